This design comes from an exercise in tuning for small area, a short achievable clock period and few clock cycles on the open sky130 flow, not from production work.
At most, simulation tests tie the RTL to the original design; equivalence was not proved.
The runs stand in the order in which they began. Some may have run side by side, so a run need not build on the results above it, and the first need not be the original design.
Some runs may be left out. An edit can pass the tests and still lose a function that they never use.
The RTL of runs 2 to 4, 11 to 17 and 23 was laid out without a check of its function.
Power figures rest on the tool's default switching activity, not on a simulated workload.

==> design/flow/design.v <==
module ALU(
	input [32 -1:0] in1      , 
	input [32 -1:0] in2      ,
	input [5 -1:0] ALUCtl    ,
	input Sign               ,
	output reg [32 -1:0] out ,
	output zero
);
	assign zero = (out==32'b0)?1:0;
	wire ss;
	assign ss = {in1[31], in2[31]};
	wire lt_31;
	assign lt_31 = (in1[30:0] < in2[30:0]);
	wire lt_signed;
	assign lt_signed = (in1[31] ^ in2[31])? 
		((ss == 2'b01)? 0: 1): lt_31;
	always @(*)
		case (ALUCtl)
			5'b00000: out <= in1 & in2;
			5'b00001: out <= in1 | in2;
			5'b00010: out <= in1 + in2;
			5'b00110: out <= in1 - in2;
			5'b00111: out <= {31'h00000000, Sign? lt_signed: (in1 < in2)};
			5'b01100: out <= ~(in1 | in2);
			5'b01101: out <= in1 ^ in2;
			5'b10000: out <= (in2 << in1[4:0]);
			5'b11000: out <= (in2 >> in1[4:0]);
			5'b11001: out <= ({{32{in2[31]}}, in2} >> in1[4:0]);
			5'b11010: out <= in1 * in2;
			default: out <= 32'h00000000;
		endcase
endmodule
module ALUControl(
	input  [4 -1:0] ALUOp      , 
	input  [6 -1:0] Funct      , 
	output reg [5 -1:0] ALUCtl , 
	output  Sign
);
	parameter aluAND = 5'b00000;
	parameter aluOR  = 5'b00001;
	parameter aluADD = 5'b00010;
	parameter aluSUB = 5'b00110;
	parameter aluSLT = 5'b00111;
	parameter aluNOR = 5'b01100;
	parameter aluXOR = 5'b01101;
	parameter aluSLL = 5'b10000;
	parameter aluSRL = 5'b11000;
	parameter aluSRA = 5'b11001;
	parameter aluMUL = 5'b11010;
	assign Sign = (ALUOp[2:0] == 3'b010)? ~Funct[0]: ~ALUOp[3];
	reg [4:0] aluFunct;
	always @(*)
		case (Funct)
			6'b00_0000: aluFunct <= aluSLL;
			6'b00_0010: aluFunct <= aluSRL;
			6'b00_0011: aluFunct <= aluSRA;
			6'b10_0000: aluFunct <= aluADD;
			6'b10_0001: aluFunct <= aluADD;
			6'b10_0010: aluFunct <= aluSUB;
			6'b10_0011: aluFunct <= aluSUB;
			6'b10_0100: aluFunct <= aluAND;
			6'b10_0101: aluFunct <= aluOR;
			6'b10_0110: aluFunct <= aluXOR;
			6'b10_0111: aluFunct <= aluNOR;
			6'b10_1010: aluFunct <= aluSLT;
			6'b10_1011: aluFunct <= aluSLT;
			default: aluFunct <= aluADD;
		endcase
	always @(*)
		case (ALUOp[2:0])
			3'b000: ALUCtl <= aluADD;
			3'b001: ALUCtl <= aluSUB;
			3'b100: ALUCtl <= aluAND;
			3'b101: ALUCtl <= aluSLT;
			3'b010: ALUCtl <= aluFunct;
			3'b110: ALUCtl <= aluMUL;
			default: ALUCtl <= aluADD;
		endcase
endmodule
module Control(
	input  [6 -1:0] OpCode   ,
	input  [6 -1:0] Funct    ,
	output [2 -1:0] PCSrc    ,
	output Branch            ,
	output RegWrite          ,
	output [2 -1:0] RegDst   ,
	output MemRead           ,
	output MemWrite          ,
	output [2 -1:0] MemtoReg ,
	output ALUSrc1           ,
	output ALUSrc2           ,
	output ExtOp             ,
	output LuOp              ,
	output [4 -1:0] ALUOp	 ,
	output [2 : 0] BranchType	
);
	assign PCSrc = (OpCode==6'h04||OpCode==6'h05||OpCode==6'h06||OpCode==6'h07)? 2'b01: (OpCode==6'h02||OpCode==6'h03)? 2'b10:(OpCode==6'h00&&(Funct==6'h08||Funct==6'h09))? 2'b11:2'b00;
	assign Branch = (OpCode == 6'h04||OpCode==6'h05||OpCode==6'h06||OpCode==6'h07)? 1'b1: 1'b0;
	assign RegWrite = ((OpCode == 6'h00 && Funct != 6'h08) || OpCode == 6'h23 || OpCode == 6'h0f || OpCode == 6'h08 || OpCode == 6'h09 || OpCode == 6'h0a || OpCode == 6'h0b || OpCode == 6'h0c || OpCode == 6'h03 || OpCode == 6'h1c)? 1'b1: 1'b0;
	assign RegDst = (OpCode == 6'h23 || OpCode == 6'h0f || OpCode == 6'h08 || OpCode == 6'h09 || OpCode == 6'h0a || OpCode == 6'h0b || OpCode == 6'h0c)? 2'b01: (OpCode == 6'h00 || OpCode == 6'h1c)? 2'b00: 2'b10;
	assign MemRead = (OpCode == 6'h23)? 1'b1: 1'b0;
	assign MemWrite = (OpCode == 6'h2b)? 1'b1: 1'b0;
	assign MemtoReg = (OpCode == 6'h03 || (OpCode == 6'h00 && Funct == 6'h09))? 2'b10: (OpCode == 6'h23)? 2'b01: 2'b00;
	assign ALUSrc1 = ((OpCode==6'h00&&Funct==6'h00)||(OpCode==6'h00&&Funct==6'h02)||(OpCode==6'h00&&Funct==6'h03))? 1'b1: 1'b0;
	assign ALUSrc2 = (OpCode == 6'h00 || OpCode == 6'h04 || OpCode == 6'h05 || OpCode == 6'h06 || OpCode == 6'h07 || OpCode == 6'h1c)? 1'b0: 1'b1;
	assign ExtOp = (OpCode == 6'h0c)? 1'b0: 1'b1;
	assign LuOp = (OpCode == 6'h0f)? 1'b1: 1'b0;
	assign ALUOp[2:0] = 
		(OpCode == 6'h00)? 3'b010: 
		(OpCode == 6'h04 || OpCode == 6'h05 || OpCode == 6'h06 || OpCode == 6'h07)? 3'b001: 
		(OpCode == 6'h0c)? 3'b100: 
		(OpCode == 6'h0a || OpCode == 6'h0b)? 3'b101:
		(OpCode == 6'h1c)? 3'b110:
		3'b000;
	assign ALUOp[3] = OpCode[0];
	assign BranchType=(OpCode==6'h04)? 3'b000:(OpCode==6'h05)? 3'b001:(OpCode==6'h06)? 3'b010:(OpCode==6'h07)? 3'b011:3'b100;
endmodule
module ImmProcess(ExtOp, LuiOp, Immediate, ImmExtOut); 
    input ExtOp;  
    input LuiOp;  
    input [15:0] Immediate;
    output [31:0] ImmExtOut;
    wire [31:0] ImmExt;
    assign ImmExt = {ExtOp? {16{Immediate[15]}}: 16'h0000, Immediate};
    assign ImmExtOut = LuiOp? {Immediate, 16'h0000}: ImmExt;
endmodule
module Forwarding(
    input EX_MEM_RegWrite,
    input MEM_WB_RegWrite,
    input [4:0] EX_MEM_Write_Address,
    input [4:0] MEM_WB_Write_Address,
    input [4:0] ID_EX_Rs,
    input [4:0] ID_EX_Rt,
    input [4:0] IF_ID_Rs,
    output [1:0] Forward_EXMEM_EX,
    output [1:0] Forward_MEMWB_EX,
    output  Forward_EXMEM_ID
);
    assign Forward_EXMEM_EX = (EX_MEM_RegWrite && (EX_MEM_Write_Address != 0) && (EX_MEM_Write_Address == ID_EX_Rs))?2'b10:
                               (MEM_WB_RegWrite && (MEM_WB_Write_Address != 0) && (MEM_WB_Write_Address == ID_EX_Rs))?2'b01:
                               2'b00;
    assign Forward_MEMWB_EX = (EX_MEM_RegWrite && (EX_MEM_Write_Address != 0) && (EX_MEM_Write_Address == ID_EX_Rt))?2'b10:
                                 (MEM_WB_RegWrite && (MEM_WB_Write_Address != 0) && (MEM_WB_Write_Address == ID_EX_Rt))?2'b01:
                                 2'b00;
    assign Forward_EXMEM_ID = (EX_MEM_RegWrite && (EX_MEM_Write_Address != 0) && (EX_MEM_Write_Address == IF_ID_Rs))?1'b1:1'b0;
endmodule
module Hazard_Detect(
    input ID_EX_MemRead,
    input [4:0] IF_ID_Rs,
    input [4:0] IF_ID_Rt,
    input [4:0] ID_EX_Rt,
    input ID_Jump_Reg,
    input ID_EX_RegWrite,
    input [4:0] ID_EX_Write_Address,
    input EX_MEM_MemRead,
    input [4:0] EX_MEM_Write_Address,
    input EX_zero,
    input EX_sign,
    input EX_Branch,
    input [2:0] EX_Branch_Type,
    input [1:0] ID_PCSrc,
    output load_use_hazard_stall,
    output branch_hazard_flush,
    output jump_flush
);
    wire load_use = (ID_EX_MemRead && ((IF_ID_Rs == ID_EX_Rt) || (IF_ID_Rt == ID_EX_Rt)))?1'b1:1'b0;
    wire jump_reg_use = ID_Jump_Reg && (IF_ID_Rs != 0) &&
                        ((ID_EX_RegWrite && ID_EX_Write_Address == IF_ID_Rs) ||
                         (EX_MEM_MemRead && EX_MEM_Write_Address == IF_ID_Rs));
    assign load_use_hazard_stall = load_use || jump_reg_use;
    wire taken = (EX_Branch_Type == 3'b000)? EX_zero:
                 (EX_Branch_Type == 3'b001)? ~EX_zero:
                 (EX_Branch_Type == 3'b010)? (EX_zero | EX_sign):
                 (EX_Branch_Type == 3'b011)? ~(EX_zero | EX_sign): 1'b0;
    assign branch_hazard_flush = (taken && EX_Branch==1)?1'b1:1'b0;
    assign jump_flush = (ID_PCSrc[1] && !load_use_hazard_stall)? 1'b1:1'b0;
endmodule
module PC(
    clk,reset,PC_i,PC_o
);
    input clk,reset;
    input [31:0] PC_i;
    output reg [31:0] PC_o;
    always @(posedge clk or posedge reset) begin
        if(reset) PC_o<=32'b0;
        else PC_o<=PC_i;
    end
endmodule
module RegisterFile(
	input  reset                    , 
	input  clk                      ,
	input  RegWrite                 ,
	input  [5 -1:0]  Read_register1 , 
	input  [5 -1:0]  Read_register2 , 
	input  [5 -1:0]  Write_register ,
	input  [32 -1:0] Write_data     ,
	output [32 -1:0] Read_data1     , 
	output [32 -1:0] Read_data2
);
	reg [31:0] RF_data[31:1];
	assign Read_data1 = (Read_register1 == 5'b00000)? 32'h00000000: RF_data[Read_register1];
	assign Read_data2 = (Read_register2 == 5'b00000)? 32'h00000000: RF_data[Read_register2];
	integer i;
	always @(posedge reset or posedge clk)
		if (reset)
			for (i = 1; i < 32; i = i + 1) begin
				if(i==29) RF_data[i]<=32'd256;
				else RF_data[i] <= 32'h00000000;
			end
		else if (RegWrite && (Write_register != 5'b00000))
			RF_data[Write_register] <= Write_data;
endmodule
module IF_ID(
    input clk,
    input rst,
    input Stall,
    input IF_Flush,
    input [31:0] IF_PC,
    input [31:0] IF_Instruction,
    output reg [31:0] ID_Instruction,
    output reg [31:0] ID_PC
);
    always@(posedge clk or posedge rst)
        if(rst)
        begin
            ID_Instruction <= 32'h00000000;
            ID_PC <= 32'h00000000;
        end
        else if(IF_Flush)
        begin
            ID_Instruction <= 32'h00000000;
            ID_PC <= 32'h00000000;
        end
        else if(Stall)
        begin
            ID_Instruction <= ID_Instruction;
            ID_PC <= ID_PC;
        end
        else 
        begin
            ID_Instruction <= IF_Instruction;
            ID_PC <= IF_PC;
        end
endmodule
module ID_EX(
    input clk,
    input rst,
    input ID_Flush,
    input [4:0] ID_Rs,
    input [4:0] ID_Rt,
    input [4:0] ID_Rd,
    input [4:0] ID_Shamt,
    input [31:0] ID_Imm,
    input [31:0] ID_ReadData_1,
    input [31:0] ID_ReadData_2,
    input [31:0] ID_PC,
    input [31:0] ID_PC_address,
    input [1:0] ID_PCSrc,
    input [5:0] ID_OPCode,
    input ID_ALUSrc_1,
    input ID_ALUSrc_2,
    input ID_MemWrite,
    input ID_MemRead,
    input ID_RegWrite,
    input ID_Branch,
    input ID_Sign,
    input ID_LuOp,
    input [1:0] ID_RegDst,
    input [1:0] ID_MemtoReg,
    input [4:0] ID_ALUCtl,
    input [2:0] ID_BranchType,
    output reg [31:0] EX_PC,
    output reg [31:0] EX_PC_address, 
    output reg [31:0] EX_Imm,
    output reg [31:0] EX_ReadData_1,
    output reg [31:0] EX_ReadData_2,
    output reg [1:0] EX_PCSrc,
    output reg [5:0] EX_OPCode,
    output reg [4:0] EX_Rs,
    output reg [4:0] EX_Rt,
    output reg [4:0] EX_Rd,
    output reg [4:0] EX_Shamt,
    output reg EX_ALUSrc_1,
    output reg EX_ALUSrc_2,
    output reg EX_MemWrite,
    output reg EX_MemRead,
    output reg EX_Branch,
    output reg EX_Sign,
    output reg EX_RegWrite,
    output reg EX_LuOp,
    output reg [1:0] EX_RegDst,
    output reg [1:0] EX_MemtoReg,
    output reg [4:0] EX_ALUCtl,
    output reg [2:0] EX_BranchType
);
always @ (posedge clk or posedge rst) begin
    if (rst) begin
        EX_PC <= 0;
        EX_PC_address <= 0;
        EX_Imm <= 0;
        EX_ReadData_1 <= 0;
        EX_ReadData_2 <= 0;
        EX_PCSrc <= 0;
        EX_OPCode <= 0;
        EX_Rs <= 0;
        EX_Rt <= 0;
        EX_Rd <= 0;
        EX_Shamt <= 0;
        EX_ALUSrc_1 <= 0;
        EX_ALUSrc_2 <= 0;
        EX_MemWrite <= 0;
        EX_MemRead <= 0;
        EX_Branch <= 0;
        EX_Sign <= 0;
        EX_RegWrite <= 0;
        EX_LuOp <= 0;
        EX_RegDst <= 0;
        EX_MemtoReg <= 0;
        EX_ALUCtl <= 0;
        EX_BranchType <= 0;
    end
    else if (ID_Flush) begin
        EX_PC <= 0;
        EX_PC_address <= 0;
        EX_Imm <= 0;
        EX_ReadData_1 <= 0;
        EX_ReadData_2 <= 0;
        EX_PCSrc <= 0;
        EX_OPCode <= 0;
        EX_Rs <= 0;
        EX_Rt <= 0;
        EX_Rd <= 0;
        EX_Shamt <= 0;
        EX_ALUSrc_1 <= 0;
        EX_ALUSrc_2 <= 0;
        EX_MemWrite <= 0;
        EX_MemRead <= 0;
        EX_Branch <= 0;
        EX_Sign <= 0;
        EX_RegWrite <= 0;
        EX_LuOp <= 0;
        EX_RegDst <= 0;
        EX_MemtoReg <= 0;
        EX_ALUCtl <= 0;
        EX_BranchType <= 0;
    end
    else begin
        EX_PC <= ID_PC;
        EX_PC_address <= ID_PC_address;
        EX_Imm <= ID_Imm;
        EX_ReadData_1 <= ID_ReadData_1;
        EX_ReadData_2 <= ID_ReadData_2;
        EX_PCSrc <= ID_PCSrc;
        EX_OPCode <= ID_OPCode;
        EX_Rs <= ID_Rs;
        EX_Rt <= ID_Rt;
        EX_Rd <= ID_Rd;
        EX_Shamt <= ID_Shamt;
        EX_ALUSrc_1 <= ID_ALUSrc_1;
        EX_ALUSrc_2 <= ID_ALUSrc_2;
        EX_MemWrite <= ID_MemWrite;
        EX_MemRead <= ID_MemRead;
        EX_Branch <= ID_Branch;
        EX_Sign <= ID_Sign;
        EX_RegWrite <= ID_RegWrite;
        EX_LuOp <= ID_LuOp;
        EX_RegDst <= ID_RegDst;
        EX_MemtoReg <= ID_MemtoReg;
        EX_ALUCtl <= ID_ALUCtl;
        EX_BranchType <= ID_BranchType;
        end
end
endmodule
module EX_MEM(
    input clk,
    input rst,
    input [31:0] EX_PC,
    input [31:0] EX_ALUOut,
    input [31:0] EX_ReadData_2,
    input [4:0] EX_Rs,
    input [4:0] EX_Rt,
    input [4:0] EX_Write_Address,
    input [1:0] EX_MemtoReg,
    input EX_MemWrite,
    input EX_RegWrite,
    input EX_MemRead,
    output reg [31:0] MEM_PC,
    output reg [31:0] MEM_ALUOut,
    output reg [31:0] MEM_ReadData_2,
    output reg [4:0] MEM_Rs,
    output reg [4:0] MEM_Rt,
    output reg [4:0] MEM_Write_Address,
    output reg [1:0] MEM_MemtoReg,
    output reg MEM_MemWrite,
    output reg MEM_RegWrite,
    output reg MEM_MemRead
);
always @(posedge clk or posedge rst) begin
    if (rst) begin
        MEM_PC <= 0;
        MEM_ALUOut <= 0;
        MEM_ReadData_2 <= 0;
        MEM_Rs <= 0;
        MEM_Rt <= 0;
        MEM_Write_Address <= 0;
        MEM_MemtoReg <= 0;
        MEM_MemWrite <= 0;
        MEM_RegWrite <= 0;
        MEM_MemRead <= 0;
    end
    else begin
        MEM_PC <= EX_PC;
        MEM_ALUOut <= EX_ALUOut;
        MEM_ReadData_2 <= EX_ReadData_2;
        MEM_Rs <= EX_Rs;
        MEM_Rt <= EX_Rt;
        MEM_Write_Address <= EX_Write_Address;
        MEM_MemtoReg <= EX_MemtoReg;
        MEM_MemWrite <= EX_MemWrite;
        MEM_RegWrite <= EX_RegWrite;
        MEM_MemRead <= EX_MemRead;
    end
end
endmodule
module MEM_WB(
    input clk,
    input rst,
    input [31:0] MEM_ALU_Out,
    input [1:0] MEM_MemtoReg,
    input [4:0] MEM_Write_Address,
    input MEM_RegWrite,
    output reg [31:0] WB_ALU_Out,
    output reg [1:0] WB_MemtoReg,
    output reg [4:0] WB_Write_Address,
    output reg WB_RegWrite
);
always @(posedge clk or posedge rst) begin
    if (rst) begin
        WB_ALU_Out <= 0;
        WB_MemtoReg <= 0;
        WB_Write_Address <= 0;
        WB_RegWrite <= 0;
    end
    else begin
        WB_ALU_Out <= MEM_ALU_Out;
        WB_MemtoReg <= MEM_MemtoReg;
        WB_Write_Address <= MEM_Write_Address;
        WB_RegWrite <= MEM_RegWrite;
    end
end
endmodule
module CPU(clk,reset,imem_addr,imem_rdata,dmem_addr,dmem_we,dmem_wdata,dmem_rdata);
	input clk,reset;
	output [31:0] imem_addr;
	input  [31:0] imem_rdata;
	output [31:0] dmem_addr;
	output dmem_we;
	output [31:0] dmem_wdata;
	input  [31:0] dmem_rdata;
	wire [31:0] IF_instruction;
	wire [31:0] ID_instruction;
	wire [31:0] PC_i;
	wire [31:0] PC_o;
	wire [31:0] IF_PC;
	wire [31:0] ID_PC;
	wire [1:0] ID_PC_Src;
	wire ID_Branch;
	wire ID_Reg_Write;
	wire [1:0] ID_Reg_Dst;
	wire ID_Mem_Read;
	wire ID_Mem_Write;
	wire [1:0] ID_Mem_To_Reg;
	wire ID_ALU_Src1;
	wire ID_ALU_Src2;
	wire ID_Ext_Op;
	wire ID_Lu_Op;
	wire [31:0] PCjump;
	wire [31:0] EX_PC;
	wire [31:0] ID_PC_Address;
	wire [31:0] EX_PC_Address;
	wire [1:0] EX_PC_Src;
	wire [31:0] ID_Imm;
	wire [31:0] ID_Read_Data1;
	wire [31:0] ID_Read_Data2;
	wire [4:0] ID_ALU_Ctl;
	wire [3:0] ID_ALU_Op;
	wire [2:0] ID_Branch_Type;
	wire ID_Sign;
	wire [4:0] EX_Rs;
	wire [4:0] EX_Rt;
	wire [4:0] EX_Rd;
	wire [4:0] EX_Shamt;
	wire [31:0] EX_Imm;
	wire [31:0] EX_Read_Data1;
	wire [31:0] EX_Read_Data2;
	wire [5:0] EX_OP_Code;
	wire EX_ALU_Src1;
	wire EX_ALU_Src2;
	wire [1:0] EX_Reg_Dst;
	wire EX_Mem_Write;
	wire EX_Branch;
	wire EX_Mem_Read;
	wire [1:0] EX_Mem_To_Reg;
	wire EX_Reg_Write;
	wire EX_Sign;
	wire [4:0] EX_ALU_Op; 
	wire EX_Lu_Op;
	wire [2:0] EX_Branch_Type;
	wire [31:0] MEM_PC;
	wire [4:0] EX_Write_Address;
	wire [31:0] ALU_Out;
	wire [31:0] EX_ALU_Out;
	wire EX_zero;
	wire [4:0] MEM_Rs;
	wire [4:0] MEM_Rt;
	wire MEM_Mem_Write;
	wire [1:0] MEM_Mem_To_Reg;
	wire MEM_Reg_Write;
	wire [4:0] MEM_Write_Address;
	wire MEM_Mem_Read;
	wire [31:0] MEM_ALU_Out;
	wire [31:0] MEM_Read_Data_2;
	wire [1:0]WB_Mem_To_Reg;
	wire WB_Reg_Write;
	wire [4:0] WB_Write_Address;
	wire [31:0] WB_ALU_Out;
	wire [31:0] Reg_Write_Data;
	wire [1:0] Forwarding1;
	wire [1:0] Forwarding2;
	wire Forwarding3;
	wire [31:0] PC_Reg;
	wire [31:0] EX_in1;
	wire [31:0] EX_in2;
	wire [31:0] EX_fwd1;
	wire [31:0] EX_fwd2;
	wire Load_Use_Hazard_Stall;
	wire Branch_Hazard_Flush;
	wire Jump_Flush;
	wire [31:0] Refresh_ID_Read_Data1;
	wire [31:0] Refresh_ID_Read_Data2;
	wire [31:0] Refresh_EX_Read_Data;
	assign IF_PC=PC_o+32'h4;
	assign PC_i=(Branch_Hazard_Flush==1'b1)?EX_PC_Address:
	(Load_Use_Hazard_Stall==1'b1)?PC_o:
	(ID_PC_Src==2'b10)?PCjump:
	(ID_PC_Src==2'b11)?PC_Reg:
	IF_PC;
	PC PC_Counter(
		.clk(clk),
		.reset(reset),
		.PC_i(PC_i),
		.PC_o(PC_o)
	);
	assign imem_addr=PC_i;
	assign IF_instruction=imem_rdata;
	IF_ID IF_ID_test(
		.clk(clk),
		.rst(reset),
		.Stall(Load_Use_Hazard_Stall),
		.IF_Flush(Jump_Flush||Branch_Hazard_Flush),
		.IF_PC(IF_PC),
		.IF_Instruction(IF_instruction),
		.ID_PC(ID_PC),
		.ID_Instruction(ID_instruction)
	);
	Control Control_test(
		.OpCode(ID_instruction[31:26]),
		.Funct(ID_instruction[5:0]),
		.PCSrc(ID_PC_Src),
		.Branch(ID_Branch),
		.RegWrite(ID_Reg_Write),
		.RegDst(ID_Reg_Dst),
		.MemRead(ID_Mem_Read),
		.MemWrite(ID_Mem_Write),
		.MemtoReg(ID_Mem_To_Reg),
		.ALUSrc1(ID_ALU_Src1),
		.ALUSrc2(ID_ALU_Src2),
		.ExtOp(ID_Ext_Op),
		.LuOp(ID_Lu_Op),
		.ALUOp(ID_ALU_Op),
		.BranchType(ID_Branch_Type)
	);
	ID_EX ID_EX_test(
		.clk(clk),
		.rst(reset),
		.ID_Flush(Load_Use_Hazard_Stall||Branch_Hazard_Flush),
		.ID_ReadData_1(Refresh_ID_Read_Data1),
		.ID_ReadData_2(Refresh_ID_Read_Data2),
		.ID_Sign(ID_Sign),
		.ID_PC(ID_PC),
		.ID_PC_address(ID_PC_Address),
		.ID_PCSrc(ID_PC_Src),
		.ID_Rs(ID_instruction[25:21]),
		.ID_Rt(ID_instruction[20:16]),
		.ID_Rd(ID_instruction[15:11]),
		.ID_Shamt(ID_instruction[10:6]),
		.ID_Imm(ID_Imm),
		.ID_OPCode(ID_instruction[31:26]),
		.ID_ALUSrc_1(ID_ALU_Src1),
		.ID_ALUSrc_2(ID_ALU_Src2),
		.ID_RegDst(ID_Reg_Dst),
		.ID_MemWrite(ID_Mem_Write),
		.ID_Branch(ID_Branch),
		.ID_MemRead(ID_Mem_Read),
		.ID_MemtoReg(ID_Mem_To_Reg),
		.ID_RegWrite(ID_Reg_Write),
		.ID_ALUCtl(ID_ALU_Ctl),
		.ID_LuOp(ID_Lu_Op),
		.ID_BranchType(ID_Branch_Type),
		.EX_PC(EX_PC),
		.EX_PC_address(EX_PC_Address),
		.EX_Imm(EX_Imm),
		.EX_ReadData_1(EX_Read_Data1),
		.EX_ReadData_2(EX_Read_Data2),
		.EX_PCSrc(EX_PC_Src),
		.EX_OPCode(EX_OP_Code),
		.EX_Rs(EX_Rs),
		.EX_Rt(EX_Rt),
		.EX_Rd(EX_Rd),
		.EX_Shamt(EX_Shamt),
		.EX_ALUSrc_1(EX_ALU_Src1),
		.EX_ALUSrc_2(EX_ALU_Src2),
		.EX_MemWrite(EX_Mem_Write),
		.EX_MemRead(EX_Mem_Read),
		.EX_Branch(EX_Branch),
		.EX_Sign(EX_Sign),
		.EX_RegWrite(EX_Reg_Write),
		.EX_LuOp(EX_Lu_Op),
		.EX_RegDst(EX_Reg_Dst),
		.EX_MemtoReg(EX_Mem_To_Reg),
		.EX_ALUCtl(EX_ALU_Op),
		.EX_BranchType(EX_Branch_Type)
	);
	ImmProcess ImmProcess_test(
		.ExtOp(ID_Ext_Op),
		.LuiOp(ID_Lu_Op),
		.Immediate(ID_instruction[15:0]),
		.ImmExtOut(ID_Imm)
	);
	RegisterFile RegisterFile_test(
		.clk(clk),
		.reset(reset),
		.RegWrite(WB_Reg_Write),
		.Read_register1(ID_instruction[25:21]),
		.Read_register2(ID_instruction[20:16]),
		.Write_register(WB_Write_Address),
		.Write_data(Reg_Write_Data),
		.Read_data1(ID_Read_Data1),
		.Read_data2(ID_Read_Data2)
	);
	ALUControl ALUControl_test(
		.ALUOp(ID_ALU_Op),
		.Funct(ID_instruction[5:0]),
		.ALUCtl(ID_ALU_Ctl),
		.Sign(ID_Sign)
	);
	assign PCjump={ID_PC[31:28],ID_instruction[25:0],2'b00};
	assign ID_PC_Address=ID_PC+{{14{ID_instruction[15]}},ID_instruction[15:0],2'b00};
	assign PC_Reg=(Forwarding3==1'b1)?MEM_ALU_Out:Refresh_ID_Read_Data1;
	assign Refresh_ID_Read_Data1=(WB_Reg_Write&&WB_Write_Address!=0&&WB_Write_Address==ID_instruction[25:21])?Reg_Write_Data:ID_Read_Data1;
	assign Refresh_ID_Read_Data2=(WB_Reg_Write&&WB_Write_Address!=0&&WB_Write_Address==ID_instruction[20:16])?Reg_Write_Data:ID_Read_Data2;
	ALU ALU_test(
		.in1(EX_in1),
		.in2(EX_in2),
		.ALUCtl(EX_ALU_Op),
		.Sign(EX_Sign),
		.out(ALU_Out),
		.zero(EX_zero)
	);
	EX_MEM EX_MEM_test(
		.clk(clk),
		.rst(reset),
		.EX_PC(EX_PC),
		.EX_ALUOut(EX_ALU_Out),
		.EX_ReadData_2(Refresh_EX_Read_Data),
		.EX_Rs(EX_Rs),
		.EX_Rt(EX_Rt),
		.EX_Write_Address(EX_Write_Address),
		.EX_MemtoReg(EX_Mem_To_Reg),
		.EX_MemWrite(EX_Mem_Write),
		.EX_MemRead(EX_Mem_Read),
		.EX_RegWrite(EX_Reg_Write),
		.MEM_PC(MEM_PC),
		.MEM_ALUOut(MEM_ALU_Out),
		.MEM_ReadData_2(MEM_Read_Data_2),
		.MEM_Rs(MEM_Rs),
		.MEM_Rt(MEM_Rt),
		.MEM_Write_Address(MEM_Write_Address),
		.MEM_MemtoReg(MEM_Mem_To_Reg),
		.MEM_MemWrite(MEM_Mem_Write),
		.MEM_MemRead(MEM_Mem_Read),
		.MEM_RegWrite(MEM_Reg_Write)
	);
	assign EX_Write_Address=(EX_Reg_Dst==2'b00)?EX_Rd:(EX_Reg_Dst==2'b01)?EX_Rt:5'b11111;
	assign EX_fwd1=(Forwarding1==2'b10)?MEM_ALU_Out:(Forwarding1==2'b01)?Reg_Write_Data:EX_Read_Data1;
	assign EX_fwd2=(Forwarding2==2'b10)?MEM_ALU_Out:(Forwarding2==2'b01)?Reg_Write_Data:EX_Read_Data2;
	assign EX_in1=(EX_ALU_Src1==1'b0)?EX_fwd1:{27'b0,EX_Shamt};
	assign EX_in2=(EX_ALU_Src2==1'b0)?EX_fwd2:EX_Imm;
	assign EX_ALU_Out=(EX_Mem_To_Reg==2'b10)?EX_PC:(EX_Lu_Op==1'b0)?ALU_Out:EX_Imm;
	assign Refresh_EX_Read_Data=EX_fwd2;
	assign dmem_addr=MEM_ALU_Out;
	assign dmem_we=MEM_Mem_Write;
	assign dmem_wdata=MEM_Read_Data_2;
	MEM_WB MEM_WB_test(
		.clk(clk),
		.rst(reset),
		.MEM_ALU_Out(MEM_ALU_Out),
		.MEM_MemtoReg(MEM_Mem_To_Reg),
		.MEM_Write_Address(MEM_Write_Address),
		.MEM_RegWrite(MEM_Reg_Write),
		.WB_ALU_Out(WB_ALU_Out),
		.WB_MemtoReg(WB_Mem_To_Reg),
		.WB_Write_Address(WB_Write_Address),
		.WB_RegWrite(WB_Reg_Write)
	);
	assign Reg_Write_Data=(WB_Mem_To_Reg==2'b01)?dmem_rdata:WB_ALU_Out;
	Forwarding Forwarding_test(
		.EX_MEM_RegWrite(MEM_Reg_Write),
		.MEM_WB_RegWrite(WB_Reg_Write),
		.EX_MEM_Write_Address(MEM_Write_Address),
		.MEM_WB_Write_Address(WB_Write_Address),
		.ID_EX_Rs(EX_Rs),
		.ID_EX_Rt(EX_Rt),
		.IF_ID_Rs(ID_instruction[25:21]),
		.Forward_EXMEM_EX(Forwarding1),
		.Forward_MEMWB_EX(Forwarding2),
		.Forward_EXMEM_ID(Forwarding3)
	);
	Hazard_Detect Hazard_Detect_test(
		.ID_EX_MemRead(EX_Mem_Read),
		.IF_ID_Rs(ID_instruction[25:21]),
		.IF_ID_Rt(ID_instruction[20:16]),
		.ID_EX_Rt(EX_Rt),
		.ID_Jump_Reg(ID_PC_Src==2'b11),
		.ID_EX_RegWrite(EX_Reg_Write),
		.ID_EX_Write_Address(EX_Write_Address),
		.EX_MEM_MemRead(MEM_Mem_Read),
		.EX_MEM_Write_Address(MEM_Write_Address),
		.EX_zero(EX_zero),
		.EX_sign(ALU_Out[31]),
		.EX_Branch(EX_Branch),
		.EX_Branch_Type(EX_Branch_Type),
		.ID_PCSrc(ID_PC_Src),
		.load_use_hazard_stall(Load_Use_Hazard_Stall),
		.branch_hazard_flush(Branch_Hazard_Flush),
		.jump_flush(Jump_Flush)
	);
endmodule
==> design/flow/run.sh <==
#!/bin/bash
# synth_recipe.tcl (not shown) runs the flow's synth.tcl, then flattens the netlist and writes it again
# the make line also repeats each setting of config.mk as NAME=value (left out here)
make -C /OpenROAD-flow-scripts/flow DESIGN_CONFIG=/design/flow/config.mk WORK_HOME=/design/flow/orfs CLKGATE_MAP_FILE= SYNTH_SCRIPT=/design/flow/synth_recipe.tcl finish
==> design/flow/config.mk <==
export PLATFORM = sky130hd
export DESIGN_NAME = CPU
export DESIGN_NICKNAME = CPU
export VERILOG_FILES = /design/flow/design.v
export SDC_FILE = /design/flow/constraint.sdc
export NUM_CORES = 8
export LEC_CHECK = 0
export CAP_MARGIN = 30
export CORE_MARGIN = 2
export CORE_UTILIZATION = 40
export SETUP_SLACK_MARGIN = 0.4
export SLEW_MARGIN = 30
==> design/flow/constraint.sdc <==
create_clock -name core_clock -period 20.0 [get_ports {clk}]
set_input_delay 4.0000 -clock core_clock [delete_from_list [all_inputs] [get_ports {clk}]]
set_output_delay 4.0000 -clock core_clock [all_outputs]
set_load 0.01 [all_outputs]
==> key figures, run 1 <==
Worst setup path
  – Critical path capture point type: primary output
  – Crit path launch type: input pin
  – Top cell by count, worst path: fa_1
  – Class of the most critical setup path: in -> out
  – Worst Reg-to-Reg Cells: 39
  – Crit path DAT: 15530 ps
  – Critical-path top delay cell: clkdlybuf4s50_1
  – CP peak stage delay: 930 ps
  – Worst EP required: 16000 ps
  – Crit Path Max Fanout: 21

Timing
  – Setup WS post-layout: 467 ps
  – Final Max Slew Viols: 0
  – Max-slew headroom: 11.8%
  – Final hold vios: 0
  – RSZ-0062 raised after global routing: false
  – Final clock skew: 44.9 ps
  – Worst Max-Slew Pin Slew: 1320 ps
  – Min Tclk post-route: 19530 ps
  – Period Utilization, post-route: 97.7%
  – FMAX: 51.2 MHz
  – Setup-failing EPs final: 0

Logic synthesis
  – Syn Inst Count: 10400
  – Avg Cell Area, Syn: 8.86 µm²
  – Synthesized area: 0.0919 mm²
  – Asr flop ratio synth: 100%
  – Number of flops mapped to enable cells by yosys: 0
  – Post-Synth Adder-Cell Area: 12.4%
  – Yosys reg bits: 1400
  – Post-synthesis compound-gate area fraction: 23.4%
  – Simple-gate share of the synthesized area: 15.7%
  – Synth unique cells: 99
  – Seq/Total Area, Yosys: 38.1%
  – Largest family of logic cells by synthesized area: compound AO/OA/AOI/OAI gates
  – Synth Flop Type: dfrtp_1
  – Synth warn: 9
  – Multiplexer area fraction after synthesis: 2.59%
  – Xor/xnor cell area share of the yosys netlist: 1.98%

Routing
  – Drt via density: 6.96
  – Routed Antenna Nets: 0
  – First-pass iteration count of the detailed router: 15
  – DR WL/cell: 36.9 µm
  – DRT Wirelength: 493000 µm
  – DRC: 0
  – Vias: 93100
  – 1st-iter DRT viols: 16100

Global routing
  – Initial antenna violation count: 42
  – Total gr overflow: 0
  – Number of global-route vias before repair: 89000
  – First-pass GRT wire length: 687000 µm
  – Total track usage: 40.9%
  – Largest net degree at the start of global routing: 179

Layout
  – # nets final: 10900
  – Fillers: 21900
  – P&R area growth vs syn: 12.8%
  – Share of cells above drive strength 1: 9.89%

Place
  – Final GP Congestion: 1.07
  – Dpl hpwl: 329000 µm
  – Place WS: 187 ps
  – Port Buf Inserts: 162

Min path
  – Worst hold path class: reg -> reg
  – Hold Path Depth: 0

Clocking
  – CTS tree: done
  – TritonCTS buffer count: 146
  – Root Driver: clkbuf_16
  – Maximum clock path buffer count: 3
  – Clock Latency Late Sink: 860 ps
  – Num Clock Sinks: 1400
  – H-tree lvl count: 4
  – Clock slew at the register clock pins of the worst setup and hold paths: 60 ps

Run status
  – Outcome: timing/DRC/antenna clean

Floorplanning
  – Die width: 483 µm
  – Die height: 483 µm
  – Core Rows: 175
  – I/O Pins: 163
  – Core area: 0.228 mm²
  – Starting Density: 40.3%
  – DIE AREA: 0.234 mm²

Flow run
  – # Max-Cap Violations: 0
## flip-flops by register name, summed over array words and instances (netlist names), 3 cells and up
name                           count
ID_EX_test.EX_Rs                   5
ID_EX_test.EX_ReadData_2          32
ID_EX_test.EX_Imm                 32
ID_EX_test.EX_Rt                   5
ID_EX_test.EX_ALUCtl               5
ID_EX_test.EX_PC_address          30
IF_ID_test.ID_PC                  32
PC_Counter.PC_o                   32
ID_EX_test.EX_ReadData_1          32
MEM_WB_test.WB_Write_Address       5
ID_EX_test.EX_Rd                   5
ID_EX_test.EX_Shamt                5
EX_MEM_test.MEM_Write_Address      5
EX_MEM_test.MEM_ALUOut            32
IF_ID_test.ID_Instruction         32
EX_MEM_test.MEM_ReadData_2        32
ID_EX_test.EX_BranchType           3
MEM_WB_test.WB_ALU_Out            32
ID_EX_test.EX_PC                  32
RegisterFile_test.RF_data        992
## per-stage QoR
stage               hold slack [ps]  area [µm²]  utilization, %  setup TNS, ps  instances
CTS                             349      103000            45.2              0      13300
finish                          350      104000            45.5              0      13400
global placement                334       97800            42.9          -2000      13000
detailed placement              336       98200            43.1              0      13000
global route                    362      104000            45.4              0      13300
floorplan                       331       91900               -       -4718030      10400
## layout make-up
type | instances | area [µm²] | share of cell area, %
well taps | 3009 | 3760 | 3.63
multi-input cells | 7605 | 52800 | 50.9
inverters | 457 | 1740 | 1.68
diodes | 42 | 105 | 0.101
clock buffers | 207 | 4220 | 4.07
flip-flops and latches | 1400 | 35000 | 33.8
clock inverters | 53 | 697 | 0.672
repair buffers | 590 | 5340 | 5.15
## logic make-up after synthesis
logic type      Yosys count
flops                  1400
fa+ha+maj               665
xor+xnor                197
buf+inv                1364
simple gates           3271
mux                     222
compound gates         3249
## worst max-delay path: cells and delay by family
family                   cells  cell delay, ps
AO/OA/AOI/OAI                5            1770
XOR/XNOR                     9            2160
adder cells (fa/ha/maj)      9            4260
buffers and inverters        6            2330
multiplexers                 2             690
AND/OR/NAND/NOR              2             290
## synthesized netlist by cell type, drive strengths merged, types with 17 or more instances
library cell | number | area share [%]
dfrtp | 1399 | 38
nand2 | 1131 | 4.6
nor2 | 1055 | 4.3
a21oi | 956 | 5.2
clkbuf | 721 | 2.9
o21ai | 718 | 3.9
inv | 439 | 1.8
a22oi | 437 | 3.6
fa | 411 | 9.0
nor3 | 374 | 2.1
ha | 254 | 3.5
a221oi | 240 | 2.3
a22o | 213 | 2.0
nand3 | 205 | 1.1
buf | 186 | 1.0
nand4 | 181 | 1.2
mux2i | 140 | 1.5
xnor2 | 133 | 1.3
o211ai | 92 | 0.77
mux2 | 77 | 0.94
o31ai | 72 | 0.70
nor4 | 71 | 0.48
a222oi | 65 | 0.71
a211oi | 62 | 0.51
xor2 | 57 | 0.54
a21o | 56 | 0.46
nor2b | 53 | 0.36
nand2b | 42 | 0.29
a32oi | 38 | 0.36
o221ai | 36 | 0.34
and3 | 33 | 0.22
nor3b | 29 | 0.24
a2111oi | 27 | 0.29
a31oi | 25 | 0.17
or3 | 25 | 0.17
and2 | 23 | 0.16
o21a | 23 | 0.19
o22ai | 23 | 0.16
a221o | 19 | 0.21
clkinv | 18 | 0.075
o311ai | 17 | 0.18
or2 | 17 | 0.12
## repair_timing
item | CTS | global route
pin swaps | 1 | 2
buffers inserted | 1 | 10
hold buffers | 0 | 0
gates resized for setup | 1 | 18
cloned | 0 | 1
setup endpoints to repair | 32 | 32
## metal layers
metal	up-vias	share of wire, %	track usage, %	wire [µm]
met5	-	0.094	0.469	462
met4	40	9.4	30.4	46600
li1	36800	-	-	-
met2	8367	39	55.8	194000
met1	45300	36	51.2	177000
met3	2539	15	17.3	75100
## placed cells by master (no fill, tap or decap), types with 70 or more instances in the layout
master,instances
dfrtp_1,1395
nand2_1,1120
nor2_1,974
a21oi_1,935
o21ai_0,710
a22oi_1,437
inv_1,424
fa_1,411
buf_4,381
nor3_1,348
ha_1,254
a221oi_1,238
a22o_1,212
nand3_1,204
nand4_1,181
clkdlybuf4s50_1,158
clkbuf_16,148
xnor2_1,133
mux2i_1,107
o211ai_1,89
nor2_4,73
mux2_2,70
## path summary, 6_finish.rpt
path / from / to / slack (ps)
hold reg to reg: EX_MEM_test.MEM_MemtoReg[1]$_DFF_PP0_ / MEM_WB_test.WB_MemtoReg[1]$_DFF_PP0_ / 350
setup reg to reg: EX_MEM_test.MEM_Write_Address[3]$_DFF_PP0_ / ID_EX_test.EX_ALUCtl[3]$_DFF_PP0_ / 5920
max in group asynchronous: reset / ID_EX_test.EX_ALUCtl[0]$_DFF_PP0_ / 12810
hold / removal: EX_MEM_test.MEM_MemtoReg[1]$_DFF_PP0_ / MEM_WB_test.WB_MemtoReg[1]$_DFF_PP0_ / 350
setup / recovery: dmem_rdata[15] / imem_addr[3] / 470
min in group asynchronous: reset / RegisterFile_test.RF_data[15][8]$_DFFE_PP0P_ / 3640
Testbench counts, summed over its fixed seeds: cycles 105,245.
Power of run 1 is left out: the tool's default activity adds up to more than one toggle a clock period on the data nets, which glitch-free logic cannot reach.
==> run 2: too many edits to list; what changed since run 1 <==
design/flow/design.v: 748 -> 1847 lines; modules unchanged: 0
  MulTree: new, 1616 lines, shown in part
  CPU: edited, 297 -> 231 lines
  removed: ALU, ALUControl, Control, ImmProcess, Forwarding, Hazard_Detect, PC, RegisterFile, IF_ID, ID_EX, EX_MEM, MEM_WB
==> module MulTree as of run 2, first 14 of 1616 lines <==
module MulTree(input [31:0] a, input [31:0] b, output [31:0] s, output [31:0] c);
  wire pp0_0, pp0_1, pp0_2, pp0_3, pp0_4, pp0_5, pp0_6, pp0_7, pp0_8, pp0_9, pp0_10, pp0_11, pp0_12, pp0_13, pp0_14, pp0_15;
  wire pp0_16, pp0_17, pp0_18, pp0_19, pp0_20, pp0_21, pp0_22, pp0_23, pp0_24, pp0_25, pp0_26, pp0_27, pp0_28, pp0_29, pp0_30, pp0_31;
  wire pp1_0, pp1_1, pp1_2, pp1_3, pp1_4, pp1_5, pp1_6, pp1_7, pp1_8, pp1_9, pp1_10, pp1_11, pp1_12, pp1_13, pp1_14, pp1_15;
  wire pp1_16, pp1_17, pp1_18, pp1_19, pp1_20, pp1_21, pp1_22, pp1_23, pp1_24, pp1_25, pp1_26, pp1_27, pp1_28, pp1_29, pp1_30, pp2_0;
  wire pp2_1, pp2_2, pp2_3, pp2_4, pp2_5, pp2_6, pp2_7, pp2_8, pp2_9, pp2_10, pp2_11, pp2_12, pp2_13, pp2_14, pp2_15, pp2_16;
  wire pp2_17, pp2_18, pp2_19, pp2_20, pp2_21, pp2_22, pp2_23, pp2_24, pp2_25, pp2_26, pp2_27, pp2_28, pp2_29, pp3_0, pp3_1, pp3_2;
  wire pp3_3, pp3_4, pp3_5, pp3_6, pp3_7, pp3_8, pp3_9, pp3_10, pp3_11, pp3_12, pp3_13, pp3_14, pp3_15, pp3_16, pp3_17, pp3_18;
  wire pp3_19, pp3_20, pp3_21, pp3_22, pp3_23, pp3_24, pp3_25, pp3_26, pp3_27, pp3_28, pp4_0, pp4_1, pp4_2, pp4_3, pp4_4, pp4_5;
  wire pp4_6, pp4_7, pp4_8, pp4_9, pp4_10, pp4_11, pp4_12, pp4_13, pp4_14, pp4_15, pp4_16, pp4_17, pp4_18, pp4_19, pp4_20, pp4_21;
  wire pp4_22, pp4_23, pp4_24, pp4_25, pp4_26, pp4_27, pp5_0, pp5_1, pp5_2, pp5_3, pp5_4, pp5_5, pp5_6, pp5_7, pp5_8, pp5_9;
  wire pp5_10, pp5_11, pp5_12, pp5_13, pp5_14, pp5_15, pp5_16, pp5_17, pp5_18, pp5_19, pp5_20, pp5_21, pp5_22, pp5_23, pp5_24, pp5_25;
  wire pp5_26, pp6_0, pp6_1, pp6_2, pp6_3, pp6_4, pp6_5, pp6_6, pp6_7, pp6_8, pp6_9, pp6_10, pp6_11, pp6_12, pp6_13, pp6_14;
  wire pp6_15, pp6_16, pp6_17, pp6_18, pp6_19, pp6_20, pp6_21, pp6_22, pp6_23, pp6_24, pp6_25, pp7_0, pp7_1, pp7_2, pp7_3, pp7_4;
==> module CPU as of run 2 <==
module CPU(clk,reset,imem_addr,imem_rdata,dmem_addr,dmem_we,dmem_wdata,dmem_rdata);
	input clk,reset;
	output [31:0] imem_addr;
	input  [31:0] imem_rdata;
	output [31:0] dmem_addr;
	output dmem_we;
	output [31:0] dmem_wdata;
	input  [31:0] dmem_rdata;
	reg [31:2] fpc;         
	reg        f2v;         
	reg [31:0] sk;          
	reg        skv;
	reg [31:0] ir;          
	reg        irv;
	reg [31:2] ipc4;        
	reg        jdone;       
	reg [31:0] opa, opb;    
	reg [4:0]  e_dst;       
	reg        e_ld, e_mul;
	reg [3:0]  e_fn;        
	reg        e_br;        
	reg [1:0]  e_bt;        
	reg [31:2] e_tgt;       
	reg [31:0] m_res;       
	reg [31:0] m_s, m_c;    
	reg [4:0]  m_dst;
	reg        m_ld, m_mul;
	reg [31:0] daddr, dwdata;
	reg        dwe;
	reg [31:0] rf [1:31];
	reg [31:1] rfv;         
	assign imem_addr  = {fpc, 2'b00};
	assign dmem_addr  = daddr;
	assign dmem_we    = dwe;
	assign dmem_wdata = dwdata;
	wire [5:0] op = ir[31:26];
	wire [4:0] rs = ir[25:21];
	wire [4:0] rt = ir[20:16];
	wire [4:0] rd = ir[15:11];
	wire [5:0] fn = ir[5:0];
	wire [15:0] imm = ir[15:0];
	wire c_mem   = op[5];                                   
	wire c_sw    = op[5] & op[3];
	wire c_lw    = op[5] & ~op[3];
	wire c_mul   = ~op[5] & op[4];                           
	wire c_imm   = ~op[5] & ~op[4] & op[3];                  
	wire c_br    = ~op[5] & ~op[4] & ~op[3] & op[2];         
	wire c_j     = ~op[5] & ~op[4] & ~op[3] & ~op[2] & op[1];  
	wire c_r     = op == 6'd0;
	wire c_jr    = c_r & ~fn[5] & fn[3];                     
	wire c_shift = c_r & ~fn[5] & ~fn[3];
	wire c_lui   = c_imm & op[2] & op[1];                    
	wire c_link  = (c_j & op[0]) | (c_jr & fn[0]);            
	wire [4:0] dst = (c_r | c_mul) ? ((c_jr & ~fn[0]) ? 5'd0 : rd) :
	                 (c_imm | c_lw) ? rt :
	                 (c_j & op[0]) ? 5'd31 : 5'd0;
	wire use_rs  = ~c_j & ~c_lui;
	wire use_rt  = c_r | c_mul | c_br | c_sw;
	wire rs_dneed = c_mem | c_jr;    
	localparam F_ADD = 4'd0, F_SUB = 4'd1, F_SLT = 4'd2, F_SLTU = 4'd3,
	           F_AND = 4'd4, F_OR = 4'd5, F_XOR = 4'd6, F_NOR = 4'd7,
	           F_SLL = 4'd8, F_SRL = 4'd9, F_SRA = 4'd10;
	reg [3:0] d_fn;
	always @(*) begin
		d_fn = F_ADD;
		if (c_r & ~c_jr) begin
			if (c_shift) d_fn = (fn[1:0] == 2'b00) ? F_SLL : fn[0] ? F_SRA : F_SRL;
			else case (fn[3:0])
				4'h2, 4'h3: d_fn = F_SUB;
				4'h4: d_fn = F_AND;
				4'h5: d_fn = F_OR;
				4'h6: d_fn = F_XOR;
				4'h7: d_fn = F_NOR;
				4'ha: d_fn = F_SLT;
				4'hb: d_fn = F_SLTU;
				default: d_fn = F_ADD;
			endcase
		end else if (c_imm) begin
			case (op[2:0])
				3'h2: d_fn = F_SLT;
				3'h3: d_fn = F_SLTU;
				3'h4: d_fn = F_AND;
				default: d_fn = F_ADD;
			endcase
		end else if (c_br) d_fn = F_SUB;
	end
	wire [31:0] rf_a = rf[rs];
	wire [31:0] rf_b = rf[rt];
	wire va = (rs != 5'd0) & rfv[rs];
	wire vb = (rt != 5'd0) & rfv[rt];
	wire [31:0] rs_rf = va ? rf_a : {23'd0, rs == 5'd29, 8'd0};
	wire [31:0] rt_rf = vb ? rf_b : {23'd0, rt == 5'd29, 8'd0};
	wire [31:0] m_prod = m_s + m_c;
	wire [31:0] m_out = m_ld ? dmem_rdata : m_mul ? m_prod : m_res;
	wire [31:0] e_out;
	wire rs_e = (rs != 5'd0) & (rs == e_dst);
	wire rt_e = (rt != 5'd0) & (rt == e_dst);
	wire rs_m = (rs != 5'd0) & (rs == m_dst);
	wire rt_m = (rt != 5'd0) & (rt == m_dst);
	wire e_late = e_ld | e_mul;
	wire m_late = m_ld | m_mul;
	wire [31:0] rs_val = rs_e ? e_out : rs_m ? m_out : rs_rf;    
	wire [31:0] rt_val = rt_e ? e_out : rt_m ? m_out : rt_rf;
	wire [31:0] rs_early = rs_m ? m_res : rs_rf;                 
	wire stall = irv & ((use_rs & rs_e & (e_late | rs_dneed)) |
	                    (use_rt & rt_e & e_late) |
	                    (rs_dneed & rs_m & m_late));
	wire e_sub = (e_fn == F_SUB) | (e_fn == F_SLT) | (e_fn == F_SLTU);
	wire [32:0] e_sum = {1'b0, opa} + {1'b0, opb ^ {32{e_sub}}} + {32'd0, e_sub};
	wire e_zero = e_sum[31:0] == 32'd0;
	wire e_lt  = (opa[31] ^ opb[31]) ? opa[31] : e_sum[31];
	wire e_ltu = ~e_sum[32];
	wire e_left = e_fn == F_SLL;
	wire [31:0] sh_in;
	wire [31:0] sh_r;
	wire [31:0] sh_out;
	genvar g;
	generate for (g = 0; g < 32; g = g + 1) begin : rev
		assign sh_in[g]  = e_left ? opb[31-g] : opb[g];
		assign sh_out[g] = e_left ? sh_r[31-g] : sh_r[g];
	end endgenerate
	wire sh_fill = (e_fn == F_SRA) & opb[31];
	assign sh_r = $signed({sh_fill, sh_in}) >>> opa[4:0];
	reg [31:0] e_alu;
	always @(*) begin
		case (e_fn)
			F_ADD, F_SUB: e_alu = e_sum[31:0];
			F_SLT:  e_alu = {31'd0, e_lt};
			F_SLTU: e_alu = {31'd0, e_ltu};
			F_AND:  e_alu = opa & opb;
			F_OR:   e_alu = opa | opb;
			F_XOR:  e_alu = opa ^ opb;
			F_NOR:  e_alu = ~(opa | opb);
			default: e_alu = sh_out;
		endcase
	end
	assign e_out = e_alu;
	wire [31:0] mt_s, mt_c;
	MulTree mul_tree(.a(opa), .b(opb), .s(mt_s), .c(mt_c));
	wire e_taken = e_br & (e_bt == 2'd0 ?  e_zero :
	                       e_bt == 2'd1 ? ~e_zero :
	                       e_bt == 2'd2 ?  (e_zero | opa[31]) :
	                                      ~(e_zero | opa[31]));
	wire d_free  = ~irv | ~stall;                  
	wire d_go    = irv & ~stall & ~e_taken;         
	wire d_redir = d_go & (c_jr | (c_j & ~jdone));
	wire [31:2] d_tgt = c_jr ? rs_early[31:2] : {ipc4[31:28], ir[25:0]};
	wire aw_j    = imem_rdata[31:27] == 5'b00001;
	wire f2j     = f2v & aw_j & d_free & ~skv & ~e_taken & ~d_redir;
	wire hold    = ~d_free & (skv | f2v);
	always @(posedge clk or posedge reset) begin
		if (reset) begin
			fpc <= 30'd1;
			f2v <= 1'b1;
			skv <= 1'b0;
			irv <= 1'b0;
		end else begin
			if (e_taken)      fpc <= e_tgt;
			else if (d_redir) fpc <= d_tgt;
			else if (f2j)     fpc <= {fpc[31:28], imem_rdata[25:0]};
			else if (!hold)   fpc <= fpc + 30'd1;
			f2v <= ~(e_taken | d_redir | f2j | hold);
			if (e_taken | d_redir) begin
				irv <= 1'b0;
				skv <= 1'b0;
			end else if (d_free) begin
				irv <= skv | f2v;
				skv <= 1'b0;
			end else if (f2v & ~skv) begin
				skv <= 1'b1;
			end
		end
	end
	always @(posedge clk) begin
		if (d_free) begin
			ir    <= skv ? sk : imem_rdata;
			ipc4  <= fpc;
			jdone <= ~skv & f2j;
		end
		if (~d_free & ~skv) sk <= imem_rdata;
	end
	always @(posedge clk or posedge reset) begin
		if (reset) begin
			e_dst <= 5'd0;
			e_ld  <= 1'b0;
			e_mul <= 1'b0;
			e_br  <= 1'b0;
			dwe   <= 1'b0;
		end else begin
			e_dst <= d_go ? dst : 5'd0;
			e_ld  <= d_go & c_lw;
			e_mul <= d_go & c_mul;
			e_br  <= d_go & c_br;
			dwe   <= d_go & c_sw;
		end
	end
	always @(posedge clk) begin
		e_fn   <= d_fn;
		e_bt   <= op[1:0];
		e_tgt  <= ipc4 + {{14{imm[15]}}, imm};
		opa    <= c_link ? {ipc4, 2'b00} : c_shift ? {27'd0, ir[10:6]} : c_lui ? 32'd0 : rs_val;
		opb    <= c_link ? 32'd0 :
		          c_imm ? (c_lui ? {imm, 16'd0} : (op[2:0] == 3'h4) ? {16'd0, imm} : {{16{imm[15]}}, imm}) :
		          rt_val;
		daddr  <= rs_early + {{16{imm[15]}}, imm};
		dwdata <= rt_val;
	end
	always @(posedge clk or posedge reset) begin
		if (reset) begin
			m_dst <= 5'd0;
			m_ld  <= 1'b0;
			m_mul <= 1'b0;
		end else begin
			m_dst <= e_dst;
			m_ld  <= e_ld;
			m_mul <= e_mul;
		end
	end
	always @(posedge clk) begin
		m_res <= e_out;
		m_s   <= mt_s;
		m_c   <= mt_c;
	end
	always @(posedge clk or posedge reset) begin
		if (reset) rfv <= 31'd0;
		else if (m_dst != 5'd0) rfv[m_dst] <= 1'b1;
	end
	always @(posedge clk) begin
		if (m_dst != 5'd0) rf[m_dst] <= m_out;
	end
endmodule
==> key figures, run 2 <==
Floorplanning
  – Core Rows: 171 (was 175)
  – Starting Density: 40.3% (about the same)
  – I/O Pins: 163 (unchanged)
  – Core area: 0.218 mm² (was 0.228 mm²)
  – DIE AREA: 0.223 mm² (was 0.234 mm²)
  – Die width: 472 µm (was 483 µm)
  – Die height: 472 µm (was 483 µm)

Worst setup path
  – Top cell by count, worst path: a21oi_1 (was fa_1)
  – Worst EP required: 20770 ps (was 16000 ps)
  – Class of the most critical setup path: reg -> reg (was in -> out)
  – Critical-path top delay cell: dfxtp_4 (was clkdlybuf4s50_1)
  – CP peak stage delay: 850 ps (was 930 ps)
  – Reg-to-reg setup timing slack: 12380 ps (was 5920 ps)
  – Worst path buffer plus inverter count: 2 (was 6)
  – Crit path DAT: 8380 ps (was 15530 ps)
  – Worst reg2reg path endpoint: daddr[30]$_DFF_P_ (was ID_EX_test.EX_ALUCtl[3]$_DFF_PP0_)
  – Worst-path cell chain: buf_4 > buf_12 > mux4_2 > mux4_2 > mux2i_1 > nor2_1 > a21o_1 > ha_1 > fa_1 > a21oi_1 > o21ai_0 > a21oi_1 > o22ai_1 > a31oi_1 > o21ai_0 > o31a_1 > a211oi_1 > nor3_1 > a21o_1 > a21oi_1 > xnor2_1
  – Worst path depth: 21 (was 33)
  – Crit path launch type: register (was input pin)
  – Worst Reg-to-Reg Cells: 21 (was 39)
  – Crit path max-delay family: compound AO/OA/AOI/OAI gates (was adder cells)
  – Crit Path Max Fanout: 94 (was 21)
  – Critical path capture point type: register (was primary output)

Logic synthesis
  – Asr flop ratio synth: 5.56% (was 100%)
  – Synthesized area: 0.0877 mm² (was 0.0919 mm²)
  – Seq/Total Area, Yosys: 45.7% (was 38.1%)
  – Synth Flop Type: edfxtp_1 (was dfrtp_1)
  – Count leader, synth: edfxtp_1 (was dfrtp_1)
  – Top cells by count, synth: edfxtp_1 (1087), nor2_1 (811), mux4_2 (616) (was dfrtp_1 (1399), nand2_1 (1131), nor2_1 (1054))
  – Cell taking the most area after synthesis: edfxtp_1 (was dfrtp_1)
  – Syn Inst Count: 6803 (was 10400)
  – Top post-synthesis cells by area: edfxtp_1 (37%), mux4_2 (16%), fa_1 (9.4%), dfxtp_1 (6.2%), nor2_1 (3.5%) (was dfrtp_1 (38%), fa_1 (9.0%), a21oi_1 (5.2%), nand2_1 (4.6%), nor2_1 (4.3%))
  – Number of flops mapped to enable cells by yosys: 1087 (was 0)
  – Share of the synthesized area in the top cell type: 37.2% (was 38.1%)
  – Synth warn: 1 (was 9)
  – Avg Cell Area, Syn: 12.9 µm² (was 8.86 µm²)
  – Yosys reg bits: 1439 (was 1400)
  – Synth unique cells: 98 (was 99)

Clocking
  – CTS tree: done (unchanged)
  – # Post-CTS Setup Buffers: 0 (was 1)
  – Num Clock Sinks: 1439 (was 1400)
  – Post-cts gate resize count: 0 (was 1)
  – Clock slew at the register clock pins of the worst setup and hold paths: 60 ps (about the same)
  – TritonCTS buffer count: 157 (was 146)
  – CTS Hold Bufs: 0 (unchanged)
  – Maximum clock path buffer count: 3 (unchanged)
  – Clock Latency Late Sink: 840 ps (was 860 ps)
  – Root Driver: clkbuf_16 (unchanged)
  – H-tree lvl count: 4 (unchanged)

Layout
  – Final Non-Filler Cells: 9862 (was 13400)
  – Share of cells above drive strength 1: 18.1% (was 9.89%)
  – Largest register FFs: 992 (unchanged)
  – # nets final: 7577 (was 10900)
  – Most common cell after layout, fill and taps aside: edfxtp_1 (was dfrtp_1)
  – Most frequent cells in the layout: edfxtp_1 (1087), nor2_1 (779), mux4_2 (616) (was dfrtp_1 (1395), nand2_1 (1120), nor2_1 (974))
  – Fillers: 19200 (was 21900)
  – Register bank with the most flops: rf (was RegisterFile_test.RF_data)
  – P&R area growth vs syn: 12.4% (was 12.8%)

Timing
  – Setup-failing EPs final: 0 (unchanged)
  – Worst Max-Slew Pin Slew: 1120 ps (was 1320 ps)
  – Period Utilization, post-route: 38.1% (was 97.7%)
  – Final Max Slew Viols: 0 (unchanged)
  – FMAX: 131 MHz (was 51.2 MHz)
  – Min Tclk post-route: 7620 ps (was 19530 ps)
  – Setup TNS: 0 ps (unchanged)
  – Final clock skew: 63.1 ps (was 44.9 ps)
  – Final hold vios: 0 (unchanged)
  – RSZ-0062 raised after global routing: false (unchanged)
  – Max-slew headroom: 23.2% (was 11.8%)

Routing
  – DRT Wirelength: 318000 µm (was 493000 µm)
  – 1st-iter DRT viols: 8065 (was 16100)
  – Routed Antenna Nets: 0 (unchanged)
  – DR WL/cell: 32.2 µm (was 36.9 µm)
  – First-pass iteration count of the detailed router: 6 (was 15)
  – Drt via density: 6.26 (was 6.96)
  – DRC: 0 (unchanged)
  – Vias: 61800 (was 93100)

Place
  – Dpl hpwl: 215000 µm (was 329000 µm)
  – Port Buf Inserts: 160 (was 162)
  – Final GP Congestion: 1.02 (was 1.07)
  – Dpl cells: 9559 (was 13000)

Global routing
  – Total track usage: 28.2% (was 40.9%)
  – First-pass GRT wire length: 451000 µm (was 687000 µm)
  – Busiest grt layer: met2 (unchanged)
  – Number of global-route vias before repair: 61400 (was 89000)
  – Met1 global-route usage: 36.7% (was 51.2%)
  – Met3 GRT Util: 6.43% (was 17.3%)
  – Largest net degree at the start of global routing: 115 (was 179)
  – Total gr overflow: 0 (unchanged)
  – Initial antenna violation count: 18 (was 42)
  – Met2 Resource Use GR: 44.3% (was 55.8%)

Min path
  – Hold Path Depth: 0 (unchanged)
  – Worst hold path class: reg -> reg (unchanged)
  – HP Start: e_mul$_DFF_PP0_ (was EX_MEM_test.MEM_MemtoReg[1]$_DFF_PP0_)
  – Hold path endpoint: m_mul$_DFF_PP0_ (was MEM_WB_test.WB_MemtoReg[1]$_DFF_PP0_)

Flow run
  – # Max-Cap Violations: 0 (unchanged)

Run status
  – Outcome: timing/DRC/antenna clean (unchanged)

Power and ir drop
  – Pwr Density: 168 mW/mm²
  – Worst VDD drop: 0.0000911 V
  – Pleak: 35.8 nW
==> run 2: cell count changes in the layout (fill, tap and decap cells not counted), sizes merged, moves of 432 or more <==
cell    before   now
mux4         5   616
a21oi      956   326
nand2     1131   319
a22oi      437     5
dfrtp     1399    78
o21ai      718   219
edfxtp       0  1087
==> run 2: logic make-up (layout without fill, tap and decap cells) <==
group	Yosys count	in the layout	synth area share (%)
fa+ha+maj	641	641	12.6
compound gates	1045	1045	7.73
other cells	1	12	0.00427
flops	1439	1439	45.7
mux	937	937	19.7
xor+xnor	248	248	2.48
simple gates	1492	1492	7.35
buf+inv	1000	1194	4.40
==> run 2: metal layers <==
layer,vias to the layer above,part of all wire (%)
met5,-,0.030
met4,12,5.9
met3,792,10
met2,3686,46
met1,32100,38
li1,25200,-
==> run 2: worst max path at each step <==
stage                   startpoint                   to  slack [ps]
global placement    imem_rdata[30]  fpc[17]$_DFFE_PP0P_       12460
detailed placement        register    daddr[30]$_DFF_P_       12380
CTS                       register    daddr[30]$_DFF_P_       12340
finish                    register    daddr[30]$_DFF_P_       12380
global route              register    daddr[30]$_DFF_P_       11920
floorplan           imem_rdata[30]  fpc[21]$_DFFE_PP0P_       13770
==> run 2: where the power goes <==
| group | switching (mW) | internal, mW | leakage (nW) | total, mW |
|---|---|---|---|---|
| registers | 0.648 | 4.36 | 13.3 | 5.01 |
| logic | 5.49 | 3.17 | 20.0 | 8.66 |
| clock network | 1.28 | 1.66 | 2.51 | 2.95 |
| total | 7.42 | 9.19 | 35.8 | 16.6 |
==> run 2: layout make-up <==
cell class,count,area (µm²),share of cell area (%)
multi-input combinational,4365,44400,45.0
sequential,1439,40100,40.7
clock buffer,188,4100,4.15
tap,2854,3570,3.62
timing repair buffer,350,3260,3.30
inverter,557,2090,2.12
clock inverter,99,1110,1.12
antenna,10,25.0,0.0254
==> run 2: worst register-to-register path: cells and delay by family, from the launching register on <==
family	cells	cell delay [ps]
compound gates	11	2370
flops	1	850
buf+inv	2	1540
fa+ha+maj	2	740
xor+xnor	1	130
simple gates	2	250
mux	3	1680
==> run 2: through the flow <==
step	utilization (%)	hold WS, ps	power [mW]	area [µm²]	setup slack, ps
after floorplan	-	346	10.0	87700	13770
after global placement	42.8	358	13.4	93100	12460
after detailed placement	42.9	360	13.5	93200	12380
after CTS	45.2	374	16.5	98500	12340
after global routing	45.3	378	17.4	98600	11920
final	45.3	373	16.6	98600	12380
==> run 3: changes to the inputs <==
--- a/design/flow/design.v
+++ b/design/flow/design.v
@@ -1635,7 +1635,4 @@
 	reg        e_ld, e_mul;
 	reg [3:0]  e_fn;        
-	reg        e_br;        
-	reg [1:0]  e_bt;        
-	reg [31:2] e_tgt;       
 	reg [31:0] m_res;       
 	reg [31:0] m_s, m_c;    
@@ -1673,5 +1670,5 @@
 	wire use_rs  = ~c_j & ~c_lui;
 	wire use_rt  = c_r | c_mul | c_br | c_sw;
-	wire rs_dneed = c_mem | c_jr;    
+	wire c_bj     = c_br | c_jr;     
 	localparam F_ADD = 4'd0, F_SUB = 4'd1, F_SLT = 4'd2, F_SLTU = 4'd3,
 	           F_AND = 4'd4, F_OR = 4'd5, F_XOR = 4'd6, F_NOR = 4'd7,
@@ -1699,12 +1696,16 @@
 				default: d_fn = F_ADD;
 			endcase
-		end else if (c_br) d_fn = F_SUB;
+		end
+	end
+	reg [31:0] rs_rf, rt_rf;
+	integer i;
+	always @(*) begin
+		rs_rf = {23'd0, (rs == 5'd29) & ~rfv[29], 8'd0};
+		rt_rf = {23'd0, (rt == 5'd29) & ~rfv[29], 8'd0};
+		for (i = 1; i < 32; i = i + 1) begin
+			rs_rf = rs_rf | ({32{(rs == i) & rfv[i]}} & rf[i]);
+			rt_rf = rt_rf | ({32{(rt == i) & rfv[i]}} & rf[i]);
+		end
 	end
-	wire [31:0] rf_a = rf[rs];
-	wire [31:0] rf_b = rf[rt];
-	wire va = (rs != 5'd0) & rfv[rs];
-	wire vb = (rt != 5'd0) & rfv[rt];
-	wire [31:0] rs_rf = va ? rf_a : {23'd0, rs == 5'd29, 8'd0};
-	wire [31:0] rt_rf = vb ? rf_b : {23'd0, rt == 5'd29, 8'd0};
 	wire [31:0] m_prod = m_s + m_c;
 	wire [31:0] m_out = m_ld ? dmem_rdata : m_mul ? m_prod : m_res;
@@ -1719,10 +1720,17 @@
 	wire [31:0] rt_val = rt_e ? e_out : rt_m ? m_out : rt_rf;
 	wire [31:0] rs_early = rs_m ? m_res : rs_rf;                 
-	wire stall = irv & ((use_rs & rs_e & (e_late | rs_dneed)) |
+	wire [31:0] rt_early = rt_m ? m_res : rt_rf;
+	wire [31:0] rs_mid = rs_e ? e_out : rs_early;                
+	wire [31:0] rt_mid = rt_e ? e_out : rt_early;
+	wire stall = irv & ((use_rs & rs_e & (e_late | c_mem)) |
 	                    (use_rt & rt_e & e_late) |
-	                    (rs_dneed & rs_m & m_late));
+	                    ((c_mem | c_bj) & rs_m & m_late) |
+	                    (c_br & rt_m & m_late));
+	wire br_eq = rs_mid == rt_mid;
+	wire br_le = rs_mid[31] | (rs_mid == 32'd0);
+	wire br_taken = op[1] ? (op[0] ^ br_le) : (op[0] ^ br_eq);
+	wire [31:2] br_tgt = ipc4 + {{14{imm[15]}}, imm};
 	wire e_sub = (e_fn == F_SUB) | (e_fn == F_SLT) | (e_fn == F_SLTU);
 	wire [32:0] e_sum = {1'b0, opa} + {1'b0, opb ^ {32{e_sub}}} + {32'd0, e_sub};
-	wire e_zero = e_sum[31:0] == 32'd0;
 	wire e_lt  = (opa[31] ^ opb[31]) ? opa[31] : e_sum[31];
 	wire e_ltu = ~e_sum[32];
@@ -1754,14 +1762,10 @@
 	wire [31:0] mt_s, mt_c;
 	MulTree mul_tree(.a(opa), .b(opb), .s(mt_s), .c(mt_c));
-	wire e_taken = e_br & (e_bt == 2'd0 ?  e_zero :
-	                       e_bt == 2'd1 ? ~e_zero :
-	                       e_bt == 2'd2 ?  (e_zero | opa[31]) :
-	                                      ~(e_zero | opa[31]));
 	wire d_free  = ~irv | ~stall;                  
-	wire d_go    = irv & ~stall & ~e_taken;         
-	wire d_redir = d_go & (c_jr | (c_j & ~jdone));
-	wire [31:2] d_tgt = c_jr ? rs_early[31:2] : {ipc4[31:28], ir[25:0]};
+	wire d_go    = irv & ~stall;                    
+	wire d_redir = d_go & (c_jr | (c_j & ~jdone) | (c_br & br_taken));
+	wire [31:2] d_tgt = c_br ? br_tgt : c_jr ? rs_mid[31:2] : {ipc4[31:28], ir[25:0]};
 	wire aw_j    = imem_rdata[31:27] == 5'b00001;
-	wire f2j     = f2v & aw_j & d_free & ~skv & ~e_taken & ~d_redir;
+	wire f2j     = f2v & aw_j & d_free & ~skv;       
 	wire hold    = ~d_free & (skv | f2v);
 	always @(posedge clk or posedge reset) begin
@@ -1772,10 +1776,9 @@
 			irv <= 1'b0;
 		end else begin
-			if (e_taken)      fpc <= e_tgt;
-			else if (d_redir) fpc <= d_tgt;
+			if (d_redir)      fpc <= d_tgt;
 			else if (f2j)     fpc <= {fpc[31:28], imem_rdata[25:0]};
 			else if (!hold)   fpc <= fpc + 30'd1;
-			f2v <= ~(e_taken | d_redir | f2j | hold);
-			if (e_taken | d_redir) begin
+			f2v <= ~(d_redir | f2j | hold);
+			if (d_redir) begin
 				irv <= 1'b0;
 				skv <= 1'b0;
@@ -1792,5 +1795,5 @@
 			ir    <= skv ? sk : imem_rdata;
 			ipc4  <= fpc;
-			jdone <= ~skv & f2j;
+			jdone <= f2j;
 		end
 		if (~d_free & ~skv) sk <= imem_rdata;
@@ -1801,5 +1804,4 @@
 			e_ld  <= 1'b0;
 			e_mul <= 1'b0;
-			e_br  <= 1'b0;
 			dwe   <= 1'b0;
 		end else begin
@@ -1807,5 +1809,4 @@
 			e_ld  <= d_go & c_lw;
 			e_mul <= d_go & c_mul;
-			e_br  <= d_go & c_br;
 			dwe   <= d_go & c_sw;
 		end
@@ -1813,6 +1814,4 @@
 	always @(posedge clk) begin
 		e_fn   <= d_fn;
-		e_bt   <= op[1:0];
-		e_tgt  <= ipc4 + {{14{imm[15]}}, imm};
 		opa    <= c_link ? {ipc4, 2'b00} : c_shift ? {27'd0, ir[10:6]} : c_lui ? 32'd0 : rs_val;
 		opb    <= c_link ? 32'd0 :
==> design/flow/flow/run.sh (new file) <==
#!/bin/bash
# Standard synthesis and layout, with repair_timing aimed at a short clock period: the
# setup margin asks every path for this much slack at the design's period, so the
# resizer works on the paths that set the period the layout achieves.
set -euo pipefail
bash standard.sh SETUP_SLACK_MARGIN=14.6 finish > make_finish.log 2>&1
==> design/flow/standard.sh (new file) <==
#!/bin/bash
# synth_recipe.tcl (not shown) runs the flow's synth.tcl, then flattens the netlist and writes it again
# the make line also repeats each setting of config.mk as NAME=value (left out here)
make -C /OpenROAD-flow-scripts/flow DESIGN_CONFIG=/design/flow/config.mk WORK_HOME=/design/flow/orfs CLKGATE_MAP_FILE= SYNTH_SCRIPT=/design/flow/synth_recipe.tcl "${@:-finish}"
--- a/design/flow/config.mk
+++ b/design/flow/config.mk
@@ -6,4 +6,5 @@
 export NUM_CORES = 8
 export LEC_CHECK = 0
+export ABC_CLOCK_PERIOD_IN_PS = 4500
 export CAP_MARGIN = 30
 export CORE_MARGIN = 2
removed: design/flow/run.sh
==> key figures, run 3 <==
Timing
  – WHS: 408 ps (was 373 ps)
  – Setup TNS: 0 ps (unchanged)
  – Setup WS post-layout: 13260 ps (was 12380 ps)
  – Min Tclk post-route: 6740 ps (was 7620 ps)
  – Final clock skew: 78.3 ps (was 63.1 ps)
  – Final Max Slew Viols: 0 (unchanged)
  – Max-slew headroom: 11.5% (was 23.2%)
  – Worst Max-Slew Pin Slew: 1310 ps (was 1120 ps)
  – Setup-failing EPs final: 0 (unchanged)
  – FMAX: 148 MHz (was 131 MHz)
  – Final hold vios: 0 (unchanged)
  – RSZ-0062 raised after global routing: true (was false)
  – Period Utilization, post-route: 33.7% (was 38.1%)

Layout
  – Register area: 0.0394 mm² (was 0.0401 mm²)
  – Final Instance Area: 0.109 mm² (was 0.0986 mm²)
  – Final core occ: 49.7% (was 45.3%)
  – Fillers: 19900 (was 19200)
  – Most common cell after layout, fill and taps aside: edfxtp_1 (unchanged)
  – Multi-input gate area: 0.0476 mm² (was 0.0444 mm²)
  – # nets final: 9813 (was 7577)
  – P&R area growth vs syn: 23.2% (was 12.4%)
  – Share of cells above drive strength 1: 20.4% (was 18.1%)
  – Register bank with the most flops: rf (unchanged)
  – Largest register FFs: 992 (unchanged)
  – Most frequent cells in the layout: edfxtp_1 (1087), nor2_1 (805), nand2_1 (618) (was edfxtp_1 (1087), nor2_1 (779), mux4_2 (616))

Clocking
  – Num Clock Sinks: 1396 (was 1439)
  – Root Driver: clkbuf_16 (unchanged)
  – H-tree lvl count: 4 (unchanged)
  – Clock Latency Late Sink: 920 ps (was 840 ps)
  – Clock slew at the register clock pins of the worst setup and hold paths: 60 ps (about the same)
  – Maximum clock path buffer count: 3 (unchanged)
  – TritonCTS buffer count: 158 (was 157)
  – CTS tree: done (unchanged)

Floorplanning
  – Starting Density: 40.3% (about the same)
  – Core area: 0.220 mm² (was 0.218 mm²)
  – Die width: 475 µm (was 472 µm)
  – DIE AREA: 0.225 mm² (was 0.223 mm²)
  – Core Rows: 172 (was 171)
  – Die height: 475 µm (was 472 µm)
  – I/O Pins: 163 (unchanged)

Worst setup path
  – CP peak stage delay: 610 ps (was 850 ps)
  – Crit path max-delay family: compound AO/OA/AOI/OAI gates (unchanged)
  – Worst path buffer plus inverter count: 4 (was 2)
  – Crit Path Max Fanout: 12 (was 94)
  – Critical-path top delay cell: nor3_1 (was dfxtp_4)
  – Crit path launch type: register (unchanged)
  – Worst-path cell chain: buf_12 > buf_16 > and4bb_4 > buf_4 > nand3_1 > o2111ai_1 > nor3_1 > nand4_1 > o21ai_2 > inv_1 > ha_1 > nand3_1 > nand2_1 > a41o_1 > o41a_1 > a41o_1 > o41ai_4 > o21ai_2 > o41ai_4 > nor2_2 > a2111oi_4 > a21oi_2 > xnor2_1 (was buf_4 > buf_12 > mux4_2 > mux4_2 > mux2i_1 > nor2_1 > a21o_1 > ha_1 > fa_1 > a21oi_1 > o21ai_0 > a21oi_1 > o22ai_1 > a31oi_1 > o21ai_0 > o31a_1 > a211oi_1 > nor3_1 > a21o_1 > a21oi_1 > xnor2_1)
  – Class of the most critical setup path: reg -> reg (unchanged)
  – Crit path DAT: 7470 ps (was 8380 ps)
  – Worst EP required: 20730 ps (was 20770 ps)
  – Critical path capture point type: register (unchanged)

Routing
  – First-pass iteration count of the detailed router: 8 (was 6)
  – Routed Antenna Nets: 0 (unchanged)
  – DR WL/cell: 50.5 µm (was 32.2 µm)
  – WL met1: 203000 µm (was 120000 µm)
  – Metal2 WL: 255000 µm (was 146000 µm)
  – 1st-iter DRT viols: 18300 (was 8065)
  – DRC: 0 (unchanged)
  – Drt via density: 7.43 (was 6.26)
  – Vias: 91300 (was 61800)
  – DRT Wirelength: 621000 µm (was 318000 µm)
  – Top Metal Used: met5 (unchanged)
  – Met3 wire len: 85700 µm (was 32800 µm)

Min path
  – Worst hold path class: reg -> reg (unchanged)

Power and ir drop
  – Flop pwr share: 29.6% (was 30.1%)
  – Psw: 7.48 mW (was 7.42 mW)
  – Worst VDD drop: 0.000132 V (was 0.0000911 V)
  – Clk pwr share: 20.6% (was 17.7%)
  – Pleak: 40.4 nW (was 35.8 nW)
  – Pwr Density: 143 mW/mm² (was 168 mW/mm²)
  – P_int: 8.12 mW (was 9.19 mW)
  – Switching share of power: 47.9% (was 44.6%)
  – Combinational power share: 49.8% (was 52.1%)

Place
  – Port Buf Inserts: 160 (unchanged)
  – Place WS: 11730 ps (was 12380 ps)
  – DP Area: 0.0955 mm² (was 0.0932 mm²)
  – Dpl hpwl: 406000 µm (was 215000 µm)
  – Final GP Congestion: 1.10 (was 1.02)

Logic synthesis
  – Asr flop ratio synth: 5.66% (was 5.56%)
  – Seq/Total Area, Yosys: 44.2% (was 45.7%)
  – Share of the synthesized area in the top cell type: 36.8% (was 37.2%)
  – Number of flops mapped to enable cells by yosys: 1087 (unchanged)
  – Yosys reg bits: 1396 (was 1439)
  – Top post-synthesis cells by area: edfxtp_1 (37%), fa_1 (9.3%), dfxtp_1 (5.2%), nor2_1 (3.6%), a22oi_1 (3.3%) (was edfxtp_1 (37%), mux4_2 (16%), fa_1 (9.4%), dfxtp_1 (6.2%), nor2_1 (3.5%))
  – Synth Flop Type: edfxtp_1 (unchanged)
  – Synthesized area: 0.0887 mm² (was 0.0877 mm²)
  – Avg Cell Area, Syn: 10.3 µm² (was 12.9 µm²)
  – Synth warn: 1 (unchanged)
  – Cell taking the most area after synthesis: edfxtp_1 (unchanged)
  – Count leader, synth: edfxtp_1 (unchanged)
  – Syn Inst Count: 8611 (was 6803)
  – Top cells by count, synth: edfxtp_1 (1087), nor2_1 (861), nand2_1 (631) (was edfxtp_1 (1087), nor2_1 (811), mux4_2 (616))
  – Synth unique cells: 111 (was 98)

Global routing
  – Total track usage: 54.0% (was 28.2%)
  – First-pass GRT wire length: 806000 µm (was 451000 µm)
  – Total gr overflow: 0 (unchanged)
  – Largest net degree at the start of global routing: 56 (was 115)
  – Number of global-route vias before repair: 84700 (was 61400)
  – Initial antenna violation count: 80 (was 18)

Flow run
  – # Max-Cap Violations: 0 (unchanged)

Run status
  – Outcome: timing/DRC/antenna clean (unchanged)
[run 3: layer usage]
layer	track usage, %	up-vias
met5	0.562	-
met4	52.6	40
met3	21.9	3270
met2	76.3	9652
met1	60.9	45200
li1	-	33200
[run 3: logic make-up after synthesis]
logic type	count (synthesis)	synth area share (%)
XOR/XNOR	245	2.42
adder cells (fa/ha/maj)	637	12.5
AND/OR/NAND/NOR	2907	16.3
AO/OA/AOI/OAI	2018	16.6
flip-flops	1396	44.2
buffers and inverters	1222	5.38
multiplexers	185	2.67
other	1	0.00423
[run 3: per-stage QoR]
stage	total power [mW]	instances
6_report	15.6	12300
5_1_grt	15.7	12200
4_1_cts	14.9	12200
3_5_place_dp	11.0	11500
3_3_place_gp	11.0	11500
2_1_floorplan	7.47	8612
[run 3: repair_timing]
action,CTS,global route
setup endpoints to repair,309,160
cloned,46,1
pin swaps,141,41
hold buffers,0,0
resized for setup,1254,122
setup buffers,330,33
[run 3: area by class of cell]
class | instances | share of cell area (%)
diodes | 88 | 0.202
clock buffers | 191 | 3.86
clock inverters | 102 | 1.29
inverters | 580 | 2.07
multi-input cells | 5996 | 43.5
flip-flops and latches | 1396 | 36.0
well taps | 2958 | 3.39
repair buffers | 978 | 9.60
[run 3: power groups by stage]
stage	sequential, mW	combinational [mW]	clock (mW)
finish	4.62	7.77	3.21
global placement	4.62	6.37	0
detailed placement	4.61	6.39	0
CTS	4.55	7.19	3.19
floorplan	4.31	3.16	0
global route	4.59	7.76	3.30
[run 3: worst register-to-register path: stages (launching register included)]
cell and delay (ps):
edfxtp_1 390, buf_12 180, buf_16 230, and4bb_4 330, buf_4 230, nand3_1 490
o2111ai_1 420, nor3_1 620, nand4_1 450, o21ai_2 330, inv_1 140, ha_1 380
nand3_1 100, nand2_1 50, a41o_1 240, o41a_1 420, a41o_1 240, o41ai_4 330
o21ai_2 140, o41ai_4 260, nor2_2 90, a2111oi_4 270, a21oi_2 120, xnor2_1 150
[run 3: worst paths after layout]
path                                       start                   to  slack (ps)  cells past startpoint
worst max-delay path            ir[25]$_DFFE_PN_    daddr[31]$_DFF_P_       13260                     23
worst min-delay path              e_ld$_DFF_PP0_       m_ld$_DFF_PP0_         410                      0
worst max register to register  ir[25]$_DFFE_PN_    daddr[31]$_DFF_P_       13260                     23
worst min register to register    e_ld$_DFF_PP0_       m_ld$_DFF_PP0_         410                      0
max in group asynchronous                  reset  fpc[21]$_DFFE_PP0P_       14720                      4
min in group asynchronous                  reset  rfv[12]$_DFFE_PP0P_        3710                      3
==> run 4: changes to the inputs <==
--- a/design/flow/design.v
+++ b/design/flow/design.v
@@ -1615,4 +1615,74 @@
   assign c[31] = s464;
 endmodule
+module ALU(
+	input  [31:0] opa,
+	input  [31:0] opb,
+	input         sub,
+	input  [7:0]  sel,
+	input         left,
+	input         sra,
+	output [31:0] out
+);
+	wire [32:0] sum = {1'b0, opa} + {1'b0, opb ^ {32{sub}}} + {32'd0, sub};
+	wire lt  = (opa[31] ^ opb[31]) ? opa[31] : sum[31];
+	wire ltu = ~sum[32];
+	wire [31:0] sh_in, sh_r, sh_out;
+	genvar g;
+	generate for (g = 0; g < 32; g = g + 1) begin : rev
+		assign sh_in[g]  = left ? opb[31-g] : opb[g];
+		assign sh_out[g] = left ? sh_r[31-g] : sh_r[g];
+	end endgenerate
+	assign sh_r = $signed({sra & opb[31], sh_in}) >>> opa[4:0];
+	assign out = ({32{sel[0]}} & sum[31:0]) |
+	             {31'd0, sel[1] & lt} |
+	             {31'd0, sel[2] & ltu} |
+	             ({32{sel[3]}} & (opa & opb)) |
+	             ({32{sel[4]}} & (opa | opb)) |
+	             ({32{sel[5]}} & (opa ^ opb)) |
+	             ({32{sel[6]}} & ~(opa | opb)) |
+	             ({32{sel[7]}} & sh_out);
+endmodule
+module Add32(
+	input  [31:0] a,
+	input  [31:0] b,
+	output [31:0] s
+);
+	assign s = a + b;
+endmodule
+module AddImm #(parameter W = 32) (
+	input  [W-1:0]  a,
+	input  [15:0]   imm,
+	output [W-1:0]  s
+);
+	assign s = a + {{(W-16){imm[15]}}, imm};
+endmodule
+module BrCmp(
+	input  [31:0] e_out,
+	input  [31:0] rs_early,
+	input  [31:0] rt_early,
+	input         rs_e,
+	input         rt_e,
+	input  [1:0]  bt,
+	output        taken
+);
+	wire [31:0] a = rs_e ? e_out : rs_early;
+	wire [31:0] b = rt_e ? e_out : rt_early;
+	wire eq = a == b;
+	wire le = a[31] | (a == 32'd0);
+	assign taken = bt[1] ? (bt[0] ^ le) : (bt[0] ^ eq);
+endmodule
+module RegRead(
+	input  [4:0]        sel,
+	input  [32*31-1:0]  rf,      
+	input  [31:1]       rfv,
+	output reg [31:0]   q
+);
+	integer i;
+	always @(*) begin
+		q = {23'd0, (sel == 5'd29) & ~rfv[29], 8'd0};
+		for (i = 1; i < 32; i = i + 1)
+			q = q | ({32{(sel == i) & rfv[i]}} & rf[32*i-1 -: 32]);
+	end
+endmodule
 module CPU(clk,reset,imem_addr,imem_rdata,dmem_addr,dmem_we,dmem_wdata,dmem_rdata);
 	input clk,reset;
@@ -1634,5 +1704,7 @@
 	reg [4:0]  e_dst;       
 	reg        e_ld, e_mul;
-	reg [3:0]  e_fn;        
+	reg        e_sub;       
+	reg [7:0]  e_sel;
+	reg        e_left, e_sra;
 	reg [31:0] m_res;       
 	reg [31:0] m_s, m_c;    
@@ -1663,4 +1735,5 @@
 	wire c_jr    = c_r & ~fn[5] & fn[3];                     
 	wire c_shift = c_r & ~fn[5] & ~fn[3];
+	wire c_alur  = c_r & fn[5];                              
 	wire c_lui   = c_imm & op[2] & op[1];                    
 	wire c_link  = (c_j & op[0]) | (c_jr & fn[0]);            
@@ -1670,43 +1743,27 @@
 	wire use_rs  = ~c_j & ~c_lui;
 	wire use_rt  = c_r | c_mul | c_br | c_sw;
-	wire c_bj     = c_br | c_jr;     
-	localparam F_ADD = 4'd0, F_SUB = 4'd1, F_SLT = 4'd2, F_SLTU = 4'd3,
-	           F_AND = 4'd4, F_OR = 4'd5, F_XOR = 4'd6, F_NOR = 4'd7,
-	           F_SLL = 4'd8, F_SRL = 4'd9, F_SRA = 4'd10;
-	reg [3:0] d_fn;
-	always @(*) begin
-		d_fn = F_ADD;
-		if (c_r & ~c_jr) begin
-			if (c_shift) d_fn = (fn[1:0] == 2'b00) ? F_SLL : fn[0] ? F_SRA : F_SRL;
-			else case (fn[3:0])
-				4'h2, 4'h3: d_fn = F_SUB;
-				4'h4: d_fn = F_AND;
-				4'h5: d_fn = F_OR;
-				4'h6: d_fn = F_XOR;
-				4'h7: d_fn = F_NOR;
-				4'ha: d_fn = F_SLT;
-				4'hb: d_fn = F_SLTU;
-				default: d_fn = F_ADD;
-			endcase
-		end else if (c_imm) begin
-			case (op[2:0])
-				3'h2: d_fn = F_SLT;
-				3'h3: d_fn = F_SLTU;
-				3'h4: d_fn = F_AND;
-				default: d_fn = F_ADD;
-			endcase
-		end
-	end
-	reg [31:0] rs_rf, rt_rf;
-	integer i;
-	always @(*) begin
-		rs_rf = {23'd0, (rs == 5'd29) & ~rfv[29], 8'd0};
-		rt_rf = {23'd0, (rt == 5'd29) & ~rfv[29], 8'd0};
-		for (i = 1; i < 32; i = i + 1) begin
-			rs_rf = rs_rf | ({32{(rs == i) & rfv[i]}} & rf[i]);
-			rt_rf = rt_rf | ({32{(rt == i) & rfv[i]}} & rf[i]);
-		end
-	end
-	wire [31:0] m_prod = m_s + m_c;
+	wire c_bj    = c_br | c_jr;      
+	wire [3:0] afn = c_alur ? fn[3:0] : {1'b0, op[2:0]};
+	wire a_arith = c_alur | c_imm;                   
+	wire d_sub  = c_alur & (fn[3:1] == 3'b001 | fn[3:1] == 3'b101) |
+	              c_imm & (op[2:1] == 2'b01);         
+	wire d_slt  = a_arith & (c_alur ? fn[3:0] == 4'ha : op[2:0] == 3'h2);
+	wire d_sltu = a_arith & (c_alur ? fn[3:0] == 4'hb : op[2:0] == 3'h3);
+	wire d_and  = a_arith & (c_alur ? fn[3:0] == 4'h4 : op[2:0] == 3'h4);
+	wire d_or   = c_alur & (fn[3:0] == 4'h5);
+	wire d_xor  = c_alur & (fn[3:0] == 4'h6);
+	wire d_nor  = c_alur & (fn[3:0] == 4'h7);
+	wire d_shl  = c_shift;
+	wire d_sum  = ~(d_slt | d_sltu | d_and | d_or | d_xor | d_nor | d_shl);
+	wire [32*31-1:0] rf_flat;
+	genvar q;
+	generate for (q = 1; q < 32; q = q + 1) begin : rff
+		assign rf_flat[32*q-1 -: 32] = rf[q];
+	end endgenerate
+	wire [31:0] rs_rf, rt_rf;
+	RegRead read_rs(.sel(rs), .rf(rf_flat), .rfv(rfv), .q(rs_rf));
+	RegRead read_rt(.sel(rt), .rf(rf_flat), .rfv(rfv), .q(rt_rf));
+	wire [31:0] m_prod;
+	Add32 cpa(.a(m_s), .b(m_c), .s(m_prod));
 	wire [31:0] m_out = m_ld ? dmem_rdata : m_mul ? m_prod : m_res;
 	wire [31:0] e_out;
@@ -1722,63 +1779,41 @@
 	wire [31:0] rt_early = rt_m ? m_res : rt_rf;
 	wire [31:0] rs_mid = rs_e ? e_out : rs_early;                
-	wire [31:0] rt_mid = rt_e ? e_out : rt_early;
 	wire stall = irv & ((use_rs & rs_e & (e_late | c_mem)) |
 	                    (use_rt & rt_e & e_late) |
 	                    ((c_mem | c_bj) & rs_m & m_late) |
 	                    (c_br & rt_m & m_late));
-	wire br_eq = rs_mid == rt_mid;
-	wire br_le = rs_mid[31] | (rs_mid == 32'd0);
-	wire br_taken = op[1] ? (op[0] ^ br_le) : (op[0] ^ br_eq);
-	wire [31:2] br_tgt = ipc4 + {{14{imm[15]}}, imm};
-	wire e_sub = (e_fn == F_SUB) | (e_fn == F_SLT) | (e_fn == F_SLTU);
-	wire [32:0] e_sum = {1'b0, opa} + {1'b0, opb ^ {32{e_sub}}} + {32'd0, e_sub};
-	wire e_lt  = (opa[31] ^ opb[31]) ? opa[31] : e_sum[31];
-	wire e_ltu = ~e_sum[32];
-	wire e_left = e_fn == F_SLL;
-	wire [31:0] sh_in;
-	wire [31:0] sh_r;
-	wire [31:0] sh_out;
-	genvar g;
-	generate for (g = 0; g < 32; g = g + 1) begin : rev
-		assign sh_in[g]  = e_left ? opb[31-g] : opb[g];
-		assign sh_out[g] = e_left ? sh_r[31-g] : sh_r[g];
-	end endgenerate
-	wire sh_fill = (e_fn == F_SRA) & opb[31];
-	assign sh_r = $signed({sh_fill, sh_in}) >>> opa[4:0];
-	reg [31:0] e_alu;
-	always @(*) begin
-		case (e_fn)
-			F_ADD, F_SUB: e_alu = e_sum[31:0];
-			F_SLT:  e_alu = {31'd0, e_lt};
-			F_SLTU: e_alu = {31'd0, e_ltu};
-			F_AND:  e_alu = opa & opb;
-			F_OR:   e_alu = opa | opb;
-			F_XOR:  e_alu = opa ^ opb;
-			F_NOR:  e_alu = ~(opa | opb);
-			default: e_alu = sh_out;
-		endcase
-	end
-	assign e_out = e_alu;
+	wire br_taken;
+	BrCmp brcmp(.e_out(e_out), .rs_early(rs_early), .rt_early(rt_early), .rs_e(rs_e), .rt_e(rt_e),
+	            .bt(op[1:0]), .taken(br_taken));
+	wire [31:2] br_tgt;
+	AddImm #(30) btgt(.a(ipc4), .imm(imm), .s(br_tgt));
+	wire [31:0] agu_sum;
+	AddImm #(32) agu(.a(rs_early), .imm(imm), .s(agu_sum));
+	ALU alu(.opa(opa), .opb(opb), .sub(e_sub), .sel(e_sel), .left(e_left), .sra(e_sra), .out(e_out));
 	wire [31:0] mt_s, mt_c;
 	MulTree mul_tree(.a(opa), .b(opb), .s(mt_s), .c(mt_c));
 	wire d_free  = ~irv | ~stall;                  
 	wire d_go    = irv & ~stall;                    
-	wire d_redir = d_go & (c_jr | (c_j & ~jdone) | (c_br & br_taken));
-	wire [31:2] d_tgt = c_br ? br_tgt : c_jr ? rs_mid[31:2] : {ipc4[31:28], ir[25:0]};
+	wire d_gobr  = d_go & c_br;
+	wire d_jump  = d_go & (c_jr | (c_j & ~jdone));  
+	wire [31:2] d_jtgt = c_jr ? rs_mid[31:2] : {ipc4[31:28], ir[25:0]};
 	wire aw_j    = imem_rdata[31:27] == 5'b00001;
-	wire f2j     = f2v & aw_j & d_free & ~skv;       
+	wire f2j     = f2v & aw_j & d_free & ~skv;
 	wire hold    = ~d_free & (skv | f2v);
+	wire [31:2] fpc_nb = d_jump ? d_jtgt :
+	                     f2j    ? {fpc[31:28], imem_rdata[25:0]} :
+	                     hold   ? fpc : fpc + 30'd1;
+	wire nb_redir = d_jump | f2j | hold;            
+	wire br_redir = d_gobr & br_taken;
 	always @(posedge clk or posedge reset) begin
 		if (reset) begin
-			fpc <= 30'd1;
-			f2v <= 1'b1;
+			fpc <= 30'd0;         
+			f2v <= 1'b0;          
 			skv <= 1'b0;
 			irv <= 1'b0;
 		end else begin
-			if (d_redir)      fpc <= d_tgt;
-			else if (f2j)     fpc <= {fpc[31:28], imem_rdata[25:0]};
-			else if (!hold)   fpc <= fpc + 30'd1;
-			f2v <= ~(d_redir | f2j | hold);
-			if (d_redir) begin
+			fpc <= br_redir ? br_tgt : fpc_nb;
+			f2v <= ~(br_redir | nb_redir);
+			if (br_redir | d_jump) begin
 				irv <= 1'b0;
 				skv <= 1'b0;
@@ -1813,10 +1848,13 @@
 	end
 	always @(posedge clk) begin
-		e_fn   <= d_fn;
+		e_sub  <= d_sub;
+		e_sel  <= {d_shl, d_nor, d_xor, d_or, d_and, d_sltu, d_slt, d_sum};
+		e_left <= ~fn[1];
+		e_sra  <= fn[0];
 		opa    <= c_link ? {ipc4, 2'b00} : c_shift ? {27'd0, ir[10:6]} : c_lui ? 32'd0 : rs_val;
 		opb    <= c_link ? 32'd0 :
 		          c_imm ? (c_lui ? {imm, 16'd0} : (op[2:0] == 3'h4) ? {16'd0, imm} : {{16{imm[15]}}, imm}) :
 		          rt_val;
-		daddr  <= rs_early + {{16{imm[15]}}, imm};
+		daddr  <= agu_sum;
 		dwdata <= rt_val;
 	end
==> design/flow/flow/run.sh (replaced) <==
#!/bin/bash
# Standard synthesis and layout (standard.sh), with:
#  - repair_timing aimed at a short clock period: the setup margin asks every path for this
#    much slack at the design's period, so the resizer works on the paths that set the
#    period the layout achieves;
#  - sizing free to change a cell's footprint;
#  - clock tree synthesis without dummy loads.
# make's full output goes to make_finish.log here; each step's log is under orfs/logs/.
set -euo pipefail
bash standard.sh \
  SETUP_SLACK_MARGIN=14.5 \
  MATCH_CELL_FOOTPRINT=0 \
  CTS_ARGS="-sink_clustering_enable -repair_clock_nets -dont_use_dummy_load" \
  finish > make_finish.log 2>&1
--- a/design/flow/config.mk
+++ b/design/flow/config.mk
@@ -6,5 +6,4 @@
 export NUM_CORES = 8
 export LEC_CHECK = 0
-export ABC_CLOCK_PERIOD_IN_PS = 4500
 export CAP_MARGIN = 30
 export CORE_MARGIN = 2
@@ -12,2 +11,3 @@
 export SETUP_SLACK_MARGIN = 0.4
 export SLEW_MARGIN = 30
+export SYNTH_HIERARCHICAL = 1
==> key figures, run 4 <==
Run status
  – Outcome: timing/DRC/antenna clean (unchanged)

Layout
  – # nets final: 8804 (was 9813)
  – Largest register FFs: 992 (unchanged)
  – Register bank with the most flops: rf (unchanged)
  – P&R area growth vs syn: 16.5% (was 23.2%)
  – Most common cell after layout, fill and taps aside: edfxtp_1 (unchanged)
  – Fillers: 19800 (was 19900)
  – Final Instance Area: 0.102 mm² (was 0.109 mm²)
  – Most frequent cells in the layout: edfxtp_1 (1087), a22oi_1 (701), nand2_1 (600) (was edfxtp_1 (1087), nor2_1 (805), nand2_1 (618))
  – Share of cells above drive strength 1: 17.7% (was 20.4%)

Routing
  – 1st-iter DRT viols: 15700 (was 18300)
  – WL met1: 161000 µm (was 203000 µm)
  – Met3 wire len: 72100 µm (was 85700 µm)
  – Drt via density: 7.19 (was 7.43)
  – DR WL/cell: 41.5 µm (was 50.5 µm)
  – Metal2 WL: 181000 µm (was 255000 µm)
  – DRT Wirelength: 456000 µm (was 621000 µm)
  – Top Metal Used: met5 (unchanged)
  – DRC: 0 (unchanged)
  – Routed Antenna Nets: 0 (unchanged)
  – First-pass iteration count of the detailed router: 10 (was 8)
  – Vias: 79100 (was 91300)

Timing
  – Setup TNS: 0 ps (unchanged)
  – Min Tclk post-route: 6220 ps (was 6740 ps)
  – Setup WS post-layout: 13780 ps (was 13260 ps)
  – Final hold vios: 0 (unchanged)
  – Worst Max-Slew Pin Slew: 1110 ps (was 1310 ps)
  – Final clock skew: 117 ps (was 78.3 ps)
  – Setup-failing EPs final: 0 (unchanged)
  – Period Utilization, post-route: 31.1% (was 33.7%)
  – RSZ-0062 raised after global routing: true (unchanged)
  – FMAX: 161 MHz (was 148 MHz)
  – Final Max Slew Viols: 0 (unchanged)
  – Max-slew headroom: 26.0% (was 11.5%)

Worst setup path
  – Crit path launch type: register (unchanged)
  – Crit path DAT: 6930 ps (was 7470 ps)
  – Class of the most critical setup path: reg -> reg (unchanged)
  – Critical path capture point type: register (unchanged)
  – Crit Path Max Fanout: 32 (was 12)
  – Worst Reg-to-Reg Cells: 21 (was 23)
  – Worst EP required: 20710 ps (was 20730 ps)

Logic synthesis
  – Top post-synthesis cells by area: edfxtp_1 (37%), fa_1 (9.3%), a22oi_1 (6.1%), dfxtp_1 (5.3%), ha_1 (3.2%) (was edfxtp_1 (37%), fa_1 (9.3%), dfxtp_1 (5.2%), nor2_1 (3.6%), a22oi_1 (3.3%))
  – Avg Cell Area, Syn: 11.1 µm² (was 10.3 µm²)
  – Yosys reg bits: 1401 (was 1396)
  – Cell taking the most area after synthesis: edfxtp_1 (unchanged)
  – Syn Inst Count: 7910 (was 8611)
  – Asr flop ratio synth: 5.64% (was 5.66%)
  – Top cells by count, synth: edfxtp_1 (1087), a22oi_1 (711), nand2_1 (647) (was edfxtp_1 (1087), nor2_1 (861), nand2_1 (631))
  – Synth Flop Type: edfxtp_1 (unchanged)
  – Count leader, synth: edfxtp_1 (unchanged)
  – Synth warn: 8 (was 1)
  – Synthesized area: 0.0880 mm² (was 0.0887 mm²)
  – Synth unique cells: 134 (was 111)
  – Number of flops mapped to enable cells by yosys: 1087 (unchanged)
  – Share of the synthesized area in the top cell type: 37.1% (was 36.8%)
  – Seq/Total Area, Yosys: 44.7% (was 44.2%)

Clocking
  – Maximum clock path buffer count: 3 (unchanged)
  – CTS tree: done (unchanged)
  – H-tree lvl count: 4 (unchanged)
  – Root Driver: clkbuf_16 (unchanged)
  – CTS Hold Bufs: 0 (unchanged)
  – Clock slew at the register clock pins of the worst setup and hold paths: 60 ps (about the same)
  – TritonCTS buffer count: 152 (was 158)
  – Clock Latency Late Sink: 910 ps (was 920 ps)
  – Num Clock Sinks: 1401 (was 1396)

Min path
  – Worst hold path class: reg -> reg (unchanged)
  – Hold Path Depth: 0 (unchanged)

Floorplanning
  – Die width: 473 µm (was 475 µm)
  – Core area: 0.219 mm² (was 0.220 mm²)
  – DIE AREA: 0.224 mm² (was 0.225 mm²)
  – Core Rows: 172 (unchanged)
  – Die height: 473 µm (was 475 µm)
  – Starting Density: 40.2% (was 40.3%)
  – I/O Pins: 163 (unchanged)

Power and ir drop
  – Pwr Density: 135 mW/mm² (was 143 mW/mm²)
  – Pleak: 39.6 nW (was 40.4 nW)
  – Worst VDD drop: 0.0000875 V (was 0.000132 V)

Global routing
  – Initial antenna violation count: 46 (was 80)
  – Total gr overflow: 0 (unchanged)
  – Largest net degree at the start of global routing: 65 (was 56)
  – Total track usage: 39.5% (was 54.0%)
  – First-pass GRT wire length: 613000 µm (was 806000 µm)
  – Number of global-route vias before repair: 75200 (was 84700)

Place
  – DP Area: 0.0930 mm² (was 0.0955 mm²)
  – Final GP Congestion: 1.00 (was 1.10)
  – Place WS: 12200 ps (was 11730 ps)
  – Port Buf Inserts: 160 (unchanged)
  – Dpl hpwl: 283000 µm (was 406000 µm)

Flow run
  – # Max-Cap Violations: 0 (unchanged)
run 4: cell types whose count changed in the layout (fill, tap and decap cells not counted), sizes merged, moves of 127 or more:
cell	before	now
nor3	172	45
a22oi	388	712
nor2	861	244
and3	193	358
and2	92	317
buf	877	449
run 4: final cells by class:
cell class | instances | area, µm² | share of cell area, %
Timing Repair Buffer | 634 | 6810 | 6.65
Clock buffer | 152 | 3800 | 3.71
Multi-Input combinational cell | 5449 | 47000 | 45.9
Tap cell | 2871 | 3590 | 3.51
Inverter | 461 | 1750 | 1.71
Timing Repair inverter | 1 | 5.00 | 0.00488
Sequential cell | 1401 | 39400 | 38.5
Antenna cell | 28 | 70.1 | 0.0684
run 4: metrics by stage:
stage	util (%)	hold slack, ps	std cells	power (mW)
floorplan	-	376	7911	7.64
detailed placement	42.4	388	10600	10.4
finish	46.8	401	11000	13.8
global route	46.8	411	11000	14.1
global placement	42.4	385	10600	10.4
CTS	46.1	399	10900	13.3
run 4: power breakdown:
part / switching [mW] / total, mW / internal [mW]
registers: 0.568 / 4.52 / 3.96
clock network: 1.14 / 2.47 / 1.33
logic: 4.64 / 6.85 / 2.21
total: 6.35 / 13.8 / 7.49
run 4: cell families after synthesis:
family | share of synthesized area [%]
AOI/OAI and AO/OA | 16.4
buffers and inverters | 5.43
other | 0.00854
DFF | 44.7
muxes | 4.17
and+or+nand+nor | 13.8
xor gates and xnor gates | 2.90
adders and majority gates | 12.6
run 4: timing repair:
item / CTS / global route
resized for setup: 777 / 201
pin swaps: 58 / 74
buffers inserted: 121 / 34
cloned: 26 / 9
setup endpoints to repair: 197 / 78
run 4: modules after synthesis, one instance, submodules excluded, a selection:
| module | cells | flip-flops and latches | times used |
|---|---|---|---|
| ALU | 896 | 0 | 1 |
| Add32 | 275 | 0 | 1 |
| BrCmp | 207 | 0 | 1 |
| CPU | 2676 | 1401 | 1 |
| MulTree | 1469 | 0 | 1 |
| RegRead | 944 | 0 | 2 |
run 4: path summary, 6_finish.rpt:
check                                           end             start  slack (ps)
worst max register to register  fpc[30]$_DFFE_PP0P_  ir[20]$_DFFE_PP_       13780
max in group asynchronous       fpc[10]$_DFFE_PP0P_             reset       15600
min in group asynchronous        m_dst[0]$_DFF_PP0_             reset        3450
worst max-delay path            fpc[30]$_DFFE_PP0P_  ir[20]$_DFFE_PP_       13780
worst min register to register      m_mul$_DFF_PP0_   e_mul$_DFF_PP0_         400
worst min-delay path                m_mul$_DFF_PP0_   e_mul$_DFF_PP0_         400
run 4: worst max-delay path, stage by stage, from the launching register on:
cell       delay (ps)
edfxtp_1          410
buf_8             200
nor3b_1           180
buf_4             200
and4b_2           280
buf_12            230
a2111oi_0         720
nand3_1           180
or4_1             710
mux2_2            410
xor2_1            180
o31ai_4           410
nand4_1           230
a31oi_2           240
o2111ai_2         160
and3_4            240
buf_4             140
nor2_4            190
nand2_1           110
o221a_4           300
o21a_1            110
a22o_1            190
run 4: metal layers:
metal / vias to the layer above / GRT usage [%]
li1: 30000 / -
met1: 39200 / 49.9
met2: 7805 / 54.2
met3: 2030 / 16.1
met4: 28 / 28.1
met5: - / 0.151
==> run 5: changes to the inputs <==
--- a/design/flow/design.v
+++ b/design/flow/design.v
@@ -1633,5 +1633,10 @@
 		assign sh_out[g] = left ? sh_r[31-g] : sh_r[g];
 	end endgenerate
-	assign sh_r = $signed({sra & opb[31], sh_in}) >>> opa[4:0];
+	wire fill = sra & opb[31];
+	wire [31:0] s1 = opa[0] ? {fill, sh_in[31:1]} : sh_in;
+	wire [31:0] s2 = opa[1] ? {{2{fill}}, s1[31:2]} : s1;
+	wire [31:0] s3 = opa[2] ? {{4{fill}}, s2[31:4]} : s2;
+	wire [31:0] s4 = opa[3] ? {{8{fill}}, s3[31:8]} : s3;
+	assign sh_r = opa[4] ? {{16{fill}}, s4[31:16]} : s4;
 	assign out = ({32{sel[0]}} & sum[31:0]) |
 	             {31'd0, sel[1] & lt} |
@@ -1666,22 +1671,43 @@
 	output        taken
 );
-	wire [31:0] a = rs_e ? e_out : rs_early;
-	wire [31:0] b = rt_e ? e_out : rt_early;
-	wire eq = a == b;
-	wire le = a[31] | (a == 32'd0);
+	wire eq_rr = rs_early == rt_early;
+	wire eq_er = e_out == rt_early;
+	wire eq_re = rs_early == e_out;
+	wire le_r = rs_early[31] | (rs_early == 32'd0);
+	wire le_e = e_out[31] | (e_out == 32'd0);
+	wire eq = rs_e ? (rt_e | eq_er) : (rt_e ? eq_re : eq_rr);
+	wire le = rs_e ? le_e : le_r;
 	assign taken = bt[1] ? (bt[0] ^ le) : (bt[0] ^ eq);
 endmodule
 module RegRead(
-	input  [4:0]        sel,
+	input  [7:0]        lo,
+	input  [3:0]        hi,
 	input  [32*31-1:0]  rf,      
 	input  [31:1]       rfv,
-	output reg [31:0]   q
+	output [31:0]       q
 );
-	integer i;
+	wire [32*32-1:0] r = {rf, 32'd0};
+	wire [31:0] v = {rfv, 1'b0};
+	reg [31:0] grp;
+	reg [31:0] acc;
+	integer a, b;
 	always @(*) begin
-		q = {23'd0, (sel == 5'd29) & ~rfv[29], 8'd0};
-		for (i = 1; i < 32; i = i + 1)
-			q = q | ({32{(sel == i) & rfv[i]}} & rf[32*i-1 -: 32]);
+		acc = {23'd0, hi[3] & lo[5] & ~rfv[29], 8'd0};
+		for (a = 0; a < 4; a = a + 1) begin
+			grp = 32'd0;
+			for (b = 0; b < 8; b = b + 1)
+				grp = grp | ({32{lo[b] & v[8*a+b]}} & r[32*(8*a+b) +: 32]);
+			acc = acc | ({32{hi[a]}} & grp);
+		end
 	end
+	assign q = acc;
+endmodule
+module LMux #(parameter W = 32) (
+	input          s,
+	input  [W-1:0] a,
+	input  [W-1:0] b,
+	output [W-1:0] y
+);
+	assign y = s ? a : b;
 endmodule
 module CPU(clk,reset,imem_addr,imem_rdata,dmem_addr,dmem_we,dmem_wdata,dmem_rdata);
@@ -1701,4 +1727,6 @@
 	reg [31:2] ipc4;        
 	reg        jdone;       
+	reg [7:0]  rs_lo, rt_lo;  
+	reg [3:0]  rs_hi, rt_hi;  
 	reg [31:0] opa, opb;    
 	reg [4:0]  e_dst;       
@@ -1762,9 +1790,11 @@
 	end endgenerate
 	wire [31:0] rs_rf, rt_rf;
-	RegRead read_rs(.sel(rs), .rf(rf_flat), .rfv(rfv), .q(rs_rf));
-	RegRead read_rt(.sel(rt), .rf(rf_flat), .rfv(rfv), .q(rt_rf));
+	RegRead read_rs(.lo(rs_lo), .hi(rs_hi), .rf(rf_flat), .rfv(rfv), .q(rs_rf));
+	RegRead read_rt(.lo(rt_lo), .hi(rt_hi), .rf(rf_flat), .rfv(rfv), .q(rt_rf));
 	wire [31:0] m_prod;
 	Add32 cpa(.a(m_s), .b(m_c), .s(m_prod));
-	wire [31:0] m_out = m_ld ? dmem_rdata : m_mul ? m_prod : m_res;
+	wire [31:0] m_alu = m_mul ? m_prod : m_res;
+	wire [31:0] m_out;
+	LMux #(32) m_out_mux(.s(m_ld), .a(dmem_rdata), .b(m_alu), .y(m_out));
 	wire [31:0] e_out;
 	wire rs_e = (rs != 5'd0) & (rs == e_dst);
@@ -1774,9 +1804,11 @@
 	wire e_late = e_ld | e_mul;
 	wire m_late = m_ld | m_mul;
-	wire [31:0] rs_val = rs_e ? e_out : rs_m ? m_out : rs_rf;    
-	wire [31:0] rt_val = rt_e ? e_out : rt_m ? m_out : rt_rf;
 	wire [31:0] rs_early = rs_m ? m_res : rs_rf;                 
 	wire [31:0] rt_early = rt_m ? m_res : rt_rf;
 	wire [31:0] rs_mid = rs_e ? e_out : rs_early;                
+	wire rs_ld = ~rs_e & rs_m & m_ld;
+	wire rt_ld = ~rt_e & rt_m & m_ld;
+	wire [31:0] rs_nold = rs_m ? m_alu : rs_rf;
+	wire [31:0] rt_nold = rt_m ? m_alu : rt_rf;
 	wire stall = irv & ((use_rs & rs_e & (e_late | c_mem)) |
 	                    (use_rt & rt_e & e_late) |
@@ -1801,9 +1833,10 @@
 	wire f2j     = f2v & aw_j & d_free & ~skv;
 	wire hold    = ~d_free & (skv | f2v);
-	wire [31:2] fpc_nb = d_jump ? d_jtgt :
-	                     f2j    ? {fpc[31:28], imem_rdata[25:0]} :
-	                     hold   ? fpc : fpc + 30'd1;
+	wire [31:2] fpc_rest = d_jump ? d_jtgt : hold ? fpc : fpc + 30'd1;
+	wire [31:2] fpc_nb, fpc_next;
+	LMux #(30) fpc_j_mux(.s(f2j & ~d_jump), .a({fpc[31:28], imem_rdata[25:0]}), .b(fpc_rest), .y(fpc_nb));
 	wire nb_redir = d_jump | f2j | hold;            
 	wire br_redir = d_gobr & br_taken;
+	LMux #(30) fpc_br_mux(.s(br_redir), .a(br_tgt), .b(fpc_nb), .y(fpc_next));
 	always @(posedge clk or posedge reset) begin
 		if (reset) begin
@@ -1813,5 +1846,5 @@
 			irv <= 1'b0;
 		end else begin
-			fpc <= br_redir ? br_tgt : fpc_nb;
+			fpc <= fpc_next;
 			f2v <= ~(br_redir | nb_redir);
 			if (br_redir | d_jump) begin
@@ -1826,12 +1859,29 @@
 		end
 	end
+	wire [31:0] ir_next = skv ? sk : imem_rdata;
 	always @(posedge clk) begin
 		if (d_free) begin
-			ir    <= skv ? sk : imem_rdata;
+			ir    <= ir_next;
 			ipc4  <= fpc;
 			jdone <= f2j;
+			rs_lo <= 8'd1 << ir_next[23:21];
+			rs_hi <= 4'd1 << ir_next[25:24];
+			rt_lo <= 8'd1 << ir_next[18:16];
+			rt_hi <= 4'd1 << ir_next[20:19];
 		end
 		if (~d_free & ~skv) sk <= imem_rdata;
 	end
+	wire a_const = c_link | c_shift | c_lui;
+	wire b_const = c_link | c_imm;
+	wire [31:0] a_fix = c_link ? {ipc4, 2'b00} : c_shift ? {27'd0, ir[10:6]} : 32'd0;
+	wire [31:0] b_fix = c_link ? 32'd0 : c_lui ? {imm, 16'd0} :
+	                    (op[2:0] == 3'h4) ? {16'd0, imm} : {{16{imm[15]}}, imm};
+	wire [31:0] opa_e, opa_next, opb_e, opb_next, dwdata_e, dwdata_next;
+	LMux #(32) opa_e_mux(.s(~a_const & rs_e), .a(e_out), .b(a_const ? a_fix : rs_nold), .y(opa_e));
+	LMux #(32) opa_l_mux(.s(~a_const & rs_ld), .a(dmem_rdata), .b(opa_e), .y(opa_next));
+	LMux #(32) opb_e_mux(.s(~b_const & rt_e), .a(e_out), .b(b_const ? b_fix : rt_nold), .y(opb_e));
+	LMux #(32) opb_l_mux(.s(~b_const & rt_ld), .a(dmem_rdata), .b(opb_e), .y(opb_next));
+	LMux #(32) dwd_e_mux(.s(rt_e), .a(e_out), .b(rt_nold), .y(dwdata_e));
+	LMux #(32) dwd_l_mux(.s(rt_ld), .a(dmem_rdata), .b(dwdata_e), .y(dwdata_next));
 	always @(posedge clk or posedge reset) begin
 		if (reset) begin
@@ -1852,10 +1902,8 @@
 		e_left <= ~fn[1];
 		e_sra  <= fn[0];
-		opa    <= c_link ? {ipc4, 2'b00} : c_shift ? {27'd0, ir[10:6]} : c_lui ? 32'd0 : rs_val;
-		opb    <= c_link ? 32'd0 :
-		          c_imm ? (c_lui ? {imm, 16'd0} : (op[2:0] == 3'h4) ? {16'd0, imm} : {{16{imm[15]}}, imm}) :
-		          rt_val;
+		opa    <= opa_next;
+		opb    <= opb_next;
 		daddr  <= agu_sum;
-		dwdata <= rt_val;
+		dwdata <= dwdata_next;
 	end
 	always @(posedge clk or posedge reset) begin
==> design/flow/flow/run.sh (replaced) <==
#!/bin/bash
# Standard synthesis and layout (standard.sh), with:
#  - repair_timing aimed at a short clock period: the setup margin asks every path for this
#    much slack at the design's period, so the resizer works on the paths that set the
#    period the layout achieves;
#  - sizing free to change a cell's footprint;
#  - clock tree synthesis without dummy loads, with larger sink clusters.
# make's full output goes to make_finish.log here; each step's log is under orfs/logs/.
set -euo pipefail
bash standard.sh \
  SETUP_SLACK_MARGIN=14.8 \
  MATCH_CELL_FOOTPRINT=0 \
  CTS_ARGS="-sink_clustering_enable -repair_clock_nets -dont_use_dummy_load -sink_clustering_size 25 -sink_clustering_max_diameter 70" \
  finish > make_finish.log 2>&1
--- a/design/flow/config.mk
+++ b/design/flow/config.mk
@@ -8,5 +8,6 @@
 export CAP_MARGIN = 30
 export CORE_MARGIN = 2
-export CORE_UTILIZATION = 40
+export CORE_UTILIZATION = 55
+export PLACE_DENSITY = 0.7
 export SETUP_SLACK_MARGIN = 0.4
 export SLEW_MARGIN = 30
==> key figures, run 5 <==
Routing
  – Vias: 75100 (was 79100)
  – DRC: 0 (unchanged)
  – DR WL/cell: 39.8 µm (was 41.5 µm)
  – Routed Antenna Nets: 0 (unchanged)
  – 1st-iter DRT viols: 14100 (was 15700)
  – Drt via density: 7.51 (was 7.19)
  – DRT Wirelength: 398000 µm (was 456000 µm)
  – First-pass iteration count of the detailed router: 13 (was 10)

Power and ir drop
  – Power, Total: 12.6 mW (was 13.8 mW)
  – Pwr Density: 127 mW/mm² (was 135 mW/mm²)
  – Psw: 5.62 mW (was 6.35 mW)
  – P_int: 6.94 mW (was 7.49 mW)
  – Clk pwr share: 14.5% (was 17.8%)
  – Switching share of power: 44.7% (was 45.9%)
  – Worst VDD drop: 0.000118 V (was 0.0000875 V)
  – Pleak: 34.3 nW (was 39.6 nW)
  – Combinational power share: 49.9% (was 49.5%)
  – Flop pwr share: 35.6% (was 32.7%)

Floorplanning
  – Core Rows: 148 (was 172)
  – DIE AREA: 0.168 mm² (was 0.224 mm²)
  – Starting Density: 55.4% (was 40.2%)
  – Die height: 409 µm (was 473 µm)
  – Core area: 0.163 mm² (was 0.219 mm²)
  – Die width: 409 µm (was 473 µm)
  – I/O Pins: 163 (unchanged)

Clocking
  – Root Driver: clkbuf_16 (unchanged)
  – TritonCTS buffer count: 95 (was 152)
  – Clock slew at the register clock pins of the worst setup and hold paths: 80 ps (was 60 ps)
  – Clock Latency Late Sink: 780 ps (was 910 ps)
  – CTS Hold Bufs: 0 (unchanged)
  – H-tree lvl count: 3 (was 4)
  – Maximum clock path buffer count: 3 (unchanged)
  – CTS tree: done (unchanged)
  – Num Clock Sinks: 1425 (was 1401)

Logic synthesis
  – Share of the synthesized area in the top cell type: 36.9% (was 37.1%)
  – Number of flops mapped to enable cells by yosys: 1111 (was 1087)
  – Synthesized area: 0.0903 mm² (was 0.0880 mm²)
  – Avg Cell Area, Syn: 11.6 µm² (was 11.1 µm²)
  – Top post-synthesis cells by area: edfxtp_1 (37%), fa_1 (9.1%), a22oi_1 (7.6%), dfxtp_1 (5.2%), mux2_4 (4.5%) (was edfxtp_1 (37%), fa_1 (9.3%), a22oi_1 (6.1%), dfxtp_1 (5.3%), ha_1 (3.2%))
  – Top cells by count, synth: edfxtp_1 (1111), a22oi_1 (909), nand2_1 (691) (was edfxtp_1 (1087), a22oi_1 (711), nand2_1 (647))
  – Synth warn: 8 (unchanged)
  – Synth unique cells: 124 (was 134)
  – Cell taking the most area after synthesis: edfxtp_1 (unchanged)
  – Syn Inst Count: 7774 (was 7910)
  – Count leader, synth: edfxtp_1 (unchanged)
  – Seq/Total Area, Yosys: 44.3% (was 44.7%)
  – Synth Flop Type: edfxtp_1 (unchanged)
  – Yosys reg bits: 1425 (was 1401)
  – Asr flop ratio synth: 5.54% (was 5.64%)

Layout
  – # nets final: 8499 (was 8804)
  – Share of cells above drive strength 1: 17.0% (was 17.7%)
  – Largest register FFs: 992 (unchanged)
  – Register bank with the most flops: rf (unchanged)
  – Most frequent cells in the layout: edfxtp_1 (1111), a22oi_1 (903), nand2_1 (686) (was edfxtp_1 (1087), a22oi_1 (701), nand2_1 (600))
  – P&R area growth vs syn: 9.59% (was 16.5%)
  – Most common cell after layout, fill and taps aside: edfxtp_1 (unchanged)

Global routing
  – Number of global-route vias before repair: 70400 (was 75200)
  – Met1 global-route usage: 57.5% (was 49.9%)
  – Largest net degree at the start of global routing: 64 (was 65)
  – Met3 GRT Util: 17.2% (was 16.1%)
  – First-pass GRT wire length: 547000 µm (was 613000 µm)
  – Met2 Resource Use GR: 66.7% (was 54.2%)
  – Total track usage: 46.2% (was 39.5%)
  – Busiest grt layer: met2 (unchanged)
  – Total gr overflow: 0 (unchanged)
  – Initial antenna violation count: 71 (was 46)

Worst setup path
  – Critical path capture point type: register (unchanged)
  – Worst EP required: 20600 ps (was 20710 ps)
  – RR Startpoint: rt_lo[5]$_SDFFCE_PN0N_ (was ir[20]$_DFFE_PP_)
  – Crit path launch type: register (unchanged)
  – Class of the most critical setup path: reg -> reg (unchanged)
  – Worst Reg-to-Reg Cells: 18 (was 21)
  – Crit path DAT: 6330 ps (was 6930 ps)
  – Reg-to-reg setup timing slack: 14260 ps (was 13780 ps)
  – Worst reg2reg path endpoint: fpc[2]$_DFF_PP0_ (was fpc[30]$_DFFE_PP0P_)
  – Crit Path Max Fanout: 32 (unchanged)

Timing
  – Setup TNS: 0 ps (unchanged)
  – Max-slew headroom: 14.1% (was 26.0%)
  – Setup WS post-layout: 14260 ps (was 13780 ps)
  – Min Tclk post-route: 5740 ps (was 6220 ps)
  – Final Max Slew Viols: 0 (unchanged)
  – Final hold vios: 0 (unchanged)
  – RSZ-0062 raised after global routing: true (unchanged)
  – Setup-failing EPs final: 0 (unchanged)
  – Worst Max-Slew Pin Slew: 1280 ps (was 1110 ps)
  – FMAX: 174 MHz (was 161 MHz)
  – Period Utilization, post-route: 28.7% (was 31.1%)
  – Final clock skew: 133 ps (was 117 ps)

Flow run
  – # Max-Cap Violations: 0 (unchanged)

Min path
  – Hold path endpoint: m_mul$_DFF_PP0_ (unchanged)
  – Hold Path Depth: 0 (unchanged)
  – Worst hold path class: reg -> reg (unchanged)
  – HP Start: e_mul$_DFF_PP0_ (unchanged)

Place
  – Final GP Congestion: 1.04 (was 1.00)
  – Place WS: 12780 ps (was 12200 ps)
  – Dpl hpwl: 257000 µm (was 283000 µm)
  – Port Buf Inserts: 160 (unchanged)

Run status
  – Outcome: timing/DRC/antenna clean (unchanged)
==> run 5: per-stage QoR <==
| step | instance area [µm²] | hold slack, ps | std cells | util, % |
|---|---|---|---|---|
| after floorplan | 90400 | 376 | 7775 | - |
| after global placement | 93200 | 379 | 9691 | 57.2 |
| after detailed placement | 93300 | 389 | 9692 | 57.3 |
| after CTS | 97700 | 405 | 9916 | 60.0 |
| after global routing | 98900 | 430 | 9974 | 60.7 |
| final | 99000 | 409 | 10000 | 60.8 |
==> run 5: worst max-delay path by stage <==
stage                         to  slack, ps                   start
3_5_place_dp   fpc[16]$_DFF_PP0_      12780          opa[0]$_DFF_P_
3_3_place_gp   fpc[31]$_DFF_PP0_      12880          opa[0]$_DFF_P_
2_1_floorplan  fpc[10]$_DFF_PP0_      14170          imem_rdata[28]
4_1_cts        fpc[18]$_DFF_PP0_      14600          imem_rdata[31]
5_1_grt         fpc[2]$_DFF_PP0_      14420           e_sub$_DFF_P_
6_report        fpc[2]$_DFF_PP0_      14260  rt_lo[5]$_SDFFCE_PN0N_
==> run 5: modules after synthesis (local to each module, per instance), excerpt <==
module	flops+latches	times used	cells
ALU	0	1	896
Add32	0	1	275
BrCmp	0	1	155
CPU	1425	1	2538
MulTree	0	1	1469
RegRead	0	2	812
==> run 5: critical path: stages, from the launching register on <==
cell and delay [ps]:
edfxtp_1 680, and2_1 210, buf_4 460, a22oi_1 160, a41oi_1 910, or4_1 390, nand2_1 140, nand2_1 150
mux2i_1 90, xnor2_1 170, nor4_2 450, nand4_1 280, nor4b_2 330, nand4bb_4 240, nand2_4 80, nor2_4 140
buf_12 160, clkbuf_16 190, mux2_4 300
==> run 5: what timing repair did <==
item,CTS,global route
setup buffers,110,44
pin swaps,47,38
endpoints found under the setup margin,147,133
resized for setup,475,123
cloned,19,4
==> run 5: metal layers <==
metal | wire length [µm] | part of all wire [%]
met1 | 135000 | 34
met5 | 735 | 0.18
met2 | 167000 | 42
met4 | 35200 | 8.8
met3 | 60500 | 15
==> run 5: kinds of logic (layout without fill, tap and decap cells) <==
family	Yosys count	in the layout	synth area share (%)
AOI/OAI and AO/OA	2126	2126	17.7
and+or+nand+nor	1680	1681	9.30
DFF	1425	1425	44.3
buffers and inverters	1114	1131	5.78
adders and majority gates	638	638	12.2
muxes	520	520	8.06
xor gates and xnor gates	269	269	2.62
other	2	37	0.00831
==> run 5: cell type report <==
cell class	instances	area [µm²]
Multi-Input combinational cell	5237	46500
Fill cell	13000	63900
Sequential cell	1425	40200
Tap cell	2175	2720
Inverter	479	1810
Antenna cell	34	85.1
Clock buffer	95	2380
Timing Repair Buffer	557	5350
==> run 5: power groups by stage <==
stage	clock network [mW]	registers [mW]	logic (mW)
finish	1.82	4.48	6.26
global route	1.90	4.47	6.38
detailed placement	0	4.51	5.35
floorplan	0	4.27	3.23
global placement	0	4.50	5.31
CTS	1.81	4.43	5.76
Testbench counts for the RTL of run 5, summed over its fixed seeds: cycles 109,020.
==> run 6: changes to the inputs <==
--- a/design/flow/design.v
+++ b/design/flow/design.v
@@ -1624,5 +1624,6 @@
 	output [31:0] out
 );
-	wire [32:0] sum = {1'b0, opa} + {1'b0, opb ^ {32{sub}}} + {32'd0, sub};
+	wire [33:0] sum_x = {1'b0, opa, 1'b1} + {1'b0, opb ^ {32{sub}}, sub};
+	wire [32:0] sum = sum_x[33:1];
 	wire lt  = (opa[31] ^ opb[31]) ? opa[31] : sum[31];
 	wire ltu = ~sum[32];
@@ -1830,8 +1831,9 @@
 	wire d_jump  = d_go & (c_jr | (c_j & ~jdone));  
 	wire [31:2] d_jtgt = c_jr ? rs_mid[31:2] : {ipc4[31:28], ir[25:0]};
-	wire aw_j    = imem_rdata[31:27] == 5'b00001;
-	wire f2j     = f2v & aw_j & d_free & ~skv;
+	wire aw_j    = ~(imem_rdata[31] | imem_rdata[30] | imem_rdata[29] | imem_rdata[28]) & imem_rdata[27];
+	wire f2ok    = f2v & d_free & ~skv;              
+	wire f2j     = f2ok & aw_j;
 	wire hold    = ~d_free & (skv | f2v);
-	wire [31:2] fpc_rest = d_jump ? d_jtgt : hold ? fpc : fpc + 30'd1;
+	wire [31:2] fpc_rest = reset ? 30'd0 : d_jump ? d_jtgt : hold ? fpc : fpc + 30'd1;
 	wire [31:2] fpc_nb, fpc_next;
 	LMux #(30) fpc_j_mux(.s(f2j & ~d_jump), .a({fpc[31:28], imem_rdata[25:0]}), .b(fpc_rest), .y(fpc_nb));
@@ -1839,12 +1841,11 @@
 	wire br_redir = d_gobr & br_taken;
 	LMux #(30) fpc_br_mux(.s(br_redir), .a(br_tgt), .b(fpc_nb), .y(fpc_next));
+	always @(posedge clk) fpc <= fpc_next;
 	always @(posedge clk or posedge reset) begin
 		if (reset) begin
-			fpc <= 30'd0;         
 			f2v <= 1'b0;          
-			skv <= 1'b0;
+			skv <= 1'b0;          
 			irv <= 1'b0;
 		end else begin
-			fpc <= fpc_next;
 			f2v <= ~(br_redir | nb_redir);
 			if (br_redir | d_jump) begin
@@ -1878,9 +1879,9 @@
 	                    (op[2:0] == 3'h4) ? {16'd0, imm} : {{16{imm[15]}}, imm};
 	wire [31:0] opa_e, opa_next, opb_e, opb_next, dwdata_e, dwdata_next;
-	LMux #(32) opa_e_mux(.s(~a_const & rs_e), .a(e_out), .b(a_const ? a_fix : rs_nold), .y(opa_e));
+	assign opa_e = (~a_const & rs_e) ? e_out : a_const ? a_fix : rs_nold;
 	LMux #(32) opa_l_mux(.s(~a_const & rs_ld), .a(dmem_rdata), .b(opa_e), .y(opa_next));
-	LMux #(32) opb_e_mux(.s(~b_const & rt_e), .a(e_out), .b(b_const ? b_fix : rt_nold), .y(opb_e));
+	assign opb_e = (~b_const & rt_e) ? e_out : b_const ? b_fix : rt_nold;
 	LMux #(32) opb_l_mux(.s(~b_const & rt_ld), .a(dmem_rdata), .b(opb_e), .y(opb_next));
-	LMux #(32) dwd_e_mux(.s(rt_e), .a(e_out), .b(rt_nold), .y(dwdata_e));
+	assign dwdata_e = rt_e ? e_out : rt_nold;
 	LMux #(32) dwd_l_mux(.s(rt_ld), .a(dmem_rdata), .b(dwdata_e), .y(dwdata_next));
 	always @(posedge clk or posedge reset) begin
@@ -1889,12 +1890,11 @@
 			e_ld  <= 1'b0;
 			e_mul <= 1'b0;
-			dwe   <= 1'b0;
 		end else begin
 			e_dst <= d_go ? dst : 5'd0;
 			e_ld  <= d_go & c_lw;
 			e_mul <= d_go & c_mul;
-			dwe   <= d_go & c_sw;
 		end
 	end
+	always @(posedge clk) dwe <= ~reset & d_go & c_sw;
 	always @(posedge clk) begin
 		e_sub  <= d_sub;
--- a/design/flow/flow/run.sh
+++ b/design/flow/flow/run.sh
@@ -4,5 +4,5 @@
 #    much slack at the design's period, so the resizer works on the paths that set the
 #    period the layout achieves;
-#  - sizing free to change a cell's footprint;
+#  - sizing free to change a cell's footprint; port buffers start as buf_4;
 #  - clock tree synthesis without dummy loads, with larger sink clusters.
 # make's full output goes to make_finish.log here; each step's log is under orfs/logs/.
@@ -11,4 +11,5 @@
   SETUP_SLACK_MARGIN=14.8 \
   MATCH_CELL_FOOTPRINT=0 \
+  BUFFER_PORTS_ARGS="-buffer_cell sky130_fd_sc_hd__buf_4" \
   CTS_ARGS="-sink_clustering_enable -repair_clock_nets -dont_use_dummy_load -sink_clustering_size 25 -sink_clustering_max_diameter 70" \
   finish > make_finish.log 2>&1
==> key figures, run 6 <==
Logic synthesis
  – Syn Inst Count: 7768 (was 7774)
  – Synthesized area: 0.0894 mm² (was 0.0903 mm²)
  – Synth warn: 8 (unchanged)
  – Post-synthesis compound-gate area fraction: 17.5% (was 17.7%)
  – Simple-gate share of the synthesized area: 9.53% (was 9.30%)
  – Count leader, synth: edfxtp_1 (unchanged)
  – Number of flops mapped to enable cells by yosys: 1111 (unchanged)
  – Asr flop ratio synth: 3.37% (was 5.54%)
  – Xor/xnor cell area share of the yosys netlist: 3.03% (was 2.62%)
  – Yosys reg bits: 1425 (unchanged)
  – Avg Cell Area, Syn: 11.5 µm² (was 11.6 µm²)
  – Top post-synthesis cells by area: edfxtp_1 (37%), fa_1 (9.2%), a22oi_1 (7.7%), dfxtp_1 (6.0%), ha_1 (3.2%) (was edfxtp_1 (37%), fa_1 (9.1%), a22oi_1 (7.6%), dfxtp_1 (5.2%), mux2_4 (4.5%))
  – Cell taking the most area after synthesis: edfxtp_1 (unchanged)
  – Share of the synthesized area in the top cell type: 37.3% (was 36.9%)
  – Seq/Total Area, Yosys: 44.6% (was 44.3%)
  – Synth Flop Type: edfxtp_1 (unchanged)
  – Largest family of logic cells by synthesized area: compound AO/OA/AOI/OAI gates (unchanged)
  – Post-Synth Adder-Cell Area: 12.4% (was 12.2%)
  – Top cells by count, synth: edfxtp_1 (1111), a22oi_1 (922), nand2_1 (674) (was edfxtp_1 (1111), a22oi_1 (909), nand2_1 (691))
  – Synth unique cells: 119 (was 124)
  – Multiplexer area fraction after synthesis: 7.33% (was 8.06%)

Timing
  – Period Utilization, post-route: 27.4% (was 28.7%)
  – Final hold vios: 0 (unchanged)
  – Final clock skew: 154 ps (was 133 ps)
  – RSZ-0062 raised after global routing: true (unchanged)
  – FMAX: 183 MHz (was 174 MHz)
  – Worst Max-Slew Pin Slew: 1250 ps (was 1280 ps)
  – Setup TNS: 0 ps (unchanged)
  – Setup-failing EPs final: 0 (unchanged)
  – Max-slew headroom: 15.9% (was 14.1%)
  – Min Tclk post-route: 5470 ps (was 5740 ps)
  – Final Max Slew Viols: 0 (unchanged)

Routing
  – Vias: 72900 (was 75100)
  – Drt via density: 7.37 (was 7.51)
  – First-pass iteration count of the detailed router: 10 (was 13)
  – 1st-iter DRT viols: 13200 (was 14100)
  – Routed Antenna Nets: 0 (unchanged)
  – DRT Wirelength: 385000 µm (was 398000 µm)
  – DRC: 0 (unchanged)
  – DR WL/cell: 38.9 µm (was 39.8 µm)

Worst setup path
  – CP peak stage delay: 850 ps (was 910 ps)
  – Crit path max-delay family: simple AND/OR/NAND/NOR gates (unchanged)
  – Critical-path top delay cell: or4_1 (was a41oi_1)
  – Worst-path cell chain: and2_1 > buf_4 > a22oi_1 > a41oi_1 > or4_1 > nand2_1 > nand2_2 > nor4_1 > nand4_1 > nor2_2 > o31ai_1 > mux2i_1 > nand4bb_4 > nand2_4 > nor2_4 > buf_12 > clkbuf_16 > mux2_4 (was and2_1 > buf_4 > a22oi_1 > a41oi_1 > or4_1 > nand2_1 > nand2_1 > mux2i_1 > xnor2_1 > nor4_2 > nand4_1 > nor4b_2 > nand4bb_4 > nand2_4 > nor2_4 > buf_12 > clkbuf_16 > mux2_4)
  – Crit Path Max Fanout: 32 (unchanged)
  – Worst EP required: 20630 ps (was 20600 ps)
  – Worst path buffer plus inverter count: 3 (unchanged)
  – Critical path capture point type: register (unchanged)
  – Class of the most critical setup path: reg -> reg (unchanged)
  – Crit path launch type: register (unchanged)
  – Crit path DAT: 6100 ps (was 6330 ps)

Layout
  – Register area: 0.0402 mm² (about the same)
  – P&R area growth vs syn: 9.20% (was 9.59%)
  – Final Non-Filler Cells: 9894 (was 10000)
  – Share of cells above drive strength 1: 17.3% (was 17.0%)
  – Largest register FFs: 992 (unchanged)
  – Fillers: 12700 (was 13000)
  – Most frequent cells in the layout: edfxtp_1 (1111), a22oi_1 (921), nand2_1 (656) (was edfxtp_1 (1111), a22oi_1 (903), nand2_1 (686))
  – Register bank with the most flops: rf (unchanged)
  – Multi-input gate area: 0.0459 mm² (was 0.0465 mm²)
  – # nets final: 8418 (was 8499)
  – Most common cell after layout, fill and taps aside: edfxtp_1 (unchanged)

Global routing
  – Total track usage: 45.3% (was 46.2%)
  – Met1 global-route usage: 57.0% (was 57.5%)
  – Largest net degree at the start of global routing: 63 (was 64)
  – Met2 Resource Use GR: 66.6% (was 66.7%)
  – Total gr overflow: 0 (unchanged)
  – First-pass GRT wire length: 533000 µm (was 547000 µm)
  – Met3 GRT Util: 15.5% (was 17.2%)
  – Number of global-route vias before repair: 68900 (was 70400)
  – Busiest grt layer: met2 (unchanged)
  – Initial antenna violation count: 58 (was 71)

Floorplanning
  – Die width: 407 µm (was 409 µm)
  – I/O Pins: 163 (unchanged)
  – Core area: 0.161 mm² (was 0.163 mm²)
  – Core Rows: 147 (was 148)
  – DIE AREA: 0.166 mm² (was 0.168 mm²)
  – Die height: 407 µm (was 409 µm)
  – Starting Density: 55.6% (was 55.4%)

Clocking
  – CTS Hold Bufs: 0 (unchanged)
  – Clock slew at the register clock pins of the worst setup and hold paths: 80 ps (about the same)
  – Maximum clock path buffer count: 3 (unchanged)
  – TritonCTS buffer count: 98 (was 95)
  – Clock Latency Late Sink: 840 ps (was 780 ps)
  – Num Clock Sinks: 1425 (unchanged)
  – Root Driver: clkbuf_16 (unchanged)
  – CTS tree: done (unchanged)
  – H-tree lvl count: 3 (unchanged)

Power and ir drop
  – Pleak: 33.2 nW (was 34.3 nW)
  – Worst VDD drop: 0.000100 V (was 0.000118 V)
  – P_int: 6.80 mW (was 6.94 mW)
  – Flop pwr share: 36.7% (was 35.6%)
  – Pwr Density: 124 mW/mm² (was 127 mW/mm²)
  – Switching share of power: 43.9% (was 44.7%)
  – Psw: 5.32 mW (was 5.62 mW)
  – Clk pwr share: 15.3% (was 14.5%)
  – Combinational power share: 47.9% (was 49.9%)

Run status
  – Outcome: timing/DRC/antenna clean (unchanged)

Place
  – Port Buf Inserts: 160 (unchanged)
  – Final GP Congestion: 1.04 (about the same)
  – Dpl cells: 9660 (was 9692)
  – Dpl hpwl: 256000 µm (was 257000 µm)

Flow run
  – # Max-Cap Violations: 0 (unchanged)

Min path
  – Worst hold path class: reg -> reg (unchanged)
-- run 6: Yosys stat by module, one instance, submodules excluded, excerpt --
module	cells	flip-flops and latches	copies in the design
CPU	2621	1425	1
MulTree	1469	0	1
Add32	275	0	1
ALU	915	0	1
RegRead	812	0	2
BrCmp	155	0	1
-- run 6: cell families (layout without fill, tap and decap cells) --
logic type,after synthesis,count (layout)
AOI/OAI and AO/OA,2118,2118
and+or+nand+nor,1698,1698
DFF,1425,1425
buffers and inverters,1081,1023
adders and majority gates,639,639
muxes,498,498
xor gates and xnor gates,307,307
other,2,26
-- run 6: what timing repair did --
action	4_1_cts	5_1_grt
gates resized for setup	425	127
gates cloned	19	4
buffers inserted	68	21
pin swaps	43	39
endpoints found under the setup margin	112	122
-- run 6: power by group through the flow --
stage / clock, mW / combinational (mW) / sequential [mW]
2_1_floorplan: 0 / 3.04 / 4.28
3_3_place_gp: 0 / 4.98 / 4.43
3_5_place_dp: 0 / 5.02 / 4.44
4_1_cts: 1.85 / 5.46 / 4.40
5_1_grt: 1.96 / 5.96 / 4.46
6_report: 1.86 / 5.81 / 4.45
-- run 6: final timing paths --
path	startpoint	end	slack, ps	cells past startpoint
hold / removal	e_mul$_DFF_PP0_	m_mul$_DFF_PP0_	420	0
min in group asynchronous	reset	f2v$_DFF_PP0_	3490	2
max in group asynchronous	reset	rfv[23]$_DFFE_PP0P_	15720	3
hold reg to reg	e_mul$_DFF_PP0_	m_mul$_DFF_PP0_	420	0
setup reg to reg	rs_lo[3]$_SDFFCE_PP0N_	fpc[9]$_DFF_P_	14530	18
setup / recovery	rs_lo[3]$_SDFFCE_PP0N_	fpc[9]$_DFF_P_	14530	18
-- run 6: metrics by stage --
stage	power (mW)	hold slack (ps)	setup WS, ps	util, %	cell area [µm²]
finish	12.1	417	14530	60.7	97600
global route	12.4	429	14570	60.6	97600
floorplan	7.32	376	14590	-	89500
CTS	11.7	414	14720	60.1	96700
global placement	9.41	387	13370	57.1	91900
detailed placement	9.46	397	13130	57.1	91900
-- run 6: area by class of cell --
class                   instances  area share [%]
flip-flops and latches       1425            41.1
inverters                     444            1.72
diodes                         23          0.0589
clock buffers                  98            2.51
repair buffers                480            4.82
multi-input cells            5263            47.0
repair inverters                1         0.00513
well taps                    2160            2.77
-- run 6: worst reg2reg max path: cells and delay by family, from the launching register on --
kind,cells,cell delay (ps)
compound gates,3,960
simple gates,10,2680
buf+inv,3,630
mux,2,510
flops,1,530
-- run 6: metal layers --
metal | vias to the layer above | share of wire [%]
met5 | - | 0.075
met4 | 44 | 8.7
met3 | 1495 | 15
met2 | 6464 | 42
met1 | 36000 | 34
li1 | 29000 | -
Testbench counts for the RTL of run 6, summed over its fixed seeds: cycles 109,020.
==> run 7: changes to the inputs <==
--- a/design/flow/design.v
+++ b/design/flow/design.v
@@ -1622,5 +1622,6 @@
 	input         left,
 	input         sra,
-	output [31:0] out
+	output [31:0] out,
+	output [31:0] sum_out       
 );
 	wire [33:0] sum_x = {1'b0, opa, 1'b1} + {1'b0, opb ^ {32{sub}}, sub};
@@ -1628,16 +1629,18 @@
 	wire lt  = (opa[31] ^ opb[31]) ? opa[31] : sum[31];
 	wire ltu = ~sum[32];
-	wire [31:0] sh_in, sh_r, sh_out;
+	wire [4:0] sa = opa[9:5];
+	wire [31:0] r1 = opa[0] ? {opb[0], opb[31:1]} : opb;
+	wire [31:0] r2 = opa[1] ? {r1[1:0], r1[31:2]} : r1;
+	wire [31:0] r3 = opa[2] ? {r2[3:0], r2[31:4]} : r2;
+	wire [31:0] r4 = opa[3] ? {r3[7:0], r3[31:8]} : r3;
+	wire [31:0] rot = opa[4] ? {r4[15:0], r4[31:16]} : r4;
+	wire fill = sra & opb[31];
+	wire [31:0] keep;
 	genvar g;
-	generate for (g = 0; g < 32; g = g + 1) begin : rev
-		assign sh_in[g]  = left ? opb[31-g] : opb[g];
-		assign sh_out[g] = left ? sh_r[31-g] : sh_r[g];
+	generate for (g = 0; g < 32; g = g + 1) begin : th
+		assign keep[g] = left ? (sa <= g) : (sa <= 31 - g);
 	end endgenerate
-	wire fill = sra & opb[31];
-	wire [31:0] s1 = opa[0] ? {fill, sh_in[31:1]} : sh_in;
-	wire [31:0] s2 = opa[1] ? {{2{fill}}, s1[31:2]} : s1;
-	wire [31:0] s3 = opa[2] ? {{4{fill}}, s2[31:4]} : s2;
-	wire [31:0] s4 = opa[3] ? {{8{fill}}, s3[31:8]} : s3;
-	assign sh_r = opa[4] ? {{16{fill}}, s4[31:16]} : s4;
+	wire [31:0] sh_out = (rot & keep) | ({32{fill}} & ~keep);
+	assign sum_out = sum[31:0];
 	assign out = ({32{sel[0]}} & sum[31:0]) |
 	             {31'd0, sel[1] & lt} |
@@ -1649,11 +1652,4 @@
 	             ({32{sel[7]}} & sh_out);
 endmodule
-module Add32(
-	input  [31:0] a,
-	input  [31:0] b,
-	output [31:0] s
-);
-	assign s = a + b;
-endmodule
 module AddImm #(parameter W = 32) (
 	input  [W-1:0]  a,
@@ -1664,5 +1660,5 @@
 endmodule
 module BrCmp(
-	input  [31:0] e_out,
+	input  [31:0] e_sum,
 	input  [31:0] rs_early,
 	input  [31:0] rt_early,
@@ -1672,10 +1668,10 @@
 	output        taken
 );
+	wire [31:0] k = rs_e ? rt_early : rs_early;      
 	wire eq_rr = rs_early == rt_early;
-	wire eq_er = e_out == rt_early;
-	wire eq_re = rs_early == e_out;
+	wire eq_e  = e_sum == k;
 	wire le_r = rs_early[31] | (rs_early == 32'd0);
-	wire le_e = e_out[31] | (e_out == 32'd0);
-	wire eq = rs_e ? (rt_e | eq_er) : (rt_e ? eq_re : eq_rr);
+	wire le_e = e_sum[31] | (e_sum == 32'd0);
+	wire eq = (rs_e | rt_e) ? ((rs_e & rt_e) | eq_e) : eq_rr;
 	wire le = rs_e ? le_e : le_r;
 	assign taken = bt[1] ? (bt[0] ^ le) : (bt[0] ^ eq);
@@ -1793,6 +1789,5 @@
 	RegRead read_rs(.lo(rs_lo), .hi(rs_hi), .rf(rf_flat), .rfv(rfv), .q(rs_rf));
 	RegRead read_rt(.lo(rt_lo), .hi(rt_hi), .rf(rf_flat), .rfv(rfv), .q(rt_rf));
-	wire [31:0] m_prod;
-	Add32 cpa(.a(m_s), .b(m_c), .s(m_prod));
+	wire [31:0] m_prod = m_s + m_c;
 	wire [31:0] m_alu = m_mul ? m_prod : m_res;
 	wire [31:0] m_out;
@@ -1813,15 +1808,17 @@
 	wire [31:0] rt_nold = rt_m ? m_alu : rt_rf;
 	wire stall = irv & ((use_rs & rs_e & (e_late | c_mem)) |
+	                    (c_br & (rs_e | rt_e) & ~e_sel[0]) |
 	                    (use_rt & rt_e & e_late) |
 	                    ((c_mem | c_bj) & rs_m & m_late) |
 	                    (c_br & rt_m & m_late));
 	wire br_taken;
-	BrCmp brcmp(.e_out(e_out), .rs_early(rs_early), .rt_early(rt_early), .rs_e(rs_e), .rt_e(rt_e),
+	BrCmp brcmp(.e_sum(e_sum), .rs_early(rs_early), .rt_early(rt_early), .rs_e(rs_e), .rt_e(rt_e),
 	            .bt(op[1:0]), .taken(br_taken));
-	wire [31:2] br_tgt;
-	AddImm #(30) btgt(.a(ipc4), .imm(imm), .s(br_tgt));
+	wire [31:2] br_tgt = ipc4 + {{14{imm[15]}}, imm};
 	wire [31:0] agu_sum;
 	AddImm #(32) agu(.a(rs_early), .imm(imm), .s(agu_sum));
-	ALU alu(.opa(opa), .opb(opb), .sub(e_sub), .sel(e_sel), .left(e_left), .sra(e_sra), .out(e_out));
+	wire [31:0] e_sum;
+	ALU alu(.opa(opa), .opb(opb), .sub(e_sub), .sel(e_sel), .left(e_left), .sra(e_sra), .out(e_out),
+	        .sum_out(e_sum));
 	wire [31:0] mt_s, mt_c;
 	MulTree mul_tree(.a(opa), .b(opb), .s(mt_s), .c(mt_c));
@@ -1875,5 +1872,6 @@
 	wire a_const = c_link | c_shift | c_lui;
 	wire b_const = c_link | c_imm;
-	wire [31:0] a_fix = c_link ? {ipc4, 2'b00} : c_shift ? {27'd0, ir[10:6]} : 32'd0;
+	wire [4:0] rot_amt = fn[1] ? ir[10:6] : 5'd0 - ir[10:6];
+	wire [31:0] a_fix = c_link ? {ipc4, 2'b00} : c_shift ? {22'd0, ir[10:6], rot_amt} : 32'd0;
 	wire [31:0] b_fix = c_link ? 32'd0 : c_lui ? {imm, 16'd0} :
 	                    (op[2:0] == 3'h4) ? {16'd0, imm} : {{16{imm[15]}}, imm};
==> key figures, run 7 <==
Power and ir drop
  – Combinational power share: 47.1% (was 47.9%)
  – Switching share of power: 44.1% (was 43.9%)
  – Worst VDD drop: 0.000108 V (was 0.000100 V)
  – Pleak: 33.0 nW (was 33.2 nW)
  – Power, Total: 11.7 mW (was 12.1 mW)
  – Flop pwr share: 37.1% (was 36.7%)
  – Pwr Density: 122 mW/mm² (was 124 mW/mm²)
  – P_int: 6.57 mW (was 6.80 mW)
  – Clk pwr share: 15.8% (was 15.3%)
  – Psw: 5.18 mW (was 5.32 mW)

Logic synthesis
  – Share of the synthesized area in the top cell type: 37.5% (was 37.3%)
  – Top cells by count, synth: edfxtp_1 (1111), a22oi_1 (948), nand2_1 (755) (was edfxtp_1 (1111), a22oi_1 (922), nand2_1 (674))
  – Top post-synthesis cells by area: edfxtp_1 (38%), fa_1 (9.2%), a22oi_1 (8.0%), dfxtp_1 (6.0%), ha_1 (3.2%) (was edfxtp_1 (37%), fa_1 (9.2%), a22oi_1 (7.7%), dfxtp_1 (6.0%), ha_1 (3.2%))
  – Yosys reg bits: 1425 (unchanged)
  – Synth Flop Type: edfxtp_1 (unchanged)
  – Seq/Total Area, Yosys: 44.9% (was 44.6%)
  – Synth warn: 8 (unchanged)
  – Avg Cell Area, Syn: 11.3 µm² (was 11.5 µm²)
  – Number of flops mapped to enable cells by yosys: 1111 (unchanged)
  – Count leader, synth: edfxtp_1 (unchanged)
  – Asr flop ratio synth: 3.37% (unchanged)
  – Synth unique cells: 116 (was 119)
  – Cell taking the most area after synthesis: edfxtp_1 (unchanged)
  – Syn Inst Count: 7851 (was 7768)
  – Synthesized area: 0.0889 mm² (was 0.0894 mm²)

Clocking
  – Maximum clock path buffer count: 3 (unchanged)
  – Clock slew at the register clock pins of the worst setup and hold paths: 70 ps (was 80 ps)
  – Clock Latency Late Sink: 840 ps (about the same)
  – CTS tree: done (unchanged)
  – TritonCTS buffer count: 98 (unchanged)
  – Num Clock Sinks: 1425 (unchanged)
  – Root Driver: clkbuf_16 (unchanged)
  – H-tree lvl count: 3 (unchanged)

Global routing
  – First-pass GRT wire length: 525000 µm (was 533000 µm)
  – Number of global-route vias before repair: 70000 (was 68900)
  – Initial antenna violation count: 26 (was 58)
  – Total track usage: 45.2% (was 45.3%)
  – Total gr overflow: 0 (unchanged)
  – Largest net degree at the start of global routing: 66 (was 63)

Routing
  – 1st-iter DRT viols: 12500 (was 13200)
  – DR WL/cell: 38.2 µm (was 38.9 µm)
  – Metal2 WL: 160000 µm (was 163000 µm)
  – Top Metal Used: met5 (unchanged)
  – Drt via density: 7.37 (about the same)
  – Vias: 73000 (was 72900)
  – Routed Antenna Nets: 0 (unchanged)
  – WL met1: 128000 µm (was 133000 µm)
  – DRT Wirelength: 379000 µm (was 385000 µm)
  – First-pass iteration count of the detailed router: 9 (was 10)
  – Met3 wire len: 55800 µm (was 56100 µm)
  – DRC: 0 (unchanged)

Timing
  – Worst Max-Slew Pin Slew: 1220 ps (was 1250 ps)
  – FMAX: 188 MHz (was 183 MHz)
  – Max-slew headroom: 18.8% (was 15.9%)
  – Final Max Slew Viols: 0 (unchanged)
  – Setup TNS: 0 ps (unchanged)
  – Period Utilization, post-route: 26.7% (was 27.4%)
  – Final clock skew: 141 ps (was 154 ps)
  – Min Tclk post-route: 5330 ps (was 5470 ps)
  – RSZ-0062 raised after global routing: true (unchanged)
  – Final hold vios: 0 (unchanged)
  – Setup-failing EPs final: 0 (unchanged)

Worst setup path
  – Critical path capture point type: register (unchanged)
  – CP peak stage delay: 850 ps (about the same)
  – Crit Path Max Fanout: 12 (was 32)
  – RR Startpoint: opa[23]$_DFF_P_ (was rs_lo[3]$_SDFFCE_PP0N_)
  – Class of the most critical setup path: reg -> reg (unchanged)
  – Reg-to-reg setup timing slack: 14670 ps (was 14530 ps)
  – Worst reg2reg path endpoint: m_c[31]$_DFF_P_ (was fpc[9]$_DFF_P_)
  – Crit path max-delay family: adder cells (was simple AND/OR/NAND/NOR gates)
  – Critical-path top delay cell: dfxtp_1 (was or4_1)
  – Top cell by count, worst path: fa_1
  – Crit path launch type: register (unchanged)
  – Worst-path cell chain: and2_1 > ha_1 > fa_1 > inv_1 > fa_1 > fa_2 > fa_1 > fa_1 > xnor2_2 > xnor2_1 > xnor2_1 > xnor2_1 > xnor2_2 > xnor3_1 (was and2_1 > buf_4 > a22oi_1 > a41oi_1 > or4_1 > nand2_1 > nand2_2 > nor4_1 > nand4_1 > nor2_2 > o31ai_1 > mux2i_1 > nand4bb_4 > nand2_4 > nor2_4 > buf_12 > clkbuf_16 > mux2_4)
  – Worst path buffer plus inverter count: 1 (was 3)
  – Crit path DAT: 5900 ps (was 6100 ps)
  – Worst Reg-to-Reg Cells: 14 (was 18)
  – Worst EP required: 20560 ps (was 20630 ps)

Layout
  – Most frequent cells in the layout: edfxtp_1 (1111), a22oi_1 (938), nand2_1 (738) (was edfxtp_1 (1111), a22oi_1 (921), nand2_1 (656))
  – Fillers: 12900 (was 12700)
  – Register area: 0.0401 mm² (was 0.0402 mm²)
  – # nets final: 8441 (was 8418)
  – P&R area growth vs syn: 7.88% (was 9.20%)
  – Final Instance Area: 0.0959 mm² (was 0.0976 mm²)
  – Multi-input gate area: 0.0452 mm² (was 0.0459 mm²)
  – Largest register FFs: 992 (unchanged)
  – Final Non-Filler Cells: 9913 (was 9894)
  – Final core occ: 59.7% (was 60.7%)
  – Share of cells above drive strength 1: 14.8% (was 17.3%)
  – Register bank with the most flops: rf (unchanged)
  – Most common cell after layout, fill and taps aside: edfxtp_1 (unchanged)

Min path
  – Hold path endpoint: m_mul$_DFF_PP0_ (unchanged)
  – Hold Path Depth: 0 (unchanged)
  – HP Start: e_mul$_DFF_PP0_ (unchanged)
  – Worst hold path class: reg -> reg (unchanged)

Flow run
  – # Max-Cap Violations: 0 (unchanged)

Place
  – Port Buf Inserts: 160 (unchanged)
  – Dpl cells: 9736 (was 9660)
  – Final GP Congestion: 1.07 (was 1.04)
  – DP Area: 0.0915 mm² (was 0.0919 mm²)
  – Dpl hpwl: 252000 µm (was 256000 µm)

Floorplanning
  – Die height: 406 µm (was 407 µm)
  – Die width: 406 µm (was 407 µm)
  – Core area: 0.161 mm² (about the same)
  – I/O Pins: 163 (unchanged)
  – DIE AREA: 0.165 mm² (was 0.166 mm²)
  – Core Rows: 147 (unchanged)
  – Starting Density: 55.4% (was 55.6%)

Run status
  – Outcome: timing/DRC/antenna clean (unchanged)
==> run 7: cell count changes in the layout (fill, tap and decap cells not counted), moves of 39 or more <==
cell / delta
o21ai_0: +44
mux2i_1: -39
mux2_2: -60
nand2_1: +82
a21oi_1: +46
a31oi_1: -43
==> run 7: modules after synthesis, one instance, submodules excluded, excerpt <==
module	cell area, µm²	copies in the design	cells
CPU	50300	1	3156
BrCmp	1230	1	150
RegRead	5780	2	812
ALU	7110	1	967
MulTree	13600	1	1469
==> run 7: stage by stage <==
| stage | hold WS, ps | setup slack [ps] |
|---|---|---|
| final | 409 | 14670 |
| after CTS | 406 | 14710 |
| after detailed placement | 396 | 14040 |
| after floorplan | 376 | 14600 |
| after global placement | 394 | 13890 |
| after global routing | 425 | 14600 |
==> run 7: kinds of logic (layout without fill, tap and decap cells) <==
family,Yosys count,in the layout,share of synthesized area (%)
simple gates,1789,1790,9.72
flops,1425,1425,44.9
other cells,2,22,0.00845
buf+inv,1097,978,5.59
xor+xnor,312,312,3.11
compound gates,2184,2184,18.0
mux,403,403,6.24
fa+ha+maj,639,639,12.4
==> run 7: cell type report <==
cell class,count,area share (%)
Antenna cell,19,0.0496
Clock buffer,98,2.56
Inverter,454,1.78
Multi-Input combinational cell,5331,47.1
Sequential cell,1425,41.8
Tap cell,2160,2.82
Timing Repair Buffer,426,3.91
==> run 7: repair_timing <==
item                       in CTS  in global routing
setup endpoints to repair      91                113
setup buffers                  36                 17
gates cloned                    5                  1
resized for setup             210                176
hold buffers                    0                  0
pin swaps                       8                 13
==> run 7: how the worst max path moves through the flow <==
stage                    startpoint              end  slack (ps)  cells past startpoint
finish              opa[23]$_DFF_P_  m_c[31]$_DFF_P_       14670                     14
global route         opb[3]$_DFF_P_  m_c[31]$_DFF_P_       14600                     17
CTS                  opb[2]$_DFF_P_  m_c[31]$_DFF_P_       14710                     15
detailed placement    e_sub$_DFF_P_  fpc[14]$_DFF_P_       14040                     21
global placement      e_sub$_DFF_P_  fpc[11]$_DFF_P_       13890                     21
floorplan            imem_rdata[30]  fpc[10]$_DFF_P_       14600                      6
==> run 7: worst reg2reg max path, cell delays in order, from the launching register on <==
cell and delay, ps:
dfxtp_1 850, and2_1 240, ha_1 240, fa_1 510
inv_1 50, fa_1 590, fa_2 500, fa_1 510
fa_1 480, xnor2_2 150, xnor2_1 130, xnor2_1 140
xnor2_1 260, xnor2_2 140, xnor3_1 270
==> run 7: power by group through the flow <==
stage | sequential [mW] | clock [mW] | combinational, mW
6_report | 4.36 | 1.86 | 5.53
3_5_place_dp | 4.39 | 0 | 5.02
5_1_grt | 4.37 | 1.95 | 5.68
4_1_cts | 4.33 | 1.85 | 5.21
2_1_floorplan | 4.27 | 0 | 3.01
3_3_place_gp | 4.38 | 0 | 4.99
==> run 7: per-layer routing <==
layer | global-route usage (%) | vias up
met1 | 55.0 | 35800
met4 | 31.9 | 40
met2 | 66.5 | 6574
met3 | 16.3 | 1676
met5 | 0.387 | -
li1 | - | 29000
Testbench counts for the RTL of run 7, summed over its fixed seeds: cycles 109,373.
==> run 8: changes to the inputs <==
--- a/design/flow/design.v
+++ b/design/flow/design.v
@@ -1661,18 +1661,26 @@
 module BrCmp(
 	input  [31:0] e_sum,
-	input  [31:0] rs_early,
-	input  [31:0] rt_early,
+	input  [31:0] m_res,
+	input  [31:0] rs_rf,
+	input  [31:0] rt_rf,
 	input         rs_e,
 	input         rt_e,
+	input         rs_m,
+	input         rt_m,
 	input  [1:0]  bt,
 	output        taken
 );
-	wire [31:0] k = rs_e ? rt_early : rs_early;      
-	wire eq_rr = rs_early == rt_early;
-	wire eq_e  = e_sum == k;
-	wire le_r = rs_early[31] | (rs_early == 32'd0);
-	wire le_e = e_sum[31] | (e_sum == 32'd0);
-	wire eq = (rs_e | rt_e) ? ((rs_e & rt_e) | eq_e) : eq_rr;
-	wire le = rs_e ? le_e : le_r;
+	wire rs_b = rs_e | rs_m;                         
+	wire rt_b = rt_e | rt_m;
+	wire [31:0] rs_x = rs_e ? e_sum : m_res;         
+	wire [31:0] rt_y = rt_e ? e_sum : m_res;
+	wire eq_ff = rs_rf == rt_rf;
+	wire eq_bf = rs_x == rt_rf;
+	wire eq_fb = rs_rf == rt_y;
+	wire eq_bb = (rs_e == rt_e) | (e_sum == m_res);  
+	wire eq = rs_b ? (rt_b ? eq_bb : eq_bf) : (rt_b ? eq_fb : eq_ff);
+	wire le_f = rs_rf[31] | (rs_rf == 32'd0);
+	wire le_b = rs_x[31] | (rs_x == 32'd0);
+	wire le = rs_b ? le_b : le_f;
 	assign taken = bt[1] ? (bt[0] ^ le) : (bt[0] ^ eq);
 endmodule
@@ -1813,6 +1821,6 @@
 	                    (c_br & rt_m & m_late));
 	wire br_taken;
-	BrCmp brcmp(.e_sum(e_sum), .rs_early(rs_early), .rt_early(rt_early), .rs_e(rs_e), .rt_e(rt_e),
-	            .bt(op[1:0]), .taken(br_taken));
+	BrCmp brcmp(.e_sum(e_sum), .m_res(m_res), .rs_rf(rs_rf), .rt_rf(rt_rf), .rs_e(rs_e), .rt_e(rt_e),
+	            .rs_m(rs_m), .rt_m(rt_m), .bt(op[1:0]), .taken(br_taken));
 	wire [31:2] br_tgt = ipc4 + {{14{imm[15]}}, imm};
 	wire [31:0] agu_sum;
@@ -1858,4 +1866,11 @@
 	end
 	wire [31:0] ir_next = skv ? sk : imem_rdata;
+	wire [9:0] sel_src = d_free ? {ir_next[25:21], ir_next[20:16]} : {ir[25:21], ir[20:16]};
+	always @(posedge clk) begin
+		rs_lo <= 8'd1 << sel_src[7:5];
+		rs_hi <= 4'd1 << sel_src[9:8];
+		rt_lo <= 8'd1 << sel_src[2:0];
+		rt_hi <= 4'd1 << sel_src[4:3];
+	end
 	always @(posedge clk) begin
 		if (d_free) begin
@@ -1863,8 +1878,4 @@
 			ipc4  <= fpc;
 			jdone <= f2j;
-			rs_lo <= 8'd1 << ir_next[23:21];
-			rs_hi <= 4'd1 << ir_next[25:24];
-			rt_lo <= 8'd1 << ir_next[18:16];
-			rt_hi <= 4'd1 << ir_next[20:19];
 		end
 		if (~d_free & ~skv) sk <= imem_rdata;
==> key figures, run 8 <==
Floorplanning
  – DIE AREA: 0.167 mm² (was 0.165 mm²)
  – Core area: 0.163 mm² (was 0.161 mm²)
  – Die width: 408 µm (was 406 µm)
  – Core Rows: 148 (was 147)
  – Die height: 408 µm (was 406 µm)
  – Starting Density: 55.3% (was 55.4%)
  – I/O Pins: 163 (unchanged)

Routing
  – DRC: 0 (unchanged)
  – Routed Antenna Nets: 0 (unchanged)
  – Vias: 74200 (was 73000)
  – First-pass iteration count of the detailed router: 13 (was 9)
  – 1st-iter DRT viols: 12700 (was 12500)
  – Drt via density: 7.34 (was 7.37)
  – DRT Wirelength: 392000 µm (was 379000 µm)
  – DR WL/cell: 38.8 µm (was 38.2 µm)

Layout
  – P&R area growth vs syn: 8.28% (was 7.88%)
  – Largest register FFs: 992 (unchanged)
  – Most frequent cells in the layout: edfxtp_1 (1087), a22oi_1 (946), nand2_1 (672) (was edfxtp_1 (1111), a22oi_1 (938), nand2_1 (738))
  – Most common cell after layout, fill and taps aside: edfxtp_1 (unchanged)
  – # nets final: 8609 (was 8441)
  – Share of cells above drive strength 1: 15.1% (was 14.8%)
  – Final core occ: 59.8% (was 59.7%)
  – Register bank with the most flops: rf (unchanged)

Power and ir drop
  – Pleak: 33.3 nW (was 33.0 nW)
  – Power, Total: 13.0 mW (was 11.7 mW)
  – Combinational power share: 50.1% (was 47.1%)
  – Flop pwr share: 35.6% (was 37.1%)
  – Worst VDD drop: 0.000104 V (was 0.000108 V)
  – Clk pwr share: 14.3% (was 15.8%)
  – P_int: 7.00 mW (was 6.57 mW)
  – Pwr Density: 133 mW/mm² (was 122 mW/mm²)
  – Psw: 5.95 mW (was 5.18 mW)
  – Switching share of power: 45.9% (was 44.1%)

Timing
  – Final hold vios: 0 (unchanged)
  – Setup TNS: 0 ps (unchanged)
  – Setup-failing EPs final: 0 (unchanged)
  – Period Utilization, post-route: 27.2% (was 26.7%)
  – Min Tclk post-route: 5450 ps (was 5330 ps)
  – Final clock skew: 106 ps (was 141 ps)
  – Final Max Slew Viols: 0 (unchanged)
  – FMAX: 184 MHz (was 188 MHz)
  – Max-slew headroom: 20.6% (was 18.8%)
  – Worst Max-Slew Pin Slew: 1170 ps (was 1220 ps)
  – RSZ-0062 raised after global routing: true (unchanged)
  – Setup WS post-layout: 14550 ps (was 14670 ps)
  – WHS: 408 ps (was 409 ps)

Logic synthesis
  – Synth unique cells: 121 (was 116)
  – Cell taking the most area after synthesis: edfxtp_1 (unchanged)
  – Top cells by count, synth: edfxtp_1 (1087), a22oi_1 (946), nand2_1 (678) (was edfxtp_1 (1111), a22oi_1 (948), nand2_1 (755))
  – Avg Cell Area, Syn: 11.3 µm² (about the same)
  – Share of the synthesized area in the top cell type: 36.3% (was 37.5%)
  – Synth Flop Type: edfxtp_1 (unchanged)
  – Top post-synthesis cells by area: edfxtp_1 (36%), fa_1 (9.1%), a22oi_1 (7.9%), dfxtp_1 (6.5%), ha_1 (3.2%) (was edfxtp_1 (38%), fa_1 (9.2%), a22oi_1 (8.0%), dfxtp_1 (6.0%), ha_1 (3.2%))
  – Count leader, synth: edfxtp_1 (unchanged)
  – Yosys reg bits: 1425 (unchanged)
  – Synth warn: 8 (unchanged)
  – Syn Inst Count: 7985 (was 7851)
  – Seq/Total Area, Yosys: 44.1% (was 44.9%)
  – Number of flops mapped to enable cells by yosys: 1087 (was 1111)
  – Synthesized area: 0.0898 mm² (was 0.0889 mm²)
  – Asr flop ratio synth: 3.37% (unchanged)

Worst setup path
  – Critical path capture point type: register (unchanged)
  – Reg-to-reg setup timing slack: 14550 ps (was 14670 ps)
  – Class of the most critical setup path: reg -> reg (unchanged)
  – Crit path DAT: 6070 ps (was 5900 ps)
  – Worst EP required: 20620 ps (was 20560 ps)
  – Crit Path Max Fanout: 32 (was 12)
  – Crit path launch type: register (unchanged)

Clocking
  – Clock Latency Late Sink: 820 ps (was 840 ps)
  – Root Driver: clkbuf_16 (unchanged)
  – Maximum clock path buffer count: 3 (unchanged)
  – Clock slew at the register clock pins of the worst setup and hold paths: 80 ps (was 70 ps)
  – CTS tree: done (unchanged)
  – H-tree lvl count: 3 (unchanged)
  – Num Clock Sinks: 1425 (unchanged)
  – TritonCTS buffer count: 97 (was 98)

Global routing
  – Initial antenna violation count: 46 (was 26)
  – Number of global-route vias before repair: 70100 (was 70000)
  – Total track usage: 45.8% (was 45.2%)
  – First-pass GRT wire length: 540000 µm (was 525000 µm)
  – Total gr overflow: 0 (unchanged)
  – Largest net degree at the start of global routing: 72 (was 66)

Place
  – Port Buf Inserts: 160 (unchanged)
  – Final GP Congestion: 1.11 (was 1.07)
  – Dpl hpwl: 267000 µm (was 252000 µm)
  – Place WS: 13450 ps (was 14040 ps)

Min path
  – Worst hold path class: reg -> reg (unchanged)

Flow run
  – # Max-Cap Violations: 0 (unchanged)

Run status
  – Outcome: timing/DRC/antenna clean (unchanged)
==> run 8: logic make-up (layout without fill, tap and decap cells) <==
| group | after synthesis | count (layout) | share of synthesized area (%) |
|---|---|---|---|
| compound gates | 2230 | 2230 | 18.1 |
| other cells | 2 | 29 | 0.00836 |
| mux | 451 | 451 | 6.72 |
| fa+ha+maj | 639 | 639 | 12.3 |
| flops | 1425 | 1425 | 44.1 |
| xor+xnor | 334 | 334 | 3.27 |
| buf+inv | 1110 | 1026 | 5.58 |
| simple gates | 1794 | 1794 | 9.84 |
==> run 8: what timing repair did <==
| item | CTS | global route |
|---|---|---|
| endpoints found under the setup margin | 113 | 138 |
| pin swaps | 22 | 32 |
| hold buffers | 0 | 0 |
| buffers inserted | 59 | 20 |
| resized for setup | 281 | 109 |
| cloned | 7 | 4 |
==> run 8: layer usage <==
metal | track usage (%) | share of wire, % | vias to the layer above
li1 | - | - | 29600
met1 | 57.6 | 34 | 36700
met2 | 66.8 | 43 | 6451
met3 | 13.6 | 14 | 1463
met4 | 34.0 | 9.2 | 34
met5 | 0.0287 | 0.056 | -
==> run 8: final timing paths <==
path                                          start                 end  cells past startpoint
worst min-delay path                 e_ld$_DFF_PP0_      m_ld$_DFF_PP0_                      0
worst max-delay path            rt_lo[5]$_SDFF_PN0_     fpc[12]$_DFF_P_                     17
worst max register to register  rt_lo[5]$_SDFF_PN0_     fpc[12]$_DFF_P_                     17
worst min register to register       e_ld$_DFF_PP0_      m_ld$_DFF_PP0_                      0
min in group asynchronous                     reset  e_dst[3]$_DFF_PP0_                      3
max in group asynchronous                     reset      m_ld$_DFF_PP0_                      3
==> run 8: modules after synthesis (local to each module, per instance), a selection <==
| module | copies in the design | flops+latches |
|---|---|---|
| CPU | 1 | 1425 |
| MulTree | 1 | 0 |
| ALU | 1 | 0 |
| RegRead | 2 | 0 |
| BrCmp | 1 | 0 |
==> run 8: layout make-up <==
class / instances / area, µm²
Fill cell: 13200 / 65300
Multi-Input combinational cell: 5451 / 46300
Sequential cell: 1425 / 39900
Timing Repair Buffer: 471 / 4220
Tap cell: 2175 / 2720
Clock buffer: 97 / 2430
Inverter: 458 / 1730
Antenna cell: 26 / 65.1
==> run 8: power groups by stage <==
stage | Sequential, mW | Clock [mW] | Combinational [mW]
5_1_grt | 4.62 | 1.94 | 6.63
6_report | 4.61 | 1.85 | 6.49
4_1_cts | 4.56 | 1.85 | 6.08
2_1_floorplan | 4.40 | 0 | 3.47
3_3_place_gp | 4.59 | 0 | 5.79
3_5_place_dp | 4.61 | 0 | 5.84
==> run 8: critical path, cell delays in order, from the launching register on <==
cell       delay, ps
dfxtp_1          500
and2_1           180
buf_4            490
a22oi_1          160
a41oi_1          990
or4_1            610
mux2i_1          140
o21ai_0          260
xnor2_1          150
nand4_1          130
nor4_2           400
a311oi_1         150
nand3_1          150
nand2_2          100
nor2_4           150
buf_12           150
clkbuf_16        180
mux2_4           300
==> run 8: metrics by stage <==
stage	area (µm²)	instances
floorplan	89900	7986
global placement	92400	9889
detailed placement	92500	9889
CTS	96400	10100
global route	97200	10100
finish	97300	10100
Testbench counts for the RTL of run 8, summed over its fixed seeds: cycles 109,373.
==> run 9: changes to the inputs <==
--- a/design/flow/flow/run.sh
+++ b/design/flow/flow/run.sh
@@ -5,8 +5,10 @@
 #    period the layout achieves;
 #  - sizing free to change a cell's footprint; port buffers start as buf_4;
-#  - clock tree synthesis without dummy loads, with larger sink clusters.
+#  - clock tree synthesis without dummy loads, with larger sink clusters;
+#  - the repair after global routing on pessimistic wire parasitics (flow/grt_rc.tcl).
 # make's full output goes to make_finish.log here; each step's log is under orfs/logs/.
 set -euo pipefail
 bash standard.sh \
+  PRE_GLOBAL_ROUTE_TCL="$PWD/flow/grt_rc.tcl" \
   SETUP_SLACK_MARGIN=14.8 \
   MATCH_CELL_FOOTPRINT=0 \
==> design/flow/flow/grt_rc.tcl (new file) <==
# Sourced before global routing (PRE_GLOBAL_ROUTE_TCL): the repair after global routing sees
# wires 25% more resistive and capacitive than the platform's estimate, since the routed and
# extracted wires come out slower than that estimate.
set s 1.25
foreach {layer c r} {
  li1  1.499e-04   7.176e-02
  met1 1.72375E-04 8.929e-04
  met2 1.36233E-04 8.929e-04
  met3 2.14962E-04 1.567e-04
  met4 1.48128E-04 1.567e-04
  met5 1.54087E-04 1.781e-05
} {
  set_layer_rc -layer $layer -capacitance [expr {$c * $s}] -resistance [expr {$r * $s}]
}
set_wire_rc -signal -layer met1
set_wire_rc -clock -layer met3
==> key figures, run 9 <==
Logic synthesis
  – Avg Cell Area, Syn: 11.3 µm² (unchanged)
  – Syn Inst Count: 7985 (unchanged)
  – Share of the synthesized area in the top cell type: 36.3% (unchanged)
  – Number of flops mapped to enable cells by yosys: 1087 (unchanged)
  – Synth unique cells: 121 (unchanged)
  – Top post-synthesis cells by area: edfxtp_1 (36%), fa_1 (9.1%), a22oi_1 (7.9%), dfxtp_1 (6.5%), ha_1 (3.2%) (unchanged)
  – Yosys reg bits: 1425 (unchanged)
  – Count leader, synth: edfxtp_1 (unchanged)
  – Synth warn: 8 (unchanged)
  – Top cells by count, synth: edfxtp_1 (1087), a22oi_1 (946), nand2_1 (678) (unchanged)
  – Asr flop ratio synth: 3.37% (unchanged)
  – Synth Flop Type: edfxtp_1 (unchanged)
  – Synthesized area: 0.0898 mm² (unchanged)
  – Cell taking the most area after synthesis: edfxtp_1 (unchanged)
  – Seq/Total Area, Yosys: 44.1% (unchanged)

Timing
  – Final hold vios: 0 (unchanged)
  – Setup-failing EPs final: 0 (unchanged)
  – Max-slew headroom: 31.4% (was 20.6%)
  – WHS: 411 ps (was 408 ps)
  – FMAX: 190 MHz (was 184 MHz)
  – RSZ-0062 raised after global routing: true (unchanged)
  – Final clock skew: 112 ps (was 106 ps)
  – Final Max Slew Viols: 0 (unchanged)
  – Setup TNS: 0 ps (unchanged)
  – Worst Max-Slew Pin Slew: 1020 ps (was 1170 ps)
  – Min Tclk post-route: 5260 ps (was 5450 ps)
  – Period Utilization, post-route: 26.3% (was 27.2%)

Worst setup path
  – Worst EP required: 16000 ps (was 20620 ps)
  – Critical-path top delay cell: dfxtp_4 (was a41oi_1)
  – Crit path launch type: register (unchanged)
  – Crit Path Max Fanout: 5 (was 32)
  – Class of the most critical setup path: reg -> out (was reg -> reg)
  – Critical path capture point type: primary output (was register)
  – Crit path max-delay family: flip-flops (was simple AND/OR/NAND/NOR gates)
  – CP peak stage delay: 410 ps (was 990 ps)
  – Crit path DAT: 1260 ps (was 6070 ps)
  – Worst path buffer plus inverter count: 1 (was 3)
  – Worst-path cell chain: buf_6 (was and2_1 > buf_4 > a22oi_1 > a41oi_1 > or4_1 > mux2i_1 > o21ai_0 > xnor2_1 > nand4_1 > nor4_2 > a311oi_1 > nand3_1 > nand2_2 > nor2_4 > buf_12 > clkbuf_16 > mux2_4)

Floorplanning
  – DIE AREA: 0.167 mm² (unchanged)
  – I/O Pins: 163 (unchanged)
  – Die width: 408 µm (unchanged)
  – Core Rows: 148 (unchanged)
  – Die height: 408 µm (unchanged)
  – Starting Density: 55.3% (unchanged)
  – Core area: 0.163 mm² (unchanged)

Routing
  – First-pass iteration count of the detailed router: 7 (was 13)
  – Drt via density: 7.33 (was 7.34)
  – Vias: 74100 (was 74200)
  – 1st-iter DRT viols: 13300 (was 12700)
  – Routed Antenna Nets: 0 (unchanged)
  – DR WL/cell: 38.9 µm (was 38.8 µm)
  – DRC: 0 (unchanged)
  – DRT Wirelength: 393000 µm (was 392000 µm)

Power and ir drop
  – Combinational power share: 50.5% (was 50.1%)
  – Clk pwr share: 14.2% (was 14.3%)
  – Flop pwr share: 35.3% (was 35.6%)
  – Psw: 6.01 mW (was 5.95 mW)
  – Worst VDD drop: 0.000106 V (was 0.000104 V)
  – Power, Total: 13.1 mW (was 13.0 mW)
  – Pleak: 33.4 nW (was 33.3 nW)
  – Switching share of power: 45.9% (about the same)
  – P_int: 7.08 mW (was 7.00 mW)
  – Pwr Density: 133 mW/mm² (about the same)

Global routing
  – Initial antenna violation count: 42 (was 46)
  – Largest net degree at the start of global routing: 72 (unchanged)
  – First-pass GRT wire length: 540000 µm (about the same)
  – Total track usage: 45.8% (about the same)
  – Total gr overflow: 0 (unchanged)
  – Number of global-route vias before repair: 70100 (about the same)

Clocking
  – Clock Latency Late Sink: 820 ps (about the same)
  – Clock slew at the register clock pins of the worst setup and hold paths: 70 ps (was 80 ps)
  – H-tree lvl count: 3 (unchanged)
  – CTS Hold Bufs: 0 (unchanged)
  – Maximum clock path buffer count: 3 (unchanged)
  – CTS tree: done (unchanged)
  – Num Clock Sinks: 1425 (unchanged)
  – TritonCTS buffer count: 97 (unchanged)
  – Root Driver: clkbuf_16 (unchanged)

Place
  – Dpl hpwl: 267000 µm (unchanged)
  – Final GP Congestion: 1.11 (unchanged)
  – Port Buf Inserts: 160 (unchanged)

Min path
  – Worst hold path class: reg -> reg (unchanged)

Layout
  – Most common cell after layout, fill and taps aside: edfxtp_1 (unchanged)
  – Share of cells above drive strength 1: 17.1% (was 15.1%)
  – Largest register FFs: 992 (unchanged)
  – Final core occ: 60.6% (was 59.8%)
  – Register bank with the most flops: rf (unchanged)
  – Fillers: 13100 (was 13200)
  – # nets final: 8612 (was 8609)
  – Most frequent cells in the layout: edfxtp_1 (1087), a22oi_1 (936), nand2_1 (669) (was edfxtp_1 (1087), a22oi_1 (946), nand2_1 (672))
  – P&R area growth vs syn: 9.68% (was 8.28%)

Run status
  – Outcome: timing/DRC/antenna clean (unchanged)

Flow run
  – # Max-Cap Violations: 0 (unchanged)
==> run 9: final cells by class <==
class	instances	area, µm²	share of cell area [%]
Multi-Input combinational cell	5451	47300	48.0
Sequential cell	1425	39900	40.5
Timing Repair Buffer	474	4420	4.49
Tap cell	2175	2720	2.76
Clock buffer	97	2430	2.46
Inverter	458	1730	1.75
Antenna cell	25	62.6	0.0635
==> run 9: power by group through the flow <==
| stage | Combinational (mW) | Sequential (mW) | Clock [mW] |
|---|---|---|---|
| finish | 6.61 | 4.62 | 1.85 |
| global route | 7.44 | 4.71 | 2.08 |
| CTS | 6.08 | 4.56 | 1.85 |
| detailed placement | 5.84 | 4.61 | 0 |
| global placement | 5.79 | 4.59 | 0 |
| floorplan | 3.47 | 4.40 | 0 |
==> run 9: kinds of logic after synthesis <==
group,after synthesis,synth area share (%)
muxes,451,6.72
AOI/OAI and AO/OA,2230,18.1
xor gates and xnor gates,334,3.27
other,2,0.00836
and+or+nand+nor,1794,9.84
DFF,1425,44.1
buffers and inverters,1110,5.58
adders and majority gates,639,12.3
==> run 9: per-module statistics from Yosys, one instance, submodules excluded, a selection <==
module   cells inside  cell area (µm²)
RegRead           812             5780
ALU               967             7110
CPU              3106            50000
MulTree          1469            13500
BrCmp             334             2480
==> run 9: path summary, 6_finish.rpt <==
path                                 start                 end  slack [ps]  depth (start not counted)
max in group asynchronous            reset      m_ld$_DFF_PP0_       15840                          3
hold / removal              e_ld$_DFF_PP0_      m_ld$_DFF_PP0_         410                          0
hold reg to reg             e_ld$_DFF_PP0_      m_ld$_DFF_PP0_         410                          0
min in group asynchronous            reset  e_dst[2]$_DFF_PP0_        3620                          3
setup reg to reg            opb[2]$_DFF_P_     m_c[31]$_DFF_P_       14780                         16
setup / recovery           fpc[10]$_DFF_P_       imem_addr[10]       14740                          1
==> run 9: worst reg2reg max path, delay by kind of cell, from the launching register on <==
kind | cells | cell delay [ps]
adder cells (fa/ha/maj) | 7 | 3360
XOR/XNOR | 6 | 990
flip-flops | 1 | 360
AND/OR/NAND/NOR | 1 | 160
buffers and inverters | 2 | 210
==> run 9: what timing repair did <==
action / in CTS / in global routing
pin swaps: 22 / 51
gates resized for setup: 281 / 295
gates cloned: 7 / 6
setup endpoints to repair: 113 / 160
buffers inserted: 59 / 20
==> run 9: layer usage <==
metal,track usage [%],vias up,share of wire [%]
li1,-,29600,-
met1,57.7,36400,34
met2,66.9,6487,43
met3,13.6,1484,14
met4,33.7,36,9.2
met5,0,-,0.059
==> run 9: metrics by stage <==
stage	cell area (µm²)	worst slack, ps	instances
detailed placement	92500	13450	9889
floorplan	89900	14410	7986
global placement	92400	13490	9889
global route	98500	14500	10100
CTS	96400	14730	10100
finish	98500	14740	10100
==> run 10: changes to the inputs <==
--- a/design/flow/design.v
+++ b/design/flow/design.v
@@ -1661,26 +1661,18 @@
 module BrCmp(
 	input  [31:0] e_sum,
-	input  [31:0] m_res,
-	input  [31:0] rs_rf,
-	input  [31:0] rt_rf,
+	input  [31:0] rs_early,
+	input  [31:0] rt_early,
 	input         rs_e,
 	input         rt_e,
-	input         rs_m,
-	input         rt_m,
 	input  [1:0]  bt,
 	output        taken
 );
-	wire rs_b = rs_e | rs_m;                         
-	wire rt_b = rt_e | rt_m;
-	wire [31:0] rs_x = rs_e ? e_sum : m_res;         
-	wire [31:0] rt_y = rt_e ? e_sum : m_res;
-	wire eq_ff = rs_rf == rt_rf;
-	wire eq_bf = rs_x == rt_rf;
-	wire eq_fb = rs_rf == rt_y;
-	wire eq_bb = (rs_e == rt_e) | (e_sum == m_res);  
-	wire eq = rs_b ? (rt_b ? eq_bb : eq_bf) : (rt_b ? eq_fb : eq_ff);
-	wire le_f = rs_rf[31] | (rs_rf == 32'd0);
-	wire le_b = rs_x[31] | (rs_x == 32'd0);
-	wire le = rs_b ? le_b : le_f;
+	wire [31:0] k = rs_e ? rt_early : rs_early;      
+	wire eq_rr = rs_early == rt_early;
+	wire eq_e  = e_sum == k;
+	wire le_r = rs_early[31] | (rs_early == 32'd0);
+	wire le_e = e_sum[31] | (e_sum == 32'd0);
+	wire eq = (rs_e | rt_e) ? ((rs_e & rt_e) | eq_e) : eq_rr;
+	wire le = rs_e ? le_e : le_r;
 	assign taken = bt[1] ? (bt[0] ^ le) : (bt[0] ^ eq);
 endmodule
@@ -1821,6 +1813,6 @@
 	                    (c_br & rt_m & m_late));
 	wire br_taken;
-	BrCmp brcmp(.e_sum(e_sum), .m_res(m_res), .rs_rf(rs_rf), .rt_rf(rt_rf), .rs_e(rs_e), .rt_e(rt_e),
-	            .rs_m(rs_m), .rt_m(rt_m), .bt(op[1:0]), .taken(br_taken));
+	BrCmp brcmp(.e_sum(e_sum), .rs_early(rs_early), .rt_early(rt_early), .rs_e(rs_e), .rt_e(rt_e),
+	            .bt(op[1:0]), .taken(br_taken));
 	wire [31:2] br_tgt = ipc4 + {{14{imm[15]}}, imm};
 	wire [31:0] agu_sum;
@@ -1866,11 +1858,4 @@
 	end
 	wire [31:0] ir_next = skv ? sk : imem_rdata;
-	wire [9:0] sel_src = d_free ? {ir_next[25:21], ir_next[20:16]} : {ir[25:21], ir[20:16]};
-	always @(posedge clk) begin
-		rs_lo <= 8'd1 << sel_src[7:5];
-		rs_hi <= 4'd1 << sel_src[9:8];
-		rt_lo <= 8'd1 << sel_src[2:0];
-		rt_hi <= 4'd1 << sel_src[4:3];
-	end
 	always @(posedge clk) begin
 		if (d_free) begin
@@ -1878,4 +1863,8 @@
 			ipc4  <= fpc;
 			jdone <= f2j;
+			rs_lo <= 8'd1 << ir_next[23:21];
+			rs_hi <= 4'd1 << ir_next[25:24];
+			rt_lo <= 8'd1 << ir_next[18:16];
+			rt_hi <= 4'd1 << ir_next[20:19];
 		end
 		if (~d_free & ~skv) sk <= imem_rdata;
==> key figures, run 10 <==
Layout
  – Register bank with the most flops: rf (unchanged)
  – Fillers: 12700 (was 13100)
  – # nets final: 8459 (was 8612)
  – Share of cells above drive strength 1: 17.5% (was 17.1%)
  – Register area: 0.0401 mm² (was 0.0399 mm²)
  – Multi-input gate area: 0.0464 mm² (was 0.0473 mm²)
  – Most common cell after layout, fill and taps aside: edfxtp_1 (unchanged)
  – Final Instance Area: 0.0976 mm² (was 0.0985 mm²)
  – Largest register FFs: 992 (unchanged)
  – P&R area growth vs syn: 9.77% (was 9.68%)
  – Most frequent cells in the layout: edfxtp_1 (1111), a22oi_1 (906), nand2_1 (724) (was edfxtp_1 (1087), a22oi_1 (936), nand2_1 (669))

Power and ir drop
  – Combinational power share: 47.6% (was 50.5%)
  – Pleak: 33.3 nW (was 33.4 nW)
  – Worst VDD drop: 0.000109 V (was 0.000106 V)
  – Pwr Density: 122 mW/mm² (was 133 mW/mm²)
  – Switching share of power: 44.1% (was 45.9%)
  – Psw: 5.25 mW (was 6.01 mW)
  – P_int: 6.65 mW (was 7.08 mW)
  – Flop pwr share: 36.8% (was 35.3%)
  – Clk pwr share: 15.6% (was 14.2%)

Floorplanning
  – Die width: 406 µm (was 408 µm)
  – Starting Density: 55.4% (was 55.3%)
  – Core area: 0.161 mm² (was 0.163 mm²)
  – DIE AREA: 0.165 mm² (was 0.167 mm²)
  – I/O Pins: 163 (unchanged)
  – Core Rows: 147 (was 148)
  – Die height: 406 µm (was 408 µm)

Routing
  – DR WL/cell: 38.5 µm (was 38.9 µm)
  – Routed Antenna Nets: 0 (unchanged)
  – DRT Wirelength: 382000 µm (was 393000 µm)
  – DRC: 0 (unchanged)
  – Drt via density: 7.41 (was 7.33)
  – Vias: 73600 (was 74100)
  – First-pass iteration count of the detailed router: 11 (was 7)
  – 1st-iter DRT viols: 12500 (was 13300)

Timing
  – Final clock skew: 141 ps (was 112 ps)
  – Max-slew headroom: 31.9% (was 31.4%)
  – RSZ-0062 raised after global routing: true (unchanged)
  – Final hold vios: 0 (unchanged)
  – Final Max Slew Viols: 0 (unchanged)
  – Worst Max-Slew Pin Slew: 1020 ps (about the same)
  – Setup-failing EPs final: 0 (unchanged)
  – Setup TNS: 0 ps (unchanged)
  – Min Tclk post-route: 5310 ps (was 5260 ps)
  – FMAX: 188 MHz (was 190 MHz)
  – Period Utilization, post-route: 26.5% (was 26.3%)

Place
  – Port Buf Inserts: 160 (unchanged)
  – Final GP Congestion: 1.07 (was 1.11)
  – DP Area: 0.0915 mm² (was 0.0925 mm²)
  – Dpl hpwl: 252000 µm (was 267000 µm)

Logic synthesis
  – Asr flop ratio synth: 3.37% (unchanged)
  – Seq/Total Area, Yosys: 44.9% (was 44.1%)
  – Yosys reg bits: 1425 (unchanged)
  – Number of flops mapped to enable cells by yosys: 1111 (was 1087)
  – Syn Inst Count: 7851 (was 7985)
  – Synth warn: 8 (unchanged)
  – Cell taking the most area after synthesis: edfxtp_1 (unchanged)
  – Synthesized area: 0.0889 mm² (was 0.0898 mm²)
  – Share of the synthesized area in the top cell type: 37.5% (was 36.3%)
  – Avg Cell Area, Syn: 11.3 µm² (about the same)
  – Synth Flop Type: edfxtp_1 (unchanged)
  – Top post-synthesis cells by area: edfxtp_1 (38%), fa_1 (9.2%), a22oi_1 (8.0%), dfxtp_1 (6.0%), ha_1 (3.2%) (was edfxtp_1 (36%), fa_1 (9.1%), a22oi_1 (7.9%), dfxtp_1 (6.5%), ha_1 (3.2%))
  – Count leader, synth: edfxtp_1 (unchanged)
  – Synth unique cells: 116 (was 121)
  – Top cells by count, synth: edfxtp_1 (1111), a22oi_1 (948), nand2_1 (755) (was edfxtp_1 (1087), a22oi_1 (946), nand2_1 (678))

Clocking
  – Clock Latency Late Sink: 840 ps (was 820 ps)
  – Root Driver: clkbuf_16 (unchanged)
  – CTS Hold Bufs: 0 (unchanged)
  – Num Clock Sinks: 1425 (unchanged)
  – Maximum clock path buffer count: 3 (unchanged)
  – TritonCTS buffer count: 98 (was 97)
  – H-tree lvl count: 3 (unchanged)
  – CTS tree: done (unchanged)
  – Clock slew at the register clock pins of the worst setup and hold paths: 60 ps (was 70 ps)

Worst setup path
  – Crit path max-delay family: adder cells (was flip-flops)
  – Crit path DAT: 5880 ps (was 1260 ps)
  – Critical-path top delay cell: fa_1 (was dfxtp_4)
  – Crit Path Max Fanout: 5 (unchanged)
  – Critical path capture point type: register (was primary output)
  – Class of the most critical setup path: reg -> reg (was reg -> out)
  – Top cell by count, worst path: fa_1
  – CP peak stage delay: 570 ps (was 410 ps)
  – Worst-path cell chain: and2_4 > fa_1 > inv_2 > fa_1 > fa_1 > fa_1 > fa_2 > fa_2 > fa_2 > xnor2_2 > xnor2_1 > xnor2_1 > xnor2_1 > xnor2_2 > xnor3_1 (was buf_6)
  – Worst EP required: 20570 ps (was 16000 ps)
  – Worst path buffer plus inverter count: 1 (unchanged)
  – Crit path launch type: register (unchanged)

Global routing
  – Initial antenna violation count: 29 (was 42)
  – Number of global-route vias before repair: 69900 (was 70100)
  – First-pass GRT wire length: 525000 µm (was 540000 µm)
  – Total gr overflow: 0 (unchanged)
  – Total track usage: 45.2% (was 45.8%)
  – Largest net degree at the start of global routing: 66 (was 72)

Flow run
  – # Max-Cap Violations: 0 (unchanged)

Min path
  – Worst hold path class: reg -> reg (unchanged)

Run status
  – Outcome: timing/DRC/antenna clean (unchanged)
run 10: logic make-up after synthesis:
| group | after synthesis | synth area share (%) |
|---|---|---|
| simple gates | 1789 | 9.72 |
| xor+xnor | 312 | 3.11 |
| other cells | 2 | 0.00845 |
| fa+ha+maj | 639 | 12.4 |
| mux | 403 | 6.24 |
| flops | 1425 | 44.9 |
| buf+inv | 1097 | 5.59 |
| compound gates | 2184 | 18.0 |
run 10: worst reg2reg max path: stages (launching register included):
cell and delay (ps):
dfxtp_4 410, and2_4 180, fa_1 560, inv_2 40, fa_1 550, fa_1 460
fa_1 570, fa_2 480, fa_2 360, fa_2 400, xnor2_2 160, xnor2_1 170
xnor2_1 110, xnor2_1 260, xnor2_2 150, xnor3_1 270
run 10: cell type report:
cell class,instances,share of cell area [%]
antenna,24,0.0615
clock buffer,98,2.51
inverter,454,1.75
multi-input combinational,5333,47.5
sequential,1425,41.1
tap,2160,2.77
timing repair buffer,442,4.27
run 10: power groups by stage:
stage / clock network, mW / registers (mW) / logic (mW)
floorplan: 0 / 4.27 / 3.01
global placement: 0 / 4.38 / 4.99
detailed placement: 0 / 4.39 / 5.02
CTS: 1.85 / 4.33 / 5.21
global route: 2.08 / 4.45 / 6.39
finish: 1.86 / 4.38 / 5.66
run 10: through the flow:
step / setup WS [ps] / hold slack [ps] / power (mW) / util, % / instances
2_1_floorplan: 14600 / 376 / 7.28 / - / 7852
6_report: 14690 / 411 / 11.9 / 60.8 / 9936
4_1_cts: 14710 / 406 / 11.4 / 59.1 / 9875
3_5_place_dp: 14040 / 396 / 9.41 / 57.0 / 9736
5_1_grt: 14390 / 435 / 12.9 / 60.8 / 9914
3_3_place_gp: 13890 / 394 / 9.37 / 56.9 / 9734
run 10: worst paths after layout:
| path | start | to | slack [ps] | depth (start not counted) |
|---|---|---|---|---|
| worst min-delay path | e_mul$_DFF_PP0_ | m_mul$_DFF_PP0_ | 410 | 0 |
| min in group asynchronous | reset | rfv[4]$_DFFE_PP0P_ | 3620 | 3 |
| max in group asynchronous | reset | m_ld$_DFF_PP0_ | 15740 | 3 |
| worst min register to register | e_mul$_DFF_PP0_ | m_mul$_DFF_PP0_ | 410 | 0 |
| worst max register to register | opb[2]$_DFF_P_ | m_c[31]$_DFF_P_ | 14690 | 15 |
| worst max-delay path | opb[2]$_DFF_P_ | m_c[31]$_DFF_P_ | 14690 | 15 |
run 10: routing by layer:
metal  vias to the layer above  GRT usage, %  wire length, µm
met5                         -         0.357              320
met4                        38          32.3            34800
met3                      1700          16.3            56000
met2                      6788          66.4           162000
met1                     36000          55.0           129000
li1                      29000             -                -
run 10: timing repair:
item,CTS,global route
gates cloned,5,5
gates resized for setup,210,443
setup buffers,36,29
pin swaps,8,45
endpoints found under the setup margin,91,190
run 10: Yosys stat by module, one instance, submodules excluded, excerpt:
| module | flip-flops and latches | cells inside |
|---|---|---|
| ALU | 0 | 967 |
| MulTree | 0 | 1469 |
| BrCmp | 0 | 150 |
| CPU | 1425 | 3156 |
| RegRead | 0 | 812 |
Testbench counts for the RTL of run 10, summed over its fixed seeds: cycles 109,373.
## Run 11: large edit since run 10, in outline
design/flow/design.v: 1930 -> 1952 lines; modules unchanged: 5
  MulTree: edited, 1616 -> 1616 lines, shown in part
  JSel: new, 10 lines
  BrSel: new, 9 lines
  CPU: edited, 221 -> 224 lines
==> module MulTree as of run 11, first 14 of 1616 lines <==
module MulTree(input [31:0] a, input [31:0] b, output [31:0] s, output [31:0] c);
  wire pp0_0, pp0_1, pp0_2, pp0_3, pp0_4, pp0_5, pp0_6, pp0_7, pp0_8, pp0_9, pp0_10, pp0_11, pp0_12, pp0_13, pp0_14, pp0_15;
  wire pp0_16, pp0_17, pp0_18, pp0_19, pp0_20, pp0_21, pp0_22, pp0_23, pp0_24, pp0_25, pp0_26, pp0_27, pp0_28, pp0_29, pp0_30, pp0_31;
  wire pp1_0, pp1_1, pp1_2, pp1_3, pp1_4, pp1_5, pp1_6, pp1_7, pp1_8, pp1_9, pp1_10, pp1_11, pp1_12, pp1_13, pp1_14, pp1_15;
  wire pp1_16, pp1_17, pp1_18, pp1_19, pp1_20, pp1_21, pp1_22, pp1_23, pp1_24, pp1_25, pp1_26, pp1_27, pp1_28, pp1_29, pp1_30, pp2_0;
  wire pp2_1, pp2_2, pp2_3, pp2_4, pp2_5, pp2_6, pp2_7, pp2_8, pp2_9, pp2_10, pp2_11, pp2_12, pp2_13, pp2_14, pp2_15, pp2_16;
  wire pp2_17, pp2_18, pp2_19, pp2_20, pp2_21, pp2_22, pp2_23, pp2_24, pp2_25, pp2_26, pp2_27, pp2_28, pp2_29, pp3_0, pp3_1, pp3_2;
  wire pp3_3, pp3_4, pp3_5, pp3_6, pp3_7, pp3_8, pp3_9, pp3_10, pp3_11, pp3_12, pp3_13, pp3_14, pp3_15, pp3_16, pp3_17, pp3_18;
  wire pp3_19, pp3_20, pp3_21, pp3_22, pp3_23, pp3_24, pp3_25, pp3_26, pp3_27, pp3_28, pp4_0, pp4_1, pp4_2, pp4_3, pp4_4, pp4_5;
  wire pp4_6, pp4_7, pp4_8, pp4_9, pp4_10, pp4_11, pp4_12, pp4_13, pp4_14, pp4_15, pp4_16, pp4_17, pp4_18, pp4_19, pp4_20, pp4_21;
  wire pp4_22, pp4_23, pp4_24, pp4_25, pp4_26, pp4_27, pp5_0, pp5_1, pp5_2, pp5_3, pp5_4, pp5_5, pp5_6, pp5_7, pp5_8, pp5_9;
  wire pp5_10, pp5_11, pp5_12, pp5_13, pp5_14, pp5_15, pp5_16, pp5_17, pp5_18, pp5_19, pp5_20, pp5_21, pp5_22, pp5_23, pp5_24, pp5_25;
  wire pp5_26, pp6_0, pp6_1, pp6_2, pp6_3, pp6_4, pp6_5, pp6_6, pp6_7, pp6_8, pp6_9, pp6_10, pp6_11, pp6_12, pp6_13, pp6_14;
  wire pp6_15, pp6_16, pp6_17, pp6_18, pp6_19, pp6_20, pp6_21, pp6_22, pp6_23, pp6_24, pp6_25, pp7_0, pp7_1, pp7_2, pp7_3, pp7_4;
==> module JSel as of run 11 <==
module JSel #(parameter W = 15) (
	input  [4:0]   op,
	input          ok,
	input  [W-1:0] a,
	input  [W-1:0] b,
	output [W-1:0] y
);
	wire s = ok & ~(op[4] | op[3] | op[2] | op[1]) & op[0];
	assign y = s ? a : b;
endmodule
==> module BrSel as of run 11 <==
module BrSel #(parameter W = 15) (
	input          taken,
	input          go,
	input  [W-1:0] a,
	input  [W-1:0] b,
	output [W-1:0] y
);
	assign y = (taken & go) ? a : b;
endmodule
==> module CPU, changes in run 11 <==
@@ -125,8 +125,11 @@
 	wire [31:2] fpc_rest = reset ? 30'd0 : d_jump ? d_jtgt : hold ? fpc : fpc + 30'd1;
 	wire [31:2] fpc_nb, fpc_next;
-	LMux #(30) fpc_j_mux(.s(f2j & ~d_jump), .a({fpc[31:28], imem_rdata[25:0]}), .b(fpc_rest), .y(fpc_nb));
+	wire f2j_ok = f2ok & ~d_jump;
+	JSel #(15) fpc_j_lo(.op(imem_rdata[31:27]), .ok(f2j_ok), .a(imem_rdata[14:0]), .b(fpc_rest[16:2]), .y(fpc_nb[16:2]));
+	JSel #(15) fpc_j_hi(.op(imem_rdata[31:27]), .ok(f2j_ok), .a({fpc[31:28], imem_rdata[25:15]}), .b(fpc_rest[31:17]), .y(fpc_nb[31:17]));
 	wire nb_redir = d_jump | f2j | hold;            
 	wire br_redir = d_gobr & br_taken;
-	LMux #(30) fpc_br_mux(.s(br_redir), .a(br_tgt), .b(fpc_nb), .y(fpc_next));
+	BrSel #(15) fpc_br_lo(.taken(br_taken), .go(d_gobr), .a(br_tgt[16:2]), .b(fpc_nb[16:2]), .y(fpc_next[16:2]));
+	BrSel #(15) fpc_br_hi(.taken(br_taken), .go(d_gobr), .a(br_tgt[31:17]), .b(fpc_nb[31:17]), .y(fpc_next[31:17]));
 	always @(posedge clk) fpc <= fpc_next;
 	always @(posedge clk or posedge reset) begin
==> key figures, run 11 <==
Clocking
  – CTS Hold Bufs: 0 (unchanged)
  – CTS tree: done (unchanged)
  – Num Clock Sinks: 1425 (unchanged)
  – Clock slew at the register clock pins of the worst setup and hold paths: 80 ps (was 60 ps)
  – H-tree lvl count: 3 (unchanged)
  – Maximum clock path buffer count: 3 (unchanged)
  – TritonCTS buffer count: 97 (was 98)
  – Root Driver: clkbuf_16 (unchanged)
  – Clock Latency Late Sink: 840 ps (about the same)

Global routing
  – Total gr overflow: 0 (unchanged)
  – Number of global-route vias before repair: 69100 (was 69900)
  – Initial antenna violation count: 25 (was 29)
  – First-pass GRT wire length: 524000 µm (was 525000 µm)
  – Total track usage: 45.1% (was 45.2%)
  – Largest net degree at the start of global routing: 65 (was 66)

Worst setup path
  – Worst Reg-to-Reg Cells: 16 (was 15)
  – RR Startpoint: opa[12]$_DFF_P_ (was opb[2]$_DFF_P_)
  – Worst-path cell chain: buf_6 (was and2_4 > fa_1 > inv_2 > fa_1 > fa_1 > fa_1 > fa_2 > fa_2 > fa_2 > xnor2_2 > xnor2_1 > xnor2_1 > xnor2_1 > xnor2_2 > xnor3_1)
  – Crit path DAT: 1280 ps (was 5880 ps)
  – Crit path launch type: register (unchanged)
  – Worst path depth: 1 (was 15)
  – Reg-to-reg setup timing slack: 14830 ps (was 14690 ps)
  – Worst reg2reg path endpoint: m_c[31]$_DFF_P_ (unchanged)
  – Crit path max-delay family: flip-flops (was adder cells)
  – Worst EP required: 16000 ps (was 20570 ps)
  – CP peak stage delay: 360 ps (was 570 ps)
  – Crit Path Max Fanout: 2 (was 5)
  – CP endpoint: imem_addr[25] (was m_c[31]$_DFF_P_)
  – Critical path launch point: fpc[25]$_DFF_P_ (was opb[2]$_DFF_P_)
  – Critical path capture point type: primary output (was register)
  – Class of the most critical setup path: reg -> out (was reg -> reg)
  – Critical-path top delay cell: dfxtp_4 (was fa_1)
  – Worst path buffer plus inverter count: 1 (unchanged)

Layout
  – Register bank with the most flops: rf (unchanged)
  – Fillers: 12600 (was 12700)
  – Final Non-Filler Cells: 10000 (was 9936)
  – # nets final: 8540 (was 8459)
  – P&R area growth vs syn: 12.1% (was 9.77%)
  – Most frequent cells in the layout: edfxtp_1 (1111), a22oi_1 (899), nand2_1 (743) (was edfxtp_1 (1111), a22oi_1 (906), nand2_1 (724))
  – Most common cell after layout, fill and taps aside: edfxtp_1 (unchanged)
  – Largest register FFs: 992 (unchanged)
  – Share of cells above drive strength 1: 19.7% (was 17.5%)
  – Final Instance Area: 0.0995 mm² (was 0.0976 mm²)
  – Final core occ: 62.1% (was 60.8%)

Min path
  – Hold Path Depth: 0 (unchanged)
  – Worst hold path class: reg -> reg (unchanged)

Routing
  – Routed Antenna Nets: 0 (unchanged)
  – 1st-iter DRT viols: 13600 (was 12500)
  – Drt via density: 7.42 (was 7.41)
  – DR WL/cell: 38.5 µm (about the same)
  – Vias: 74200 (was 73600)
  – DRC: 0 (unchanged)
  – DRT Wirelength: 385000 µm (was 382000 µm)
  – First-pass iteration count of the detailed router: 11 (unchanged)

Logic synthesis
  – Yosys reg bits: 1425 (unchanged)
  – Top cells by count, synth: edfxtp_1 (1111), a22oi_1 (940), nand2_1 (777) (was edfxtp_1 (1111), a22oi_1 (948), nand2_1 (755))
  – Seq/Total Area, Yosys: 44.9% (about the same)
  – Synthesized area: 0.0888 mm² (was 0.0889 mm²)
  – Top post-synthesis cells by area: edfxtp_1 (38%), fa_1 (9.2%), a22oi_1 (7.9%), dfxtp_1 (6.0%), nand2_1 (3.3%) (was edfxtp_1 (38%), fa_1 (9.2%), a22oi_1 (8.0%), dfxtp_1 (6.0%), ha_1 (3.2%))
  – Synth Flop Type: edfxtp_1 (unchanged)
  – Count leader, synth: edfxtp_1 (unchanged)
  – Share of the synthesized area in the top cell type: 37.6% (was 37.5%)
  – Number of flops mapped to enable cells by yosys: 1111 (unchanged)
  – Asr flop ratio synth: 3.37% (unchanged)
  – Cell taking the most area after synthesis: edfxtp_1 (unchanged)
  – Synth unique cells: 117 (was 116)
  – Avg Cell Area, Syn: 11.4 µm² (was 11.3 µm²)
  – Syn Inst Count: 7812 (was 7851)
  – Synth warn: 8 (unchanged)

Place
  – Port Buf Inserts: 160 (unchanged)
  – Dpl cells: 9699 (was 9736)
  – Place WS: 14130 ps (was 14040 ps)
  – DP Area: 0.0914 mm² (was 0.0915 mm²)
  – Dpl hpwl: 250000 µm (was 252000 µm)
  – Final GP Congestion: 1.07 (about the same)

Timing
  – Max-slew headroom: 23.8% (was 31.9%)
  – Final clock skew: 133 ps (was 141 ps)
  – Setup TNS: 0 ps (unchanged)
  – RSZ-0062 raised after global routing: true (unchanged)
  – Final hold vios: 0 (unchanged)
  – Period Utilization, post-route: 26.4% (was 26.5%)
  – Setup-failing EPs final: 0 (unchanged)
  – Min Tclk post-route: 5280 ps (was 5310 ps)
  – Setup WS post-layout: 14720 ps (was 14690 ps)
  – Final Max Slew Viols: 0 (unchanged)
  – FMAX: 190 MHz (was 188 MHz)
  – Worst Max-Slew Pin Slew: 1130 ps (was 1020 ps)

Floorplanning
  – I/O Pins: 163 (unchanged)
  – Die height: 406 µm (about the same)
  – DIE AREA: 0.165 mm² (about the same)
  – Core Rows: 147 (unchanged)
  – Core area: 0.160 mm² (was 0.161 mm²)
  – Starting Density: 55.3% (was 55.4%)
  – Die width: 406 µm (about the same)

Power and ir drop
  – Pwr Density: 111 mW/mm² (was 122 mW/mm²)
  – Pleak: 33.3 nW (about the same)
  – Worst VDD drop: 0.000110 V (was 0.000109 V)

Run status
  – Outcome: timing/DRC/antenna clean (unchanged)

Flow run
  – # Max-Cap Violations: 0 (unchanged)
==> run 11: power by group <==
group	total [mW]	leakage (nW)	switching, mW	internal, mW
combinational	4.76	18.9	3.17	1.59
clock	1.85	1.20	0.995	0.851
sequential	4.41	13.3	0.456	3.95
==> run 11: final cells by class <==
cell class              instances  area [µm²]  area share, %
multi-input cells            5368       46800           47.0
well taps                    2160        2700           2.72
flip-flops and latches       1425       40200           40.4
clock buffers                  97        2430           2.44
diodes                         11        27.5         0.0277
inverters                     390        1470           1.48
repair buffers                551        5840           5.86
==> run 11: how the worst min path moves through the flow <==
stage               startpoint               to  slack, ps
2_1_floorplan   e_ld$_DFF_PP0_   m_ld$_DFF_PP0_        360
3_3_place_gp   e_mul$_DFF_PP0_  m_mul$_DFF_PP0_        380
3_5_place_dp    e_ld$_DFF_PP0_   m_ld$_DFF_PP0_        390
4_1_cts         e_ld$_DFF_PP0_   m_ld$_DFF_PP0_        400
5_1_grt        e_mul$_DFF_PP0_  m_mul$_DFF_PP0_        420
6_report       e_mul$_DFF_PP0_  m_mul$_DFF_PP0_        400
==> run 11: logic make-up after synthesis <==
| kind of cell | after synthesis | share of synthesized area [%] |
|---|---|---|
| AOI/OAI and AO/OA | 2191 | 18.1 |
| and+or+nand+nor | 1822 | 9.99 |
| DFF | 1425 | 44.9 |
| buffers and inverters | 1024 | 5.24 |
| adders and majority gates | 641 | 12.5 |
| muxes | 401 | 6.14 |
| xor gates and xnor gates | 306 | 3.04 |
| other | 2 | 0.00846 |
==> run 11: per-layer routing <==
layer  GRT usage, %  wire (µm)
met1           55.5     129000
met2           66.8     163000
met3           17.3      58700
met4           28.0      34600
met5              0        197
==> run 11: through the flow <==
stage          total power, mW  hold slack (ps)
2_1_floorplan             6.62              361
3_3_place_gp              8.28              384
3_5_place_dp              8.33              386
4_1_cts                   10.4              399
5_1_grt                   11.9              419
6_report                  11.0              402
==> run 11: repair_timing <==
action                                  4_1_cts  5_1_grt
pin swaps                                    14       82
endpoints found under the setup margin      102      215
buffers inserted                             76       87
cloned                                       14       15
resized for setup                           303      589
==> run 11: Yosys stat by module (local to each module, per instance), a selection <==
module   cell area [µm²]  cells
BrCmp               1230    150
RegRead             5780    812
CPU                50500   3183
MulTree            13200   1399
ALU                 7110    967
## Run 12: large edit since run 11, in outline
design/flow/design.v: 1952 -> 1921 lines; modules unchanged: 7
  MulTree: edited, 1616 -> 1584 lines, shown in part
  CPU: edited, 224 -> 225 lines
==> module MulTree as of run 12, first 14 of 1584 lines <==
module MulTree(input [31:0] a, input [31:0] b, output [31:0] s, output [31:0] c, output [31:0] d);
  wire pp0_0, pp0_1, pp0_2, pp0_3, pp0_4, pp0_5, pp0_6, pp0_7, pp0_8, pp0_9, pp0_10, pp0_11, pp0_12, pp0_13, pp0_14, pp0_15;
  wire pp0_16, pp0_17, pp0_18, pp0_19, pp0_20, pp0_21, pp0_22, pp0_23, pp0_24, pp0_25, pp0_26, pp0_27, pp0_28, pp0_29, pp0_30, pp0_31;
  wire pp1_0, pp1_1, pp1_2, pp1_3, pp1_4, pp1_5, pp1_6, pp1_7, pp1_8, pp1_9, pp1_10, pp1_11, pp1_12, pp1_13, pp1_14, pp1_15;
  wire pp1_16, pp1_17, pp1_18, pp1_19, pp1_20, pp1_21, pp1_22, pp1_23, pp1_24, pp1_25, pp1_26, pp1_27, pp1_28, pp1_29, pp1_30, pp2_0;
  wire pp2_1, pp2_2, pp2_3, pp2_4, pp2_5, pp2_6, pp2_7, pp2_8, pp2_9, pp2_10, pp2_11, pp2_12, pp2_13, pp2_14, pp2_15, pp2_16;
  wire pp2_17, pp2_18, pp2_19, pp2_20, pp2_21, pp2_22, pp2_23, pp2_24, pp2_25, pp2_26, pp2_27, pp2_28, pp2_29, pp3_0, pp3_1, pp3_2;
  wire pp3_3, pp3_4, pp3_5, pp3_6, pp3_7, pp3_8, pp3_9, pp3_10, pp3_11, pp3_12, pp3_13, pp3_14, pp3_15, pp3_16, pp3_17, pp3_18;
  wire pp3_19, pp3_20, pp3_21, pp3_22, pp3_23, pp3_24, pp3_25, pp3_26, pp3_27, pp3_28, pp4_0, pp4_1, pp4_2, pp4_3, pp4_4, pp4_5;
  wire pp4_6, pp4_7, pp4_8, pp4_9, pp4_10, pp4_11, pp4_12, pp4_13, pp4_14, pp4_15, pp4_16, pp4_17, pp4_18, pp4_19, pp4_20, pp4_21;
  wire pp4_22, pp4_23, pp4_24, pp4_25, pp4_26, pp4_27, pp5_0, pp5_1, pp5_2, pp5_3, pp5_4, pp5_5, pp5_6, pp5_7, pp5_8, pp5_9;
  wire pp5_10, pp5_11, pp5_12, pp5_13, pp5_14, pp5_15, pp5_16, pp5_17, pp5_18, pp5_19, pp5_20, pp5_21, pp5_22, pp5_23, pp5_24, pp5_25;
  wire pp5_26, pp6_0, pp6_1, pp6_2, pp6_3, pp6_4, pp6_5, pp6_6, pp6_7, pp6_8, pp6_9, pp6_10, pp6_11, pp6_12, pp6_13, pp6_14;
  wire pp6_15, pp6_16, pp6_17, pp6_18, pp6_19, pp6_20, pp6_21, pp6_22, pp6_23, pp6_24, pp6_25, pp7_0, pp7_1, pp7_2, pp7_3, pp7_4;
==> module CPU, changes in run 12 <==
@@ -24,5 +24,5 @@
 	reg        e_left, e_sra;
 	reg [31:0] m_res;       
-	reg [31:0] m_s, m_c;    
+	reg [31:0] m_s, m_c, m_d;  
 	reg [4:0]  m_dst;
 	reg        m_ld, m_mul;
@@ -80,5 +80,5 @@
 	RegRead read_rs(.lo(rs_lo), .hi(rs_hi), .rf(rf_flat), .rfv(rfv), .q(rs_rf));
 	RegRead read_rt(.lo(rt_lo), .hi(rt_hi), .rf(rf_flat), .rfv(rfv), .q(rt_rf));
-	wire [31:0] m_prod = m_s + m_c;
+	wire [31:0] m_prod = m_s + m_c + m_d;
 	wire [31:0] m_alu = m_mul ? m_prod : m_res;
 	wire [31:0] m_out;
@@ -112,6 +112,6 @@
 	ALU alu(.opa(opa), .opb(opb), .sub(e_sub), .sel(e_sel), .left(e_left), .sra(e_sra), .out(e_out),
 	        .sum_out(e_sum));
-	wire [31:0] mt_s, mt_c;
-	MulTree mul_tree(.a(opa), .b(opb), .s(mt_s), .c(mt_c));
+	wire [31:0] mt_s, mt_c, mt_d;
+	MulTree mul_tree(.a(opa), .b(opb), .s(mt_s), .c(mt_c), .d(mt_d));
 	wire d_free  = ~irv | ~stall;                  
 	wire d_go    = irv & ~stall;                    
@@ -214,4 +214,5 @@
 		m_s   <= mt_s;
 		m_c   <= mt_c;
+		m_d   <= mt_d;
 	end
 	always @(posedge clk or posedge reset) begin
==> key figures, run 12 <==
Layout
  – Final Instance Area: 0.0998 mm² (was 0.0995 mm²)
  – P&R area growth vs syn: 10.4% (was 12.1%)
  – Register bank with the most flops: rf (unchanged)
  – Most frequent cells in the layout: edfxtp_1 (1111), a22oi_1 (863), nand2_1 (765) (was edfxtp_1 (1111), a22oi_1 (899), nand2_1 (743))
  – Largest register FFs: 992 (unchanged)
  – Final Non-Filler Cells: 10100 (was 10000)
  – # nets final: 8631 (was 8540)
  – Share of cells above drive strength 1: 18.1% (was 19.7%)
  – Most common cell after layout, fill and taps aside: edfxtp_1 (unchanged)

Timing
  – Period Utilization, post-route: 26.5% (was 26.4%)
  – Final clock skew: 120 ps (was 133 ps)
  – Final Max Slew Viols: 0 (unchanged)
  – Setup-failing EPs final: 0 (unchanged)
  – RSZ-0062 raised after global routing: true (unchanged)
  – Setup TNS: 0 ps (unchanged)
  – FMAX: 189 MHz (was 190 MHz)
  – Max-slew headroom: 22.5% (was 23.8%)
  – Worst Max-Slew Pin Slew: 1160 ps (was 1130 ps)
  – Final hold vios: 0 (unchanged)
  – Min Tclk post-route: 5290 ps (was 5280 ps)

Power and ir drop
  – Flop pwr share: 35.8% (was 40.0%)
  – Switching share of power: 44.7% (was 42.0%)
  – Pleak: 34.9 nW (was 33.3 nW)
  – Worst VDD drop: 0.000112 V (was 0.000110 V)
  – Pwr Density: 127 mW/mm² (was 111 mW/mm²)
  – P_int: 7.01 mW (was 6.39 mW)
  – Combinational power share: 49.2% (was 43.2%)
  – Clk pwr share: 15.0% (was 16.8%)
  – Psw: 5.66 mW (was 4.62 mW)

Min path
  – HP Start: e_mul$_DFF_PP0_ (unchanged)
  – Worst hold path class: reg -> reg (unchanged)

Clocking
  – Maximum clock path buffer count: 3 (unchanged)
  – Clock Latency Late Sink: 840 ps (about the same)
  – CTS tree: done (unchanged)
  – Clock slew at the register clock pins of the worst setup and hold paths: 80 ps (about the same)
  – Root Driver: clkbuf_16 (unchanged)
  – CTS Hold Bufs: 0 (unchanged)
  – TritonCTS buffer count: 100 (was 97)
  – H-tree lvl count: 3 (unchanged)
  – Num Clock Sinks: 1457 (was 1425)

Worst setup path
  – RR Startpoint: rs_lo[1]$_SDFFCE_PP0N_ (was opa[12]$_DFF_P_)
  – Class of the most critical setup path: reg -> out (unchanged)
  – Worst EP required: 16000 ps (about the same)
  – Crit path launch type: register (unchanged)
  – Critical path capture point type: primary output (unchanged)
  – CP peak stage delay: 420 ps (was 360 ps)
  – Critical-path top delay cell: dfxtp_4 (unchanged)
  – Worst path buffer plus inverter count: 1 (unchanged)
  – Crit path DAT: 1290 ps (was 1280 ps)
  – Crit Path Max Fanout: 7 (was 2)
  – Worst-path cell chain: buf_6 (unchanged)
  – Critical path launch point: fpc[4]$_DFF_P_ (was fpc[25]$_DFF_P_)
  – Crit path max-delay family: flip-flops (unchanged)

Logic synthesis
  – Synth Flop Type: edfxtp_1 (unchanged)
  – Top post-synthesis cells by area: edfxtp_1 (37%), fa_1 (9.1%), a22oi_1 (7.7%), dfxtp_1 (6.6%), nand2_1 (3.2%) (was edfxtp_1 (38%), fa_1 (9.2%), a22oi_1 (7.9%), dfxtp_1 (6.0%), nand2_1 (3.3%))
  – Syn Inst Count: 8041 (was 7812)
  – Avg Cell Area, Syn: 11.2 µm² (was 11.4 µm²)
  – Top cells by count, synth: edfxtp_1 (1111), a22oi_1 (927), nand2_1 (782) (was edfxtp_1 (1111), a22oi_1 (940), nand2_1 (777))
  – Seq/Total Area, Yosys: 44.8% (was 44.9%)
  – Asr flop ratio synth: 3.29% (was 3.37%)
  – Synthesized area: 0.0904 mm² (was 0.0888 mm²)
  – Share of the synthesized area in the top cell type: 36.9% (was 37.6%)
  – Number of flops mapped to enable cells by yosys: 1111 (unchanged)
  – Cell taking the most area after synthesis: edfxtp_1 (unchanged)
  – Count leader, synth: edfxtp_1 (unchanged)
  – Yosys reg bits: 1457 (was 1425)
  – Synth warn: 8 (unchanged)
  – Synth unique cells: 125 (was 117)

Place
  – DP Area: 0.0927 mm² (was 0.0914 mm²)
  – Dpl hpwl: 257000 µm (was 250000 µm)
  – Dpl cells: 9905 (was 9699)
  – Port Buf Inserts: 160 (unchanged)
  – Final GP Congestion: 1.07 (about the same)

Floorplanning
  – Die height: 409 µm (was 406 µm)
  – Die width: 409 µm (was 406 µm)
  – Core Rows: 148 (was 147)
  – I/O Pins: 163 (unchanged)
  – DIE AREA: 0.168 mm² (was 0.165 mm²)
  – Starting Density: 55.5% (was 55.3%)
  – Core area: 0.163 mm² (was 0.160 mm²)

Routing
  – Drt via density: 7.35 (was 7.42)
  – 1st-iter DRT viols: 13700 (was 13600)
  – DRC: 0 (unchanged)
  – Routed Antenna Nets: 0 (unchanged)
  – Vias: 74400 (was 74200)
  – DR WL/cell: 38.2 µm (was 38.5 µm)
  – First-pass iteration count of the detailed router: 13 (was 11)
  – DRT Wirelength: 387000 µm (was 385000 µm)

Global routing
  – Number of global-route vias before repair: 69400 (was 69100)
  – Initial antenna violation count: 47 (was 25)
  – First-pass GRT wire length: 529000 µm (was 524000 µm)
  – Largest net degree at the start of global routing: 74 (was 65)
  – Total track usage: 44.4% (was 45.1%)
  – Total gr overflow: 0 (unchanged)

Run status
  – Outcome: timing/DRC/antenna clean (unchanged)

Flow run
  – # Max-Cap Violations: 0 (unchanged)
run 12: cell count changes after synthesis, sizes merged, moves of 13 or more:
cell | previous run | this run
a211oi | 71 | 85
a221o | 36 | 10
a22oi | 940 | 927
and3 | 28 | 41
buf | 234 | 264
dfxtp | 266 | 298
inv | 386 | 531
mux2 | 244 | 258
mux2i | 115 | 142
run 12: logic make-up after synthesis:
family,after synthesis,synth area share [%]
mux,440,6.47
other cells,2,0.00831
simple gates,1832,9.85
buf+inv,1206,6.05
xor+xnor,298,2.92
fa+ha+maj,640,12.3
flops,1457,44.8
compound gates,2166,17.6
run 12: Yosys stat by module, one instance, submodules excluded, a selection:
| module | flops+latches | copies in the design | area (µm²) | cells inside |
|---|---|---|---|---|
| CPU | 1457 | 1 | 51600 | 3257 |
| MulTree | 0 | 1 | 13400 | 1537 |
| ALU | 0 | 1 | 7440 | 984 |
| RegRead | 0 | 2 | 5780 | 812 |
| BrCmp | 0 | 1 | 1230 | 150 |
run 12: through the flow:
step | power (mW) | utilization [%] | hold WS (ps) | setup WS, ps
after floorplan | 7.68 | - | 367 | 14740
after global placement | 9.89 | 56.8 | 393 | 14010
after detailed placement | 9.95 | 56.9 | 402 | 14010
after CTS | 11.9 | 59.0 | 383 | 14710
after global routing | 13.7 | 61.2 | 399 | 14590
final | 12.7 | 61.2 | 381 | 14710
run 12: timing repair:
action / CTS / global route
resized for setup: 229 / 545
pin swaps: 1 / 88
buffers inserted: 30 / 52
setup endpoints to repair: 115 / 428
cloned: 1 / 8
run 12: power by group through the flow:
stage | combinational (mW) | clock (mW) | sequential (mW)
4_1_cts | 5.57 | 1.89 | 4.49
2_1_floorplan | 3.28 | 0 | 4.40
3_3_place_gp | 5.37 | 0 | 4.53
6_report | 6.23 | 1.90 | 4.53
3_5_place_dp | 5.41 | 0 | 4.54
5_1_grt | 7.00 | 2.13 | 4.61
run 12: area by class of cell:
type | count | area [µm²]
diodes | 18 | 45.0
clock buffers | 100 | 2500
fillers | 12900 | 63200
inverters | 533 | 2010
multi-input cells | 5383 | 47400
flip-flops and latches | 1457 | 40800
well taps | 2175 | 2720
repair buffers | 450 | 4300
run 12: per-layer routing:
metal  part of all wire, %  track usage [%]
met5                 0.078                0
met4                   8.6             27.5
met3                    15             16.1
met2                    42             64.5
met1                    34             56.4
run 12: worst paths after layout:
kind	depth (start not counted)	slack, ps	to
hold / removal	0	380	m_mul$_DFF_PP0_
setup / recovery	1	14710	imem_addr[4]
max in group asynchronous	3	15820	m_dst[0]$_DFF_PP0_
setup reg to reg	18	14930	fpc[23]$_DFF_P_
min in group asynchronous	2	3290	skv$_DFFE_PP0P_
hold reg to reg	0	380	m_mul$_DFF_PP0_
==> run 13: changes to the inputs <==
==> design/flow/design.v: back to that of run 11 <==
--- a/design/flow/flow/run.sh
+++ b/design/flow/flow/run.sh
@@ -7,4 +7,6 @@
 #  - clock tree synthesis without dummy loads, with larger sink clusters;
 #  - the repair after global routing on pessimistic wire parasitics (flow/grt_rc.tcl).
+#  - repair_timing works on the worst 5% of the failing endpoints only (TNS_END_PERCENT),
+#    which keeps it from sizing up paths that do not set the period.
 # make's full output goes to make_finish.log here; each step's log is under orfs/logs/.
 set -euo pipefail
@@ -12,4 +14,5 @@
   PRE_GLOBAL_ROUTE_TCL="$PWD/flow/grt_rc.tcl" \
   SETUP_SLACK_MARGIN=14.8 \
+  TNS_END_PERCENT=5 \
   MATCH_CELL_FOOTPRINT=0 \
   BUFFER_PORTS_ARGS="-buffer_cell sky130_fd_sc_hd__buf_4" \
==> key figures, run 13 <==
Routing
  – Drt via density: 7.35 (about the same)
  – DR WL/cell: 37.6 µm (was 38.2 µm)
  – 1st-iter DRT viols: 13100 (was 13700)
  – Routed Antenna Nets: 0 (unchanged)
  – Vias: 72700 (was 74400)
  – DRT Wirelength: 372000 µm (was 387000 µm)
  – DRC: 0 (unchanged)
  – First-pass iteration count of the detailed router: 10 (was 13)

Timing
  – RSZ-0062 raised after global routing: true (unchanged)
  – Max-slew headroom: 31.1% (was 22.5%)
  – Final hold vios: 0 (unchanged)
  – Period Utilization, post-route: 26.7% (was 26.5%)
  – Final clock skew: 154 ps (was 120 ps)
  – Final Max Slew Viols: 0 (unchanged)
  – Min Tclk post-route: 5330 ps (was 5290 ps)
  – WHS: 400 ps (was 381 ps)
  – Setup TNS: 0 ps (unchanged)
  – Worst Max-Slew Pin Slew: 1030 ps (was 1160 ps)
  – Setup-failing EPs final: 0 (unchanged)
  – FMAX: 188 MHz (was 189 MHz)

Min path
  – Worst hold path class: reg -> reg (unchanged)

Global routing
  – Total track usage: 44.0% (was 44.4%)
  – Number of global-route vias before repair: 68700 (was 69400)
  – First-pass GRT wire length: 513000 µm (was 529000 µm)
  – Initial antenna violation count: 28 (was 47)
  – Total gr overflow: 0 (unchanged)
  – Largest net degree at the start of global routing: 65 (was 74)

Clocking
  – TritonCTS buffer count: 98 (was 100)
  – CTS Hold Bufs: 0 (unchanged)
  – Maximum clock path buffer count: 3 (unchanged)
  – Num Clock Sinks: 1425 (was 1457)
  – Clock Latency Late Sink: 830 ps (was 840 ps)
  – Clock slew at the register clock pins of the worst setup and hold paths: 60 ps (was 80 ps)
  – CTS tree: done (unchanged)
  – Root Driver: clkbuf_16 (unchanged)
  – H-tree lvl count: 3 (unchanged)

Floorplanning
  – Starting Density: 55.3% (was 55.5%)
  – Core area: 0.160 mm² (was 0.163 mm²)
  – Die height: 406 µm (was 409 µm)
  – I/O Pins: 163 (unchanged)
  – Die width: 406 µm (was 409 µm)
  – Core Rows: 147 (was 148)
  – DIE AREA: 0.165 mm² (was 0.168 mm²)

Logic synthesis
  – Seq/Total Area, Yosys: 44.9% (was 44.8%)
  – Synth unique cells: 117 (was 125)
  – Share of the synthesized area in the top cell type: 37.6% (was 36.9%)
  – Cell taking the most area after synthesis: edfxtp_1 (unchanged)
  – Top post-synthesis cells by area: edfxtp_1 (38%), fa_1 (9.2%), a22oi_1 (7.9%), dfxtp_1 (6.0%), nand2_1 (3.3%) (was edfxtp_1 (37%), fa_1 (9.1%), a22oi_1 (7.7%), dfxtp_1 (6.6%), nand2_1 (3.2%))
  – Asr flop ratio synth: 3.37% (was 3.29%)
  – Synth Flop Type: edfxtp_1 (unchanged)
  – Avg Cell Area, Syn: 11.4 µm² (was 11.2 µm²)
  – Number of flops mapped to enable cells by yosys: 1111 (unchanged)
  – Synthesized area: 0.0888 mm² (was 0.0904 mm²)
  – Count leader, synth: edfxtp_1 (unchanged)
  – Top cells by count, synth: edfxtp_1 (1111), a22oi_1 (940), nand2_1 (777) (was edfxtp_1 (1111), a22oi_1 (927), nand2_1 (782))
  – Synth warn: 8 (unchanged)
  – Yosys reg bits: 1425 (was 1457)
  – Syn Inst Count: 7812 (was 8041)

Place
  – Final GP Congestion: 1.05 (was 1.07)
  – Port Buf Inserts: 160 (unchanged)
  – Dpl hpwl: 247000 µm (was 257000 µm)

Worst setup path
  – Critical path capture point type: register (was primary output)
  – Worst path buffer plus inverter count: 2 (was 1)
  – CP peak stage delay: 640 ps (was 420 ps)
  – Critical-path top delay cell: fa_2 (was dfxtp_4)
  – Class of the most critical setup path: reg -> reg (was reg -> out)
  – Worst EP required: 20580 ps (was 16000 ps)
  – Crit Path Max Fanout: 44 (was 7)
  – Crit path DAT: 5910 ps (was 1290 ps)
  – Crit path launch type: register (unchanged)
  – Worst-path cell chain: buf_12 > and2_4 > fa_1 > inv_1 > fa_2 > fa_2 > fa_1 > fa_2 > fa_1 > fa_2 > xor2_2 > xnor2_1 > xnor2_1 > xnor2_1 > xnor2_2 > xnor3_1 (was buf_6)
  – Top cell by count, worst path: fa_2
  – Crit path max-delay family: adder cells (was flip-flops)

Layout
  – # nets final: 8425 (was 8631)
  – P&R area growth vs syn: 10.2% (was 10.4%)
  – Final core occ: 61.0% (was 61.2%)
  – Share of cells above drive strength 1: 17.7% (was 18.1%)
  – Most common cell after layout, fill and taps aside: edfxtp_1 (unchanged)
  – Most frequent cells in the layout: edfxtp_1 (1111), a22oi_1 (873), nand2_1 (740) (was edfxtp_1 (1111), a22oi_1 (863), nand2_1 (765))
  – Register bank with the most flops: rf (unchanged)
  – Fillers: 12800 (was 12900)
  – Largest register FFs: 992 (unchanged)

Power and ir drop
  – Power, Total: 10.7 mW (was 12.7 mW)
  – Pleak: 32.4 nW (was 34.9 nW)
  – Pwr Density: 109 mW/mm² (was 127 mW/mm²)
  – Worst VDD drop: 0.0000942 V (was 0.000112 V)

Run status
  – Outcome: timing/DRC/antenna clean (unchanged)

Flow run
  – # Max-Cap Violations: 0 (unchanged)
==> run 13: cell count changes after synthesis, moves of 16 or more <==
cell / before / now
inv_1: 526 / 383
a221o_1: 10 / 36
a211oi_1: 85 / 69
dfxtp_1: 298 / 266
mux2i_1: 141 / 114
buf_4: 106 / 73
==> run 13: what timing repair did <==
item	4_1_cts	5_1_grt
pin swaps	18	111
endpoints found under the hold margin	0	0
setup endpoints to repair	102	170
resized for setup	224	470
gates cloned	8	11
setup buffers	19	46
==> run 13: layer usage <==
metal	vias to the layer above	track usage (%)	part of all wire [%]
met2	6257	64.5	42
met5	-	0	0.071
li1	29100	-	-
met3	1601	16.1	15
met1	35800	54.8	34
met4	30	28.3	8.7
==> run 13: cell families after synthesis <==
kind of cell,count (synthesis),share of synthesized area [%]
DFF,1425,44.9
and+or+nand+nor,1822,9.99
AOI/OAI and AO/OA,2191,18.1
xor gates and xnor gates,306,3.04
buffers and inverters,1024,5.24
adders and majority gates,641,12.5
muxes,401,6.14
other,2,0.00846
==> run 13: cell type report <==
class	count	area (µm²)	area share [%]
antenna	22	55.1	0.0563
timing repair buffer	433	4140	4.23
multi-input combinational	5370	47000	48.0
inverter	390	1470	1.50
clock buffer	98	2450	2.51
tap	2160	2700	2.76
sequential	1425	40100	41.0
==> run 13: worst paths after layout <==
kind | from | endpoint | slack, ps | cells after the start
hold / removal | e_ld$_DFF_PP0_ | m_ld$_DFF_PP0_ | 400 | 0
min in group asynchronous | reset | e_dst[1]$_DFF_PP0_ | 3630 | 3
setup / recovery | opa[6]$_DFF_P_ | m_c[31]$_DFF_P_ | 14670 | 16
hold reg to reg | e_ld$_DFF_PP0_ | m_ld$_DFF_PP0_ | 400 | 0
max in group asynchronous | reset | rfv[7]$_DFFE_PP0P_ | 15800 | 3
setup reg to reg | opa[6]$_DFF_P_ | m_c[31]$_DFF_P_ | 14670 | 16
==> run 13: modules after synthesis, one instance, submodules excluded, a selection <==
module,area (µm²),cells inside
ALU,7110,967
BrCmp,1230,150
RegRead,5780,812
MulTree,13200,1399
CPU,50500,3183
==> run 13: metrics by stage <==
stage	area, µm²	worst slack (ps)	std cells
2_1_floorplan	88800	14130	7813
5_1_grt	97800	14440	9880
6_report	97900	14670	9898
3_3_place_gp	91200	13810	9687
4_1_cts	94700	14690	9812
3_5_place_dp	91200	13910	9687
==> run 13: worst register-to-register path, stage by stage, from the launching register on <==
cell and delay (ps):
dfxtp_2 320, buf_12 170, and2_4 290, fa_1 530
inv_1 50, fa_2 350, fa_2 640, fa_1 450
fa_2 360, fa_1 500, fa_2 400, xor2_2 190
xnor2_1 200, xnor2_1 110, xnor2_1 260, xnor2_2 150
xnor3_1 220
==> run 13: report_power, final <==
part | internal, mW | switching (mW) | total, mW
clock | 0.859 | 0.987 | 1.85
sequential | 3.93 | 0.450 | 4.38
combinational | 1.42 | 3.01 | 4.43
==> run 14: changes to the inputs <==
--- a/design/flow/design.v
+++ b/design/flow/design.v
@@ -1811,5 +1811,5 @@
 	wire [31:0] m_alu = m_mul ? m_prod : m_res;
 	wire [31:0] m_out;
-	LMux #(32) m_out_mux(.s(m_ld), .a(dmem_rdata), .b(m_alu), .y(m_out));
+	assign m_out = m_ld ? dmem_rdata : m_alu;
 	wire [31:0] e_out;
 	wire rs_e = (rs != 5'd0) & (rs == e_dst);
@@ -1900,9 +1900,9 @@
 	wire [31:0] opa_e, opa_next, opb_e, opb_next, dwdata_e, dwdata_next;
 	assign opa_e = (~a_const & rs_e) ? e_out : a_const ? a_fix : rs_nold;
-	LMux #(32) opa_l_mux(.s(~a_const & rs_ld), .a(dmem_rdata), .b(opa_e), .y(opa_next));
+	assign opa_next = (~a_const & rs_ld) ? dmem_rdata : opa_e;
 	assign opb_e = (~b_const & rt_e) ? e_out : b_const ? b_fix : rt_nold;
-	LMux #(32) opb_l_mux(.s(~b_const & rt_ld), .a(dmem_rdata), .b(opb_e), .y(opb_next));
+	assign opb_next = (~b_const & rt_ld) ? dmem_rdata : opb_e;
 	assign dwdata_e = rt_e ? e_out : rt_nold;
-	LMux #(32) dwd_l_mux(.s(rt_ld), .a(dmem_rdata), .b(dwdata_e), .y(dwdata_next));
+	assign dwdata_next = rt_ld ? dmem_rdata : dwdata_e;
 	always @(posedge clk or posedge reset) begin
 		if (reset) begin
--- a/design/flow/flow/run.sh
+++ b/design/flow/flow/run.sh
@@ -7,6 +7,4 @@
 #  - clock tree synthesis without dummy loads, with larger sink clusters;
 #  - the repair after global routing on pessimistic wire parasitics (flow/grt_rc.tcl).
-#  - repair_timing works on the worst 5% of the failing endpoints only (TNS_END_PERCENT),
-#    which keeps it from sizing up paths that do not set the period.
 # make's full output goes to make_finish.log here; each step's log is under orfs/logs/.
 set -euo pipefail
@@ -14,5 +12,4 @@
   PRE_GLOBAL_ROUTE_TCL="$PWD/flow/grt_rc.tcl" \
   SETUP_SLACK_MARGIN=14.8 \
-  TNS_END_PERCENT=5 \
   MATCH_CELL_FOOTPRINT=0 \
   BUFFER_PORTS_ARGS="-buffer_cell sky130_fd_sc_hd__buf_4" \
==> key figures, run 14 <==
Routing
  – DRC: 0 (unchanged)
  – Routed Antenna Nets: 0 (unchanged)
  – 1st-iter DRT viols: 13700 (was 13100)
  – First-pass iteration count of the detailed router: 9 (was 10)
  – Vias: 74100 (was 72700)
  – DR WL/cell: 39.7 µm (was 37.6 µm)
  – Drt via density: 7.51 (was 7.35)
  – DRT Wirelength: 391000 µm (was 372000 µm)

Clocking
  – Clock slew at the register clock pins of the worst setup and hold paths: 70 ps (was 60 ps)
  – TritonCTS buffer count: 105 (was 98)
  – Clock Latency Late Sink: 840 ps (was 830 ps)
  – Maximum clock path buffer count: 3 (unchanged)
  – CTS tree: done (unchanged)
  – H-tree lvl count: 3 (unchanged)
  – CTS Hold Bufs: 0 (unchanged)
  – Num Clock Sinks: 1425 (unchanged)
  – Root Driver: clkbuf_16 (unchanged)

Logic synthesis
  – Top cells by count, synth: edfxtp_1 (1111), a22oi_1 (933), nand2_1 (793) (was edfxtp_1 (1111), a22oi_1 (940), nand2_1 (777))
  – Number of flops mapped to enable cells by yosys: 1111 (unchanged)
  – Share of the synthesized area in the top cell type: 38.2% (was 37.6%)
  – Synth warn: 8 (unchanged)
  – Syn Inst Count: 7805 (was 7812)
  – Top post-synthesis cells by area: edfxtp_1 (38%), fa_1 (9.4%), a22oi_1 (8.0%), dfxtp_1 (6.1%), nand2_1 (3.4%) (was edfxtp_1 (38%), fa_1 (9.2%), a22oi_1 (7.9%), dfxtp_1 (6.0%), nand2_1 (3.3%))
  – Cell taking the most area after synthesis: edfxtp_1 (unchanged)
  – Seq/Total Area, Yosys: 45.7% (was 44.9%)
  – Avg Cell Area, Syn: 11.2 µm² (was 11.4 µm²)
  – Synth unique cells: 115 (was 117)
  – Synth Flop Type: edfxtp_1 (unchanged)
  – Asr flop ratio synth: 3.37% (unchanged)
  – Yosys reg bits: 1425 (unchanged)
  – Synthesized area: 0.0873 mm² (was 0.0888 mm²)
  – Count leader, synth: edfxtp_1 (unchanged)

Layout
  – Largest register FFs: 992 (unchanged)
  – Final Non-Filler Cells: 9862 (was 9898)
  – Register bank with the most flops: rf (unchanged)
  – # nets final: 8469 (was 8425)
  – P&R area growth vs syn: 11.2% (was 10.2%)
  – Final Instance Area: 0.0970 mm² (was 0.0979 mm²)
  – Most frequent cells in the layout: edfxtp_1 (1111), a22oi_1 (896), nand2_1 (761) (was edfxtp_1 (1111), a22oi_1 (873), nand2_1 (740))
  – Most common cell after layout, fill and taps aside: edfxtp_1 (unchanged)
  – Share of cells above drive strength 1: 17.3% (was 17.7%)

Worst setup path
  – Worst EP required: 16000 ps (was 20580 ps)
  – Critical-path top delay cell: dfxtp_4 (was fa_2)
  – Crit path launch type: register (unchanged)
  – Worst-path cell chain: buf_6 (was buf_12 > and2_4 > fa_1 > inv_1 > fa_2 > fa_2 > fa_1 > fa_2 > fa_1 > fa_2 > xor2_2 > xnor2_1 > xnor2_1 > xnor2_1 > xnor2_2 > xnor3_1)
  – Critical path capture point type: primary output (was register)
  – Worst path buffer plus inverter count: 1 (was 2)
  – Class of the most critical setup path: reg -> out (was reg -> reg)
  – Crit Path Max Fanout: 1 (was 44)
  – Crit path max-delay family: flip-flops (was adder cells)
  – Crit path DAT: 1360 ps (was 5910 ps)
  – CP peak stage delay: 410 ps (was 640 ps)

Timing
  – FMAX: 186 MHz (was 188 MHz)
  – Max-slew headroom: 26.0% (was 31.1%)
  – Setup-failing EPs final: 0 (unchanged)
  – RSZ-0062 raised after global routing: true (unchanged)
  – Setup WS post-layout: 14640 ps (was 14670 ps)
  – Period Utilization, post-route: 26.8% (was 26.7%)
  – Setup TNS: 0 ps (unchanged)
  – Final Max Slew Viols: 0 (unchanged)
  – Final clock skew: 162 ps (was 154 ps)
  – Worst Max-Slew Pin Slew: 1110 ps (was 1030 ps)
  – Min Tclk post-route: 5360 ps (was 5330 ps)
  – Final hold vios: 0 (unchanged)

Power and ir drop
  – Pleak: 32.5 nW (was 32.4 nW)
  – Switching share of power: 43.6% (was 41.7%)
  – Flop pwr share: 38.8% (was 41.1%)
  – P_int: 6.64 mW (was 6.21 mW)
  – Pwr Density: 121 mW/mm² (was 109 mW/mm²)
  – Psw: 5.13 mW (was 4.44 mW)
  – Clk pwr share: 16.5% (was 17.3%)
  – Combinational power share: 44.8% (was 41.6%)
  – Worst VDD drop: 0.0000995 V (was 0.0000942 V)
  – Power, Total: 11.8 mW (was 10.7 mW)

Global routing
  – Total gr overflow: 0 (unchanged)
  – Number of global-route vias before repair: 70400 (was 68700)
  – Largest net degree at the start of global routing: 63 (was 65)
  – First-pass GRT wire length: 531000 µm (was 513000 µm)
  – Total track usage: 46.3% (was 44.0%)
  – Initial antenna violation count: 46 (was 28)

Run status
  – Outcome: timing/DRC/antenna clean (unchanged)

Floorplanning
  – Core area: 0.158 mm² (was 0.160 mm²)
  – Die width: 402 µm (was 406 µm)
  – I/O Pins: 163 (unchanged)
  – Die height: 402 µm (was 406 µm)
  – Core Rows: 146 (was 147)
  – Starting Density: 55.3% (about the same)
  – DIE AREA: 0.162 mm² (was 0.165 mm²)

Place
  – Dpl hpwl: 258000 µm (was 247000 µm)
  – Dpl cells: 9622 (was 9687)
  – Port Buf Inserts: 160 (unchanged)
  – Place WS: 14110 ps (was 13910 ps)
  – Final GP Congestion: 1.07 (was 1.05)
  – DP Area: 0.0903 mm² (was 0.0912 mm²)

Flow run
  – # Max-Cap Violations: 0 (unchanged)

Min path
  – Worst hold path class: reg -> reg (unchanged)
-- run 14: cell count changes after synthesis, moves of 12 or more --
cell,delta
a21o_1,+18
a21oi_1,+29
a222oi_1,+13
a31oi_1,+13
buf_12,-12
clkbuf_1,+21
mux2_4,-120
nand2_1,+16
nor2_1,+37
nor3_1,+14
o21ai_0,+16
o21bai_1,-30
-- run 14: worst paths after layout --
kind | startpoint | endpoint | slack (ps) | depth (start not counted)
worst max-delay path | dwdata[30]$_DFF_P_ | dmem_wdata[30] | 14640 | 1
worst min-delay path | e_ld$_DFF_PP0_ | m_ld$_DFF_PP0_ | 390 | 0
min in group asynchronous | reset | rfv[9]$_DFFE_PP0P_ | 3650 | 3
max in group asynchronous | reset | m_dst[0]$_DFF_PP0_ | 15790 | 3
worst min register to register | e_ld$_DFF_PP0_ | m_ld$_DFF_PP0_ | 390 | 0
worst max register to register | opa[9]$_DFF_P_ | m_c[31]$_DFF_P_ | 14700 | 17
-- run 14: kinds of logic (layout without fill, tap and decap cells) --
logic type	count (synthesis)	in the layout	synth area share, %
DFF	1425	1425	45.7
other	2	33	0.00860
xor gates and xnor gates	313	313	3.16
buffers and inverters	1020	969	5.06
adders and majority gates	641	641	12.7
AOI/OAI and AO/OA	2238	2238	18.7
muxes	289	289	4.28
and+or+nand+nor	1877	1882	10.4
-- run 14: what timing repair did --
item,CTS,global route
setup endpoints to repair,134,265
gates cloned,1,16
pin swaps,8,89
buffers inserted,34,52
gates resized for setup,288,439
-- run 14: layer usage --
layer	global-route usage [%]	vias to the layer above	part of all wire [%]
met5	1.43	-	0.18
met4	33.8	32	9.9
met3	17.7	1896	15
met2	68.7	6797	42
met1	55.0	36200	33
li1	-	29100	-
-- run 14: stage by stage --
step | util [%] | hold slack (ps)
after floorplan | - | 370
after global placement | 57.1 | 380
after detailed placement | 57.1 | 382
after CTS | 59.5 | 390
after global routing | 61.4 | 414
final | 61.4 | 392
-- run 14: layout make-up --
type,instances,area [µm²]
Fill cell,12400,61000
Multi-Input combinational cell,5366,45300
Sequential cell,1425,40200
Timing Repair Buffer,478,4720
Clock buffer,105,2630
Tap cell,2072,2590
Inverter,386,1450
Antenna cell,30,75.1
-- run 14: power groups by stage --
stage                     Combinational, mW  Sequential, mW  Clock (mW)
after floorplan                        2.75            4.34           0
after global placement                 4.53            4.56           0
after detailed placement               4.58            4.57           0
after CTS                              4.76            4.51        1.93
after global routing                   5.97            4.65        2.16
final                                  5.27            4.57        1.94
-- run 14: per-module statistics from Yosys (local to each module, per instance), excerpt --
module | times used | cells inside
CPU | 1 | 3320
ALU | 1 | 967
RegRead | 2 | 812
MulTree | 1 | 1399
BrCmp | 1 | 150
==> run 15: changes to the inputs <==
==> design/flow/design.v: back to that of run 12 <==
--- a/design/flow/flow/run.sh
+++ b/design/flow/flow/run.sh
@@ -11,5 +11,5 @@
 bash standard.sh \
   PRE_GLOBAL_ROUTE_TCL="$PWD/flow/grt_rc.tcl" \
-  SETUP_SLACK_MARGIN=14.8 \
+  SETUP_SLACK_MARGIN=14.72 \
   MATCH_CELL_FOOTPRINT=0 \
   BUFFER_PORTS_ARGS="-buffer_cell sky130_fd_sc_hd__buf_4" \
==> key figures, run 15 <==
Run status
  – Outcome: timing/DRC/antenna clean (unchanged)

Timing
  – Period Utilization, post-route: 26.3% (was 26.8%)
  – Min Tclk post-route: 5270 ps (was 5360 ps)
  – Final Max Slew Viols: 0 (unchanged)
  – RSZ-0062 raised after global routing: true (unchanged)
  – FMAX: 190 MHz (was 186 MHz)
  – Worst Max-Slew Pin Slew: 1410 ps (was 1110 ps)
  – Max-slew headroom: 5.93% (was 26.0%)
  – Setup-failing EPs final: 0 (unchanged)
  – Final hold vios: 0 (unchanged)
  – Final clock skew: 142 ps (was 162 ps)
  – Setup TNS: 0 ps (unchanged)

Power and ir drop
  – Combinational power share: 49.8% (was 44.8%)
  – Worst VDD drop: 0.000101 V (was 0.0000995 V)
  – Clk pwr share: 14.8% (was 16.5%)
  – Pwr Density: 128 mW/mm² (was 121 mW/mm²)
  – Power, Total: 12.7 mW (was 11.8 mW)
  – Flop pwr share: 35.4% (was 38.8%)
  – P_int: 6.99 mW (was 6.64 mW)
  – Psw: 5.73 mW (was 5.13 mW)
  – Switching share of power: 45.0% (was 43.6%)
  – Pleak: 34.9 nW (was 32.5 nW)

Floorplanning
  – I/O Pins: 163 (unchanged)
  – Die height: 409 µm (was 402 µm)
  – Starting Density: 55.5% (was 55.3%)
  – Die width: 409 µm (was 402 µm)
  – Core area: 0.163 mm² (was 0.158 mm²)
  – Core Rows: 148 (was 146)
  – DIE AREA: 0.168 mm² (was 0.162 mm²)

Logic synthesis
  – Asr flop ratio synth: 3.29% (was 3.37%)
  – Synthesized area: 0.0904 mm² (was 0.0873 mm²)
  – Synth Flop Type: edfxtp_1 (unchanged)
  – Top cells by count, synth: edfxtp_1 (1111), a22oi_1 (927), nand2_1 (782) (was edfxtp_1 (1111), a22oi_1 (933), nand2_1 (793))
  – Yosys reg bits: 1457 (was 1425)
  – Count leader, synth: edfxtp_1 (unchanged)
  – Avg Cell Area, Syn: 11.2 µm² (about the same)
  – Number of flops mapped to enable cells by yosys: 1111 (unchanged)
  – Synth unique cells: 125 (was 115)
  – Share of the synthesized area in the top cell type: 36.9% (was 38.2%)
  – Syn Inst Count: 8041 (was 7805)
  – Top post-synthesis cells by area: edfxtp_1 (37%), fa_1 (9.1%), a22oi_1 (7.7%), dfxtp_1 (6.6%), nand2_1 (3.2%) (was edfxtp_1 (38%), fa_1 (9.4%), a22oi_1 (8.0%), dfxtp_1 (6.1%), nand2_1 (3.4%))
  – Cell taking the most area after synthesis: edfxtp_1 (unchanged)
  – Synth warn: 8 (unchanged)
  – Seq/Total Area, Yosys: 44.8% (was 45.7%)

Routing
  – DRT Wirelength: 399000 µm (was 391000 µm)
  – 1st-iter DRT viols: 13300 (was 13700)
  – DR WL/cell: 39.4 µm (was 39.7 µm)
  – DRC: 0 (unchanged)
  – Vias: 74200 (was 74100)
  – Routed Antenna Nets: 0 (unchanged)
  – Drt via density: 7.32 (was 7.51)
  – First-pass iteration count of the detailed router: 10 (was 9)

Worst setup path
  – Worst reg2reg path endpoint: fpc[10]$_DFF_P_ (was m_c[31]$_DFF_P_)
  – Worst path buffer plus inverter count: 1 (unchanged)
  – Worst path depth: 1 (unchanged)
  – CP peak stage delay: 350 ps (was 410 ps)
  – CP endpoint: imem_addr[28] (was dmem_wdata[30])
  – Crit Path Max Fanout: 2 (was 1)
  – Worst EP required: 16000 ps (about the same)
  – Crit path max-delay family: flip-flops (unchanged)
  – RR Startpoint: rs_lo[4]$_SDFFCE_PN0N_ (was opa[9]$_DFF_P_)
  – Class of the most critical setup path: reg -> out (unchanged)
  – Worst-path cell chain: buf_6 (unchanged)
  – Critical path capture point type: primary output (unchanged)
  – Crit path launch type: register (unchanged)
  – Reg-to-reg setup timing slack: 14930 ps (was 14700 ps)
  – Critical-path top delay cell: dfxtp_4 (unchanged)
  – Critical path launch point: fpc[28]$_DFF_P_ (was dwdata[30]$_DFF_P_)
  – Worst Reg-to-Reg Cells: 17 (unchanged)
  – Crit path DAT: 1270 ps (was 1360 ps)

Min path
  – Worst hold path class: reg -> reg (unchanged)

Clocking
  – Maximum clock path buffer count: 3 (unchanged)
  – CTS tree: done (unchanged)
  – TritonCTS buffer count: 99 (was 105)
  – Clock slew at the register clock pins of the worst setup and hold paths: 70 ps (about the same)
  – Root Driver: clkbuf_16 (unchanged)
  – Num Clock Sinks: 1457 (was 1425)
  – Clock Latency Late Sink: 830 ps (was 840 ps)
  – H-tree lvl count: 3 (unchanged)

Global routing
  – Total gr overflow: 0 (unchanged)
  – First-pass GRT wire length: 544000 µm (was 531000 µm)
  – Largest net degree at the start of global routing: 74 (was 63)
  – Met3 GRT Util: 15.6% (was 17.7%)
  – Initial antenna violation count: 46 (unchanged)
  – Busiest grt layer: met2 (unchanged)
  – Total track usage: 46.0% (was 46.3%)
  – Number of global-route vias before repair: 70100 (was 70400)
  – Met1 global-route usage: 57.6% (was 55.0%)
  – Met2 Resource Use GR: 67.5% (was 68.7%)

Layout
  – # nets final: 8644 (was 8469)
  – Most common cell after layout, fill and taps aside: edfxtp_1 (unchanged)
  – Register bank with the most flops: rf (unchanged)
  – Largest register FFs: 992 (unchanged)
  – Multi-input gate area: 0.0471 mm² (was 0.0453 mm²)
  – Most frequent cells in the layout: edfxtp_1 (1111), a22oi_1 (878), nand2_1 (758) (was edfxtp_1 (1111), a22oi_1 (896), nand2_1 (761))
  – Register area: 0.0407 mm² (was 0.0402 mm²)
  – P&R area growth vs syn: 10.2% (was 11.2%)
  – Fillers: 12900 (was 12400)
  – Share of cells above drive strength 1: 17.6% (was 17.3%)

Flow run
  – # Max-Cap Violations: 0 (unchanged)

Place
  – Final GP Congestion: 1.06 (was 1.07)
  – Dpl hpwl: 269000 µm (was 258000 µm)
  – Port Buf Inserts: 160 (unchanged)
-- run 15: cells by family (layout without fill, tap and decap cells) --
logic type	after synthesis	after routing	share of synthesized area (%)
adder cells (fa/ha/maj)	640	640	12.3
flip-flops	1457	1457	44.8
multiplexers	440	440	6.47
AO/OA/AOI/OAI	2166	2166	17.6
other	2	28	0.00831
AND/OR/NAND/NOR	1832	1834	9.85
XOR/XNOR	298	298	2.92
buffers and inverters	1206	1096	6.05
-- run 15: layer usage --
layer	wire length, µm	vias to the layer above
met5	338	-
met4	35400	50
met3	57100	1600
met2	169000	6520
met1	137000	36500
li1	-	29500
-- run 15: area by class of cell --
cell class / instances / area share, %
Antenna cell: 23 / 0.0578
Clock buffer: 99 / 2.49
Inverter: 533 / 2.02
Multi-Input combinational cell: 5383 / 47.3
Sequential cell: 1457 / 40.9
Tap cell: 2175 / 2.73
Timing Repair Buffer: 464 / 4.47
-- run 15: stage by stage --
step	instances	cell area [µm²]	util [%]	worst slack, ps	hold slack [ps]
6_report	10100	99600	61.1	14730	418
5_1_grt	10100	99500	61.1	14630	446
4_1_cts	10100	95800	58.8	14700	416
3_5_place_dp	9924	92900	57.0	13980	389
3_3_place_gp	9923	92800	56.9	13970	393
2_1_floorplan	8044	90400	-	14730	367
-- run 15: modules after synthesis (local to each module, per instance), a selection --
module   flops+latches  cells inside  area, µm²
ALU                  0           984       7440
BrCmp                0           150       1230
MulTree              0          1537      13400
CPU               1457          3257      51600
RegRead              0           812       5780
-- run 15: what timing repair did --
| item | 4_1_cts | 5_1_grt |
|---|---|---|
| hold buffers | 0 | 0 |
| resized for setup | 109 | 581 |
| endpoints found under the setup margin | 74 | 240 |
| setup buffers | 28 | 44 |
| gates cloned | 0 | 13 |
| pin swaps | 3 | 68 |
-- run 15: power by group through the flow --
stage	logic (mW)	clock network (mW)	registers (mW)
final	6.34	1.88	4.50
after global routing	7.13	2.12	4.58
after CTS	5.68	1.89	4.45
after detailed placement	5.57	0	4.51
after global placement	5.53	0	4.50
after floorplan	3.28	0	4.40
-- run 15: worst min-delay path by stage --
stage                           end  cells after the start       startpoint  slack [ps]
global placement    m_mul$_DFF_PP0_                      0  e_mul$_DFF_PP0_         390
floorplan            m_ld$_DFF_PP0_                      0   e_ld$_DFF_PP0_         370
global route        m_mul$_DFF_PP0_                      0  e_mul$_DFF_PP0_         450
finish              m_mul$_DFF_PP0_                      0  e_mul$_DFF_PP0_         420
detailed placement  m_mul$_DFF_PP0_                      0  e_mul$_DFF_PP0_         390
CTS                 m_mul$_DFF_PP0_                      0  e_mul$_DFF_PP0_         420
==> run 16: changes to the inputs <==
--- a/design/flow/design.v
+++ b/design/flow/design.v
@@ -1779,5 +1779,5 @@
 	wire [31:0] m_alu = m_mul ? m_prod : m_res;
 	wire [31:0] m_out;
-	LMux #(32) m_out_mux(.s(m_ld), .a(dmem_rdata), .b(m_alu), .y(m_out));
+	assign m_out = m_ld ? dmem_rdata : m_alu;
 	wire [31:0] e_out;
 	wire rs_e = (rs != 5'd0) & (rs == e_dst);
@@ -1868,9 +1868,9 @@
 	wire [31:0] opa_e, opa_next, opb_e, opb_next, dwdata_e, dwdata_next;
 	assign opa_e = (~a_const & rs_e) ? e_out : a_const ? a_fix : rs_nold;
-	LMux #(32) opa_l_mux(.s(~a_const & rs_ld), .a(dmem_rdata), .b(opa_e), .y(opa_next));
+	assign opa_next = (~a_const & rs_ld) ? dmem_rdata : opa_e;
 	assign opb_e = (~b_const & rt_e) ? e_out : b_const ? b_fix : rt_nold;
-	LMux #(32) opb_l_mux(.s(~b_const & rt_ld), .a(dmem_rdata), .b(opb_e), .y(opb_next));
+	assign opb_next = (~b_const & rt_ld) ? dmem_rdata : opb_e;
 	assign dwdata_e = rt_e ? e_out : rt_nold;
-	LMux #(32) dwd_l_mux(.s(rt_ld), .a(dmem_rdata), .b(dwdata_e), .y(dwdata_next));
+	assign dwdata_next = rt_ld ? dmem_rdata : dwdata_e;
 	always @(posedge clk or posedge reset) begin
 		if (reset) begin
--- a/design/flow/flow/run.sh
+++ b/design/flow/flow/run.sh
@@ -11,5 +11,5 @@
 bash standard.sh \
   PRE_GLOBAL_ROUTE_TCL="$PWD/flow/grt_rc.tcl" \
-  SETUP_SLACK_MARGIN=14.72 \
+  SETUP_SLACK_MARGIN=14.8 \
   MATCH_CELL_FOOTPRINT=0 \
   BUFFER_PORTS_ARGS="-buffer_cell sky130_fd_sc_hd__buf_4" \
==> key figures, run 16 <==
Power and ir drop
  – Pwr Density: 131 mW/mm² (was 128 mW/mm²)
  – Pleak: 34.6 nW (was 34.9 nW)
  – Worst VDD drop: 0.000103 V (was 0.000101 V)
  – Power, Total: 12.8 mW (was 12.7 mW)

Global routing
  – Largest net degree at the start of global routing: 62 (was 74)
  – Number of global-route vias before repair: 73300 (was 70100)
  – First-pass GRT wire length: 557000 µm (was 544000 µm)
  – Total gr overflow: 0 (unchanged)
  – Initial antenna violation count: 43 (was 46)
  – Total track usage: 48.5% (was 46.0%)

Logic synthesis
  – Avg Cell Area, Syn: 11.1 µm² (was 11.2 µm²)
  – Top post-synthesis cells by area: edfxtp_1 (38%), fa_1 (9.3%), a22oi_1 (7.8%), dfxtp_1 (6.7%), nand2_1 (3.4%) (was edfxtp_1 (37%), fa_1 (9.1%), a22oi_1 (7.7%), dfxtp_1 (6.6%), nand2_1 (3.2%))
  – Share of the synthesized area in the top cell type: 37.5% (was 36.9%)
  – Count leader, synth: edfxtp_1 (unchanged)
  – Number of flops mapped to enable cells by yosys: 1111 (unchanged)
  – Asr flop ratio synth: 3.29% (unchanged)
  – Seq/Total Area, Yosys: 45.6% (was 44.8%)
  – Syn Inst Count: 8013 (was 8041)
  – Synth Flop Type: edfxtp_1 (unchanged)
  – Yosys reg bits: 1457 (unchanged)
  – Top cells by count, synth: edfxtp_1 (1111), a22oi_1 (924), nand2_1 (805) (was edfxtp_1 (1111), a22oi_1 (927), nand2_1 (782))
  – Synth unique cells: 129 (was 125)
  – Cell taking the most area after synthesis: edfxtp_1 (unchanged)
  – Synth warn: 8 (unchanged)
  – Synthesized area: 0.0889 mm² (was 0.0904 mm²)

Routing
  – DR WL/cell: 40.4 µm (was 39.4 µm)
  – First-pass iteration count of the detailed router: 13 (was 10)
  – Vias: 76700 (was 74200)
  – Drt via density: 7.57 (was 7.32)
  – DRT Wirelength: 409000 µm (was 399000 µm)
  – DRC: 0 (unchanged)
  – 1st-iter DRT viols: 14400 (was 13300)
  – Routed Antenna Nets: 0 (unchanged)

Timing
  – Final hold vios: 0 (unchanged)
  – Setup TNS: 0 ps (unchanged)
  – Final clock skew: 130 ps (was 142 ps)
  – WHS: 385 ps (was 418 ps)
  – Period Utilization, post-route: 26.9% (was 26.3%)
  – FMAX: 186 MHz (was 190 MHz)
  – Setup WS post-layout: 14620 ps (was 14730 ps)
  – Max-slew headroom: 30.0% (was 5.93%)
  – Min Tclk post-route: 5380 ps (was 5270 ps)
  – RSZ-0062 raised after global routing: true (unchanged)
  – Setup-failing EPs final: 0 (unchanged)
  – Final Max Slew Viols: 0 (unchanged)
  – Worst Max-Slew Pin Slew: 1050 ps (was 1410 ps)

Place
  – Place WS: 13900 ps (was 13980 ps)
  – DP Area: 0.0920 mm² (was 0.0929 mm²)
  – Dpl cells: 9935 (was 9924)
  – Final GP Congestion: 1.06 (about the same)
  – Port Buf Inserts: 160 (unchanged)
  – Dpl hpwl: 269000 µm (about the same)

Floorplanning
  – I/O Pins: 163 (unchanged)
  – Die width: 406 µm (was 409 µm)
  – Core area: 0.161 mm² (was 0.163 mm²)
  – Starting Density: 55.4% (was 55.5%)
  – Core Rows: 147 (was 148)
  – Die height: 406 µm (was 409 µm)
  – DIE AREA: 0.165 mm² (was 0.168 mm²)

Worst setup path
  – Critical path capture point type: primary output (unchanged)
  – Crit Path Max Fanout: 1 (was 2)
  – Crit path launch type: register (unchanged)
  – RR Startpoint: rt_lo[6]$_SDFFCE_PN0N_ (was rs_lo[4]$_SDFFCE_PN0N_)
  – Worst EP required: 16000 ps (about the same)
  – Reg-to-reg setup timing slack: 14860 ps (was 14930 ps)
  – Crit path DAT: 1380 ps (was 1270 ps)
  – Class of the most critical setup path: reg -> out (unchanged)
  – Worst-path cell chain: buf_6 (unchanged)
  – CP peak stage delay: 420 ps (was 350 ps)
  – Worst Reg-to-Reg Cells: 17 (unchanged)
  – Worst reg2reg path endpoint: fpc[10]$_DFF_P_ (unchanged)
  – Worst path buffer plus inverter count: 1 (unchanged)
  – Crit path max-delay family: flip-flops (unchanged)
  – Critical-path top delay cell: dfxtp_4 (unchanged)

Layout
  – Fillers: 12900 (about the same)
  – # nets final: 8654 (was 8644)
  – Final core occ: 60.8% (was 61.1%)
  – Final Instance Area: 0.0977 mm² (was 0.0996 mm²)
  – Register area: 0.0408 mm² (was 0.0407 mm²)
  – Largest register FFs: 992 (unchanged)
  – Share of cells above drive strength 1: 15.5% (was 17.6%)
  – Most frequent cells in the layout: edfxtp_1 (1111), a22oi_1 (912), nand2_1 (772) (was edfxtp_1 (1111), a22oi_1 (878), nand2_1 (758))
  – Final Non-Filler Cells: 10100 (about the same)
  – Most common cell after layout, fill and taps aside: edfxtp_1 (unchanged)
  – Register bank with the most flops: rf (unchanged)
  – Multi-input gate area: 0.0449 mm² (was 0.0471 mm²)
  – P&R area growth vs syn: 9.83% (was 10.2%)

Clocking
  – Num Clock Sinks: 1457 (unchanged)
  – Clock Latency Late Sink: 850 ps (was 830 ps)
  – CTS Hold Bufs: 0 (unchanged)
  – Maximum clock path buffer count: 3 (unchanged)
  – Clock slew at the register clock pins of the worst setup and hold paths: 70 ps (about the same)
  – Root Driver: clkbuf_16 (unchanged)
  – TritonCTS buffer count: 100 (was 99)
  – CTS tree: done (unchanged)
  – H-tree lvl count: 3 (unchanged)

Min path
  – Hold path endpoint: m_ld$_DFF_PP0_ (was m_mul$_DFF_PP0_)
  – Worst hold path class: reg -> reg (unchanged)
  – Hold Path Depth: 0 (unchanged)
  – HP Start: e_ld$_DFF_PP0_ (was e_mul$_DFF_PP0_)

Flow run
  – # Max-Cap Violations: 0 (unchanged)

Run status
  – Outcome: timing/DRC/antenna clean (unchanged)
[run 16: power by group]
group          switching, mW  internal, mW  total, mW
registers              0.419          4.16       4.58
clock network           1.04         0.877       1.91
logic                   4.39          1.91       6.29
[run 16: Yosys stat by module, one instance, submodules excluded, excerpt]
| module | copies in the design | flip-flops and latches |
|---|---|---|
| CPU | 1 | 1457 |
| MulTree | 1 | 0 |
| ALU | 1 | 0 |
| RegRead | 2 | 0 |
| BrCmp | 1 | 0 |
[run 16: cell families after synthesis]
family / synth area share, %
DFF: 45.6
adders and majority gates: 12.5
and+or+nand+nor: 10.2
xor gates and xnor gates: 3.03
muxes: 4.56
AOI/OAI and AO/OA: 18.4
other: 0.00845
buffers and inverters: 5.76
[run 16: layout make-up]
class                      instances  area share (%)
tap                             2160            2.77
inverter                         518            2.00
timing repair buffer             487            4.83
antenna                           21          0.0538
sequential                      1457            41.8
multi-input combinational       5384            46.0
clock buffer                     100            2.56
[run 16: how the worst max path moves through the flow]
stage	from	to	slack (ps)	cells after the start
after floorplan	dmem_rdata[10]	rf[10][10]$_DFFE_PP_	14710	2
after global placement	e_sub$_DFF_P_	fpc[3]$_DFF_P_	13850	18
after detailed placement	e_sub$_DFF_P_	fpc[19]$_DFF_P_	13900	18
after CTS	dwdata[1]$_DFF_P_	dmem_wdata[1]	14640	1
after global routing	dwdata[1]$_DFF_P_	dmem_wdata[1]	14520	1
final	dwdata[23]$_DFF_P_	dmem_wdata[23]	14620	1
[run 16: routing by layer]
metal  wire [µm]  GRT usage, %
met1      135000          57.7
met2      172000          70.9
met5         284             0
met4       40500          36.1
met3       62200          19.1
[run 16: repair_timing]
action,4_1_cts,5_1_grt
gates resized for setup,316,313
buffers inserted,32,24
setup endpoints to repair,199,236
pin swaps,4,23
cloned,1,12
==> run 17: changes to the inputs <==
--- a/design/flow/flow/run.sh
+++ b/design/flow/flow/run.sh
@@ -6,9 +6,10 @@
 #  - sizing free to change a cell's footprint; port buffers start as buf_4;
 #  - clock tree synthesis without dummy loads, with larger sink clusters;
-#  - the repair after global routing on pessimistic wire parasitics (flow/grt_rc.tcl).
+#  - every step's timing on pessimistic wire parasitics (flow/grt_rc.tcl, in place of the
+#    platform's setRC.tcl), since the routed and extracted wires come out slower.
 # make's full output goes to make_finish.log here; each step's log is under orfs/logs/.
 set -euo pipefail
 bash standard.sh \
-  PRE_GLOBAL_ROUTE_TCL="$PWD/flow/grt_rc.tcl" \
+  LAYER_PARASITICS_FILE="$PWD/flow/grt_rc.tcl" \
   SETUP_SLACK_MARGIN=14.8 \
   MATCH_CELL_FOOTPRINT=0 \
==> design/flow/flow/grt_rc.tcl (replaced) <==
# Sourced in place of the platform's setRC.tcl (LAYER_PARASITICS_FILE): every step's timing
# sees wires 25% more resistive and capacitive than the platform's estimate, since the routed
# and extracted wires come out slower than that estimate.
set_layer_rc -via mcon -resistance 9.249146E-3
set_layer_rc -via via -resistance 4.5E-3
set_layer_rc -via via2 -resistance 3.368786E-3
set_layer_rc -via via3 -resistance 0.376635E-3
set_layer_rc -via via4 -resistance 0.00580E-3
set s 1.25
foreach {layer c r} {
  li1  1.499e-04   7.176e-02
  met1 1.72375E-04 8.929e-04
  met2 1.36233E-04 8.929e-04
  met3 2.14962E-04 1.567e-04
  met4 1.48128E-04 1.567e-04
  met5 1.54087E-04 1.781e-05
} {
  set_layer_rc -layer $layer -capacitance [expr {$c * $s}] -resistance [expr {$r * $s}]
}
set_wire_rc -signal -layer met1
set_wire_rc -clock -layer met3
==> key figures, run 17 <==
Run status
  – Outcome: timing/DRC/antenna clean (unchanged)

Worst setup path
  – Critical-path top delay cell: dfxtp_4 (unchanged)
  – Crit path DAT: 1370 ps (was 1380 ps)
  – Class of the most critical setup path: reg -> out (unchanged)
  – CP peak stage delay: 440 ps (was 420 ps)
  – Worst path buffer plus inverter count: 1 (unchanged)
  – Crit path max-delay family: flip-flops (unchanged)
  – Worst EP required: 16000 ps (about the same)
  – Crit Path Max Fanout: 1 (unchanged)
  – Crit path launch type: register (unchanged)
  – Critical path capture point type: primary output (unchanged)
  – Worst-path cell chain: buf_6 (unchanged)

Logic synthesis
  – Cell taking the most area after synthesis: edfxtp_1 (unchanged)
  – Yosys reg bits: 1457 (unchanged)
  – Seq/Total Area, Yosys: 45.6% (unchanged)
  – Number of flops mapped to enable cells by yosys: 1111 (unchanged)
  – Synth warn: 8 (unchanged)
  – Synth unique cells: 129 (unchanged)
  – Synthesized area: 0.0889 mm² (unchanged)
  – Syn Inst Count: 8013 (unchanged)
  – Top post-synthesis cells by area: edfxtp_1 (38%), fa_1 (9.3%), a22oi_1 (7.8%), dfxtp_1 (6.7%), nand2_1 (3.4%) (unchanged)
  – Share of the synthesized area in the top cell type: 37.5% (unchanged)
  – Count leader, synth: edfxtp_1 (unchanged)
  – Top cells by count, synth: edfxtp_1 (1111), a22oi_1 (924), nand2_1 (805) (unchanged)
  – Synth Flop Type: edfxtp_1 (unchanged)
  – Asr flop ratio synth: 3.29% (unchanged)
  – Avg Cell Area, Syn: 11.1 µm² (unchanged)

Timing
  – Setup-failing EPs final: 0 (unchanged)
  – Min Tclk post-route: 5370 ps (was 5380 ps)
  – Period Utilization, post-route: 26.8% (was 26.9%)
  – Max-slew headroom: 33.6% (was 30.0%)
  – Setup TNS: 0 ps (unchanged)
  – FMAX: 186 MHz (about the same)
  – RSZ-0062 raised after global routing: true (unchanged)
  – Worst Max-Slew Pin Slew: 990 ps (was 1050 ps)
  – Final Max Slew Viols: 0 (unchanged)
  – Final clock skew: 97.8 ps (was 130 ps)
  – Final hold vios: 0 (unchanged)

Global routing
  – Total track usage: 47.1% (was 48.5%)
  – Largest net degree at the start of global routing: 60 (was 62)
  – First-pass GRT wire length: 543000 µm (was 557000 µm)
  – Initial antenna violation count: 39 (was 43)
  – Total gr overflow: 0 (unchanged)
  – Number of global-route vias before repair: 73000 (was 73300)

Power and ir drop
  – Pleak: 35.0 nW (was 34.6 nW)
  – Worst VDD drop: 0.000107 V (was 0.000103 V)
  – Pwr Density: 130 mW/mm² (was 131 mW/mm²)
  – Clk pwr share: 14.9% (was 15.0%)
  – Combinational power share: 49.3% (was 49.2%)
  – Psw: 5.83 mW (was 5.84 mW)
  – Switching share of power: 45.3% (was 45.7%)
  – P_int: 7.02 mW (was 6.94 mW)
  – Flop pwr share: 35.7% (was 35.8%)

Clocking
  – CTS tree: done (unchanged)
  – Num Clock Sinks: 1457 (unchanged)
  – H-tree lvl count: 3 (unchanged)
  – Root Driver: clkbuf_16 (unchanged)
  – Clock slew at the register clock pins of the worst setup and hold paths: 100 ps (was 70 ps)
  – Clock Latency Late Sink: 810 ps (was 850 ps)
  – TritonCTS buffer count: 102 (was 100)
  – Maximum clock path buffer count: 3 (unchanged)

Layout
  – Register bank with the most flops: rf (unchanged)
  – Share of cells above drive strength 1: 16.7% (was 15.5%)
  – P&R area growth vs syn: 10.9% (was 9.83%)
  – Fillers: 12900 (about the same)
  – # nets final: 8718 (was 8654)
  – Most common cell after layout, fill and taps aside: edfxtp_1 (unchanged)
  – Largest register FFs: 992 (unchanged)
  – Most frequent cells in the layout: edfxtp_1 (1111), a22oi_1 (910), nand2_1 (771) (was edfxtp_1 (1111), a22oi_1 (912), nand2_1 (772))
  – Multi-input gate area: 0.0452 mm² (was 0.0449 mm²)
  – Register area: 0.0408 mm² (about the same)
  – Final Non-Filler Cells: 10200 (was 10100)
  – Final core occ: 61.4% (was 60.8%)
  – Final Instance Area: 0.0986 mm² (was 0.0977 mm²)

Floorplanning
  – I/O Pins: 163 (unchanged)
  – Die width: 406 µm (unchanged)
  – DIE AREA: 0.165 mm² (unchanged)
  – Die height: 406 µm (unchanged)
  – Starting Density: 55.4% (unchanged)
  – Core Rows: 147 (unchanged)
  – Core area: 0.161 mm² (unchanged)

Place
  – Dpl cells: 9958 (was 9935)
  – DP Area: 0.0924 mm² (was 0.0920 mm²)
  – Dpl hpwl: 269000 µm (about the same)
  – Port Buf Inserts: 160 (unchanged)
  – Final GP Congestion: 1.07 (was 1.06)

Min path
  – Worst hold path class: reg -> reg (unchanged)

Routing
  – Drt via density: 7.42 (was 7.57)
  – First-pass iteration count of the detailed router: 21 (was 13)
  – DR WL/cell: 38.9 µm (was 40.4 µm)
  – DRT Wirelength: 396000 µm (was 409000 µm)
  – 1st-iter DRT viols: 13700 (was 14400)
  – Vias: 75500 (was 76700)
  – DRC: 0 (unchanged)
  – Routed Antenna Nets: 0 (unchanged)

Flow run
  – # Max-Cap Violations: 0 (unchanged)
==> run 17: cell counts after synthesis <==
Identical to the previous run, type by type.
==> run 17: cells by family after synthesis <==
kind of cell,count (synthesis),share of synthesized area [%]
flip-flops,1457,45.6
multiplexers,321,4.56
AO/OA/AOI/OAI,2226,18.4
other,2,0.00845
adder cells (fa/ha/maj),640,12.5
AND/OR/NAND/NOR,1887,10.2
XOR/XNOR,303,3.03
buffers and inverters,1177,5.76
==> run 17: final cells by class <==
class	count	area share, %
Antenna cell	18	0.0457
Clock buffer	102	2.59
Inverter	518	1.98
Multi-Input combinational cell	5384	45.9
Sequential cell	1457	41.4
Tap cell	2160	2.74
Timing Repair Buffer	549	5.39
==> run 17: per-layer routing <==
metal | share of wire, % | wire (µm) | GRT usage, % | up-vias
met3 | 15 | 59600 | 18.5 | 2159
met5 | 0.13 | 504 | 0.357 | -
met2 | 42 | 166000 | 68.2 | 7025
li1 | - | - | - | 29700
met1 | 33 | 130000 | 55.1 | 36700
met4 | 10 | 40600 | 39.0 | 42
==> run 17: per-stage QoR <==
stage	hold slack (ps)	total power [mW]	setup slack (ps)
2_1_floorplan	354	7.62	14710
3_3_place_gp	364	10.6	13480
3_5_place_dp	365	10.1	13930
4_1_cts	380	12.9	14540
5_1_grt	411	14.0	14530
6_report	378	12.9	14630
==> run 17: final timing paths <==
kind	start	endpoint	slack [ps]	cells past startpoint
max	dwdata[16]$_DFF_P_	dmem_wdata[16]	14630	1
min	e_ld$_DFF_PP0_	m_ld$_DFF_PP0_	380	0
max reg2reg	opa[13]$_DFF_P_	m_d[31]$_DFF_P_	15020	15
min reg2reg	e_ld$_DFF_PP0_	m_ld$_DFF_PP0_	380	0
max in group asynchronous	reset	m_dst[0]$_DFF_PP0_	15790	3
min in group asynchronous	reset	rfv[31]$_DFFE_PP0P_	3670	3
==> run 17: power groups by stage <==
stage          logic (mW)  clock network [mW]  registers [mW]
2_1_floorplan        3.16                   0            4.47
3_3_place_gp         5.95                   0            4.62
3_5_place_dp         5.49                   0            4.59
4_1_cts              6.28                2.03            4.61
5_1_grt              7.13                2.16            4.67
6_report             6.34                1.92            4.59
==> run 17: modules after synthesis (local to each module, per instance), a selection <==
module,cell area [µm²],flip-flops and latches,cells,times used
MulTree,13400,0,1537,1
BrCmp,1230,0,150,1
CPU,52300,1457,3373,1
RegRead,5780,0,812,2
ALU,7440,0,984,1
==> run 17: repair_timing <==
| item | in CTS | in global routing |
|---|---|---|
| hold buffers | 0 | 0 |
| buffers inserted | 39 | 45 |
| pin swaps | 17 | 60 |
| resized for setup | 438 | 208 |
| gates cloned | 8 | 6 |
| hold endpoints to repair | 0 | 0 |
| endpoints found under the setup margin | 140 | 171 |
==> run 18: changes to the inputs <==
--- a/design/flow/design.v
+++ b/design/flow/design.v
@@ -1819,7 +1819,7 @@
 	wire f2j     = f2ok & aw_j;
 	wire hold    = ~d_free & (skv | f2v);
-	wire [31:2] fpc_rest = reset ? 30'd0 : d_jump ? d_jtgt : hold ? fpc : fpc + 30'd1;
+	wire [31:2] fpc_rest = reset ? 30'd1 : d_jump ? d_jtgt : hold ? fpc : fpc + 30'd1;
 	wire [31:2] fpc_nb, fpc_next;
-	wire f2j_ok = f2ok & ~d_jump;
+	wire f2j_ok = f2ok & ~d_jump & ~reset;
 	JSel #(15) fpc_j_lo(.op(imem_rdata[31:27]), .ok(f2j_ok), .a(imem_rdata[14:0]), .b(fpc_rest[16:2]), .y(fpc_nb[16:2]));
 	JSel #(15) fpc_j_hi(.op(imem_rdata[31:27]), .ok(f2j_ok), .a({fpc[31:28], imem_rdata[25:15]}), .b(fpc_rest[31:17]), .y(fpc_nb[31:17]));
@@ -1831,6 +1831,6 @@
 	always @(posedge clk or posedge reset) begin
 		if (reset) begin
-			f2v <= 1'b0;          
-			skv <= 1'b0;          
+			f2v <= 1'b1;
+			skv <= 1'b0;
 			irv <= 1'b0;
 		end else begin
==> design/flow/flow/run.sh (replaced) <==
#!/bin/bash
# Standard synthesis and layout (standard.sh), with:
#  - repair_timing aimed at a short clock period: the setup margin asks every path for this
#    much slack at the design's period, so the resizer works on the paths that set the
#    period the layout achieves;
#  - sizing free to change a cell's footprint; port buffers start as buf_4;
#  - clock tree synthesis without dummy loads, with larger sink clusters;
#  - the repair after global routing on pessimistic wire parasitics (flow/grt_rc.tcl).
#  - global placement weighs the nets of critical paths more (GLOBAL_PLACEMENT_ARGS).
# make's full output goes to make_finish.log here; each step's log is under orfs/logs/.
set -euo pipefail
bash standard.sh \
  PRE_GLOBAL_ROUTE_TCL="$PWD/flow/grt_rc.tcl" \
  SETUP_SLACK_MARGIN=14.8 \
  MATCH_CELL_FOOTPRINT=0 \
  GLOBAL_PLACEMENT_ARGS="-timing_driven_net_weight_max 5 -timing_driven_nets_percentage 20" \
  BUFFER_PORTS_ARGS="-buffer_cell sky130_fd_sc_hd__buf_4" \
  CTS_ARGS="-sink_clustering_enable -repair_clock_nets -dont_use_dummy_load -sink_clustering_size 25 -sink_clustering_max_diameter 70" \
  finish > make_finish.log 2>&1
==> design/flow/flow/grt_rc.tcl (replaced) <==
# Sourced before global routing (PRE_GLOBAL_ROUTE_TCL): the repair after global routing sees
# wires 25% more resistive and capacitive than the platform's estimate, since the routed and
# extracted wires come out slower than that estimate.
set s 1.25
foreach {layer c r} {
  li1  1.499e-04   7.176e-02
  met1 1.72375E-04 8.929e-04
  met2 1.36233E-04 8.929e-04
  met3 2.14962E-04 1.567e-04
  met4 1.48128E-04 1.567e-04
  met5 1.54087E-04 1.781e-05
} {
  set_layer_rc -layer $layer -capacitance [expr {$c * $s}] -resistance [expr {$r * $s}]
}
set_wire_rc -signal -layer met1
set_wire_rc -clock -layer met3
==> key figures, run 18 <==
Timing
  – Final Max Slew Viols: 0 (unchanged)
  – Setup-failing EPs final: 0 (unchanged)
  – Period Utilization, post-route: 26.8% (about the same)
  – Max-slew headroom: 36.0% (was 33.6%)
  – RSZ-0062 raised after global routing: true (unchanged)
  – FMAX: 187 MHz (was 186 MHz)
  – Min Tclk post-route: 5360 ps (was 5370 ps)
  – Final clock skew: 103 ps (was 97.8 ps)
  – Setup TNS: 0 ps (unchanged)
  – Worst Max-Slew Pin Slew: 958 ps (was 990 ps)
  – Final hold vios: 0 (unchanged)

Logic synthesis
  – Number of flops mapped to enable cells by yosys: 1111 (unchanged)
  – Synthesized area: 0.0892 mm² (was 0.0889 mm²)
  – Synth warn: 8 (unchanged)
  – Yosys reg bits: 1457 (unchanged)
  – Seq/Total Area, Yosys: 45.4% (was 45.6%)
  – Avg Cell Area, Syn: 11.1 µm² (about the same)
  – Top cells by count, synth: edfxtp_1 (1111), a22oi_1 (922), nand2_1 (812) (was edfxtp_1 (1111), a22oi_1 (924), nand2_1 (805))
  – Count leader, synth: edfxtp_1 (unchanged)
  – Top post-synthesis cells by area: edfxtp_1 (37%), fa_1 (9.2%), a22oi_1 (7.8%), dfxtp_1 (6.7%), nand2_1 (3.4%) (was edfxtp_1 (38%), fa_1 (9.3%), a22oi_1 (7.8%), dfxtp_1 (6.7%), nand2_1 (3.4%))
  – Synth Flop Type: edfxtp_1 (unchanged)
  – Asr flop ratio synth: 3.29% (unchanged)
  – Share of the synthesized area in the top cell type: 37.4% (was 37.5%)
  – Synth unique cells: 122 (was 129)
  – Syn Inst Count: 8064 (was 8013)
  – Cell taking the most area after synthesis: edfxtp_1 (unchanged)

Layout
  – Largest register FFs: 992 (unchanged)
  – P&R area growth vs syn: 10.3% (was 10.9%)
  – Final Non-Filler Cells: 10200 (about the same)
  – Final core occ: 61.2% (was 61.4%)
  – Share of cells above drive strength 1: 15.9% (was 16.7%)
  – Most frequent cells in the layout: edfxtp_1 (1111), a22oi_1 (902), nand2_1 (782) (was edfxtp_1 (1111), a22oi_1 (910), nand2_1 (771))
  – # nets final: 8712 (was 8718)
  – Most common cell after layout, fill and taps aside: edfxtp_1 (unchanged)
  – Register bank with the most flops: rf (unchanged)

Worst setup path
  – Critical-path top delay cell: dfxtp_4 (unchanged)
  – Worst reg2reg path endpoint: fpc[25]$_DFF_P_ (was m_d[31]$_DFF_P_)
  – Crit path max-delay family: flip-flops (unchanged)
  – Reg-to-reg setup timing slack: 14970 ps (was 15020 ps)
  – Crit Path Max Fanout: 1 (unchanged)
  – Crit path launch type: register (unchanged)
  – Class of the most critical setup path: reg -> out (unchanged)
  – CP peak stage delay: 430 ps (was 440 ps)
  – Worst path buffer plus inverter count: 1 (unchanged)
  – RR Startpoint: rs_lo[5]$_SDFFCE_PN0N_ (was opa[13]$_DFF_P_)
  – Critical path capture point type: primary output (unchanged)
  – Crit path DAT: 1360 ps (was 1370 ps)
  – Worst-path cell chain: buf_6 (unchanged)
  – Worst EP required: 16000 ps (about the same)
  – Worst Reg-to-Reg Cells: 19 (was 15)

Clocking
  – TritonCTS buffer count: 103 (was 102)
  – Num Clock Sinks: 1457 (unchanged)
  – CTS tree: done (unchanged)
  – Maximum clock path buffer count: 3 (unchanged)
  – Root Driver: clkbuf_16 (unchanged)
  – Clock slew at the register clock pins of the worst setup and hold paths: 80 ps (was 100 ps)
  – CTS Hold Bufs: 0 (unchanged)
  – H-tree lvl count: 3 (unchanged)
  – Clock Latency Late Sink: 810 ps (about the same)

Floorplanning
  – Die height: 407 µm (was 406 µm)
  – Die width: 407 µm (was 406 µm)
  – Core Rows: 147 (unchanged)
  – I/O Pins: 163 (unchanged)
  – Core area: 0.161 mm² (about the same)
  – Starting Density: 55.5% (was 55.4%)
  – DIE AREA: 0.165 mm² (about the same)

Routing
  – 1st-iter DRT viols: 16000 (was 13700)
  – WL met1: 130000 µm (about the same)
  – DRC: 0 (unchanged)
  – Met3 wire len: 64500 µm (was 59600 µm)
  – DR WL/cell: 39.4 µm (was 38.9 µm)
  – Routed Antenna Nets: 0 (unchanged)
  – Drt via density: 7.56 (was 7.42)
  – Vias: 77100 (was 75500)
  – Top Metal Used: met5 (unchanged)
  – Metal2 WL: 166000 µm (about the same)
  – DRT Wirelength: 402000 µm (was 396000 µm)
  – First-pass iteration count of the detailed router: 11 (was 21)

Run status
  – Outcome: timing/DRC/antenna clean (unchanged)

Global routing
  – Largest net degree at the start of global routing: 69 (was 60)
  – Initial antenna violation count: 41 (was 39)
  – First-pass GRT wire length: 549000 µm (was 543000 µm)
  – Total gr overflow: 0 (unchanged)
  – Number of global-route vias before repair: 73400 (was 73000)
  – Total track usage: 47.4% (was 47.1%)

Place
  – Port Buf Inserts: 160 (unchanged)
  – Dpl cells: 9958 (unchanged)
  – Final GP Congestion: 1.09 (was 1.07)
  – Dpl hpwl: 264000 µm (was 269000 µm)

Min path
  – Hold path endpoint: m_mul$_DFF_PP0_ (was m_ld$_DFF_PP0_)
  – HP Start: e_mul$_DFF_PP0_ (was e_ld$_DFF_PP0_)
  – Worst hold path class: reg -> reg (unchanged)
  – Hold Path Depth: 0 (unchanged)

Power and ir drop
  – Pleak: 34.5 nW (was 35.0 nW)
  – Worst VDD drop: 0.0000921 V (was 0.000107 V)
  – Pwr Density: 132 mW/mm² (was 130 mW/mm²)

Flow run
  – # Max-Cap Violations: 0 (unchanged)
-- run 18: changes by cell type after synthesis, moves of 10 or more --
cell | before | now
o211ai_1 | 29 | 39
a21o_1 | 68 | 54
a311oi_1 | 18 | 5
a211oi_1 | 75 | 92
xor2_1 | 94 | 83
clkbuf_1 | 404 | 419
a21oi_1 | 238 | 225
a31oi_1 | 97 | 111
inv_1 | 512 | 524
-- run 18: kinds of logic (layout without fill, tap and decap cells) --
family / after synthesis / after routing / synth area share (%)
adder cells (fa/ha/maj): 640 / 640 / 12.4
flip-flops: 1457 / 1457 / 45.4
other: 2 / 37 / 0.00842
AND/OR/NAND/NOR: 1924 / 1927 / 10.4
AO/OA/AOI/OAI: 2218 / 2218 / 18.2
multiplexers: 323 / 323 / 4.58
buffers and inverters: 1201 / 1135 / 5.86
XOR/XNOR: 299 / 299 / 2.98
-- run 18: how the worst max path moves through the flow --
stage,startpoint,to,cells after the start
finish,dwdata[31]$_DFF_P_,dmem_wdata[31],1
global route,dwdata[31]$_DFF_P_,dmem_wdata[31],1
CTS,dwdata[31]$_DFF_P_,dmem_wdata[31],1
detailed placement,opb[3]$_DFF_P_,fpc[25]$_DFF_P_,18
global placement,e_sub$_DFF_P_,fpc[25]$_DFF_P_,18
floorplan,ir[20]$_DFFE_PN_,sk[0]$_DFFE_PP_,7
-- run 18: per-stage QoR --
stage | hold slack (ps) | power [mW] | worst slack (ps) | area (µm²)
2_1_floorplan | 389 | 7.79 | 13060 | 89300
3_3_place_gp | 407 | 10.2 | 13870 | 92100
3_5_place_dp | 415 | 10.2 | 13830 | 92100
4_1_cts | 425 | 12.3 | 14660 | 95800
5_1_grt | 456 | 14.1 | 14540 | 98300
6_report | 425 | 13.0 | 14640 | 98400
-- run 18: timing repair --
item,in CTS,in global routing
gates cloned,1,12
buffers inserted,30,49
pin swaps,3,33
endpoints found under the setup margin,121,345
gates resized for setup,299,372
hold endpoints to repair,0,0
-- run 18: power by group --
group          internal (mW)  total, mW  switching [mW]
logic                   1.95       6.36            4.41
clock network          0.902       1.93            1.03
registers               4.21       4.68           0.465
-- run 18: area by class of cell --
cell class	count	area, µm²
antenna	32	80.1
clock buffer	103	2580
fill	12800	62400
inverter	530	2000
multi-input combinational	5412	45200
sequential	1457	40900
tap	2160	2700
timing repair buffer	502	4920
-- run 18: layer usage --
metal | up-vias | GRT usage (%)
li1 | 29700 | -
met1 | 37200 | 55.3
met2 | 7723 | 68.2
met3 | 2482 | 21.7
met4 | 30 | 35.3
met5 | - | 0.922
-- run 18: per-module statistics from Yosys, one instance, submodules excluded, a selection --
module / cells inside / flip-flops and latches / copies in the design / cell area [µm²]
CPU: 3424 / 1457 / 1 / 52600
BrCmp: 150 / 0 / 1 / 1230
MulTree: 1537 / 0 / 1 / 13400
RegRead: 812 / 0 / 2 / 5780
ALU: 984 / 0 / 1 / 7440
-- run 18: worst register-to-register path: stages, from the launching register on --
cell and delay (ps):
edfxtp_1 400, buf_4 160, and2_1 130, buf_4 270, buf_6 260, a22oi_1 220, a41oi_1 300, or4_4 660
nand2_1 110, nand2_2 240, mux2i_2 310, xnor2_1 90, nor4_1 220, nand4_1 170, nor2_2 240, o31ai_4 140
xnor2_4 310, nand2_4 90, buf_12 180, mux2_4 320
Testbench counts for the RTL of run 18, summed over its fixed seeds: cycles 109,277.
==> run 19: changes to the inputs <==
--- a/design/flow/flow/run.sh
+++ b/design/flow/flow/run.sh
@@ -7,12 +7,13 @@
 #  - clock tree synthesis without dummy loads, with larger sink clusters;
 #  - the repair after global routing on pessimistic wire parasitics (flow/grt_rc.tcl).
-#  - global placement weighs the nets of critical paths more (GLOBAL_PLACEMENT_ARGS).
+#  - the flops that drive output ports go next to their port buffers after global
+#    placement (flow/out_flops.tcl).
 # make's full output goes to make_finish.log here; each step's log is under orfs/logs/.
 set -euo pipefail
 bash standard.sh \
   PRE_GLOBAL_ROUTE_TCL="$PWD/flow/grt_rc.tcl" \
+  POST_GLOBAL_PLACE_TCL="$PWD/flow/out_flops.tcl" \
   SETUP_SLACK_MARGIN=14.8 \
   MATCH_CELL_FOOTPRINT=0 \
-  GLOBAL_PLACEMENT_ARGS="-timing_driven_net_weight_max 5 -timing_driven_nets_percentage 20" \
   BUFFER_PORTS_ARGS="-buffer_cell sky130_fd_sc_hd__buf_4" \
   CTS_ARGS="-sink_clustering_enable -repair_clock_nets -dont_use_dummy_load -sink_clustering_size 25 -sink_clustering_max_diameter 70" \
==> design/flow/flow/out_flops.tcl (new file) <==
# Sourced after global placement (POST_GLOBAL_PLACE_TCL). Each output port is driven by a
# port buffer placed near its pin; the flop that drives that buffer is moved next to it, so
# the path from the flop to the pin is short. Detailed placement then legalizes.
set block [ord::get_db_block]
set moved 0
foreach bterm [$block getBTerms] {
  if {[$bterm getIoType] ne "OUTPUT"} { continue }
  set net [$bterm getNet]
  if {$net eq "NULL"} { continue }
  set buf ""
  foreach iterm [$net getITerms] {
    if {[$iterm isOutputSignal]} { set buf [$iterm getInst] }
  }
  if {$buf eq ""} { continue }
  set flop ""
  foreach iterm [$buf getITerms] {
    if {![$iterm isInputSignal]} { continue }
    set in_net [$iterm getNet]
    if {$in_net eq "NULL"} { continue }
    foreach it2 [$in_net getITerms] {
      if {[$it2 isOutputSignal]} {
        set m [[$it2 getInst] getMaster]
        if {[string match "sky130_fd_sc_hd__df*" [$m getName]]} { set flop [$it2 getInst] }
      }
    }
  }
  if {$flop eq ""} { continue }
  set loc [$buf getLocation]
  $flop setLocation [lindex $loc 0] [lindex $loc 1]
  incr moved
}
puts "out_flops.tcl: moved $moved flops next to their output buffers"
==> key figures, run 19 <==
Clocking
  – CTS tree: done (unchanged)
  – Num Clock Sinks: 1457 (unchanged)
  – Clock slew at the register clock pins of the worst setup and hold paths: 90 ps (was 80 ps)
  – Clock Latency Late Sink: 840 ps (was 810 ps)
  – Maximum clock path buffer count: 3 (unchanged)
  – H-tree lvl count: 3 (unchanged)
  – TritonCTS buffer count: 100 (was 103)
  – Root Driver: clkbuf_16 (unchanged)

Timing
  – Period Utilization, post-route: 26.5% (was 26.8%)
  – Final hold vios: 0 (unchanged)
  – WHS: 434 ps (was 425 ps)
  – Min Tclk post-route: 5290 ps (was 5360 ps)
  – Max-slew headroom: 33.1% (was 36.0%)
  – Worst Max-Slew Pin Slew: 997 ps (was 958 ps)
  – Final clock skew: 150 ps (was 103 ps)
  – RSZ-0062 raised after global routing: true (unchanged)
  – Setup-failing EPs final: 0 (unchanged)
  – FMAX: 189 MHz (was 187 MHz)
  – Setup TNS: 0 ps (unchanged)
  – Final Max Slew Viols: 0 (unchanged)

Logic synthesis
  – Synthesized area: 0.0892 mm² (unchanged)
  – Top post-synthesis cells by area: edfxtp_1 (37%), fa_1 (9.2%), a22oi_1 (7.8%), dfxtp_1 (6.7%), nand2_1 (3.4%) (unchanged)
  – Synth unique cells: 122 (unchanged)
  – Simple-gate share of the synthesized area: 10.4% (unchanged)
  – Avg Cell Area, Syn: 11.1 µm² (unchanged)
  – Multiplexer area fraction after synthesis: 4.58% (unchanged)
  – Top cells by count, synth: edfxtp_1 (1111), a22oi_1 (922), nand2_1 (812) (unchanged)
  – Syn Inst Count: 8064 (unchanged)
  – Yosys reg bits: 1457 (unchanged)
  – Synth Flop Type: edfxtp_1 (unchanged)
  – Count leader, synth: edfxtp_1 (unchanged)
  – Seq/Total Area, Yosys: 45.4% (unchanged)
  – Largest family of logic cells by synthesized area: compound AO/OA/AOI/OAI gates (unchanged)
  – Synth warn: 8 (unchanged)
  – Number of flops mapped to enable cells by yosys: 1111 (unchanged)
  – Share of the synthesized area in the top cell type: 37.4% (unchanged)
  – Cell taking the most area after synthesis: edfxtp_1 (unchanged)
  – Post-Synth Adder-Cell Area: 12.4% (unchanged)
  – Xor/xnor cell area share of the yosys netlist: 2.98% (unchanged)
  – Post-synthesis compound-gate area fraction: 18.2% (unchanged)
  – Asr flop ratio synth: 3.29% (unchanged)

Floorplanning
  – Core area: 0.161 mm² (unchanged)
  – Die height: 407 µm (unchanged)
  – DIE AREA: 0.165 mm² (unchanged)
  – Starting Density: 55.5% (unchanged)
  – I/O Pins: 163 (unchanged)
  – Die width: 407 µm (unchanged)
  – Core Rows: 147 (unchanged)

Worst setup path
  – CP peak stage delay: 360 ps (was 430 ps)
  – Crit path launch type: register (unchanged)
  – Class of the most critical setup path: reg -> out (unchanged)
  – Crit path DAT: 1290 ps (was 1360 ps)
  – Crit Path Max Fanout: 2 (was 1)
  – Reg-to-reg setup timing slack: 14890 ps (was 14970 ps)
  – Worst EP required: 16000 ps (about the same)
  – Crit path max-delay family: flip-flops (unchanged)
  – Critical-path top delay cell: dfxtp_4 (unchanged)
  – Worst-path cell chain: buf_6 (unchanged)
  – Critical path capture point type: primary output (unchanged)
  – Worst path buffer plus inverter count: 1 (unchanged)

Run status
  – Outcome: timing/DRC/antenna clean (unchanged)

Layout
  – Share of cells above drive strength 1: 15.5% (was 15.9%)
  – Most common cell after layout, fill and taps aside: edfxtp_1 (unchanged)
  – P&R area growth vs syn: 9.90% (was 10.3%)
  – Register bank with the most flops: rf (unchanged)
  – Largest register FFs: 992 (unchanged)
  – Most frequent cells in the layout: edfxtp_1 (1111), a22oi_1 (916), nand2_1 (787) (was edfxtp_1 (1111), a22oi_1 (902), nand2_1 (782))
  – # nets final: 8723 (was 8712)

Routing
  – Vias: 77500 (was 77100)
  – Drt via density: 7.60 (was 7.56)
  – DRC: 0 (unchanged)
  – 1st-iter DRT viols: 15600 (was 16000)
  – DRT Wirelength: 410000 µm (was 402000 µm)
  – Routed Antenna Nets: 0 (unchanged)
  – DR WL/cell: 40.2 µm (was 39.4 µm)
  – First-pass iteration count of the detailed router: 12 (was 11)

Global routing
  – Initial antenna violation count: 42 (was 41)
  – Largest net degree at the start of global routing: 72 (was 69)
  – Total gr overflow: 0 (unchanged)
  – Number of global-route vias before repair: 74200 (was 73400)
  – First-pass GRT wire length: 556000 µm (was 549000 µm)
  – Total track usage: 48.2% (was 47.4%)

Power and ir drop
  – Worst VDD drop: 0.000102 V (was 0.0000921 V)
  – Pleak: 34.6 nW (was 34.5 nW)
  – Pwr Density: 133 mW/mm² (was 132 mW/mm²)

Min path
  – Worst hold path class: reg -> reg (unchanged)

Flow run
  – # Max-Cap Violations: 0 (unchanged)

Place
  – Dpl hpwl: 262000 µm (was 264000 µm)
  – Port Buf Inserts: 160 (unchanged)
==> run 19: worst paths after layout <==
| kind | start | endpoint | depth (start not counted) |
|---|---|---|---|
| worst min register to register | e_mul$_DFF_PP0_ | m_mul$_DFF_PP0_ | 0 |
| worst max register to register | rs_lo[3]$_SDFFCE_PP0N_ | fpc[6]$_DFF_P_ | 18 |
| worst min-delay path | e_mul$_DFF_PP0_ | m_mul$_DFF_PP0_ | 0 |
| min in group asynchronous | reset | skv$_DFFE_PP0P_ | 3 |
| max in group asynchronous | reset | m_mul$_DFF_PP0_ | 3 |
| worst max-delay path | fpc[5]$_DFF_P_ | imem_addr[5] | 1 |
==> run 19: final cells by class <==
class	count	area (µm²)
Antenna cell	23	57.6
Inverter	530	1990
Clock buffer	100	2500
Timing Repair Buffer	518	5110
Fill cell	12800	62700
Sequential cell	1457	40800
Multi-Input combinational cell	5410	44900
Tap cell	2160	2700
==> run 19: metal layers <==
layer	track usage, %	vias to the layer above	routed length [µm]
li1	-	29700	-
met1	56.6	37000	131000
met2	68.0	8159	167000
met3	20.9	2536	67300
met4	39.9	40	43900
met5	2.71	-	869
==> run 19: what timing repair did <==
action / in CTS / in global routing
buffers inserted: 42 / 46
pin swaps: 7 / 33
gates resized for setup: 282 / 308
cloned: 5 / 10
hold buffers: 0 / 0
endpoints found under the setup margin: 129 / 416
==> run 19: power breakdown <==
group / internal (mW) / switching (mW) / total [mW]
sequential: 4.21 / 0.413 / 4.62
clock: 0.877 / 1.03 / 1.90
combinational: 1.96 / 4.52 / 6.49
total: 7.05 / 5.96 / 13.0
==> run 19: cells by family (layout without fill, tap and decap cells) <==
family                     after synthesis  after routing
and+or+nand+nor                       1924           1925
buffers and inverters                 1201           1148
adders and majority gates              640            640
AOI/OAI and AO/OA                     2218           2218
xor gates and xnor gates               299            299
other                                    2             28
muxes                                  323            323
DFF                                   1457           1457
==> run 19: modules after synthesis, one instance, submodules excluded, a selection <==
module | times used | cell area, µm² | cells inside | flip-flops and latches
CPU | 1 | 52600 | 3424 | 1457
ALU | 1 | 7440 | 984 | 0
RegRead | 2 | 5780 | 812 | 0
BrCmp | 1 | 1230 | 150 | 0
MulTree | 1 | 13400 | 1537 | 0
==> run 19: through the flow <==
stage / instance area [µm²] / cells / power (mW) / utilization, % / worst slack, ps
floorplan: 89300 / 8067 / 7.79 / - / 13060
global placement: 92200 / 9966 / 10.2 / 57.3 / 13900
detailed placement: 92200 / 9966 / 10.3 / 57.4 / 13870
CTS: 96000 / 10100 / 12.3 / 59.7 / 14690
global route: 98000 / 10200 / 14.1 / 60.9 / 14610
finish: 98000 / 10200 / 13.0 / 61.0 / 14710
==> run 20: changes to the inputs <==
--- a/design/flow/flow/run.sh
+++ b/design/flow/flow/run.sh
@@ -14,5 +14,5 @@
   PRE_GLOBAL_ROUTE_TCL="$PWD/flow/grt_rc.tcl" \
   POST_GLOBAL_PLACE_TCL="$PWD/flow/out_flops.tcl" \
-  SETUP_SLACK_MARGIN=14.8 \
+  SETUP_SLACK_MARGIN=14.75 \
   MATCH_CELL_FOOTPRINT=0 \
   BUFFER_PORTS_ARGS="-buffer_cell sky130_fd_sc_hd__buf_4" \
==> key figures, run 20 <==
Layout
  – Multi-input gate area: 0.0446 mm² (was 0.0449 mm²)
  – Share of cells above drive strength 1: 14.7% (was 15.5%)
  – Most frequent cells in the layout: edfxtp_1 (1111), a22oi_1 (917), nand2_1 (797) (was edfxtp_1 (1111), a22oi_1 (916), nand2_1 (787))
  – Most common cell after layout, fill and taps aside: edfxtp_1 (unchanged)
  – P&R area growth vs syn: 9.60% (was 9.90%)
  – Largest register FFs: 992 (unchanged)
  – Register area: 0.0408 mm² (about the same)
  – # nets final: 8723 (unchanged)
  – Register bank with the most flops: rf (unchanged)
  – Final core occ: 60.8% (was 61.0%)
  – Fillers: 12800 (about the same)

Logic synthesis
  – Yosys reg bits: 1457 (unchanged)
  – Synth unique cells: 122 (unchanged)
  – Count leader, synth: edfxtp_1 (unchanged)
  – Avg Cell Area, Syn: 11.1 µm² (unchanged)
  – Top cells by count, synth: edfxtp_1 (1111), a22oi_1 (922), nand2_1 (812) (unchanged)
  – Cell taking the most area after synthesis: edfxtp_1 (unchanged)
  – Share of the synthesized area in the top cell type: 37.4% (unchanged)
  – Synthesized area: 0.0892 mm² (unchanged)
  – Number of flops mapped to enable cells by yosys: 1111 (unchanged)
  – Synth warn: 8 (unchanged)
  – Synth Flop Type: edfxtp_1 (unchanged)
  – Asr flop ratio synth: 3.29% (unchanged)
  – Syn Inst Count: 8064 (unchanged)
  – Seq/Total Area, Yosys: 45.4% (unchanged)
  – Top post-synthesis cells by area: edfxtp_1 (37%), fa_1 (9.2%), a22oi_1 (7.8%), dfxtp_1 (6.7%), nand2_1 (3.4%) (unchanged)

Floorplanning
  – Core Rows: 147 (unchanged)
  – Starting Density: 55.5% (unchanged)
  – DIE AREA: 0.165 mm² (unchanged)
  – Die width: 407 µm (unchanged)
  – Die height: 407 µm (unchanged)
  – Core area: 0.161 mm² (unchanged)
  – I/O Pins: 163 (unchanged)

Place
  – Port Buf Inserts: 160 (unchanged)
  – Dpl hpwl: 262000 µm (unchanged)
  – Place WS: 13870 ps (unchanged)

Timing
  – Worst Max-Slew Pin Slew: 1010 ps (was 997 ps)
  – Period Utilization, post-route: 26.5% (about the same)
  – Max-slew headroom: 31.6% (was 33.1%)
  – Final hold vios: 0 (unchanged)
  – WHS: 425 ps (was 434 ps)
  – Min Tclk post-route: 5300 ps (was 5290 ps)
  – FMAX: 189 MHz (about the same)
  – Setup TNS: 0 ps (unchanged)
  – Setup WS post-layout: 14700 ps (was 14710 ps)
  – Setup-failing EPs final: 0 (unchanged)
  – Final Max Slew Viols: 0 (unchanged)
  – RSZ-0062 raised after global routing: true (unchanged)
  – Final clock skew: 149 ps (was 150 ps)

Clocking
  – CTS Hold Bufs: 0 (unchanged)
  – Num Clock Sinks: 1457 (unchanged)
  – Root Driver: clkbuf_16 (unchanged)
  – TritonCTS buffer count: 100 (unchanged)
  – H-tree lvl count: 3 (unchanged)
  – Clock Latency Late Sink: 840 ps (about the same)
  – CTS tree: done (unchanged)
  – Maximum clock path buffer count: 3 (unchanged)
  – Clock slew at the register clock pins of the worst setup and hold paths: 90 ps (about the same)

Global routing
  – Initial antenna violation count: 48 (was 42)
  – Number of global-route vias before repair: 74100 (was 74200)
  – Largest net degree at the start of global routing: 72 (unchanged)
  – Total gr overflow: 0 (unchanged)
  – Total track usage: 48.1% (was 48.2%)
  – First-pass GRT wire length: 555000 µm (was 556000 µm)

Worst setup path
  – Worst-path cell chain: buf_6 (unchanged)
  – CP endpoint: imem_addr[5] (unchanged)
  – Worst Reg-to-Reg Cells: 18 (unchanged)
  – RR Startpoint: rs_lo[7]$_SDFFCE_PN0N_ (was rs_lo[3]$_SDFFCE_PP0N_)
  – Critical path capture point type: primary output (unchanged)
  – Crit path max-delay family: flip-flops (unchanged)
  – Class of the most critical setup path: reg -> out (unchanged)
  – Crit Path Max Fanout: 2 (unchanged)
  – Crit path launch type: register (unchanged)
  – Critical path launch point: fpc[5]$_DFF_P_ (unchanged)
  – CP peak stage delay: 360 ps (about the same)
  – Critical-path top delay cell: dfxtp_4 (unchanged)
  – Reg-to-reg setup timing slack: 14810 ps (was 14890 ps)
  – Worst path buffer plus inverter count: 1 (unchanged)
  – Worst reg2reg path endpoint: fpc[6]$_DFF_P_ (unchanged)
  – Worst path depth: 1 (unchanged)
  – Crit path DAT: 1300 ps (was 1290 ps)
  – Worst EP required: 16000 ps (about the same)

Power and ir drop
  – Pleak: 34.6 nW (about the same)
  – Worst VDD drop: 0.000101 V (was 0.000102 V)
  – Pwr Density: 133 mW/mm² (about the same)

Routing
  – DRT Wirelength: 410000 µm (about the same)
  – 1st-iter DRT viols: 15900 (was 15600)
  – Drt via density: 7.61 (was 7.60)
  – DRC: 0 (unchanged)
  – First-pass iteration count of the detailed router: 12 (unchanged)
  – Vias: 77700 (was 77500)
  – DR WL/cell: 40.2 µm (about the same)
  – Routed Antenna Nets: 0 (unchanged)

Run status
  – Outcome: timing/DRC/antenna clean (unchanged)

Min path
  – Worst hold path class: reg -> reg (unchanged)

Flow run
  – # Max-Cap Violations: 0 (unchanged)
-- run 20: where the power goes --
group	switching [mW]	internal [mW]
Combinational	4.52	1.94
Clock	1.03	0.877
Sequential	0.410	4.21
Total	5.95	7.02
-- run 20: layout make-up --
type / count / area share [%]
repair buffers: 518 / 5.18
flip-flops and latches: 1457 / 41.7
well taps: 2160 / 2.77
inverters: 530 / 2.04
multi-input cells: 5410 / 45.7
clock buffers: 100 / 2.56
diodes: 33 / 0.0845
-- run 20: what timing repair did --
action	CTS	global route
resized for setup	257	245
cloned	3	11
pin swaps	5	25
endpoints found under the setup margin	123	360
setup buffers	35	54
-- run 20: worst min path at each step --
stage	from	endpoint	cells after the start
after global placement	e_ld$_DFF_PP0_	m_ld$_DFF_PP0_	0
after CTS	e_mul$_DFF_PP0_	m_mul$_DFF_PP0_	0
after detailed placement	e_mul$_DFF_PP0_	m_mul$_DFF_PP0_	0
after floorplan	e_ld$_DFF_PP0_	m_ld$_DFF_PP0_	0
after global routing	e_mul$_DFF_PP0_	m_mul$_DFF_PP0_	0
final	e_mul$_DFF_PP0_	m_mul$_DFF_PP0_	0
-- run 20: per-stage QoR --
| step | std cells | total power [mW] | instance area [µm²] |
|---|---|---|---|
| 2_1_floorplan | 8067 | 7.79 | 89300 |
| 4_1_cts | 10100 | 12.3 | 95800 |
| 3_5_place_dp | 9966 | 10.3 | 92200 |
| 3_3_place_gp | 9966 | 10.2 | 92200 |
| 5_1_grt | 10200 | 14.0 | 97700 |
| 6_report | 10200 | 13.0 | 97700 |
-- run 20: kinds of logic (layout without fill, tap and decap cells) --
family	after synthesis	count (layout)	synth area share, %
adders and majority gates	640	640	12.4
other	2	38	0.00842
buffers and inverters	1201	1148	5.86
DFF	1457	1457	45.4
xor gates and xnor gates	299	299	2.98
AOI/OAI and AO/OA	2218	2218	18.2
and+or+nand+nor	1924	1925	10.4
muxes	323	323	4.58
-- run 20: routing by layer --
metal | GRT usage, % | up-vias | wire length [µm]
met5 | 0.981 | - | 539
met1 | 56.0 | 37100 | 131000
li1 | - | 29800 | -
met4 | 39.4 | 28 | 45100
met3 | 21.6 | 2607 | 67400
met2 | 68.0 | 8228 | 166000
-- run 20: Yosys stat by module (local to each module, per instance), a selection --
module	cells inside	cell area, µm²
MulTree	1537	13400
ALU	984	7440
CPU	3424	52600
BrCmp	150	1230
RegRead	812	5780
==> run 21: changes to the inputs <==
--- a/design/flow/design.v
+++ b/design/flow/design.v
@@ -1826,6 +1826,6 @@
 	wire nb_redir = d_jump | f2j | hold;            
 	wire br_redir = d_gobr & br_taken;
-	BrSel #(15) fpc_br_lo(.taken(br_taken), .go(d_gobr), .a(br_tgt[16:2]), .b(fpc_nb[16:2]), .y(fpc_next[16:2]));
-	BrSel #(15) fpc_br_hi(.taken(br_taken), .go(d_gobr), .a(br_tgt[31:17]), .b(fpc_nb[31:17]), .y(fpc_next[31:17]));
+	BrSel #(15) fpc_br_lo(.taken(br_taken), .go(d_gobr & ~reset), .a(br_tgt[16:2]), .b(fpc_nb[16:2]), .y(fpc_next[16:2]));
+	BrSel #(15) fpc_br_hi(.taken(br_taken), .go(d_gobr & ~reset), .a(br_tgt[31:17]), .b(fpc_nb[31:17]), .y(fpc_next[31:17]));
 	always @(posedge clk) fpc <= fpc_next;
 	always @(posedge clk or posedge reset) begin
--- a/design/flow/flow/run.sh
+++ b/design/flow/flow/run.sh
@@ -14,5 +14,5 @@
   PRE_GLOBAL_ROUTE_TCL="$PWD/flow/grt_rc.tcl" \
   POST_GLOBAL_PLACE_TCL="$PWD/flow/out_flops.tcl" \
-  SETUP_SLACK_MARGIN=14.75 \
+  SETUP_SLACK_MARGIN=14.8 \
   MATCH_CELL_FOOTPRINT=0 \
   BUFFER_PORTS_ARGS="-buffer_cell sky130_fd_sc_hd__buf_4" \
==> key figures, run 21 <==
Floorplanning
  – DIE AREA: 0.165 mm² (about the same)
  – Die height: 407 µm (about the same)
  – Core area: 0.161 mm² (unchanged)
  – Die width: 407 µm (about the same)
  – Starting Density: 55.4% (was 55.5%)
  – Core Rows: 147 (unchanged)
  – I/O Pins: 163 (unchanged)

Global routing
  – Number of global-route vias before repair: 72400 (was 74100)
  – Total gr overflow: 0 (unchanged)
  – First-pass GRT wire length: 534000 µm (was 555000 µm)
  – Initial antenna violation count: 36 (was 48)
  – Largest net degree at the start of global routing: 74 (was 72)
  – Total track usage: 45.9% (was 48.1%)

Min path
  – Hold path endpoint: m_dst[3]$_DFF_PP0_ (was m_mul$_DFF_PP0_)
  – HP Start: e_dst[3]$_DFF_PP0_ (was e_mul$_DFF_PP0_)
  – Worst hold path class: reg -> reg (unchanged)
  – Hold Path Depth: 0 (unchanged)

Logic synthesis
  – Seq/Total Area, Yosys: 45.5% (was 45.4%)
  – Yosys reg bits: 1457 (unchanged)
  – Cell taking the most area after synthesis: edfxtp_1 (unchanged)
  – Synthesized area: 0.0891 mm² (was 0.0892 mm²)
  – Count leader, synth: edfxtp_1 (unchanged)
  – Asr flop ratio synth: 3.29% (unchanged)
  – Syn Inst Count: 8064 (unchanged)
  – Synth warn: 8 (unchanged)
  – Top cells by count, synth: edfxtp_1 (1111), a22oi_1 (939), nand2_1 (805) (was edfxtp_1 (1111), a22oi_1 (922), nand2_1 (812))
  – Number of flops mapped to enable cells by yosys: 1111 (unchanged)
  – Synth unique cells: 117 (was 122)
  – Share of the synthesized area in the top cell type: 37.4% (about the same)
  – Top post-synthesis cells by area: edfxtp_1 (37%), fa_1 (9.3%), a22oi_1 (7.9%), dfxtp_1 (6.7%), nand2_1 (3.4%) (was edfxtp_1 (37%), fa_1 (9.2%), a22oi_1 (7.8%), dfxtp_1 (6.7%), nand2_1 (3.4%))
  – Synth Flop Type: edfxtp_1 (unchanged)
  – Avg Cell Area, Syn: 11.1 µm² (about the same)

Routing
  – 1st-iter DRT viols: 15300 (was 15900)
  – DRT Wirelength: 393000 µm (was 410000 µm)
  – Drt via density: 7.54 (was 7.61)
  – DR WL/cell: 38.5 µm (was 40.2 µm)
  – Routed Antenna Nets: 0 (unchanged)
  – Vias: 77000 (was 77700)
  – DRC: 0 (unchanged)
  – First-pass iteration count of the detailed router: 10 (was 12)

Worst setup path
  – Critical path launch point: fpc[27]$_DFF_P_ (was fpc[5]$_DFF_P_)
  – Worst Reg-to-Reg Cells: 14 (was 18)
  – Crit path max-delay family: flip-flops (unchanged)
  – Crit Path Max Fanout: 2 (unchanged)
  – Critical path capture point type: primary output (unchanged)
  – Reg-to-reg setup timing slack: 15000 ps (was 14810 ps)
  – RR Startpoint: rs_lo[5]$_SDFFCE_PN0N_ (was rs_lo[7]$_SDFFCE_PN0N_)
  – CP peak stage delay: 350 ps (was 360 ps)
  – Worst EP required: 16000 ps (about the same)
  – Critical-path top delay cell: dfxtp_4 (unchanged)
  – Crit path DAT: 1240 ps (was 1300 ps)
  – Worst-path cell chain: buf_6 (unchanged)
  – Class of the most critical setup path: reg -> out (unchanged)
  – Crit path launch type: register (unchanged)
  – Worst reg2reg path endpoint: daddr[30]$_DFF_P_ (was fpc[6]$_DFF_P_)
  – Worst path buffer plus inverter count: 1 (unchanged)

Timing
  – Period Utilization, post-route: 26.2% (was 26.5%)
  – Final hold vios: 0 (unchanged)
  – Setup TNS: 0 ps (unchanged)
  – FMAX: 191 MHz (was 189 MHz)
  – Worst Max-Slew Pin Slew: 1100 ps (was 1010 ps)
  – Min Tclk post-route: 5240 ps (was 5300 ps)
  – Setup WS post-layout: 14760 ps (was 14700 ps)
  – Final clock skew: 156 ps (was 149 ps)
  – Setup-failing EPs final: 0 (unchanged)
  – RSZ-0062 raised after global routing: true (unchanged)
  – Final Max Slew Viols: 0 (unchanged)
  – Max-slew headroom: 26.5% (was 31.6%)

Place
  – Place WS: 13800 ps (was 13870 ps)
  – Port Buf Inserts: 160 (unchanged)
  – Dpl hpwl: 255000 µm (was 262000 µm)
  – DP Area: 0.0921 mm² (was 0.0922 mm²)

Clocking
  – Root Driver: clkbuf_16 (unchanged)
  – TritonCTS buffer count: 94 (was 100)
  – Clock Latency Late Sink: 820 ps (was 840 ps)
  – Clock slew at the register clock pins of the worst setup and hold paths: 90 ps (about the same)
  – H-tree lvl count: 3 (unchanged)
  – Maximum clock path buffer count: 3 (unchanged)
  – Num Clock Sinks: 1457 (unchanged)
  – CTS Hold Bufs: 0 (unchanged)
  – CTS tree: done (unchanged)

Layout
  – Most common cell after layout, fill and taps aside: edfxtp_1 (unchanged)
  – Register area: 0.0408 mm² (about the same)
  – Register bank with the most flops: rf (unchanged)
  – Fillers: 12800 (about the same)
  – Multi-input gate area: 0.0456 mm² (was 0.0446 mm²)
  – Largest register FFs: 992 (unchanged)
  – Most frequent cells in the layout: edfxtp_1 (1111), a22oi_1 (903), nand2_1 (773) (was edfxtp_1 (1111), a22oi_1 (917), nand2_1 (797))
  – # nets final: 8724 (was 8723)
  – Share of cells above drive strength 1: 16.6% (was 14.7%)
  – Final Instance Area: 0.0987 mm² (was 0.0977 mm²)
  – Final core occ: 61.4% (was 60.8%)
  – P&R area growth vs syn: 10.7% (was 9.60%)

Run status
  – Outcome: timing/DRC/antenna clean (unchanged)

Flow run
  – # Max-Cap Violations: 0 (unchanged)

Power and ir drop
  – Pwr Density: 126 mW/mm² (was 133 mW/mm²)
  – Pleak: 35.0 nW (was 34.6 nW)
  – Worst VDD drop: 0.000104 V (was 0.000101 V)
[run 21: cell types whose count changed after synthesis, moves of 15 or more]
cell / delta
a21oi_1: +15
o22ai_1: +21
a211oi_1: -43
nor2_1: -23
o21ai_0: +39
a22oi_1: +17
a21o_1: +21
nor3_1: -15
o21bai_1: -32
a221o_1: +20
[run 21: area by class of cell]
cell class	count	area share, %
repair buffers	521	5.19
well taps	2160	2.74
clock buffers	94	2.38
inverters	535	2.04
diodes	28	0.0710
flip-flops and latches	1457	41.3
multi-input cells	5409	46.3
[run 21: worst max-delay path by stage]
stage / to / slack [ps] / depth (start not counted)
2_1_floorplan: fpc[10]$_DFF_P_ / 13700 / 9
3_3_place_gp: fpc[27]$_DFF_P_ / 13680 / 18
3_5_place_dp: fpc[14]$_DFF_P_ / 13800 / 7
4_1_cts: imem_addr[27] / 14740 / 1
5_1_grt: imem_addr[28] / 14670 / 1
6_report: imem_addr[27] / 14760 / 1
[run 21: cell families after synthesis]
kind of cell | after synthesis | share of synthesized area [%]
other | 2 | 0.00843
AND/OR/NAND/NOR | 1856 | 10.0
AO/OA/AOI/OAI | 2273 | 18.5
adder cells (fa/ha/maj) | 640 | 12.5
XOR/XNOR | 305 | 3.04
flip-flops | 1457 | 45.5
buffers and inverters | 1206 | 5.87
multiplexers | 325 | 4.60
[run 21: per-stage QoR]
step	cells	total power, mW	hold WS [ps]
final	10200	12.4	435
after global placement	9941	9.58	349
after floorplan	8067	7.42	346
after CTS	10100	11.6	427
after global routing	10200	13.4	467
after detailed placement	9945	9.68	352
[run 21: modules after synthesis, one instance, submodules excluded, a selection]
| module | area (µm²) | cells | flip-flops and latches |
|---|---|---|---|
| CPU | 52800 | 3441 | 1457 |
| BrCmp | 1230 | 150 | 0 |
| ALU | 7110 | 967 | 0 |
| MulTree | 13400 | 1537 | 0 |
| RegRead | 5780 | 812 | 0 |
[run 21: routing by layer]
layer | vias to the layer above | wire length (µm) | track usage, %
met1 | 37100 | 127000 | 55.2
li1 | 29800 | - | -
met5 | - | 476 | 1.61
met2 | 7793 | 162000 | 65.8
met4 | 34 | 38600 | 33.6
met3 | 2200 | 64900 | 19.1
[run 21: timing repair]
| action | CTS | global route |
|---|---|---|
| endpoints found under the setup margin | 151 | 542 |
| pin swaps | 5 | 68 |
| cloned | 2 | 11 |
| setup buffers | 35 | 79 |
| resized for setup | 265 | 480 |
| hold endpoints to repair | 0 | 0 |
[run 21: report_power, final]
group / leakage [nW] / total, mW / switching [mW] / internal, mW
clock network: 1.16 / 1.84 / 1.01 / 0.827
registers: 13.5 / 4.54 / 0.459 / 4.08
logic: 20.3 / 6.04 / 4.13 / 1.91
total: 35.0 / 12.4 / 5.60 / 6.82
Testbench counts for the RTL of run 21, summed over its fixed seeds: cycles 109,277.
==> run 22: changes to the inputs <==
--- a/design/flow/flow/run.sh
+++ b/design/flow/flow/run.sh
@@ -9,4 +9,6 @@
 #  - the flops that drive output ports go next to their port buffers after global
 #    placement (flow/out_flops.tcl).
+#  - no repair_timing right after clock tree synthesis: the repair after global routing,
+#    on routed wire estimates, does it once.
 # make's full output goes to make_finish.log here; each step's log is under orfs/logs/.
 set -euo pipefail
@@ -16,4 +18,5 @@
   SETUP_SLACK_MARGIN=14.8 \
   MATCH_CELL_FOOTPRINT=0 \
+  SKIP_CTS_REPAIR_TIMING=1 \
   BUFFER_PORTS_ARGS="-buffer_cell sky130_fd_sc_hd__buf_4" \
   CTS_ARGS="-sink_clustering_enable -repair_clock_nets -dont_use_dummy_load -sink_clustering_size 25 -sink_clustering_max_diameter 70" \
==> key figures, run 22 <==
Place
  – Place WS: 13800 ps (unchanged)
  – DP Area: 0.0921 mm² (unchanged)
  – Port Buf Inserts: 160 (unchanged)
  – Dpl cells: 9945 (unchanged)
  – Dpl hpwl: 255000 µm (unchanged)

Floorplanning
  – I/O Pins: 163 (unchanged)
  – Core Rows: 147 (unchanged)
  – Die height: 407 µm (unchanged)
  – Starting Density: 55.4% (unchanged)
  – Die width: 407 µm (unchanged)
  – DIE AREA: 0.165 mm² (unchanged)
  – Core area: 0.161 mm² (unchanged)

Global routing
  – Largest net degree at the start of global routing: 74 (unchanged)
  – Total track usage: 45.6% (was 45.9%)
  – Number of global-route vias before repair: 72000 (was 72400)
  – Total gr overflow: 0 (unchanged)
  – First-pass GRT wire length: 530000 µm (was 534000 µm)
  – Initial antenna violation count: 43 (was 36)

Layout
  – Share of cells above drive strength 1: 16.5% (was 16.6%)
  – Register bank with the most flops: rf (unchanged)
  – P&R area growth vs syn: 10.5% (was 10.7%)
  – # nets final: 8711 (was 8724)
  – Register area: 0.0408 mm² (about the same)
  – Most frequent cells in the layout: edfxtp_1 (1111), a22oi_1 (906), nand2_1 (770) (was edfxtp_1 (1111), a22oi_1 (903), nand2_1 (773))
  – Largest register FFs: 992 (unchanged)
  – Most common cell after layout, fill and taps aside: edfxtp_1 (unchanged)
  – Final core occ: 61.3% (was 61.4%)
  – Final Non-Filler Cells: 10200 (about the same)
  – Final Instance Area: 0.0985 mm² (was 0.0987 mm²)
  – Multi-input gate area: 0.0456 mm² (about the same)
  – Fillers: 12900 (was 12800)

Worst setup path
  – Crit path DAT: 1290 ps (was 1240 ps)
  – Class of the most critical setup path: reg -> out (unchanged)
  – Worst EP required: 16000 ps (about the same)
  – Crit Path Max Fanout: 6 (was 2)
  – Worst path buffer plus inverter count: 1 (unchanged)
  – Crit path launch type: register (unchanged)
  – Crit path max-delay family: flip-flops (unchanged)
  – Worst-path cell chain: buf_6 (unchanged)
  – CP peak stage delay: 400 ps (was 350 ps)
  – Critical-path top delay cell: dfxtp_4 (unchanged)
  – Critical path capture point type: primary output (unchanged)

Timing
  – Period Utilization, post-route: 26.4% (was 26.2%)
  – Max-slew headroom: 32.1% (was 26.5%)
  – Setup-failing EPs final: 0 (unchanged)
  – Worst Max-Slew Pin Slew: 1010 ps (was 1100 ps)
  – Final Max Slew Viols: 0 (unchanged)
  – Setup WS post-layout: 14710 ps (was 14760 ps)
  – Final clock skew: 160 ps (was 156 ps)
  – RSZ-0062 raised after global routing: true (unchanged)
  – FMAX: 189 MHz (was 191 MHz)
  – WHS: 433 ps (was 435 ps)
  – Final hold vios: 0 (unchanged)
  – Min Tclk post-route: 5290 ps (was 5240 ps)
  – Setup TNS: 0 ps (unchanged)

Logic synthesis
  – Count leader, synth: edfxtp_1 (unchanged)
  – Syn Inst Count: 8064 (unchanged)
  – Cell taking the most area after synthesis: edfxtp_1 (unchanged)
  – Avg Cell Area, Syn: 11.1 µm² (unchanged)
  – Top cells by count, synth: edfxtp_1 (1111), a22oi_1 (939), nand2_1 (805) (unchanged)
  – Number of flops mapped to enable cells by yosys: 1111 (unchanged)
  – Synth Flop Type: edfxtp_1 (unchanged)
  – Synth warn: 8 (unchanged)
  – Yosys reg bits: 1457 (unchanged)
  – Synth unique cells: 117 (unchanged)
  – Synthesized area: 0.0891 mm² (unchanged)
  – Share of the synthesized area in the top cell type: 37.4% (unchanged)
  – Top post-synthesis cells by area: edfxtp_1 (37%), fa_1 (9.3%), a22oi_1 (7.9%), dfxtp_1 (6.7%), nand2_1 (3.4%) (unchanged)
  – Asr flop ratio synth: 3.29% (unchanged)
  – Seq/Total Area, Yosys: 45.5% (unchanged)

Routing
  – Vias: 77000 (about the same)
  – Routed Antenna Nets: 0 (unchanged)
  – Drt via density: 7.56 (was 7.54)
  – DRT Wirelength: 393000 µm (about the same)
  – DRC: 0 (unchanged)
  – DR WL/cell: 38.6 µm (was 38.5 µm)
  – 1st-iter DRT viols: 15600 (was 15300)
  – First-pass iteration count of the detailed router: 12 (was 10)

Power and ir drop
  – Pwr Density: 126 mW/mm² (about the same)
  – Pleak: 34.9 nW (was 35.0 nW)
  – Worst VDD drop: 0.000139 V (was 0.000104 V)
  – Power, Total: 12.4 mW (about the same)

Clocking
  – Clock slew at the register clock pins of the worst setup and hold paths: 100 ps (was 90 ps)
  – TritonCTS buffer count: 94 (unchanged)
  – CTS tree: done (unchanged)
  – Num Clock Sinks: 1457 (unchanged)
  – Maximum clock path buffer count: 3 (unchanged)
  – Clock Latency Late Sink: 840 ps (was 820 ps)
  – Root Driver: clkbuf_16 (unchanged)
  – H-tree lvl count: 3 (unchanged)

Min path
  – Worst hold path class: reg -> reg (unchanged)

Run status
  – Outcome: timing/DRC/antenna clean (unchanged)

Flow run
  – # Max-Cap Violations: 0 (unchanged)
-- run 22: cell type report --
cell class,instances,area share [%]
well taps,2160,2.74
clock buffers,94,2.39
inverters,535,2.04
repair buffers,510,5.08
flip-flops and latches,1457,41.4
multi-input cells,5407,46.3
diodes,23,0.0584
-- run 22: logic make-up after synthesis --
group | after synthesis | synth area share (%)
other | 2 | 0.00843
xor gates and xnor gates | 305 | 3.04
muxes | 325 | 4.60
adders and majority gates | 640 | 12.5
DFF | 1457 | 45.5
AOI/OAI and AO/OA | 2273 | 18.5
buffers and inverters | 1206 | 5.87
and+or+nand+nor | 1856 | 10.0
-- run 22: metal layers --
metal  part of all wire (%)  GRT usage (%)  vias up
met2                     42           65.4     7686
met5                   0.13           1.34        -
li1                       -              -    29700
met4                    9.6           33.5       36
met1                     32           55.1    37300
met3                     16           18.7     2231
-- run 22: per-module statistics from Yosys (local to each module, per instance), a selection --
| module | copies in the design | area, µm² |
|---|---|---|
| BrCmp | 1 | 1230 |
| ALU | 1 | 7110 |
| RegRead | 2 | 5780 |
| CPU | 1 | 52800 |
| MulTree | 1 | 13400 |
-- run 22: worst paths after layout --
| path | slack [ps] | depth (start not counted) | start | end |
|---|---|---|---|---|
| worst max-delay path | 14710 | 1 | fpc[25]$_DFF_P_ | imem_addr[25] |
| worst min-delay path | 430 | 0 | e_dst[3]$_DFF_PP0_ | m_dst[3]$_DFF_PP0_ |
| worst max register to register | 14970 | 14 | rs_lo[5]$_SDFFCE_PN0N_ | daddr[30]$_DFF_P_ |
| worst min register to register | 430 | 0 | e_dst[3]$_DFF_PP0_ | m_dst[3]$_DFF_PP0_ |
| max in group asynchronous | 16070 | 3 | reset | m_ld$_DFF_PP0_ |
| min in group asynchronous | 3460 | 3 | reset | e_ld$_DFF_PP0_ |
-- run 22: power breakdown --
| part | internal [mW] | leakage [nW] | total, mW | switching (mW) |
|---|---|---|---|---|
| sequential | 4.08 | 13.5 | 4.54 | 0.462 |
| clock | 0.827 | 1.16 | 1.84 | 1.01 |
| combinational | 1.90 | 20.2 | 6.01 | 4.10 |
==> run 23: too many edits to list; what changed since run 22 <==
design/flow/design.v: 1921 -> 1952 lines; modules unchanged: 7
  MulTree: edited, 1584 -> 1616 lines, shown in part
  CPU: edited, 225 -> 224 lines
==> module MulTree, changes in run 23, first 31 of 1976 lines <==
@@ -1,3 +1,3 @@
-module MulTree(input [31:0] a, input [31:0] b, output [31:0] s, output [31:0] c, output [31:0] d);
+module MulTree(input [31:0] a, input [31:0] b, output [31:0] s, output [31:0] c);
   wire pp0_0, pp0_1, pp0_2, pp0_3, pp0_4, pp0_5, pp0_6, pp0_7, pp0_8, pp0_9, pp0_10, pp0_11, pp0_12, pp0_13, pp0_14, pp0_15;
   wire pp0_16, pp0_17, pp0_18, pp0_19, pp0_20, pp0_21, pp0_22, pp0_23, pp0_24, pp0_25, pp0_26, pp0_27, pp0_28, pp0_29, pp0_30, pp0_31;
@@ -87,5 +87,9 @@
   wire s416, c416, s417, c417, s418, c418, s419, c419, s420, c420, s421, c421, s422, c422, s423, c423;
   wire s424, c424, s425, c425, s426, c426, s427, c427, s428, c428, s429, c429, s430, c430, s431, c431;
-  wire s432, c432, s433, c433, s434, c434;
+  wire s432, c432, s433, c433, s434, c434, s435, c435, s436, c436, s437, c437, s438, c438, s439, c439;
+  wire s440, c440, s441, c441, s442, c442, s443, c443, s444, c444, s445, c445, s446, c446, s447, c447;
+  wire s448, c448, s449, c449, s450, c450, s451, c451, s452, c452, s453, c453, s454, c454, s455, c455;
+  wire s456, c456, s457, c457, s458, c458, s459, c459, s460, c460, s461, c461, s462, c462, s463, c463;
+  wire s464, c464;
   assign pp0_0 = a[0] & b[0];
   assign pp0_1 = a[1] & b[0];
@@ -616,969 +620,997 @@
   assign pp30_1 = a[1] & b[30];
   assign pp31_0 = a[0] & b[31];
-  assign s0 = pp0_3 ^ pp1_2;
-  assign c0 = pp0_3 & pp1_2;
-  assign s1 = pp0_4 ^ pp1_3 ^ pp2_2;
-  assign c1 = (pp0_4 & pp1_3) | (pp2_2 & (pp0_4 ^ pp1_3));
-  assign s2 = pp3_1 ^ pp4_0;
-  assign c2 = pp3_1 & pp4_0;
-  assign s3 = pp0_5 ^ pp1_4 ^ pp2_3;
-  assign c3 = (pp0_5 & pp1_4) | (pp2_3 & (pp0_5 ^ pp1_4));
-  assign s4 = pp3_2 ^ pp4_1 ^ pp5_0;
-  assign c4 = (pp3_2 & pp4_1) | (pp5_0 & (pp3_2 ^ pp4_1));
-  assign s5 = c2 ^ c1;
-  assign c5 = c2 & c1;
==> module CPU, changes in run 23 <==
@@ -24,5 +24,5 @@
 	reg        e_left, e_sra;
 	reg [31:0] m_res;       
-	reg [31:0] m_s, m_c, m_d;  
+	reg [31:0] m_s, m_c;    
 	reg [4:0]  m_dst;
 	reg        m_ld, m_mul;
@@ -80,5 +80,5 @@
 	RegRead read_rs(.lo(rs_lo), .hi(rs_hi), .rf(rf_flat), .rfv(rfv), .q(rs_rf));
 	RegRead read_rt(.lo(rt_lo), .hi(rt_hi), .rf(rf_flat), .rfv(rfv), .q(rt_rf));
-	wire [31:0] m_prod = m_s + m_c + m_d;
+	wire [31:0] m_prod = m_s + m_c;
 	wire [31:0] m_alu = m_mul ? m_prod : m_res;
 	wire [31:0] m_out;
@@ -112,6 +112,6 @@
 	ALU alu(.opa(opa), .opb(opb), .sub(e_sub), .sel(e_sel), .left(e_left), .sra(e_sra), .out(e_out),
 	        .sum_out(e_sum));
-	wire [31:0] mt_s, mt_c, mt_d;
-	MulTree mul_tree(.a(opa), .b(opb), .s(mt_s), .c(mt_c), .d(mt_d));
+	wire [31:0] mt_s, mt_c;
+	MulTree mul_tree(.a(opa), .b(opb), .s(mt_s), .c(mt_c));
 	wire d_free  = ~irv | ~stall;                  
 	wire d_go    = irv & ~stall;                    
@@ -214,5 +214,4 @@
 		m_s   <= mt_s;
 		m_c   <= mt_c;
-		m_d   <= mt_d;
 	end
 	always @(posedge clk or posedge reset) begin
--- a/design/flow/flow/run.sh
+++ b/design/flow/flow/run.sh
@@ -9,6 +9,4 @@
 #  - the flops that drive output ports go next to their port buffers after global
 #    placement (flow/out_flops.tcl).
-#  - no repair_timing right after clock tree synthesis: the repair after global routing,
-#    on routed wire estimates, does it once.
 # make's full output goes to make_finish.log here; each step's log is under orfs/logs/.
 set -euo pipefail
@@ -18,5 +16,4 @@
   SETUP_SLACK_MARGIN=14.8 \
   MATCH_CELL_FOOTPRINT=0 \
-  SKIP_CTS_REPAIR_TIMING=1 \
   BUFFER_PORTS_ARGS="-buffer_cell sky130_fd_sc_hd__buf_4" \
   CTS_ARGS="-sink_clustering_enable -repair_clock_nets -dont_use_dummy_load -sink_clustering_size 25 -sink_clustering_max_diameter 70" \
==> key figures, run 23 <==
Layout
  – Most frequent cells in the layout: edfxtp_1 (1111), a22oi_1 (884), nand2_1 (781) (was edfxtp_1 (1111), a22oi_1 (906), nand2_1 (770))
  – P&R area growth vs syn: 11.9% (was 10.5%)
  – Most common cell after layout, fill and taps aside: edfxtp_1 (unchanged)
  – # nets final: 8561 (was 8711)
  – Register bank with the most flops: rf (unchanged)
  – Share of cells above drive strength 1: 17.9% (was 16.5%)
  – Final core occ: 62.0% (was 61.3%)
  – Largest register FFs: 992 (unchanged)

Clocking
  – H-tree lvl count: 3 (unchanged)
  – TritonCTS buffer count: 102 (was 94)
  – Num Clock Sinks: 1425 (was 1457)
  – CTS Hold Bufs: 0
  – Maximum clock path buffer count: 3 (unchanged)
  – Clock slew at the register clock pins of the worst setup and hold paths: 100 ps (about the same)
  – Clock Latency Late Sink: 840 ps (about the same)
  – CTS tree: done (unchanged)
  – Root Driver: clkbuf_16 (unchanged)

Logic synthesis
  – Cell taking the most area after synthesis: edfxtp_1 (unchanged)
  – Share of the synthesized area in the top cell type: 38.0% (was 37.4%)
  – Avg Cell Area, Syn: 11.1 µm² (about the same)
  – Synth Flop Type: edfxtp_1 (unchanged)
  – Syn Inst Count: 7883 (was 8064)
  – Synth unique cells: 124 (was 117)
  – Yosys reg bits: 1425 (was 1457)
  – Count leader, synth: edfxtp_1 (unchanged)
  – Seq/Total Area, Yosys: 45.4% (was 45.5%)
  – Top post-synthesis cells by area: edfxtp_1 (38%), fa_1 (9.3%), a22oi_1 (8.0%), dfxtp_1 (6.1%), nand2_1 (3.5%) (was edfxtp_1 (37%), fa_1 (9.3%), a22oi_1 (7.9%), dfxtp_1 (6.7%), nand2_1 (3.4%))
  – Synth warn: 8 (unchanged)
  – Top cells by count, synth: edfxtp_1 (1111), a22oi_1 (939), nand2_1 (821) (was edfxtp_1 (1111), a22oi_1 (939), nand2_1 (805))
  – Number of flops mapped to enable cells by yosys: 1111 (unchanged)
  – Asr flop ratio synth: 3.37% (was 3.29%)
  – Synthesized area: 0.0878 mm² (was 0.0891 mm²)

Power and ir drop
  – Pleak: 32.8 nW (was 34.9 nW)
  – Worst VDD drop: 0.0000965 V (was 0.000139 V)
  – Pwr Density: 120 mW/mm² (was 126 mW/mm²)

Timing
  – Setup-failing EPs final: 0 (unchanged)
  – RSZ-0062 raised after global routing: true (unchanged)
  – Min Tclk post-route: 5300 ps (was 5290 ps)
  – Worst Max-Slew Pin Slew: 1160 ps (was 1010 ps)
  – Final clock skew: 129 ps (was 160 ps)
  – Final hold vios: 0 (unchanged)
  – Max-slew headroom: 22.3% (was 32.1%)
  – Setup WS post-layout: 14700 ps (was 14710 ps)
  – Period Utilization, post-route: 26.5% (was 26.4%)
  – Setup TNS: 0 ps (unchanged)
  – FMAX: 189 MHz (about the same)
  – Final Max Slew Viols: 0 (unchanged)

Worst setup path
  – Worst Reg-to-Reg Cells: 16 (was 14)
  – Critical path capture point type: primary output (unchanged)
  – Class of the most critical setup path: reg -> out (unchanged)
  – Crit path launch type: register (unchanged)
  – Crit Path Max Fanout: 2 (was 6)
  – CP peak stage delay: 370 ps (was 400 ps)
  – Crit path max-delay family: flip-flops (unchanged)
  – RR Startpoint: opb[1]$_DFF_P_ (was rs_lo[5]$_SDFFCE_PN0N_)
  – Worst path buffer plus inverter count: 1 (unchanged)
  – Worst-path cell chain: buf_6 (unchanged)
  – Reg-to-reg setup timing slack: 14840 ps (was 14970 ps)
  – Critical path launch point: fpc[5]$_DFF_P_ (was fpc[25]$_DFF_P_)
  – Critical-path top delay cell: dfxtp_4 (unchanged)
  – Worst EP required: 16000 ps (about the same)
  – Worst path depth: 1 (unchanged)
  – Crit path DAT: 1300 ps (was 1290 ps)

Routing
  – DRT Wirelength: 405000 µm (was 393000 µm)
  – Drt via density: 7.65 (was 7.56)
  – DR WL/cell: 40.7 µm (was 38.6 µm)
  – DRC: 0 (unchanged)
  – Vias: 76200 (was 77000)
  – First-pass iteration count of the detailed router: 10 (was 12)
  – 1st-iter DRT viols: 14000 (was 15600)
  – Routed Antenna Nets: 0 (unchanged)

Global routing
  – Number of global-route vias before repair: 72000 (about the same)
  – First-pass GRT wire length: 548000 µm (was 530000 µm)
  – Total track usage: 47.9% (was 45.6%)
  – Initial antenna violation count: 48 (was 43)
  – Largest net degree at the start of global routing: 60 (was 74)
  – Total gr overflow: 0 (unchanged)

Place
  – Place WS: 13970 ps (was 13800 ps)
  – Port Buf Inserts: 160 (unchanged)
  – Dpl hpwl: 259000 µm (was 255000 µm)

Min path
  – Worst hold path class: reg -> reg (unchanged)
  – HP Start: e_ld$_DFF_PP0_ (was e_dst[3]$_DFF_PP0_)
  – Hold Path Depth: 0 (unchanged)

Floorplanning
  – Core area: 0.159 mm² (was 0.161 mm²)
  – Die height: 404 µm (was 407 µm)
  – Die width: 404 µm (was 407 µm)
  – Starting Density: 55.4% (about the same)
  – Core Rows: 146 (was 147)
  – I/O Pins: 163 (unchanged)
  – DIE AREA: 0.163 mm² (was 0.165 mm²)

Run status
  – Outcome: timing/DRC/antenna clean (unchanged)

Flow run
  – # Max-Cap Violations: 0 (unchanged)
-- run 23: cell types whose count changed after synthesis, sizes merged, moves of 11 or more --
| cell | before | now |
|---|---|---|
| o21bai | 15 | 38 |
| xnor2 | 216 | 193 |
| o22ai | 39 | 20 |
| o31ai | 15 | 26 |
| mux2i | 151 | 112 |
| nor3 | 56 | 76 |
| inv | 532 | 379 |
| o21ai | 237 | 199 |
| xor2 | 88 | 108 |
| o221ai | 5 | 18 |
| nand2 | 809 | 824 |
| dfxtp | 298 | 266 |
| a211oi | 51 | 72 |
| buf | 245 | 217 |
-- run 23: timing repair --
| item | in CTS | in global routing |
|---|---|---|
| gates resized for setup | 369 | 458 |
| endpoints found under the setup margin | 129 | 228 |
| gates cloned | 17 | 9 |
| buffers inserted | 76 | 42 |
| pin swaps | 13 | 49 |
-- run 23: cells by family after synthesis --
| logic type | synth area share (%) |
|---|---|
| adder cells (fa/ha/maj) | 12.6 |
| other | 0.00855 |
| multiplexers | 4.22 |
| AO/OA/AOI/OAI | 19.1 |
| flip-flops | 45.4 |
| XOR/XNOR | 3.04 |
| AND/OR/NAND/NOR | 10.5 |
| buffers and inverters | 5.05 |
-- run 23: modules after synthesis (local to each module, per instance), a selection --
module,copies in the design,cell area (µm²),flops+latches
BrCmp,1,1230,0
CPU,1,51700,1425
RegRead,2,5780,0
ALU,1,7110,0
MulTree,1,13200,0
-- run 23: where the power goes --
| part | internal (mW) | total (mW) | switching, mW |
|---|---|---|---|
| combinational | 1.71 | 5.35 | 3.64 |
| clock | 0.893 | 1.92 | 1.02 |
| sequential | 4.00 | 4.56 | 0.551 |
| total | 6.61 | 11.8 | 5.21 |
-- run 23: worst paths after layout --
| path | endpoint |
|---|---|
| hold / removal | m_ld$_DFF_PP0_ |
| min in group asynchronous | e_dst[1]$_DFF_PP0_ |
| max in group asynchronous | m_dst[0]$_DFF_PP0_ |
| hold reg to reg | m_ld$_DFF_PP0_ |
| setup reg to reg | m_c[31]$_DFF_P_ |
| setup / recovery | imem_addr[5] |
-- run 23: layer usage --
layer | part of all wire, % | track usage (%) | up-vias
li1 | - | - | 29500
met4 | 9.9 | 35.2 | 34
met1 | 32 | 57.2 | 37100
met2 | 42 | 69.7 | 7454
met5 | 0.083 | 0 | -
met3 | 16 | 19.5 | 2080
-- run 23: per-stage QoR --
stage / hold slack [ps] / std cells / power (mW) / area, µm²
CTS: 404 / 9865 / 11.2 / 95200
finish: 415 / 9957 / 11.8 / 98300
detailed placement: 386 / 9670 / 8.98 / 90600
global placement: 382 / 9668 / 8.91 / 90500
floorplan: 367 / 7884 / 6.98 / 88100
global route: 430 / 9930 / 12.8 / 98200
-- run 23: cell type report --
cell class / count / area, µm²
antenna: 33 / 82.6
clock buffer: 102 / 2550
fill: 12500 / 60300
inverter: 384 / 1460
multi-input combinational: 5437 / 46000
sequential: 1425 / 40300
tap: 2072 / 2590
timing repair buffer: 504 / 5330
==> run 24: changes to the inputs <==
==> design/flow/design.v: back to that of run 21 <==
--- a/design/flow/flow/run.sh
+++ b/design/flow/flow/run.sh
@@ -17,4 +17,4 @@
   MATCH_CELL_FOOTPRINT=0 \
   BUFFER_PORTS_ARGS="-buffer_cell sky130_fd_sc_hd__buf_4" \
-  CTS_ARGS="-sink_clustering_enable -repair_clock_nets -dont_use_dummy_load -sink_clustering_size 25 -sink_clustering_max_diameter 70" \
+  CTS_ARGS="-sink_clustering_enable -repair_clock_nets -dont_use_dummy_load -sink_clustering_size 20 -sink_clustering_max_diameter 70" \
   finish > make_finish.log 2>&1
==> key figures, run 24 <==
Timing
  – WHS: 369 ps (was 415 ps)
  – Setup TNS: 0 ps (unchanged)
  – FMAX: 190 MHz (was 189 MHz)
  – Period Utilization, post-route: 26.3% (was 26.5%)
  – Setup-failing EPs final: 0 (unchanged)
  – RSZ-0062 raised after global routing: true (unchanged)
  – Final Max Slew Viols: 0 (unchanged)
  – Max-slew headroom: 29.6% (was 22.3%)
  – Final hold vios: 0 (unchanged)
  – Final clock skew: 171 ps (was 129 ps)
  – Min Tclk post-route: 5270 ps (was 5300 ps)
  – Worst Max-Slew Pin Slew: 1050 ps (was 1160 ps)

Min path
  – Hold Path Depth: 0 (unchanged)
  – Worst hold path class: reg -> reg (unchanged)
  – HP Start: e_ld$_DFF_PP0_ (unchanged)
  – Hold path endpoint: m_ld$_DFF_PP0_ (unchanged)

Clocking
  – Clock Latency Late Sink: 830 ps (was 840 ps)
  – Maximum clock path buffer count: 3 (unchanged)
  – TritonCTS buffer count: 98 (was 102)
  – CTS tree: done (unchanged)
  – Num Clock Sinks: 1457 (was 1425)
  – Clock slew at the register clock pins of the worst setup and hold paths: 80 ps (was 100 ps)
  – Root Driver: clkbuf_16 (unchanged)
  – H-tree lvl count: 3 (unchanged)

Logic synthesis
  – Synth unique cells: 117 (was 124)
  – Syn Inst Count: 8064 (was 7883)
  – Yosys reg bits: 1457 (was 1425)
  – Synthesized area: 0.0891 mm² (was 0.0878 mm²)
  – Top cells by count, synth: edfxtp_1 (1111), a22oi_1 (939), nand2_1 (805) (was edfxtp_1 (1111), a22oi_1 (939), nand2_1 (821))
  – Seq/Total Area, Yosys: 45.5% (was 45.4%)
  – Count leader, synth: edfxtp_1 (unchanged)
  – Avg Cell Area, Syn: 11.1 µm² (about the same)
  – Top post-synthesis cells by area: edfxtp_1 (37%), fa_1 (9.3%), a22oi_1 (7.9%), dfxtp_1 (6.7%), nand2_1 (3.4%) (was edfxtp_1 (38%), fa_1 (9.3%), a22oi_1 (8.0%), dfxtp_1 (6.1%), nand2_1 (3.5%))
  – Synth warn: 8 (unchanged)
  – Asr flop ratio synth: 3.29% (was 3.37%)
  – Cell taking the most area after synthesis: edfxtp_1 (unchanged)
  – Synth Flop Type: edfxtp_1 (unchanged)
  – Number of flops mapped to enable cells by yosys: 1111 (unchanged)
  – Share of the synthesized area in the top cell type: 37.4% (was 38.0%)

Run status
  – Outcome: timing/DRC/antenna clean (unchanged)

Layout
  – Final Instance Area: 0.0989 mm² (was 0.0983 mm²)
  – Share of cells above drive strength 1: 16.8% (was 17.9%)
  – P&R area growth vs syn: 11.0% (was 11.9%)
  – Final Non-Filler Cells: 10200 (was 9957)
  – # nets final: 8723 (was 8561)
  – Largest register FFs: 992 (unchanged)
  – Register bank with the most flops: rf (unchanged)
  – Most frequent cells in the layout: edfxtp_1 (1111), a22oi_1 (910), nand2_1 (769) (was edfxtp_1 (1111), a22oi_1 (884), nand2_1 (781))
  – Fillers: 12800 (was 12500)
  – Most common cell after layout, fill and taps aside: edfxtp_1 (unchanged)

Global routing
  – Total gr overflow: 0 (unchanged)
  – First-pass GRT wire length: 535000 µm (was 548000 µm)
  – Largest net degree at the start of global routing: 74 (was 60)
  – Number of global-route vias before repair: 72300 (was 72000)
  – Total track usage: 46.0% (was 47.9%)
  – Initial antenna violation count: 49 (was 48)

Place
  – Dpl hpwl: 255000 µm (was 259000 µm)
  – Port Buf Inserts: 160 (unchanged)
  – DP Area: 0.0921 mm² (was 0.0906 mm²)
  – Dpl cells: 9945 (was 9670)

Routing
  – DRC: 0 (unchanged)
  – 1st-iter DRT viols: 15700 (was 14000)
  – Drt via density: 7.57 (was 7.65)
  – DRT Wirelength: 395000 µm (was 405000 µm)
  – DR WL/cell: 38.7 µm (was 40.7 µm)
  – First-pass iteration count of the detailed router: 10 (unchanged)
  – Routed Antenna Nets: 0 (unchanged)
  – Vias: 77200 (was 76200)

Floorplanning
  – I/O Pins: 163 (unchanged)
  – DIE AREA: 0.165 mm² (was 0.163 mm²)
  – Die height: 407 µm (was 404 µm)
  – Die width: 407 µm (was 404 µm)
  – Core area: 0.161 mm² (was 0.159 mm²)
  – Core Rows: 147 (was 146)
  – Starting Density: 55.4% (about the same)

Power and ir drop
  – Pwr Density: 127 mW/mm² (was 120 mW/mm²)
  – Pleak: 35.0 nW (was 32.8 nW)
  – Worst VDD drop: 0.000102 V (was 0.0000965 V)

Worst setup path
  – Critical-path top delay cell: dfxtp_2 (was dfxtp_4)
  – Worst reg2reg path endpoint: fpc[16]$_DFF_P_ (was m_c[31]$_DFF_P_)
  – Crit path launch type: register (unchanged)
  – RR Startpoint: e_sub$_DFF_P_ (was opb[1]$_DFF_P_)
  – Reg-to-reg setup timing slack: 15010 ps (was 14840 ps)
  – Worst path buffer plus inverter count: 1 (unchanged)
  – Crit path max-delay family: flip-flops (unchanged)
  – Worst-path cell chain: buf_6 (unchanged)
  – Crit Path Max Fanout: 1 (was 2)
  – Worst EP required: 16000 ps (about the same)
  – Class of the most critical setup path: reg -> out (unchanged)
  – Critical path capture point type: primary output (unchanged)
  – Worst Reg-to-Reg Cells: 22 (was 16)
  – CP peak stage delay: 330 ps (was 370 ps)
  – Crit path DAT: 1270 ps (was 1300 ps)

Flow run
  – # Max-Cap Violations: 0 (unchanged)
-- run 24: what timing repair did --
action	4_1_cts	5_1_grt
endpoints found under the setup margin	156	453
cloned	2	12
gates resized for setup	263	495
pin swaps	4	74
setup buffers	35	75
hold buffers	0	0
-- run 24: modules after synthesis, one instance, submodules excluded, a selection --
module	flops+latches	cells inside	area (µm²)
CPU	1457	3441	52800
MulTree	0	1537	13400
ALU	0	967	7110
RegRead	0	812	5780
BrCmp	0	150	1230
-- run 24: layer usage --
metal | vias up | routed length [µm] | global-route usage (%) | share of wire, %
li1 | 29800 | - | - | -
met1 | 37400 | 126000 | 55.3 | 32
met2 | 7738 | 162000 | 66.0 | 41
met3 | 2250 | 66700 | 19.3 | 17
met4 | 42 | 38700 | 33.8 | 9.8
met5 | - | 344 | 0.922 | 0.087
-- run 24: layout make-up --
class / instances / area, µm² / share of cell area, %
sequential: 1457 / 40800 / 41.2
multi-input combinational: 5409 / 45700 / 46.2
tap: 2160 / 2700 / 2.73
antenna: 31 / 77.6 / 0.0784
inverter: 535 / 2010 / 2.03
clock buffer: 98 / 2450 / 2.48
timing repair buffer: 516 / 5180 / 5.24
-- run 24: logic make-up (layout without fill, tap and decap cells) --
family	count (synthesis)	after routing	share of synthesized area, %
fa+ha+maj	640	640	12.5
flops	1457	1457	45.5
other cells	2	36	0.00843
simple gates	1856	1860	10.0
xor+xnor	305	305	3.04
mux	325	326	4.60
buf+inv	1206	1149	5.87
compound gates	2273	2273	18.5
-- run 24: through the flow --
step	power (mW)	setup WS, ps	utilization, %
2_1_floorplan	7.42	13700	-
3_3_place_gp	9.58	13680	57.2
3_5_place_dp	9.68	13800	57.3
4_1_cts	11.7	14720	59.5
5_1_grt	13.5	14500	61.5
6_report	12.5	14730	61.5
-- run 24: how the worst max path moves through the flow --
stage / endpoint / slack [ps] / depth (start not counted) / startpoint
after floorplan: fpc[10]$_DFF_P_ / 13700 / 9 / reset
final: dmem_wdata[24] / 14730 / 1 / dwdata[24]$_DFF_P_
after global placement: fpc[27]$_DFF_P_ / 13680 / 18 / e_sub$_DFF_P_
after global routing: dwdata[23]$_DFF_P_ / 14500 / 15 / m_s[0]$_DFF_P_
after detailed placement: fpc[14]$_DFF_P_ / 13800 / 7 / reset
after CTS: dmem_wdata[24] / 14720 / 1 / dwdata[24]$_DFF_P_
-- run 24: power by group --
group / total (mW) / internal, mW / switching (mW)
sequential: 4.54 / 4.08 / 0.459
combinational: 6.12 / 1.96 / 4.16
clock: 1.88 / 0.861 / 1.02
total: 12.5 / 6.90 / 5.64
Testbench counts for the RTL of run 24, summed over its fixed seeds: cycles 109,277.
==> run 25: changes to the inputs <==
--- a/design/flow/design.v
+++ b/design/flow/design.v
@@ -1703,5 +1703,5 @@
 	output [31:0] dmem_wdata;
 	input  [31:0] dmem_rdata;
-	reg [31:2] fpc;         
+	reg [31:0] fpc;         
 	reg        f2v;         
 	reg [31:0] sk;          
@@ -1709,5 +1709,5 @@
 	reg [31:0] ir;          
 	reg        irv;
-	reg [31:2] ipc4;        
+	reg [31:0] ipc4;        
 	reg        jdone;       
 	reg [7:0]  rs_lo, rt_lo;  
@@ -1727,5 +1727,5 @@
 	reg [31:0] rf [1:31];
 	reg [31:1] rfv;         
-	assign imem_addr  = {fpc, 2'b00};
+	assign imem_addr  = fpc;
 	assign dmem_addr  = daddr;
 	assign dmem_we    = dwe;
@@ -1802,5 +1802,5 @@
 	BrCmp brcmp(.e_sum(e_sum), .rs_early(rs_early), .rt_early(rt_early), .rs_e(rs_e), .rt_e(rt_e),
 	            .bt(op[1:0]), .taken(br_taken));
-	wire [31:2] br_tgt = ipc4 + {{14{imm[15]}}, imm};
+	wire [31:0] br_tgt = {ipc4[31:2] + {{14{imm[15]}}, imm}, ipc4[1:0]};
 	wire [31:0] agu_sum;
 	AddImm #(32) agu(.a(rs_early), .imm(imm), .s(agu_sum));
@@ -1814,18 +1814,18 @@
 	wire d_gobr  = d_go & c_br;
 	wire d_jump  = d_go & (c_jr | (c_j & ~jdone));  
-	wire [31:2] d_jtgt = c_jr ? rs_mid[31:2] : {ipc4[31:28], ir[25:0]};
+	wire [31:0] d_jtgt = c_jr ? rs_mid : {ipc4[31:28], ir[25:0], 2'b00};
 	wire aw_j    = ~(imem_rdata[31] | imem_rdata[30] | imem_rdata[29] | imem_rdata[28]) & imem_rdata[27];
 	wire f2ok    = f2v & d_free & ~skv;              
 	wire f2j     = f2ok & aw_j;
 	wire hold    = ~d_free & (skv | f2v);
-	wire [31:2] fpc_rest = reset ? 30'd1 : d_jump ? d_jtgt : hold ? fpc : fpc + 30'd1;
-	wire [31:2] fpc_nb, fpc_next;
+	wire [31:0] fpc_rest = reset ? 32'd4 : d_jump ? d_jtgt : hold ? fpc : {fpc[31:2] + 30'd1, fpc[1:0]};
+	wire [31:0] fpc_nb, fpc_next;
 	wire f2j_ok = f2ok & ~d_jump & ~reset;
-	JSel #(15) fpc_j_lo(.op(imem_rdata[31:27]), .ok(f2j_ok), .a(imem_rdata[14:0]), .b(fpc_rest[16:2]), .y(fpc_nb[16:2]));
-	JSel #(15) fpc_j_hi(.op(imem_rdata[31:27]), .ok(f2j_ok), .a({fpc[31:28], imem_rdata[25:15]}), .b(fpc_rest[31:17]), .y(fpc_nb[31:17]));
+	JSel #(16) fpc_j_lo(.op(imem_rdata[31:27]), .ok(f2j_ok), .a({imem_rdata[13:0], 2'b00}), .b(fpc_rest[15:0]), .y(fpc_nb[15:0]));
+	JSel #(16) fpc_j_hi(.op(imem_rdata[31:27]), .ok(f2j_ok), .a({fpc[31:28], imem_rdata[25:14]}), .b(fpc_rest[31:16]), .y(fpc_nb[31:16]));
 	wire nb_redir = d_jump | f2j | hold;            
 	wire br_redir = d_gobr & br_taken;
-	BrSel #(15) fpc_br_lo(.taken(br_taken), .go(d_gobr & ~reset), .a(br_tgt[16:2]), .b(fpc_nb[16:2]), .y(fpc_next[16:2]));
-	BrSel #(15) fpc_br_hi(.taken(br_taken), .go(d_gobr & ~reset), .a(br_tgt[31:17]), .b(fpc_nb[31:17]), .y(fpc_next[31:17]));
+	BrSel #(16) fpc_br_lo(.taken(br_taken), .go(d_gobr & ~reset), .a(br_tgt[15:0]), .b(fpc_nb[15:0]), .y(fpc_next[15:0]));
+	BrSel #(16) fpc_br_hi(.taken(br_taken), .go(d_gobr & ~reset), .a(br_tgt[31:16]), .b(fpc_nb[31:16]), .y(fpc_next[31:16]));
 	always @(posedge clk) fpc <= fpc_next;
 	always @(posedge clk or posedge reset) begin
@@ -1863,5 +1863,5 @@
 	wire b_const = c_link | c_imm;
 	wire [4:0] rot_amt = fn[1] ? ir[10:6] : 5'd0 - ir[10:6];
-	wire [31:0] a_fix = c_link ? {ipc4, 2'b00} : c_shift ? {22'd0, ir[10:6], rot_amt} : 32'd0;
+	wire [31:0] a_fix = c_link ? ipc4 : c_shift ? {22'd0, ir[10:6], rot_amt} : 32'd0;
 	wire [31:0] b_fix = c_link ? 32'd0 : c_lui ? {imm, 16'd0} :
 	                    (op[2:0] == 3'h4) ? {16'd0, imm} : {{16{imm[15]}}, imm};
--- a/design/flow/flow/run.sh
+++ b/design/flow/flow/run.sh
@@ -17,4 +17,4 @@
   MATCH_CELL_FOOTPRINT=0 \
   BUFFER_PORTS_ARGS="-buffer_cell sky130_fd_sc_hd__buf_4" \
-  CTS_ARGS="-sink_clustering_enable -repair_clock_nets -dont_use_dummy_load -sink_clustering_size 20 -sink_clustering_max_diameter 70" \
+  CTS_ARGS="-sink_clustering_enable -repair_clock_nets -dont_use_dummy_load -sink_clustering_size 25 -sink_clustering_max_diameter 70" \
   finish > make_finish.log 2>&1
==> key figures, run 25 <==
Logic synthesis
  – Avg Cell Area, Syn: 11.0 µm² (was 11.1 µm²)
  – Synth unique cells: 115 (was 117)
  – Yosys reg bits: 1461 (was 1457)
  – Top post-synthesis cells by area: edfxtp_1 (37%), fa_1 (9.2%), a22oi_1 (7.9%), dfxtp_1 (6.7%), nand2_1 (3.5%) (was edfxtp_1 (37%), fa_1 (9.3%), a22oi_1 (7.9%), dfxtp_1 (6.7%), nand2_1 (3.4%))
  – Share of the synthesized area in the top cell type: 37.4% (about the same)
  – Cell taking the most area after synthesis: edfxtp_1 (unchanged)
  – Syn Inst Count: 8102 (was 8064)
  – Number of flops mapped to enable cells by yosys: 1113 (was 1111)
  – Count leader, synth: edfxtp_1 (unchanged)
  – Asr flop ratio synth: 3.29% (about the same)
  – Synthesized area: 0.0893 mm² (was 0.0891 mm²)
  – Synth Flop Type: edfxtp_1 (unchanged)
  – Seq/Total Area, Yosys: 45.5% (about the same)
  – Top cells by count, synth: edfxtp_1 (1113), a22oi_1 (942), nand2_1 (828) (was edfxtp_1 (1111), a22oi_1 (939), nand2_1 (805))
  – Synth warn: 8 (unchanged)

Layout
  – Share of cells above drive strength 1: 15.4% (was 16.8%)
  – # nets final: 8745 (was 8723)
  – Final Non-Filler Cells: 10200 (about the same)
  – Most frequent cells in the layout: edfxtp_1 (1113), a22oi_1 (931), nand2_1 (796) (was edfxtp_1 (1111), a22oi_1 (910), nand2_1 (769))
  – Fillers: 12900 (was 12800)
  – Most common cell after layout, fill and taps aside: edfxtp_1 (unchanged)
  – Multi-input gate area: 0.0449 mm² (was 0.0457 mm²)
  – Largest register FFs: 992 (unchanged)
  – P&R area growth vs syn: 9.81% (was 11.0%)
  – Register bank with the most flops: rf (unchanged)
  – Final Instance Area: 0.0980 mm² (was 0.0989 mm²)
  – Register area: 0.0409 mm² (was 0.0408 mm²)

Place
  – Dpl cells: 9976 (was 9945)
  – Dpl hpwl: 256000 µm (was 255000 µm)
  – DP Area: 0.0921 mm² (about the same)
  – Port Buf Inserts: 162 (was 160)

Routing
  – DRC: 0 (unchanged)
  – DR WL/cell: 39.4 µm (was 38.7 µm)
  – 1st-iter DRT viols: 15300 (was 15700)
  – DRT Wirelength: 403000 µm (was 395000 µm)
  – Routed Antenna Nets: 0 (unchanged)
  – First-pass iteration count of the detailed router: 12 (was 10)
  – Drt via density: 7.57 (about the same)
  – Vias: 77400 (was 77200)

Worst setup path
  – Critical-path top delay cell: dfxtp_4 (was dfxtp_2)
  – Worst Reg-to-Reg Cells: 16 (was 22)
  – Crit path max-delay family: flip-flops (unchanged)
  – RR Startpoint: rs_lo[5]$_SDFFCE_PN0N_ (was e_sub$_DFF_P_)
  – Crit Path Max Fanout: 2 (was 1)
  – Crit path launch type: register (unchanged)
  – Worst path buffer plus inverter count: 2 (was 1)
  – Class of the most critical setup path: reg -> out (unchanged)
  – Worst-path cell chain: buf_12 > buf_6 (was buf_6)
  – Critical path capture point type: primary output (unchanged)
  – Reg-to-reg setup timing slack: 14980 ps (was 15010 ps)
  – CP peak stage delay: 360 ps (was 330 ps)
  – Worst EP required: 16000 ps (about the same)
  – Worst reg2reg path endpoint: daddr[26]$_DFF_P_ (was fpc[16]$_DFF_P_)
  – Crit path DAT: 1370 ps (was 1270 ps)

Clocking
  – TritonCTS buffer count: 98 (unchanged)
  – Maximum clock path buffer count: 3 (unchanged)
  – Num Clock Sinks: 1461 (was 1457)
  – H-tree lvl count: 3 (unchanged)
  – Clock slew at the register clock pins of the worst setup and hold paths: 80 ps (about the same)
  – Clock Latency Late Sink: 820 ps (was 830 ps)
  – Root Driver: clkbuf_16 (unchanged)
  – CTS tree: done (unchanged)

Timing
  – FMAX: 186 MHz (was 190 MHz)
  – Worst Max-Slew Pin Slew: 1270 ps (was 1050 ps)
  – Setup TNS: 0 ps (unchanged)
  – RSZ-0062 raised after global routing: true (unchanged)
  – Final Max Slew Viols: 0 (unchanged)
  – WHS: 394 ps (was 369 ps)
  – Final clock skew: 92.4 ps (was 171 ps)
  – Min Tclk post-route: 5370 ps (was 5270 ps)
  – Setup-failing EPs final: 0 (unchanged)
  – Final hold vios: 0 (unchanged)
  – Period Utilization, post-route: 26.8% (was 26.3%)
  – Max-slew headroom: 15.1% (was 29.6%)

Min path
  – HP Start: e_mul$_DFF_PP0_ (was e_ld$_DFF_PP0_)
  – Hold path endpoint: m_mul$_DFF_PP0_ (was m_ld$_DFF_PP0_)
  – Hold Path Depth: 0 (unchanged)
  – Worst hold path class: reg -> reg (unchanged)

Flow run
  – # Max-Cap Violations: 0 (unchanged)

Power and ir drop
  – Worst VDD drop: 0.000118 V (was 0.000102 V)
  – Pleak: 34.6 nW (was 35.0 nW)
  – Power, Total: 12.4 mW (was 12.5 mW)
  – Pwr Density: 127 mW/mm² (about the same)

Floorplanning
  – Die height: 407 µm (about the same)
  – DIE AREA: 0.166 mm² (was 0.165 mm²)
  – I/O Pins: 163 (unchanged)
  – Die width: 407 µm (about the same)
  – Starting Density: 55.5% (was 55.4%)
  – Core Rows: 147 (unchanged)
  – Core area: 0.161 mm² (about the same)

Global routing
  – Number of global-route vias before repair: 73200 (was 72300)
  – Total gr overflow: 0 (unchanged)
  – Initial antenna violation count: 52 (was 49)
  – First-pass GRT wire length: 549000 µm (was 535000 µm)
  – Total track usage: 47.5% (was 46.0%)
  – Largest net degree at the start of global routing: 61 (was 74)

Run status
  – Outcome: timing/DRC/antenna clean (unchanged)
-- run 25: area by class of cell --
type	count	share of cell area [%]
multi-input cells	5436	45.8
flip-flops and latches	1461	41.7
repair buffers	511	5.12
well taps	2160	2.76
clock buffers	98	2.50
inverters	531	2.03
diodes	30	0.0766
-- run 25: where the power goes --
group | leakage [nW] | switching, mW | total [mW] | internal, mW
clock network | 1.21 | 1.02 | 1.88 | 0.860
registers | 13.5 | 0.433 | 4.56 | 4.13
logic | 19.8 | 4.15 | 6.00 | 1.85
total | 34.6 | 5.61 | 12.4 | 6.83
-- run 25: through the flow --
stage               utilization (%)  setup WS, ps
CTS                            59.5         14620
finish                         60.9         14630
detailed placement             57.2         13940
floorplan                         -         14420
global route                   60.9         14540
global placement               57.2         13920
-- run 25: routing by layer --
layer  wire [µm]  track usage (%)  up-vias
met5         379             1.19        -
met4       40900             38.0       46
met3       66800             20.8     2377
met2      166000             67.4     7716
met1      129000             55.9    37400
li1            -                -    29900
-- run 25: worst max-delay path by stage --
stage                        start              end  slack (ps)  depth (start not counted)
global placement     e_sub$_DFF_P_  fpc[26]$_DFF_P_       13920                         19
CTS                 fpc[4]$_DFF_P_     imem_addr[4]       14620                          2
detailed placement   e_sub$_DFF_P_  fpc[30]$_DFF_P_       13940                         19
floorplan                    reset  fpc[10]$_DFF_P_       14420                          8
finish              fpc[4]$_DFF_P_     imem_addr[4]       14630                          2
global route        fpc[4]$_DFF_P_     imem_addr[4]       14540                          2
-- run 25: cells by family (layout without fill, tap and decap cells) --
kind of cell             after synthesis  count (layout)  synth area share, %
adder cells (fa/ha/maj)              640             640                 12.4
XOR/XNOR                             297             297                 2.95
AO/OA/AOI/OAI                       2268            2270                 18.5
flip-flops                          1461            1461                 45.5
buffers and inverters               1211            1140                 5.91
other                                  2              35              0.00841
AND/OR/NAND/NOR                     1930            1931                 10.4
multiplexers                         293             293                 4.23
-- run 25: timing repair --
action | 4_1_cts | 5_1_grt
hold buffers | 0 | 0
pin swaps | 2 | 31
resized for setup | 283 | 315
gates cloned | 7 | 8
buffers inserted | 38 | 61
endpoints found under the setup margin | 127 | 231
-- run 25: per-module statistics from Yosys (local to each module, per instance), a selection --
module   cells  area, µm²  times used  flip-flops and latches
CPU       3475      52900           1                    1461
BrCmp      150       1230           1                       0
RegRead    812       5780           2                       0
MulTree   1537      13400           1                       0
ALU        967       7110           1                       0
Testbench counts for the RTL of run 25, summed over its fixed seeds: cycles 109,277.
==> run 26: changes to the inputs <==
--- a/design/flow/design.v
+++ b/design/flow/design.v
@@ -1711,4 +1711,5 @@
 	reg [31:0] ipc4;        
 	reg        jdone;       
+	reg        kill;        
 	reg [7:0]  rs_lo, rt_lo;  
 	reg [3:0]  rs_hi, rt_hi;  
@@ -1813,19 +1814,25 @@
 	wire d_go    = irv & ~stall;                    
 	wire d_gobr  = d_go & c_br;
+	wire br_imm0 = imm == 16'd0;
+	wire br_imm1 = imm == 16'd1;
+	wire br_far  = ~(br_imm0 | br_imm1);
+	wire kill_set = d_gobr & br_taken & br_imm1;
 	wire d_jump  = d_go & (c_jr | (c_j & ~jdone));  
 	wire [31:0] d_jtgt = c_jr ? rs_mid : {ipc4[31:28], ir[25:0], 2'b00};
 	wire aw_j    = ~(imem_rdata[31] | imem_rdata[30] | imem_rdata[29] | imem_rdata[28]) & imem_rdata[27];
 	wire f2ok    = f2v & d_free & ~skv;              
-	wire f2j     = f2ok & aw_j;
+	wire f2j_en  = ~reset & ~kill & ~(irv & c_br & br_imm1);
+	wire f2j     = f2ok & aw_j & f2j_en;
 	wire hold    = ~d_free & (skv | f2v);
 	wire [31:0] fpc_rest = reset ? 32'd4 : d_jump ? d_jtgt : hold ? fpc : {fpc[31:2] + 30'd1, fpc[1:0]};
 	wire [31:0] fpc_nb, fpc_next;
-	wire f2j_ok = f2ok & ~d_jump & ~reset;
+	wire f2j_ok = f2ok & ~d_jump & f2j_en;
 	JSel #(16) fpc_j_lo(.op(imem_rdata[31:27]), .ok(f2j_ok), .a({imem_rdata[13:0], 2'b00}), .b(fpc_rest[15:0]), .y(fpc_nb[15:0]));
 	JSel #(16) fpc_j_hi(.op(imem_rdata[31:27]), .ok(f2j_ok), .a({fpc[31:28], imem_rdata[25:14]}), .b(fpc_rest[31:16]), .y(fpc_nb[31:16]));
 	wire nb_redir = d_jump | f2j | hold;            
-	wire br_redir = d_gobr & br_taken;
-	BrSel #(16) fpc_br_lo(.taken(br_taken), .go(d_gobr & ~reset), .a(br_tgt[15:0]), .b(fpc_nb[15:0]), .y(fpc_next[15:0]));
-	BrSel #(16) fpc_br_hi(.taken(br_taken), .go(d_gobr & ~reset), .a(br_tgt[31:16]), .b(fpc_nb[31:16]), .y(fpc_next[31:16]));
+	wire br_go    = d_gobr & br_far & ~reset;
+	wire br_redir = br_go & br_taken;
+	BrSel #(16) fpc_br_lo(.taken(br_taken), .go(br_go), .a(br_tgt[15:0]), .b(fpc_nb[15:0]), .y(fpc_next[15:0]));
+	BrSel #(16) fpc_br_hi(.taken(br_taken), .go(br_go), .a(br_tgt[31:16]), .b(fpc_nb[31:16]), .y(fpc_next[31:16]));
 	always @(posedge clk) fpc <= fpc_next;
 	always @(posedge clk or posedge reset) begin
@@ -1834,4 +1841,5 @@
 			skv <= 1'b0;
 			irv <= 1'b0;
+			kill <= 1'b0;
 		end else begin
 			f2v <= ~(br_redir | nb_redir);
@@ -1839,6 +1847,8 @@
 				irv <= 1'b0;
 				skv <= 1'b0;
+				kill <= 1'b0;
 			end else if (d_free) begin
-				irv <= skv | f2v;
+				irv <= (skv | f2v) & ~(kill | kill_set);
+				kill <= (kill | kill_set) & ~(skv | f2v);
 				skv <= 1'b0;
 			end else if (f2v & ~skv) begin
==> key figures, run 26 <==
Clocking
  – TritonCTS buffer count: 98 (unchanged)
  – Clock slew at the register clock pins of the worst setup and hold paths: 90 ps (was 80 ps)
  – Num Clock Sinks: 1462 (was 1461)
  – H-tree lvl count: 3 (unchanged)
  – Clock Latency Late Sink: 830 ps (was 820 ps)
  – CTS tree: done (unchanged)
  – Maximum clock path buffer count: 3 (unchanged)
  – Root Driver: clkbuf_16 (unchanged)

Floorplanning
  – Core area: 0.161 mm² (about the same)
  – Die height: 407 µm (about the same)
  – Starting Density: 55.5% (about the same)
  – Die width: 407 µm (about the same)
  – DIE AREA: 0.166 mm² (about the same)
  – I/O Pins: 163 (unchanged)
  – Core Rows: 147 (unchanged)

Logic synthesis
  – Synthesized area: 0.0894 mm² (was 0.0893 mm²)
  – Synth Flop Type: edfxtp_1 (unchanged)
  – Asr flop ratio synth: 3.35% (was 3.29%)
  – Yosys reg bits: 1462 (was 1461)
  – Multiplexer area fraction after synthesis: 4.35% (was 4.23%)
  – Top post-synthesis cells by area: edfxtp_1 (37%), fa_1 (9.2%), a22oi_1 (7.8%), dfxtp_1 (6.7%), nand2_1 (3.5%) (was edfxtp_1 (37%), fa_1 (9.2%), a22oi_1 (7.9%), dfxtp_1 (6.7%), nand2_1 (3.5%))
  – Largest family of logic cells by synthesized area: compound AO/OA/AOI/OAI gates (unchanged)
  – Cell taking the most area after synthesis: edfxtp_1 (unchanged)
  – Count leader, synth: edfxtp_1 (unchanged)
  – Synth unique cells: 128 (was 115)
  – Number of flops mapped to enable cells by yosys: 1113 (unchanged)
  – Syn Inst Count: 8101 (was 8102)
  – Share of the synthesized area in the top cell type: 37.4% (about the same)
  – Post-synthesis compound-gate area fraction: 18.6% (was 18.5%)
  – Simple-gate share of the synthesized area: 10.3% (was 10.4%)
  – Avg Cell Area, Syn: 11.0 µm² (about the same)
  – Seq/Total Area, Yosys: 45.5% (about the same)
  – Synth warn: 8 (unchanged)
  – Post-Synth Adder-Cell Area: 12.4% (about the same)
  – Xor/xnor cell area share of the yosys netlist: 3.02% (was 2.95%)
  – Top cells by count, synth: edfxtp_1 (1113), a22oi_1 (935), nand2_1 (825) (was edfxtp_1 (1113), a22oi_1 (942), nand2_1 (828))

Global routing
  – First-pass GRT wire length: 552000 µm (was 549000 µm)
  – Met2 Resource Use GR: 69.6% (was 67.4%)
  – Met3 GRT Util: 17.3% (was 20.8%)
  – Busiest grt layer: met2 (unchanged)
  – Largest net degree at the start of global routing: 63 (was 61)
  – Number of global-route vias before repair: 70800 (was 73200)
  – Met1 global-route usage: 58.2% (was 55.9%)
  – Total track usage: 47.0% (was 47.5%)
  – Initial antenna violation count: 41 (was 52)
  – Total gr overflow: 0 (unchanged)

Worst setup path
  – Reg-to-reg setup timing slack: 14860 ps (was 14980 ps)
  – Worst reg2reg path endpoint: fpc[0]$_DFF_P_ (was daddr[26]$_DFF_P_)
  – Worst Reg-to-Reg Cells: 16 (unchanged)
  – RR Startpoint: rt_lo[7]$_SDFFCE_PN0N_ (was rs_lo[5]$_SDFFCE_PN0N_)
  – Crit Path Max Fanout: 2 (unchanged)
  – Crit path max-delay family: flip-flops (unchanged)
  – Crit path launch type: register (unchanged)
  – Worst path depth: 1 (was 2)
  – CP endpoint: imem_addr[22] (was imem_addr[4])
  – Worst EP required: 16000 ps (about the same)
  – Crit path DAT: 1280 ps (was 1370 ps)
  – Critical path launch point: fpc[22]$_DFF_P_ (was fpc[4]$_DFF_P_)
  – CP peak stage delay: 360 ps (about the same)
  – Class of the most critical setup path: reg -> out (unchanged)
  – Critical path capture point type: primary output (unchanged)
  – Worst-path cell chain: buf_6 (was buf_12 > buf_6)
  – Worst path buffer plus inverter count: 1 (was 2)
  – Critical-path top delay cell: dfxtp_4 (unchanged)

Routing
  – DRT Wirelength: 405000 µm (was 403000 µm)
  – Routed Antenna Nets: 0 (unchanged)
  – DRC: 0 (unchanged)
  – 1st-iter DRT viols: 14400 (was 15300)
  – First-pass iteration count of the detailed router: 10 (was 12)
  – DR WL/cell: 39.6 µm (was 39.4 µm)
  – Vias: 76200 (was 77400)
  – Drt via density: 7.45 (was 7.57)

Min path
  – Worst hold path class: reg -> reg (unchanged)

Timing
  – Final clock skew: 143 ps (was 92.4 ps)
  – Max-slew headroom: 35.1% (was 15.1%)
  – Period Utilization, post-route: 26.4% (was 26.8%)
  – Setup TNS: 0 ps (unchanged)
  – Final Max Slew Viols: 0 (unchanged)
  – RSZ-0062 raised after global routing: true (unchanged)
  – FMAX: 189 MHz (was 186 MHz)
  – Setup-failing EPs final: 0 (unchanged)
  – Min Tclk post-route: 5280 ps (was 5370 ps)
  – Final hold vios: 0 (unchanged)
  – WHS: 399 ps (was 394 ps)
  – Worst Max-Slew Pin Slew: 974 ps (was 1270 ps)

Power and ir drop
  – Combinational power share: 50.9% (was 48.2%)
  – Flop pwr share: 34.9% (was 36.6%)
  – Pleak: 34.7 nW (was 34.6 nW)
  – Clk pwr share: 14.2% (was 15.1%)
  – Psw: 6.17 mW (was 5.61 mW)
  – P_int: 7.06 mW (was 6.83 mW)
  – Pwr Density: 134 mW/mm² (was 127 mW/mm²)
  – Switching share of power: 46.6% (was 45.1%)
  – Worst VDD drop: 0.0000996 V (was 0.000118 V)

Run status
  – Outcome: timing/DRC/antenna clean (unchanged)

Flow run
  – # Max-Cap Violations: 0 (unchanged)

Layout
  – Share of cells above drive strength 1: 16.3% (was 15.4%)
  – Largest register FFs: 992 (unchanged)
  – Most frequent cells in the layout: edfxtp_1 (1113), a22oi_1 (923), nand2_1 (797) (was edfxtp_1 (1113), a22oi_1 (931), nand2_1 (796))
  – Most common cell after layout, fill and taps aside: edfxtp_1 (unchanged)
  – Register bank with the most flops: rf (unchanged)
  – # nets final: 8749 (was 8745)
  – P&R area growth vs syn: 10.5% (was 9.81%)
  – Final core occ: 61.3% (was 60.9%)

Place
  – Dpl hpwl: 274000 µm (was 256000 µm)
  – Port Buf Inserts: 162 (unchanged)
[run 26: cell count changes after synthesis, sizes merged, moves of 7 or more]
cell,delta
o31ai,+12
o21a,-9
a311oi,-11
a21oi,+10
a222oi,+8
a22oi,-7
inv,-8
nand4,-21
xor2,-15
xnor2,+23
[run 26: layout make-up]
type                    instances  area (µm²)
repair buffers                514        4820
flip-flops and latches       1462       40900
fillers                     12800       62300
diodes                         28        70.1
clock buffers                  98        2450
multi-input cells            5443       45900
repair inverters                1        7.51
inverters                     523        1970
well taps                    2160        2700
[run 26: stage by stage]
step	worst slack, ps	total power, mW	cells	area [µm²]
2_1_floorplan	14380	7.82	8104	89500
3_3_place_gp	13830	10.4	9992	92300
3_5_place_dp	13720	10.5	9994	92400
4_1_cts	14700	12.5	10100	96000
5_1_grt	14480	14.4	10200	98800
6_report	14720	13.2	10200	98800
[run 26: per-module statistics from Yosys (local to each module, per instance), a selection]
module,flip-flops and latches,area (µm²)
RegRead,0,5780
CPU,1462,53100
ALU,0,7110
MulTree,0,13400
BrCmp,0,1230
[run 26: power by group through the flow]
| stage | clock (mW) | combinational [mW] | sequential, mW |
|---|---|---|---|
| 3_3_place_gp | 0 | 5.77 | 4.63 |
| 4_1_cts | 1.87 | 6.03 | 4.57 |
| 2_1_floorplan | 0 | 3.33 | 4.49 |
| 3_5_place_dp | 0 | 5.85 | 4.63 |
| 5_1_grt | 2.11 | 7.56 | 4.70 |
| 6_report | 1.88 | 6.73 | 4.61 |
[run 26: kinds of logic (layout without fill, tap and decap cells)]
logic type	Yosys count	after routing
flip-flops	1462	1462
buffers and inverters	1203	1136
AND/OR/NAND/NOR	1905	1909
adder cells (fa/ha/maj)	640	640
AO/OA/AOI/OAI	2281	2281
XOR/XNOR	305	305
multiplexers	303	303
other	2	33
[run 26: how the worst min path moves through the flow]
stage / from / depth (start not counted) / to
after CTS: e_ld$_DFF_PP0_ / 0 / m_ld$_DFF_PP0_
after global placement: e_mul$_DFF_PP0_ / 0 / m_mul$_DFF_PP0_
after global routing: e_mul$_DFF_PP0_ / 0 / m_mul$_DFF_PP0_
after floorplan: e_ld$_DFF_PP0_ / 0 / m_ld$_DFF_PP0_
final: e_ld$_DFF_PP0_ / 0 / m_ld$_DFF_PP0_
after detailed placement: e_ld$_DFF_PP0_ / 0 / m_ld$_DFF_PP0_
[run 26: routing by layer]
layer / part of all wire [%] / up-vias / routed length (µm)
met3: 15 / 1813 / 60300
met2: 43 / 7075 / 172000
met1: 34 / 37400 / 136000
met4: 8.8 / 38 / 35800
met5: 0.13 / - / 532
li1: - / 29900 / -
[run 26: what timing repair did]
action / CTS / global route
setup endpoints to repair: 222 / 359
gates cloned: 2 / 9
gates resized for setup: 279 / 408
pin swaps: 5 / 66
hold buffers: 0 / 0
buffers inserted: 36 / 61
Testbench counts for the RTL of run 26, summed over its fixed seeds: cycles 108,076.
==> run 27: changes to the inputs <==
--- a/design/flow/design.v
+++ b/design/flow/design.v
@@ -1818,5 +1818,6 @@
 	wire br_far  = ~(br_imm0 | br_imm1);
 	wire kill_set = d_gobr & br_taken & br_imm1;
-	wire d_jump  = d_go & (c_jr | (c_j & ~jdone));  
+	wire jr_next = rs_e ? (e_sel[0] & (e_sum == ipc4)) : (rs_early == ipc4);
+	wire d_jump  = d_go & ((c_jr & ~jr_next) | (c_j & ~jdone));  
 	wire [31:0] d_jtgt = c_jr ? rs_mid : {ipc4[31:28], ir[25:0], 2'b00};
 	wire aw_j    = ~(imem_rdata[31] | imem_rdata[30] | imem_rdata[29] | imem_rdata[28]) & imem_rdata[27];
==> key figures, run 27 <==
Global routing
  – Met1 global-route usage: 59.5% (was 58.2%)
  – Initial antenna violation count: 75 (was 41)
  – Met2 Resource Use GR: 68.3% (was 69.6%)
  – Total gr overflow: 0 (unchanged)
  – Met3 GRT Util: 20.4% (was 17.3%)
  – Number of global-route vias before repair: 72500 (was 70800)
  – First-pass GRT wire length: 576000 µm (was 552000 µm)
  – Total track usage: 48.9% (was 47.0%)
  – Largest net degree at the start of global routing: 68 (was 63)
  – Busiest grt layer: met2 (unchanged)

Clocking
  – H-tree lvl count: 3 (unchanged)
  – Root Driver: clkbuf_16 (unchanged)
  – Maximum clock path buffer count: 3 (unchanged)
  – CTS Hold Bufs: 0 (unchanged)
  – TritonCTS buffer count: 98 (unchanged)
  – Num Clock Sinks: 1462 (unchanged)
  – CTS tree: done (unchanged)
  – Clock Latency Late Sink: 850 ps (was 830 ps)
  – Clock slew at the register clock pins of the worst setup and hold paths: 60 ps (was 90 ps)

Floorplanning
  – Die height: 410 µm (was 407 µm)
  – DIE AREA: 0.168 mm² (was 0.166 mm²)
  – Core area: 0.164 mm² (was 0.161 mm²)
  – Die width: 410 µm (was 407 µm)
  – I/O Pins: 163 (unchanged)
  – Starting Density: 55.2% (was 55.5%)
  – Core Rows: 149 (was 147)

Logic synthesis
  – Yosys reg bits: 1462 (unchanged)
  – Count leader, synth: edfxtp_1 (unchanged)
  – Top post-synthesis cells by area: edfxtp_1 (37%), fa_1 (9.1%), a22oi_1 (7.8%), dfxtp_1 (6.6%), nand2_1 (3.2%) (was edfxtp_1 (37%), fa_1 (9.2%), a22oi_1 (7.8%), dfxtp_1 (6.7%), nand2_1 (3.5%))
  – Share of the synthesized area in the top cell type: 36.8% (was 37.4%)
  – Synth warn: 8 (unchanged)
  – Avg Cell Area, Syn: 10.9 µm² (was 11.0 µm²)
  – Cell taking the most area after synthesis: edfxtp_1 (unchanged)
  – Asr flop ratio synth: 3.35% (unchanged)
  – Seq/Total Area, Yosys: 44.8% (was 45.5%)
  – Synthesized area: 0.0907 mm² (was 0.0894 mm²)
  – Number of flops mapped to enable cells by yosys: 1113 (unchanged)
  – Synth unique cells: 117 (was 128)
  – Syn Inst Count: 8298 (was 8101)
  – Synth Flop Type: edfxtp_1 (unchanged)
  – Top cells by count, synth: edfxtp_1 (1113), a22oi_1 (938), nand2_1 (768) (was edfxtp_1 (1113), a22oi_1 (935), nand2_1 (825))

Worst setup path
  – Critical path launch point: opb[9]$_DFF_P_ (was fpc[22]$_DFF_P_)
  – Worst reg2reg path endpoint: fpc[23]$_DFF_P_ (was fpc[0]$_DFF_P_)
  – RR Startpoint: opb[9]$_DFF_P_ (was rt_lo[7]$_SDFFCE_PN0N_)
  – Crit path launch type: register (unchanged)
  – Reg-to-reg setup timing slack: 14270 ps (was 14860 ps)
  – Worst Reg-to-Reg Cells: 24 (was 16)
  – Class of the most critical setup path: reg -> reg (was reg -> out)
  – CP endpoint: fpc[23]$_DFF_P_ (was imem_addr[22])
  – Crit path DAT: 6410 ps (was 1280 ps)
  – Critical path capture point type: register (was primary output)
  – Crit Path Max Fanout: 15 (was 2)
  – Worst EP required: 20680 ps (was 16000 ps)

Power and ir drop
  – Clk pwr share: 13.0% (was 14.2%)
  – Combinational power share: 54.2% (was 50.9%)
  – Psw: 7.03 mW (was 6.17 mW)
  – Flop pwr share: 32.8% (was 34.9%)
  – Pleak: 35.8 nW (was 34.7 nW)
  – Power, Total: 14.5 mW (was 13.2 mW)
  – Worst VDD drop: 0.000137 V (was 0.0000996 V)
  – Pwr Density: 141 mW/mm² (was 134 mW/mm²)
  – P_int: 7.50 mW (was 7.06 mW)
  – Switching share of power: 48.4% (was 46.6%)

Flow run
  – # Max-Cap Violations: 0 (unchanged)

Timing
  – Setup-failing EPs final: 0 (unchanged)
  – Max-slew headroom: 31.1% (was 35.1%)
  – Setup WS post-layout: 14270 ps (was 14720 ps)
  – RSZ-0062 raised after global routing: true (unchanged)
  – Final hold vios: 0 (unchanged)
  – Worst Max-Slew Pin Slew: 1030 ps (was 974 ps)
  – Setup TNS: 0 ps (unchanged)
  – Period Utilization, post-route: 28.6% (was 26.4%)
  – Final Max Slew Viols: 0 (unchanged)
  – Final clock skew: 129 ps (was 143 ps)
  – Min Tclk post-route: 5730 ps (was 5280 ps)
  – FMAX: 175 MHz (was 189 MHz)

Layout
  – Final core occ: 62.8% (was 61.3%)
  – Most frequent cells in the layout: edfxtp_1 (1113), a22oi_1 (851), nand2_1 (726) (was edfxtp_1 (1113), a22oi_1 (923), nand2_1 (797))
  – Share of cells above drive strength 1: 19.5% (was 16.3%)
  – Final Non-Filler Cells: 10500 (was 10200)
  – Most common cell after layout, fill and taps aside: edfxtp_1 (unchanged)
  – Register bank with the most flops: rf (unchanged)
  – Largest register FFs: 992 (unchanged)
  – # nets final: 9005 (was 8749)
  – P&R area growth vs syn: 13.7% (was 10.5%)

Run status
  – Outcome: timing/DRC/antenna clean (unchanged)

Place
  – Dpl hpwl: 287000 µm (was 274000 µm)
  – Dpl cells: 10200 (was 9994)
  – Place WS: 12990 ps (was 13720 ps)
  – Port Buf Inserts: 162 (unchanged)

Routing
  – DRC: 0 (unchanged)
  – DR WL/cell: 40.7 µm (was 39.6 µm)
  – Routed Antenna Nets: 0 (unchanged)
  – DRT Wirelength: 429000 µm (was 405000 µm)
  – Vias: 79300 (was 76200)
  – First-pass iteration count of the detailed router: 14 (was 10)
  – Drt via density: 7.54 (was 7.45)
  – 1st-iter DRT viols: 15100 (was 14400)

Min path
  – Worst hold path class: reg -> reg (unchanged)
## run 27: cell count changes in the layout (fill, tap and decap cells not counted), sizes merged, moves of 21 or more
cell	change
buf	+65
nand2	-61
a211oi	+28
xnor2	+25
nor2	+24
xor2	+21
## run 27: final cells by class
class / instances / area, µm²
sequential: 1462 / 40900
fill: 12800 / 61200
multi-input combinational: 5600 / 49000
antenna: 42 / 105
inverter: 546 / 2060
timing repair buffer: 591 / 5930
tap: 2189 / 2740
clock buffer: 98 / 2450
## run 27: how the worst min path moves through the flow
stage | from | end | cells past startpoint
6_report | e_mul$_DFF_PP0_ | m_mul$_DFF_PP0_ | 0
5_1_grt | e_ld$_DFF_PP0_ | m_ld$_DFF_PP0_ | 0
4_1_cts | e_mul$_DFF_PP0_ | m_mul$_DFF_PP0_ | 0
3_5_place_dp | e_mul$_DFF_PP0_ | m_mul$_DFF_PP0_ | 0
3_3_place_gp | e_mul$_DFF_PP0_ | m_mul$_DFF_PP0_ | 0
2_1_floorplan | e_mul$_DFF_PP0_ | m_mul$_DFF_PP0_ | 0
## run 27: critical path, cell delays in order (launching register included)
cell      delay [ps]
dfxtp_4          430
buf_12           190
xor2_1           170
ha_2             350
a211oi_4         280
o221ai_2         150
a41o_2           280
a211oi_4         320
buf_4            190
o211a_4          180
nor2_4            50
xor2_4           170
xor2_1           170
nor4_2           340
nand4_1          170
o211ai_1         530
a21oi_2          140
o21ai_4          110
buf_12           130
and2_4           150
nor4b_4          250
nand3b_4         160
buf_12           180
mux2_4           290
mux2_4           270
## run 27: through the flow
step | instance area, µm² | hold slack, ps
2_1_floorplan | 90900 | 354
3_3_place_gp | 93800 | 364
3_5_place_dp | 93900 | 380
4_1_cts | 98300 | 393
5_1_grt | 103000 | 417
6_report | 103000 | 393
## run 27: power by group through the flow
stage,Clock (mW),Combinational (mW),Sequential (mW)
2_1_floorplan,0,3.72,4.56
4_1_cts,1.87,6.83,4.70
3_3_place_gp,0,6.48,4.76
3_5_place_dp,0,6.58,4.77
5_1_grt,2.12,8.77,4.84
6_report,1.89,7.88,4.76
## run 27: Yosys stat by module, one instance, submodules excluded, a selection
module / times used / area (µm²) / cells inside
CPU: 1 / 54400 / 3671
MulTree: 1 / 13400 / 1537
ALU: 1 / 7110 / 967
RegRead: 2 / 5780 / 812
BrCmp: 1 / 1230 / 150
## run 27: kinds of logic (layout without fill, tap and decap cells)
| group | Yosys count | count (layout) | share of synthesized area [%] |
|---|---|---|---|
| AND/OR/NAND/NOR | 1957 | 1958 | 10.5 |
| AO/OA/AOI/OAI | 2345 | 2345 | 18.9 |
| multiplexers | 301 | 301 | 4.26 |
| other | 2 | 47 | 0.00828 |
| XOR/XNOR | 351 | 351 | 3.42 |
| buffers and inverters | 1240 | 1235 | 5.92 |
| adder cells (fa/ha/maj) | 640 | 640 | 12.2 |
| flip-flops | 1462 | 1462 | 44.8 |
## run 27: layer usage
| layer | vias up | share of wire (%) |
|---|---|---|
| met5 | - | 0.19 |
| met4 | 68 | 11 |
| met3 | 2071 | 15 |
| met2 | 7805 | 41 |
| met1 | 38500 | 33 |
| li1 | 30900 | - |
## run 27: repair_timing
item / CTS / global route
buffers inserted: 55 / 76
gates resized for setup: 333 / 677
pin swaps: 21 / 110
cloned: 10 / 12
hold endpoints to repair: 0 / 0
setup endpoints to repair: 107 / 270
Testbench counts for the RTL of run 27, summed over its fixed seeds: cycles 106,071.
==> run 28: changes to the inputs <==
--- a/design/flow/design.v
+++ b/design/flow/design.v
@@ -1645,4 +1645,18 @@
 	assign taken = bt[1] ? (bt[0] ^ le) : (bt[0] ^ eq);
 endmodule
+module SumEq(
+	input  [31:0] a,
+	input  [31:0] b,
+	input         sub,
+	input  [31:0] k,
+	output        eq
+);
+	wire [31:0] bb = b ^ {32{sub}};
+	wire [31:0] p = a ^ bb;
+	wire [31:0] g = a & bb;
+	wire [31:0] cin = p ^ k;                  
+	wire [31:0] cout = g | (p & ~k);          
+	assign eq = (cin[0] == sub) & (cin[31:1] == cout[30:0]);
+endmodule
 module RegRead(
 	input  [7:0]        lo,
@@ -1818,5 +1832,7 @@
 	wire br_far  = ~(br_imm0 | br_imm1);
 	wire kill_set = d_gobr & br_taken & br_imm1;
-	wire jr_next = rs_e ? (e_sel[0] & (e_sum == ipc4)) : (rs_early == ipc4);
+	wire e_sum_next;
+	SumEq jr_eq(.a(opa), .b(opb), .sub(e_sub), .k(ipc4), .eq(e_sum_next));
+	wire jr_next = rs_e ? (e_sel[0] & e_sum_next) : (rs_early == ipc4);
 	wire d_jump  = d_go & ((c_jr & ~jr_next) | (c_j & ~jdone));  
 	wire [31:0] d_jtgt = c_jr ? rs_mid : {ipc4[31:28], ir[25:0], 2'b00};
==> key figures, run 28 <==
Clocking
  – CTS tree: done (unchanged)
  – Clock Latency Late Sink: 810 ps (was 850 ps)
  – Clock slew at the register clock pins of the worst setup and hold paths: 80 ps (was 60 ps)
  – H-tree lvl count: 3 (unchanged)
  – TritonCTS buffer count: 103 (was 98)
  – Maximum clock path buffer count: 3 (unchanged)
  – CTS Hold Bufs: 0 (unchanged)
  – Root Driver: clkbuf_16 (unchanged)
  – Num Clock Sinks: 1462 (unchanged)

Logic synthesis
  – Yosys reg bits: 1462 (unchanged)
  – Cell taking the most area after synthesis: edfxtp_1 (unchanged)
  – Top post-synthesis cells by area: edfxtp_1 (37%), fa_1 (9.7%), a22oi_1 (7.7%), dfxtp_1 (6.6%), ha_1 (3.1%) (was edfxtp_1 (37%), fa_1 (9.1%), a22oi_1 (7.8%), dfxtp_1 (6.6%), nand2_1 (3.2%))
  – Seq/Total Area, Yosys: 44.4% (was 44.8%)
  – Synth Flop Type: edfxtp_1 (unchanged)
  – Number of flops mapped to enable cells by yosys: 1113 (unchanged)
  – Share of the synthesized area in the top cell type: 36.5% (was 36.8%)
  – Top cells by count, synth: edfxtp_1 (1113), a22oi_1 (936), nand2_1 (753) (was edfxtp_1 (1113), a22oi_1 (938), nand2_1 (768))
  – Asr flop ratio synth: 3.35% (unchanged)
  – Avg Cell Area, Syn: 11.0 µm² (was 10.9 µm²)
  – Synth warn: 8 (unchanged)
  – Syn Inst Count: 8336 (was 8298)
  – Count leader, synth: edfxtp_1 (unchanged)
  – Synthesized area: 0.0915 mm² (was 0.0907 mm²)
  – Synth unique cells: 115 (was 117)

Global routing
  – Met3 GRT Util: 19.3% (was 20.4%)
  – Total track usage: 48.0% (was 48.9%)
  – Initial antenna violation count: 43 (was 75)
  – Met2 Resource Use GR: 69.1% (was 68.3%)
  – Met1 global-route usage: 58.3% (was 59.5%)
  – Busiest grt layer: met2 (unchanged)
  – Total gr overflow: 0 (unchanged)
  – Largest net degree at the start of global routing: 62 (was 68)
  – First-pass GRT wire length: 572000 µm (was 576000 µm)
  – Number of global-route vias before repair: 74400 (was 72500)

Floorplanning
  – Die width: 412 µm (was 410 µm)
  – I/O Pins: 163 (unchanged)
  – Core Rows: 149 (unchanged)
  – Starting Density: 55.4% (was 55.2%)
  – Core area: 0.165 mm² (was 0.164 mm²)
  – Die height: 412 µm (was 410 µm)
  – DIE AREA: 0.170 mm² (was 0.168 mm²)

Worst setup path
  – Crit path DAT: 6130 ps (was 6410 ps)
  – CP peak stage delay: 570 ps (was 530 ps)
  – Crit path launch type: register (unchanged)
  – Worst reg2reg path endpoint: fpc[5]$_DFF_P_ (was fpc[23]$_DFF_P_)
  – Worst Reg-to-Reg Cells: 19 (was 24)
  – Crit Path Max Fanout: 16 (was 15)
  – Critical path capture point type: register (unchanged)
  – Worst-path cell chain: buf_6 > and2_4 > clkbuf_16 > a22oi_2 > a41oi_4 > or4_4 > xor2_1 > a221oi_1 > nand4_2 > a2111oi_4 > nand4_1 > o311ai_4 > clkbuf_16 > and2_4 > nor4b_4 > nand3b_4 > clkbuf_16 > mux2_4 > mux2_4 (was buf_12 > xor2_1 > ha_2 > a211oi_4 > o221ai_2 > a41o_2 > a211oi_4 > buf_4 > o211a_4 > nor2_4 > xor2_4 > xor2_1 > nor4_2 > nand4_1 > o211ai_1 > a21oi_2 > o21ai_4 > buf_12 > and2_4 > nor4b_4 > nand3b_4 > buf_12 > mux2_4 > mux2_4)
  – Reg-to-reg setup timing slack: 14490 ps (was 14270 ps)
  – Crit path max-delay family: simple AND/OR/NAND/NOR gates (was compound AO/OA/AOI/OAI gates)
  – Worst EP required: 20620 ps (was 20680 ps)
  – RR Startpoint: rs_lo[5]$_SDFFCE_PN0N_ (was opb[9]$_DFF_P_)
  – Worst path buffer plus inverter count: 4 (unchanged)
  – Top cell by count, worst path: clkbuf_16 (was buf_12)
  – Critical-path top delay cell: or4_4 (was o211ai_1)
  – Class of the most critical setup path: reg -> reg (unchanged)

Layout
  – Largest register FFs: 992 (unchanged)
  – Most common cell after layout, fill and taps aside: edfxtp_1 (unchanged)
  – Register area: 0.0410 mm² (was 0.0409 mm²)
  – Multi-input gate area: 0.0481 mm² (was 0.0490 mm²)
  – Final Non-Filler Cells: 10600 (was 10500)
  – Fillers: 13000 (was 12800)
  – Most frequent cells in the layout: edfxtp_1 (1113), a22oi_1 (882), nand2_1 (736) (was edfxtp_1 (1113), a22oi_1 (851), nand2_1 (726))
  – Share of cells above drive strength 1: 17.6% (was 19.5%)
  – # nets final: 9069 (was 9005)
  – Register bank with the most flops: rf (unchanged)
  – P&R area growth vs syn: 12.2% (was 13.7%)

Timing
  – Max-slew headroom: 33.2% (was 31.1%)
  – Min Tclk post-route: 5510 ps (was 5730 ps)
  – Setup TNS: 0 ps (unchanged)
  – Worst Max-Slew Pin Slew: 1000 ps (was 1030 ps)
  – Final clock skew: 128 ps (was 129 ps)
  – FMAX: 181 MHz (was 175 MHz)
  – Final hold vios: 0 (unchanged)
  – Period Utilization, post-route: 27.6% (was 28.6%)
  – Final Max Slew Viols: 0 (unchanged)
  – RSZ-0062 raised after global routing: true (unchanged)
  – Setup-failing EPs final: 0 (unchanged)

Power and ir drop
  – Pleak: 35.9 nW (was 35.8 nW)
  – Pwr Density: 135 mW/mm² (was 141 mW/mm²)
  – Worst VDD drop: 0.000115 V (was 0.000137 V)

Place
  – Dpl cells: 10300 (was 10200)
  – Port Buf Inserts: 162 (unchanged)
  – Dpl hpwl: 277000 µm (was 287000 µm)

Min path
  – Worst hold path class: reg -> reg (unchanged)
  – Hold Path Depth: 0 (unchanged)
  – HP Start: e_mul$_DFF_PP0_ (unchanged)
  – Hold path endpoint: m_mul$_DFF_PP0_ (unchanged)

Routing
  – DRC: 0 (unchanged)
  – First-pass iteration count of the detailed router: 14 (unchanged)
  – Routed Antenna Nets: 0 (unchanged)
  – 1st-iter DRT viols: 14800 (was 15100)
  – Drt via density: 7.57 (was 7.54)
  – DRT Wirelength: 424000 µm (was 429000 µm)
  – Vias: 79900 (was 79300)
  – DR WL/cell: 40.2 µm (was 40.7 µm)

Flow run
  – # Max-Cap Violations: 0 (unchanged)

Run status
  – Outcome: timing/DRC/antenna clean (unchanged)
run 28: changes by cell type in the layout (fill, tap and decap cells not counted), sizes merged, moves of 14 or more:
cell and delta:
inv +43, nor2 -39, buf -32, fa +31
xnor2 +29, clkbuf +19, nand2b +14
run 28: area by class of cell:
cell class,count,area share (%)
multi-input cells,5606,46.8
clock buffers,103,2.51
flip-flops and latches,1462,39.9
diodes,31,0.0755
repair buffers,573,5.92
well taps,2189,2.67
inverters,586,2.14
run 28: Yosys stat by module (local to each module, per instance), a selection:
module   copies in the design  cells  cell area (µm²)
BrCmp                       1    150             1230
SumEq                       1    143             1420
MulTree                     1   1537            13400
ALU                         1    967             7110
RegRead                     2    812             5780
CPU                         1   3566            53800
run 28: cells by family after synthesis:
logic type      after synthesis  share of synthesized area [%]
flops                      1462                           44.4
compound gates             2344                           18.7
simple gates               1892                           10.1
buf+inv                    1274                           6.03
other cells                   2                        0.00820
fa+ha+maj                   671                           12.8
xor+xnor                    381                           3.67
mux                         310                           4.32
run 28: worst register-to-register path, cell delays in order (launching register included):
cell	delay, ps
edfxtp_1	500
buf_6	180
and2_4	190
clkbuf_16	240
a22oi_2	240
a41oi_4	300
or4_4	570
xor2_1	200
a221oi_1	320
nand4_2	170
a2111oi_4	380
nand4_1	200
o311ai_4	380
clkbuf_16	210
and2_4	140
nor4b_4	230
nand3b_4	150
clkbuf_16	200
mux2_4	290
mux2_4	250
run 28: report_power, final:
group          leakage (nW)  internal (mW)  switching (mW)
Combinational          21.1           2.28            4.87
Clock                  1.27          0.902            1.03
Sequential             13.5           4.17           0.626
Total                  35.9           7.35            6.53
run 28: how the worst max path moves through the flow:
stage / endpoint / from / cells past startpoint
global placement: fpc[21]$_DFF_P_ / rs_lo[2]$_SDFFCE_PP0N_ / 18
global route: fpc[3]$_DFF_P_ / rs_lo[5]$_SDFFCE_PN0N_ / 19
floorplan: fpc[14]$_DFF_P_ / reset / 9
detailed placement: fpc[2]$_DFF_P_ / rs_lo[2]$_SDFFCE_PP0N_ / 18
CTS: fpc[13]$_DFF_P_ / reset / 9
finish: fpc[5]$_DFF_P_ / rs_lo[5]$_SDFFCE_PN0N_ / 19
run 28: layer usage:
layer	part of all wire, %	wire, µm
met1	32	138000
met2	41	174000
met3	16	67600
met4	10	44100
met5	0.11	464
run 28: what timing repair did:
action | CTS | global route
pin swaps | 14 | 76
resized for setup | 402 | 488
endpoints found under the setup margin | 126 | 546
gates cloned | 15 | 18
buffers inserted | 48 | 72
run 28: stage by stage:
| step | utilization [%] | area, µm² | setup WS (ps) | hold WS, ps | power (mW) |
|---|---|---|---|---|---|
| finish | 62.2 | 103000 | 14490 | 408 | 13.9 |
| global route | 62.2 | 103000 | 14220 | 429 | 15.0 |
| detailed placement | 57.3 | 94600 | 13450 | 366 | 10.8 |
| CTS | 60.0 | 99200 | 14550 | 405 | 13.0 |
| floorplan | - | 91600 | 13900 | 354 | 8.08 |
| global placement | 57.2 | 94500 | 13550 | 356 | 10.8 |
Testbench counts for the RTL of run 28, summed over its fixed seeds: cycles 106,071.

==> what the ideal ports hide <==
The flow's constraints put no driver on any port. The routed layouts listed below were extracted and timed again, unchanged, in two steps. Step 1 assumes that a clkbuf_16 drives the clock port and a buf_2 every other input. Step 2 moves the port delays by t, midway between the first and last clock arrival at a register: inputs arrive t later, outputs are due t later. That takes back most of the time a late clock gives input paths. Slacks: no drivers / after step 1 / after step 2; pairs: no drivers / after step 1.
| run | t, ns | setup slack, ns | slew at the worst register clock pin (ns) | worst data-port slew with drivers (ns) | cell pins on the clock port's net |
|---|---|---|---|---|---|
| run 1 | 0.923 | 0.467 / 0.293 / 0.293 | 0.07 / 0.07 | 0.21 | 1 |
| run 2 | 0.898 | 12.383 / 12.383 / 12.355 | 0.07 / 0.07 | 0.11 | 1 |
| run 3 | 0.990 | 13.262 / 13.262 / 13.262 | 0.08 / 0.08 | 0.11 | 1 |
| run 4 | 0.945 | 13.785 / 13.785 / 13.360 | 0.07 / 0.07 | 0.11 | 1 |
| run 5 | 0.793 | 14.263 / 14.263 / 13.801 | 0.10 / 0.10 | 0.18 | 1 |
| run 6 | 0.858 | 14.527 / 14.527 / 14.062 | 0.10 / 0.10 | 0.11 | 1 |
| run 7 | 0.860 | 14.668 / 14.657 / 14.173 | 0.10 / 0.10 | 0.15 | 1 |
| run 8 | 0.864 | 14.551 / 14.551 / 14.049 | 0.10 / 0.10 | 0.16 | 1 |
| run 9 | 0.861 | 14.736 / 14.640 / 14.048 | 0.10 / 0.10 | 0.18 | 1 |
| run 10 | 0.860 | 14.692 / 14.659 / 14.178 | 0.10 / 0.10 | 0.17 | 1 |
| run 11 | 0.866 | 14.725 / 14.636 / 14.141 | 0.10 / 0.10 | 0.10 | 1 |
| run 12 | 0.859 | 14.706 / 14.622 / 14.359 | 0.10 / 0.10 | 0.26 | 1 |
| run 13 | 0.835 | 14.668 / 14.613 / 14.161 | 0.10 / 0.10 | 0.12 | 1 |
| run 14 | 0.856 | 14.637 / 14.542 / 14.331 | 0.10 / 0.10 | 0.15 | 1 |
| run 15 | 0.841 | 14.731 / 14.644 / 14.364 | 0.10 / 0.10 | 0.22 | 1 |
| run 16 | 0.883 | 14.615 / 14.518 / 14.159 | 0.10 / 0.10 | 0.19 | 1 |
| run 17 | 0.854 | 14.632 / 14.539 / 14.237 | 0.10 / 0.10 | 0.15 | 1 |
| run 18 | 0.849 | 14.642 / 14.553 / 14.106 | 0.10 / 0.10 | 0.25 | 1 |
| run 19 | 0.851 | 14.709 / 14.619 / 14.078 | 0.10 / 0.10 | 0.12 | 1 |
| run 20 | 0.863 | 14.701 / 14.600 / 14.088 | 0.10 / 0.10 | 0.13 | 1 |
| run 21 | 0.828 | 14.762 / 14.672 / 14.064 | 0.10 / 0.10 | 0.25 | 1 |
| run 22 | 0.842 | 14.714 / 14.628 / 14.095 | 0.10 / 0.10 | 0.26 | 1 |
| run 23 | 0.862 | 14.695 / 14.608 / 14.084 | 0.10 / 0.10 | 0.23 | 1 |
| run 24 | 0.836 | 14.730 / 14.642 / 14.106 | 0.09 / 0.09 | 0.26 | 1 |
| run 25 | 0.858 | 14.633 / 14.546 / 14.103 | 0.10 / 0.10 | 0.23 | 1 |
| run 26 | 0.854 | 14.717 / 14.623 / 14.051 | 0.10 / 0.10 | 0.24 | 1 |
| run 27 | 0.874 | 14.274 / 14.274 / 13.596 | 0.10 / 0.10 | 0.15 | 1 |
| run 28 | 0.840 | 14.485 / 14.485 / 13.649 | 0.10 / 0.10 | 0.18 | 1 |
After both steps every run listed still meets setup and hold. The setup slack of run 28, which loses most, moves by 0.000 ns with the drivers and by -0.836 ns with both steps.
